Background: an optimization exercise with open tools, aiming at a short achievable clock period and few clock cycles. Do not read the settings as production practice. At most, simulation tests tie the RTL to the original design; equivalence was not proved. The runs stand in the order in which they began. Some may have run side by side, so a run need not build on the results above it, and the first need not be the original design. Some runs may be left out. An edit can pass the tests and still lose a function that they never use. Only the layout flow was run in runs 5 to 9, 11 to 18, 20, 22, 26, 28 to 34, 36, 39, 47, 48, 50 and 51; the RTL was not checked for function there. Power and IR drop assume default switching activity.

--- design/flow/config.mk ---
export PLATFORM = sky130hd
export DESIGN_NAME = core
export DESIGN_NICKNAME = core
export VERILOG_FILES = /design/flow/design.v
export SDC_FILE = /design/flow/constraint.sdc
export NUM_CORES = 4
export LEC_CHECK = 0
export CAP_MARGIN = 20
export CORE_MARGIN = 2
export CORE_UTILIZATION = 40
export SLEW_MARGIN = 20
--- design/flow/constraint.sdc ---
create_clock -name core_clock -period 6.0 [get_ports {clk}]
set_input_delay 1.2000 -clock core_clock [delete_from_list [all_inputs] [get_ports {clk}]]
set_output_delay 1.2000 -clock core_clock [all_outputs]
set_load 0.01 [all_outputs]
--- design/flow/design.v ---
module alu (
    input [15:0] in_a,
    input [15:0] in_b,
    input [2:0] select,
    output reg [15:0] alu_out
);
  always @(*) begin
        case(select)
                3'b000: alu_out = in_a + in_b;
                3'b001: alu_out = in_a - in_b;
                3'b010: alu_out = in_a & in_b;
                3'b011: alu_out = in_a | in_b;
                3'b100: alu_out = in_a ^ in_b;
                3'b101: alu_out = (in_b < 16) ? in_a << in_b : 0;
                3'b110: alu_out = (in_b < 16) ? in_a >> in_b : 0;
                3'b111: alu_out = (in_a == in_b) ? 0 : ((in_a > in_b) ? 1 : 2);
        endcase
  end
endmodule
module mux (
    input wire [15:0] reg0,
    input wire [15:0] reg1,
    input wire [15:0] reg2,
    input wire [15:0] reg3,  
    input wire [15:0] reg4,
    input wire [15:0] reg5,
    input wire [15:0] reg6,
    input wire [15:0] reg7,
    input wire [15:0] imd,
    input wire [3:0] mux_sel,         
    output reg [15:0] out_data       
);
    always @(*) begin
        case (mux_sel)
            4'b0000: out_data = reg0;
            4'b0001: out_data = reg1;
            4'b0010: out_data = reg2;
            4'b0011: out_data = reg3;
            4'b0100: out_data = reg4;
            4'b0101: out_data = reg5;
            4'b0110: out_data = reg6;
            4'b0111: out_data = reg7;
            4'b1000: out_data = imd;
            default: out_data = 16'b0;   
        endcase
    end
endmodule
module register (
	input reset,
	input clk,
	input [15:0] d_in,
	input en,
	output reg [15:0] d_out 
);
	always @(posedge clk or posedge reset) begin
        if (reset) begin
            d_out <= 16'h0001;        
        end 
        else if (en) begin
            d_out <= d_in;         
        end
    end
endmodule
module pc (
    input wire reset,
	input wire clk,
	input wire [11:0] d_in,
	input wire en,
	output reg [11:0] d_out 
);
    always @(posedge clk or posedge reset) begin
        if (reset) begin
            d_out <= 12'd0;        
        end 
        else if (en) begin
            d_out <= d_in;         
        end
    end
endmodule
module branch(
    input [15:0] last_alu,
    input done,
    input [15:0] mem_out,
    input [11:0] pc_out,
    output reg [11:0] new_pc
);
    always @(*) begin
        new_pc = pc_out;
        if (done == 1) begin 
            new_pc = pc_out + 1;
            if (mem_out[1:0] == 2'b10) begin
                case(mem_out[3:2])
                    2'b00: begin 
                        if (last_alu == 16'd0) begin 
                            new_pc = mem_out[15:4];
                        end 
                    end
                    2'b01: begin 
                        if (last_alu == 16'd1) begin 
                            new_pc = mem_out[15:4];
                        end 
                    end
                    2'b10: begin 
                        if (last_alu == 16'd2) begin 
                            new_pc = mem_out[15:4];
                        end 
                    end
                    default: begin
                    end
                endcase
            end
        end 
    end 
endmodule
module control_unit (
    input clk,
    input rst,
    input run,
    input [15:0] reg_inst,
	output reg [2:0] alu_select,
    output reg [3:0] mux_select,
	output reg en_s,
	output reg en_c,
	output reg en_0,
	output reg en_1,
	output reg en_2,
	output reg en_3,
	output reg en_4,
    output reg en_5,
    output reg en_6,
    output reg en_7,
	output reg en_i,
	output reg done,   
    output reg [15:0] immediate
);
parameter s1 = 3'b000, s2 = 3'b001, s3 = 3'b010, s4 = 3'b011, s5 = 3'b100, s6 = 3'b101, s7 = 3'b110; 
reg [2:0] current_state, next_state;
always @(posedge clk or posedge rst) begin
    if (rst) begin
        current_state <= s2;
    end else begin
        current_state <= next_state;
    end
end
    always @(*) begin
        next_state = current_state;
        case (current_state)
            s2: begin
                next_state = s3;
            end
            s3: begin
                next_state = s4;
            end
            s4: begin
                next_state = s5;
            end
            s5: begin 
                next_state = s6;
            end
            s6: begin
                next_state = s7;
            end
            s7: begin
                next_state = s2;
            end
            default: begin
                next_state = s2;
            end
        endcase
    end
    always @(*) begin
        en_c = 0; 
        en_s = 0; 
        en_i = 0; 
        en_0 = 0; en_1 = 0; en_2 = 0; en_3 = 0; en_4 = 0; en_5 = 0; en_6 = 0; en_7 = 0;
        mux_select = 0; alu_select = 0;
        done = 0;
        immediate = 0;
        case (current_state)
            s2: begin
            end
            s3: begin
            end
            s4: begin
                en_i = 1;
            end
            s5: begin
                en_s = 1;
                if (reg_inst[1:0] < 2) begin
                    mux_select = {1'b0, reg_inst[15:13]};
                end 
            end
            s6: begin
                en_c = (reg_inst[1:0] < 2);  
                if (run == 1) begin 
                    case(reg_inst[1:0])
                        2'b00: begin 
                            mux_select = {1'b0, reg_inst[12:10]};  
                            alu_select = reg_inst[4:2];
                        end
                        2'b01: begin 
                            immediate = {8'd0, reg_inst[12:5]}; 
                            mux_select = 4'b1000;   
                            alu_select = reg_inst[4:2];
                        end   
                    endcase
                end
            end
            s7: begin
                if (reg_inst[1:0] < 2) begin
                    case (reg_inst[15:13])
                        3'b000: en_0 = 1;
                        3'b001: en_1 = 1;
                        3'b010: en_2 = 1;
                        3'b011: en_3 = 1;
                        3'b100: en_4 = 1;
                        3'b101: en_5 = 1;
                        3'b110: en_6 = 1;
                        3'b111: en_7 = 1;
                    endcase
                end
                done = 1;
            end
        endcase
    end
endmodule
module bitty_core (
    input clk,
    input rst,
    input [15:0] instr,
    input run,
    output done,
    output [15:0] out_C,
    output [2:0] out_rx
);
    wire en_s, en_c, en_0, en_1, en_2, en_3, en_4, en_5, en_6, en_7, en_i; 
    wire [15:0] to_control, mux_out, to_ina, out_to_regC, immediate;
    wire [2:0] sel_to_alu; 
    wire [3:0] sel_to_mux;
    wire [15:0] reg0, reg1, reg2, reg3, reg4, reg5, reg6, reg7; 
    register reg_i(
        .d_in(instr),
        .reset(rst),
        .clk(clk),
        .en(en_i),
        .d_out(to_control)
    );
    control_unit Control(
        .clk(clk), 
        .rst(rst), 
        .run(run), 
        .reg_inst(to_control),
        .alu_select(sel_to_alu), 
        .mux_select(sel_to_mux), 
        .en_i(en_i), 
        .en_s(en_s), 
        .en_c(en_c), 
        .en_0(en_0), 
        .en_1(en_1), 
        .en_2(en_2), 
        .en_3(en_3), 
        .en_4(en_4), 
        .en_5(en_5), 
        .en_6(en_6), 
        .en_7(en_7), 
        .done(done),
        .immediate(immediate)
    );
    register reg_s(
        .d_in(mux_out), 
        .reset(rst), 
        .clk(clk), 
        .en(en_s),
        .d_out(to_ina)
    );
    alu alu_inst(
        .in_a(to_ina), 
        .in_b(mux_out), 
        .select(sel_to_alu), 
        .alu_out(out_to_regC)
    );
    register reg_c(
        .d_in(out_to_regC), 
        .reset(rst), 
        .clk(clk), 
        .en(en_c), 
        .d_out(out_C)
    );
    register reg_0(
        .d_in(out_C), 
        .reset(rst), 
        .clk(clk), 
        .en(en_0), 
        .d_out(reg0));
    register reg_1(
        .d_in(out_C), 
        .reset(rst), 
        .clk(clk), 
        .en(en_1), 
        .d_out(reg1)
    );
    register reg_2(
        .d_in(out_C), 
        .reset(rst), 
        .clk(clk), 
        .en(en_2), 
        .d_out(reg2));
    register reg_3(
          .d_in(out_C), .reset(rst), .clk(clk), .en(en_3), 
          .d_out(reg3));
    register reg_4(
          .d_in(out_C), .reset(rst), .clk(clk), .en(en_4), 
          .d_out(reg4));
    register reg_5(
          .d_in(out_C), .reset(rst), .clk(clk), .en(en_5), 
          .d_out(reg5));
    register reg_6(
          .d_in(out_C), .reset(rst), .clk(clk), .en(en_6), 
          .d_out(reg6));
    register reg_7(
          .d_in(out_C), .reset(rst), .clk(clk), .en(en_7), 
          .d_out(reg7));
    mux mux_inst(
          .reg0(reg0), .reg1(reg1), .reg2(reg2), .reg3(reg3), .reg4(reg4), .reg5(reg5), .reg6(reg6), .reg7(reg7),
          .mux_sel(sel_to_mux), .imd(immediate),
          .out_data(mux_out));
    assign out_rx = to_control[15:13];
endmodule
module ifu(
    input clk,
    input reset,
    input en_pc,
    input done,
    input [15:0] last_alu,
    input [15:0] imem_data,
    output [11:0] imem_addr,
    output [15:0] instruction
);
    wire [11:0] current_address;  
    wire [11:0] next_address;
    assign instruction = imem_data;
    assign imem_addr = current_address;
    branch BranchLogic(
        .last_alu(last_alu),
        .done(done),
        .mem_out(instruction),
        .pc_out(next_address),
        .new_pc(current_address)
    );
    pc ProgramCounter(
        .clk(clk), 
        .reset(reset), 
        .en(en_pc), 
        .d_in(current_address), 
        .d_out(next_address)
    );
endmodule
module core (
    input clk,
    input reset,
    output [11:0] imem_addr,
    input [15:0] imem_data,
    output wb_valid,
    output [2:0] wb_reg,
    output [15:0] wb_data
);             
    wire bitty_core_done;
    wire [15:0] last_alu_result;
    wire [15:0] instruction;
    wire runny;
    assign runny = instruction[1:0] != 2'b10;
    ifu ifu_inst (
        .clk(clk),
        .reset(reset),
        .en_pc(bitty_core_done),
        .done(bitty_core_done),
        .last_alu(last_alu_result),
        .imem_data(imem_data),
        .imem_addr(imem_addr),
        .instruction(instruction)     
    );
    bitty_core bitty_core_inst (
        .clk(clk),
        .rst(reset),
        .instr(instruction),
        .run(runny),
        .done(bitty_core_done),
        .out_C(last_alu_result),
        .out_rx(wb_reg)
    );
    assign wb_valid = bitty_core_done && (instruction[1] == 1'b0);
    assign wb_data = last_alu_result;
endmodule
--- design/flow/run.sh ---
#!/bin/bash
# synth_recipe.tcl (not shown) runs the flow's synth.tcl, then flattens the netlist and writes it again
# the make line also repeats each setting of config.mk as NAME=value (left out here)
make -C /OpenROAD-flow-scripts/flow DESIGN_CONFIG=/design/flow/config.mk WORK_HOME=/design/flow/orfs CLKGATE_MAP_FILE= SYNTH_SCRIPT=/design/flow/synth_recipe.tcl finish
==> results of run 1 <==
## area by class of cell
type	count	share of cell area [%]
multi-input cells	1058	49.3
flip-flops and latches	191	31.4
repair buffers	202	10.9
well taps	402	3.29
clock buffers	19	2.96
inverters	54	1.35
clock inverters	13	0.802
## state kept, by name (all words and copies together) (netlist names)
name / flops
bitty_core_inst.Control.current_state: 3
bitty_core_inst.reg_0.d_out: 16
bitty_core_inst.reg_1.d_out: 16
bitty_core_inst.reg_2.d_out: 16
bitty_core_inst.reg_3.d_out: 16
bitty_core_inst.reg_4.d_out: 16
bitty_core_inst.reg_5.d_out: 16
bitty_core_inst.reg_6.d_out: 16
bitty_core_inst.reg_7.d_out: 16
bitty_core_inst.reg_c.d_out: 16
bitty_core_inst.reg_i.d_out: 16
bitty_core_inst.reg_s.d_out: 16
ifu_inst.ProgramCounter.d_out: 12
## power groups by stage
stage | clock (mW) | combinational, mW | sequential, mW
2_1_floorplan | 0 | 0.831 | 1.58
3_3_place_gp | 0 | 1.26 | 1.71
3_5_place_dp | 0 | 1.26 | 1.72
4_1_cts | 1.18 | 1.27 | 1.69
5_1_grt | 1.22 | 1.41 | 1.72
6_report | 1.14 | 1.30 | 1.70
## stage by stage
step	power, mW	setup slack (ns)	hold slack [ns]	instances	util (%)
after detailed placement	2.98	-0.506	0.474	1906	46.3
final	4.15	0.174	0.486	1939	48.3
after CTS	4.14	0.0121	0.490	1938	48.1
after floorplan	2.41	0.00905	0.444	1400	-
after global routing	4.36	0.00694	0.516	1939	48.3
after global placement	2.97	-0.571	0.461	1905	46.2
## cell families (layout without fill, tap and decap cells)
group | after synthesis | count (layout) | share of synthesized area, %
xor gates and xnor gates | 19 | 19 | 1.29
and+or+nand+nor | 414 | 414 | 16.3
buffers and inverters | 151 | 288 | 4.97
muxes | 167 | 167 | 14.4
DFF | 191 | 191 | 37.2
AOI/OAI and AO/OA | 399 | 399 | 19.9
adders and majority gates | 59 | 59 | 5.85
## worst register-to-register path: stages (launching register included)
cell	delay, ns
sky130_fd_sc_hd__dfrtp_1	0.56
sky130_fd_sc_hd__or3b_1	0.69
sky130_fd_sc_hd__nor2_2	0.26
sky130_fd_sc_hd__nor2_2	0.07
sky130_fd_sc_hd__mux2_2	0.27
sky130_fd_sc_hd__a222oi_1	0.33
sky130_fd_sc_hd__and3_4	0.29
sky130_fd_sc_hd__buf_6	0.17
sky130_fd_sc_hd__ha_1	0.20
sky130_fd_sc_hd__inv_1	0.08
sky130_fd_sc_hd__a221oi_2	0.28
sky130_fd_sc_hd__buf_4	0.15
sky130_fd_sc_hd__o41ai_1	0.10
sky130_fd_sc_hd__o41ai_1	0.39
sky130_fd_sc_hd__buf_4	0.17
sky130_fd_sc_hd__nor4_1	0.04
sky130_fd_sc_hd__buf_4	0.14
sky130_fd_sc_hd__o41a_1	0.42
sky130_fd_sc_hd__o21ai_1	0.15
sky130_fd_sc_hd__o31ai_1	0.10
sky130_fd_sc_hd__nor4bb_1	0.36
sky130_fd_sc_hd__buf_4	0.18
sky130_fd_sc_hd__a41o_1	0.16
sky130_fd_sc_hd__a21oi_1	0.04
## synthesized netlist by cell type, drive strengths merged, types with 17 or more instances
| master | count | area, sq um |
|---|---|---|
| and3 | 18 | 113 |
| inv | 53 | 199 |
| nand3 | 60 | 300 |
| dfrtp | 179 | 4480 |
| nor2b | 17 | 106 |
| mux2i | 20 | 200 |
| nand2 | 104 | 393 |
| buf | 39 | 218 |
| mux2 | 147 | 1660 |
| clkbuf | 58 | 219 |
| nor2 | 100 | 407 |
| a21oi | 112 | 561 |
| ha | 57 | 713 |
| nor3 | 42 | 210 |
| o21ai | 120 | 601 |
## repair_timing
item | 4_1_cts | 5_1_grt
resized for setup | 3 | 15
pin swaps | 1 | 3
endpoints found under the setup margin | 1 | 5
buffers inserted | 0 | 1
## layer usage
layer  GRT usage, %  part of all wire, %  vias up
met1           42.0                   45     5931
met2           43.0                   43      557
li1               -                    -     5384
met3           6.77                  9.3       88
met4           9.34                  3.0        0
met5              0                    0        -
## path summary, 6_finish.rpt
kind	depth (start not counted)	slack [ns]	endpoint	start
worst max register to register	23	0.26	bitty_core_inst.reg_c.d_out[15]	bitty_core_inst.Control.current_state[2]
max in group asynchronous	4	3.43	bitty_core_inst.reg_0.d_out[2]	reset
worst min-delay path	2	0.49	bitty_core_inst.reg_5.d_out[5]	bitty_core_inst.reg_5.d_out[5]
min in group asynchronous	3	1.31	bitty_core_inst.reg_3.d_out[15]	reset
worst min register to register	2	0.49	bitty_core_inst.reg_5.d_out[5]	bitty_core_inst.reg_5.d_out[5]
worst max-delay path	26	0.17	bitty_core_inst.reg_c.d_out[15]	imem_data[1]
==> notes.md, run 1 <==
status finished clean; #FFs+latches synth about 190; Seq/Total Area, Yosys around 37%; number of levels the H-tree was split into 4; Iter 0 DRT Violations 1231; most frequent cells in the layout sky130_fd_sc_hd__dfrtp_1, sky130_fd_sc_hd__buf_4, sky130_fd_sc_hd__mux2_2; yosys warns 6; antenna violations before repair 1; DR vias around 12000; per-cell via count in the routed design ~6; RSZ-0062 raised after global routing false; critical path data required time ~6.3 ns; overflow left after global routing 0; CTS tree yes; Die Wd 183 microns; commonest register cell after synthesis sky130_fd_sc_hd__dfrtp_1; kind of critical path in -> reg; net count of the mapped netlist ~1500; GRT Overall Usage approximately 29%; Final Hold Violating Endpoints 0; Post-Route Skew roughly 0.016 ns; highest fanout seen on the critical path 5; upper clock frequency limit roughly 170 MHz; antenna cells 0; last weighted congestion value of the routability-driven placer just over 1; estimated wirelength of the detail-placed design roughly 35 mm; share of power burned in combinational logic a little under a third; Layout Nets roughly 1600; largest stage delay on the critical path 0.42 ns; Final Instance Area between 0.015 and 0.02 sq mm; Startpoint Class input pin; peak supply drop ~220 uV; Num CTS Buffers 17; total power density per cell area about 270 mW/mm^2; clock tree root driver cell sky130_fd_sc_hd__clkbuf_16; clock network latency to the later pin of the worst-skew pair roughly 0.46 ns; number of port buffers 49; count of clock tree sinks between 150 and 200; Reg power frac 41.0%; count of buffering cells on the critical path with inverters included 8; CTS Hold Bufs 0; highest-delay cell along the critical path sky130_fd_sc_hd__o41a_1; final routed wirelength across all metal layers 48.4 mm; Power Internal approximately 2.6 mW; FF/Latch Area between 0.004 and 0.005 sq mm; Post-Syn Area per Cell 9.20 sq um; Setup crit end kind register; final-report max-slew violation count 0; transition time of the tightest slew-check pin around 1.1 ns; post-route clock period utilization between 90% and 100%; number of standard cells after synthesis 1400; number of global-route vias before repair 11600; clock network power share 27.6%; clock tree buffer depth 2; EDFF count, synth 0; total iterations of the first detailed-routing run 6; Die Y 183 microns; Largest delay share family, worst path compound AO/OA/AOI/OAI gates; count of filler cells inserted in the layout slightly above 3000; cell seen most often among critical-path stages sky130_fd_sc_hd__buf_4; wire length of the first global-routing pass approximately 73 mm; worst slew slack as a fraction of its limit 26.5%; remaining number of nets flagged by the antenna check after routing 0; setup_tns 0 ns; number of maximum-capacitance violations 0; Remaining DRCs 0; share of flip-flops with an asynchronous set or reset 100%; Initial Utilization approximately two fifths; classification of the worst-slack hold path reg -> reg; detailed-route wire length per cell approximately 25 microns; Leakage Power approximately 6.7 nW; worst endpoint data arrival time roughly 6.2 ns; Rows 65; area used by multi-input combinational logic 0.00754 sq mm; largest net degree at the start of global routing around 150; min Tclk post-route 5.83 ns; clock-pin slew of the registers on the worst-case setup and hold paths 0.08 ns; total standard cell area after synthesis approximately 0.013 sq mm; most common cell after layout, fill and taps aside sky130_fd_sc_hd__dfrtp_1; Final Setup Violations 0; count of cell types in the netlist between 90 and 100; Sw Pwr between 1.5 and 2 mW; Sw Share between 30% and 40%; layout cell share with drive strength beyond 1 roughly 25%; area growth from synthesis to layout 18.8%; I/O pins 50; floorplan core area 0.0316 sq mm; floorplan die area roughly 0.034 sq mm; placed inst area ~0.015 sq mm
Testbench counts, summed over its fixed seeds: cycles 544,020.
==> run 2: changes to the inputs <==
==> design/flow/design.v (replaced) <==
module core (
    input clk,
    input reset,
    output [11:0] imem_addr,
    input [15:0] imem_data,
    output wb_valid,
    output [2:0] wb_reg,
    output [15:0] wb_data
);
    reg [11:0] fa;              
    reg        dv;              
    reg [11:0] dpc;             
    reg        dpred;           
    reg        ev, e_alu, e_br;
    reg [2:0]  e_rx;
    reg [15:0] e_a, e_b;
    reg        e_fa, e_fb;      
    reg [7:0]  e_op;            
    reg [1:0]  e_cond;
    reg [11:0] e_tgt, e_fall, e_pc;
    reg        e_pred;
    reg [15:0] R [0:7];
    reg [15:0] C;
    reg        wbv;
    reg [2:0]  wbr;
    reg        bv   [0:7];
    reg [8:0]  btag [0:7];
    reg [11:0] btgt [0:7];
    reg [1:0]  bctr [0:7];
    assign imem_addr = fa;
    assign wb_valid  = wbv;
    assign wb_reg    = wbr;
    assign wb_data   = C;
    wire [15:0] a = e_fa ? C : e_a;
    wire [15:0] b = e_fb ? C : e_b;
    wire [15:0] r_add = a + b;
    wire [16:0] r_sub = {1'b0, a} - {1'b0, b};
    wire        eq    = (a == b);
    wire        b_big = |b[15:4];
    wire [15:0] r_shl = b_big ? 16'd0 : (a << b[3:0]);
    wire [15:0] r_shr = b_big ? 16'd0 : (a >> b[3:0]);
    wire [15:0] r_cmp = {14'd0, r_sub[16], ~r_sub[16] & ~eq};
    wire [15:0] res = ({16{e_op[0]}} & r_add)
                    | ({16{e_op[1]}} & r_sub[15:0])
                    | ({16{e_op[2]}} & (a & b))
                    | ({16{e_op[3]}} & (a | b))
                    | ({16{e_op[4]}} & (a ^ b))
                    | ({16{e_op[5]}} & r_shl)
                    | ({16{e_op[6]}} & r_shr)
                    | ({16{e_op[7]}} & r_cmp);
    wire do_alu = ev & e_alu;
    wire c_hi0 = ~|C[15:2];
    wire c_eq0 = c_hi0 & ~C[1] & ~C[0];
    wire c_eq1 = c_hi0 & ~C[1] &  C[0];
    wire c_eq2 = c_hi0 &  C[1] & ~C[0];
    wire taken = (e_cond == 2'd0) ? c_eq0 :
                 (e_cond == 2'd1) ? c_eq1 :
                 (e_cond == 2'd2) ? c_eq2 : 1'b0;
    wire do_br = ev & e_br;
    wire mis   = do_br & (taken != e_pred);
    wire [2:0]  fi   = fa[2:0];
    wire        bhit = bv[fi] & (btag[fi] == fa[11:3]) & bctr[fi][1];
    wire [11:0] fa_next = mis  ? (taken ? e_tgt : e_fall) :
                          bhit ? btgt[fi] : fa + 12'd1;
    wire [1:0] fmt = imem_data[1:0];
    wire [2:0] rx  = imem_data[15:13];
    wire [2:0] ry  = imem_data[12:10];
    wire       d_alu = ~fmt[1];
    wire [2:0] d_opc = imem_data[4:2];
    wire       ex_wr = do_alu;    
    integer i;
    always @(posedge clk or posedge reset) begin
        if (reset) begin
            fa <= 12'd0; dv <= 1'b0; dpc <= 12'd0; dpred <= 1'b0;
            ev <= 1'b0; e_alu <= 1'b0; e_br <= 1'b0; e_rx <= 3'd0;
            e_a <= 16'd0; e_b <= 16'd0; e_fa <= 1'b0; e_fb <= 1'b0;
            e_op <= 8'd0; e_cond <= 2'd0; e_tgt <= 12'd0; e_fall <= 12'd0;
            e_pc <= 12'd0; e_pred <= 1'b0;
            for (i = 0; i < 8; i = i + 1) R[i] <= 16'h0001;
            C <= 16'h0001;
            wbv <= 1'b0; wbr <= 3'd0;
            for (i = 0; i < 8; i = i + 1) begin
                bv[i] <= 1'b0; btag[i] <= 9'd0; btgt[i] <= 12'd0; bctr[i] <= 2'd0;
            end
        end else begin
            fa    <= fa_next;
            dv    <= ~mis;
            dpc   <= fa;
            dpred <= bhit;
            ev     <= dv & ~mis;
            e_alu  <= d_alu;
            e_br   <= (fmt == 2'b10) & (imem_data[3:2] != 2'b11);
            e_rx   <= rx;
            e_a    <= R[rx];
            e_b    <= fmt[0] ? {8'd0, imem_data[12:5]} : R[ry];
            e_fa   <= ex_wr & (e_rx == rx);
            e_fb   <= ex_wr & (e_rx == ry) & ~fmt[0];
            e_op   <= 8'd1 << d_opc;
            e_cond <= imem_data[3:2];
            e_tgt  <= imem_data[15:4];
            e_fall <= dpc + 12'd1;
            e_pc   <= dpc;
            e_pred <= dpred;
            wbv <= do_alu;
            wbr <= e_rx;
            if (do_alu) begin
                C       <= res;
                R[e_rx] <= res;
            end
            if (do_br) begin
                if (bv[e_pc[2:0]] && btag[e_pc[2:0]] == e_pc[11:3]) begin
                    if (taken && bctr[e_pc[2:0]] != 2'd3)
                        bctr[e_pc[2:0]] <= bctr[e_pc[2:0]] + 2'd1;
                    else if (!taken && bctr[e_pc[2:0]] != 2'd0)
                        bctr[e_pc[2:0]] <= bctr[e_pc[2:0]] - 2'd1;
                end else if (taken) begin
                    bv[e_pc[2:0]]   <= 1'b1;
                    btag[e_pc[2:0]] <= e_pc[11:3];
                    btgt[e_pc[2:0]] <= e_tgt;
                    bctr[e_pc[2:0]] <= 2'd2;
                end
            end
        end
    end
endmodule
==> notes.md, run 2 <==
status finished clean (unchanged); cell with the most instances after synthesis sky130_fd_sc_hd__dfrtp_1 (unchanged); last weighted congestion value of the routability-driven placer 0.996 (was 1.04); clock network latency to the later pin of the worst-skew pair 0.62 ns (was 0.46 ns); number of maximum-capacitance violations 0 (unchanged); total standard cell area after synthesis 0.0250 sq mm (was 0.0129 sq mm); largest stage delay on the critical path 0.67 ns (was 0.42 ns); detailed-route wire length per cell 24.3 microns (was 24.9 microns); worst endpoint data arrival time 5.41 ns (was 6.16 ns); Die Y 254 microns (was 183 microns); remaining number of nets flagged by the antenna check after routing 0 (unchanged); total iterations of the first detailed-routing run 7 (was 6); CTS tree yes (unchanged); Layout Nets 2400 (was 1601); Rows 91 (was 65); layout cell share with drive strength beyond 1 20.8% (was 25.4%); post-synthesis share of cell area spent on and, or, nand and nor gates 10.1% (was 16.3%); number of levels the H-tree was split into 2 (was 4); R2R setup slack 1.12 ns (was 0.26 ns); share of the synthesized area in compound gates (AO/OA/AOI/OAI) 14.0% (was 19.9%); Die Wd 254 microns (was 183 microns); Synth top cells by count sky130_fd_sc_hd__dfrtp_1, sky130_fd_sc_hd__mux2_2, sky130_fd_sc_hd__mux2i_1, sky130_fd_sc_hd__nor2_1, sky130_fd_sc_hd__nand2_1 (was sky130_fd_sc_hd__dfrtp_1, sky130_fd_sc_hd__mux2_2, sky130_fd_sc_hd__o21ai_0); peak supply drop 221 uV (was 222 uV); Initial Utilization 40.5% (was 40.7%); final-report max-slew violation count 0 (unchanged); share of flip-flops with an asynchronous set or reset 100% (unchanged); flip-flop count of the largest register, all copies and words added approximately 130; worst min-delay path startpoint dpred (was bitty_core_inst.reg_5.d_out[5]); transition time of the tightest slew-check pin 1.16 ns (was 1.10 ns); RSZ-0062 raised after global routing false (unchanged); min Tclk post-route 4.88 ns (was 5.83 ns); setup_tns 0 ns (unchanged); count of buffering cells on the critical path with inverters included 2 (was 8); Iter 0 DRT Violations 1762 (was 1231); floorplan die area 0.0644 sq mm (was 0.0336 sq mm); end of the worst register-to-register path R[3][14] (was bitty_core_inst.reg_c.d_out[15]); Post-Syn Area per Cell 10.7 sq um (was 9.20 sq um); worst slack, placed 1.23 ns (was -0.506 ns); DR vias 19300 (was 12000); total instance count after detailed placement 3109 (was 1906); most frequent cells in the layout sky130_fd_sc_hd__dfrtp_1, sky130_fd_sc_hd__mux2_2, sky130_fd_sc_hd__mux2i_1 (was sky130_fd_sc_hd__dfrtp_1, sky130_fd_sc_hd__buf_4, sky130_fd_sc_hd__mux2_2); net count of the mapped netlist 2403 (was 1477); CTS Hold Bufs 0 (unchanged); most common cell after layout, fill and taps aside sky130_fd_sc_hd__dfrtp_1 (unchanged); highest-delay cell along the critical path sky130_fd_sc_hd__o211ai_1 (was sky130_fd_sc_hd__o41a_1); clock tree buffer depth 3 (was 2); worst hold path depth 0 (was 2); highest fanout seen on the critical path 24 (was 5); Synth Area in Adders 2.97% (was 5.85%); antenna violations before repair 0 (was 1); number of port buffers 49 (unchanged); Num CTS Buffers 50 (was 17); overflow left after global routing 0 (unchanged); Reg-to-Reg Start e_fb (was bitty_core_inst.Control.current_state[2]); count of cell types in the netlist 88 (was 96); worst slew slack as a fraction of its limit 22.1% (was 26.5%); final routed wirelength across all metal layers 77.7 mm (was 48.4 mm); commonest register cell after synthesis sky130_fd_sc_hd__dfrtp_1 (unchanged); clock-pin slew of the registers on the worst-case setup and hold paths 0.06 ns (was 0.08 ns); Startpoint Class register (was input pin); Leakage Power 12.6 nW (was 6.65 nW); floorplan core area 0.0617 sq mm (was 0.0316 sq mm); Seq/Total Area, Yosys 45.1% (was 37.2%); Final Hold Violating Endpoints 0 (unchanged); I/O pins 50 (unchanged); post-CTS setup buffer count 0 (unchanged); total power density per cell area 398 mW/mm^2 (was 271 mW/mm^2); Synth Area in XOR/XNOR 1.61% (was 1.29%); post-route clock period utilization 81.3% (was 97.1%); Setup crit end kind register (unchanged); post-synth top area share 44.2% (was 34.8%)
-- run 2: cell types whose count changed in the layout (fill, tap and decap cells not counted), moves of 20 or more --
| cell | previous run | this run |
|---|---|---|
| sky130_fd_sc_hd__a21oi_1 | 112 | 140 |
| sky130_fd_sc_hd__a222oi_1 | 3 | 23 |
| sky130_fd_sc_hd__buf_4 | 150 | 55 |
| sky130_fd_sc_hd__clkbuf_16 | 17 | 50 |
| sky130_fd_sc_hd__dfrtp_1 | 179 | 439 |
| sky130_fd_sc_hd__inv_1 | 49 | 93 |
| sky130_fd_sc_hd__mux2_1 | 1 | 25 |
| sky130_fd_sc_hd__mux2_2 | 146 | 277 |
| sky130_fd_sc_hd__mux2i_1 | 20 | 154 |
| sky130_fd_sc_hd__mux4_2 | 0 | 23 |
| sky130_fd_sc_hd__nand2_1 | 102 | 145 |
| sky130_fd_sc_hd__nand3_1 | 59 | 28 |
| sky130_fd_sc_hd__nor2_1 | 92 | 152 |
-- run 2: routing by layer --
layer | GRT usage, % | share of wire (%) | vias up
li1 | - | - | 8552
met1 | 35.3 | 45 | 9750
met2 | 36.3 | 44 | 814
met3 | 4.09 | 7.3 | 149
met4 | 8.37 | 3.4 | 0
met5 | 0 | 0 | -
-- run 2: per-stage QoR --
step                cell area (sq um)  hold slack (ns)
floorplan                       25000            0.331
global placement                26400            0.334
detailed placement              26400            0.338
CTS                             28000            0.352
global route                    28000            0.356
finish                          28000            0.349
-- run 2: area by class of cell --
type,count,area (sq um)
diodes,2,5.00
clock buffers,79,1510
clock inverters,10,136
fillers,5796,33700
inverters,96,364
multi-input cells,1620,12800
flip-flops and latches,450,11300
well taps,837,1050
repair buffers,106,918
-- run 2: worst max-delay path by stage --
stage | from | to | slack, ns | cells past startpoint
after floorplan | reset | C[10] | -1.28 | 1
after global placement | e_fb | R[7][14] | 1.35 | 13
after detailed placement | e_fb | R[7][14] | 1.23 | 13
after CTS | e_fb | R[3][14] | 1.19 | 13
after global routing | e_fb | R[0][14] | 0.96 | 13
final | e_fb | R[3][14] | 1.12 | 13
-- run 2: where the power goes --
group | total, mW | switching [mW] | leakage (nW) | internal, mW
registers | 4.27 | 0.655 | 5.86 | 3.61
logic | 3.80 | 2.31 | 5.95 | 1.49
clock network | 3.08 | 1.27 | 0.806 | 1.81
total | 11.2 | 4.24 | 12.6 | 6.91
Testbench counts for the RTL of run 2, summed over its fixed seeds: cycles 91,006.
==> run 3: changes to the inputs <==
--- a/design/flow/config.mk
+++ b/design/flow/config.mk
@@ -5,7 +5,10 @@
 export SDC_FILE = /design/flow/constraint.sdc
 export NUM_CORES = 4
 export LEC_CHECK = 0
+export ABC_CLOCK_PERIOD_IN_PS = 2000
 export CAP_MARGIN = 20
 export CORE_MARGIN = 2
 export CORE_UTILIZATION = 40
+export SETUP_SLACK_MARGIN = 3.5
 export SLEW_MARGIN = 20
+export TNS_END_PERCENT = 100
==> notes.md, run 3 <==
Post-Syn Area per Cell 10.7 sq um (unchanged); number of levels the H-tree was split into 2 (unchanged); Num CTS Buffers 50 (unchanged); Final Setup Violations 0 (unchanged); post-route clock period utilization 60.4% (was 81.3%); share of flip-flops with an asynchronous set or reset 100% (unchanged); highest fanout seen on the critical path 10 (was 24); #FFs+latches synth 450 (unchanged); min Tclk post-route 3.62 ns (was 4.88 ns); EDFF count, synth 0 (unchanged); clock-pin slew of the registers on the worst-case setup and hold paths 0.07 ns (was 0.06 ns); yosys warns 6 (unchanged); CTS tree yes (unchanged); Final Hold Violating Endpoints 0 (unchanged); clock network latency to the later pin of the worst-skew pair 0.62 ns (about the same); kind of critical path reg -> reg (unchanged); cell type with the highest aggregate area in the netlist sky130_fd_sc_hd__dfrtp_1 (unchanged); Leakage Power 15.2 nW (was 12.6 nW); met3 usage in global routing 4.44% (was 4.09%); Iter 0 DRT Violations 2337 (was 1762); DR vias 22000 (was 19300); post-synth top area share 44.2% (unchanged); worst endpoint data arrival time 4.12 ns (was 5.41 ns); upper clock frequency limit 276 MHz (was 205 MHz); Rows 91 (unchanged); FF/Latch Area 0.0113 sq mm (about the same); Die Y 254 microns (unchanged); Initial Utilization 40.5% (unchanged); fraction of met1 tracks used by global routing 37.3% (was 35.3%); remaining number of nets flagged by the antenna check after routing 0 (unchanged); most common cell after layout, fill and taps aside sky130_fd_sc_hd__dfrtp_1 (unchanged); count of buffering cells on the critical path with inverters included 2 (unchanged); number of cells in the finished layout apart from fillers 3507 (was 3200); last weighted congestion value of the routability-driven placer 0.940 (was 0.996); count of filler cells inserted in the layout 5084 (was 5796); CTS Hold Bufs 0 (unchanged); Setup crit end kind register (unchanged); cell types with the largest area share after synthesis sky130_fd_sc_hd__dfrtp_1, sky130_fd_sc_hd__mux2_2, sky130_fd_sc_hd__mux2i_1, sky130_fd_sc_hd__a21oi_1, sky130_fd_sc_hd__ha_1 (unchanged); wire length of the first global-routing pass 139 mm (was 120 mm); Remaining DRCs 0 (unchanged); Largest delay share family, worst path compound AO/OA/AOI/OAI gates (unchanged); RSZ-0062 raised after global routing true (was false); detailed-route wire length per cell 27.6 microns (was 24.3 microns); Seq/Total Area, Yosys 45.1% (unchanged); Startpoint Class register (unchanged); total instance count after detailed placement 3104 (was 3109); net count of the mapped netlist 2403 (unchanged); GRT busiest layer met2 (unchanged); commonest register cell after synthesis sky130_fd_sc_hd__dfrtp_1 (unchanged); area used by multi-input combinational logic 0.0154 sq mm (was 0.0128 sq mm); per-cell via count in the routed design 6.26 (was 6.02); Synth top cells by count sky130_fd_sc_hd__dfrtp_1, sky130_fd_sc_hd__mux2_2, sky130_fd_sc_hd__mux2i_1, sky130_fd_sc_hd__nor2_1, sky130_fd_sc_hd__nand2_1 (unchanged); setup_tns 0 ns (unchanged); met2 capacity usage during global routing 46.7% (was 36.3%); number of standard cells after synthesis 2327 (unchanged); estimated wirelength of the detail-placed design 55.5 mm (was 52.1 mm); antenna violations before repair 0 (unchanged); layout cell share with drive strength beyond 1 42.8% (was 20.8%); classification of the worst-slack hold path reg -> reg (unchanged); largest stage delay on the critical path 0.51 ns (was 0.67 ns); Die Wd 254 microns (unchanged); most frequent cells in the layout sky130_fd_sc_hd__dfrtp_1, sky130_fd_sc_hd__mux2_2, sky130_fd_sc_hd__buf_4 (was sky130_fd_sc_hd__dfrtp_1, sky130_fd_sc_hd__mux2_2, sky130_fd_sc_hd__mux2i_1); peak supply drop 281 uV (was 221 uV); clock tree root driver cell sky130_fd_sc_hd__clkbuf_16 (unchanged); total power density per cell area 406 mW/mm^2 (was 398 mW/mm^2); critical path data required time 6.49 ns (was 6.53 ns); flip-flop count of the largest register, all copies and words added 128 (unchanged); clock tree buffer depth 3 (unchanged); final routed wirelength across all metal layers 96.8 mm (was 77.7 mm); tightest hold margin 0.342 ns (was 0.349 ns); status finished clean (unchanged)
==> run 3: through the flow <==
| step | area [sq um] | util [%] | power [mW] | worst slack (ns) |
|---|---|---|---|---|
| floorplan | 26000 | - | 7.05 | -1.28 |
| global placement | 27100 | 44.0 | 8.34 | 1.39 |
| detailed placement | 27100 | 44.0 | 8.40 | 1.26 |
| CTS | 33100 | 53.7 | 13.1 | 2.62 |
| global route | 34500 | 55.9 | 14.5 | 2.28 |
| finish | 34500 | 55.9 | 14.0 | 2.38 |
==> run 3: layer usage <==
layer  up-vias  part of all wire (%)
met5         -                     0
met4         0                   6.8
met3       377                   7.8
met2      1312                    47
met1     11100                    39
li1       9196                     -
==> run 3: what timing repair did <==
action	CTS	global route
gates cloned	26	8
hold endpoints to repair	0	0
buffers inserted	205	70
setup endpoints to repair	540	581
pin swaps	74	56
resized for setup	520	154
==> run 3: logic make-up (layout without fill, tap and decap cells) <==
group | after synthesis | after routing | share of synthesized area (%)
AO/OA/AOI/OAI | 518 | 522 | 14.0
AND/OR/NAND/NOR | 515 | 519 | 10.1
multiplexers | 483 | 483 | 22.1
flip-flops | 450 | 450 | 45.1
buffers and inverters | 257 | 590 | 4.10
adder cells (fa/ha/maj) | 58 | 58 | 2.97
XOR/XNOR | 46 | 46 | 1.61
other | 0 | 2 | 0
==> run 3: area by class of cell <==
cell class,instances,share of cell area (%)
clock inverter,21,0.573
tap,837,3.04
sequential,450,32.8
timing repair buffer,400,13.3
antenna,2,0.0145
inverter,96,1.21
clock buffer,71,4.29
multi-input combinational,1628,44.7
timing repair inverter,2,0.0399
==> run 3: final timing paths <==
kind / start / to / slack, ns / cells after the start
min in group asynchronous: reset / e_br / 1.11 / 2
max in group asynchronous: reset / fa[2] / 3.77 / 3
worst min register to register: dpred / e_pred / 0.34 / 0
worst min-delay path: dpred / e_pred / 0.34 / 0
worst max-delay path: e_pc[0] / bctr[6][1] / 2.38 / 10
worst max register to register: e_pc[0] / bctr[6][1] / 2.38 / 10
==> run 3: where the power goes <==
| group | total [mW] | switching [mW] | leakage (nW) | internal [mW] |
|---|---|---|---|---|
| clock | 3.14 | 1.33 | 0.821 | 1.81 |
| sequential | 4.26 | 0.631 | 5.82 | 3.63 |
| combinational | 6.60 | 3.51 | 8.57 | 3.09 |
--- run 4: outline of the changes from run 3 ---
design/flow/design.v: 125 -> 203 lines; modules unchanged: 0
  bitty_add16: new, 53 lines, not shown
  core: edited, 125 -> 150 lines, shown in part
==> module core, changes in run 4, first 54 of 180 lines <==
@@ -10,7 +10,8 @@
     reg [11:0] fa;              
     reg        dv;              
     reg [11:0] dpc;             
-    reg        dpred;           
+    reg        dhit;            
+    reg [3:0]  dmask;           
     reg        ev, e_alu, e_br;
     reg [2:0]  e_rx;
     reg [15:0] e_a, e_b;
@@ -18,77 +19,91 @@
     reg [7:0]  e_op;            
     reg [1:0]  e_cond;
     reg [11:0] e_tgt, e_fall, e_pc;
-    reg        e_pred;
+    reg        e_hit;
+    reg [3:0]  e_mask;
+    reg        vv;              
+    reg [3:0]  v_mask;
+    reg [11:0] v_fall;
+    reg        r_act, r_len;    
+    reg [11:0] r_key;
+    reg [3:0]  r_mask;
     reg [15:0] R [0:7];
     reg [15:0] C;
     reg        wbv;
     reg [2:0]  wbr;
-    reg        bv   [0:7];
-    reg [8:0]  btag [0:7];
-    reg [11:0] btgt [0:7];
-    reg [1:0]  bctr [0:7];
+    reg        tv    [0:15];
+    reg [7:0]  ttag  [0:15];
+    reg [11:0] tnext [0:15];
+    reg [3:0]  tmask [0:15];
     assign imem_addr = fa;
     assign wb_valid  = wbv;
     assign wb_reg    = wbr;
     assign wb_data   = C;
+    wire c_hi0 = ~|C[15:2];
+    wire [3:0] ccls = {~c_hi0, c_hi0 & C[1] & ~C[0], c_hi0 & ~C[1] & C[0], c_hi0 & ~C[1] & ~C[0]};
+    wire mis_v = vv & ~|(v_mask & ccls);
     wire [15:0] a = e_fa ? C : e_a;
     wire [15:0] b = e_fb ? C : e_b;
-    wire [15:0] r_add = a + b;
-    wire [16:0] r_sub = {1'b0, a} - {1'b0, b};
+    wire [15:0] r_add, r_sub;
+    wire        c_add, c_sub;
+    bitty_add16 u_add (.a(a), .b(b),  .cin(1'b0), .s(r_add), .cout(c_add));
+    bitty_add16 u_sub (.a(a), .b(~b), .cin(1'b1), .s(r_sub), .cout(c_sub));
+    wire        lt    = ~c_sub;
     wire        eq    = (a == b);
     wire        b_big = |b[15:4];
     wire [15:0] r_shl = b_big ? 16'd0 : (a << b[3:0]);
==> notes.md, run 4 <==
estimated wirelength of the detail-placed design 74.4 mm (was 55.5 mm); overflow left after global routing 0 (unchanged); clock tree buffer depth 3 (unchanged); final routed wirelength across all metal layers 144 mm (was 96.8 mm); count of buffering cells on the critical path with inverters included 2 (unchanged); Startpoint Class register (unchanged); Layout Nets 3438 (was 2704); worst slack, placed 1.22 ns (was 1.26 ns); Setup crit end kind register (unchanged); floorplan core area 0.0866 sq mm (was 0.0617 sq mm); count of clock tree sinks 701 (was 450); post-synth top area share 49.7% (was 44.2%); cell with the most instances after synthesis sky130_fd_sc_hd__dfrtp_1 (unchanged); Iter 0 DRT Violations 3423 (was 2337); Final Hold Violating Endpoints 0 (unchanged); post-synthesis share of cell area spent on and, or, nand and nor gates 8.70% (was 10.1%); #FFs+latches synth 701 (was 450); Final Instance Area 0.0479 sq mm (was 0.0345 sq mm); GRT Overall Usage 29.9% (was 28.9%); number of levels the H-tree was split into 3 (was 2); Die Y 299 microns (was 254 microns); Synth Area in XOR/XNOR 0.955% (was 1.61%); net count of the mapped netlist 3093 (was 2403); Num CTS Buffers 75 (was 50); most frequent cells in the layout sky130_fd_sc_hd__dfrtp_1, sky130_fd_sc_hd__mux2_4, sky130_fd_sc_hd__buf_4 (was sky130_fd_sc_hd__dfrtp_1, sky130_fd_sc_hd__mux2_2, sky130_fd_sc_hd__buf_4); antenna violations before repair 0 (unchanged); classification of the worst-slack hold path reg -> reg (unchanged); critical path data required time 6.57 ns (was 6.49 ns); count of cell types in the netlist 90 (was 88); upper clock frequency limit 271 MHz (was 276 MHz); total power of the final layout 24.3 mW (was 14.0 mW); placed inst area 0.0373 sq mm (was 0.0271 sq mm); last weighted congestion value of the routability-driven placer 0.904 (was 0.940); peak supply drop 325 uV (was 281 uV); per-cell via count in the routed design 6.36 (was 6.26); number of standard cells after synthesis 3019 (was 2327); number of global-route vias before repair 28800 (was 21600); yosys warns 6 (unchanged); total instance count after detailed placement 4083 (was 3104); Seq/Total Area, Yosys 50.3% (was 45.1%); layout cell share with drive strength beyond 1 43.2% (was 42.8%); total standard cell area after synthesis 0.0349 sq mm (was 0.0250 sq mm); clock tree root driver cell sky130_fd_sc_hd__clkbuf_16 (unchanged); cell type with the highest aggregate area in the netlist sky130_fd_sc_hd__dfrtp_1 (unchanged); Remaining DRCs 0 (unchanged); total power density per cell area 507 mW/mm^2 (was 406 mW/mm^2); Rows 108 (was 91); post-route clock period utilization 61.5% (was 60.4%); clock-pin slew of the registers on the worst-case setup and hold paths 0.06 ns (was 0.07 ns); highest-delay cell along the critical path sky130_fd_sc_hd__o21a_1 (was sky130_fd_sc_hd__dfrtp_4); cell types with the largest area share after synthesis sky130_fd_sc_hd__dfrtp_1, sky130_fd_sc_hd__mux2_2, sky130_fd_sc_hd__mux2i_1, sky130_fd_sc_hd__a22oi_1, sky130_fd_sc_hd__ha_1 (was sky130_fd_sc_hd__dfrtp_1, sky130_fd_sc_hd__mux2_2, sky130_fd_sc_hd__mux2i_1, sky130_fd_sc_hd__a21oi_1, sky130_fd_sc_hd__ha_1); dominant combinational cell family by area after synthesis multiplexers (unchanged); Post-Route Utilization 55.3% (was 55.9%); kind of critical path reg -> reg (unchanged); floorplan die area 0.0895 sq mm (was 0.0644 sq mm); Die Wd 299 microns (was 254 microns); remaining number of nets flagged by the antenna check after routing 0 (unchanged); number of cells in the finished layout apart from fillers 4581 (was 3507); tightest hold margin 0.347 ns (was 0.342 ns); number of port buffers 49 (unchanged); Leakage Power 20.7 nW (was 15.2 nW); area growth from synthesis to layout 37.3% (was 38.2%); min Tclk post-route 3.69 ns (was 3.62 ns); CTS Hold Bufs 0 (unchanged); total iterations of the first detailed-routing run 7 (was 8); Final Setup Violations 0 (unchanged); flip-flop count of the largest register, all copies and words added 192 (was 128); status finished clean (unchanged); RSZ-0062 raised after global routing true (unchanged); share of the synthesized area in compound gates (AO/OA/AOI/OAI) 12.4% (was 14.0%); CTS tree yes (unchanged)
-- run 4: changes by cell type in the layout (fill, tap and decap cells not counted), sizes merged, moves of 13 or more --
cell    previous run  this run
a22o              21        34
nand3             29        59
a21oi            140       122
buf              367       456
mux2             302       495
dfrtp            441       692
a22oi             12        97
inv               93        80
nor2             157       182
o21ai             98       124
mux2i            157       141
clkbuf            76       118
nand2            146       164
a211oi            24        38
-- run 4: worst paths after layout --
check	start	to	slack [ns]	cells after the start
worst min-delay path	dmask[1]	e_mask[1]	0.35	0
min in group asynchronous	reset	e_a[0]	1.25	3
worst max-delay path	e_fb	R[2][14]	2.31	10
max in group asynchronous	reset	tnext[1][9]	3.95	4
worst min register to register	dmask[1]	e_mask[1]	0.35	0
worst max register to register	e_fb	R[2][14]	2.31	10
-- run 4: what timing repair did --
action,CTS,global route
setup endpoints to repair,681,608
cloned,43,11
setup buffers,240,65
gates resized for setup,630,547
pin swaps,89,84
-- run 4: worst register-to-register path, cell delays in order, from the launching register on --
cell and delay, ns:
sky130_fd_sc_hd__dfrtp_4 0.50, sky130_fd_sc_hd__buf_8 0.15, sky130_fd_sc_hd__buf_4 0.17, sky130_fd_sc_hd__nor4_1 0.35
sky130_fd_sc_hd__nand4_1 0.19, sky130_fd_sc_hd__o21a_1 0.57, sky130_fd_sc_hd__nor2_2 0.46, sky130_fd_sc_hd__nand3_1 0.27
sky130_fd_sc_hd__o221ai_2 0.48, sky130_fd_sc_hd__a311o_2 0.30, sky130_fd_sc_hd__mux2_2 0.18
-- run 4: metal layers --
layer / share of wire [%] / vias up / routed length (microns) / track usage (%)
met1: 37 / 15000 / 53900 / 37.2
met4: 8.5 / 0 / 12200 / 20.3
met3: 8.4 / 581 / 12100 / 5.40
met5: 0 / - / 0 / 0
li1: - / 11800 / - / -
met2: 46 / 1777 / 65800 / 47.8
-- run 4: area by class of cell --
class                      count  area [sq um]  share of cell area [%]
multi-input combinational   2010         19800                    41.4
timing repair buffer         488          6140                    12.8
timing repair inverter         1          5.00                  0.0105
sequential                   701         17600                    36.8
clock inverter                30           340                   0.711
inverter                      87           387                   0.808
tap                         1155          1450                    3.02
clock buffer                 106          2140                    4.48
antenna                        3          7.51                  0.0157
-- run 4: power by group --
group	internal (mW)	total, mW	switching [mW]
logic	5.57	10.9	5.33
registers	6.71	8.62	1.90
clock network	2.70	4.77	2.08
total	15.0	24.3	9.31
Testbench counts for the RTL of run 4, summed over its fixed seeds: cycles 66,700.
==> run 5: changes to the inputs <==
--- a/design/flow/design.v
+++ b/design/flow/design.v
@@ -68,7 +68,6 @@
     reg        ev, e_alu, e_br;
     reg [2:0]  e_rx;
     reg [15:0] e_a, e_b;
-    reg        e_fa, e_fb;      
     reg [7:0]  e_op;            
     reg [1:0]  e_cond;
     reg [11:0] e_tgt, e_fall, e_pc;
@@ -95,8 +94,8 @@
     wire c_hi0 = ~|C[15:2];
     wire [3:0] ccls = {~c_hi0, c_hi0 & C[1] & ~C[0], c_hi0 & ~C[1] & C[0], c_hi0 & ~C[1] & ~C[0]};
     wire mis_v = vv & ~|(v_mask & ccls);
-    wire [15:0] a = e_fa ? C : e_a;
-    wire [15:0] b = e_fb ? C : e_b;
+    wire [15:0] a = e_a;
+    wire [15:0] b = e_b;
     wire [15:0] r_add, r_sub;
     wire        c_add, c_sub;
     bitty_add16 u_add (.a(a), .b(b),  .cin(1'b0), .s(r_add), .cout(c_add));
@@ -133,70 +132,69 @@
     wire [2:0] ry  = imem_data[12:10];
     wire [2:0] d_opc = imem_data[4:2];
     wire       ex_wr = ev & e_alu;    
+    wire       fwd_a = ex_wr & (e_rx == rx);
+    wire       fwd_b = ex_wr & (e_rx == ry);
     integer i;
     always @(posedge clk or posedge reset) begin
         if (reset) begin
-            fa <= 12'd0; dv <= 1'b0; dpc <= 12'd0; dhit <= 1'b0; dmask <= 4'd0;
-            ev <= 1'b0; e_alu <= 1'b0; e_br <= 1'b0; e_rx <= 3'd0;
-            e_a <= 16'd0; e_b <= 16'd0; e_fa <= 1'b0; e_fb <= 1'b0;
-            e_op <= 8'd0; e_cond <= 2'd0; e_tgt <= 12'd0; e_fall <= 12'd0;
-            e_pc <= 12'd0; e_hit <= 1'b0; e_mask <= 4'd0;
-            vv <= 1'b0; v_mask <= 4'd0; v_fall <= 12'd0;
-            r_act <= 1'b0; r_len <= 1'b0; r_key <= 12'd0; r_mask <= 4'd0;
+            fa <= 12'd0; dv <= 1'b0;
+            ev <= 1'b0;
+            vv <= 1'b0;
+            r_act <= 1'b0;
             for (i = 0; i < 8; i = i + 1) R[i] <= 16'h0001;
             C <= 16'h0001;
-            wbv <= 1'b0; wbr <= 3'd0;
-            for (i = 0; i < 16; i = i + 1) begin
-                tv[i] <= 1'b0; ttag[i] <= 8'd0; tnext[i] <= 12'd0; tmask[i] <= 4'd0;
-            end
+            wbv <= 1'b0;
+            for (i = 0; i < 16; i = i + 1) tv[i] <= 1'b0;
         end else begin
             fa    <= fa_next;
             dv    <= ~mis;
-            dpc   <= fa;
-            dhit  <= hit;
-            dmask <= tmask[fi];
             ev     <= dv & ~mis;
-            e_alu  <= ~fmt[1];
-            e_br   <= (fmt == 2'b10) & (imem_data[3:2] != 2'b11);
-            e_rx   <= rx;
-            e_a    <= R[rx];
-            e_b    <= fmt[0] ? {8'd0, imem_data[12:5]} : R[ry];
-            e_fa   <= ex_wr & (e_rx == rx);
-            e_fb   <= ex_wr & (e_rx == ry) & ~fmt[0];
-            e_op   <= 8'd1 << d_opc;
-            e_cond <= imem_data[3:2];
-            e_tgt  <= imem_data[15:4];
-            e_fall <= dpc + 12'd1;
-            e_pc   <= dpc;
-            e_hit  <= dhit;
-            e_mask <= dmask;
             wbv <= do_alu;
-            wbr <= e_rx;
             if (do_alu) begin
                 C       <= res;
                 R[e_rx] <= res;
             end
             vv     <= do_alu & e_hit;
-            v_mask <= e_mask;
-            v_fall <= e_fall;
             if (e_commit) begin
-                if (e_alu) begin
-                    if (r_act && r_len) begin
-                        tv[r_key[3:0]]    <= 1'b1;
-                        ttag[r_key[3:0]]  <= r_key[11:4];
-                        tnext[r_key[3:0]] <= e_pc;
-                        tmask[r_key[3:0]] <= r_mask;
-                    end
-                    r_act  <= 1'b1;
-                    r_len  <= 1'b0;
-                    r_key  <= e_pc;
-                    r_mask <= 4'b1111;
-                end else begin
-                    r_act  <= 1'b1;
-                    r_len  <= 1'b1;
-                    if (!r_act) r_key <= e_pc;
-                    r_mask <= (r_act ? r_mask : 4'b1111) & k_grp;
+                r_act <= 1'b1;
+                if (e_alu && r_act && r_len)
+                    tv[r_key[3:0]] <= 1'b1;
+            end
+        end
+    end
+    always @(posedge clk) begin
+        dpc    <= fa;
+        dhit   <= hit;
+        dmask  <= tmask[fi];
+        e_alu  <= ~fmt[1];
+        e_br   <= (fmt == 2'b10) & (imem_data[3:2] != 2'b11);
+        e_rx   <= rx;
+        e_a    <= fwd_a ? res : R[rx];
+        e_b    <= fmt[0] ? {8'd0, imem_data[12:5]} : fwd_b ? res : R[ry];
+        e_op   <= 8'd1 << d_opc;
+        e_cond <= imem_data[3:2];
+        e_tgt  <= imem_data[15:4];
+        e_fall <= dpc + 12'd1;
+        e_pc   <= dpc;
+        e_hit  <= dhit;
+        e_mask <= dmask;
+        wbr    <= e_rx;
+        v_mask <= e_mask;
+        v_fall <= e_fall;
+        if (e_commit) begin
+            if (e_alu) begin
+                if (r_act && r_len) begin
+                    ttag[r_key[3:0]]  <= r_key[11:4];
+                    tnext[r_key[3:0]] <= e_pc;
+                    tmask[r_key[3:0]] <= r_mask;
                 end
+                r_len  <= 1'b0;
+                r_key  <= e_pc;
+                r_mask <= 4'b1111;
+            end else begin
+                r_len  <= 1'b1;
+                if (!r_act) r_key <= e_pc;
+                r_mask <= (r_act ? r_mask : 4'b1111) & k_grp;
             end
         end
     end
==> notes.md, run 5 <==
status finished clean (unchanged); flip-flop count of the largest register, all copies and words added 192 (unchanged); peak supply drop 259 uV (was 325 uV); layout cell share with drive strength beyond 1 40.1% (was 43.2%); Final Setup Violations 0 (unchanged); floorplan die area 0.0815 sq mm (was 0.0895 sq mm); per-cell via count in the routed design 6.21 (was 6.36); final-report max-slew violation count 0 (unchanged); RSZ-0062 raised after global routing true (unchanged); largest net degree at the start of global routing 94 (was 123); clock tree buffer depth 3 (unchanged); Die Y 286 microns (was 299 microns); cell types with the largest area share after synthesis sky130_fd_sc_hd__edfxtp_1, sky130_fd_sc_hd__dfrtp_1, sky130_fd_sc_hd__mux4_2, sky130_fd_sc_hd__dfxtp_1, sky130_fd_sc_hd__mux2_2 (was sky130_fd_sc_hd__dfrtp_1, sky130_fd_sc_hd__mux2_2, sky130_fd_sc_hd__mux2i_1, sky130_fd_sc_hd__a22oi_1, sky130_fd_sc_hd__ha_1); Crit path depth 12 (was 10); placed inst area 0.0337 sq mm (was 0.0373 sq mm); CTS Hold Bufs 0 (unchanged); end of the worst register-to-register path fa[11] (was R[2][14]); clock-pin slew of the registers on the worst-case setup and hold paths 0.06 ns (about the same); clock network latency to the later pin of the worst-skew pair 0.66 ns (was 0.67 ns); final worst setup slack 2.86 ns (was 2.31 ns); transition time of the tightest slew-check pin 1.27 ns (was 1.21 ns); min Tclk post-route 3.14 ns (was 3.69 ns); Remaining DRCs 0 (unchanged); number of port buffers 49 (unchanged); total power density per cell area 467 mW/mm^2 (was 507 mW/mm^2); worst hold path depth 0 (unchanged); Initial Utilization 40.3% (about the same); Leakage Power 16.1 nW (was 20.7 nW); upper clock frequency limit 319 MHz (was 271 MHz); highest fanout seen on the critical path 13 (was 14); hold path endpoint e_mask[3] (was e_mask[1]); setup_tns 0 ns (unchanged); Largest delay share family, worst path compound AO/OA/AOI/OAI gates (unchanged); largest stage delay on the critical path 0.53 ns (was 0.57 ns); area growth from synthesis to layout 33.9% (was 37.3%); number of maximum-capacitance violations 0 (unchanged); Synth top cells by count sky130_fd_sc_hd__edfxtp_1, sky130_fd_sc_hd__nand2_1, sky130_fd_sc_hd__dfrtp_1 (was sky130_fd_sc_hd__dfrtp_1, sky130_fd_sc_hd__mux2_2, sky130_fd_sc_hd__nor2_1); post-synth top area share 38.0% (was 49.7%); number of standard cells after synthesis 2303 (was 3019); classification of the worst-slack hold path reg -> reg (unchanged); count of cell types in the netlist 83 (was 90); Layout Nets 2752 (was 3438); Post-Syn Area per Cell 13.8 sq um (was 11.5 sq um); net count of the mapped netlist 2382 (was 3093); Startpoint Class register (unchanged); floorplan core area 0.0787 sq mm (was 0.0866 sq mm); CTS tree yes (unchanged); Final Instance Area 0.0425 sq mm (was 0.0479 sq mm); total power of the final layout 19.8 mW (was 24.3 mW); cell seen most often among critical-path stages sky130_fd_sc_hd__a22oi_1; worst slack, placed 1.66 ns (was 1.22 ns); cell with the most instances after synthesis sky130_fd_sc_hd__edfxtp_1 (was sky130_fd_sc_hd__dfrtp_1); Final Hold Violating Endpoints 0 (unchanged); Iter 0 DRT Violations 2826 (was 3423); I/O pins 50 (unchanged); Rows 103 (was 108); worst endpoint data arrival time 3.63 ns (was 4.26 ns); estimated wirelength of the detail-placed design 56.8 mm (was 74.4 mm); R2R setup slack 2.86 ns (was 2.31 ns); most common cell after layout, fill and taps aside sky130_fd_sc_hd__edfxtp_1 (was sky130_fd_sc_hd__dfrtp_1); yosys warns 3 (was 6); GRT Overall Usage 26.8% (was 29.9%); count of clock tree sinks 699 (was 701); worst slew slack as a fraction of its limit 14.8% (was 19.6%); post-route clock period utilization 52.3% (was 61.5%); Num CTS Buffers 73 (was 75); cell type with the highest aggregate area in the netlist sky130_fd_sc_hd__edfxtp_1 (was sky130_fd_sc_hd__dfrtp_1); detailed-route wire length per cell 30.2 microns (was 31.4 microns); highest-delay cell along the critical path sky130_fd_sc_hd__dfrtp_4 (was sky130_fd_sc_hd__o21a_1); Setup crit end kind register (unchanged); Post-Route Utilization 53.9% (was 55.3%)
run 5: changes by cell type after synthesis, sizes merged, moves of 14 or more:
cell and change:
dfrtp -524, edfxtp +401, mux2 -369, dfxtp +121, mux4 +115, clkbuf -79
a22oi -74, nor2 -70, mux2i -44, a211oi -30, a21oi -30, nand3 -30
a22o -28, a221oi -14
run 5: worst max-delay path by stage:
stage	start	endpoint	slack, ns
after floorplan	reset	C[10]	2.54
after global placement	C[13]	ttag[4][6]	1.72
after detailed placement	C[13]	ttag[4][6]	1.66
after CTS	e_b[1]	R[2][13]	2.97
after global routing	fa[0]	fa[11]	2.80
final	fa[0]	fa[11]	2.86
run 5: per-stage QoR:
stage / hold WS [ns] / cells
4_1_cts: 0.343 / 3703
6_report: 0.340 / 3782
3_5_place_dp: 0.312 / 3297
2_1_floorplan: 0.310 / 2303
5_1_grt: 0.344 / 3782
3_3_place_gp: 0.313 / 3297
run 5: final cells by class:
class | count | area (sq um) | share of cell area [%]
Multi-Input combinational cell | 1394 | 14100 | 33.1
Clock inverter | 26 | 277 | 0.651
Clock buffer | 108 | 2070 | 4.87
Timing Repair inverter | 2 | 11.3 | 0.0265
Inverter | 88 | 370 | 0.872
Sequential cell | 699 | 19000 | 44.8
Tap cell | 1050 | 1310 | 3.09
Timing Repair Buffer | 415 | 5340 | 12.6
run 5: metal layers:
| layer | GRT usage, % | part of all wire (%) |
|---|---|---|
| met3 | 4.87 | 9.3 |
| met1 | 34.8 | 37 |
| met5 | 0 | 0.011 |
| met4 | 12.8 | 7.2 |
| met2 | 43.6 | 47 |
run 5: repair_timing:
action	4_1_cts	5_1_grt
buffers inserted	217	69
pin swaps	79	61
hold endpoints to repair	0	0
setup endpoints to repair	645	604
gates resized for setup	568	201
gates cloned	55	10
run 5: kinds of logic (layout without fill, tap and decap cells):
| logic type | count (synthesis) | count (layout) | share of synthesized area, % |
|---|---|---|---|
| adders and majority gates | 61 | 61 | 2.45 |
| muxes | 366 | 366 | 17.8 |
| xor gates and xnor gates | 40 | 40 | 1.13 |
| AOI/OAI and AO/OA | 440 | 443 | 9.07 |
| and+or+nand+nor | 463 | 484 | 6.82 |
| DFF | 699 | 699 | 59.6 |
| buffers and inverters | 234 | 639 | 3.10 |
run 5: report_power, final:
group	switching (mW)	total [mW]	internal, mW
sequential	1.10	7.35	6.25
clock	1.99	4.46	2.47
combinational	4.11	8.02	3.92
==> run 6: changes to the inputs <==
--- a/design/flow/design.v
+++ b/design/flow/design.v
@@ -67,7 +67,8 @@
     reg [3:0]  dmask;           
     reg        ev, e_alu, e_br;
     reg [2:0]  e_rx;
-    reg [15:0] e_a, e_b;
+    reg [15:0] e_a, e_b, e_bx;
+    reg        e_sub;
     reg [7:0]  e_op;            
     reg [1:0]  e_cond;
     reg [11:0] e_tgt, e_fall, e_pc;
@@ -96,18 +97,16 @@
     wire mis_v = vv & ~|(v_mask & ccls);
     wire [15:0] a = e_a;
     wire [15:0] b = e_b;
-    wire [15:0] r_add, r_sub;
-    wire        c_add, c_sub;
-    bitty_add16 u_add (.a(a), .b(b),  .cin(1'b0), .s(r_add), .cout(c_add));
-    bitty_add16 u_sub (.a(a), .b(~b), .cin(1'b1), .s(r_sub), .cout(c_sub));
-    wire        lt    = ~c_sub;
+    wire [15:0] r_sum;
+    wire        c_out;
+    bitty_add16 u_add (.a(a), .b(e_bx), .cin(e_sub), .s(r_sum), .cout(c_out));
+    wire        lt    = ~c_out;
     wire        eq    = (a == b);
     wire        b_big = |b[15:4];
     wire [15:0] r_shl = b_big ? 16'd0 : (a << b[3:0]);
     wire [15:0] r_shr = b_big ? 16'd0 : (a >> b[3:0]);
     wire [15:0] r_cmp = {14'd0, lt, ~lt & ~eq};
-    wire [15:0] res = ({16{e_op[0]}} & r_add)
-                    | ({16{e_op[1]}} & r_sub)
+    wire [15:0] res = ({16{e_op[0] | e_op[1]}} & r_sum)
                     | ({16{e_op[2]}} & (a & b))
                     | ({16{e_op[3]}} & (a | b))
                     | ({16{e_op[4]}} & (a ^ b))
@@ -134,6 +133,8 @@
     wire       ex_wr = ev & e_alu;    
     wire       fwd_a = ex_wr & (e_rx == rx);
     wire       fwd_b = ex_wr & (e_rx == ry);
+    wire [15:0] d_b  = fmt[0] ? {8'd0, imem_data[12:5]} : fwd_b ? res : R[ry];
+    wire       d_sub = (d_opc == 3'd1) | (d_opc == 3'd7);
     integer i;
     always @(posedge clk or posedge reset) begin
         if (reset) begin
@@ -170,7 +171,9 @@
         e_br   <= (fmt == 2'b10) & (imem_data[3:2] != 2'b11);
         e_rx   <= rx;
         e_a    <= fwd_a ? res : R[rx];
-        e_b    <= fmt[0] ? {8'd0, imem_data[12:5]} : fwd_b ? res : R[ry];
+        e_b    <= d_b;
+        e_bx   <= d_sub ? ~d_b : d_b;
+        e_sub  <= d_sub;
         e_op   <= 8'd1 << d_opc;
         e_cond <= imem_data[3:2];
         e_tgt  <= imem_data[15:4];
==> notes.md, run 6 <==
status finished clean (unchanged); GRT Overall Usage 24.5% (was 26.8%); per-cell via count in the routed design 5.96 (was 6.21); Initial Utilization 40.3% (about the same); most common cell after layout, fill and taps aside sky130_fd_sc_hd__edfxtp_1 (unchanged); number of standard cells after synthesis 2346 (was 2303); kind of critical path reg -> reg (unchanged); critical path data required time 6.49 ns (about the same); clock-pin slew of the registers on the worst-case setup and hold paths 0.07 ns (was 0.06 ns); Startpoint Class register (unchanged); antenna violations before repair 4 (was 1); Num CTS Buffers 74 (was 73); floorplan die area 0.0816 sq mm (was 0.0815 sq mm); worst endpoint data arrival time 3.74 ns (was 3.63 ns); clock tree buffer depth 3 (unchanged); I/O pins 50 (unchanged); total power of the final layout 18.2 mW (was 19.8 mW); wire length of the first global-routing pass 148 mm (was 161 mm); estimated wirelength of the detail-placed design 59.3 mm (was 56.8 mm); floorplan core area 0.0787 sq mm (unchanged); detailed-route wire length per cell 27.9 microns (was 30.2 microns); overflow left after global routing 0 (unchanged); cell type with the highest aggregate area in the netlist sky130_fd_sc_hd__edfxtp_1 (unchanged); final worst setup slack 2.75 ns (was 2.86 ns); Iter 0 DRT Violations 2585 (was 2826); final routed wirelength across all metal layers 106 mm (was 114 mm); cell types with the largest area share after synthesis sky130_fd_sc_hd__edfxtp_1, sky130_fd_sc_hd__dfrtp_1, sky130_fd_sc_hd__mux4_2, sky130_fd_sc_hd__dfxtp_1, sky130_fd_sc_hd__mux2i_1 (was sky130_fd_sc_hd__edfxtp_1, sky130_fd_sc_hd__dfrtp_1, sky130_fd_sc_hd__mux4_2, sky130_fd_sc_hd__dfxtp_1, sky130_fd_sc_hd__mux2_2); count of filler cells inserted in the layout 6208 (was 6205); Setup crit end kind register (unchanged); most frequent cells in the layout sky130_fd_sc_hd__edfxtp_1, sky130_fd_sc_hd__nand2_1, sky130_fd_sc_hd__mux4_2 (was sky130_fd_sc_hd__edfxtp_1, sky130_fd_sc_hd__nand2_1, sky130_fd_sc_hd__dfrtp_1); Die Wd 286 microns (about the same); worst slew slack as a fraction of its limit 30.2% (was 14.8%); CTS tree yes (unchanged); upper clock frequency limit 308 MHz (was 319 MHz); Die Y 286 microns (about the same); Final Setup Violations 0 (unchanged); Leakage Power 15.8 nW (was 16.1 nW); share of flip-flops with an asynchronous set or reset 24.7% (was 25.3%); #FFs+latches synth 716 (was 699); FF/Latch Area 0.0193 sq mm (was 0.0190 sq mm); highest fanout seen on the critical path 6 (was 13); min Tclk post-route 3.25 ns (was 3.14 ns); post-route clock period utilization 54.2% (was 52.3%); Remaining DRCs 0 (unchanged); count of cell types in the netlist 86 (was 83); last weighted congestion value of the routability-driven placer 0.897 (was 0.928); worst slack, placed 1.40 ns (was 1.66 ns); peak supply drop 322 uV (was 259 uV); largest net degree at the start of global routing 147 (was 94); area growth from synthesis to layout 33.7% (was 33.9%); total iterations of the first detailed-routing run 8 (was 6); largest stage delay on the critical path 0.51 ns (was 0.53 ns); layout cell share with drive strength beyond 1 39.1% (was 40.1%); number of maximum-capacitance violations 0 (unchanged); net count of the mapped netlist 2419 (was 2382); highest-delay cell along the critical path sky130_fd_sc_hd__dfrtp_4 (unchanged); number of levels the H-tree was split into 3 (unchanged); Synth top cells by count sky130_fd_sc_hd__edfxtp_1, sky130_fd_sc_hd__nand2_1, sky130_fd_sc_hd__dfrtp_1 (unchanged); met3 usage in global routing 3.98% (was 4.87%); fraction of met1 tracks used by global routing 32.1% (was 34.8%); remaining number of nets flagged by the antenna check after routing 0 (unchanged); EDFF count, synth 401 (unchanged); commonest register cell after synthesis sky130_fd_sc_hd__edfxtp_1 (unchanged); Rows 103 (unchanged); total power density per cell area 430 mW/mm^2 (was 467 mW/mm^2); classification of the worst-slack hold path reg -> reg (unchanged); area used by multi-input combinational logic 0.0137 sq mm (was 0.0141 sq mm); Post-Route Skew 0.0762 ns (was 0.0514 ns); Layout Nets 2753 (was 2752); Seq/Total Area, Yosys 60.7% (was 59.6%); met2 capacity usage during global routing 40.0% (was 43.6%)
## run 6: changes by cell type after synthesis, sizes merged, moves of 22 or more
cell,change
clkbuf,+32
o21ai,+51
nor2,+40
nand2,+32
mux2,-88
a21oi,+22
## run 6: what timing repair did
action                     in CTS  in global routing
gates cloned                   39                 25
setup buffers                 182                 80
setup endpoints to repair     667                704
resized for setup             468                320
hold buffers                    0                  0
pin swaps                      70                114
## run 6: cell type report
cell class	instances	area share, %
Antenna cell	2	0.0118
Tap cell	1050	3.10
Multi-Input combinational cell	1424	32.2
Inverter	66	0.673
Sequential cell	716	45.6
Timing Repair Buffer	398	12.6
Clock buffer	107	5.09
Clock inverter	30	0.761
## run 6: metal layers
layer,share of wire (%),wire (microns),vias up
li1,-,-,9538
met2,48,50500,1178
met3,7.8,8230,318
met5,0,0,-
met4,6.0,6320,0
met1,39,40800,11600
## run 6: cells by family after synthesis
group	share of synthesized area [%]
compound gates	8.61
xor+xnor	1.68
fa+ha+maj	2.22
buf+inv	2.93
flops	60.7
mux	16.2
simple gates	7.71
## run 6: worst max-delay path: cells and delay by family, from the launching register on
| family | cells | cell delay [ns] |
|---|---|---|
| compound gates | 4 | 0.93 |
| xor+xnor | 1 | 0.18 |
| buf+inv | 4 | 0.60 |
| flops | 1 | 0.51 |
| mux | 3 | 0.71 |
| simple gates | 1 | 0.16 |
## run 6: worst paths after layout
check / startpoint / end / slack, ns / cells past startpoint
setup / recovery: fa[0] / fa[3] / 2.75 / 13
hold / removal: dmask[0] / e_mask[0] / 0.33 / 0
setup reg to reg: fa[0] / fa[3] / 2.75 / 13
hold reg to reg: dmask[0] / e_mask[0] / 0.33 / 0
max in group asynchronous: reset / R[3][0] / 3.96 / 3
min in group asynchronous: reset / R[1][15] / 1.08 / 2
## run 6: report_power, final
group | internal (mW) | switching (mW) | total (mW)
logic | 3.21 | 3.25 | 6.46
registers | 6.17 | 0.970 | 7.14
clock network | 2.63 | 1.99 | 4.62
## run 6: per-stage QoR
stage	std cells	util, %	hold WS (ns)	instance area, sq um
2_1_floorplan	2346	-	0.310	32300
3_3_place_gp	3328	42.6	0.314	33500
3_5_place_dp	3328	42.6	0.314	33500
4_1_cts	3686	50.5	0.330	39800
5_1_grt	3791	53.9	0.335	42400
6_report	3793	53.9	0.332	42400
==> run 7: changes to the inputs <==
--- a/design/flow/design.v
+++ b/design/flow/design.v
@@ -60,14 +60,17 @@
     output [2:0] wb_reg,
     output [15:0] wb_data
 );
-    reg [11:0] fa;              
+    localparam NT = 8;          
+    reg [11:0] fa_out;          
+    reg [11:0] fa_n;            
+    wire [11:0] fa = ~fa_n;
     reg        dv;              
     reg [11:0] dpc;             
     reg        dhit;            
     reg [3:0]  dmask;           
     reg        ev, e_alu, e_br;
     reg [2:0]  e_rx;
-    reg [15:0] e_a, e_b, e_bx;
+    reg [15:0] e_a, e_b, e_bx;  
     reg        e_sub;
     reg [7:0]  e_op;            
     reg [1:0]  e_cond;
@@ -81,17 +84,20 @@
     reg [11:0] r_key;
     reg [3:0]  r_mask;
     reg [15:0] R [0:7];
-    reg [15:0] C;
+    reg [15:0] C_n;             
+    reg [15:0] wbd;             
     reg        wbv;
     reg [2:0]  wbr;
-    reg        tv    [0:15];
-    reg [7:0]  ttag  [0:15];
-    reg [11:0] tnext [0:15];
-    reg [3:0]  tmask [0:15];
-    assign imem_addr = fa;
+    reg          tv    [0:NT-1];
+    reg [11:0]   tkey  [0:NT-1];
+    reg [11:0]   tnext [0:NT-1];
+    reg [3:0]    tmask [0:NT-1];
+    reg [$clog2(NT)-1:0] tptr;        
+    assign imem_addr = fa_out;
     assign wb_valid  = wbv;
     assign wb_reg    = wbr;
-    assign wb_data   = C;
+    assign wb_data   = wbd;
+    wire [15:0] C = ~C_n;
     wire c_hi0 = ~|C[15:2];
     wire [3:0] ccls = {~c_hi0, c_hi0 & C[1] & ~C[0], c_hi0 & ~C[1] & C[0], c_hi0 & ~C[1] & ~C[0]};
     wire mis_v = vv & ~|(v_mask & ccls);
@@ -123,9 +129,26 @@
     wire [11:0] raddr = mis_v ? v_fall : (taken ? e_tgt : e_fall);
     wire [3:0] k_br  = ~e_br ? 4'b1111 : (taken ? cond_oh : ~cond_oh);
     wire [3:0] k_grp = k_br & ((e_hit & e_ok) ? e_mask : 4'b1111);
-    wire [3:0]  fi   = fa[3:0];
-    wire        hit  = tv[fi] & (ttag[fi] == fa[11:4]);
-    wire [11:0] fa_next = mis ? raddr : hit ? tnext[fi] : fa + 12'd1;
+    reg  [NT-1:0] m;            
+    reg  [NT-1:0] u;            
+    reg  [11:0]   t_next;
+    reg  [3:0]    t_mask;
+    integer k;
+    always @(*) begin
+        t_next = 12'd0;
+        t_mask = 4'd0;
+        for (k = 0; k < NT; k = k + 1) begin
+            m[k] = tv[k] & (tkey[k] == fa);
+            u[k] = tv[k] & (tkey[k] == r_key);
+            t_next = t_next | ({12{m[k]}} & tnext[k]);
+            t_mask = t_mask | ({4{m[k]}} & tmask[k]);
+        end
+    end
+    wire        hit  = |m;
+    wire [11:0] fa_next = mis ? raddr : hit ? t_next : fa + 12'd1;
+    wire          install = e_commit & e_alu & r_act & r_len;
+    wire          upd     = |u;
+    wire [NT-1:0] wsel    = upd ? u : ({{(NT-1){1'b0}}, 1'b1} << tptr);
     wire [1:0] fmt = imem_data[1:0];
     wire [2:0] rx  = imem_data[15:13];
     wire [2:0] ry  = imem_data[12:10];
@@ -138,35 +161,40 @@
     integer i;
     always @(posedge clk or posedge reset) begin
         if (reset) begin
-            fa <= 12'd0; dv <= 1'b0;
+            fa_out <= 12'd0; fa_n <= 12'hfff; dv <= 1'b0;
             ev <= 1'b0;
             vv <= 1'b0;
             r_act <= 1'b0;
             for (i = 0; i < 8; i = i + 1) R[i] <= 16'h0001;
-            C <= 16'h0001;
+            C_n <= 16'hfffe;
+            wbd <= 16'h0001;
             wbv <= 1'b0;
-            for (i = 0; i < 16; i = i + 1) tv[i] <= 1'b0;
+            for (i = 0; i < NT; i = i + 1) tv[i] <= 1'b0;
+            tptr <= 0;
         end else begin
-            fa    <= fa_next;
-            dv    <= ~mis;
+            fa_out <= fa_next;
+            fa_n   <= ~fa_next;
+            dv     <= ~mis;
             ev     <= dv & ~mis;
             wbv <= do_alu;
             if (do_alu) begin
-                C       <= res;
+                C_n     <= ~res;
+                wbd     <= res;
                 R[e_rx] <= res;
             end
             vv     <= do_alu & e_hit;
-            if (e_commit) begin
-                r_act <= 1'b1;
-                if (e_alu && r_act && r_len)
-                    tv[r_key[3:0]] <= 1'b1;
+            if (e_commit) r_act <= 1'b1;
+            if (install) begin
+                for (i = 0; i < NT; i = i + 1)
+                    if (wsel[i]) tv[i] <= 1'b1;
+                if (!upd) tptr <= tptr + 1'b1;
             end
         end
     end
     always @(posedge clk) begin
         dpc    <= fa;
         dhit   <= hit;
-        dmask  <= tmask[fi];
+        dmask  <= t_mask;
         e_alu  <= ~fmt[1];
         e_br   <= (fmt == 2'b10) & (imem_data[3:2] != 2'b11);
         e_rx   <= rx;
@@ -184,13 +212,16 @@
         wbr    <= e_rx;
         v_mask <= e_mask;
         v_fall <= e_fall;
+        if (install) begin
+            for (i = 0; i < NT; i = i + 1)
+                if (wsel[i]) begin
+                    tkey[i]  <= r_key;
+                    tnext[i] <= e_pc;
+                    tmask[i] <= r_mask;
+                end
+        end
         if (e_commit) begin
             if (e_alu) begin
-                if (r_act && r_len) begin
-                    ttag[r_key[3:0]]  <= r_key[11:4];
-                    tnext[r_key[3:0]] <= e_pc;
-                    tmask[r_key[3:0]] <= r_mask;
-                end
                 r_len  <= 1'b0;
                 r_key  <= e_pc;
                 r_mask <= 4'b1111;
==> notes.md, run 7 <==
#FFs+latches synth 579 (was 716); post-synth top area share 25.9% (was 38.0%); layout cell share with drive strength beyond 1 40.0% (was 39.1%); worst slack, placed 1.38 ns (was 1.40 ns); GRT Overall Usage 27.7% (was 24.5%); classification of the worst-slack hold path reg -> reg (unchanged); highest-delay cell along the critical path sky130_fd_sc_hd__nor4_4 (was sky130_fd_sc_hd__dfrtp_4); floorplan die area 0.0720 sq mm (was 0.0816 sq mm); per-cell via count in the routed design 6.04 (was 5.96); Seq/Total Area, Yosys 53.8% (was 60.7%); Die Wd 268 microns (was 286 microns); count of buffering cells on the critical path with inverters included 4 (unchanged); Iter 0 DRT Violations 2722 (was 2585); total power density per cell area 397 mW/mm^2 (was 430 mW/mm^2); flip-flop count of the largest register, all copies and words added 128 (was 192); total iterations of the first detailed-routing run 9 (was 8); min Tclk post-route 2.99 ns (was 3.25 ns); area growth from synthesis to layout 41.5% (was 33.7%); share of flip-flops with an asynchronous set or reset 34.5% (was 24.7%); total standard cell area after synthesis 0.0280 sq mm (was 0.0317 sq mm); count of cell types in the netlist 83 (was 86); number of standard cells after synthesis 2444 (was 2346); Layout Nets 2945 (was 2753); Die Y 268 microns (was 286 microns); largest stage delay on the critical path 0.57 ns (was 0.51 ns); cell type with the highest aggregate area in the netlist sky130_fd_sc_hd__edfxtp_1 (unchanged); last weighted congestion value of the routability-driven placer 0.885 (was 0.897); Final Setup Violations 0 (unchanged); CTS Hold Bufs 0 (unchanged); most frequent cells in the layout sky130_fd_sc_hd__edfxtp_1, sky130_fd_sc_hd__nand2_1, sky130_fd_sc_hd__buf_4 (was sky130_fd_sc_hd__edfxtp_1, sky130_fd_sc_hd__nand2_1, sky130_fd_sc_hd__mux4_2); Remaining DRCs 0 (unchanged); number of port buffers 49 (unchanged); worst endpoint data arrival time 3.30 ns (was 3.74 ns); DR vias 23300 (was 22600); Leakage Power 15.5 nW (was 15.8 nW); highest fanout seen on the critical path 14 (was 6); transition time of the tightest slew-check pin 0.761 ns (was 1.05 ns); Startpoint Class register (unchanged); number of global-route vias before repair 22700 (was 21800); total instance count after detailed placement 3317 (was 3328); EDFF count, synth 241 (was 401); FF/Latch Area 0.0151 sq mm (was 0.0193 sq mm); clock tree buffer depth 3 (unchanged); floorplan core area 0.0689 sq mm (was 0.0787 sq mm); final worst setup slack 3.01 ns (was 2.75 ns); Post-Syn Area per Cell 11.4 sq um (was 13.5 sq um); setup_tns 0 ns (unchanged); yosys warns 6 (was 3); clock tree root driver cell sky130_fd_sc_hd__clkbuf_16 (unchanged); RSZ-0062 raised after global routing true (unchanged); status finished clean (unchanged); net count of the mapped netlist 2520 (was 2419); worst slew slack as a fraction of its limit 49.2% (was 30.2%); Final Hold Violating Endpoints 0 (unchanged); clock network latency to the later pin of the worst-skew pair 0.65 ns (was 0.66 ns); kind of critical path reg -> reg (unchanged); cell seen most often among critical-path stages sky130_fd_sc_hd__buf_4 (was sky130_fd_sc_hd__mux2i_1); number of levels the H-tree was split into 2 (was 3); Num CTS Buffers 61 (was 74); largest net degree at the start of global routing 135 (was 147); I/O pins 50 (unchanged); Rows 96 (was 103); final routed wirelength across all metal layers 105 mm (was 106 mm); Post-Route Skew 0.0510 ns (was 0.0762 ns); CTS tree yes (unchanged); peak supply drop 313 uV (was 322 uV); estimated wirelength of the detail-placed design 56.3 mm (was 59.3 mm); cell with the most instances after synthesis sky130_fd_sc_hd__edfxtp_1 (unchanged); count of filler cells inserted in the layout 5285 (was 6208); cell types with the largest area share after synthesis sky130_fd_sc_hd__edfxtp_1, sky130_fd_sc_hd__dfrtp_1, sky130_fd_sc_hd__dfxtp_1, sky130_fd_sc_hd__xnor2_1, sky130_fd_sc_hd__mux4_2 (was sky130_fd_sc_hd__edfxtp_1, sky130_fd_sc_hd__dfrtp_1, sky130_fd_sc_hd__mux4_2, sky130_fd_sc_hd__dfxtp_1, sky130_fd_sc_hd__mux2i_1); Initial Utilization 40.6% (was 40.3%)
==> run 7: layout make-up <==
class                   count  share of cell area [%]
clock inverters            24                   0.756
well taps                 931                    2.94
repair buffers            486                    14.5
multi-input cells        1659                    37.8
diodes                      1                 0.00632
repair inverters            3                  0.0980
clock buffers              92                    4.72
flip-flops and latches    579                    38.3
inverters                  79                   0.882
==> run 7: through the flow <==
step | cell area [sq um] | hold WS, ns | power (mW) | util [%]
floorplan | 28700 | 0.310 | 8.19 | -
global placement | 29800 | 0.317 | 9.42 | 43.2
detailed placement | 29800 | 0.314 | 9.53 | 43.3
CTS | 37900 | 0.327 | 15.0 | 55.0
global route | 39600 | 0.333 | 16.2 | 57.4
finish | 39600 | 0.325 | 15.7 | 57.4
==> run 7: worst paths after layout <==
| check | end | cells past startpoint | startpoint | slack [ns] |
|---|---|---|---|---|
| hold reg to reg | e_mask[1] | 0 | dmask[1] | 0.32 |
| setup reg to reg | tmask[6][1] | 11 | r_key[4] | 3.01 |
| min in group asynchronous | wbd[9] | 2 | reset | 0.95 |
| hold / removal | e_mask[1] | 0 | dmask[1] | 0.32 |
| max in group asynchronous | wbd[11] | 3 | reset | 3.86 |
| setup / recovery | tmask[6][1] | 11 | r_key[4] | 3.01 |
==> run 7: logic make-up (layout without fill, tap and decap cells) <==
logic type / Yosys count / in the layout / share of synthesized area, %
AOI/OAI and AO/OA: 508 / 515 / 12.0
xor gates and xnor gates: 236 / 236 / 7.39
adders and majority gates: 58 / 58 / 2.65
buffers and inverters: 227 / 684 / 3.38
DFF: 579 / 579 / 53.8
muxes: 204 / 204 / 9.65
other: 0 / 1 / 0
and+or+nand+nor: 632 / 646 / 11.1
==> run 7: routing by layer <==
metal  global-route usage, %  vias to the layer above  wire [microns]  part of all wire [%]
li1                        -                     9818               -                     -
met1                    39.1                    11800           43500                    42
met2                    42.4                     1381           46200                    44
met3                    5.37                      309            9910                   9.5
met4                    10.1                        2            4950                   4.7
met5                       0                        -              13                 0.012
==> run 7: repair_timing <==
item | 4_1_cts | 5_1_grt
resized for setup | 681 | 279
setup buffers | 316 | 54
cloned | 42 | 8
hold endpoints to repair | 0 | 0
pin swaps | 127 | 100
setup endpoints to repair | 521 | 494
==> run 7: power by group <==
part | switching, mW | internal, mW
Combinational | 2.85 | 2.69
Sequential | 0.990 | 5.14
Clock | 1.65 | 2.37
Total | 5.49 | 10.2
==> run 8: changes to the inputs <==
--- a/design/flow/design.v
+++ b/design/flow/design.v
@@ -83,6 +83,12 @@
     reg        r_act, r_len;    
     reg [11:0] r_key;
     reg [3:0]  r_mask;
+    reg        i_v;             
+    reg [11:0] i_key, i_next;
+    reg [3:0]  i_mask;
+    reg        k_v;
+    reg [2:0]  k_rx;
+    reg [15:0] k_a, k_cn;
     reg [15:0] R [0:7];
     reg [15:0] C_n;             
     reg [15:0] wbd;             
@@ -121,6 +127,7 @@
                     | ({16{e_op[7]}} & r_cmp);
     wire e_commit = ev & ~mis_v;
     wire do_alu   = e_commit & e_alu;
+    wire ex_alu   = ev & e_alu;       
     wire [3:0] cond_oh = 4'd1 << e_cond;
     wire taken   = e_br & |(cond_oh[2:0] & ccls[2:0]);
     wire e_ok    = |(e_mask & ccls);
@@ -139,7 +146,7 @@
         t_mask = 4'd0;
         for (k = 0; k < NT; k = k + 1) begin
             m[k] = tv[k] & (tkey[k] == fa);
-            u[k] = tv[k] & (tkey[k] == r_key);
+            u[k] = tv[k] & (tkey[k] == i_key);
             t_next = t_next | ({12{m[k]}} & tnext[k]);
             t_mask = t_mask | ({4{m[k]}} & tmask[k]);
         end
@@ -147,7 +154,7 @@
     wire        hit  = |m;
     wire [11:0] fa_next = mis ? raddr : hit ? t_next : fa + 12'd1;
     wire          install = e_commit & e_alu & r_act & r_len;
-    wire          upd     = |u;
+    wire          upd     = |u;       
     wire [NT-1:0] wsel    = upd ? u : ({{(NT-1){1'b0}}, 1'b1} << tptr);
     wire [1:0] fmt = imem_data[1:0];
     wire [2:0] rx  = imem_data[15:13];
@@ -165,6 +172,8 @@
             ev <= 1'b0;
             vv <= 1'b0;
             r_act <= 1'b0;
+            i_v <= 1'b0;
+            k_v <= 1'b0;
             for (i = 0; i < 8; i = i + 1) R[i] <= 16'h0001;
             C_n <= 16'hfffe;
             wbd <= 16'h0001;
@@ -177,14 +186,19 @@
             dv     <= ~mis;
             ev     <= dv & ~mis;
             wbv <= do_alu;
-            if (do_alu) begin
+            if (ex_alu) begin
                 C_n     <= ~res;
                 wbd     <= res;
                 R[e_rx] <= res;
-            end
+            end else if (k_v) begin
+                C_n     <= k_cn;
+                R[k_rx] <= k_a;
+            end
+            k_v <= mis_v & ex_alu;
             vv     <= do_alu & e_hit;
             if (e_commit) r_act <= 1'b1;
-            if (install) begin
+            i_v <= install;
+            if (i_v) begin
                 for (i = 0; i < NT; i = i + 1)
                     if (wsel[i]) tv[i] <= 1'b1;
                 if (!upd) tptr <= tptr + 1'b1;
@@ -212,12 +226,18 @@
         wbr    <= e_rx;
         v_mask <= e_mask;
         v_fall <= e_fall;
-        if (install) begin
+        k_rx   <= e_rx;
+        k_a    <= e_a;
+        k_cn   <= C_n;
+        i_key  <= r_key;
+        i_next <= e_pc;
+        i_mask <= r_mask;
+        if (i_v) begin
             for (i = 0; i < NT; i = i + 1)
                 if (wsel[i]) begin
-                    tkey[i]  <= r_key;
-                    tnext[i] <= e_pc;
-                    tmask[i] <= r_mask;
+                    tkey[i]  <= i_key;
+                    tnext[i] <= i_next;
+                    tmask[i] <= i_mask;
                 end
         end
         if (e_commit) begin
==> notes.md, run 8 <==
status finished clean (unchanged); estimated wirelength of the detail-placed design 56.5 mm (was 56.3 mm); Seq group 6.45 mW (was 6.13 mW); number of global-route vias before repair 22500 (was 22700); overflow left after global routing 0 (unchanged); Sw Pwr 5.32 mW (was 5.49 mW); power of the combinational group 5.05 mW (was 5.54 mW); detailed-route wire length per cell 25.7 microns (was 27.1 microns); Synth top cells by count sky130_fd_sc_hd__nand2_1, sky130_fd_sc_hd__edfxtp_1, sky130_fd_sc_hd__dfxtp_1 (was sky130_fd_sc_hd__edfxtp_1, sky130_fd_sc_hd__nand2_1, sky130_fd_sc_hd__dfrtp_1); CTS Hold Bufs 0 (unchanged); Power Clock 4.38 mW (was 4.03 mW); startpoint of the worst setup timing path e_a[0] (was r_key[4]); Iter 0 DRT Violations 2283 (was 2722); EDFF count, synth 241 (unchanged); Layout Nets 2977 (was 2945); total iterations of the first detailed-routing run 5 (was 9); highest-delay cell along the critical path sky130_fd_sc_hd__fa_2 (was sky130_fd_sc_hd__nor4_4); RSZ-0062 raised after global routing true (unchanged); I/O pins 50 (unchanged); wire length of the first global-routing pass 143 mm (was 148 mm); most common cell after layout, fill and taps aside sky130_fd_sc_hd__edfxtp_1 (unchanged); cell type with the highest aggregate area in the netlist sky130_fd_sc_hd__edfxtp_1 (unchanged); hold path endpoint e_mask[0] (was e_mask[1]); clock-pin slew of the registers on the worst-case setup and hold paths 0.06 ns (about the same); antenna cells 0 (was 1); end point of the critical path e_bx[0] (was tmask[6][1]); clock network power share 27.6% (was 25.6%); final routed wirelength across all metal layers 101 mm (was 105 mm); Sw Share 33.5% (was 35.0%); area growth from synthesis to layout 34.8% (was 41.5%); flip-flop count of the largest register, all copies and words added 128 (unchanged); number of port buffers 49 (unchanged); number of levels the H-tree was split into 3 (was 2); cell types with the largest area share after synthesis sky130_fd_sc_hd__edfxtp_1, sky130_fd_sc_hd__dfrtp_1, sky130_fd_sc_hd__dfxtp_1, sky130_fd_sc_hd__xnor2_1, sky130_fd_sc_hd__mux4_2 (unchanged); count of clock tree sinks 641 (was 579); cell with the most instances after synthesis sky130_fd_sc_hd__nand2_1 (was sky130_fd_sc_hd__edfxtp_1); Largest delay share family, worst path compound AO/OA/AOI/OAI gates (was simple AND/OR/NAND/NOR gates); Final Hold Violating Endpoints 0 (unchanged); last weighted congestion value of the routability-driven placer 0.933 (was 0.885); count of cell types in the netlist 86 (was 83); Num CTS Buffers 69 (was 61); DR vias 22900 (was 23300); share of power burned in combinational logic 31.8% (was 35.3%); per-cell via count in the routed design 5.87 (was 6.04); worst slew slack as a fraction of its limit 40.4% (was 49.2%); Power Internal 10.6 mW (was 10.2 mW); share of flip-flops with an asynchronous set or reset 31.5% (was 34.5%); largest net degree at the start of global routing 149 (was 135); setup_tns 0 ns (unchanged); worst endpoint data arrival time 3.33 ns (was 3.30 ns); layout cell share with drive strength beyond 1 34.3% (was 40.0%); clock tree root driver cell sky130_fd_sc_hd__clkbuf_16 (unchanged); Post-Syn Area per Cell 11.5 sq um (was 11.4 sq um); Reg-to-Reg Start e_a[0] (was r_key[4]); Post-Route Utilization 54.7% (was 57.4%); peak supply drop 267 uV (was 313 uV); total standard cell area after synthesis 0.0291 sq mm (was 0.0280 sq mm); total power density per cell area 405 mW/mm^2 (was 397 mW/mm^2); critical path data required time 6.49 ns (was 6.31 ns); upper clock frequency limit 352 MHz (was 335 MHz); Post-Route Skew 0.0309 ns (was 0.0510 ns); remaining number of nets flagged by the antenna check after routing 0 (unchanged); number of standard cells after synthesis 2522 (was 2444); antenna violations before repair 2 (was 4); count of buffering cells on the critical path with inverters included 3 (was 4); Final Setup Violations 0 (unchanged); post-synth top area share 24.9% (was 25.9%); Initial Utilization 40.6% (about the same); clock network latency to the later pin of the worst-skew pair 0.62 ns (was 0.65 ns); #FFs+latches synth 641 (was 579); worst reg2reg path depth 13 (was 11)
-- run 8: changes by cell type in the layout (fill, tap and decap cells not counted), moves of 21 or more --
cell                      change
sky130_fd_sc_hd__o21ai_1     +48
sky130_fd_sc_hd__o21a_1      +25
sky130_fd_sc_hd__buf_4       +48
sky130_fd_sc_hd__buf_6       -58
sky130_fd_sc_hd__dfxtp_1     +42
sky130_fd_sc_hd__nand2_1     +33
sky130_fd_sc_hd__mux2_4      -48
sky130_fd_sc_hd__a21oi_1     +21
sky130_fd_sc_hd__o21ai_2     +28
sky130_fd_sc_hd__nor2_4      -26
sky130_fd_sc_hd__a21oi_2     -28
sky130_fd_sc_hd__dfxtp_4     +23
-- run 8: cell families (layout without fill, tap and decap cells) --
group | count (synthesis) | after routing | synth area share (%)
AO/OA/AOI/OAI | 597 | 598 | 13.4
AND/OR/NAND/NOR | 593 | 606 | 9.86
multiplexers | 158 | 158 | 7.64
buffers and inverters | 236 | 657 | 3.39
flip-flops | 641 | 641 | 56.0
XOR/XNOR | 239 | 239 | 7.19
adder cells (fa/ha/maj) | 58 | 58 | 2.54
-- run 8: per-stage QoR --
stage / instance area (sq um) / hold WS (ns) / worst slack, ns / power (mW) / cells
2_1_floorplan: 29500 / 0.310 / 2.21 / 8.38 / 2522
3_3_place_gp: 30700 / 0.318 / 2.08 / 9.53 / 3411
3_5_place_dp: 30700 / 0.319 / 2.06 / 9.62 / 3411
4_1_cts: 37000 / 0.325 / 3.17 / 15.0 / 3784
5_1_grt: 39200 / 0.336 / 3.13 / 16.5 / 3907
6_report: 39200 / 0.324 / 3.16 / 15.9 / 3907
-- run 8: final cells by class --
type	instances	area [sq um]
Clock buffer	99	2020
Multi-Input combinational cell	1659	14100
Timing Repair Buffer	444	4800
Tap cell	950	1190
Clock inverter	28	322
Inverter	86	338
Fill cell	5785	32500
Sequential cell	641	16500
-- run 8: per-layer routing --
metal | global-route usage [%] | wire length (microns) | up-vias
met1 | 33.4 | 40300 | 11600
li1 | - | - | 9979
met3 | 3.41 | 7310 | 282
met5 | 0 | 13 | -
met2 | 41.7 | 47800 | 1106
met4 | 11.5 | 5170 | 2
-- run 8: timing repair --
| item | in CTS | in global routing |
|---|---|---|
| pin swaps | 116 | 156 |
| endpoints found under the setup margin | 521 | 485 |
| gates cloned | 14 | 7 |
| gates resized for setup | 457 | 314 |
| setup buffers | 232 | 116 |
==> run 9: changes to the inputs <==
--- a/design/flow/config.mk
+++ b/design/flow/config.mk
@@ -8,7 +8,7 @@
 export ABC_CLOCK_PERIOD_IN_PS = 2000
 export CAP_MARGIN = 20
 export CORE_MARGIN = 2
-export CORE_UTILIZATION = 40
-export SETUP_SLACK_MARGIN = 3.5
+export CORE_UTILIZATION = 60
+export SETUP_SLACK_MARGIN = 4.0
 export SLEW_MARGIN = 20
 export TNS_END_PERCENT = 100
==> notes.md, run 9 <==
post-synthesis share of cell area spent on and, or, nand and nor gates 9.86% (unchanged); yosys warns 6 (unchanged); layout cell share with drive strength beyond 1 38.5% (was 34.3%); count of clock tree sinks 641 (unchanged); CTS tree yes (unchanged); flip-flop count of the largest register, all copies and words added 128 (unchanged); status finished clean (unchanged); net count of the mapped netlist 2598 (unchanged); EDFF count, synth 241 (unchanged); Post-Route Skew 0.0456 ns (was 0.0309 ns); detailed-route wire length per cell 33.6 microns (was 25.7 microns); Setup crit end kind register (unchanged); per-cell via count in the routed design 7.00 (was 5.87); dominant combinational cell family by area after synthesis compound AO/OA/AOI/OAI gates (unchanged); most common cell after layout, fill and taps aside sky130_fd_sc_hd__edfxtp_1 (unchanged); count of cell types in the netlist 86 (unchanged); Post-Syn Area per Cell 11.5 sq um (unchanged); Leakage Power 16.1 nW (was 15.3 nW); Largest delay share family, worst path simple AND/OR/NAND/NOR gates (was compound AO/OA/AOI/OAI gates); number of global-route vias before repair 24300 (was 22500); Final Hold Violating Endpoints 0 (unchanged); Num CTS Buffers 67 (was 69); final-report max-slew violation count 0 (unchanged); worst min-delay path startpoint dmask[3] (was dmask[0]); area growth from synthesis to layout 39.0% (was 34.8%); overflow left after global routing 0 (unchanged); area used by multi-input combinational logic 0.0145 sq mm (was 0.0141 sq mm); Synth Area in Adders 2.54% (unchanged); clock-pin slew of the registers on the worst-case setup and hold paths 0.07 ns (was 0.06 ns); antenna violations before repair 12 (was 2); count of filler cells inserted in the layout 2268 (was 5785); number of maximum-capacitance violations 0 (unchanged); upper clock frequency limit 318 MHz (was 352 MHz); commonest register cell after synthesis sky130_fd_sc_hd__edfxtp_1 (unchanged); remaining number of nets flagged by the antenna check after routing 0 (unchanged); clock tree root driver cell sky130_fd_sc_hd__clkbuf_16 (unchanged); largest stage delay on the critical path 0.39 ns (was 0.37 ns); Rows 80 (was 98); Seq/Total Area, Yosys 56.0% (unchanged); RSZ-0062 raised after global routing true (unchanged); DR vias 25600 (was 22900); wire length of the first global-routing pass 158 mm (was 143 mm); GRT busiest layer met2 (unchanged); share of the synthesized area in compound gates (AO/OA/AOI/OAI) 13.4% (unchanged); floorplan die area 0.0503 sq mm (was 0.0750 sq mm); GRT Overall Usage 42.9% (was 25.4%); Layout Nets 3060 (was 2977); count of buffering cells on the critical path with inverters included 6 (was 3); #FFs+latches synth 641 (unchanged); total power of the final layout 16.6 mW (was 15.9 mW); final routed wirelength across all metal layers 123 mm (was 101 mm); Final Setup Violations 0 (unchanged); Synth top cells by count sky130_fd_sc_hd__nand2_1, sky130_fd_sc_hd__edfxtp_1, sky130_fd_sc_hd__dfxtp_1 (unchanged); most frequent cells in the layout sky130_fd_sc_hd__edfxtp_1, sky130_fd_sc_hd__buf_4, sky130_fd_sc_hd__nand2_1 (unchanged); number of standard cells after synthesis 2522 (unchanged); tightest hold margin 0.340 ns (was 0.324 ns); fraction of met1 tracks used by global routing 51.0% (was 33.4%); number of port buffers 49 (unchanged); clock network latency to the later pin of the worst-skew pair 0.66 ns (was 0.62 ns); worst slew slack as a fraction of its limit 22.0% (was 40.4%); post-synth top area share 24.9% (unchanged); clock tree buffer depth 3 (unchanged); peak supply drop 349 uV (was 267 uV); R2R setup slack 2.86 ns (was 3.16 ns); floorplan core area 0.0478 sq mm (was 0.0717 sq mm); kind of critical path reg -> reg (unchanged); total power density per cell area 411 mW/mm^2 (was 405 mW/mm^2); multiplexer area fraction after synthesis 7.64% (unchanged); number of levels the H-tree was split into 3 (unchanged); cell type with the highest aggregate area in the netlist sky130_fd_sc_hd__edfxtp_1 (unchanged); worst endpoint data arrival time 3.49 ns (was 3.33 ns)
-- run 9: per-layer routing --
layer,up-vias,routed length (microns)
met5,-,99
met4,14,12500
met3,793,16000
met2,2165,54100
met1,12500,40300
li1,10200,-
-- run 9: power breakdown --
| part | switching (mW) | internal (mW) | total [mW] |
|---|---|---|---|
| clock | 1.92 | 2.41 | 4.32 |
| sequential | 0.985 | 5.58 | 6.57 |
| combinational | 3.10 | 2.64 | 5.74 |
-- run 9: timing repair --
action | CTS | global route
endpoints found under the setup margin | 708 | 531
setup buffers | 332 | 91
gates cloned | 28 | 6
pin swaps | 172 | 138
resized for setup | 804 | 218
-- run 9: metrics by stage --
stage	instances	setup WS, ns	util [%]	cell area (sq um)
final	3659	2.86	84.6	40500
after global routing	3654	2.89	84.6	40500
after CTS	3557	3.25	80.6	38600
after detailed placement	3073	1.83	63.2	30200
after global placement	3073	1.94	63.2	30200
after floorplan	2522	2.21	-	29300
-- run 9: cell families (layout without fill, tap and decap cells) --
kind of cell / Yosys count / count (layout)
xor gates and xnor gates: 239 / 239
and+or+nand+nor: 593 / 609
adders and majority gates: 58 / 58
muxes: 158 / 158
other: 0 / 5
buffers and inverters: 236 / 737
DFF: 641 / 641
AOI/OAI and AO/OA: 597 / 597
-- run 9: how the worst max path moves through the flow --
stage                        end      from  slack (ns)  cells after the start
floorplan                 C_n[0]     reset        2.21                      1
global placement       fa_out[8]    C_n[4]        1.94                      7
detailed placement     fa_out[6]    C_n[4]        1.83                      7
CTS                     e_bx[14]    e_a[0]        3.25                     12
global route        tnext[4][10]  i_key[5]        2.89                     13
finish               tnext[4][7]  i_key[5]        2.86                     13
-- run 9: worst reg2reg max path, delay by kind of cell, from the launching register on --
kind | cells | cell delay, ns
AOI/OAI and AO/OA | 1 | 0.06
xor gates and xnor gates | 1 | 0.13
buffers and inverters | 6 | 1.02
DFF | 1 | 0.39
and+or+nand+nor | 5 | 1.26
-- run 9: layout make-up --
type	count	share of cell area, %
repair buffers	526	15.0
well taps	615	1.90
clock inverters	25	0.609
flip-flops and latches	641	40.7
diodes	5	0.0309
inverters	86	0.853
repair inverters	1	0.0124
multi-input cells	1661	35.9
clock buffers	99	4.96
==> run 10: changes to the inputs <==
--- a/design/flow/design.v
+++ b/design/flow/design.v
@@ -98,7 +98,7 @@
     reg [11:0]   tkey  [0:NT-1];
     reg [11:0]   tnext [0:NT-1];
     reg [3:0]    tmask [0:NT-1];
-    reg [$clog2(NT)-1:0] tptr;        
+    reg [2:0]    tptr;        
     assign imem_addr = fa_out;
     assign wb_valid  = wbv;
     assign wb_reg    = wbr;
@@ -155,7 +155,7 @@
     wire [11:0] fa_next = mis ? raddr : hit ? t_next : fa + 12'd1;
     wire          install = e_commit & e_alu & r_act & r_len;
     wire          upd     = |u;       
-    wire [NT-1:0] wsel    = upd ? u : ({{(NT-1){1'b0}}, 1'b1} << tptr);
+    wire [NT-1:0] wsel    = upd ? u : (8'd1 << tptr);
     wire [1:0] fmt = imem_data[1:0];
     wire [2:0] rx  = imem_data[15:13];
     wire [2:0] ry  = imem_data[12:10];
--- a/design/flow/config.mk
+++ b/design/flow/config.mk
@@ -8,7 +8,7 @@
 export ABC_CLOCK_PERIOD_IN_PS = 2000
 export CAP_MARGIN = 20
 export CORE_MARGIN = 2
-export CORE_UTILIZATION = 60
-export SETUP_SLACK_MARGIN = 4.0
+export CORE_UTILIZATION = 40
+export SETUP_SLACK_MARGIN = 3.5
 export SLEW_MARGIN = 20
 export TNS_END_PERCENT = 100
==> notes.md, run 10 <==
status finished clean (unchanged); count of filler cells inserted in the layout 5785 (was 2268); RSZ-0062 raised after global routing true (unchanged); clock tree root driver cell sky130_fd_sc_hd__clkbuf_16 (unchanged); total iterations of the first detailed-routing run 5 (was 6); number of maximum-capacitance violations 0 (unchanged); number of levels the H-tree was split into 3 (unchanged); Sw Pwr 5.32 mW (was 6.00 mW); floorplan die area 0.0750 sq mm (was 0.0503 sq mm); routed wire length on met2 47.8 mm (was 54.1 mm); bufs w/o clock 444 (was 526); commonest register cell after synthesis sky130_fd_sc_hd__edfxtp_1 (unchanged); cell with the most instances after synthesis sky130_fd_sc_hd__nand2_1 (unchanged); FF/Latch Area 0.0165 sq mm (unchanged); multiplexer area fraction after synthesis 7.64% (unchanged); relative area of clock buffers and inverters in the final design 5.98% (was 5.57%); CTS tree yes (unchanged); layout cell share with drive strength beyond 1 34.3% (was 38.5%); net count of the mapped netlist 2598 (unchanged); Power Clock 4.38 mW (was 4.32 mW); floorplan core area 0.0717 sq mm (was 0.0478 sq mm); Synth Area in XOR/XNOR 7.19% (unchanged); worst slew slack as a fraction of its limit 40.4% (was 22.0%); classification of the worst-slack hold path reg -> reg (unchanged); Initial Utilization 40.6% (was 60.8%); Post-Syn Area per Cell 11.5 sq um (unchanged); multi-input gate share of the layout cell area 35.9% (about the same); yosys warns 6 (unchanged); dominant combinational cell family by area after synthesis compound AO/OA/AOI/OAI gates (unchanged); highest metal layer with signal wires met5 (unchanged); cell kind with the greatest summed area registers (unchanged); routed length on met3 7.31 mm (was 16.0 mm); number of cells in the finished layout apart from fillers 3907 (was 3659); Seq area share 42.0% (was 40.7%); I/O pins 50 (unchanged); antenna cells 0 (was 5); DR vias 22900 (was 25600); upper clock frequency limit 352 MHz (was 318 MHz); share of power burned in combinational logic 31.8% (was 34.5%); Layout Nets 2977 (was 3060); total power density per cell area 405 mW/mm^2 (was 411 mW/mm^2); met3 usage in global routing 3.41% (was 9.09%); critical path data required time 6.49 ns (was 6.35 ns); top power consumer group registers (unchanged); power of the combinational group 5.05 mW (was 5.74 mW); Final Setup Violations 0 (unchanged); count of cell types in the netlist 86 (unchanged); Non-CTS inverters 86 (was 87); final-report max-slew violation count 0 (unchanged); Reg power frac 40.6% (was 39.5%); post-synthesis share of cell area spent on and, or, nand and nor gates 9.86% (unchanged); Post-Route Skew 0.0309 ns (was 0.0456 ns); number of multi-input combinational cells 1659 (was 1661); clock tree buffer depth 3 (unchanged); share of flip-flops with an asynchronous set or reset 31.5% (unchanged); number of global-route vias before repair 22500 (was 24300); post-route clock period utilization 47.3% (was 52.4%); peak supply drop 267 uV (was 349 uV); clock-pin slew of the registers on the worst-case setup and hold paths 0.06 ns (was 0.07 ns); detailed-route wire length per cell 25.7 microns (was 33.6 microns); share of the synthesized area in compound gates (AO/OA/AOI/OAI) 13.4% (unchanged); Synth Area in Adders 2.54% (unchanged); Startpoint Class register (unchanged); overflow left after global routing 0 (unchanged); EDFF count, synth 241 (unchanged); Die Y 274 microns (was 224 microns); Remaining DRCs 0 (unchanged); fraction of met1 tracks used by global routing 33.4% (was 51.0%); estimated wirelength of the detail-placed design 56.5 mm (was 54.3 mm); most frequent cells in the layout sky130_fd_sc_hd__edfxtp_1, sky130_fd_sc_hd__buf_4, sky130_fd_sc_hd__nand2_1 (unchanged); setup_tns 0 ns (unchanged)
[run 10: cell types whose count changed in the layout (fill, tap and decap cells not counted), sizes merged]
cell           before  now
bufbuf              6    1
dlygate4sd2         3   12
bufinv              1    4
a21oi             107  108
nand2             250  246
clkdlybuf4s50       7    8
clkinvlp           10    5
clkinv             16   21
buf               503  396
inv                85   84
clkdlybuf4s15       1   21
diode               5    0
and2               10   11
[run 10: worst max-delay path, stage by stage (launching register included)]
cell and delay, ns:
sky130_fd_sc_hd__dfxtp_4 0.36, sky130_fd_sc_hd__fa_2 0.37, sky130_fd_sc_hd__inv_2 0.07, sky130_fd_sc_hd__fa_2 0.23, sky130_fd_sc_hd__nor2b_4 0.06, sky130_fd_sc_hd__o21ai_2 0.19, sky130_fd_sc_hd__a211oi_2 0.09, sky130_fd_sc_hd__buf_4 0.17
sky130_fd_sc_hd__o32ai_4 0.28, sky130_fd_sc_hd__buf_4 0.18, sky130_fd_sc_hd__o221a_4 0.22, sky130_fd_sc_hd__nor2_1 0.07, sky130_fd_sc_hd__o31a_1 0.28, sky130_fd_sc_hd__xnor2_1 0.15
[run 10: kinds of logic (layout without fill, tap and decap cells)]
logic type	count (synthesis)	count (layout)
AOI/OAI and AO/OA	597	598
xor gates and xnor gates	239	239
adders and majority gates	58	58
buffers and inverters	236	657
DFF	641	641
muxes	158	158
and+or+nand+nor	593	606
[run 10: metrics by stage]
| stage | worst slack [ns] | area [sq um] | utilization [%] | power, mW |
|---|---|---|---|---|
| CTS | 3.17 | 37000 | 51.6 | 15.0 |
| floorplan | 2.21 | 29500 | - | 8.38 |
| global placement | 2.08 | 30700 | 42.8 | 9.53 |
| detailed placement | 2.06 | 30700 | 42.8 | 9.62 |
| global route | 3.13 | 39200 | 54.7 | 16.5 |
| finish | 3.16 | 39200 | 54.7 | 15.9 |
[run 10: path summary, 6_finish.rpt]
kind | slack [ns] | start | end | cells after the start
min in group asynchronous | 1.22 | reset | R[2][7] | 3
worst max-delay path | 3.16 | e_a[0] | e_bx[0] | 13
worst min-delay path | 0.32 | dmask[0] | e_mask[0] | 0
max in group asynchronous | 4.11 | reset | wbd[4] | 3
worst max register to register | 3.16 | e_a[0] | e_bx[0] | 13
worst min register to register | 0.32 | dmask[0] | e_mask[0] | 0
Testbench counts for the RTL of run 10, summed over its fixed seeds: cycles 66,292.
==> run 11: changes to the inputs <==
--- a/design/flow/design.v
+++ b/design/flow/design.v
@@ -70,8 +70,7 @@
     reg [3:0]  dmask;           
     reg        ev, e_alu, e_br;
     reg [2:0]  e_rx;
-    reg [15:0] e_a, e_b, e_bx;  
-    reg        e_sub;
+    reg [15:0] e_a, e_b, e_nb;  
     reg [7:0]  e_op;            
     reg [1:0]  e_cond;
     reg [11:0] e_tgt, e_fall, e_pc;
@@ -86,9 +85,10 @@
     reg        i_v;             
     reg [11:0] i_key, i_next;
     reg [3:0]  i_mask;
+    reg        w_v;
+    reg [2:0]  w_rx;
     reg        k_v;
-    reg [2:0]  k_rx;
-    reg [15:0] k_a, k_cn;
+    reg [15:0] k_cn;
     reg [15:0] R [0:7];
     reg [15:0] C_n;             
     reg [15:0] wbd;             
@@ -109,16 +109,18 @@
     wire mis_v = vv & ~|(v_mask & ccls);
     wire [15:0] a = e_a;
     wire [15:0] b = e_b;
-    wire [15:0] r_sum;
-    wire        c_out;
-    bitty_add16 u_add (.a(a), .b(e_bx), .cin(e_sub), .s(r_sum), .cout(c_out));
-    wire        lt    = ~c_out;
+    wire [15:0] r_add, r_sub;
+    wire        c_add, c_sub;
+    bitty_add16 u_add (.a(a), .b(b),    .cin(1'b0), .s(r_add), .cout(c_add));
+    bitty_add16 u_sub (.a(a), .b(e_nb), .cin(1'b1), .s(r_sub), .cout(c_sub));
+    wire        lt    = ~c_sub;
     wire        eq    = (a == b);
     wire        b_big = |b[15:4];
     wire [15:0] r_shl = b_big ? 16'd0 : (a << b[3:0]);
     wire [15:0] r_shr = b_big ? 16'd0 : (a >> b[3:0]);
     wire [15:0] r_cmp = {14'd0, lt, ~lt & ~eq};
-    wire [15:0] res = ({16{e_op[0] | e_op[1]}} & r_sum)
+    wire [15:0] res = ({16{e_op[0]}} & r_add)
+                    | ({16{e_op[1]}} & r_sub)
                     | ({16{e_op[2]}} & (a & b))
                     | ({16{e_op[3]}} & (a | b))
                     | ({16{e_op[4]}} & (a ^ b))
@@ -162,9 +164,11 @@
     wire [2:0] d_opc = imem_data[4:2];
     wire       ex_wr = ev & e_alu;    
     wire       fwd_a = ex_wr & (e_rx == rx);
-    wire       fwd_b = ex_wr & (e_rx == ry);
-    wire [15:0] d_b  = fmt[0] ? {8'd0, imem_data[12:5]} : fwd_b ? res : R[ry];
-    wire       d_sub = (d_opc == 3'd1) | (d_opc == 3'd7);
+    wire       fwd_b = ex_wr & (e_rx == ry) & ~fmt[0];
+    wire [15:0] ra   = (w_v & (w_rx == rx)) ? C : R[rx];
+    wire [15:0] rb   = fmt[0] ? {8'd0, imem_data[12:5]} : (w_v & (w_rx == ry)) ? C : R[ry];
+    wire [15:0] d_a  = fwd_a ? res : ra;
+    wire [15:0] d_b  = fwd_b ? res : rb;
     integer i;
     always @(posedge clk or posedge reset) begin
         if (reset) begin
@@ -174,6 +178,7 @@
             r_act <= 1'b0;
             i_v <= 1'b0;
             k_v <= 1'b0;
+            w_v <= 1'b0;
             for (i = 0; i < 8; i = i + 1) R[i] <= 16'h0001;
             C_n <= 16'hfffe;
             wbd <= 16'h0001;
@@ -189,12 +194,12 @@
             if (ex_alu) begin
                 C_n     <= ~res;
                 wbd     <= res;
-                R[e_rx] <= res;
             end else if (k_v) begin
                 C_n     <= k_cn;
-                R[k_rx] <= k_a;
             end
             k_v <= mis_v & ex_alu;
+            w_v <= do_alu;
+            if (w_v) R[w_rx] <= C;
             vv     <= do_alu & e_hit;
             if (e_commit) r_act <= 1'b1;
             i_v <= install;
@@ -212,10 +217,9 @@
         e_alu  <= ~fmt[1];
         e_br   <= (fmt == 2'b10) & (imem_data[3:2] != 2'b11);
         e_rx   <= rx;
-        e_a    <= fwd_a ? res : R[rx];
+        e_a    <= d_a;
         e_b    <= d_b;
-        e_bx   <= d_sub ? ~d_b : d_b;
-        e_sub  <= d_sub;
+        e_nb   <= ~d_b;
         e_op   <= 8'd1 << d_opc;
         e_cond <= imem_data[3:2];
         e_tgt  <= imem_data[15:4];
@@ -226,9 +230,8 @@
         wbr    <= e_rx;
         v_mask <= e_mask;
         v_fall <= e_fall;
-        k_rx   <= e_rx;
-        k_a    <= e_a;
         k_cn   <= C_n;
+        w_rx   <= e_rx;
         i_key  <= r_key;
         i_next <= e_pc;
         i_mask <= r_mask;
==> notes.md, run 11 <==
status finished clean (unchanged); count of filler cells inserted in the layout 6017 (was 5785); worst slew slack as a fraction of its limit 23.4% (was 40.4%); Non-CTS inverters 76 (was 86); worst reg2reg path depth 11 (was 13); yosys warns 6 (unchanged); CP Cell Sequence buf_4 > xor2_1 > nand4_1 > nor4_4 > buf_12 > or4_4 > nor4b_4 > buf_6 > inv_8 > o2111a_1 > mux2_4 (was fa_2 > inv_2 > fa_2 > nor2b_4 > o21ai_2 > a211oi_2 > buf_4 > o32ai_4 > buf_4 > o221a_4 > nor2_1 > o31a_1 > xnor2_1); clock tree root driver cell sky130_fd_sc_hd__clkbuf_16 (unchanged); Sw Share 35.3% (was 33.5%); Initial Utilization 40.5% (was 40.6%); Post-Route Skew 0.0470 ns (was 0.0309 ns); Num CTS Buffers 67 (was 69); clock buffer instance count of the final layout 97 (was 99); Largest delay share family, worst path simple AND/OR/NAND/NOR gates (was compound AO/OA/AOI/OAI gates); critical path data required time 6.55 ns (was 6.49 ns); number of levels the H-tree was split into 3 (unchanged); Rows 99 (was 98); Leakage Power 14.9 nW (was 15.3 nW); per-cell via count in the routed design 5.96 (was 5.87); layout cell share with drive strength beyond 1 31.9% (was 34.3%); tap cell count 959 (was 950); last weighted congestion value of the routability-driven placer 0.928 (was 0.933); estimated wirelength of the detail-placed design 57.4 mm (was 56.5 mm); Die Y 276 microns (was 274 microns); flip-flop count of the largest register, all copies and words added 128 (unchanged); Final Hold Violating Endpoints 0 (unchanged); detailed-route wire length per cell 25.6 microns (was 25.7 microns); total power density per cell area 424 mW/mm^2 (was 405 mW/mm^2); cell kind with the greatest summed area registers (unchanged); Die Wd 276 microns (was 274 microns); Iter 0 DRT Violations 2790 (was 2283); placed inst area 0.0312 sq mm (was 0.0307 sq mm); hold path endpoint i_key[11] (was e_mask[0]); net count of the mapped netlist 2689 (was 2598); peak supply drop 208 uV (was 267 uV); Post-Syn Area per Cell 11.3 sq um (was 11.5 sq um); I/O pins 50 (unchanged); RSZ-0062 raised after global routing true (unchanged); Remaining DRCs 0 (unchanged); commonest register cell after synthesis sky130_fd_sc_hd__edfxtp_1 (unchanged); highest-delay cell along the critical path sky130_fd_sc_hd__dfstp_4 (was sky130_fd_sc_hd__fa_2); Power Internal 10.6 mW (about the same); remaining number of nets flagged by the antenna check after routing 0 (unchanged); num sequential 624 (was 641); Non-Clock Buffer Area Fraction 10.7% (was 12.2%); Post-Route Utilization 52.8% (was 54.7%); Layout Nets 2990 (was 2977); worst endpoint data arrival time 3.44 ns (was 3.33 ns); number of cells in the finished layout apart from fillers 3926 (was 3907); number of multi-input combinational cells 1744 (was 1659); final routed wirelength across all metal layers 101 mm (about the same); Sw Pwr 5.78 mW (was 5.32 mW); CTS Hold Bufs 0 (unchanged); setup_tns 0 ns (unchanged); most common cell after layout, fill and taps aside sky130_fd_sc_hd__nand2_1 (was sky130_fd_sc_hd__edfxtp_1); transition time of the tightest slew-check pin 1.15 ns (was 0.893 ns); min Tclk post-route 2.89 ns (was 2.84 ns); Seq area share 41.9% (was 42.0%); Setup crit end kind register (unchanged); floorplan core area 0.0731 sq mm (was 0.0717 sq mm); #FFs+latches synth 624 (was 641); worst min-delay path startpoint r_key[11] (was dmask[0]); most frequent cells in the layout sky130_fd_sc_hd__nand2_1, sky130_fd_sc_hd__edfxtp_1, sky130_fd_sc_hd__buf_4 (was sky130_fd_sc_hd__edfxtp_1, sky130_fd_sc_hd__buf_4, sky130_fd_sc_hd__nand2_1); antenna violations before repair 3 (was 2); clock tree buffer depth 3 (unchanged); upper clock frequency limit 346 MHz (was 352 MHz); Final Setup Violations 0 (unchanged); clock network latency to the later pin of the worst-skew pair 0.64 ns (was 0.62 ns); post-synth top area share 24.4% (was 24.9%); area growth from synthesis to layout 30.3% (was 34.8%); Reg power frac 39.6% (was 40.6%)
[run 11: cell count changes after synthesis, moves of 17 or more]
| cell | previous run | this run |
|---|---|---|
| sky130_fd_sc_hd__o21ai_0 | 176 | 229 |
| sky130_fd_sc_hd__clkbuf_1 | 87 | 132 |
| sky130_fd_sc_hd__nand2_1 | 244 | 276 |
| sky130_fd_sc_hd__buf_2 | 47 | 17 |
| sky130_fd_sc_hd__mux2_2 | 30 | 58 |
| sky130_fd_sc_hd__o21ai_1 | 23 | 0 |
| sky130_fd_sc_hd__a21oi_1 | 102 | 85 |
| sky130_fd_sc_hd__dfxtp_1 | 198 | 181 |
| sky130_fd_sc_hd__o22ai_1 | 22 | 5 |
[run 11: per-layer routing]
metal  routed length, microns  up-vias  part of all wire, %  GRT usage [%]
li1                         -    10200                    -              -
met1                    41900    11800                   42           34.8
met2                    45500     1179                   45           39.1
met3                     9360      247                  9.3           5.26
met4                     3760        4                  3.7           8.86
met5                       26        -                0.026              0
[run 11: kinds of logic (layout without fill, tap and decap cells)]
group	count (synthesis)	count (layout)	synth area share (%)
and+or+nand+nor	635	643	10.3
DFF	624	624	53.9
xor gates and xnor gates	240	240	7.10
AOI/OAI and AO/OA	602	604	13.2
adders and majority gates	60	60	2.59
muxes	197	197	9.28
buffers and inverters	253	599	3.58
[run 11: worst max path at each step]
stage	slack (ns)	endpoint	start	cells past startpoint
after global placement	1.85	fa_n[10]	C_n[3]	8
after floorplan	2.21	C_n[0]	reset	1
after CTS	3.18	fa_n[5]	fa_n[11]	11
final	3.11	fa_n[7]	fa_n[11]	11
after detailed placement	1.99	e_a[0]	imem_data[13]	9
after global routing	3.07	fa_n[7]	fa_n[11]	11
[run 11: power by group through the flow]
stage	clock network (mW)	registers [mW]	logic (mW)
global placement	0	6.73	3.58
finish	4.10	6.48	5.77
floorplan	0	6.02	3.04
global route	4.33	6.57	6.11
CTS	4.15	6.50	5.02
detailed placement	0	6.78	3.66
[run 11: what timing repair did]
| action | CTS | global route |
|---|---|---|
| gates resized for setup | 444 | 154 |
| endpoints found under the setup margin | 400 | 349 |
| pin swaps | 114 | 96 |
| cloned | 13 | 4 |
| buffers inserted | 218 | 87 |
==> run 12: changes to the inputs <==
==> design/flow/config.mk (replaced) <==
export PLATFORM = sky130hd
export DESIGN_NAME = core
export DESIGN_NICKNAME = core
export VERILOG_FILES = /design/flow/design.v
export SDC_FILE = /design/flow/constraint.sdc
export NUM_CORES = 4
export LEC_CHECK = 0
export CAP_MARGIN = 20
export CORE_MARGIN = 2
export CORE_UTILIZATION = 30
export SETUP_SLACK_MARGIN = 3.5
export SLEW_MARGIN = 20
export TNS_END_PERCENT = 100
==> notes.md, run 12 <==
status finished clean (unchanged); Post-Route Utilization 39.0% (was 52.8%); yosys warns 6 (unchanged); cell type with the highest aggregate area in the netlist sky130_fd_sc_hd__edfxtp_1 (unchanged); last weighted congestion value of the routability-driven placer 0.919 (was 0.928); Sw Pwr 5.61 mW (was 5.78 mW); dominant combinational cell family by area after synthesis compound AO/OA/AOI/OAI gates (unchanged); commonest register cell after synthesis sky130_fd_sc_hd__edfxtp_1 (unchanged); clock-pin slew of the registers on the worst-case setup and hold paths 0.07 ns (about the same); Final Instance Area 0.0383 sq mm (was 0.0386 sq mm); layout cell share with drive strength beyond 1 29.4% (was 31.9%); multiplexer area fraction after synthesis 9.28% (unchanged); worst slack, placed 2.32 ns (was 1.99 ns); Iter 0 DRT Violations 2602 (was 2790); post-synthesis share of cell area spent on and, or, nand and nor gates 10.3% (unchanged); CTS tree yes (unchanged); power of the combinational group 5.58 mW (was 5.77 mW); number of standard cells after synthesis 2611 (unchanged); DR vias 22700 (was 23400); Largest delay share family, worst path compound AO/OA/AOI/OAI gates (was simple AND/OR/NAND/NOR gates); total iterations of the first detailed-routing run 6 (was 20); Synth Area in Adders 2.59% (unchanged); Initial Utilization 30.2% (was 40.5%); number of maximum-capacitance violations 0 (unchanged); clock tree root driver cell sky130_fd_sc_hd__clkbuf_16 (unchanged); upper clock frequency limit 346 MHz (about the same); CP Cell Sequence clkinvlp_4 > ha_4 > a21oi_4 > o211ai_1 > a211o_1 > buf_6 > o41a_1 > nor2b_4 > nor4_4 > buf_6 > buf_6 > a31o_4 (was buf_4 > xor2_1 > nand4_1 > nor4_4 > buf_12 > or4_4 > nor4b_4 > buf_6 > inv_8 > o2111a_1 > mux2_4); net count of the mapped netlist 2689 (unchanged); clock network latency to the later pin of the worst-skew pair 0.66 ns (was 0.64 ns); detailed-route wire length per cell 23.3 microns (was 25.6 microns); number of levels the H-tree was split into 2 (was 3); remaining number of nets flagged by the antenna check after routing 0 (unchanged); Seq/Total Area, Yosys 53.9% (unchanged); share of the synthesized area in compound gates (AO/OA/AOI/OAI) 13.2% (unchanged); clock network power share 26.0% (was 25.1%); overflow left after global routing 0 (unchanged); top power consumer group registers (unchanged); Startpoint Class register (unchanged); transition time of the tightest slew-check pin 1.13 ns (was 1.15 ns); highest-delay cell along the critical path sky130_fd_sc_hd__dfxtp_4 (was sky130_fd_sc_hd__dfstp_4); Power Internal 10.6 mW (about the same); Remaining DRCs 0 (unchanged); Power Clock 4.23 mW (was 4.10 mW); estimated wirelength of the detail-placed design 56.1 mm (was 57.4 mm); cell seen most often among critical-path stages sky130_fd_sc_hd__buf_6; worst endpoint data arrival time 3.45 ns (was 3.44 ns); EDFF count, synth 241 (unchanged); Num CTS Buffers 60 (was 67); post-synth top area share 24.4% (unchanged); largest stage delay on the critical path 0.43 ns (was 0.69 ns); Sw Share 34.5% (was 35.3%); share of power burned in combinational logic 34.3% (was 35.3%); flip-flop count of the largest register, all copies and words added 128 (unchanged); total standard cell area after synthesis 0.0296 sq mm (unchanged); count of clock tree sinks 624 (unchanged); kind of critical path reg -> reg (unchanged); Synth Area in XOR/XNOR 7.10% (unchanged); clock tree buffer depth 3 (unchanged); total instance count after detailed placement 3805 (was 3480); classification of the worst-slack hold path reg -> reg (unchanged); count of cell types in the netlist 82 (unchanged); Leakage Power 14.5 nW (was 14.9 nW); wire length of the first global-routing pass 141 mm (was 146 mm); post-route clock period utilization 48.1% (about the same); Post-Route Skew 0.0481 ns (was 0.0470 ns); cell with the most instances after synthesis sky130_fd_sc_hd__nand2_1 (unchanged); total power density per cell area 424 mW/mm^2 (about the same); largest net degree at the start of global routing 131 (was 87); Post-Syn Area per Cell 11.3 sq um (unchanged); Final Setup Violations 0 (unchanged); share of flip-flops with an asynchronous set or reset 32.4% (unchanged)
==> run 12: cell types whose count changed in the layout (fill, tap and decap cells not counted), moves of 6 or more <==
cell                              previous run  this run
sky130_fd_sc_hd__ha_1                       30        40
sky130_fd_sc_hd__buf_4                     223       169
sky130_fd_sc_hd__bufinv_16                   0        12
sky130_fd_sc_hd__clkbuf_1                   16        10
sky130_fd_sc_hd__ha_4                       21        12
sky130_fd_sc_hd__buf_12                     49        59
sky130_fd_sc_hd__xnor2_1                   114       122
sky130_fd_sc_hd__clkdlybuf4s15_1            20        10
sky130_fd_sc_hd__xnor2_2                    21        13
sky130_fd_sc_hd__buf_8                      11         4
sky130_fd_sc_hd__buf_6                      63        53
==> run 12: logic make-up (layout without fill, tap and decap cells) <==
kind of cell	after synthesis	count (layout)
AO/OA/AOI/OAI	602	604
XOR/XNOR	240	240
adder cells (fa/ha/maj)	60	60
buffers and inverters	253	527
flip-flops	624	624
multiplexers	197	197
other	0	1
AND/OR/NAND/NOR	635	645
==> run 12: final timing paths <==
kind	slack (ns)	end	start	depth (start not counted)
min in group asynchronous	0.94	fa_out[10]	reset	2
worst min-delay path	0.31	i_key[4]	r_key[4]	0
worst max-delay path	3.11	C_n[13]	e_a[1]	12
max in group asynchronous	3.80	wbd[4]	reset	3
worst min register to register	0.31	i_key[4]	r_key[4]	0
worst max register to register	3.11	C_n[13]	e_a[1]	12
==> run 12: cell type report <==
class	count	area [sq um]	area share, %
Sequential cell	624	16200	42.2
Multi-Input combinational cell	1746	14300	37.4
Timing Repair Buffer	337	3680	9.62
Clock buffer	79	1670	4.37
Tap cell	1287	1610	4.20
Clock inverter	35	547	1.43
Inverter	76	310	0.810
Antenna cell	1	2.50	0.00653
==> run 12: layer usage <==
| layer | vias up | wire [microns] | GRT usage (%) |
|---|---|---|---|
| met3 | 235 | 8420 | 3.08 |
| met2 | 1118 | 43600 | 28.1 |
| li1 | 10000 | - | - |
| met4 | 4 | 3630 | 6.07 |
| met1 | 11300 | 41900 | 25.6 |
| met5 | - | 23 | 0 |
==> run 12: timing repair <==
action / CTS / global route
gates cloned: 12 / 8
pin swaps: 65 / 93
buffers inserted: 156 / 89
setup endpoints to repair: 397 / 349
resized for setup: 354 / 173
hold buffers: 0 / 0
==> run 13: changes to the inputs <==
--- a/design/flow/config.mk
+++ b/design/flow/config.mk
@@ -7,7 +7,7 @@
 export LEC_CHECK = 0
 export CAP_MARGIN = 20
 export CORE_MARGIN = 2
-export CORE_UTILIZATION = 30
-export SETUP_SLACK_MARGIN = 3.5
+export CORE_UTILIZATION = 40
+export SETUP_SLACK_MARGIN = 3.3
 export SLEW_MARGIN = 20
 export TNS_END_PERCENT = 100
==> notes.md, run 13 <==
final worst setup slack 3.15 ns (was 3.11 ns); Iter 0 DRT Violations 2396 (was 2602); clock network latency to the later pin of the worst-skew pair 0.62 ns (was 0.66 ns); estimated wirelength of the detail-placed design 57.3 mm (was 56.1 mm); startpoint of the worst setup timing path fa_n[11] (was e_a[1]); yosys warns 6 (unchanged); classification of the worst-slack hold path reg -> reg (unchanged); count of buffering cells on the critical path with inverters included 4 (unchanged); clock tree root driver cell sky130_fd_sc_hd__clkbuf_16 (unchanged); Final Setup Violations 0 (unchanged); total power of the final layout 16.0 mW (was 16.3 mW); Final Hold Violating Endpoints 0 (unchanged); largest stage delay on the critical path 0.68 ns (was 0.43 ns); Num CTS Buffers 67 (was 60); number of maximum-capacitance violations 0 (unchanged); number of standard cells after synthesis 2611 (unchanged); number of port buffers 49 (unchanged); detailed-route wire length per cell 25.3 microns (was 23.3 microns); per-cell via count in the routed design 5.88 (was 5.42); total standard cell area after synthesis 0.0296 sq mm (unchanged); final routed wirelength across all metal layers 96.6 mm (was 97.6 mm); most common cell after layout, fill and taps aside sky130_fd_sc_hd__nand2_1 (unchanged); cell with the most instances after synthesis sky130_fd_sc_hd__nand2_1 (unchanged); worst slew slack as a fraction of its limit 24.0% (was 24.7%); highest-delay cell along the critical path sky130_fd_sc_hd__dfstp_4 (was sky130_fd_sc_hd__dfxtp_4); transition time of the tightest slew-check pin 1.14 ns (was 1.13 ns); number of cells in the finished layout apart from fillers 3814 (was 4185); clock-pin slew of the registers on the worst-case setup and hold paths 0.06 ns (was 0.07 ns); most frequent cells in the layout sky130_fd_sc_hd__nand2_1, sky130_fd_sc_hd__edfxtp_1, sky130_fd_sc_hd__o21ai_0 (unchanged); floorplan die area 0.0762 sq mm (was 0.101 sq mm); Reg-to-Reg Start fa_n[11] (was e_a[1]); remaining number of nets flagged by the antenna check after routing 0 (unchanged); total power density per cell area 432 mW/mm^2 (was 424 mW/mm^2); clock tree buffer depth 3 (unchanged); GRT busiest layer met2 (unchanged); upper clock frequency limit 351 MHz (was 346 MHz); setup_tns 0 ns (unchanged); GRT Overall Usage 24.5% (was 18.1%); worst endpoint data arrival time 3.39 ns (was 3.45 ns); antenna violations before repair 0 (was 2); area growth from synthesis to layout 24.7% (was 29.4%); net count of the mapped netlist 2689 (unchanged); total iterations of the first detailed-routing run 17 (was 6); Synth top cells by count sky130_fd_sc_hd__nand2_1, sky130_fd_sc_hd__edfxtp_1, sky130_fd_sc_hd__o21ai_0 (unchanged); Die Y 276 microns (was 318 microns); overflow left after global routing 0 (unchanged); Initial Utilization 40.5% (was 30.2%); I/O pins 50 (unchanged); critical path data required time 6.54 ns (was 6.56 ns); Die Wd 276 microns (was 318 microns); status finished clean (unchanged); number of levels the H-tree was split into 3 (was 2); count of clock tree sinks 624 (unchanged); Setup crit end kind register (unchanged); Crit path depth 11 (was 12); floorplan core area 0.0731 sq mm (was 0.0981 sq mm); wire length of the first global-routing pass 143 mm (was 141 mm); cell seen most often among critical-path stages sky130_fd_sc_hd__buf_6 (unchanged); Post-Syn Area per Cell 11.3 sq um (unchanged); largest net degree at the start of global routing 107 (was 131); Layout Nets 2876 (was 2923); min Tclk post-route 2.85 ns (was 2.89 ns); Largest delay share family, worst path simple AND/OR/NAND/NOR gates (was compound AO/OA/AOI/OAI gates); last weighted congestion value of the routability-driven placer 0.932 (was 0.919); peak supply drop 227 uV (was 241 uV); post-route clock period utilization 47.5% (was 48.1%); flip-flop count of the largest register, all copies and words added 128 (unchanged); R2R setup slack 3.15 ns (was 3.11 ns); post-synth top area share 24.4% (unchanged); fraction of met1 tracks used by global routing 34.7% (was 25.6%); DR vias 22400 (was 22700)
==> run 13: worst min-delay path by stage <==
stage | from | endpoint | slack, ns | depth (start not counted)
floorplan | dhit | e_hit | 0.31 | 0
global placement | dmask[2] | e_mask[2] | 0.31 | 0
detailed placement | dmask[3] | e_mask[3] | 0.31 | 0
CTS | dmask[0] | e_mask[0] | 0.32 | 0
global route | dmask[1] | e_mask[1] | 0.33 | 0
finish | dmask[0] | e_mask[0] | 0.32 | 0
==> run 13: cell type report <==
type	instances	area [sq um]	share of cell area [%]
multi-input combinational	1744	14000	38.0
clock inverter	28	313	0.847
timing repair buffer	285	2890	7.83
antenna	2	5.00	0.0135
sequential	624	16200	43.8
inverter	76	340	0.921
tap	959	1200	3.25
clock buffer	96	1990	5.39
==> run 13: where the power goes <==
group | switching (mW) | internal [mW] | leakage, nW
combinational | 2.75 | 2.42 | 6.80
sequential | 1.02 | 5.52 | 6.18
clock | 1.79 | 2.48 | 1.13
total | 5.56 | 10.4 | 14.1
==> run 13: worst reg2reg max path: cells and delay by family, from the launching register on <==
| kind | cells | cell delay [ns] |
|---|---|---|
| buffers and inverters | 4 | 0.49 |
| xor gates and xnor gates | 1 | 0.06 |
| AOI/OAI and AO/OA | 1 | 0.27 |
| DFF | 1 | 0.68 |
| and+or+nand+nor | 4 | 1.00 |
| muxes | 1 | 0.28 |
==> run 13: metal layers <==
layer  vias up  part of all wire (%)
met2       955                    45
li1       9938                     -
met5         -                     0
met3       212                   8.1
met4         0                   3.7
met1     11300                    44
==> run 13: stage by stage <==
stage / hold WS, ns / utilization (%) / area [sq um]
final: 0.318 / 50.5 / 36900
after global routing: 0.327 / 50.5 / 36900
after CTS: 0.316 / 49.0 / 35800
after detailed placement: 0.312 / 42.4 / 31000
after global placement: 0.314 / 42.4 / 31000
after floorplan: 0.310 / - / 29900
==> run 13: cell families after synthesis <==
kind of cell               count (synthesis)  synth area share (%)
AOI/OAI and AO/OA                        602                  13.2
xor gates and xnor gates                 240                  7.10
adders and majority gates                 60                  2.59
buffers and inverters                    253                  3.58
DFF                                      624                  53.9
muxes                                    197                  9.28
and+or+nand+nor                          635                  10.3
==> run 13: timing repair <==
action / 4_1_cts / 5_1_grt
resized for setup: 313 / 131
setup buffers: 130 / 68
setup endpoints to repair: 391 / 237
cloned: 11 / 1
pin swaps: 67 / 58
--- run 14: outline of the changes from run 13 ---
design/flow/design.v: 258 -> 285 lines; modules unchanged: 1
  bitty_geq16: new, 32 lines
  core: edited, 205 -> 200 lines, shown in part
==> module bitty_geq16 as of run 14 <==
module bitty_geq16 (
    input  [15:0] x,
    input  [15:0] y,
    output        cout
);
    wire [15:0] g0 = x & y;
    wire [15:0] p0 = x | y;
    wire [7:0] g1, p1;
    wire [3:0] g2, p2;
    wire [1:0] g3, p3;
    genvar i;
    generate
        for (i = 0; i < 8; i = i + 1) begin : l1
            if (i == 0) begin : c0
                assign g1[i] = g0[1] | (p0[1] & (g0[0] | p0[0]));
                assign p1[i] = 1'b0;
            end else begin : cn
                assign g1[i] = g0[2*i+1] | (p0[2*i+1] & g0[2*i]);
                assign p1[i] = p0[2*i+1] & p0[2*i];
            end
        end
        for (i = 0; i < 4; i = i + 1) begin : l2
            assign g2[i] = g1[2*i+1] | (p1[2*i+1] & g1[2*i]);
            assign p2[i] = p1[2*i+1] & p1[2*i];
        end
        for (i = 0; i < 2; i = i + 1) begin : l3
            assign g3[i] = g2[2*i+1] | (p2[2*i+1] & g2[2*i]);
            assign p3[i] = p2[2*i+1] & p2[2*i];
        end
    endgenerate
    assign cout = g3[1] | (p3[1] & g3[0]);
endmodule
==> module core, changes in run 14, first 41 of 164 lines <==
@@ -8,16 +8,15 @@
     output [15:0] wb_data
 );
     localparam NT = 8;          
-    reg [11:0] fa_out;          
-    reg [11:0] fa_n;            
-    wire [11:0] fa = ~fa_n;
+    reg [11:0] fa;              
     reg        dv;              
     reg [11:0] dpc;             
     reg        dhit;            
     reg [3:0]  dmask;           
     reg        ev, e_alu, e_br;
     reg [2:0]  e_rx;
-    reg [15:0] e_a, e_b, e_nb;  
+    reg [15:0] e_a, e_b;        
+    reg [15:0] e_na, e_nb;      
     reg [7:0]  e_op;            
     reg [1:0]  e_cond;
     reg [11:0] e_tgt, e_fall, e_pc;
@@ -30,27 +29,25 @@
     reg [11:0] r_key;
     reg [3:0]  r_mask;
     reg        i_v;             
-    reg [11:0] i_key, i_next;
+    reg [11:0] i_key, i_del;
     reg [3:0]  i_mask;
     reg        w_v;
     reg [2:0]  w_rx;
     reg        k_v;
-    reg [15:0] k_cn;
+    reg [15:0] k_c;
     reg [15:0] R [0:7];
-    reg [15:0] C_n;             
-    reg [15:0] wbd;             
+    reg [15:0] C;               
     reg        wbv;
     reg [2:0]  wbr;
     reg          tv    [0:NT-1];
     reg [11:0]   tkey  [0:NT-1];
-    reg [11:0]   tnext [0:NT-1];
==> notes.md, run 14 <==
highest-delay cell along the critical path sky130_fd_sc_hd__fa_2 (was sky130_fd_sc_hd__dfstp_4); commonest register cell after synthesis sky130_fd_sc_hd__edfxtp_1 (unchanged); count of clock tree sinks 612 (was 624); total instance count after detailed placement 3571 (was 3478); Post-Syn Area per Cell 11.3 sq um (about the same); cell types with the largest area share after synthesis sky130_fd_sc_hd__edfxtp_1, sky130_fd_sc_hd__dfrtp_1, sky130_fd_sc_hd__dfxtp_1, sky130_fd_sc_hd__xnor2_1, sky130_fd_sc_hd__mux2_2 (was sky130_fd_sc_hd__edfxtp_1, sky130_fd_sc_hd__dfrtp_1, sky130_fd_sc_hd__dfxtp_1, sky130_fd_sc_hd__mux4_2, sky130_fd_sc_hd__xnor2_1); classification of the worst-slack hold path reg -> reg (unchanged); total power density per cell area 442 mW/mm^2 (was 432 mW/mm^2); I/O pins 50 (unchanged); upper clock frequency limit 356 MHz (was 351 MHz); transition time of the tightest slew-check pin 1.08 ns (was 1.14 ns); Iter 0 DRT Violations 2347 (was 2396); DR vias 22800 (was 22400); CP Cell Sequence inv_2 > ha_2 > fa_2 > nor2b_4 > o2111ai_2 > nand3_2 > a41oi_2 > or3_1 > nand4_1 > buf_6 > nor2_4 > a21o_1 (was buf_6 > xor2_2 > nand4_1 > nor4_4 > buf_12 > or4_4 > nor4b_4 > buf_6 > inv_8 > o2111a_1 > mux2_4); number of standard cells after synthesis 2648 (was 2611); total standard cell area after synthesis 0.0300 sq mm (was 0.0296 sq mm); floorplan core area 0.0743 sq mm (was 0.0731 sq mm); antenna violations before repair 0 (unchanged); highest fanout seen on the critical path 3 (was 6); Post-Route Skew 0.0326 ns (was 0.0323 ns); flip-flop count of the largest register, all copies and words added 128 (unchanged); critical path data required time 6.47 ns (was 6.54 ns); final-report max-slew violation count 0 (unchanged); Die Y 278 microns (was 276 microns); number of cells in the finished layout apart from fillers 3854 (was 3814); CTS tree yes (unchanged); overflow left after global routing 0 (unchanged); Rows 100 (was 99); count of filler cells inserted in the layout 6583 (was 6293); status finished clean (unchanged); FF/Latch Area 0.0157 sq mm (was 0.0162 sq mm); #FFs+latches synth 612 (was 624); last weighted congestion value of the routability-driven placer 0.903 (was 0.932); setup_tns 0 ns (unchanged); Seq/Total Area, Yosys 51.9% (was 53.9%); yosys warns 6 (unchanged); most frequent cells in the layout sky130_fd_sc_hd__xnor2_1, sky130_fd_sc_hd__edfxtp_1, sky130_fd_sc_hd__nand2_1 (was sky130_fd_sc_hd__nand2_1, sky130_fd_sc_hd__edfxtp_1, sky130_fd_sc_hd__o21ai_0); remaining number of nets flagged by the antenna check after routing 0 (unchanged); net count of the mapped netlist 2742 (was 2689); estimated wirelength of the detail-placed design 61.7 mm (was 57.3 mm); Remaining DRCs 0 (unchanged); Num CTS Buffers 68 (was 67); clock-pin slew of the registers on the worst-case setup and hold paths 0.06 ns (about the same); Final Hold Violating Endpoints 0 (unchanged); Leakage Power 14.2 nW (was 14.1 nW); min Tclk post-route 2.81 ns (was 2.85 ns); total power of the final layout 16.4 mW (was 16.0 mW); Startpoint Class register (unchanged); cell with the most instances after synthesis sky130_fd_sc_hd__xnor2_1 (was sky130_fd_sc_hd__nand2_1); Synth top cells by count sky130_fd_sc_hd__xnor2_1, sky130_fd_sc_hd__edfxtp_1, sky130_fd_sc_hd__nand2_1 (was sky130_fd_sc_hd__nand2_1, sky130_fd_sc_hd__edfxtp_1, sky130_fd_sc_hd__o21ai_0); peak supply drop 217 uV (was 227 uV); number of global-route vias before repair 22500 (was 22100); placed inst area 0.0316 sq mm (was 0.0310 sq mm); EDFF count, synth 241 (unchanged); cell type with the highest aggregate area in the netlist sky130_fd_sc_hd__edfxtp_1 (unchanged); number of levels the H-tree was split into 3 (unchanged); layout cell share with drive strength beyond 1 26.4% (was 26.1%); post-route clock period utilization 46.8% (was 47.5%); worst slew slack as a fraction of its limit 28.1% (was 24.0%); Layout Nets 2925 (was 2876); number of port buffers 49 (unchanged); RSZ-0062 raised after global routing true (unchanged); share of flip-flops with an asynchronous set or reset 28.4% (was 32.4%); largest stage delay on the critical path 0.43 ns (was 0.68 ns); tightest hold margin 0.324 ns (was 0.318 ns); area used by multi-input combinational logic 0.0145 sq mm (was 0.0140 sq mm); count of cell types in the netlist 94 (was 82); clock network latency to the later pin of the worst-skew pair 0.61 ns (was 0.62 ns); R2R setup slack 3.19 ns (was 3.15 ns); kind of critical path reg -> reg (unchanged); per-cell via count in the routed design 5.91 (was 5.88)
[run 14: area by class of cell]
type | count | area share (%)
clock buffer | 96 | 5.06
clock inverter | 27 | 1.05
sequential | 612 | 42.4
timing repair buffer | 267 | 7.78
tap | 969 | 3.27
inverter | 101 | 1.24
multi-input combinational | 1781 | 39.2
antenna | 1 | 0.00675
[run 14: worst max-delay path, delay by kind of cell, from the launching register on]
kind                     cells  cell delay (ns)
adder cells (fa/ha/maj)      2             0.63
AO/OA/AOI/OAI                3             0.48
buffers and inverters        2             0.23
AND/OR/NAND/NOR              5             0.96
flip-flops                   1             0.39
[run 14: through the flow]
step,setup WS (ns),utilization (%)
after detailed placement,1.68,42.5
final,3.19,49.9
after global placement,1.82,42.5
after floorplan,2.58,-
after CTS,3.21,48.2
after global routing,3.09,49.9
[run 14: worst max-delay path by stage]
| stage | start | to | slack, ns | depth (start not counted) |
|---|---|---|---|---|
| finish | e_a[0] | e_na[12] | 3.19 | 12 |
| detailed placement | imem_data[14] | e_a[8] | 1.68 | 6 |
| global route | fa[6] | fa[10] | 3.09 | 11 |
| global placement | imem_data[14] | e_na[11] | 1.82 | 6 |
| CTS | e_a[1] | e_b[15] | 3.21 | 10 |
| floorplan | reset | C[10] | 2.58 | 1 |
[run 14: timing repair]
action,in CTS,in global routing
hold endpoints to repair,0,0
resized for setup,332,155
pin swaps,42,56
hold buffers,0,0
buffers inserted,91,59
setup endpoints to repair,383,320
gates cloned,6,3
[run 14: cells by family after synthesis]
| group | share of synthesized area, % |
|---|---|
| DFF | 51.9 |
| adders and majority gates | 3.22 |
| buffers and inverters | 3.65 |
| xor gates and xnor gates | 7.83 |
| and+or+nand+nor | 10.1 |
| AOI/OAI and AO/OA | 12.8 |
| muxes | 10.6 |
[run 14: report_power, final]
part / switching [mW] / internal (mW)
Clock: 1.70 / 2.55
Combinational: 3.05 / 2.66
Sequential: 0.946 / 5.49
[run 14: layer usage]
| layer | vias to the layer above | share of wire (%) | global-route usage, % |
|---|---|---|---|
| met5 | - | 0 | 0 |
| li1 | 10100 | - | - |
| met4 | 0 | 3.3 | 8.04 |
| met1 | 11500 | 43 | 35.3 |
| met3 | 198 | 8.5 | 4.35 |
| met2 | 1087 | 45 | 38.1 |
==> run 15: changes to the inputs <==
--- a/design/flow/config.mk
+++ b/design/flow/config.mk
@@ -8,6 +8,6 @@
 export CAP_MARGIN = 20
 export CORE_MARGIN = 2
 export CORE_UTILIZATION = 40
-export SETUP_SLACK_MARGIN = 3.3
+export SETUP_SLACK_MARGIN = 3.5
 export SLEW_MARGIN = 20
 export TNS_END_PERCENT = 100
==> notes.md, run 15 <==
status finished clean (unchanged); share of flip-flops with an asynchronous set or reset 28.4% (unchanged); number of levels the H-tree was split into 3 (unchanged); Die Wd 278 microns (unchanged); highest fanout seen on the critical path 5 (was 3); detailed-route wire length per cell 26.9 microns (was 25.4 microns); kind of critical path reg -> reg (unchanged); cell types with the largest area share after synthesis sky130_fd_sc_hd__edfxtp_1, sky130_fd_sc_hd__dfrtp_1, sky130_fd_sc_hd__dfxtp_1, sky130_fd_sc_hd__xnor2_1, sky130_fd_sc_hd__mux2_2 (unchanged); Rows 100 (unchanged); most frequent cells in the layout sky130_fd_sc_hd__buf_4, sky130_fd_sc_hd__edfxtp_1, sky130_fd_sc_hd__xnor2_1 (was sky130_fd_sc_hd__xnor2_1, sky130_fd_sc_hd__edfxtp_1, sky130_fd_sc_hd__nand2_1); Remaining DRCs 0 (unchanged); Iter 0 DRT Violations 2840 (was 2347); RSZ-0062 raised after global routing true (unchanged); dominant combinational cell family by area after synthesis compound AO/OA/AOI/OAI gates (unchanged); classification of the worst-slack hold path reg -> reg (unchanged); EDFF count, synth 241 (unchanged); Synth top cells by count sky130_fd_sc_hd__xnor2_1, sky130_fd_sc_hd__edfxtp_1, sky130_fd_sc_hd__nand2_1 (unchanged); number of maximum-capacitance violations 0 (unchanged); number of global-route vias before repair 23900 (was 22500); DR vias 24500 (was 22800); Final Hold Violating Endpoints 0 (unchanged); #FFs+latches synth 612 (unchanged); clock tree buffer depth 3 (unchanged); post-synth top area share 24.1% (unchanged); Die Y 278 microns (unchanged); most common cell after layout, fill and taps aside sky130_fd_sc_hd__buf_4; worst slew slack as a fraction of its limit 16.4% (was 28.1%); critical path data required time 6.46 ns (was 6.47 ns); cell type with the highest aggregate area in the netlist sky130_fd_sc_hd__edfxtp_1 (unchanged); startpoint of the worst setup timing path e_a[3] (was e_a[0]); per-cell via count in the routed design 6.04 (was 5.91); FF/Latch Area 0.0157 sq mm (about the same); met2 capacity usage during global routing 43.7% (was 38.1%); GRT busiest layer met2 (unchanged); Synth Area in Adders 3.22% (unchanged); net count of the mapped netlist 2742 (unchanged); post-synthesis share of cell area spent on and, or, nand and nor gates 10.1% (unchanged); final routed wirelength across all metal layers 109 mm (was 97.7 mm); antenna violations before repair 4 (was 0); area used by multi-input combinational logic 0.0156 sq mm (was 0.0145 sq mm); final worst setup slack 3.22 ns (was 3.19 ns); upper clock frequency limit 359 MHz (was 356 MHz); remaining number of nets flagged by the antenna check after routing 0 (unchanged); Reg-to-Reg Start e_a[3] (was e_a[0]); CTS tree yes (unchanged); share of the synthesized area in compound gates (AO/OA/AOI/OAI) 12.8% (unchanged); clock tree root driver cell sky130_fd_sc_hd__clkbuf_16 (unchanged); setup_tns 0 ns (unchanged); yosys warns 6 (unchanged); I/O pins 50 (unchanged); count of filler cells inserted in the layout 6078 (was 6583); estimated wirelength of the detail-placed design 59.7 mm (was 61.7 mm); Layout Nets 3120 (was 2925); post-route clock period utilization 46.4% (was 46.8%); Post-Route Skew 0.0981 ns (was 0.0326 ns); Setup crit end kind register (unchanged); GRT Overall Usage 26.7% (was 24.7%); met3 usage in global routing 5.26% (was 4.35%); total iterations of the first detailed-routing run 6 (unchanged); count of cell types in the netlist 94 (unchanged); clock network latency to the later pin of the worst-skew pair 0.66 ns (was 0.61 ns); count of clock tree sinks 612 (unchanged); commonest register cell after synthesis sky130_fd_sc_hd__edfxtp_1 (unchanged); area growth from synthesis to layout 34.0% (was 23.6%); number of port buffers 49 (unchanged); wire length of the first global-routing pass 155 mm (was 146 mm); multiplexer area fraction after synthesis 10.6% (unchanged); floorplan die area 0.0772 sq mm (unchanged); worst min-delay path startpoint dmask[0] (was dmask[1]); clock-pin slew of the registers on the worst-case setup and hold paths 0.06 ns (about the same); Post-Route Utilization 54.1% (was 49.9%)
run 15: cell counts after synthesis:
No cell type changed its count.
run 15: worst max-delay path: stages, from the launching register on:
cell                         delay (ns)
sky130_fd_sc_hd__dfxtp_4           0.39
sky130_fd_sc_hd__clkinvlp_4        0.16
sky130_fd_sc_hd__ha_4              0.35
sky130_fd_sc_hd__o21ai_4           0.08
sky130_fd_sc_hd__o21ai_4           0.19
sky130_fd_sc_hd__a2111oi_4         0.10
sky130_fd_sc_hd__buf_4             0.18
sky130_fd_sc_hd__o31ai_4           0.21
sky130_fd_sc_hd__mux2i_2           0.30
sky130_fd_sc_hd__nor4b_4           0.07
sky130_fd_sc_hd__buf_4             0.18
sky130_fd_sc_hd__buf_6             0.12
sky130_fd_sc_hd__mux2_4            0.25
run 15: cells by family (layout without fill, tap and decap cells):
kind of cell | after synthesis | in the layout
fa+ha+maj | 76 | 76
mux | 252 | 252
buf+inv | 257 | 681
compound gates | 576 | 576
other cells | 0 | 1
xor+xnor | 268 | 268
flops | 612 | 612
simple gates | 607 | 618
run 15: layout make-up:
| cell class | count | area share (%) |
|---|---|---|
| antenna | 1 | 0.00623 |
| multi-input combinational | 1790 | 38.9 |
| tap | 969 | 3.02 |
| timing repair buffer | 452 | 12.0 |
| clock buffer | 96 | 4.75 |
| inverter | 101 | 1.13 |
| clock inverter | 32 | 0.953 |
| sequential | 612 | 39.2 |
run 15: final timing paths:
check	end	slack (ns)	cells after the start
min in group asynchronous	R[3][6]	1.10	3
worst min-delay path	e_mask[0]	0.33	0
worst max register to register	e_na[15]	3.22	12
max in group asynchronous	fa[11]	3.71	3
worst max-delay path	e_na[15]	3.22	12
worst min register to register	e_mask[0]	0.33	0
run 15: timing repair:
action | in CTS | in global routing
pin swaps | 128 | 128
gates cloned | 24 | 5
endpoints found under the setup margin | 389 | 321
gates resized for setup | 561 | 231
buffers inserted | 256 | 90
hold buffers | 0 | 0
run 15: where the power goes:
| group | internal [mW] | switching (mW) |
|---|---|---|
| Sequential | 5.51 | 1.01 |
| Clock | 2.40 | 1.83 |
| Combinational | 3.31 | 3.56 |
run 15: routing by layer:
layer	routed length (microns)	share of wire [%]
met1	42100	39
met2	51300	47
met3	9790	9.0
met4	5820	5.3
met5	22	0.020
==> run 16: changes to the inputs <==
==> design/flow/flow/run.sh (new file) <==
#!/bin/bash
# Layout flow: the standard layout (standard.sh), plus one more setup repair
# pass after global routing that only removes buffers, resizes and swaps pins.
set -euo pipefail
export POST_GLOBAL_ROUTE_TCL="$PWD/flow/post_grt.tcl"
bash standard.sh > standard.log 2>&1
==> design/flow/flow/post_grt.tcl (new file) <==
# extra setup repair on global-route parasitics, then reroute what changed
global_route -start_incremental
repair_timing -setup -setup_margin 3.5 -sequence "unbuffer,sizeup,swap" -verbose
detailed_placement
global_route -end_incremental
estimate_parasitics -global_routing
write_guides $::env(RESULTS_DIR)/route.guide
==> design/flow/standard.sh (new file) <==
#!/bin/bash
# synth_recipe.tcl (not shown) runs the flow's synth.tcl, then flattens the netlist and writes it again
# the make line also repeats each setting of config.mk as NAME=value (left out here)
make -C /OpenROAD-flow-scripts/flow DESIGN_CONFIG=/design/flow/config.mk WORK_HOME=/design/flow/orfs CLKGATE_MAP_FILE= SYNTH_SCRIPT=/design/flow/synth_recipe.tcl "${@:-finish}"
removed: design/flow/run.sh
==> notes.md, run 16 <==
Crit path depth 11 (was 12); number of levels the H-tree was split into 3 (unchanged); Final Instance Area 0.0405 sq mm (was 0.0402 sq mm); final-report max-slew violation count 0 (unchanged); upper clock frequency limit 359 MHz (about the same); Reg-to-Reg Start e_a[2] (was e_a[3]); min Tclk post-route 2.78 ns (about the same); count of buffering cells on the critical path with inverters included 4 (unchanged); CP Cell Sequence clkinvlp_4 > ha_4 > buf_6 > a211oi_4 > o21ai_2 > a31oi_4 > buf_6 > buf_6 > or4b_4 > and3_4 > mux2_2 (was clkinvlp_4 > ha_4 > o21ai_4 > o21ai_4 > a2111oi_4 > buf_4 > o31ai_4 > mux2i_2 > nor4b_4 > buf_4 > buf_6 > mux2_4); Post-Route Utilization 54.5% (was 54.1%); Power Internal 11.3 mW (was 11.2 mW); number of standard cells after synthesis 2648 (unchanged); end of the worst register-to-register path e_na[14] (was e_na[15]); CTS tree yes (unchanged); commonest register cell after synthesis sky130_fd_sc_hd__edfxtp_1 (unchanged); Leakage Power 15.8 nW (was 15.7 nW); post-CTS setup buffer count 256 (unchanged); number of port buffers 49 (unchanged); floorplan die area 0.0772 sq mm (unchanged); DR vias 24600 (was 24500); Initial Utilization 40.3% (unchanged); Seq/Total Area, Yosys 51.9% (unchanged); most frequent cells in the layout sky130_fd_sc_hd__edfxtp_1, sky130_fd_sc_hd__buf_4, sky130_fd_sc_hd__xnor2_1 (was sky130_fd_sc_hd__buf_4, sky130_fd_sc_hd__edfxtp_1, sky130_fd_sc_hd__xnor2_1); yosys warns 6 (unchanged); routed wire length on met2 51.7 mm (was 51.3 mm); Reg power frac 36.7% (was 37.0%); last weighted congestion value of the routability-driven placer 0.935 (unchanged); detailed-route wire length per cell 27.1 microns (was 26.9 microns); CTS Hold Bufs 0 (unchanged); GRT Overall Usage 26.7% (unchanged); total power density per cell area 439 mW/mm^2 (about the same); Sw Share 36.5% (was 36.4%); Layout Nets 3120 (unchanged); highest fanout seen on the critical path 4 (was 5); largest net degree at the start of global routing 175 (unchanged); Rows 100 (unchanged); net count of the mapped netlist 2742 (unchanged); worst slew slack as a fraction of its limit 18.3% (was 16.4%); status finished clean (unchanged); cell with the most instances after synthesis sky130_fd_sc_hd__xnor2_1 (unchanged); total standard cell area after synthesis 0.0300 sq mm (unchanged); number of maximum-capacitance violations 0 (unchanged); met2 capacity usage during global routing 43.7% (unchanged); count of filler cells inserted in the layout 6013 (was 6078); setup_tns 0 ns (unchanged); share of flip-flops with an asynchronous set or reset 28.4% (unchanged); highest metal layer with signal wires met5 (unchanged); highest-delay cell along the critical path sky130_fd_sc_hd__or4b_4 (was sky130_fd_sc_hd__dfxtp_4); flip-flop count of the largest register, all copies and words added 128 (unchanged); floorplan core area 0.0743 sq mm (unchanged); clock tree buffer depth 3 (unchanged); transition time of the tightest slew-check pin 1.23 ns (was 1.25 ns); kind of critical path reg -> reg (unchanged); final routed wirelength across all metal layers 110 mm (was 109 mm); worst endpoint data arrival time 3.31 ns (was 3.24 ns); overflow left after global routing 0 (unchanged); worst min-delay path startpoint dmask[0] (unchanged); Final Setup Violations 0 (unchanged); number of global-route vias before repair 23900 (unchanged); Die Y 278 microns (unchanged); routed length on met1 42.0 mm (was 42.1 mm); post-synth top area share 24.1% (unchanged); EDFF count, synth 241 (unchanged); clock network latency to the later pin of the worst-skew pair 0.66 ns (about the same); hold path endpoint e_mask[0] (unchanged); cell types with the largest area share after synthesis sky130_fd_sc_hd__edfxtp_1, sky130_fd_sc_hd__dfrtp_1, sky130_fd_sc_hd__dfxtp_1, sky130_fd_sc_hd__xnor2_1, sky130_fd_sc_hd__mux2_2 (unchanged); GRT busiest layer met2 (unchanged); Synth top cells by count sky130_fd_sc_hd__xnor2_1, sky130_fd_sc_hd__edfxtp_1, sky130_fd_sc_hd__nand2_1 (unchanged); tightest hold margin 0.325 ns (about the same); Sw Pwr 6.49 mW (was 6.41 mW); Remaining DRCs 0 (unchanged)
==> run 16: cell counts after synthesis <==
No cell type changed its count.
==> run 16: how the worst max path moves through the flow <==
| stage | startpoint | to | slack, ns |
|---|---|---|---|
| 2_1_floorplan | reset | C[10] | 2.58 |
| 3_3_place_gp | imem_data[12] | e_nb[5] | 2.20 |
| 3_5_place_dp | imem_data[12] | e_nb[5] | 2.17 |
| 4_1_cts | e_b[1] | e_b[15] | 3.20 |
| 6_report | e_a[2] | e_na[14] | 3.22 |
==> run 16: cell families (layout without fill, tap and decap cells) <==
group	Yosys count	count (layout)	share of synthesized area [%]
AO/OA/AOI/OAI	576	576	12.8
AND/OR/NAND/NOR	607	618	10.1
XOR/XNOR	268	268	7.83
adder cells (fa/ha/maj)	76	76	3.22
flip-flops	612	612	51.9
multiplexers	252	252	10.6
other	0	1	0
buffers and inverters	257	681	3.65
==> run 16: layout make-up <==
type                    count  area, sq um  area share (%)
diodes                      1         2.50         0.00617
clock buffers              96         1910            4.71
clock inverters            32          383           0.945
inverters                 101          453            1.12
multi-input cells        1790        15900            39.2
flip-flops and latches    612        15700            38.8
well taps                 969         1210            2.99
repair buffers            452         4940            12.2
==> run 16: power by group through the flow <==
| stage | combinational [mW] | sequential [mW] | clock (mW) |
|---|---|---|---|
| final | 7.04 | 6.53 | 4.24 |
| after detailed placement | 4.01 | 6.93 | 0 |
| after CTS | 5.90 | 6.50 | 4.25 |
| after floorplan | 3.28 | 6.10 | 0 |
| after global placement | 3.94 | 6.89 | 0 |
==> run 16: worst reg2reg max path, stage by stage, from the launching register on <==
cell and delay (ns):
sky130_fd_sc_hd__dfxtp_4 0.38, sky130_fd_sc_hd__clkinvlp_4 0.15, sky130_fd_sc_hd__ha_4 0.32, sky130_fd_sc_hd__buf_6 0.12, sky130_fd_sc_hd__a211oi_4 0.07, sky130_fd_sc_hd__o21ai_2 0.22, sky130_fd_sc_hd__a31oi_4 0.18, sky130_fd_sc_hd__buf_6 0.16
sky130_fd_sc_hd__buf_6 0.11, sky130_fd_sc_hd__or4b_4 0.49, sky130_fd_sc_hd__and3_4 0.20, sky130_fd_sc_hd__mux2_2 0.27
==> run 16: metrics by stage <==
step           std cells  worst slack [ns]
2_1_floorplan       2648              2.58
3_3_place_gp        3547              2.20
3_5_place_dp        3549              2.17
4_1_cts             3957              3.20
6_report            4053              3.22
==> run 17: changes to the inputs <==
==> design/flow/flow/run.sh (replaced) <==
#!/bin/bash
# Layout flow: the standard layout (standard.sh), with setup repair told not
# to insert buffers (the sequence below has no "buffer" move).
set -euo pipefail
export SETUP_MOVE_SEQUENCE="unbuffer,sizeup,swap,clone,split"
bash standard.sh > standard.log 2>&1
removed: design/flow/flow/post_grt.tcl
==> notes.md, run 17 <==
Post-Route Skew 0.0950 ns (was 0.0938 ns); #FFs+latches synth 612 (unchanged); highest fanout seen on the critical path 10 (was 4); Iter 0 DRT Violations 2596 (was 2923); total instance count after detailed placement 3549 (unchanged); remaining number of nets flagged by the antenna check after routing 0 (unchanged); post-route clock period utilization 49.5% (was 46.4%); CTS tree yes (unchanged); wire length of the first global-routing pass 155 mm (about the same); R2R setup slack 3.03 ns (was 3.22 ns); Final Hold Violating Endpoints 0 (unchanged); peak supply drop 357 uV (was 398 uV); multiplexer area fraction after synthesis 10.6% (unchanged); total power of the final layout 16.5 mW (was 17.8 mW); placed inst area 0.0316 sq mm (unchanged); clock tree root driver cell sky130_fd_sc_hd__clkbuf_16 (unchanged); estimated wirelength of the detail-placed design 59.7 mm (unchanged); Post-Syn Area per Cell 11.3 sq um (unchanged); post-CTS setup buffer count 53 (was 256); per-cell via count in the routed design 6.12 (was 6.07); clock tree buffer depth 3 (unchanged); share of flip-flops with an asynchronous set or reset 28.4% (unchanged); cell types with the largest area share after synthesis sky130_fd_sc_hd__edfxtp_1, sky130_fd_sc_hd__dfrtp_1, sky130_fd_sc_hd__dfxtp_1, sky130_fd_sc_hd__xnor2_1, sky130_fd_sc_hd__mux2_2 (unchanged); RSZ-0062 raised after global routing true; Die Wd 278 microns (unchanged); cell type with the highest aggregate area in the netlist sky130_fd_sc_hd__edfxtp_1 (unchanged); number of levels the H-tree was split into 3 (unchanged); total power density per cell area 451 mW/mm^2 (was 439 mW/mm^2); most frequent cells in the layout sky130_fd_sc_hd__edfxtp_1, sky130_fd_sc_hd__xnor2_1, sky130_fd_sc_hd__nand2_1 (was sky130_fd_sc_hd__edfxtp_1, sky130_fd_sc_hd__buf_4, sky130_fd_sc_hd__xnor2_1); total standard cell area after synthesis 0.0300 sq mm (unchanged); Setup crit end kind register (unchanged); EDFF count, synth 241 (unchanged); worst endpoint data arrival time 3.47 ns (was 3.31 ns); share of the synthesized area in compound gates (AO/OA/AOI/OAI) 12.8% (unchanged); final-report max-slew violation count 0 (unchanged); Initial Utilization 40.3% (unchanged); worst slack, placed 2.17 ns (unchanged); count of clock tree sinks 612 (unchanged); met3 usage in global routing 4.77% (was 5.26%); I/O pins 50 (unchanged); kind of critical path reg -> reg (unchanged); clock network latency to the later pin of the worst-skew pair 0.65 ns (was 0.66 ns); final routed wirelength across all metal layers 106 mm (was 110 mm); GRT Overall Usage 26.9% (was 26.7%); tightest hold margin 0.325 ns (about the same); flip-flop count of the largest register, all copies and words added 128 (unchanged); area growth from synthesis to layout 22.0% (was 35.2%); commonest register cell after synthesis sky130_fd_sc_hd__edfxtp_1 (unchanged); Num CTS Buffers 69 (unchanged); CTS Hold Bufs 0 (unchanged); number of port buffers 49 (unchanged); layout cell share with drive strength beyond 1 26.5% (was 37.8%); Leakage Power 13.7 nW (was 15.8 nW); Post-Route Utilization 49.2% (was 54.5%); Rows 100 (unchanged); status finished clean (unchanged); cell with the most instances after synthesis sky130_fd_sc_hd__xnor2_1 (unchanged); dominant combinational cell family by area after synthesis compound AO/OA/AOI/OAI gates (unchanged); transition time of the tightest slew-check pin 1.04 ns (was 1.23 ns); count of cell types in the netlist 94 (unchanged); Seq/Total Area, Yosys 51.9% (unchanged); DR vias 23100 (was 24600); Synth top cells by count sky130_fd_sc_hd__xnor2_1, sky130_fd_sc_hd__edfxtp_1, sky130_fd_sc_hd__nand2_1 (unchanged); Layout Nets 2843 (was 3120); antenna violations before repair 3 (was 4); worst slew slack as a fraction of its limit 30.7% (was 18.3%); detailed-route wire length per cell 28.0 microns (was 27.1 microns); net count of the mapped netlist 2742 (unchanged); Final Instance Area 0.0366 sq mm (was 0.0405 sq mm); GRT busiest layer met2 (unchanged); count of cells resized by post-cts repair 503 (was 561)
==> run 17: cell types whose count changed in the layout (fill, tap and decap cells not counted), sizes merged <==
cell,delta
buf,-288
nor2b,+14
clkbuf,-8
clkdlybuf4s18,+3
dlygate4sd2,-3
a21oi,+2
clkdlybuf4s15,-2
inv,+1
nand2,+1
nand4,+1
nor4,+1
or3b,+1
==> run 17: routing by layer <==
| layer | vias to the layer above | part of all wire [%] |
|---|---|---|
| met5 | - | 0.010 |
| met4 | 2 | 5.4 |
| met3 | 314 | 8.1 |
| met2 | 1215 | 47 |
| met1 | 11600 | 40 |
| li1 | 9951 | - |
==> run 17: layout make-up <==
type | instances | area [sq um]
repair buffers | 154 | 1620
clock buffers | 96 | 1910
multi-input cells | 1810 | 15300
fillers | 6504 | 37700
well taps | 969 | 1210
diodes | 1 | 2.50
flip-flops and latches | 612 | 15700
inverters | 101 | 435
clock inverters | 32 | 383
repair inverters | 1 | 5.00
==> run 17: power by group <==
| part | internal, mW | leakage [nW] | switching (mW) |
|---|---|---|---|
| Combinational | 2.47 | 6.59 | 2.97 |
| Clock | 2.40 | 1.10 | 1.81 |
| Sequential | 5.51 | 5.97 | 1.34 |
| Total | 10.4 | 13.7 | 6.11 |
==> run 17: final timing paths <==
check                      startpoint         to  depth (start not counted)
setup / recovery                C[11]      fa[5]                          7
hold / removal               dmask[0]  e_mask[0]                          0
setup reg to reg                C[11]      fa[5]                          7
hold reg to reg              dmask[0]  e_mask[0]                          0
max in group asynchronous       reset      C[15]                          3
min in group asynchronous       reset    R[3][6]                          3
==> run 17: cell families (layout without fill, tap and decap cells) <==
group	count (synthesis)	in the layout
xor gates and xnor gates	268	268
muxes	252	252
adders and majority gates	76	76
and+or+nand+nor	607	636
AOI/OAI and AO/OA	576	578
DFF	612	612
other	0	1
buffers and inverters	257	384
==> run 17: critical path, stage by stage, from the launching register on <==
cell                      delay (ns)
sky130_fd_sc_hd__dfrtp_2        0.53
sky130_fd_sc_hd__nor4_4         0.36
sky130_fd_sc_hd__nand4_4        0.29
sky130_fd_sc_hd__or3b_4         0.56
sky130_fd_sc_hd__or2_4          0.30
sky130_fd_sc_hd__a21oi_4        0.34
sky130_fd_sc_hd__nor2_2         0.12
sky130_fd_sc_hd__a221o_1        0.32
==> run 18: changes to the inputs <==
--- a/design/flow/design.v
+++ b/design/flow/design.v
@@ -51,6 +51,59 @@
     assign s    = p ^ {g4[14:0], cin};
     assign cout = g4[15];
 endmodule
+module bitty_carry16 (
+    input  [15:0] a,
+    input  [15:0] b,
+    input         cin,
+    output [15:0] c,
+    output        cout
+);
+    wire [15:0] p = a ^ b;
+    wire [15:0] g0 = a & b;
+    wire [15:0] g1, p1, g2, p2, g3, p3, g4, p4;
+    wire [15:0] gi = {g0[15:1], g0[0] | (p[0] & cin)};
+    genvar i;
+    generate
+        for (i = 0; i < 16; i = i + 1) begin : l1
+            if (i >= 1) begin : a1
+                assign g1[i] = gi[i] | (p[i] & gi[i-1]);
+                assign p1[i] = p[i] & p[i-1];
+            end else begin : b1
+                assign g1[i] = gi[i];
+                assign p1[i] = p[i];
+            end
+        end
+        for (i = 0; i < 16; i = i + 1) begin : l2
+            if (i >= 2) begin : a2
+                assign g2[i] = g1[i] | (p1[i] & g1[i-2]);
+                assign p2[i] = p1[i] & p1[i-2];
+            end else begin : b2
+                assign g2[i] = g1[i];
+                assign p2[i] = p1[i];
+            end
+        end
+        for (i = 0; i < 16; i = i + 1) begin : l3
+            if (i >= 4) begin : a3
+                assign g3[i] = g2[i] | (p2[i] & g2[i-4]);
+                assign p3[i] = p2[i] & p2[i-4];
+            end else begin : b3
+                assign g3[i] = g2[i];
+                assign p3[i] = p2[i];
+            end
+        end
+        for (i = 0; i < 16; i = i + 1) begin : l4
+            if (i >= 8) begin : a4
+                assign g4[i] = g3[i] | (p3[i] & g3[i-8]);
+                assign p4[i] = p3[i] & p3[i-8];
+            end else begin : b4
+                assign g4[i] = g3[i];
+                assign p4[i] = p3[i];
+            end
+        end
+    endgenerate
+    assign c    = {g4[14:0], cin};
+    assign cout = g4[15];
+endmodule
 module bitty_geq16 (
     input  [15:0] x,
     input  [15:0] y,
@@ -102,6 +155,8 @@
     reg [2:0]  e_rx;
     reg [15:0] e_a, e_b;        
     reg [15:0] e_na, e_nb;      
+    reg [15:0] e_bx;            
+    reg        e_sub, e_ar;     
     reg [7:0]  e_op;            
     reg [1:0]  e_cond;
     reg [11:0] e_tgt, e_fall, e_pc;
@@ -138,10 +193,10 @@
     wire mis_v = vv & ~|(v_mask & ccls);
     wire [15:0] a = e_a;
     wire [15:0] b = e_b;
-    wire [15:0] r_add, r_sub;
-    wire        c_add, c_sub;
-    bitty_add16 u_add (.a(a), .b(b),    .cin(1'b0), .s(r_add), .cout(c_add));
-    bitty_add16 u_sub (.a(a), .b(e_nb), .cin(1'b1), .s(r_sub), .cout(c_sub));
+    wire [15:0] cy;
+    wire        cy_out;
+    bitty_carry16 u_cy (.a(a), .b(e_bx), .cin(e_sub), .c(cy), .cout(cy_out));
+    wire [15:0] p_ab = a ^ e_bx;
     wire        ge, le;
     bitty_geq16 u_ge (.x(a), .y(e_nb), .cout(ge));    
     bitty_geq16 u_le (.x(b), .y(e_na), .cout(le));    
@@ -149,14 +204,15 @@
     wire [15:0] r_shl = b_big ? 16'd0 : (a << b[3:0]);
     wire [15:0] r_shr = b_big ? 16'd0 : (a >> b[3:0]);
     wire [15:0] r_cmp = {14'd0, ~ge, ~le};
-    wire [15:0] res = ({16{e_op[0]}} & r_add)
-                    | ({16{e_op[1]}} & r_sub)
-                    | ({16{e_op[2]}} & (a & b))
+    wire [15:0] oth = ({16{e_op[2]}} & (a & b))
                     | ({16{e_op[3]}} & (a | b))
                     | ({16{e_op[4]}} & (a ^ b))
                     | ({16{e_op[5]}} & r_shl)
                     | ({16{e_op[6]}} & r_shr)
                     | ({16{e_op[7]}} & r_cmp);
+    wire [15:0] res0 = ({16{e_ar}} &  p_ab) | oth;    
+    wire [15:0] res1 = ({16{e_ar}} & ~p_ab) | oth;    
+    wire [15:0] res  = (cy & res1) | (~cy & res0);
     wire e_commit = ev & ~mis_v;
     wire do_alu   = e_commit & e_alu;
     wire ex_alu   = ev & e_alu;       
@@ -199,6 +255,13 @@
     wire [15:0] rb   = fmt[0] ? {8'd0, imem_data[12:5]} : (w_v & (w_rx == ry)) ? C : R[ry];
     wire [15:0] d_a  = fwd_a ? res : ra;
     wire [15:0] d_b  = fwd_b ? res : rb;
+    wire       d_sub = (d_opc == 3'd1) | (d_opc == 3'd7);
+    wire [15:0] a1   = fwd_a ? res1 : ra;
+    wire [15:0] a0   = fwd_a ? res0 : ra;
+    wire [15:0] b1   = fwd_b ? res1 : rb;
+    wire [15:0] b0   = fwd_b ? res0 : rb;
+    wire [15:0] bx1  = b1 ^ {16{d_sub}};
+    wire [15:0] bx0  = b0 ^ {16{d_sub}};
     integer i;
     always @(posedge clk or posedge reset) begin
         if (reset) begin
@@ -243,10 +306,13 @@
         e_alu  <= ~fmt[1];
         e_br   <= (fmt == 2'b10) & (imem_data[3:2] != 2'b11);
         e_rx   <= rx;
-        e_a    <= d_a;
-        e_b    <= d_b;
-        e_nb   <= ~d_b;
-        e_na   <= ~d_a;
+        e_a    <= (cy & a1) | (~cy & a0);
+        e_b    <= (cy & b1) | (~cy & b0);
+        e_nb   <= ~((cy & b1) | (~cy & b0));
+        e_na   <= ~((cy & a1) | (~cy & a0));
+        e_bx   <= (cy & bx1) | (~cy & bx0);
+        e_sub  <= d_sub;
+        e_ar   <= ~d_opc[2] & ~d_opc[1];
         e_op   <= 8'd1 << d_opc;
         e_cond <= imem_data[3:2];
         e_tgt  <= imem_data[15:4];
==> design/flow/run.sh (new file) <==
#!/bin/bash
# synth_recipe.tcl (not shown) runs the flow's synth.tcl, then flattens the netlist and writes it again
# the make line also repeats each setting of config.mk as NAME=value (left out here)
make -C /OpenROAD-flow-scripts/flow DESIGN_CONFIG=/design/flow/config.mk WORK_HOME=/design/flow/orfs CLKGATE_MAP_FILE= SYNTH_SCRIPT=/design/flow/synth_recipe.tcl finish
removed: design/flow/flow/run.sh
removed: design/flow/standard.sh
==> notes.md, run 18 <==
Iter 0 DRT Violations 2391 (was 2596); largest net degree at the start of global routing 175 (unchanged); Final Setup Violations 0 (unchanged); cell types with the largest area share after synthesis sky130_fd_sc_hd__edfxtp_1, sky130_fd_sc_hd__dfxtp_1, sky130_fd_sc_hd__dfrtp_1, sky130_fd_sc_hd__xnor2_1, sky130_fd_sc_hd__mux2_2 (was sky130_fd_sc_hd__edfxtp_1, sky130_fd_sc_hd__dfrtp_1, sky130_fd_sc_hd__dfxtp_1, sky130_fd_sc_hd__xnor2_1, sky130_fd_sc_hd__mux2_2); EDFF count, synth 241 (unchanged); Final Hold Violating Endpoints 0 (unchanged); final worst setup slack 3.14 ns (was 3.03 ns); Post-Route Skew 0.0509 ns (was 0.0950 ns); cell with the most instances after synthesis sky130_fd_sc_hd__edfxtp_1 (was sky130_fd_sc_hd__xnor2_1); classification of the worst-slack hold path reg -> reg (unchanged); DR vias 22800 (was 23100); CTS tree yes (unchanged); number of levels the H-tree was split into 3 (unchanged); number of port buffers 49 (unchanged); number of cells in the finished layout apart from fillers 3843 (was 3776); worst slew slack as a fraction of its limit 30.1% (was 30.7%); total power of the final layout 16.7 mW (was 16.5 mW); peak supply drop 258 uV (was 357 uV); clock network power share 25.2% (was 25.5%); clock-pin slew of the registers on the worst-case setup and hold paths 0.06 ns (about the same); Layout Nets 2903 (was 2843); total instance count after detailed placement 3385 (was 3549); RSZ-0062 raised after global routing true (unchanged); status finished clean (unchanged); CTS Hold Bufs 0 (unchanged); share of power burned in combinational logic 35.1% (was 33.0%); flip-flop count of the largest register, all copies and words added 128 (unchanged); Num CTS Buffers 68 (was 69); Leakage Power 15.1 nW (was 13.7 nW); estimated wirelength of the detail-placed design 56.4 mm (was 59.7 mm); Sw Share 34.7% (was 37.1%); number of maximum-capacitance violations 0 (unchanged); Reg power frac 39.7% (was 41.5%); overflow left after global routing 0 (unchanged); total iterations of the first detailed-routing run 6 (was 8); clock tree root driver cell sky130_fd_sc_hd__clkbuf_16 (unchanged); worst slack, placed 1.98 ns (was 2.17 ns); Die Wd 276 microns (was 278 microns); Final Instance Area 0.0390 sq mm (was 0.0366 sq mm); post-synth top area share 24.5% (was 24.1%); layout cell share with drive strength beyond 1 34.9% (was 26.5%); Post-Route Utilization 53.5% (was 49.2%); most common cell after layout, fill and taps aside sky130_fd_sc_hd__edfxtp_1 (unchanged); tightest hold margin 0.330 ns (was 0.325 ns); per-cell via count in the routed design 5.93 (was 6.12); antenna cells 0 (was 1); placed inst area 0.0311 sq mm (was 0.0316 sq mm); cell type with the highest aggregate area in the netlist sky130_fd_sc_hd__edfxtp_1 (unchanged); post-route clock period utilization 47.6% (was 49.5%); clock network latency to the later pin of the worst-skew pair 0.63 ns (was 0.65 ns); yosys warns 6 (unchanged); count of cell types in the netlist 96 (was 94); GRT Overall Usage 25.6% (was 26.9%); CP Cell Sequence buf_12 > xnor2_1 > nand4_1 > nor4_4 > or4_4 > nor4b_4 > buf_4 > and2_4 > a21oi_4 > nor2b_4 > clkbuf_16 (was nor4_4 > nand4_4 > or3b_4 > or2_4 > a21oi_4 > nor2_2 > a221o_1); final-report max-slew violation count 0 (unchanged); highest fanout seen on the critical path 7 (was 10); upper clock frequency limit 350 MHz (was 336 MHz); net count of the mapped netlist 2563 (was 2742); number of global-route vias before repair 22300 (was 22800); worst endpoint data arrival time 3.18 ns (was 3.47 ns); setup_tns 0 ns (unchanged); commonest register cell after synthesis sky130_fd_sc_hd__edfxtp_1 (unchanged); Initial Utilization 40.4% (was 40.3%); transition time of the tightest slew-check pin 1.05 ns (was 1.04 ns); largest stage delay on the critical path 0.54 ns (was 0.56 ns); antenna violations before repair 1 (was 3); count of clock tree sinks 628 (was 612); detailed-route wire length per cell 26.3 microns (was 28.0 microns); total standard cell area after synthesis 0.0295 sq mm (was 0.0300 sq mm); final routed wirelength across all metal layers 101 mm (was 106 mm); Post-Syn Area per Cell 11.9 sq um (was 11.3 sq um)
run 18: cell types whose count changed after synthesis, sizes merged, moves of 16 or more:
cell / change
nor2: -47
a21oi: -36
o21ai: -25
dfxtp: +16
xor2: +29
a22o: -18
ha: -17
a22oi: +28
a221oi: -19
nand2: -32
run 18: worst max-delay path, delay by kind of cell, from the launching register on:
kind,cells,cell delay (ns)
simple gates,6,1.41
buf+inv,3,0.51
flops,1,0.37
xor+xnor,1,0.13
compound gates,1,0.11
run 18: area by class of cell:
type / instances / area [sq um]
Fill cell: 5911 / 33900
Sequential cell: 628 / 16000
Multi-Input combinational cell: 1616 / 14300
Timing Repair Buffer: 421 / 4880
Clock buffer: 108 / 2020
Tap cell: 959 / 1200
Inverter: 93 / 377
Clock inverter: 18 / 226
run 18: routing by layer:
layer  vias to the layer above  wire length [microns]  global-route usage, %
li1                       9839                      -                      -
met1                     11500                  42500                   35.7
met2                      1173                  45000                   39.5
met3                       264                   9280                   4.94
met4                         2                   4470                   10.0
met5                         -                     13                      0
run 18: power groups by stage:
stage / sequential [mW] / clock (mW) / combinational (mW)
5_1_grt: 6.73 / 4.44 / 6.20
4_1_cts: 6.61 / 4.26 / 5.19
6_report: 6.63 / 4.22 / 5.87
2_1_floorplan: 6.24 / 0 / 3.00
3_5_place_dp: 6.97 / 0 / 3.69
3_3_place_gp: 6.91 / 0 / 3.61
run 18: logic make-up after synthesis:
| family | after synthesis | share of synthesized area, % |
|---|---|---|
| flops | 628 | 53.8 |
| compound gates | 489 | 11.3 |
| mux | 261 | 11.3 |
| buf+inv | 250 | 3.78 |
| simple gates | 516 | 8.80 |
| xor+xnor | 284 | 8.43 |
| fa+ha+maj | 60 | 2.52 |
run 18: final timing paths:
check / start / endpoint / slack (ns) / depth (start not counted)
worst max register to register: i_key[3] / tmask[0][3] / 3.14 / 11
max in group asynchronous: reset / C[14] / 3.89 / 3
worst min-delay path: dmask[0] / e_mask[0] / 0.33 / 0
worst max-delay path: i_key[3] / tmask[0][3] / 3.14 / 11
min in group asynchronous: reset / R[5][2] / 1.23 / 3
worst min register to register: dmask[0] / e_mask[0] / 0.33 / 0
run 18: repair_timing:
item	CTS	global route
gates resized for setup	437	217
hold endpoints to repair	0	0
buffers inserted	210	95
gates cloned	16	11
pin swaps	65	132
setup endpoints to repair	406	358
==> run 19: changes to the inputs <==
--- a/design/flow/design.v
+++ b/design/flow/design.v
@@ -169,6 +169,8 @@
     reg [11:0] r_key;
     reg [3:0]  r_mask;
     reg        i_v;             
+    reg [7:0]  i_sel;           
+    reg        i_upd;           
     reg [11:0] i_key, i_del;
     reg [3:0]  i_mask;
     reg        w_v;
@@ -234,7 +236,7 @@
         t_mask = 4'd0;
         for (k = 0; k < NT; k = k + 1) begin
             m[k] = tv[k] & (tkey[k] == fa);
-            u[k] = tv[k] & (tkey[k] == i_key);
+            u[k] = tv[k] & (tkey[k] == r_key);
             t_del = t_del | ({12{m[k]}} & tdel[k]);
             t_mask = t_mask | ({4{m[k]}} & tmask[k]);
         end
@@ -242,7 +244,7 @@
     wire        hit  = |m;
     wire [11:0] fa_next = mis ? raddr : (fa + 12'd1) ^ t_del;
     wire          install = e_commit & e_alu & r_act & r_len;
-    wire          upd     = |u;       
+    wire          upd     = |u;
     wire [NT-1:0] wsel    = upd ? u : (8'd1 << tptr);
     wire [1:0] fmt = imem_data[1:0];
     wire [2:0] rx  = imem_data[15:13];
@@ -294,8 +296,8 @@
             i_v <= install;
             if (i_v) begin
                 for (i = 0; i < NT; i = i + 1)
-                    if (wsel[i]) tv[i] <= 1'b1;
-                if (!upd) tptr <= tptr + 1'b1;
+                    if (i_sel[i]) tv[i] <= 1'b1;
+                if (!i_upd) tptr <= tptr + 1'b1;
             end
         end
     end
@@ -328,9 +330,11 @@
         i_key  <= r_key;
         i_del  <= e_pc ^ (r_key + 12'd1);
         i_mask <= r_mask;
+        i_sel  <= wsel;
+        i_upd  <= upd;
         if (i_v) begin
             for (i = 0; i < NT; i = i + 1)
-                if (wsel[i]) begin
+                if (i_sel[i]) begin
                     tkey[i]  <= i_key;
                     tdel[i]  <= i_del;
                     tmask[i] <= i_mask;
--- a/design/flow/config.mk
+++ b/design/flow/config.mk
@@ -8,6 +8,8 @@
 export CAP_MARGIN = 20
 export CORE_MARGIN = 2
 export CORE_UTILIZATION = 40
+export CTS_CLUSTER_DIAMETER = 100
+export CTS_CLUSTER_SIZE = 30
 export SETUP_SLACK_MARGIN = 3.5
 export SLEW_MARGIN = 20
 export TNS_END_PERCENT = 100
==> notes.md, run 19 <==
status finished clean (unchanged); number of global-route vias before repair 21400 (was 22300); clock network latency to the later pin of the worst-skew pair 0.64 ns (was 0.63 ns); total standard cell area after synthesis 0.0302 sq mm (was 0.0295 sq mm); Largest delay share family, worst path flip-flops (was simple AND/OR/NAND/NOR gates); per-cell via count in the routed design 5.95 (was 5.93); net count of the mapped netlist 2604 (was 2563); Final Hold Violating Endpoints 0 (unchanged); number of port buffers 49 (unchanged); area growth from synthesis to layout 18.5% (was 32.3%); commonest register cell after synthesis sky130_fd_sc_hd__edfxtp_1 (unchanged); cell types with the largest area share after synthesis sky130_fd_sc_hd__edfxtp_1, sky130_fd_sc_hd__dfxtp_1, sky130_fd_sc_hd__dfrtp_1, sky130_fd_sc_hd__xnor2_1, sky130_fd_sc_hd__mux2_2 (unchanged); overflow left after global routing 0 (unchanged); worst slew slack as a fraction of its limit 41.5% (was 30.1%); number of cells in the finished layout apart from fillers 3674 (was 3843); CP Cell Sequence buf_6 (was buf_12 > xnor2_1 > nand4_1 > nor4_4 > or4_4 > nor4b_4 > buf_4 > and2_4 > a21oi_4 > nor2b_4 > clkbuf_16); number of standard cells after synthesis 2529 (was 2488); count of filler cells inserted in the layout 6602 (was 5911); CTS tree yes (unchanged); wire length of the first global-routing pass 142 mm (was 145 mm); layout cell share with drive strength beyond 1 29.1% (was 34.9%); Die Y 279 microns (was 276 microns); final worst setup slack 3.39 ns (was 3.14 ns); GRT Overall Usage 24.1% (was 25.6%); peak supply drop 306 uV (was 258 uV); total power density per cell area 402 mW/mm^2 (was 429 mW/mm^2); floorplan core area 0.0746 sq mm (was 0.0730 sq mm); most frequent cells in the layout sky130_fd_sc_hd__edfxtp_1, sky130_fd_sc_hd__xnor2_1, sky130_fd_sc_hd__dfxtp_1 (was sky130_fd_sc_hd__edfxtp_1, sky130_fd_sc_hd__buf_4, sky130_fd_sc_hd__xnor2_1); Synth top cells by count sky130_fd_sc_hd__edfxtp_1, sky130_fd_sc_hd__xnor2_1, sky130_fd_sc_hd__dfxtp_1 (unchanged); number of maximum-capacitance violations 0 (unchanged); largest stage delay on the critical path 0.66 ns (was 0.54 ns); share of flip-flops with an asynchronous set or reset 27.3% (was 27.7%); detailed-route wire length per cell 26.3 microns (about the same); I/O pins 50 (unchanged); total instance count after detailed placement 3426 (was 3385); critical path data required time 4.80 ns (was 6.32 ns); clock tree buffer depth 3 (unchanged); upper clock frequency limit 384 MHz (was 350 MHz); count of cell types in the netlist 95 (was 96); most common cell after layout, fill and taps aside sky130_fd_sc_hd__edfxtp_1 (unchanged); antenna violations before repair 3 (was 1); highest fanout seen on the critical path 2 (was 7); tightest hold margin 0.339 ns (was 0.330 ns); Remaining DRCs 0 (unchanged); DR vias 21900 (was 22800); highest-delay cell along the critical path sky130_fd_sc_hd__dfstp_4 (was sky130_fd_sc_hd__or4_4); number of levels the H-tree was split into 1 (was 3); kind of critical path reg -> out (was reg -> reg); clock-pin slew of the registers on the worst-case setup and hold paths 0.11 ns (was 0.06 ns); worst slack, placed 1.81 ns (was 1.98 ns); worst hold path depth 0 (unchanged); min Tclk post-route 2.61 ns (was 2.86 ns); total iterations of the first detailed-routing run 7 (was 6); worst endpoint data arrival time 1.41 ns (was 3.18 ns); CTS Hold Bufs 0 (unchanged); yosys warns 6 (unchanged); final-report max-slew violation count 0 (unchanged); Post-Route Utilization 47.9% (was 53.5%); Layout Nets 2757 (was 2903); #FFs+latches synth 637 (was 628); total power of the final layout 14.4 mW (was 16.7 mW); Rows 100 (was 99); worst reg2reg path depth 11 (unchanged); RSZ-0062 raised after global routing true (unchanged); final routed wirelength across all metal layers 96.5 mm (was 101 mm); R2R setup slack 3.44 ns (was 3.14 ns); flip-flop count of the largest register, all copies and words added 128 (unchanged); Startpoint Class register (unchanged); Final Setup Violations 0 (unchanged); Setup crit end kind primary output (was register); transition time of the tightest slew-check pin 0.872 ns (was 1.05 ns)
-- run 19: cell types whose count changed in the layout (fill, tap and decap cells not counted), moves of 17 or more --
cell                        before  now
sky130_fd_sc_hd__buf_4         219  167
sky130_fd_sc_hd__clkbuf_16      78   31
sky130_fd_sc_hd__buf_12         75   34
sky130_fd_sc_hd__o21ai_0       104   66
sky130_fd_sc_hd__nand2_1       156  134
sky130_fd_sc_hd__xnor2_1       215  236
sky130_fd_sc_hd__a22oi_1        56   74
sky130_fd_sc_hd__dfxtp_1       181  198
sky130_fd_sc_hd__mux2_2        138  155
-- run 19: layout make-up --
| class | instances | area, sq um | share of cell area, % |
|---|---|---|---|
| Antenna cell | 2 | 5.00 | 0.0140 |
| Sequential cell | 637 | 16200 | 45.3 |
| Tap cell | 969 | 1210 | 3.39 |
| Timing Repair Buffer | 289 | 2990 | 8.36 |
| Inverter | 95 | 383 | 1.07 |
| Multi-Input combinational cell | 1632 | 14100 | 39.4 |
| Clock buffer | 42 | 732 | 2.05 |
| Clock inverter | 8 | 125 | 0.350 |
-- run 19: cells by family (layout without fill, tap and decap cells) --
group / Yosys count / in the layout / share of synthesized area [%]
adders and majority gates: 59 / 59 / 2.43
DFF: 637 / 637 / 53.2
buffers and inverters: 261 / 434 / 3.66
AOI/OAI and AO/OA: 492 / 492 / 11.7
muxes: 285 / 285 / 12.2
and+or+nand+nor: 518 / 519 / 8.84
other: 0 / 2 / 0
xor gates and xnor gates: 277 / 277 / 8.04
-- run 19: final timing paths --
kind,endpoint,from
setup / recovery,wb_data[0],C[0]
hold / removal,e_hit,dhit
setup reg to reg,r_key[6],C[10]
hold reg to reg,e_hit,dhit
max in group asynchronous,R[5][13],reset
min in group asynchronous,tv[4],reset
-- run 19: where the power goes --
group	leakage, nW	internal (mW)	total [mW]	switching, mW
combinational	7.05	2.57	5.33	2.75
clock	0.405	0.895	2.32	1.42
sequential	6.17	5.70	6.73	1.03
total	13.6	9.17	14.4	5.21
-- run 19: routing by layer --
metal	track usage, %	up-vias	share of wire (%)
met1	32.5	11200	42
met4	6.51	0	3.3
met5	0	-	0
met3	3.10	158	7.0
met2	41.0	919	48
li1	-	9622	-
-- run 19: what timing repair did --
action                     4_1_cts  5_1_grt
cloned                           6        4
pin swaps                       29       54
hold endpoints to repair         0        0
buffers inserted               152       33
setup endpoints to repair      180      128
resized for setup              352      132
Testbench counts for the RTL of run 19, summed over its fixed seeds: cycles 66,292.
==> run 20: changes to the inputs <==
--- a/design/flow/design.v
+++ b/design/flow/design.v
@@ -171,7 +171,7 @@
     reg        i_v;             
     reg [7:0]  i_sel;           
     reg        i_upd;           
-    reg [11:0] i_key, i_del;
+    reg [11:0] i_key, i_next;
     reg [3:0]  i_mask;
     reg        w_v;
     reg [2:0]  w_rx;
@@ -183,7 +183,10 @@
     reg [2:0]  wbr;
     reg          tv    [0:NT-1];
     reg [11:0]   tkey  [0:NT-1];
-    reg [11:0]   tdel  [0:NT-1];    
+    reg [11:0]   tnext [0:NT-1];
+    reg [11:0]   tkm1  [0:NT-1];    
+    reg [NT-1:0] chain [0:NT-1];    
+    reg [NT-1:0] m;                 
     reg [3:0]    tmask [0:NT-1];
     reg [2:0]    tptr;        
     assign imem_addr = fa;
@@ -226,23 +229,32 @@
     wire [11:0] raddr = mis_v ? v_fall : (taken ? e_tgt : e_fall);
     wire [3:0] k_br  = ~e_br ? 4'b1111 : (taken ? cond_oh : ~cond_oh);
     wire [3:0] k_grp = k_br & ((e_hit & e_ok) ? e_mask : 4'b1111);
-    reg  [NT-1:0] m;            
     reg  [NT-1:0] u;            
-    reg  [11:0]   t_del;
+    reg  [NT-1:0] m_seq;        
+    reg  [NT-1:0] m_hit;        
+    reg  [NT-1:0] m_vf, m_tg, m_fl;    
+    reg  [11:0]   t_next;
     reg  [3:0]    t_mask;
     integer k;
     always @(*) begin
-        t_del = 12'd0;
+        t_next = 12'd0;
         t_mask = 4'd0;
+        m_hit  = {NT{1'b0}};
         for (k = 0; k < NT; k = k + 1) begin
-            m[k] = tv[k] & (tkey[k] == fa);
-            u[k] = tv[k] & (tkey[k] == r_key);
-            t_del = t_del | ({12{m[k]}} & tdel[k]);
+            u[k]     = tv[k] & (tkey[k] == r_key);
+            m_seq[k] = tv[k] & (tkm1[k] == fa);
+            m_vf[k]  = tv[k] & (tkey[k] == v_fall);
+            m_tg[k]  = tv[k] & (tkey[k] == e_tgt);
+            m_fl[k]  = tv[k] & (tkey[k] == e_fall);
+            t_next = t_next | ({12{m[k]}} & tnext[k]);
             t_mask = t_mask | ({4{m[k]}} & tmask[k]);
+            m_hit  = m_hit  | ({NT{m[k]}} & chain[k]);
         end
     end
     wire        hit  = |m;
-    wire [11:0] fa_next = mis ? raddr : (fa + 12'd1) ^ t_del;
+    wire [11:0] fa_next = mis ? raddr : hit ? t_next : fa + 12'd1;
+    wire [NT-1:0] m_mis  = mis_v ? m_vf : (taken ? m_tg : m_fl);    
+    wire [NT-1:0] m_next = (mis ? m_mis : hit ? m_hit : m_seq) & ~({NT{i_v & ~i_upd}} & i_sel);
     wire          install = e_commit & e_alu & r_act & r_len;
     wire          upd     = |u;
     wire [NT-1:0] wsel    = upd ? u : (8'd1 << tptr);
@@ -267,7 +279,7 @@
     integer i;
     always @(posedge clk or posedge reset) begin
         if (reset) begin
-            fa <= 12'd0; dv <= 1'b0;
+            fa <= 12'd0; dv <= 1'b0; m <= {NT{1'b0}};
             ev <= 1'b0;
             vv <= 1'b0;
             r_act <= 1'b0;
@@ -281,6 +293,7 @@
             tptr <= 0;
         end else begin
             fa     <= fa_next;
+            m      <= m_next;
             dv     <= ~mis;
             ev     <= dv & ~mis;
             wbv <= do_alu;
@@ -328,15 +341,24 @@
         k_c    <= C;
         w_rx   <= e_rx;
         i_key  <= r_key;
-        i_del  <= e_pc ^ (r_key + 12'd1);
+        i_next <= e_pc;
         i_mask <= r_mask;
         i_sel  <= wsel;
         i_upd  <= upd;
         if (i_v) begin
             for (i = 0; i < NT; i = i + 1)
+                for (k = 0; k < NT; k = k + 1)
+                    if (i_sel[i])
+                        chain[i][k] <= i_sel[k] ? (i_key == i_next) : (tv[k] & (tkey[k] == i_next));
+                    else if (i_sel[k])
+                        chain[i][k] <= (tnext[i] == i_key);
+        end
+        if (i_v) begin
+            for (i = 0; i < NT; i = i + 1)
                 if (i_sel[i]) begin
                     tkey[i]  <= i_key;
-                    tdel[i]  <= i_del;
+                    tnext[i] <= i_next;
+                    tkm1[i]  <= i_key - 12'd1;
                     tmask[i] <= i_mask;
                 end
         end
--- a/design/flow/config.mk
+++ b/design/flow/config.mk
@@ -8,8 +8,6 @@
 export CAP_MARGIN = 20
 export CORE_MARGIN = 2
 export CORE_UTILIZATION = 40
-export CTS_CLUSTER_DIAMETER = 100
-export CTS_CLUSTER_SIZE = 30
 export SETUP_SLACK_MARGIN = 3.5
 export SLEW_MARGIN = 20
 export TNS_END_PERCENT = 100
==> notes.md, run 20 <==
status finished clean (unchanged); overflow left after global routing 0 (unchanged); net count of the mapped netlist 3482 (was 2604); count of filler cells inserted in the layout 8442 (was 6602); antenna violations before repair 5 (was 3); Num CTS Buffers 88 (was 27); Seq/Total Area, Yosys 52.8% (was 53.2%); worst hold path depth 0 (unchanged); setup_tns 0 ns (unchanged); final routed wirelength across all metal layers 152 mm (was 96.5 mm); final worst setup slack 2.81 ns (was 3.39 ns); highest fanout seen on the critical path 25 (was 2); number of global-route vias before repair 30200 (was 21400); remaining number of nets flagged by the antenna check after routing 0 (unchanged); wire length of the first global-routing pass 217 mm (was 142 mm); most frequent cells in the layout sky130_fd_sc_hd__edfxtp_1, sky130_fd_sc_hd__xnor2_1, sky130_fd_sc_hd__buf_4 (was sky130_fd_sc_hd__edfxtp_1, sky130_fd_sc_hd__xnor2_1, sky130_fd_sc_hd__dfxtp_1); floorplan die area 0.102 sq mm (was 0.0776 sq mm); end point of the critical path m[4] (was wb_data[0]); hold path endpoint e_mask[3] (was e_hit); per-cell via count in the routed design 6.25 (was 5.95); largest stage delay on the critical path 0.45 ns (was 0.66 ns); total power density per cell area 412 mW/mm^2 (was 402 mW/mm^2); Initial Utilization 40.4% (was 40.5%); most common cell after layout, fill and taps aside sky130_fd_sc_hd__edfxtp_1 (unchanged); #FFs+latches synth 805 (was 637); RSZ-0062 raised after global routing true (unchanged); Startpoint Class register (unchanged); floorplan core area 0.0986 sq mm (was 0.0746 sq mm); layout cell share with drive strength beyond 1 30.6% (was 29.1%); Reg-to-Reg Start m[7] (was C[10]); clock-pin slew of the registers on the worst-case setup and hold paths 0.06 ns (was 0.11 ns); Rows 115 (was 100); worst slack, placed 1.90 ns (was 1.81 ns); CTS Hold Bufs 0 (unchanged); Leakage Power 18.7 nW (was 13.6 nW); highest-delay cell along the critical path sky130_fd_sc_hd__nor4_2 (was sky130_fd_sc_hd__dfstp_4); min Tclk post-route 3.19 ns (was 2.61 ns); commonest register cell after synthesis sky130_fd_sc_hd__edfxtp_1 (unchanged); CP Cell Sequence buf_4 > nor4_4 > and2_1 > clkinvlp_4 > buf_4 > nor4_2 > nand3_2 > nand3_1 > nand3_1 > o41ai_2 (was buf_6); worst min-delay path startpoint dmask[3] (was dhit); number of levels the H-tree was split into 3 (was 1); GRT Overall Usage 28.9% (was 24.1%); count of buffering cells on the critical path with inverters included 3 (was 1); worst reg2reg path depth 10 (was 11); Die Y 320 microns (was 279 microns); cell types with the largest area share after synthesis sky130_fd_sc_hd__edfxtp_1, sky130_fd_sc_hd__dfxtp_1, sky130_fd_sc_hd__dfrtp_1, sky130_fd_sc_hd__xnor2_1, sky130_fd_sc_hd__mux2_2 (unchanged); clock tree buffer depth 3 (unchanged); Post-Route Skew 0.0439 ns (was 0.0457 ns); Iter 0 DRT Violations 4374 (was 2148); startpoint of the worst setup timing path m[7] (was C[0]); count of cell types in the netlist 96 (was 95); Final Setup Violations 0 (unchanged); post-synth top area share 30.2% (was 24.0%); detailed-route wire length per cell 29.8 microns (was 26.3 microns); Final Hold Violating Endpoints 0 (unchanged); Largest delay share family, worst path simple AND/OR/NAND/NOR gates (was flip-flops); clock tree root driver cell sky130_fd_sc_hd__clkbuf_16 (unchanged); area growth from synthesis to layout 25.4% (was 18.5%); largest net degree at the start of global routing 153 (was 72); yosys warns 8 (was 6); classification of the worst-slack hold path reg -> reg (unchanged); number of standard cells after synthesis 3407 (was 2529); worst endpoint data arrival time 3.75 ns (was 1.41 ns); number of maximum-capacitance violations 0 (unchanged); DR vias 31800 (was 21900); worst slew slack as a fraction of its limit 28.6% (was 41.5%); Layout Nets 3795 (was 2757); clock network latency to the later pin of the worst-skew pair 0.68 ns (was 0.64 ns); R2R setup slack 2.81 ns (was 3.44 ns); end of the worst register-to-register path m[4] (was r_key[6]); total iterations of the first detailed-routing run 6 (was 7)
==> run 20: cell types whose count changed after synthesis, sizes merged, moves of 30 or more <==
cell | previous run | this run
a22o | 13 | 47
xnor2 | 240 | 324
nor4 | 29 | 66
o21ai | 94 | 126
nand2 | 138 | 262
a21o | 15 | 45
nand4 | 47 | 93
xor2 | 37 | 167
clkbuf | 106 | 166
edfxtp | 241 | 401
==> run 20: timing repair <==
action / CTS / global route
endpoints found under the setup margin: 360 / 300
pin swaps: 81 / 95
gates cloned: 10 / 2
endpoints found under the hold margin: 0 / 0
setup buffers: 229 / 64
resized for setup: 499 / 192
==> run 20: stage by stage <==
step | cell area, sq um | total power [mW] | hold slack [ns] | instances | utilization [%]
2_1_floorplan | 40500 | 11.1 | 0.310 | 3407 | -
3_3_place_gp | 42100 | 13.0 | 0.311 | 4612 | 42.7
3_5_place_dp | 42100 | 13.1 | 0.312 | 4612 | 42.7
4_1_cts | 48600 | 19.9 | 0.308 | 5017 | 49.3
5_1_grt | 50000 | 21.3 | 0.304 | 5084 | 50.7
6_report | 50000 | 20.6 | 0.297 | 5084 | 50.7
==> run 20: kinds of logic (layout without fill, tap and decap cells) <==
group	count (synthesis)	in the layout	synth area share (%)
buffers and inverters	346	731	3.45
multiplexers	264	266	8.82
AO/OA/AOI/OAI	668	669	12.4
other	0	1	0
XOR/XNOR	491	491	10.8
flip-flops	805	805	52.8
AND/OR/NAND/NOR	776	777	9.95
adder cells (fa/ha/maj)	57	57	1.79
==> run 20: layout make-up <==
type                            instances  area, sq um  area share [%]
Sequential cell                       805        21200            42.5
Multi-Input combinational cell       2260        19300            38.6
Timing Repair Buffer                  446         4350            8.69
Clock buffer                          129         2660            5.32
Tap cell                             1287         1610            3.22
Inverter                              119          494           0.989
Clock inverter                         37          348           0.696
Antenna cell                            1         2.50         0.00501
==> run 20: routing by layer <==
metal	share of wire (%)	track usage, %
met1	43	42.1
met2	43	41.9
met3	11	6.41
met4	3.9	10.6
met5	0	0
==> run 20: report_power, final <==
part / leakage (nW) / switching (mW) / internal [mW] / total [mW]
sequential: 7.34 / 1.11 / 6.91 / 8.02
clock: 1.48 / 2.34 / 3.27 / 5.62
combinational: 9.93 / 3.74 / 3.23 / 6.97
total: 18.7 / 7.20 / 13.4 / 20.6
==> run 21: changes to the inputs <==
==> design/flow/design.v: back to that of run 19 <==
==> notes.md, run 21 <==
yosys warns 6 (was 8); largest stage delay on the critical path 0.65 ns (was 0.45 ns); floorplan die area 0.0776 sq mm (was 0.102 sq mm); remaining number of nets flagged by the antenna check after routing 0 (unchanged); cell type with the highest aggregate area in the netlist sky130_fd_sc_hd__edfxtp_1 (unchanged); post-synth top area share 24.0% (was 30.2%); Final Hold Violating Endpoints 0 (unchanged); clock-pin slew of the registers on the worst-case setup and hold paths 0.06 ns (about the same); clock network latency to the later pin of the worst-skew pair 0.62 ns (was 0.68 ns); status finished clean (unchanged); total instance count after detailed placement 3426 (was 4612); count of clock tree sinks 637 (was 805); GRT Overall Usage 24.6% (was 28.9%); Initial Utilization 40.5% (was 40.4%); Rows 100 (was 115); Iter 0 DRT Violations 2241 (was 4374); Post-Route Skew 0.0311 ns (was 0.0439 ns); Num CTS Buffers 68 (was 88); Layout Nets 2790 (was 3795); per-cell via count in the routed design 5.94 (was 6.25); share of flip-flops with an asynchronous set or reset 27.3% (was 22.6%); classification of the worst-slack hold path reg -> reg (unchanged); number of levels the H-tree was split into 3 (unchanged); worst min-delay path startpoint dmask[3] (unchanged); cell with the most instances after synthesis sky130_fd_sc_hd__edfxtp_1 (unchanged); number of cells in the finished layout apart from fillers 3738 (was 5084); commonest register cell after synthesis sky130_fd_sc_hd__edfxtp_1 (unchanged); flip-flop count of the largest register, all copies and words added 128 (unchanged); worst reg2reg path depth 9 (was 10); Crit path depth 1 (was 10); Final Setup Violations 0 (unchanged); RSZ-0062 raised after global routing true (unchanged); upper clock frequency limit 390 MHz (was 314 MHz); Die Y 279 microns (was 320 microns); most frequent cells in the layout sky130_fd_sc_hd__edfxtp_1, sky130_fd_sc_hd__xnor2_1, sky130_fd_sc_hd__dfxtp_1 (was sky130_fd_sc_hd__edfxtp_1, sky130_fd_sc_hd__xnor2_1, sky130_fd_sc_hd__buf_4); total power density per cell area 442 mW/mm^2 (was 412 mW/mm^2); Reg-to-Reg Start e_b[1] (was m[7]); CP Cell Sequence buf_6 (was buf_4 > nor4_4 > and2_1 > clkinvlp_4 > buf_4 > nor4_2 > nand3_2 > nand3_1 > nand3_1 > o41ai_2); worst endpoint data arrival time 1.36 ns (was 3.75 ns); Remaining DRCs 0 (unchanged); detailed-route wire length per cell 26.1 microns (was 29.8 microns); R2R setup slack 3.46 ns (was 2.81 ns); transition time of the tightest slew-check pin 0.869 ns (was 1.06 ns); layout cell share with drive strength beyond 1 29.9% (was 30.6%); number of global-route vias before repair 21800 (was 30200); Post-Syn Area per Cell 11.9 sq um (was 11.7 sq um); largest net degree at the start of global routing 72 (was 153); clock tree root driver cell sky130_fd_sc_hd__clkbuf_16 (unchanged); EDFF count, synth 241 (was 401); end of the worst register-to-register path C[10] (was m[4]); Largest delay share family, worst path flip-flops (was simple AND/OR/NAND/NOR gates); last weighted congestion value of the routability-driven placer 0.919 (was 1.00); Seq/Total Area, Yosys 53.2% (was 52.8%); setup_tns 0 ns (unchanged); final-report max-slew violation count 0 (unchanged); #FFs+latches synth 637 (was 805); kind of critical path reg -> out (was reg -> reg); total iterations of the first detailed-routing run 7 (was 6); cell types with the largest area share after synthesis sky130_fd_sc_hd__edfxtp_1, sky130_fd_sc_hd__dfxtp_1, sky130_fd_sc_hd__dfrtp_1, sky130_fd_sc_hd__xnor2_1, sky130_fd_sc_hd__mux2_2 (unchanged); count of buffering cells on the critical path with inverters included 1 (was 3); Die Wd 279 microns (was 320 microns); estimated wirelength of the detail-placed design 60.2 mm (was 96.0 mm); DR vias 22200 (was 31800); number of maximum-capacitance violations 0 (unchanged); count of cell types in the netlist 95 (was 96); final routed wirelength across all metal layers 97.4 mm (was 152 mm); hold path endpoint e_mask[3] (unchanged); worst hold path depth 0 (unchanged); peak supply drop 458 uV (was 231 uV); worst slew slack as a fraction of its limit 41.7% (was 28.6%); highest fanout seen on the critical path 2 (was 25)
[run 21: cell type report]
class | count | area (sq um)
repair buffers | 281 | 2790
clock buffers | 92 | 1960
multi-input cells | 1632 | 14000
flip-flops and latches | 637 | 16200
inverters | 95 | 385
clock inverters | 32 | 370
fillers | 6504 | 37700
well taps | 969 | 1210
[run 21: worst max-delay path by stage]
stage / start / end / slack (ns)
CTS: C[0] / wb_data[0] / 3.41
detailed placement: imem_data[12] / e_bx[3] / 1.81
finish: C[0] / wb_data[0] / 3.44
global placement: imem_data[12] / e_bx[3] / 1.88
global route: e_b[1] / C[10] / 3.37
floorplan: reset / C[10] / 2.58
[run 21: layer usage]
| layer | routed length (microns) | GRT usage, % |
|---|---|---|
| met1 | 40500 | 32.7 |
| met2 | 47100 | 41.2 |
| met3 | 6710 | 3.88 |
| met4 | 3030 | 7.73 |
| met5 | 13 | 0 |
[run 21: logic make-up after synthesis]
logic type | count (synthesis) | share of synthesized area (%)
AO/OA/AOI/OAI | 492 | 11.7
XOR/XNOR | 277 | 8.04
adder cells (fa/ha/maj) | 59 | 2.43
buffers and inverters | 261 | 3.66
flip-flops | 637 | 53.2
multiplexers | 285 | 12.2
AND/OR/NAND/NOR | 518 | 8.84
[run 21: through the flow]
stage	setup slack (ns)	hold WS [ns]	total power, mW	area (sq um)
final	3.44	0.327	16.3	36900
after global routing	3.37	0.330	17.0	36900
after CTS	3.41	0.328	16.0	36200
after detailed placement	1.81	0.313	11.0	31800
after global placement	1.88	0.311	10.9	31800
after floorplan	2.58	0.310	9.49	30700
[run 21: repair_timing]
| action | CTS | global route |
|---|---|---|
| gates resized for setup | 334 | 105 |
| buffers inserted | 148 | 31 |
| gates cloned | 5 | 3 |
| hold buffers | 0 | 0 |
| setup endpoints to repair | 180 | 108 |
| hold endpoints to repair | 0 | 0 |
| pin swaps | 23 | 35 |
[run 21: where the power goes]
group / internal, mW / leakage (nW) / switching (mW)
clock network: 2.54 / 1.15 / 1.80
registers: 5.72 / 6.17 / 1.05
logic: 2.51 / 6.97 / 2.70
Testbench counts for the RTL of run 21, summed over its fixed seeds: cycles 66,292.
==> run 22: changes to the inputs <==
--- a/design/flow/design.v
+++ b/design/flow/design.v
@@ -179,6 +179,7 @@
     reg [15:0] k_c;
     reg [15:0] R [0:7];
     reg [15:0] C;               
+    reg [15:0] wbd;             
     reg        wbv;
     reg [2:0]  wbr;
     reg          tv    [0:NT-1];
@@ -189,7 +190,7 @@
     assign imem_addr = fa;
     assign wb_valid  = wbv;
     assign wb_reg    = wbr;
-    assign wb_data   = C;
+    assign wb_data   = wbd;
     wire c_hi0 = ~|C[15:2];
     wire [3:0] ccls = {~c_hi0, c_hi0 & C[1] & ~C[0], c_hi0 & ~C[1] & C[0], c_hi0 & ~C[1] & ~C[0]};
     wire mis_v = vv & ~|(v_mask & ccls);
@@ -323,6 +324,7 @@
         e_hit  <= dhit;
         e_mask <= dmask;
         wbr    <= e_rx;
+        if (ex_alu) wbd <= res;
         v_mask <= e_mask;
         v_fall <= e_fall;
         k_c    <= C;
==> notes.md, run 22 <==
kind of critical path reg -> reg (was reg -> out); Die Y 282 microns (was 279 microns); Iter 0 DRT Violations 2750 (was 2241); total power density per cell area 441 mW/mm^2 (was 442 mW/mm^2); cell with the most instances after synthesis sky130_fd_sc_hd__edfxtp_1 (unchanged); cell types with the largest area share after synthesis sky130_fd_sc_hd__edfxtp_1, sky130_fd_sc_hd__dfxtp_1, sky130_fd_sc_hd__dfrtp_1, sky130_fd_sc_hd__xnor2_1, sky130_fd_sc_hd__mux2_2 (unchanged); FF/Latch Area 0.0167 sq mm (was 0.0162 sq mm); number of levels the H-tree was split into 3 (unchanged); total standard cell area after synthesis 0.0310 sq mm (was 0.0302 sq mm); number of maximum-capacitance violations 0 (unchanged); Sw Pwr 6.02 mW (was 5.56 mW); most common cell after layout, fill and taps aside sky130_fd_sc_hd__edfxtp_1 (unchanged); last weighted congestion value of the routability-driven placer 0.935 (was 0.919); Post-Syn Area per Cell 11.8 sq um (was 11.9 sq um); post-synth top area share 24.9% (was 24.0%); Die Wd 282 microns (was 279 microns); detailed-route wire length per cell 26.4 microns (was 26.1 microns); status finished clean (unchanged); tightest hold margin 0.326 ns (was 0.327 ns); Initial Utilization 40.2% (was 40.5%); critical path data required time 6.50 ns (was 4.80 ns); Power Clock 4.15 mW (was 4.34 mW); overflow left after global routing 0 (unchanged); count of cell types in the netlist 91 (was 95); power of the combinational group 5.92 mW (was 5.21 mW); count of filler cells inserted in the layout 6647 (was 6504); Seq group 7.00 mW (was 6.77 mW); area growth from synthesis to layout 25.2% (was 22.3%); wire length of the first global-routing pass 151 mm (was 143 mm); Leakage Power 15.1 nW (was 14.3 nW); flip-flop count of the largest register, all copies and words added 128 (unchanged); total iterations of the first detailed-routing run 7 (unchanged); worst min-delay path startpoint dmask[0] (was dmask[3]); floorplan die area 0.0796 sq mm (was 0.0776 sq mm); Startpoint Class register (unchanged); transition time of the tightest slew-check pin 0.905 ns (was 0.869 ns); worst slew slack as a fraction of its limit 39.0% (was 41.7%); worst endpoint data arrival time 3.14 ns (was 1.36 ns); CTS Hold Bufs 0 (unchanged); CTS tree yes (unchanged); Final Hold Violating Endpoints 0 (unchanged); Seq/Total Area, Yosys 53.4% (was 53.2%); net count of the mapped netlist 2696 (was 2604); I/O pins 50 (unchanged); floorplan core area 0.0771 sq mm (was 0.0746 sq mm); Reg power frac 41.0% (was 41.5%); peak supply drop 217 uV (was 458 uV); final worst setup slack 3.36 ns (was 3.44 ns); EDFF count, synth 257 (was 241); Layout Nets 2953 (was 2790); Post-Route Skew 0.0234 ns (was 0.0311 ns); clock network power share 24.3% (was 26.6%); clock network latency to the later pin of the worst-skew pair 0.62 ns (about the same); area used by multi-input combinational logic 0.0146 sq mm (was 0.0140 sq mm); min Tclk post-route 2.64 ns (was 2.56 ns); clock tree root driver cell sky130_fd_sc_hd__clkbuf_16 (unchanged); final-report max-slew violation count 0 (unchanged); RSZ-0062 raised after global routing true (unchanged); yosys warns 6 (unchanged); clock tree buffer depth 3 (unchanged); antenna violations before repair 3 (was 5); GRT Overall Usage 25.5% (was 24.6%); Setup crit end kind register (was primary output); largest net degree at the start of global routing 157 (was 72); worst slack, placed 2.07 ns (was 1.81 ns); number of port buffers 49 (unchanged); upper clock frequency limit 379 MHz (was 390 MHz); number of standard cells after synthesis 2621 (was 2529); Reg-to-Reg Start e_bx[2] (was e_b[1]); final routed wirelength across all metal layers 105 mm (was 97.4 mm); setup_tns 0 ns (unchanged)
run 22: area by class of cell:
class	count	share of cell area (%)
tap	1040	3.36
multi-input combinational	1706	37.7
timing repair buffer	342	9.18
clock buffer	96	4.97
inverter	109	1.16
clock inverter	24	0.649
sequential	653	43.0
run 22: worst paths after layout:
path	slack [ns]	depth (start not counted)	endpoint
max reg2reg	3.36	9	e_b[13]
min reg2reg	0.33	0	e_mask[0]
min	0.33	0	e_mask[0]
max	3.36	9	e_b[13]
max in group asynchronous	3.91	3	R[0][0]
min in group asynchronous	1.13	2	tptr[0]
run 22: logic make-up (layout without fill, tap and decap cells):
family,Yosys count,after routing,synth area share [%]
AO/OA/AOI/OAI,497,497,11.2
XOR/XNOR,269,269,7.61
adder cells (fa/ha/maj),57,57,2.30
buffers and inverters,264,571,3.62
flip-flops,653,653,53.4
multiplexers,273,273,11.6
AND/OR/NAND/NOR,608,610,10.3
run 22: per-stage QoR:
stage / utilization [%] / cell area [sq um] / power, mW / cells
2_1_floorplan: - / 31400 / 9.79 / 2621
3_3_place_gp: 42.5 / 32800 / 11.3 / 3618
3_5_place_dp: 42.5 / 32800 / 11.4 / 3618
4_1_cts: 48.6 / 37500 / 16.5 / 3907
5_1_grt: 50.3 / 38800 / 17.7 / 3970
6_report: 50.3 / 38800 / 17.1 / 3970
run 22: per-layer routing:
layer / part of all wire (%) / track usage [%] / wire [microns]
met4: 3.0 / 7.69 / 3130
met2: 44 / 38.8 / 46400
met3: 9.3 / 4.28 / 9740
met5: 0.024 / 0 / 25
met1: 43 / 37.1 / 45400
run 22: repair_timing:
action,4_1_cts,5_1_grt
buffers inserted,161,58
setup endpoints to repair,187,254
gates resized for setup,354,172
cloned,8,5
pin swaps,55,68
run 22: critical path: stages (launching register included):
cell,delay [ns]
sky130_fd_sc_hd__dfxtp_2,0.34
sky130_fd_sc_hd__ha_4,0.25
sky130_fd_sc_hd__a21o_1,0.17
sky130_fd_sc_hd__a221o_2,0.45
sky130_fd_sc_hd__a2111oi_4,0.40
sky130_fd_sc_hd__nor4_2,0.08
sky130_fd_sc_hd__nor3_2,0.29
sky130_fd_sc_hd__nor2b_4,0.29
sky130_fd_sc_hd__inv_2,0.10
sky130_fd_sc_hd__a21o_1,0.17
==> run 23: changes to the inputs <==
--- a/design/flow/design.v
+++ b/design/flow/design.v
@@ -179,7 +179,6 @@
     reg [15:0] k_c;
     reg [15:0] R [0:7];
     reg [15:0] C;               
-    reg [15:0] wbd;             
     reg        wbv;
     reg [2:0]  wbr;
     reg          tv    [0:NT-1];
@@ -190,7 +189,7 @@
     assign imem_addr = fa;
     assign wb_valid  = wbv;
     assign wb_reg    = wbr;
-    assign wb_data   = wbd;
+    assign wb_data   = C;
     wire c_hi0 = ~|C[15:2];
     wire [3:0] ccls = {~c_hi0, c_hi0 & C[1] & ~C[0], c_hi0 & ~C[1] & C[0], c_hi0 & ~C[1] & ~C[0]};
     wire mis_v = vv & ~|(v_mask & ccls);
@@ -324,7 +323,6 @@
         e_hit  <= dhit;
         e_mask <= dmask;
         wbr    <= e_rx;
-        if (ex_alu) wbd <= res;
         v_mask <= e_mask;
         v_fall <= e_fall;
         k_c    <= C;
--- a/design/flow/config.mk
+++ b/design/flow/config.mk
@@ -8,6 +8,7 @@
 export CAP_MARGIN = 20
 export CORE_MARGIN = 2
 export CORE_UTILIZATION = 40
+export PLACE_DENSITY = 0.75
 export SETUP_SLACK_MARGIN = 3.5
 export SLEW_MARGIN = 20
 export TNS_END_PERCENT = 100
==> notes.md, run 23 <==
largest stage delay on the critical path 0.53 ns (was 0.45 ns); most frequent cells in the layout sky130_fd_sc_hd__edfxtp_1, sky130_fd_sc_hd__xnor2_1, sky130_fd_sc_hd__buf_4 (was sky130_fd_sc_hd__edfxtp_1, sky130_fd_sc_hd__buf_4, sky130_fd_sc_hd__xnor2_1); worst slew slack as a fraction of its limit 27.5% (was 39.0%); status finished clean (unchanged); peak supply drop 271 uV (was 217 uV); Remaining DRCs 0 (unchanged); worst min-delay path startpoint e_fall[5] (was dmask[0]); wire length of the first global-routing pass 143 mm (was 151 mm); Die Y 279 microns (was 282 microns); worst endpoint data arrival time 3.17 ns (was 3.14 ns); clock tree buffer depth 3 (unchanged); layout cell share with drive strength beyond 1 31.8% (was 31.4%); Layout Nets 2832 (was 2953); antenna cells 0 (unchanged); largest net degree at the start of global routing 49 (was 157); commonest register cell after synthesis sky130_fd_sc_hd__edfxtp_1 (unchanged); CTS tree yes (unchanged); min Tclk post-route 2.63 ns (was 2.64 ns); per-cell via count in the routed design 6.21 (was 6.00); Initial Utilization 40.5% (was 40.2%); Startpoint Class register (unchanged); floorplan die area 0.0776 sq mm (was 0.0796 sq mm); Die Wd 279 microns (was 282 microns); RSZ-0062 raised after global routing true (unchanged); remaining number of nets flagged by the antenna check after routing 0 (unchanged); Synth top cells by count sky130_fd_sc_hd__edfxtp_1, sky130_fd_sc_hd__xnor2_1, sky130_fd_sc_hd__dfxtp_1 (was sky130_fd_sc_hd__edfxtp_1, sky130_fd_sc_hd__dfxtp_1, sky130_fd_sc_hd__xnor2_1); startpoint of the worst setup timing path e_b[0] (was e_bx[2]); share of flip-flops with an asynchronous set or reset 27.3% (was 26.6%); number of levels the H-tree was split into 2 (was 3); number of standard cells after synthesis 2529 (was 2621); transition time of the tightest slew-check pin 1.08 ns (was 0.905 ns); Post-Route Skew 0.0533 ns (was 0.0234 ns); CP Cell Sequence buf_12 > mux4_2 > mux2_4 > a221o_1 > a211o_4 > mux2i_4 > xnor2_1 (was ha_4 > a21o_1 > a221o_2 > a2111oi_4 > nor4_2 > nor3_2 > nor2b_4 > inv_2 > a21o_1); Final Hold Violating Endpoints 0 (unchanged); DR vias 23500 (was 23800); cell types with the largest area share after synthesis sky130_fd_sc_hd__edfxtp_1, sky130_fd_sc_hd__dfxtp_1, sky130_fd_sc_hd__dfrtp_1, sky130_fd_sc_hd__xnor2_1, sky130_fd_sc_hd__mux2_2 (unchanged); yosys warns 6 (unchanged); clock-pin slew of the registers on the worst-case setup and hold paths 0.07 ns (was 0.06 ns); Rows 100 (was 102); floorplan core area 0.0746 sq mm (was 0.0771 sq mm); I/O pins 50 (unchanged); Post-Route Utilization 50.0% (was 50.3%); antenna violations before repair 1 (was 3); setup_tns 0 ns (unchanged); flip-flop count of the largest register, all copies and words added 128 (unchanged); GRT Overall Usage 24.0% (was 25.5%); FF/Latch Area 0.0162 sq mm (was 0.0167 sq mm); count of cell types in the netlist 95 (was 91); clock network latency to the later pin of the worst-skew pair 0.68 ns (was 0.62 ns); total standard cell area after synthesis 0.0302 sq mm (was 0.0310 sq mm); number of global-route vias before repair 22400 (was 22600); overflow left after global routing 0 (unchanged); Seq/Total Area, Yosys 53.2% (was 53.4%); Num CTS Buffers 61 (was 66); most common cell after layout, fill and taps aside sky130_fd_sc_hd__edfxtp_1 (unchanged); number of port buffers 49 (unchanged); highest-delay cell along the critical path sky130_fd_sc_hd__mux4_2 (was sky130_fd_sc_hd__a221o_2); post-route clock period utilization 43.8% (was 44.0%); number of maximum-capacitance violations 0 (unchanged); cell with the most instances after synthesis sky130_fd_sc_hd__edfxtp_1 (unchanged); net count of the mapped netlist 2604 (was 2696); Final Setup Violations 0 (unchanged); count of clock tree sinks 637 (was 653); area growth from synthesis to layout 23.7% (was 25.2%); Largest delay share family, worst path multiplexers (was compound AO/OA/AOI/OAI gates); count of buffering cells on the critical path with inverters included 1 (unchanged); Post-Syn Area per Cell 11.9 sq um (was 11.8 sq um); estimated wirelength of the detail-placed design 56.7 mm (was 63.1 mm); critical path data required time 6.55 ns (was 6.50 ns); total power density per cell area 442 mW/mm^2 (was 441 mW/mm^2); clock tree root driver cell sky130_fd_sc_hd__clkbuf_16 (unchanged)
## run 23: per-layer routing
layer | share of wire (%) | routed length [microns] | vias up | GRT usage (%)
li1 | - | - | 9799 | -
met1 | 38 | 37600 | 11500 | 31.9
met4 | 6.5 | 6420 | 2 | 12.9
met5 | 0.013 | 13 | - | 0
met3 | 11 | 10500 | 422 | 4.49
met2 | 45 | 44100 | 1711 | 37.3
## run 23: final cells by class
type	instances	area share [%]
tap	969	3.25
inverter	95	1.04
multi-input combinational	1632	37.7
timing repair buffer	327	8.70
clock buffer	76	4.54
sequential	637	43.4
timing repair inverter	3	0.0469
clock inverter	39	1.39
## run 23: stage by stage
step                cells  hold slack, ns  setup WS (ns)  total power [mW]  instance area (sq um)
finish               3778           0.317           3.37              16.5                  37300
global route         3778           0.326           3.34              17.1                  37300
CTS                  3728           0.311           3.42              15.9                  36300
floorplan            2529           0.310           2.58              9.49                  30700
detailed placement   3427           0.314           1.80              10.9                  31700
global placement     3427           0.312           1.87              10.8                  31700
## run 23: logic make-up (layout without fill, tap and decap cells)
group,Yosys count,after routing,share of synthesized area (%)
flops,637,637,53.2
simple gates,518,519,8.84
compound gates,492,492,11.7
mux,285,285,12.2
xor+xnor,277,277,8.04
buf+inv,261,540,3.66
fa+ha+maj,59,59,2.43
## run 23: what timing repair did
| item | in CTS | in global routing |
|---|---|---|
| gates cloned | 9 | 7 |
| resized for setup | 342 | 119 |
| endpoints found under the setup margin | 178 | 211 |
| pin swaps | 33 | 47 |
| hold buffers | 0 | 0 |
| buffers inserted | 177 | 43 |
## run 23: where the power goes
group | internal [mW] | total (mW) | switching, mW
Sequential | 5.70 | 6.79 | 1.09
Clock | 2.41 | 4.21 | 1.80
Combinational | 2.67 | 5.51 | 2.84
Total | 10.8 | 16.5 | 5.72
## run 23: final timing paths
check                       endpoint  slack, ns  cells after the start
min                        v_fall[5]       0.32                      0
min reg2reg                v_fall[5]       0.32                      0
max                          e_bx[6]       3.37                      7
max reg2reg                  e_bx[6]       3.37                      7
min in group asynchronous    R[4][2]       1.11                      2
max in group asynchronous      fa[0]       3.69                      3
Testbench counts for the RTL of run 23, summed over its fixed seeds: cycles 66,292.
==> run 24: changes to the inputs <==
--- a/design/flow/config.mk
+++ b/design/flow/config.mk
@@ -7,8 +7,8 @@
 export LEC_CHECK = 0
 export CAP_MARGIN = 20
 export CORE_MARGIN = 2
-export CORE_UTILIZATION = 40
-export PLACE_DENSITY = 0.75
-export SETUP_SLACK_MARGIN = 3.5
+export CORE_UTILIZATION = 50
+export PLACE_DENSITY = 0.7
+export SETUP_SLACK_MARGIN = 3.6
 export SLEW_MARGIN = 20
 export TNS_END_PERCENT = 100
==> notes.md, run 24 <==
status finished clean (unchanged); Die Wd 250 microns (was 279 microns); number of standard cells after synthesis 2529 (unchanged); critical path data required time 4.80 ns (was 6.55 ns); Remaining DRCs 0 (unchanged); dominant combinational cell family by area after synthesis multiplexers (unchanged); yosys warns 6 (unchanged); number of levels the H-tree was split into 3 (was 2); final-report max-slew violation count 0 (unchanged); floorplan core area 0.0600 sq mm (was 0.0746 sq mm); EDFF count, synth 241 (unchanged); flip-flop count of the largest register, all copies and words added 128 (unchanged); clock tree buffer depth 3 (unchanged); peak supply drop 317 uV (was 271 uV); Synth Area in Adders 2.43% (unchanged); worst slew slack as a fraction of its limit 29.9% (was 27.5%); largest stage delay on the critical path 0.64 ns (was 0.53 ns); count of clock tree sinks 637 (unchanged); post-route clock period utilization 42.7% (was 43.8%); min Tclk post-route 2.56 ns (was 2.63 ns); number of cells in the finished layout apart from fillers 3651 (was 3778); GRT Overall Usage 32.4% (was 24.0%); Iter 0 DRT Violations 2937 (was 3256); Final Hold Violating Endpoints 0 (unchanged); post-synth top area share 24.0% (unchanged); #FFs+latches synth 637 (unchanged); Num CTS Buffers 67 (was 61); clock-pin slew of the registers on the worst-case setup and hold paths 0.06 ns (was 0.07 ns); total iterations of the first detailed-routing run 16 (was 8); Post-Syn Area per Cell 11.9 sq um (unchanged); Synth Area in XOR/XNOR 8.04% (unchanged); clock tree root driver cell sky130_fd_sc_hd__clkbuf_16 (unchanged); Post-Route Skew 0.0317 ns (was 0.0533 ns); highest-delay cell along the critical path sky130_fd_sc_hd__dfstp_4 (was sky130_fd_sc_hd__mux4_2); overflow left after global routing 0 (unchanged); DR vias 23700 (was 23500); highest fanout seen on the critical path 2 (was 7); Final Setup Violations 0 (unchanged); I/O pins 50 (unchanged); largest net degree at the start of global routing 175 (was 49); CTS Hold Bufs 0 (unchanged); total power density per cell area 438 mW/mm^2 (was 442 mW/mm^2); setup_tns 0 ns (unchanged); most common cell after layout, fill and taps aside sky130_fd_sc_hd__edfxtp_1 (unchanged); RSZ-0062 raised after global routing true (unchanged); CTS tree yes (unchanged); per-cell via count in the routed design 6.49 (was 6.21); total instance count after detailed placement 3234 (was 3427); Layout Nets 2890 (was 2832); clock network latency to the later pin of the worst-skew pair 0.63 ns (was 0.68 ns); Seq/Total Area, Yosys 53.2% (unchanged); area growth from synthesis to layout 28.3% (was 23.7%); count of cell types in the netlist 95 (unchanged); detailed-route wire length per cell 28.6 microns (was 26.1 microns); share of the synthesized area in compound gates (AO/OA/AOI/OAI) 11.7% (unchanged); cell with the most instances after synthesis sky130_fd_sc_hd__edfxtp_1 (unchanged); count of buffering cells on the critical path with inverters included 1 (unchanged); transition time of the tightest slew-check pin 1.05 ns (was 1.08 ns); wire length of the first global-routing pass 151 mm (was 143 mm); Largest delay share family, worst path flip-flops (was multiplexers); Die Y 250 microns (was 279 microns); number of global-route vias before repair 23400 (was 22400); commonest register cell after synthesis sky130_fd_sc_hd__edfxtp_1 (unchanged); worst endpoint data arrival time 1.36 ns (was 3.17 ns); cell type with the highest aggregate area in the netlist sky130_fd_sc_hd__edfxtp_1 (unchanged); number of maximum-capacitance violations 0 (unchanged); upper clock frequency limit 390 MHz (was 381 MHz); post-synthesis share of cell area spent on and, or, nand and nor gates 8.84% (unchanged); classification of the worst-slack hold path reg -> reg (unchanged); cell types with the largest area share after synthesis sky130_fd_sc_hd__edfxtp_1, sky130_fd_sc_hd__dfxtp_1, sky130_fd_sc_hd__dfrtp_1, sky130_fd_sc_hd__xnor2_1, sky130_fd_sc_hd__mux2_2 (unchanged); last weighted congestion value of the routability-driven placer 0.955 (was 0.963); Rows 90 (was 100); number of port buffers 49 (unchanged); antenna violations before repair 5 (was 1); Leakage Power 15.1 nW (was 14.5 nW); layout cell share with drive strength beyond 1 35.7% (was 31.8%); CP Cell Sequence buf_6 (was buf_12 > mux4_2 > mux2_4 > a221o_1 > a211o_4 > mux2i_4 > xnor2_1); Startpoint Class register (unchanged); multiplexer area fraction after synthesis 12.2% (unchanged); total standard cell area after synthesis 0.0302 sq mm (unchanged); most frequent cells in the layout sky130_fd_sc_hd__edfxtp_1, sky130_fd_sc_hd__xnor2_1, sky130_fd_sc_hd__buf_4 (unchanged); Setup crit end kind primary output (was register); floorplan die area 0.0623 sq mm (was 0.0776 sq mm); share of flip-flops with an asynchronous set or reset 27.3% (unchanged); final routed wirelength across all metal layers 105 mm (was 98.7 mm); remaining number of nets flagged by the antenna check after routing 0 (unchanged); kind of critical path reg -> out (was reg -> reg); net count of the mapped netlist 2604 (unchanged); Synth top cells by count sky130_fd_sc_hd__edfxtp_1, sky130_fd_sc_hd__xnor2_1, sky130_fd_sc_hd__dfxtp_1 (unchanged); FF/Latch Area 0.0162 sq mm (about the same); count of filler cells inserted in the layout 4260 (was 6078); Initial Utilization 50.3% (was 40.5%); area used by multi-input combinational logic 0.0147 sq mm (was 0.0141 sq mm); estimated wirelength of the detail-placed design 59.5 mm (was 56.7 mm)
run 24: worst paths after layout:
check | from | end | slack (ns) | cells past startpoint
setup / recovery | C[0] | wb_data[0] | 3.44 | 1
hold / removal | dhit | e_hit | 0.32 | 0
setup reg to reg | e_b[1] | e_bx[15] | 3.44 | 7
hold reg to reg | dhit | e_hit | 0.32 | 0
max in group asynchronous | reset | C[3] | 3.87 | 3
min in group asynchronous | reset | R[7][15] | 1.21 | 3
run 24: logic make-up after synthesis:
logic type | after synthesis
compound gates | 492
xor+xnor | 277
fa+ha+maj | 59
buf+inv | 261
flops | 637
mux | 285
simple gates | 518
run 24: routing by layer:
| layer | GRT usage, % | routed length, microns |
|---|---|---|
| met5 | 0 | 29 |
| met4 | 16.1 | 5940 |
| met3 | 8.23 | 11100 |
| met2 | 51.7 | 49000 |
| met1 | 41.1 | 38500 |
run 24: power breakdown:
part           internal (mW)  total (mW)  switching (mW)
registers               5.72        6.87            1.15
logic                   2.88        5.87            3.00
clock network           2.38        4.19            1.81
run 24: area by class of cell:
| cell class | count | share of cell area [%] |
|---|---|---|
| flip-flops and latches | 637 | 41.9 |
| repair buffers | 380 | 10.8 |
| well taps | 782 | 2.53 |
| repair inverters | 1 | 0.0194 |
| inverters | 95 | 1.04 |
| diodes | 1 | 0.00647 |
| multi-input cells | 1633 | 38.0 |
| clock buffers | 98 | 5.14 |
| clock inverters | 24 | 0.592 |
run 24: metrics by stage:
step	setup slack [ns]	utilization (%)	hold slack [ns]	cell area [sq um]	power [mW]
floorplan	2.58	-	0.310	30900	9.52
global placement	1.53	52.7	0.310	31600	10.9
detailed placement	1.49	52.7	0.312	31600	11.1
CTS	3.41	62.2	0.326	37300	16.3
global route	3.40	64.5	0.330	38700	17.5
finish	3.44	64.5	0.324	38700	16.9
run 24: timing repair:
action                                  CTS  global route
pin swaps                                62            78
endpoints found under the setup margin  180           146
gates resized for setup                 486           180
cloned                                   17             4
setup buffers                           221            52
==> run 25: changes to the inputs <==
--- a/design/flow/design.v
+++ b/design/flow/design.v
@@ -147,6 +147,8 @@
 );
     localparam NT = 8;          
     reg [11:0] fa;              
+    reg [11:0] fa_out;          
+    reg        first;           
     reg        dv;              
     reg [11:0] dpc;             
     reg        dhit;            
@@ -179,6 +181,7 @@
     reg [15:0] k_c;
     reg [15:0] R [0:7];
     reg [15:0] C;               
+    reg [15:0] wbd;             
     reg        wbv;
     reg [2:0]  wbr;
     reg          tv    [0:NT-1];
@@ -186,10 +189,10 @@
     reg [11:0]   tdel  [0:NT-1];    
     reg [3:0]    tmask [0:NT-1];
     reg [2:0]    tptr;        
-    assign imem_addr = fa;
+    assign imem_addr = fa_out;
     assign wb_valid  = wbv;
     assign wb_reg    = wbr;
-    assign wb_data   = C;
+    assign wb_data   = wbd;
     wire c_hi0 = ~|C[15:2];
     wire [3:0] ccls = {~c_hi0, c_hi0 & C[1] & ~C[0], c_hi0 & ~C[1] & C[0], c_hi0 & ~C[1] & ~C[0]};
     wire mis_v = vv & ~|(v_mask & ccls);
@@ -267,7 +270,7 @@
     integer i;
     always @(posedge clk or posedge reset) begin
         if (reset) begin
-            fa <= 12'd0; dv <= 1'b0;
+            fa <= 12'd0; dv <= 1'b0; first <= 1'b1;
             ev <= 1'b0;
             vv <= 1'b0;
             r_act <= 1'b0;
@@ -280,8 +283,9 @@
             for (i = 0; i < NT; i = i + 1) tv[i] <= 1'b0;
             tptr <= 0;
         end else begin
-            fa     <= fa_next;
-            dv     <= ~mis;
+            first  <= 1'b0;
+            fa     <= first ? 12'd0 : fa_next;
+            dv     <= ~mis & ~first;
             ev     <= dv & ~mis;
             wbv <= do_alu;
             if (ex_alu)
@@ -323,6 +327,8 @@
         e_hit  <= dhit;
         e_mask <= dmask;
         wbr    <= e_rx;
+        fa_out <= first ? 12'd0 : fa_next;
+        if (ex_alu) wbd <= res;
         v_mask <= e_mask;
         v_fall <= e_fall;
         k_c    <= C;
--- a/design/flow/config.mk
+++ b/design/flow/config.mk
@@ -7,8 +7,7 @@
 export LEC_CHECK = 0
 export CAP_MARGIN = 20
 export CORE_MARGIN = 2
-export CORE_UTILIZATION = 50
-export PLACE_DENSITY = 0.7
-export SETUP_SLACK_MARGIN = 3.6
+export CORE_UTILIZATION = 40
+export SETUP_SLACK_MARGIN = 3.5
 export SLEW_MARGIN = 20
 export TNS_END_PERCENT = 100
==> notes.md, run 25 <==
status finished clean (unchanged); startpoint of the worst setup timing path C[2] (was C[0]); fraction of met1 tracks used by global routing 33.3% (was 41.1%); Sw Share 30.6% (was 35.2%); number of levels the H-tree was split into 3 (unchanged); antenna violations before repair 2 (was 5); Synth top cells by count sky130_fd_sc_hd__edfxtp_1, sky130_fd_sc_hd__dfxtp_1, sky130_fd_sc_hd__xnor2_1 (was sky130_fd_sc_hd__edfxtp_1, sky130_fd_sc_hd__xnor2_1, sky130_fd_sc_hd__dfxtp_1); Final Setup Violations 0 (unchanged); Reg power frac 43.8% (was 40.6%); clock network power share 33.8% (was 24.7%); Post-Route Utilization 49.8% (was 64.5%); Setup crit end kind register (was primary output); highest fanout seen on the critical path 6 (was 2); met3 usage in global routing 3.98% (was 8.23%); net count of the mapped netlist 2681 (was 2604); final routed wirelength across all metal layers 99.3 mm (was 105 mm); met2 capacity usage during global routing 40.4% (was 51.7%); worst slack, placed 1.94 ns (was 1.49 ns); yosys warns 6 (unchanged); GRT Overall Usage 24.5% (was 32.4%); count of cells resized by post-cts repair 291 (was 486); routed wire length on met2 47.0 mm (was 49.0 mm); clock-pin slew of the registers on the worst-case setup and hold paths 0.06 ns (about the same); kind of critical path reg -> reg (was reg -> out); number of port buffers 49 (unchanged); Initial Utilization 40.2% (was 50.3%); worst endpoint data arrival time 3.12 ns (was 1.36 ns); clock tree buffer depth 3 (unchanged); #FFs+latches synth 666 (was 637); Die Wd 283 microns (was 250 microns); most frequent cells in the layout sky130_fd_sc_hd__edfxtp_1, sky130_fd_sc_hd__xnor2_1, sky130_fd_sc_hd__dfxtp_1 (was sky130_fd_sc_hd__edfxtp_1, sky130_fd_sc_hd__xnor2_1, sky130_fd_sc_hd__buf_4); post-route clock period utilization 43.4% (was 42.7%); critical path data required time 6.51 ns (was 4.80 ns); Leakage Power 14.6 nW (was 15.1 nW); Startpoint Class register (unchanged); clock tree root driver cell sky130_fd_sc_hd__clkbuf_16 (unchanged); floorplan core area 0.0772 sq mm (was 0.0600 sq mm); cell with the most instances after synthesis sky130_fd_sc_hd__edfxtp_1 (unchanged); clock network latency to the later pin of the worst-skew pair 0.63 ns (about the same); worst slew slack as a fraction of its limit 37.3% (was 29.9%); routed length on met3 7.32 mm (was 11.1 mm); total standard cell area after synthesis 0.0311 sq mm (was 0.0302 sq mm); final worst setup slack 3.40 ns (was 3.44 ns); area growth from synthesis to layout 23.8% (was 28.3%); post-CTS setup buffer count 117 (was 221); RSZ-0062 raised after global routing true (unchanged); classification of the worst-slack hold path reg -> reg (unchanged); largest net degree at the start of global routing 168 (was 175); remaining number of nets flagged by the antenna check after routing 0 (unchanged); GRT busiest layer met2 (unchanged); EDFF count, synth 257 (was 241); cell type with the highest aggregate area in the netlist sky130_fd_sc_hd__edfxtp_1 (unchanged); per-cell via count in the routed design 5.84 (was 6.49); share of power burned in combinational logic 22.4% (was 34.7%); Num CTS Buffers 70 (was 67); Layout Nets 2862 (was 2890); total instance count after detailed placement 3577 (was 3234); min Tclk post-route 2.60 ns (was 2.56 ns); commonest register cell after synthesis sky130_fd_sc_hd__edfxtp_1 (unchanged); floorplan die area 0.0799 sq mm (was 0.0623 sq mm); count of cell types in the netlist 97 (was 95); post-synth top area share 24.8% (was 24.0%); final-report max-slew violation count 0 (unchanged); Iter 0 DRT Violations 2413 (was 2937); Seq/Total Area, Yosys 54.1% (was 53.2%); worst min-delay path startpoint dmask[1] (was dhit); DR vias 22700 (was 23700); transition time of the tightest slew-check pin 0.941 ns (was 1.05 ns); detailed-route wire length per cell 25.5 microns (was 28.6 microns); Power Internal 9.61 mW (was 11.0 mW); number of cells in the finished layout apart from fillers 3886 (was 3651)
==> run 25: cell count changes in the layout (fill, tap and decap cells not counted), sizes merged, moves of 15 or more <==
| cell | before | now |
|---|---|---|
| a22oi | 77 | 60 |
| buf | 358 | 224 |
| edfxtp | 241 | 257 |
| inv | 91 | 111 |
| mux2 | 164 | 149 |
| nand2 | 139 | 171 |
| o21ai | 94 | 110 |
| xnor2 | 240 | 218 |
| xor2 | 37 | 56 |
==> run 25: final cells by class <==
class                   instances  area, sq um
diodes                          1         2.50
repair buffers                270         2690
well taps                    1040         1300
clock inverters                34          490
multi-input cells            1666        14500
repair inverters                1         5.00
inverters                     112          458
flip-flops and latches        666        16900
fillers                      6643        38800
clock buffers                  96         2030
==> run 25: worst paths after layout <==
kind                              to  slack [ns]
min reg2reg                e_mask[1]        0.33
max reg2reg                    fa[4]        3.40
max                            fa[4]        3.40
min in group asynchronous      tv[6]        0.85
max in group asynchronous      C[10]        3.83
min                        e_mask[1]        0.33
==> run 25: through the flow <==
step	total power [mW]	area [sq um]
after floorplan	7.67	31600
after global placement	8.50	32800
after detailed placement	8.55	32800
after CTS	13.6	37600
after global routing	14.4	38400
final	13.8	38400
==> run 25: power by group through the flow <==
stage	logic (mW)	registers [mW]	clock network, mW
finish	3.10	6.06	4.68
global route	3.30	6.12	4.94
CTS	2.82	6.07	4.74
detailed placement	2.38	6.17	0
global placement	2.34	6.15	0
floorplan	1.95	5.73	0
==> run 25: critical path, cell delays in order (launching register included) <==
cell                       delay [ns]
sky130_fd_sc_hd__dfrtp_4         0.52
sky130_fd_sc_hd__nor4_4          0.39
sky130_fd_sc_hd__buf_4           0.18
sky130_fd_sc_hd__and4_4          0.29
sky130_fd_sc_hd__o211ai_1        0.11
sky130_fd_sc_hd__o211ai_1        0.26
sky130_fd_sc_hd__and3_4          0.33
sky130_fd_sc_hd__a311o_1         0.34
sky130_fd_sc_hd__a31oi_4         0.06
==> run 25: logic make-up (layout without fill, tap and decap cells) <==
group,after synthesis,in the layout,synth area share (%)
muxes,278,278,11.6
other,1,2,0.0121
AOI/OAI and AO/OA,497,497,11.4
and+or+nand+nor,558,559,9.21
adders and majority gates,57,57,2.30
DFF,666,666,54.1
xor gates and xnor gates,274,274,7.73
buffers and inverters,275,513,3.74
Testbench counts for the RTL of run 25, summed over its fixed seeds: cycles 66,324.
==> run 26: changes to the inputs <==
--- a/design/flow/design.v
+++ b/design/flow/design.v
@@ -202,16 +202,19 @@
     wire        cy_out;
     bitty_carry16 u_cy (.a(a), .b(e_bx), .cin(e_sub), .c(cy), .cout(cy_out));
     wire [15:0] p_ab = a ^ e_bx;
+    wire [15:0] b_n  = ~e_nb;
+    wire [15:0] a_n  = ~e_na;
     wire        ge, le;
-    bitty_geq16 u_ge (.x(a), .y(e_nb), .cout(ge));    
-    bitty_geq16 u_le (.x(b), .y(e_na), .cout(le));    
-    wire        b_big = |b[15:4];
-    wire [15:0] r_shl = b_big ? 16'd0 : (a << b[3:0]);
-    wire [15:0] r_shr = b_big ? 16'd0 : (a >> b[3:0]);
+    bitty_geq16 u_ge (.x(a),   .y(e_nb), .cout(ge));    
+    bitty_geq16 u_le (.x(b_n), .y(e_na), .cout(le));    
+    wire        big_l = |b[15:4];
+    wire        big_r = |b_n[15:4];
+    wire [15:0] r_shl = big_l ? 16'd0 : (a << b[3:0]);
+    wire [15:0] r_shr = big_r ? 16'd0 : (a_n >> b_n[3:0]);
     wire [15:0] r_cmp = {14'd0, ~ge, ~le};
-    wire [15:0] oth = ({16{e_op[2]}} & (a & b))
-                    | ({16{e_op[3]}} & (a | b))
-                    | ({16{e_op[4]}} & (a ^ b))
+    wire [15:0] oth = ({16{e_op[2]}} & (a & e_bx))
+                    | ({16{e_op[3]}} & (a | e_bx))
+                    | ({16{e_op[4]}} & p_ab)
                     | ({16{e_op[5]}} & r_shl)
                     | ({16{e_op[6]}} & r_shr)
                     | ({16{e_op[7]}} & r_cmp);
==> notes.md, run 26 <==
post-route clock period utilization 45.4% (was 43.4%); area used by multi-input combinational logic 0.0148 sq mm (was 0.0145 sq mm); worst slack, placed 1.92 ns (was 1.94 ns); DR vias 23000 (was 22700); share of flip-flops with an asynchronous set or reset 26.3% (unchanged); area growth from synthesis to layout 30.2% (was 23.8%); cell with the most instances after synthesis sky130_fd_sc_hd__edfxtp_1 (unchanged); net count of the mapped netlist 2640 (was 2681); number of cells in the finished layout apart from fillers 3894 (was 3886); kind of critical path reg -> reg (unchanged); Synth top cells by count sky130_fd_sc_hd__edfxtp_1, sky130_fd_sc_hd__dfxtp_1, sky130_fd_sc_hd__xnor2_1 (unchanged); Die Y 281 microns (was 283 microns); CTS tree yes (unchanged); cell type with the highest aggregate area in the netlist sky130_fd_sc_hd__edfxtp_1 (unchanged); Crit path depth 12 (was 8); Initial Utilization 40.3% (was 40.2%); Setup crit end kind register (unchanged); final routed wirelength across all metal layers 104 mm (was 99.3 mm); peak supply drop 202 uV (was 291 uV); count of clock tree sinks 666 (unchanged); clock-pin slew of the registers on the worst-case setup and hold paths 0.07 ns (was 0.06 ns); count of cell types in the netlist 98 (was 97); per-cell via count in the routed design 5.92 (was 5.84); Die Wd 281 microns (was 283 microns); EDFF count, synth 257 (unchanged); Rows 101 (was 102); placed inst area 0.0323 sq mm (was 0.0328 sq mm); detailed-route wire length per cell 26.6 microns (was 25.5 microns); Final Hold Violating Endpoints 0 (unchanged); upper clock frequency limit 367 MHz (was 384 MHz); largest stage delay on the critical path 0.37 ns (was 0.52 ns); Iter 0 DRT Violations 2410 (was 2413); Num CTS Buffers 73 (was 70); total power density per cell area 365 mW/mm^2 (was 360 mW/mm^2); commonest register cell after synthesis sky130_fd_sc_hd__edfxtp_1 (unchanged); FF/Latch Area 0.0170 sq mm (was 0.0169 sq mm); flip-flop count of the largest register, all copies and words added 128 (unchanged); end point of the critical path e_bx[6] (was fa[4]); status finished clean (unchanged); Reg-to-Reg Start e_a[0] (was C[2]); classification of the worst-slack hold path reg -> reg (unchanged); Post-Syn Area per Cell 11.8 sq um (was 11.9 sq um); startpoint of the worst setup timing path e_a[0] (was C[2]); Seq/Total Area, Yosys 54.9% (was 54.1%); last weighted congestion value of the routability-driven placer 0.925 (was 0.938); post-synth top area share 25.2% (was 24.8%); cell types with the largest area share after synthesis sky130_fd_sc_hd__edfxtp_1, sky130_fd_sc_hd__dfxtp_1, sky130_fd_sc_hd__dfrtp_1, sky130_fd_sc_hd__xnor2_1, sky130_fd_sc_hd__mux2_2 (unchanged); total instance count after detailed placement 3499 (was 3577); count of filler cells inserted in the layout 6308 (was 6643); clock network latency to the later pin of the worst-skew pair 0.63 ns (about the same); number of maximum-capacitance violations 0 (unchanged); Remaining DRCs 0 (unchanged); worst slew slack as a fraction of its limit 23.4% (was 37.3%); wire length of the first global-routing pass 146 mm (about the same); highest fanout seen on the critical path 3 (was 6); R2R setup slack 3.27 ns (was 3.40 ns); Layout Nets 2917 (was 2862); GRT Overall Usage 25.0% (was 24.5%); floorplan core area 0.0758 sq mm (was 0.0772 sq mm); final worst setup slack 3.27 ns (was 3.40 ns); yosys warns 6 (unchanged); CP Cell Sequence inv_4 > ha_4 > a211oi_4 > o21bai_4 > buf_6 > buf_6 > o311a_4 > a21oi_4 > a221o_2 > a2bb2oi_1 > mux2i_2 > xnor2_1 (was nor4_4 > buf_4 > and4_4 > o211ai_1 > o211ai_1 > and3_4 > a311o_1 > a31oi_4); number of port buffers 49 (unchanged); count of buffering cells on the critical path with inverters included 3 (was 1); critical path data required time 6.50 ns (was 6.51 ns); RSZ-0062 raised after global routing true (unchanged); Final Instance Area 0.0398 sq mm (was 0.0384 sq mm); Post-Route Skew 0.0325 ns (was 0.0452 ns); overflow left after global routing 0 (unchanged); total standard cell area after synthesis 0.0306 sq mm (was 0.0311 sq mm); CTS Hold Bufs 0 (unchanged)
[run 26: how the worst min path moves through the flow]
stage | startpoint | endpoint | slack, ns | depth (start not counted)
floorplan | dhit | e_hit | 0.31 | 0
global placement | dmask[1] | e_mask[1] | 0.32 | 0
detailed placement | dmask[1] | e_mask[1] | 0.32 | 0
CTS | dmask[2] | e_mask[2] | 0.33 | 0
global route | dmask[3] | e_mask[3] | 0.34 | 0
finish | dmask[2] | e_mask[2] | 0.33 | 0
[run 26: routing by layer]
layer / track usage [%] / share of wire, % / wire length, microns / up-vias
li1: - / - / - / 9987
met2: 39.0 / 45 / 46600 / 1056
met1: 35.4 / 44 / 45300 / 11700
met3: 3.94 / 7.6 / 7870 / 238
met4: 8.75 / 3.6 / 3720 / 4
met5: 0 / 0.027 / 28 / -
[run 26: cell type report]
cell class / count / area share (%)
clock buffer: 98 / 5.34
clock inverter: 35 / 1.17
inverter: 112 / 1.14
multi-input combinational: 1643 / 37.1
sequential: 666 / 42.6
tap: 978 / 3.07
timing repair buffer: 361 / 9.51
timing repair inverter: 1 / 0.0189
[run 26: what timing repair did]
item                                    in CTS  in global routing
pin swaps                                   60                122
endpoints found under the setup margin     206                149
setup buffers                              143                104
gates resized for setup                    390                264
cloned                                       7                  7
[run 26: kinds of logic (layout without fill, tap and decap cells)]
logic type               Yosys count  count (layout)  share of synthesized area (%)
flip-flops                       666             666                           54.9
AND/OR/NAND/NOR                  559             559                           9.36
AO/OA/AOI/OAI                    492             494                           11.3
XOR/XNOR                         278             278                           7.96
buffers and inverters            274             607                           3.65
multiplexers                     265             265                           10.9
adder cells (fa/ha/maj)           46              46                           1.85
other                              1               1                         0.0123
[run 26: power breakdown]
part / internal (mW) / leakage, nW / total (mW) / switching, mW
combinational: 1.75 / 7.60 / 3.65 / 1.90
clock: 2.90 / 1.27 / 4.81 / 1.91
sequential: 5.40 / 6.48 / 6.05 / 0.655
total: 10.1 / 15.4 / 14.5 / 4.47
==> run 27: changes to the inputs <==
--- a/design/flow/design.v
+++ b/design/flow/design.v
@@ -202,19 +202,16 @@
     wire        cy_out;
     bitty_carry16 u_cy (.a(a), .b(e_bx), .cin(e_sub), .c(cy), .cout(cy_out));
     wire [15:0] p_ab = a ^ e_bx;
-    wire [15:0] b_n  = ~e_nb;
-    wire [15:0] a_n  = ~e_na;
     wire        ge, le;
-    bitty_geq16 u_ge (.x(a),   .y(e_nb), .cout(ge));    
-    bitty_geq16 u_le (.x(b_n), .y(e_na), .cout(le));    
-    wire        big_l = |b[15:4];
-    wire        big_r = |b_n[15:4];
-    wire [15:0] r_shl = big_l ? 16'd0 : (a << b[3:0]);
-    wire [15:0] r_shr = big_r ? 16'd0 : (a_n >> b_n[3:0]);
+    bitty_geq16 u_ge (.x(a), .y(e_nb), .cout(ge));    
+    bitty_geq16 u_le (.x(b), .y(e_na), .cout(le));    
+    wire        b_big = |b[15:4];
+    wire [15:0] r_shl = b_big ? 16'd0 : (a << b[3:0]);
+    wire [15:0] r_shr = b_big ? 16'd0 : (a >> b[3:0]);
     wire [15:0] r_cmp = {14'd0, ~ge, ~le};
-    wire [15:0] oth = ({16{e_op[2]}} & (a & e_bx))
-                    | ({16{e_op[3]}} & (a | e_bx))
-                    | ({16{e_op[4]}} & p_ab)
+    wire [15:0] oth = ({16{e_op[2]}} & (a & b))
+                    | ({16{e_op[3]}} & (a | b))
+                    | ({16{e_op[4]}} & (a ^ b))
                     | ({16{e_op[5]}} & r_shl)
                     | ({16{e_op[6]}} & r_shr)
                     | ({16{e_op[7]}} & r_cmp);
--- a/design/flow/config.mk
+++ b/design/flow/config.mk
@@ -10,4 +10,6 @@
 export CORE_UTILIZATION = 40
 export SETUP_SLACK_MARGIN = 3.5
 export SLEW_MARGIN = 20
+export SYNTH_HIERARCHICAL = 1
+export SYNTH_MINIMUM_KEEP_SIZE = 0
 export TNS_END_PERCENT = 100
==> notes.md, run 27 <==
FF/Latch Area 0.0170 sq mm (about the same); overflow left after global routing 0 (unchanged); number of maximum-capacitance violations 0 (unchanged); highest fanout seen on the critical path 4 (was 3); number of port buffers 49 (unchanged); worst slew slack as a fraction of its limit 32.6% (was 23.4%); most frequent cells in the layout sky130_fd_sc_hd__edfxtp_1, sky130_fd_sc_hd__buf_4, sky130_fd_sc_hd__dfxtp_1 (unchanged); antenna violations before repair 2 (unchanged); most common cell after layout, fill and taps aside sky130_fd_sc_hd__edfxtp_1 (unchanged); I/O pins 50 (unchanged); kind of critical path reg -> reg (unchanged); clock tree buffer depth 3 (unchanged); per-cell via count in the routed design 6.04 (was 5.92); total power of the final layout 13.9 mW (was 14.5 mW); yosys warns 12 (was 6); Reg-to-Reg Start e_a[0] (unchanged); number of standard cells after synthesis 2677 (was 2581); Layout Nets 2984 (was 2917); placed inst area 0.0332 sq mm (was 0.0323 sq mm); post-route clock period utilization 50.2% (was 45.4%); clock network latency to the later pin of the worst-skew pair 0.64 ns (was 0.63 ns); Final Instance Area 0.0402 sq mm (was 0.0398 sq mm); CTS tree yes (unchanged); total power density per cell area 346 mW/mm^2 (was 365 mW/mm^2); Die Wd 284 microns (was 281 microns); Crit path depth 13 (was 12); final-report max-slew violation count 0 (unchanged); floorplan core area 0.0776 sq mm (was 0.0758 sq mm); Remaining DRCs 0 (unchanged); largest net degree at the start of global routing 143 (was 176); total instance count after detailed placement 3633 (was 3499); estimated wirelength of the detail-placed design 67.9 mm (was 63.6 mm); CP Cell Sequence ha_4 > a21o_4 > nand4_1 > buf_4 > a21oi_4 > o211ai_1 > a31oi_1 > xnor3_1 > o2111ai_2 > a31oi_1 > o211ai_2 > buf_6 > mux2_4 (was inv_4 > ha_4 > a211oi_4 > o21bai_4 > buf_6 > buf_6 > o311a_4 > a21oi_4 > a221o_2 > a2bb2oi_1 > mux2i_2 > xnor2_1); Leakage Power 15.1 nW (was 15.4 nW); largest stage delay on the critical path 0.36 ns (was 0.37 ns); net count of the mapped netlist 2752 (was 2640); worst endpoint data arrival time 3.52 ns (was 3.22 ns); Setup crit end kind register (unchanged); R2R setup slack 2.99 ns (was 3.27 ns); wire length of the first global-routing pass 157 mm (was 146 mm); remaining number of nets flagged by the antenna check after routing 0 (unchanged); count of clock tree sinks 666 (unchanged); detailed-route wire length per cell 26.9 microns (was 26.6 microns); area growth from synthesis to layout 27.7% (was 30.2%); DR vias 24200 (was 23000); area used by multi-input combinational logic 0.0157 sq mm (was 0.0148 sq mm); Post-Syn Area per Cell 11.8 sq um (about the same); Post-Route Skew 0.0239 ns (was 0.0325 ns); critical path data required time 6.51 ns (was 6.50 ns); transition time of the tightest slew-check pin 1.01 ns (was 1.15 ns); tightest hold margin 0.326 ns (was 0.328 ns); count of filler cells inserted in the layout 6599 (was 6308); Die Y 284 microns (was 281 microns); peak supply drop 251 uV (was 202 uV); total standard cell area after synthesis 0.0315 sq mm (was 0.0306 sq mm); min Tclk post-route 3.01 ns (was 2.73 ns); worst reg2reg path depth 13 (was 12); final routed wirelength across all metal layers 108 mm (was 104 mm); Iter 0 DRT Violations 2695 (was 2410); Initial Utilization 40.5% (was 40.3%); RSZ-0062 raised after global routing true (unchanged); Largest delay share family, worst path compound AO/OA/AOI/OAI gates (unchanged); total iterations of the first detailed-routing run 8 (was 6); clock tree root driver cell sky130_fd_sc_hd__clkbuf_16 (unchanged); Startpoint Class register (unchanged); CTS Hold Bufs 0 (unchanged); GRT Overall Usage 25.7% (was 25.0%); clock-pin slew of the registers on the worst-case setup and hold paths 0.06 ns (was 0.07 ns); highest-delay cell along the critical path sky130_fd_sc_hd__dfxtp_4 (unchanged); classification of the worst-slack hold path reg -> reg (unchanged); Final Setup Violations 0 (unchanged); last weighted congestion value of the routability-driven placer 0.957 (was 0.925); layout cell share with drive strength beyond 1 34.5% (was 35.2%); end of the worst register-to-register path e_a[11] (was e_bx[6]); number of global-route vias before repair 23800 (was 22200); Num CTS Buffers 72 (was 73); number of levels the H-tree was split into 3 (unchanged); setup_tns 0 ns (unchanged); Final Hold Violating Endpoints 0 (unchanged); count of buffering cells on the critical path with inverters included 2 (was 3); upper clock frequency limit 332 MHz (was 367 MHz); number of cells in the finished layout apart from fillers 4010 (was 3894); cell seen most often among critical-path stages sky130_fd_sc_hd__a31oi_1 (was sky130_fd_sc_hd__buf_6); startpoint of the worst setup timing path e_a[0] (unchanged); status finished clean (unchanged); flip-flop count of the largest register, all copies and words added 128 (unchanged); end point of the critical path e_a[11] (was e_bx[6]); Rows 102 (was 101); floorplan die area 0.0809 sq mm (was 0.0787 sq mm)
==> run 27: worst reg2reg max path, cell delays in order, from the launching register on <==
cell and delay [ns]:
sky130_fd_sc_hd__dfxtp_4 0.36, sky130_fd_sc_hd__ha_4 0.26, sky130_fd_sc_hd__a21o_4 0.11, sky130_fd_sc_hd__nand4_1 0.16, sky130_fd_sc_hd__buf_4 0.19, sky130_fd_sc_hd__a21oi_4 0.20
sky130_fd_sc_hd__o211ai_1 0.19, sky130_fd_sc_hd__a31oi_1 0.24, sky130_fd_sc_hd__xnor3_1 0.20, sky130_fd_sc_hd__o2111ai_2 0.14, sky130_fd_sc_hd__a31oi_1 0.19, sky130_fd_sc_hd__o211ai_2 0.20
sky130_fd_sc_hd__buf_6 0.19, sky130_fd_sc_hd__mux2_4 0.26
==> run 27: layer usage <==
layer | share of wire (%) | GRT usage [%]
met1 | 39 | 32.8
met2 | 48 | 43.0
met3 | 7.3 | 4.02
met4 | 5.4 | 11.8
met5 | 0 | 0
==> run 27: through the flow <==
stage               setup slack [ns]  utilization [%]
floorplan                       2.57                -
global placement                1.96             42.7
detailed placement              2.01             42.8
CTS                             3.09             49.9
global route                    2.92             51.8
finish                          2.99             51.8
==> run 27: area by class of cell <==
class,instances,area share (%)
flip-flops and latches,666,42.2
multi-input cells,1727,39.0
repair buffers,342,8.39
clock buffers,102,5.23
well taps,1040,3.24
inverters,100,0.990
clock inverters,32,0.925
diodes,1,0.00623
==> run 27: what timing repair did <==
action | 4_1_cts | 5_1_grt
endpoints found under the setup margin | 210 | 163
pin swaps | 104 | 89
setup buffers | 191 | 47
gates cloned | 3 | 1
gates resized for setup | 381 | 189
==> run 27: power by group <==
group	internal [mW]	switching, mW
clock	2.72	1.89
combinational	1.57	1.66
sequential	5.35	0.719
==> run 27: worst min path at each step <==
stage | cells after the start | from | endpoint | slack, ns
2_1_floorplan | 0 | dhit | e_hit | 0.31
3_3_place_gp | 0 | dhit | e_hit | 0.31
3_5_place_dp | 0 | dhit | e_hit | 0.31
4_1_cts | 0 | dhit | e_hit | 0.33
5_1_grt | 0 | dmask[1] | e_mask[1] | 0.34
6_report | 0 | dhit | e_hit | 0.33
Testbench counts for the RTL of run 27, summed over its fixed seeds: cycles 66,324.
==> run 28: changes to the inputs <==
--- a/design/flow/design.v
+++ b/design/flow/design.v
@@ -104,6 +104,14 @@
     assign c    = {g4[14:0], cin};
     assign cout = g4[15];
 endmodule
+module bitty_csel16 (
+    input  [15:0] c,
+    input  [15:0] x1,
+    input  [15:0] x0,
+    output [15:0] y
+);
+    assign y = (c & x1) | (~c & x0);
+endmodule
 module bitty_geq16 (
     input  [15:0] x,
     input  [15:0] y,
@@ -217,7 +225,8 @@
                     | ({16{e_op[7]}} & r_cmp);
     wire [15:0] res0 = ({16{e_ar}} &  p_ab) | oth;    
     wire [15:0] res1 = ({16{e_ar}} & ~p_ab) | oth;    
-    wire [15:0] res  = (cy & res1) | (~cy & res0);
+    wire [15:0] res;
+    bitty_csel16 u_res (.c(cy), .x1(res1), .x0(res0), .y(res));
     wire e_commit = ev & ~mis_v;
     wire do_alu   = e_commit & e_alu;
     wire ex_alu   = ev & e_alu;       
@@ -267,6 +276,12 @@
     wire [15:0] b0   = fwd_b ? res0 : rb;
     wire [15:0] bx1  = b1 ^ {16{d_sub}};
     wire [15:0] bx0  = b0 ^ {16{d_sub}};
+    wire [15:0] d_a_c, d_b_c, d_na_c, d_nb_c, d_bx_c;
+    bitty_csel16 u_da  (.c(cy), .x1(a1),   .x0(a0),   .y(d_a_c));
+    bitty_csel16 u_db  (.c(cy), .x1(b1),   .x0(b0),   .y(d_b_c));
+    bitty_csel16 u_dna (.c(cy), .x1(~a1),  .x0(~a0),  .y(d_na_c));
+    bitty_csel16 u_dnb (.c(cy), .x1(~b1),  .x0(~b0),  .y(d_nb_c));
+    bitty_csel16 u_dbx (.c(cy), .x1(bx1),  .x0(bx0),  .y(d_bx_c));
     integer i;
     always @(posedge clk or posedge reset) begin
         if (reset) begin
@@ -312,11 +327,11 @@
         e_alu  <= ~fmt[1];
         e_br   <= (fmt == 2'b10) & (imem_data[3:2] != 2'b11);
         e_rx   <= rx;
-        e_a    <= (cy & a1) | (~cy & a0);
-        e_b    <= (cy & b1) | (~cy & b0);
-        e_nb   <= ~((cy & b1) | (~cy & b0));
-        e_na   <= ~((cy & a1) | (~cy & a0));
-        e_bx   <= (cy & bx1) | (~cy & bx0);
+        e_a    <= d_a_c;
+        e_b    <= d_b_c;
+        e_nb   <= d_nb_c;
+        e_na   <= d_na_c;
+        e_bx   <= d_bx_c;
         e_sub  <= d_sub;
         e_ar   <= ~d_opc[2] & ~d_opc[1];
         e_op   <= 8'd1 << d_opc;
==> notes.md, run 28 <==
CTS tree yes (unchanged); Post-Route Skew 0.0333 ns (was 0.0239 ns); worst slew slack as a fraction of its limit 27.2% (was 32.6%); status finished clean (unchanged); fraction of met1 tracks used by global routing 33.1% (was 32.8%); upper clock frequency limit 354 MHz (was 332 MHz); total iterations of the first detailed-routing run 6 (was 8); final worst setup slack 3.17 ns (was 2.99 ns); area growth from synthesis to layout 31.0% (was 27.7%); number of levels the H-tree was split into 3 (unchanged); clock-pin slew of the registers on the worst-case setup and hold paths 0.07 ns (was 0.06 ns); most common cell after layout, fill and taps aside sky130_fd_sc_hd__buf_4 (was sky130_fd_sc_hd__edfxtp_1); Leakage Power 17.0 nW (was 15.1 nW); number of cells in the finished layout apart from fillers 4430 (was 4010); wire length of the first global-routing pass 171 mm (was 157 mm); clock tree root driver cell sky130_fd_sc_hd__clkbuf_16 (unchanged); setup_tns 0 ns (unchanged); clock tree buffer depth 3 (unchanged); estimated wirelength of the detail-placed design 72.9 mm (was 67.9 mm); CTS Hold Bufs 0 (unchanged); remaining number of nets flagged by the antenna check after routing 0 (unchanged); GRT busiest layer met2 (unchanged); worst endpoint data arrival time 3.34 ns (was 3.52 ns); Rows 106 (was 102); number of standard cells after synthesis 2942 (was 2677); number of maximum-capacitance violations 0 (unchanged); post-route clock period utilization 47.1% (was 50.2%); Final Setup Violations 0 (unchanged); overflow left after global routing 0 (unchanged); DR vias 26800 (was 24200); I/O pins 50 (unchanged); worst slack, placed 1.62 ns (was 2.01 ns); per-cell via count in the routed design 6.06 (was 6.04); worst hold path depth 0 (unchanged); count of clock tree sinks 666 (unchanged); final-report max-slew violation count 0 (unchanged); layout cell share with drive strength beyond 1 38.4% (was 34.5%); clock network latency to the later pin of the worst-skew pair 0.64 ns (about the same); total standard cell area after synthesis 0.0337 sq mm (was 0.0315 sq mm); Die Wd 294 microns (was 284 microns); GRT Overall Usage 26.2% (was 25.7%); last weighted congestion value of the routability-driven placer 0.918 (was 0.957); Die Y 294 microns (was 284 microns); total power of the final layout 16.8 mW (was 13.9 mW); largest net degree at the start of global routing 90 (was 143); Startpoint Class register (unchanged); total instance count after detailed placement 3932 (was 3633); Post-Syn Area per Cell 11.5 sq um (was 11.8 sq um); transition time of the tightest slew-check pin 1.09 ns (was 1.01 ns); Final Instance Area 0.0442 sq mm (was 0.0402 sq mm); Iter 0 DRT Violations 2545 (was 2695); Num CTS Buffers 72 (unchanged); final routed wirelength across all metal layers 119 mm (was 108 mm); peak supply drop 253 uV (was 251 uV); Final Hold Violating Endpoints 0 (unchanged); Remaining DRCs 0 (unchanged); antenna violations before repair 0 (was 2); critical path data required time 6.51 ns (about the same); detailed-route wire length per cell 26.8 microns (was 26.9 microns); RSZ-0062 raised after global routing true (unchanged); classification of the worst-slack hold path reg -> reg (unchanged); Setup crit end kind register (unchanged); Initial Utilization 40.4% (was 40.5%); highest fanout seen on the critical path 5 (was 4); floorplan core area 0.0836 sq mm (was 0.0776 sq mm); net count of the mapped netlist 3017 (was 2752); worst reg2reg path depth 8 (was 13); total power density per cell area 379 mW/mm^2 (was 346 mW/mm^2); kind of critical path reg -> reg (unchanged); most frequent cells in the layout sky130_fd_sc_hd__buf_4, sky130_fd_sc_hd__edfxtp_1, sky130_fd_sc_hd__xnor2_1 (was sky130_fd_sc_hd__edfxtp_1, sky130_fd_sc_hd__buf_4, sky130_fd_sc_hd__dfxtp_1); number of global-route vias before repair 26400 (was 23800); placed inst area 0.0357 sq mm (was 0.0332 sq mm); Layout Nets 3364 (was 2984); flip-flop count of the largest register, all copies and words added 128 (unchanged); met2 capacity usage during global routing 44.7% (was 43.0%); yosys warns 12 (unchanged); floorplan die area 0.0867 sq mm (was 0.0809 sq mm); min Tclk post-route 2.83 ns (was 3.01 ns); met3 usage in global routing 4.41% (was 4.02%); number of port buffers 49 (unchanged)
==> run 28: area by class of cell <==
type / count / area [sq um]
Antenna cell: 1 / 2.50
Clock buffer: 100 / 2050
Clock inverter: 34 / 350
Fill cell: 6910 / 39300
Inverter: 107 / 430
Multi-Input combinational cell: 1973 / 18100
Sequential cell: 666 / 17000
Tap cell: 1080 / 1350
Timing Repair Buffer: 467 / 4920
Timing Repair inverter: 2 / 15.0
==> run 28: final timing paths <==
check                         start   endpoint  slack [ns]
hold reg to reg            dmask[3]  e_mask[3]        0.33
max in group asynchronous     reset    R[5][5]        3.87
setup / recovery             e_b[0]    e_a[14]        3.17
hold / removal             dmask[3]  e_mask[3]        0.33
setup reg to reg             e_b[0]    e_a[14]        3.17
min in group asynchronous     reset      tv[2]        1.07
==> run 28: stage by stage <==
step	hold slack, ns	util [%]
after floorplan	0.310	-
after global placement	0.313	42.7
after detailed placement	0.315	42.7
after CTS	0.328	50.2
after global routing	0.336	52.9
final	0.328	52.9
==> run 28: repair_timing <==
action,in CTS,in global routing
resized for setup,441,248
endpoints found under the hold margin,0,0
gates cloned,16,7
setup endpoints to repair,208,209
buffers inserted,221,119
pin swaps,117,100
==> run 28: routing by layer <==
metal / part of all wire [%] / routed length [microns]
met1: 40 / 47200
met2: 49 / 57900
met3: 7.2 / 8510
met4: 4.3 / 5120
met5: 0 / 0
==> run 28: critical path: stages (launching register included) <==
cell                       delay [ns]
sky130_fd_sc_hd__dfxtp_4         0.43
sky130_fd_sc_hd__buf_8           0.16
sky130_fd_sc_hd__mux2_4          0.31
sky130_fd_sc_hd__mux4_2          0.54
sky130_fd_sc_hd__a221oi_4        0.36
sky130_fd_sc_hd__o211ai_1        0.26
sky130_fd_sc_hd__buf_4           0.24
sky130_fd_sc_hd__a21o_1          0.16
sky130_fd_sc_hd__mux2_4          0.25
==> run 28: report_power, final <==
group	leakage, nW	internal [mW]	switching, mW
Sequential	6.54	5.57	1.11
Combinational	9.30	2.81	2.74
Clock	1.17	2.63	1.93
Total	17.0	11.0	5.77
==> run 29: changes to the inputs <==
==> design/flow/design.v: back to that of run 22 <==
--- a/design/flow/config.mk
+++ b/design/flow/config.mk
@@ -8,8 +8,6 @@
 export CAP_MARGIN = 20
 export CORE_MARGIN = 2
 export CORE_UTILIZATION = 40
-export SETUP_SLACK_MARGIN = 3.5
+export SETUP_SLACK_MARGIN = 3.7
 export SLEW_MARGIN = 20
-export SYNTH_HIERARCHICAL = 1
-export SYNTH_MINIMUM_KEEP_SIZE = 0
 export TNS_END_PERCENT = 100
==> notes.md, run 29 <==
count of clock tree sinks 653 (was 666); hold path endpoint e_mask[0] (was e_mask[3]); CTS tree yes (unchanged); Crit path depth 9 (was 8); transition time of the tightest slew-check pin 1.01 ns (was 1.09 ns); count of cell types in the netlist 91; min Tclk post-route 2.77 ns (was 2.83 ns); floorplan core area 0.0771 sq mm (was 0.0836 sq mm); most common cell after layout, fill and taps aside sky130_fd_sc_hd__edfxtp_1 (was sky130_fd_sc_hd__buf_4); cell types with the largest area share after synthesis sky130_fd_sc_hd__edfxtp_1, sky130_fd_sc_hd__dfxtp_1, sky130_fd_sc_hd__dfrtp_1, sky130_fd_sc_hd__xnor2_1, sky130_fd_sc_hd__mux2_2; end of the worst register-to-register path wbd[13] (was e_a[14]); worst slew slack as a fraction of its limit 32.7% (was 27.2%); Die Y 282 microns (was 294 microns); setup_tns 0 ns (unchanged); Synth top cells by count sky130_fd_sc_hd__edfxtp_1, sky130_fd_sc_hd__dfxtp_1, sky130_fd_sc_hd__xnor2_1; cell with the most instances after synthesis sky130_fd_sc_hd__edfxtp_1; #FFs+latches synth between 600 and 700; antenna cells 0 (was 1); count of buffering cells on the critical path with inverters included 2 (unchanged); Startpoint Class register (unchanged); kind of critical path reg -> reg (unchanged); clock-pin slew of the registers on the worst-case setup and hold paths 0.06 ns (was 0.07 ns); wire length of the first global-routing pass 157 mm (was 171 mm); Leakage Power 15.6 nW (was 17.0 nW); post-route clock period utilization 46.1% (was 47.1%); total power density per cell area 445 mW/mm^2 (was 379 mW/mm^2); estimated wirelength of the detail-placed design 65.0 mm (was 72.9 mm); worst min-delay path startpoint dmask[0] (was dmask[3]); worst reg2reg path depth 9 (was 8); total iterations of the first detailed-routing run 6 (unchanged); per-cell via count in the routed design 5.94 (was 6.06); highest-delay cell along the critical path sky130_fd_sc_hd__a221o_2 (was sky130_fd_sc_hd__mux4_2); number of global-route vias before repair 23300 (was 26400); last weighted congestion value of the routability-driven placer 0.928 (was 0.918); commonest register cell after synthesis sky130_fd_sc_hd__edfxtp_1; number of standard cells after synthesis 2621 (was 2942); classification of the worst-slack hold path reg -> reg (unchanged); critical path data required time 6.35 ns (was 6.51 ns); GRT busiest layer met2 (unchanged); Layout Nets 2998 (was 3364); share of flip-flops with an asynchronous set or reset 26.6%; fraction of met1 tracks used by global routing 38.5% (was 33.1%); Final Setup Violations 0 (unchanged); clock tree buffer depth 3 (unchanged); Num CTS Buffers 70 (was 72); Seq/Total Area, Yosys around 53%; tightest hold margin 0.327 ns (was 0.328 ns); Setup crit end kind register (unchanged); yosys warns 6 (was 12); CP Cell Sequence ha_4 > a21o_1 > a221o_2 > a2111oi_4 > buf_4 > nor4_2 > nor3_2 > nor2b_4 > inv_2 (was buf_8 > mux2_4 > mux4_2 > a221oi_4 > o211ai_1 > buf_4 > a21o_1 > mux2_4); post-synth top area share between 20% and 30%; GRT Overall Usage 26.6% (was 26.2%); Post-Syn Area per Cell 11.8 sq um (was 11.5 sq um); clock tree root driver cell sky130_fd_sc_hd__clkbuf_16 (unchanged); worst hold path depth 0 (unchanged); largest stage delay on the critical path 0.44 ns (was 0.54 ns); status finished clean (unchanged); I/O pins 50 (unchanged); Reg-to-Reg Start e_a[0] (was e_b[0]); largest net degree at the start of global routing 79 (was 90); peak supply drop 186 uV (was 253 uV); total standard cell area after synthesis 0.0310 sq mm (was 0.0337 sq mm); highest fanout seen on the critical path 4 (was 5); upper clock frequency limit 361 MHz (was 354 MHz); overflow left after global routing 0 (unchanged); Post-Route Skew 0.0272 ns (was 0.0333 ns); number of port buffers 49 (unchanged); met3 usage in global routing 4.15% (was 4.41%); cell type with the highest aggregate area in the netlist sky130_fd_sc_hd__edfxtp_1; floorplan die area 0.0796 sq mm (was 0.0867 sq mm); Final Hold Violating Endpoints 0 (unchanged)
-- run 29: cell count changes in the layout (fill, tap and decap cells not counted), sizes merged, moves of 18 or more --
cell   previous run  this run
a21oi            84        66
a22oi            36        78
buf             412       359
mux2            248       136
mux2i            64        83
nand4           142        55
nor2            101        67
o22ai            60        24
xnor2           253       212
-- run 29: power breakdown --
part | total, mW | internal (mW) | switching, mW | leakage, nW
logic | 6.22 | 2.97 | 3.25 | 8.04
clock network | 4.63 | 2.83 | 1.81 | 1.23
registers | 7.04 | 5.88 | 1.16 | 6.38
total | 17.9 | 11.7 | 6.21 | 15.6
-- run 29: per-layer routing --
layer  part of all wire [%]  routed length, microns
met5                      0                       0
met2                     44                   47700
met3                    8.6                    9250
met4                    4.0                    4300
met1                     43                   46700
-- run 29: kinds of logic (layout without fill, tap and decap cells) --
family                     after synthesis  in the layout  share of synthesized area (%)
AOI/OAI and AO/OA                      497            497                           11.2
buffers and inverters                  264            621                           3.62
xor gates and xnor gates               269            269                           7.61
and+or+nand+nor                        608            610                           10.3
muxes                                  273            273                           11.6
DFF                                    653            653                           53.4
adders and majority gates               57             57                           2.30
-- run 29: cell type report --
class,instances,area (sq um)
Timing Repair inverter,1,5.00
Clock inverter,29,397
Sequential cell,653,16700
Fill cell,6537,36900
Tap cell,1040,1300
Multi-Input combinational cell,1706,15200
Timing Repair Buffer,382,4040
Inverter,109,473
Clock buffer,100,2090
-- run 29: how the worst max path moves through the flow --
stage / from / to / slack, ns
3_3_place_gp: imem_data[12] / e_bx[5] / 1.75
6_report: e_a[0] / wbd[13] / 3.23
5_1_grt: e_a[2] / e_b[13] / 3.24
4_1_cts: e_a[2] / e_b[13] / 3.30
2_1_floorplan: reset / C[10] / 2.58
3_5_place_dp: imem_data[12] / e_bx[5] / 1.68
-- run 29: timing repair --
action	CTS	global route
endpoints found under the setup margin	359	197
hold buffers	0	0
gates resized for setup	586	118
gates cloned	13	3
pin swaps	86	94
setup buffers	203	57
-- run 29: stage by stage --
step / setup WS (ns) / std cells / power (mW) / utilization [%]
floorplan: 2.58 / 2621 / 9.86 / -
global placement: 1.75 / 3615 / 11.4 / 42.7
detailed placement: 1.68 / 3615 / 11.5 / 42.7
CTS: 3.30 / 3960 / 17.4 / 50.8
global route: 3.24 / 4020 / 18.6 / 52.1
finish: 3.23 / 4020 / 17.9 / 52.1
==> run 30: changes to the inputs <==
--- a/design/flow/config.mk
+++ b/design/flow/config.mk
@@ -8,6 +8,6 @@
 export CAP_MARGIN = 20
 export CORE_MARGIN = 2
 export CORE_UTILIZATION = 40
-export SETUP_SLACK_MARGIN = 3.7
+export SETUP_SLACK_MARGIN = 3.3
 export SLEW_MARGIN = 20
 export TNS_END_PERCENT = 100
==> notes.md, run 30 <==
CP Cell Sequence buf_4 > inv_1 > mux4_2 > o21ai_0 > a2111o_1 > nor2_1 > o31a_1 > xnor2_1 (was ha_4 > a21o_1 > a221o_2 > a2111oi_4 > buf_4 > nor4_2 > nor3_2 > nor2b_4 > inv_2); total iterations of the first detailed-routing run 9 (was 6); final-report max-slew violation count 0 (unchanged); flip-flop count of the largest register, all copies and words added 128 (unchanged); Setup crit end kind register (unchanged); total power density per cell area 442 mW/mm^2 (was 445 mW/mm^2); CTS Hold Bufs 0 (unchanged); clock-pin slew of the registers on the worst-case setup and hold paths 0.06 ns (about the same); Iter 0 DRT Violations 2731 (was 2858); wire length of the first global-routing pass 144 mm (was 157 mm); worst endpoint data arrival time 3.20 ns (was 3.12 ns); Layout Nets 2859 (was 2998); number of levels the H-tree was split into 3 (unchanged); Final Hold Violating Endpoints 0 (unchanged); R2R setup slack 3.30 ns (was 3.23 ns); worst min-delay path startpoint dmask[0] (unchanged); Num CTS Buffers 69 (was 70); RSZ-0062 raised after global routing true (unchanged); count of clock tree sinks 653 (unchanged); remaining number of nets flagged by the antenna check after routing 0 (unchanged); cell type with the highest aggregate area in the netlist sky130_fd_sc_hd__edfxtp_1 (unchanged); number of standard cells after synthesis 2621 (unchanged); Post-Syn Area per Cell 11.8 sq um (unchanged); most frequent cells in the layout sky130_fd_sc_hd__edfxtp_1, sky130_fd_sc_hd__xnor2_1, sky130_fd_sc_hd__dfxtp_1 (was sky130_fd_sc_hd__edfxtp_1, sky130_fd_sc_hd__buf_4, sky130_fd_sc_hd__xnor2_1); overflow left after global routing 0 (unchanged); CTS tree yes (unchanged); clock tree buffer depth 3 (unchanged); detailed-route wire length per cell 25.0 microns (was 26.9 microns); routed length on met3 7.64 mm (was 9.25 mm); post-route clock period utilization 45.0% (was 46.1%); Post-Route Skew 0.0269 ns (was 0.0272 ns); total power of the final layout 16.3 mW (was 17.9 mW); post-synth top area share 24.9% (unchanged); worst slack, placed 1.85 ns (was 1.68 ns); Final Setup Violations 0 (unchanged); Remaining DRCs 0 (unchanged); worst reg2reg path depth 8 (was 9); number of port buffers 49 (unchanged); kind of critical path reg -> reg (unchanged); area growth from synthesis to layout 19.2% (was 29.8%); Reg-to-Reg Start e_a[3] (was e_a[0]); clock tree root driver cell sky130_fd_sc_hd__clkbuf_16 (unchanged); Seq/Total Area, Yosys 53.4% (unchanged); number of global-route vias before repair 22100 (was 23300); floorplan die area 0.0796 sq mm (unchanged); status finished clean (unchanged); highest-delay cell along the critical path sky130_fd_sc_hd__o21ai_0 (was sky130_fd_sc_hd__a221o_2); Rows 102 (unchanged); worst hold path depth 0 (unchanged); final routed wirelength across all metal layers 97.1 mm (was 108 mm); cell types with the largest area share after synthesis sky130_fd_sc_hd__edfxtp_1, sky130_fd_sc_hd__dfxtp_1, sky130_fd_sc_hd__dfrtp_1, sky130_fd_sc_hd__xnor2_1, sky130_fd_sc_hd__mux2_2 (unchanged); hold path endpoint e_mask[0] (unchanged); Largest delay share family, worst path compound AO/OA/AOI/OAI gates (unchanged); Initial Utilization 40.2% (unchanged); #FFs+latches synth 653 (unchanged); cell with the most instances after synthesis sky130_fd_sc_hd__edfxtp_1 (unchanged); end of the worst register-to-register path e_bx[4] (was wbd[13]); estimated wirelength of the detail-placed design 62.5 mm (was 65.0 mm); floorplan core area 0.0771 sq mm (unchanged); critical path data required time 6.50 ns (was 6.35 ns); Post-Route Utilization 47.9% (was 52.1%); per-cell via count in the routed design 5.87 (was 5.94); routed length on met1 43.3 mm (was 46.7 mm); last weighted congestion value of the routability-driven placer 0.969 (was 0.928); Leakage Power 14.3 nW (was 15.6 nW); I/O pins 50 (unchanged); commonest register cell after synthesis sky130_fd_sc_hd__edfxtp_1 (unchanged); DR vias 22800 (was 23900); number of cells in the finished layout apart from fillers 3880 (was 4020); Startpoint Class register (unchanged); Die Wd 282 microns (unchanged)
-- run 30: metrics by stage --
step	hold WS, ns	area, sq um
after floorplan	0.310	31100
after global placement	0.317	32600
after detailed placement	0.314	32600
after CTS	0.332	36200
after global routing	0.344	36900
final	0.330	36900
-- run 30: how the worst max path moves through the flow --
| stage | startpoint | to | cells after the start |
|---|---|---|---|
| detailed placement | imem_data[12] | e_bx[5] | 8 |
| finish | e_a[3] | e_bx[4] | 8 |
| floorplan | reset | C[10] | 1 |
| CTS | imem_data[11] | e_bx[9] | 8 |
| global placement | imem_data[12] | e_bx[5] | 8 |
| global route | e_b[0] | e_bx[3] | 11 |
-- run 30: area by class of cell --
type / instances / area, sq um
sequential: 653 / 16600
clock inverter: 23 / 243
clock buffer: 104 / 2010
timing repair buffer: 243 / 2330
tap: 1040 / 1300
multi-input combinational: 1708 / 13900
fill: 6836 / 40200
inverter: 109 / 437
-- run 30: cells by family (layout without fill, tap and decap cells) --
family | count (synthesis) | after routing | synth area share (%)
DFF | 653 | 653 | 53.4
and+or+nand+nor | 608 | 611 | 10.3
AOI/OAI and AO/OA | 497 | 498 | 11.2
muxes | 273 | 273 | 11.6
xor gates and xnor gates | 269 | 269 | 7.61
buffers and inverters | 264 | 479 | 3.62
adders and majority gates | 57 | 57 | 2.30
-- run 30: timing repair --
| item | 4_1_cts | 5_1_grt |
|---|---|---|
| endpoints found under the setup margin | 176 | 85 |
| setup buffers | 85 | 50 |
| pin swaps | 19 | 19 |
| resized for setup | 190 | 68 |
| hold endpoints to repair | 0 | 0 |
| gates cloned | 6 | 0 |
-- run 30: layer usage --
metal	global-route usage (%)	up-vias
met3	4.23	182
met1	35.3	11500
li1	-	10100
met2	36.4	999
met4	8.59	2
met5	0	-
-- run 30: report_power, final --
group          internal, mW  leakage [nW]  switching [mW]
clock network          2.43          1.10            1.80
registers              5.87          6.39            1.09
logic                  2.36          6.76            2.76
total                  10.7          14.3            5.65
==> run 31: changes to the inputs <==
--- a/design/flow/design.v
+++ b/design/flow/design.v
@@ -177,8 +177,10 @@
     reg [2:0]  w_rx;
     reg        k_v;
     reg [15:0] k_c;
+    reg        k_chz;
     reg [15:0] R [0:7];
     reg [15:0] C;               
+    reg        chz;             
     reg [15:0] wbd;             
     reg        wbv;
     reg [2:0]  wbr;
@@ -191,7 +193,7 @@
     assign wb_valid  = wbv;
     assign wb_reg    = wbr;
     assign wb_data   = wbd;
-    wire c_hi0 = ~|C[15:2];
+    wire c_hi0 = chz;
     wire [3:0] ccls = {~c_hi0, c_hi0 & C[1] & ~C[0], c_hi0 & ~C[1] & C[0], c_hi0 & ~C[1] & ~C[0]};
     wire mis_v = vv & ~|(v_mask & ccls);
     wire [15:0] a = e_a;
@@ -213,6 +215,10 @@
                     | ({16{e_op[5]}} & r_shl)
                     | ({16{e_op[6]}} & r_shr)
                     | ({16{e_op[7]}} & r_cmp);
+    wire [15:0] t_ab   = a | e_bx;
+    wire        hz_sum = ~(cy[2] ^ p_ab[2]) & ~|(p_ab[15:3] ^ t_ab[14:2]);
+    wire        hz_oth = ~|oth[15:2];
+    wire        hz     = e_ar ? hz_sum : hz_oth;
     wire [15:0] res0 = ({16{e_ar}} &  p_ab) | oth;    
     wire [15:0] res1 = ({16{e_ar}} & ~p_ab) | oth;    
     wire [15:0] res  = (cy & res1) | (~cy & res0);
@@ -277,6 +283,7 @@
             w_v <= 1'b0;
             for (i = 0; i < 8; i = i + 1) R[i] <= 16'h0001;
             C <= 16'h0001;
+            chz <= 1'b1;
             wbv <= 1'b0;
             for (i = 0; i < NT; i = i + 1) tv[i] <= 1'b0;
             tptr <= 0;
@@ -285,10 +292,13 @@
             dv     <= ~mis;
             ev     <= dv & ~mis;
             wbv <= do_alu;
-            if (ex_alu)
-                C <= res;
-            else if (k_v)
-                C <= k_c;
+            if (ex_alu) begin
+                C   <= res;
+                chz <= hz;
+            end else if (k_v) begin
+                C   <= k_c;
+                chz <= k_chz;
+            end
             k_v <= mis_v & ex_alu;
             w_v <= do_alu;
             if (w_v) R[w_rx] <= C;
@@ -328,6 +338,7 @@
         v_mask <= e_mask;
         v_fall <= e_fall;
         k_c    <= C;
+        k_chz  <= chz;
         w_rx   <= e_rx;
         i_key  <= r_key;
         i_del  <= e_pc ^ (r_key + 12'd1);
--- a/design/flow/config.mk
+++ b/design/flow/config.mk
@@ -8,6 +8,6 @@
 export CAP_MARGIN = 20
 export CORE_MARGIN = 2
 export CORE_UTILIZATION = 40
-export SETUP_SLACK_MARGIN = 3.3
+export SETUP_SLACK_MARGIN = 3.5
 export SLEW_MARGIN = 20
 export TNS_END_PERCENT = 100
==> notes.md, run 31 <==
cell with the most instances after synthesis sky130_fd_sc_hd__xnor2_1 (was sky130_fd_sc_hd__edfxtp_1); commonest register cell after synthesis sky130_fd_sc_hd__edfxtp_1 (unchanged); Setup crit end kind register (unchanged); post-route clock period utilization 44.4% (was 45.0%); floorplan die area 0.0791 sq mm (was 0.0796 sq mm); floorplan core area 0.0761 sq mm (was 0.0771 sq mm); flip-flop count of the largest register, all copies and words added 128 (unchanged); total iterations of the first detailed-routing run 6 (was 9); CTS Hold Bufs 0 (unchanged); Synth Area in XOR/XNOR 8.46% (was 7.61%); last weighted congestion value of the routability-driven placer 0.977 (was 0.969); final routed wirelength across all metal layers 104 mm (was 97.1 mm); share of flip-flops with an asynchronous set or reset 26.7% (was 26.6%); post-synthesis share of cell area spent on and, or, nand and nor gates 8.92% (was 10.3%); share of the synthesized area in compound gates (AO/OA/AOI/OAI) 11.6% (was 11.2%); number of port buffers 49 (unchanged); Layout Nets 3006 (was 2859); worst hold path depth 0 (unchanged); Die Y 281 microns (was 282 microns); largest net degree at the start of global routing 90 (was 152); Post-Syn Area per Cell 11.7 sq um (was 11.8 sq um); end of the worst register-to-register path e_bx[10] (was e_bx[4]); Reg-to-Reg Start e_a[4] (was e_a[3]); CTS tree yes (unchanged); transition time of the tightest slew-check pin 0.960 ns (was 0.946 ns); post-synth top area share 25.1% (was 24.9%); worst endpoint data arrival time 3.21 ns (was 3.20 ns); hold path endpoint e_mask[2] (was e_mask[0]); highest-delay cell along the critical path sky130_fd_sc_hd__a2111o_1 (was sky130_fd_sc_hd__o21ai_0); count of clock tree sinks 655 (was 653); Final Hold Violating Endpoints 0 (unchanged); DR vias 23400 (was 22800); number of global-route vias before repair 22800 (was 22100); yosys warns 6 (unchanged); antenna violations before repair 4 (was 2); multiplexer area fraction after synthesis 10.5% (was 11.6%); total power density per cell area 434 mW/mm^2 (was 442 mW/mm^2); peak supply drop 258 uV (was 195 uV); kind of critical path reg -> reg (unchanged); estimated wirelength of the detail-placed design 65.2 mm (was 62.5 mm); cell type with the highest aggregate area in the netlist sky130_fd_sc_hd__edfxtp_1 (unchanged); dominant combinational cell family by area after synthesis compound AO/OA/AOI/OAI gates (was multiplexers); I/O pins 50 (unchanged); RSZ-0062 raised after global routing true (unchanged); cell seen most often among critical-path stages sky130_fd_sc_hd__buf_6; highest fanout seen on the critical path 4 (was 15); startpoint of the worst setup timing path e_a[4] (was e_a[3]); clock tree root driver cell sky130_fd_sc_hd__clkbuf_16 (unchanged); Iter 0 DRT Violations 2478 (was 2731); upper clock frequency limit 376 MHz (was 370 MHz); Startpoint Class register (unchanged); Synth top cells by count sky130_fd_sc_hd__xnor2_1, sky130_fd_sc_hd__edfxtp_1, sky130_fd_sc_hd__dfxtp_1 (was sky130_fd_sc_hd__edfxtp_1, sky130_fd_sc_hd__dfxtp_1, sky130_fd_sc_hd__xnor2_1); FF/Latch Area 0.0167 sq mm (was 0.0166 sq mm); #FFs+latches synth 655 (was 653); remaining number of nets flagged by the antenna check after routing 0 (unchanged); area used by multi-input combinational logic 0.0147 sq mm (was 0.0139 sq mm); total standard cell area after synthesis 0.0307 sq mm (was 0.0310 sq mm); number of maximum-capacitance violations 0 (unchanged); total power of the final layout 17.1 mW (was 16.3 mW); worst slew slack as a fraction of its limit 35.7% (was 36.7%); count of filler cells inserted in the layout 6460 (was 6836); count of cell types in the netlist 87 (was 91); CP Cell Sequence clkinvlp_4 > ha_4 > and3_4 > a211o_4 > buf_6 > buf_6 > a2111o_1 > o211ai_4 > nand2_1 > a21oi_2 > xnor2_1 (was buf_4 > inv_1 > mux4_2 > o21ai_0 > a2111o_1 > nor2_1 > o31a_1 > xnor2_1); number of standard cells after synthesis 2638 (was 2621); clock tree buffer depth 3 (unchanged); status finished clean (unchanged); Die Wd 281 microns (was 282 microns); R2R setup slack 3.34 ns (was 3.30 ns); clock network latency to the later pin of the worst-skew pair 0.65 ns (was 0.62 ns); GRT Overall Usage 25.7% (was 24.3%); Synth Area in Adders 2.91% (was 2.30%)
## run 31: critical path: cells and delay by family, from the launching register on
family | cells | cell delay (ns)
adder cells (fa/ha/maj) | 1 | 0.28
AO/OA/AOI/OAI | 4 | 1.10
buffers and inverters | 3 | 0.39
XOR/XNOR | 1 | 0.14
AND/OR/NAND/NOR | 2 | 0.27
flip-flops | 1 | 0.37
## run 31: stage by stage
stage	hold WS [ns]	std cells	setup slack (ns)	cell area (sq um)	util, %
2_1_floorplan	0.310	2638	2.57	31400	-
3_3_place_gp	0.316	3609	2.01	32600	42.9
3_5_place_dp	0.319	3609	1.95	32600	42.9
4_1_cts	0.325	3942	3.36	38200	50.2
5_1_grt	0.339	4005	3.25	39500	51.9
6_report	0.320	4006	3.34	39500	51.9
## run 31: timing repair
item	CTS	global route
setup buffers	198	57
pin swaps	83	90
cloned	6	5
setup endpoints to repair	214	146
gates resized for setup	422	173
## run 31: worst max path at each step
stage	endpoint	slack [ns]
final	e_bx[10]	3.34
after global placement	e_bx[1]	2.01
after global routing	e_bx[4]	3.25
after CTS	e_bx[10]	3.36
after detailed placement	e_bx[0]	1.95
after floorplan	C[10]	2.57
## run 31: kinds of logic (layout without fill, tap and decap cells)
group           count (synthesis)  count (layout)
compound gates                520             520
other cells                     0               1
mux                           264             264
buf+inv                       289             625
xor+xnor                      297             297
simple gates                  541             542
flops                         655             655
fa+ha+maj                      72              72
## run 31: where the power goes
group	internal [mW]	leakage (nW)	switching, mW
clock network	2.62	1.19	1.89
registers	5.80	6.38	1.07
logic	2.76	7.62	3.01
## run 31: layout make-up
class	count	share of cell area, %
Tap cell	1030	3.27
Multi-Input combinational cell	1695	37.1
Clock inverter	21	0.900
Clock buffer	108	5.29
Timing Repair Buffer	374	9.82
Inverter	122	1.29
Antenna cell	1	0.00634
Sequential cell	655	42.3
## run 31: per-layer routing
layer / routed length (microns) / GRT usage [%] / vias up
met5: 22 / 0 / -
met4: 4620 / 10.1 / 4
met3: 8880 / 5.17 / 280
met2: 47300 / 40.5 / 1197
met1: 43300 / 34.8 / 11700
li1: - / - / 10200
==> run 32: changes to the inputs <==
--- a/design/flow/design.v
+++ b/design/flow/design.v
@@ -177,10 +177,8 @@
     reg [2:0]  w_rx;
     reg        k_v;
     reg [15:0] k_c;
-    reg        k_chz;
     reg [15:0] R [0:7];
     reg [15:0] C;               
-    reg        chz;             
     reg [15:0] wbd;             
     reg        wbv;
     reg [2:0]  wbr;
@@ -193,7 +191,7 @@
     assign wb_valid  = wbv;
     assign wb_reg    = wbr;
     assign wb_data   = wbd;
-    wire c_hi0 = chz;
+    wire c_hi0 = ~|C[15:2];
     wire [3:0] ccls = {~c_hi0, c_hi0 & C[1] & ~C[0], c_hi0 & ~C[1] & C[0], c_hi0 & ~C[1] & ~C[0]};
     wire mis_v = vv & ~|(v_mask & ccls);
     wire [15:0] a = e_a;
@@ -215,10 +213,6 @@
                     | ({16{e_op[5]}} & r_shl)
                     | ({16{e_op[6]}} & r_shr)
                     | ({16{e_op[7]}} & r_cmp);
-    wire [15:0] t_ab   = a | e_bx;
-    wire        hz_sum = ~(cy[2] ^ p_ab[2]) & ~|(p_ab[15:3] ^ t_ab[14:2]);
-    wire        hz_oth = ~|oth[15:2];
-    wire        hz     = e_ar ? hz_sum : hz_oth;
     wire [15:0] res0 = ({16{e_ar}} &  p_ab) | oth;    
     wire [15:0] res1 = ({16{e_ar}} & ~p_ab) | oth;    
     wire [15:0] res  = (cy & res1) | (~cy & res0);
@@ -283,7 +277,6 @@
             w_v <= 1'b0;
             for (i = 0; i < 8; i = i + 1) R[i] <= 16'h0001;
             C <= 16'h0001;
-            chz <= 1'b1;
             wbv <= 1'b0;
             for (i = 0; i < NT; i = i + 1) tv[i] <= 1'b0;
             tptr <= 0;
@@ -292,13 +285,10 @@
             dv     <= ~mis;
             ev     <= dv & ~mis;
             wbv <= do_alu;
-            if (ex_alu) begin
-                C   <= res;
-                chz <= hz;
-            end else if (k_v) begin
-                C   <= k_c;
-                chz <= k_chz;
-            end
+            if (ex_alu)
+                C <= res;
+            else if (k_v)
+                C <= k_c;
             k_v <= mis_v & ex_alu;
             w_v <= do_alu;
             if (w_v) R[w_rx] <= C;
@@ -338,7 +328,6 @@
         v_mask <= e_mask;
         v_fall <= e_fall;
         k_c    <= C;
-        k_chz  <= chz;
         w_rx   <= e_rx;
         i_key  <= r_key;
         i_del  <= e_pc ^ (r_key + 12'd1);
--- a/design/flow/config.mk
+++ b/design/flow/config.mk
@@ -7,7 +7,7 @@
 export LEC_CHECK = 0
 export CAP_MARGIN = 20
 export CORE_MARGIN = 2
-export CORE_UTILIZATION = 40
+export CORE_UTILIZATION = 45
 export SETUP_SLACK_MARGIN = 3.5
 export SLEW_MARGIN = 20
 export TNS_END_PERCENT = 100
==> notes.md, run 32 <==
clock tree buffer depth 3 (unchanged); per-cell via count in the routed design 6.24 (was 5.83); overflow left after global routing 0 (unchanged); Iter 0 DRT Violations 3097 (was 2478); end of the worst register-to-register path e_b[13] (was e_bx[10]); highest fanout seen on the critical path 5 (was 4); count of buffering cells on the critical path with inverters included 1 (was 3); number of standard cells after synthesis 2621 (was 2638); Post-Route Utilization 56.5% (was 51.9%); Initial Utilization 45.3% (was 40.4%); I/O pins 50 (unchanged); tightest hold margin 0.318 ns (was 0.320 ns); wire length of the first global-routing pass 149 mm (was 151 mm); final-report max-slew violation count 0 (unchanged); floorplan die area 0.0709 sq mm (was 0.0791 sq mm); floorplan core area 0.0683 sq mm (was 0.0761 sq mm); Setup crit end kind register (unchanged); number of levels the H-tree was split into 3 (unchanged); last weighted congestion value of the routability-driven placer 0.943 (was 0.977); yosys warns 6 (unchanged); peak supply drop 284 uV (was 258 uV); worst hold path depth 0 (unchanged); Leakage Power 15.1 nW (was 15.2 nW); clock tree root driver cell sky130_fd_sc_hd__clkbuf_16 (unchanged); total power of the final layout 17.1 mW (about the same); net count of the mapped netlist 2696 (was 2726); number of global-route vias before repair 22600 (was 22800); total iterations of the first detailed-routing run 6 (unchanged); clock-pin slew of the registers on the worst-case setup and hold paths 0.06 ns (was 0.07 ns); status finished clean (unchanged); critical path data required time 6.51 ns (was 6.55 ns); worst endpoint data arrival time 3.12 ns (was 3.21 ns); commonest register cell after synthesis sky130_fd_sc_hd__edfxtp_1 (unchanged); flip-flop count of the largest register, all copies and words added 128 (unchanged); kind of critical path reg -> reg (unchanged); Die Wd 266 microns (was 281 microns); total power density per cell area 444 mW/mm^2 (was 434 mW/mm^2); Largest delay share family, worst path compound AO/OA/AOI/OAI gates (unchanged); cell types with the largest area share after synthesis sky130_fd_sc_hd__edfxtp_1, sky130_fd_sc_hd__dfxtp_1, sky130_fd_sc_hd__dfrtp_1, sky130_fd_sc_hd__xnor2_1, sky130_fd_sc_hd__mux2_2 (unchanged); Seq/Total Area, Yosys 53.4% (was 53.9%); Post-Route Skew 0.0267 ns (was 0.0570 ns); startpoint of the worst setup timing path e_a[2] (was e_a[4]); detailed-route wire length per cell 27.3 microns (was 26.0 microns); post-synth top area share 24.9% (was 25.1%); antenna violations before repair 1 (was 4); RSZ-0062 raised after global routing true (unchanged); DR vias 23800 (was 23400); Startpoint Class register (unchanged); Post-Syn Area per Cell 11.8 sq um (was 11.7 sq um); Sw Pwr 6.01 mW (was 5.96 mW); classification of the worst-slack hold path reg -> reg (unchanged); remaining number of nets flagged by the antenna check after routing 0 (unchanged); #FFs+latches synth 653 (was 655); Crit path depth 9 (was 11); upper clock frequency limit 384 MHz (was 376 MHz); Power Internal 11.1 mW (was 11.2 mW); count of cell types in the netlist 91 (was 87); cell seen most often among critical-path stages sky130_fd_sc_hd__a21o_1 (was sky130_fd_sc_hd__buf_6); Rows 96 (was 101); end point of the critical path e_b[13] (was e_bx[10]); antenna cells 0 (was 1); Remaining DRCs 0 (unchanged); cell with the most instances after synthesis sky130_fd_sc_hd__edfxtp_1 (was sky130_fd_sc_hd__xnor2_1); min Tclk post-route 2.61 ns (was 2.66 ns); Final Setup Violations 0 (unchanged); transition time of the tightest slew-check pin 0.969 ns (was 0.960 ns); highest-delay cell along the critical path sky130_fd_sc_hd__a221o_2 (was sky130_fd_sc_hd__a2111o_1); total standard cell area after synthesis 0.0310 sq mm (was 0.0307 sq mm); cell type with the highest aggregate area in the netlist sky130_fd_sc_hd__edfxtp_1 (unchanged); largest net degree at the start of global routing 175 (was 90); worst reg2reg path depth 9 (was 11)
## run 32: cell count changes after synthesis, moves of 15 or more
cell / previous run / this run
sky130_fd_sc_hd__o21ai_0: 125 / 110
sky130_fd_sc_hd__nor2_1: 85 / 67
sky130_fd_sc_hd__xnor2_1: 260 / 212
sky130_fd_sc_hd__mux4_2: 29 / 54
sky130_fd_sc_hd__a221oi_1: 30 / 15
sky130_fd_sc_hd__nor3_1: 17 / 32
sky130_fd_sc_hd__inv_1: 119 / 101
sky130_fd_sc_hd__nand3_1: 67 / 85
sky130_fd_sc_hd__nand2_1: 163 / 184
sky130_fd_sc_hd__xor2_1: 37 / 57
## run 32: kinds of logic after synthesis
group | Yosys count | share of synthesized area [%]
flip-flops | 653 | 53.4
multiplexers | 273 | 11.6
adder cells (fa/ha/maj) | 57 | 2.30
buffers and inverters | 264 | 3.62
AO/OA/AOI/OAI | 497 | 11.2
AND/OR/NAND/NOR | 608 | 10.3
XOR/XNOR | 269 | 7.61
## run 32: how the worst min path moves through the flow
stage              from        end  slack (ns)
4_1_cts        dmask[1]  e_mask[1]        0.32
5_1_grt        dmask[1]  e_mask[1]        0.32
6_report       dmask[1]  e_mask[1]        0.32
2_1_floorplan      dhit      e_hit        0.31
3_5_place_dp   dmask[3]  e_mask[3]        0.31
3_3_place_gp   dmask[2]  e_mask[2]        0.31
## run 32: per-layer routing
metal	wire length, microns	vias up	global-route usage (%)
met5	0	-	0
met4	2890	0	8.35
met3	9820	205	5.08
met2	45600	1237	42.2
met1	45800	12100	42.1
li1	-	10200	-
## run 32: power by group through the flow
| stage | combinational, mW | clock (mW) | sequential [mW] |
|---|---|---|---|
| floorplan | 3.27 | 0 | 6.52 |
| global placement | 4.08 | 0 | 7.19 |
| detailed placement | 4.15 | 0 | 7.25 |
| CTS | 5.21 | 4.47 | 6.97 |
| global route | 6.08 | 4.66 | 7.09 |
| finish | 5.74 | 4.42 | 6.98 |
## run 32: cell type report
type,instances,area (sq um)
multi-input cells,1709,14600
well taps,882,1100
clock buffers,109,2130
repair buffers,327,3410
inverters,109,442
flip-flops and latches,653,16600
clock inverters,23,244
fillers,5508,29700
## run 32: timing repair
item / 4_1_cts / 5_1_grt
endpoints found under the setup margin: 188 / 138
pin swaps: 40 / 47
cloned: 4 / 13
buffers inserted: 153 / 52
gates resized for setup: 343 / 142
==> run 33: changes to the inputs <==
--- a/design/flow/design.v
+++ b/design/flow/design.v
@@ -52,14 +52,12 @@
     assign cout = g4[15];
 endmodule
 module bitty_carry16 (
-    input  [15:0] a,
-    input  [15:0] b,
+    input  [15:0] g0,           
+    input  [15:0] p,            
     input         cin,
     output [15:0] c,
     output        cout
 );
-    wire [15:0] p = a ^ b;
-    wire [15:0] g0 = a & b;
     wire [15:0] g1, p1, g2, p2, g3, p3, g4, p4;
     wire [15:0] gi = {g0[15:1], g0[0] | (p[0] & cin)};
     genvar i;
@@ -156,6 +154,7 @@
     reg [15:0] e_a, e_b;        
     reg [15:0] e_na, e_nb;      
     reg [15:0] e_bx;            
+    reg [15:0] e_nbx;           
     reg        e_sub, e_ar;     
     reg [7:0]  e_op;            
     reg [1:0]  e_cond;
@@ -177,8 +176,10 @@
     reg [2:0]  w_rx;
     reg        k_v;
     reg [15:0] k_c;
+    reg        k_chz;
     reg [15:0] R [0:7];
     reg [15:0] C;               
+    reg        chz;             
     reg [15:0] wbd;             
     reg        wbv;
     reg [2:0]  wbr;
@@ -191,14 +192,16 @@
     assign wb_valid  = wbv;
     assign wb_reg    = wbr;
     assign wb_data   = wbd;
-    wire c_hi0 = ~|C[15:2];
+    wire c_hi0 = chz;
     wire [3:0] ccls = {~c_hi0, c_hi0 & C[1] & ~C[0], c_hi0 & ~C[1] & C[0], c_hi0 & ~C[1] & ~C[0]};
     wire mis_v = vv & ~|(v_mask & ccls);
     wire [15:0] a = e_a;
     wire [15:0] b = e_b;
     wire [15:0] cy;
     wire        cy_out;
-    bitty_carry16 u_cy (.a(a), .b(e_bx), .cin(e_sub), .c(cy), .cout(cy_out));
+    wire [15:0] g_ab = ~(e_na | e_nbx);
+    wire [15:0] t_ab = ~(e_na & e_nbx);
+    bitty_carry16 u_cy (.g0(g_ab), .p(t_ab), .cin(e_sub), .c(cy), .cout(cy_out));
     wire [15:0] p_ab = a ^ e_bx;
     wire        ge, le;
     bitty_geq16 u_ge (.x(a), .y(e_nb), .cout(ge));    
@@ -209,10 +212,13 @@
     wire [15:0] r_cmp = {14'd0, ~ge, ~le};
     wire [15:0] oth = ({16{e_op[2]}} & (a & b))
                     | ({16{e_op[3]}} & (a | b))
-                    | ({16{e_op[4]}} & (a ^ b))
+                    | ({16{e_op[4]}} & p_ab)
                     | ({16{e_op[5]}} & r_shl)
                     | ({16{e_op[6]}} & r_shr)
                     | ({16{e_op[7]}} & r_cmp);
+    wire        hz_sum = ~(cy[2] ^ p_ab[2]) & ~|(p_ab[15:3] ^ t_ab[14:2]);
+    wire        hz_oth = ~|oth[15:2];
+    wire        hz     = e_ar ? hz_sum : hz_oth;
     wire [15:0] res0 = ({16{e_ar}} &  p_ab) | oth;    
     wire [15:0] res1 = ({16{e_ar}} & ~p_ab) | oth;    
     wire [15:0] res  = (cy & res1) | (~cy & res0);
@@ -277,6 +283,7 @@
             w_v <= 1'b0;
             for (i = 0; i < 8; i = i + 1) R[i] <= 16'h0001;
             C <= 16'h0001;
+            chz <= 1'b1;
             wbv <= 1'b0;
             for (i = 0; i < NT; i = i + 1) tv[i] <= 1'b0;
             tptr <= 0;
@@ -285,10 +292,13 @@
             dv     <= ~mis;
             ev     <= dv & ~mis;
             wbv <= do_alu;
-            if (ex_alu)
-                C <= res;
-            else if (k_v)
-                C <= k_c;
+            if (ex_alu) begin
+                C   <= res;
+                chz <= hz;
+            end else if (k_v) begin
+                C   <= k_c;
+                chz <= k_chz;
+            end
             k_v <= mis_v & ex_alu;
             w_v <= do_alu;
             if (w_v) R[w_rx] <= C;
@@ -314,6 +324,7 @@
         e_nb   <= ~((cy & b1) | (~cy & b0));
         e_na   <= ~((cy & a1) | (~cy & a0));
         e_bx   <= (cy & bx1) | (~cy & bx0);
+        e_nbx  <= ~((cy & bx1) | (~cy & bx0));
         e_sub  <= d_sub;
         e_ar   <= ~d_opc[2] & ~d_opc[1];
         e_op   <= 8'd1 << d_opc;
@@ -328,6 +339,7 @@
         v_mask <= e_mask;
         v_fall <= e_fall;
         k_c    <= C;
+        k_chz  <= chz;
         w_rx   <= e_rx;
         i_key  <= r_key;
         i_del  <= e_pc ^ (r_key + 12'd1);
--- a/design/flow/config.mk
+++ b/design/flow/config.mk
@@ -7,7 +7,7 @@
 export LEC_CHECK = 0
 export CAP_MARGIN = 20
 export CORE_MARGIN = 2
-export CORE_UTILIZATION = 45
+export CORE_UTILIZATION = 40
 export SETUP_SLACK_MARGIN = 3.5
 export SLEW_MARGIN = 20
 export TNS_END_PERCENT = 100
==> notes.md, run 33 <==
Synth top cells by count sky130_fd_sc_hd__edfxtp_1, sky130_fd_sc_hd__xnor2_1, sky130_fd_sc_hd__dfxtp_1 (was sky130_fd_sc_hd__edfxtp_1, sky130_fd_sc_hd__dfxtp_1, sky130_fd_sc_hd__xnor2_1); most frequent cells in the layout sky130_fd_sc_hd__edfxtp_1, sky130_fd_sc_hd__xnor2_1, sky130_fd_sc_hd__dfxtp_1 (was sky130_fd_sc_hd__edfxtp_1, sky130_fd_sc_hd__buf_4, sky130_fd_sc_hd__xnor2_1); estimated wirelength of the detail-placed design 61.8 mm (was 63.0 mm); floorplan core area 0.0771 sq mm (was 0.0683 sq mm); clock-pin slew of the registers on the worst-case setup and hold paths 0.06 ns (about the same); final routed wirelength across all metal layers 101 mm (was 104 mm); tightest hold margin 0.321 ns (was 0.318 ns); setup_tns 0 ns (unchanged); R2R setup slack 3.22 ns (was 3.39 ns); largest stage delay on the critical path 0.55 ns (was 0.43 ns); CP Cell Sequence buf_12 > mux4_2 > mux4_2 > a221o_2 > nor2_4 > inv_4 > a311o_1 (was ha_4 > a21o_1 > a221o_2 > a2111oi_4 > nor4_2 > nor3_2 > nor2b_4 > inv_2 > a21o_1); worst min-delay path startpoint dhit (was dmask[1]); worst hold path depth 0 (unchanged); min Tclk post-route 2.78 ns (was 2.61 ns); wire length of the first global-routing pass 148 mm (was 149 mm); count of clock tree sinks 670 (was 653); I/O pins 50 (unchanged); number of standard cells after synthesis 2648 (was 2621); Initial Utilization 40.3% (was 45.3%); Rows 102 (was 96); hold path endpoint e_hit (was e_mask[1]); yosys warns 6 (unchanged); clock tree buffer depth 3 (unchanged); total power density per cell area 440 mW/mm^2 (was 444 mW/mm^2); total iterations of the first detailed-routing run 5 (was 6); FF/Latch Area 0.0170 sq mm (was 0.0166 sq mm); total standard cell area after synthesis 0.0310 sq mm (about the same); Largest delay share family, worst path multiplexers (was compound AO/OA/AOI/OAI gates); antenna violations before repair 2 (was 1); Layout Nets 2890 (was 2946); flip-flop count of the largest register, all copies and words added 128 (unchanged); worst endpoint data arrival time 3.29 ns (was 3.12 ns); peak supply drop 267 uV (was 284 uV); Die Y 283 microns (was 266 microns); layout cell share with drive strength beyond 1 30.6% (was 31.0%); per-cell via count in the routed design 5.85 (was 6.24); Leakage Power 14.9 nW (was 15.1 nW); Post-Route Skew 0.0335 ns (was 0.0267 ns); clock network latency to the later pin of the worst-skew pair 0.63 ns (about the same); largest net degree at the start of global routing 86 (was 175); post-synth top area share 24.9% (about the same); count of filler cells inserted in the layout 6635 (was 5508); cell seen most often among critical-path stages sky130_fd_sc_hd__mux4_2 (was sky130_fd_sc_hd__a21o_1); #FFs+latches synth 670 (was 653); highest fanout seen on the critical path 6 (was 5); highest-delay cell along the critical path sky130_fd_sc_hd__mux4_2 (was sky130_fd_sc_hd__a221o_2); Seq/Total Area, Yosys 54.4% (was 53.4%); area used by multi-input combinational logic 0.0147 sq mm (was 0.0146 sq mm); clock tree root driver cell sky130_fd_sc_hd__clkbuf_16 (unchanged); number of port buffers 49 (unchanged); status finished clean (unchanged); Setup crit end kind register (unchanged); worst slew slack as a fraction of its limit 37.0% (was 35.4%); Startpoint Class register (unchanged); EDFF count, synth 257 (unchanged); Post-Route Utilization 50.8% (was 56.5%); transition time of the tightest slew-check pin 0.943 ns (was 0.969 ns); area growth from synthesis to layout 26.1% (was 24.8%); RSZ-0062 raised after global routing true (unchanged); remaining number of nets flagged by the antenna check after routing 0 (unchanged); cell types with the largest area share after synthesis sky130_fd_sc_hd__edfxtp_1, sky130_fd_sc_hd__dfxtp_1, sky130_fd_sc_hd__dfrtp_1, sky130_fd_sc_hd__xnor2_1, sky130_fd_sc_hd__mux2_2 (unchanged); detailed-route wire length per cell 25.5 microns (was 27.3 microns); CTS Hold Bufs 0 (unchanged); post-route clock period utilization 46.4% (was 43.4%); classification of the worst-slack hold path reg -> reg (unchanged); floorplan die area 0.0798 sq mm (was 0.0709 sq mm); kind of critical path reg -> reg (unchanged); Reg-to-Reg Start e_b[0] (was e_a[2]); worst reg2reg path depth 7 (was 9); critical path data required time 6.51 ns (about the same); share of flip-flops with an asynchronous set or reset 26.1% (was 26.6%)
==> run 33: how the worst max path moves through the flow <==
stage / to / slack [ns] / cells past startpoint
detailed placement: e_nbx[1] / 1.74 / 7
global placement: e_nbx[1] / 1.77 / 7
finish: e_nbx[1] / 3.22 / 7
global route: chz / 3.20 / 9
floorplan: C[10] / 2.57 / 1
CTS: e_nbx[2] / 3.27 / 9
==> run 33: report_power, final <==
part           switching [mW]  internal [mW]  leakage [nW]
Clock                    1.91           2.62          1.19
Combinational            2.82           2.64          7.20
Sequential               1.26           5.99          6.47
==> run 33: stage by stage <==
step | instances | cell area (sq um) | worst slack, ns | power (mW)
after global routing | 3963 | 39100 | 3.20 | 18.0
after CTS | 3898 | 37600 | 3.27 | 16.7
after floorplan | 2648 | 31700 | 2.57 | 9.88
after detailed placement | 3621 | 32900 | 1.74 | 11.5
after global placement | 3621 | 32900 | 1.77 | 11.4
final | 3965 | 39100 | 3.22 | 17.2
==> run 33: repair_timing <==
action | in CTS | in global routing
pin swaps | 35 | 88
setup endpoints to repair | 203 | 167
setup buffers | 137 | 58
endpoints found under the hold margin | 0 | 0
resized for setup | 319 | 214
cloned | 5 | 7
==> run 33: area by class of cell <==
class / instances / area share (%)
Sequential cell: 670 / 43.4
Multi-Input combinational cell: 1730 / 37.4
Clock inverter: 32 / 0.860
Antenna cell: 2 / 0.0128
Timing Repair Buffer: 311 / 8.74
Clock buffer: 103 / 5.38
Inverter: 77 / 0.844
Tap cell: 1040 / 3.33
==> run 33: kinds of logic (layout without fill, tap and decap cells) <==
logic type	count (synthesis)	after routing	synth area share, %
flops	670	670	54.4
simple gates	569	569	9.34
compound gates	541	541	12.0
xor+xnor	323	323	9.12
mux	278	278	11.3
buf+inv	248	523	3.16
fa+ha+maj	19	19	0.689
other cells	0	2	0
==> run 33: routing by layer <==
metal,track usage [%],vias to the layer above,routed length [microns]
met3,3.68,215,7150
met2,41.2,1063,48400
met4,9.28,0,4190
li1,-,10200,-
met1,33.0,11700,41500
met5,0,-,0
==> run 34: changes to the inputs <==
--- a/design/flow/design.v
+++ b/design/flow/design.v
@@ -155,6 +155,7 @@
     reg [15:0] e_na, e_nb;      
     reg [15:0] e_bx;            
     reg [15:0] e_nbx;           
+    reg [3:0]  e_sl_lo, e_sl_hi, e_sr_lo_n, e_sr_hi_n;    
     reg        e_sub, e_ar;     
     reg [7:0]  e_op;            
     reg [1:0]  e_cond;
@@ -206,9 +207,27 @@
     wire        ge, le;
     bitty_geq16 u_ge (.x(a), .y(e_nb), .cout(ge));    
     bitty_geq16 u_le (.x(b), .y(e_na), .cout(le));    
-    wire        b_big = |b[15:4];
-    wire [15:0] r_shl = b_big ? 16'd0 : (a << b[3:0]);
-    wire [15:0] r_shr = b_big ? 16'd0 : (a >> b[3:0]);
+    reg  [15:0] s1l, s1r, r_shl, r_shr;
+    wire [3:0]  e_sr_lo = ~e_sr_lo_n;
+    wire [3:0]  e_sr_hi = ~e_sr_hi_n;
+    wire [15:0] a_r     = ~e_na;          
+    integer q, j;
+    always @(*) begin
+        for (q = 0; q < 16; q = q + 1) begin
+            s1l[q] = 1'b0; s1r[q] = 1'b0;
+            for (j = 0; j < 4; j = j + 1) begin
+                if (q - j >= 0)  s1l[q] = s1l[q] | (e_sl_lo[j] & a[q-j]);
+                if (q + j <= 15) s1r[q] = s1r[q] | (e_sr_lo[j] & a_r[q+j]);
+            end
+        end
+        for (q = 0; q < 16; q = q + 1) begin
+            r_shl[q] = 1'b0; r_shr[q] = 1'b0;
+            for (j = 0; j < 4; j = j + 1) begin
+                if (q - 4*j >= 0)  r_shl[q] = r_shl[q] | (e_sl_hi[j] & s1l[q-4*j]);
+                if (q + 4*j <= 15) r_shr[q] = r_shr[q] | (e_sr_hi[j] & s1r[q+4*j]);
+            end
+        end
+    end
     wire [15:0] r_cmp = {14'd0, ~ge, ~le};
     wire [15:0] oth = ({16{e_op[2]}} & (a & b))
                     | ({16{e_op[3]}} & (a | b))
@@ -219,6 +238,8 @@
     wire        hz_sum = ~(cy[2] ^ p_ab[2]) & ~|(p_ab[15:3] ^ t_ab[14:2]);
     wire        hz_oth = ~|oth[15:2];
     wire        hz     = e_ar ? hz_sum : hz_oth;
+    wire        hz4_sum = ~(cy[4] ^ p_ab[4]) & ~|(p_ab[15:5] ^ t_ab[14:4]);
+    wire        hz4     = e_ar ? hz4_sum : ~|oth[15:4];
     wire [15:0] res0 = ({16{e_ar}} &  p_ab) | oth;    
     wire [15:0] res1 = ({16{e_ar}} & ~p_ab) | oth;    
     wire [15:0] res  = (cy & res1) | (~cy & res0);
@@ -264,6 +285,10 @@
     wire [15:0] rb   = fmt[0] ? {8'd0, imem_data[12:5]} : (w_v & (w_rx == ry)) ? C : R[ry];
     wire [15:0] d_a  = fwd_a ? res : ra;
     wire [15:0] d_b  = fwd_b ? res : rb;
+    wire [3:0]  d_sa  = fwd_b ? res[3:0] : rb[3:0];
+    wire        d_big = fwd_b ? ~hz4 : |rb[15:4];
+    wire [3:0]  d_lo  = 4'd1 << d_sa[1:0];
+    wire [3:0]  d_hi  = d_big ? 4'd0 : (4'd1 << d_sa[3:2]);
     wire       d_sub = (d_opc == 3'd1) | (d_opc == 3'd7);
     wire [15:0] a1   = fwd_a ? res1 : ra;
     wire [15:0] a0   = fwd_a ? res0 : ra;
@@ -325,6 +350,10 @@
         e_na   <= ~((cy & a1) | (~cy & a0));
         e_bx   <= (cy & bx1) | (~cy & bx0);
         e_nbx  <= ~((cy & bx1) | (~cy & bx0));
+        e_sl_lo <= d_lo;
+        e_sl_hi <= d_hi;
+        e_sr_lo_n <= ~d_lo;
+        e_sr_hi_n <= ~d_hi;
         e_sub  <= d_sub;
         e_ar   <= ~d_opc[2] & ~d_opc[1];
         e_op   <= 8'd1 << d_opc;
==> notes.md, run 34 <==
status finished clean (unchanged); Non-CTS inverters 81 (was 77); setup_tns 0 ns (unchanged); final worst setup slack 2.75 ns (was 3.22 ns); worst slack, placed 1.45 ns (was 1.74 ns); clock-pin slew of the registers on the worst-case setup and hold paths 0.06 ns (about the same); net count of the mapped netlist 2670 (was 2675); Final Setup Violations 0 (unchanged); RSZ-0062 raised after global routing true (unchanged); last weighted congestion value of the routability-driven placer 0.960 (was 0.945); Post-Syn Area per Cell 11.6 sq um (was 11.7 sq um); area growth from synthesis to layout 30.1% (was 26.1%); worst min-delay path startpoint dmask[1] (was dhit); detailed-route wire length per cell 25.8 microns (was 25.5 microns); floorplan die area 0.0789 sq mm (was 0.0798 sq mm); post-route clock period utilization 54.2% (was 46.4%); Rows 101 (was 102); floorplan core area 0.0759 sq mm (was 0.0771 sq mm); Layout Nets 2931 (was 2890); remaining number of nets flagged by the antenna check after routing 0 (unchanged); largest net degree at the start of global routing 171 (was 86); count of clock tree sinks 686 (was 670); fraction of met1 tracks used by global routing 33.1% (was 33.0%); wire length of the first global-routing pass 151 mm (was 148 mm); worst endpoint data arrival time 3.80 ns (was 3.29 ns); Setup crit end kind register (unchanged); Non-Clock Buffer Area Fraction 9.03% (was 8.74%); num sequential 686 (was 670); estimated wirelength of the detail-placed design 65.6 mm (was 61.8 mm); highest-delay cell along the critical path sky130_fd_sc_hd__or3_4 (was sky130_fd_sc_hd__mux4_2); number of global-route vias before repair 22900 (was 23000); per-cell via count in the routed design 5.82 (was 5.85); commonest register cell after synthesis sky130_fd_sc_hd__edfxtp_1 (unchanged); R2R setup slack 2.75 ns (was 3.22 ns); multi-input gate share of the layout cell area 36.7% (was 37.4%); Final Instance Area 0.0399 sq mm (was 0.0391 sq mm); highest metal layer with signal wires met4 (unchanged); layout cell share with drive strength beyond 1 33.5% (was 30.6%); Num CTS Buffers 75 (was 73); placed inst area 0.0327 sq mm (was 0.0329 sq mm); routed length on met3 6.84 mm (was 7.15 mm); I/O pins 50 (unchanged); end of the worst register-to-register path e_sr_lo_n[0] (was e_nbx[1]); relative area of clock buffers and inverters in the final design 6.73% (was 6.24%); Remaining DRCs 0 (unchanged); largest stage delay on the critical path 0.42 ns (was 0.55 ns); Die Wd 281 microns (was 283 microns); tap cell count 1030 (was 1040); number of multi-input combinational cells 1713 (was 1730); total iterations of the first detailed-routing run 8 (was 5); Initial Utilization 40.4% (was 40.3%); routed wire length on met2 49.3 mm (was 48.4 mm); min Tclk post-route 3.25 ns (was 2.78 ns); #FFs+latches synth 686 (was 670); Post-Route Utilization 52.6% (was 50.8%); critical path data required time 6.55 ns (was 6.51 ns); Leakage Power 15.5 nW (was 14.9 nW); CTS tree yes (unchanged); worst hold path depth 0 (unchanged); most common cell after layout, fill and taps aside sky130_fd_sc_hd__edfxtp_1 (unchanged); clock tree root driver cell sky130_fd_sc_hd__clkbuf_16 (unchanged); GRT Overall Usage 25.7% (was 24.9%); GRT busiest layer met2 (unchanged); most frequent cells in the layout sky130_fd_sc_hd__edfxtp_1, sky130_fd_sc_hd__dfxtp_1, sky130_fd_sc_hd__buf_4 (was sky130_fd_sc_hd__edfxtp_1, sky130_fd_sc_hd__xnor2_1, sky130_fd_sc_hd__dfxtp_1); number of port buffers 49 (unchanged); worst reg2reg path depth 12 (was 7); kind of critical path reg -> reg (unchanged); total power density per cell area 478 mW/mm^2 (was 440 mW/mm^2); number of maximum-capacitance violations 0 (unchanged); highest fanout seen on the critical path 6 (unchanged); flip-flop count of the largest register, all copies and words added 128 (unchanged)
==> run 34: cell count changes after synthesis, moves of 18 or more <==
cell	delta
sky130_fd_sc_hd__buf_2	-20
sky130_fd_sc_hd__a31oi_1	-18
sky130_fd_sc_hd__o21ai_0	+31
sky130_fd_sc_hd__clkbuf_1	+19
sky130_fd_sc_hd__a22oi_1	-26
sky130_fd_sc_hd__mux2i_1	-50
sky130_fd_sc_hd__a21oi_1	-21
sky130_fd_sc_hd__nor2_1	+38
sky130_fd_sc_hd__a22o_1	+42
==> run 34: timing repair <==
action,in CTS,in global routing
setup endpoints to repair,222,171
pin swaps,79,90
setup buffers,182,55
resized for setup,428,192
gates cloned,11,2
endpoints found under the hold margin,0,0
==> run 34: worst max path at each step <==
| stage | to | start | cells past startpoint | slack [ns] |
|---|---|---|---|---|
| after global routing | e_sl_hi[1] | e_a[2] | 11 | 2.68 |
| after floorplan | C[10] | reset | 1 | 2.57 |
| final | e_sr_lo_n[0] | e_a[0] | 12 | 2.75 |
| after detailed placement | e_sr_hi_n[2] | imem_data[11] | 9 | 1.45 |
| after CTS | e_sl_hi[1] | e_sl_lo[1] | 11 | 2.80 |
| after global placement | e_sr_hi_n[3] | imem_data[11] | 9 | 1.64 |
==> run 34: power breakdown <==
group	switching [mW]	internal (mW)	leakage [nW]
clock network	2.02	2.90	1.32
registers	1.59	6.32	6.68
logic	3.19	3.08	7.54
total	6.80	12.3	15.5
==> run 34: logic make-up after synthesis <==
logic type / count (synthesis) / synth area share, %
AND/OR/NAND/NOR: 578 / 9.17
AO/OA/AOI/OAI: 558 / 12.5
flip-flops: 686 / 56.1
adder cells (fa/ha/maj): 22 / 0.800
XOR/XNOR: 327 / 9.34
buffers and inverters: 246 / 3.12
multiplexers: 226 / 9.05
==> run 34: critical path: cells and delay by family (launching register included) <==
family / cells / cell delay (ns)
DFF: 1 / 0.37
and+or+nand+nor: 3 / 0.61
AOI/OAI and AO/OA: 5 / 1.29
buffers and inverters: 2 / 0.31
adders and majority gates: 2 / 0.62
==> run 34: through the flow <==
stage	power [mW]	hold WS (ns)	std cells
floorplan	10.6	0.310	2643
global placement	12.3	0.312	3606
detailed placement	12.4	0.313	3606
CTS	18.5	0.327	3939
global route	19.9	0.330	3997
finish	19.1	0.326	3997
==> run 35: changes to the inputs <==
==> design/flow/design.v: back to that of run 19 <==
--- a/design/flow/config.mk
+++ b/design/flow/config.mk
@@ -10,4 +10,4 @@
 export CORE_UTILIZATION = 40
 export SETUP_SLACK_MARGIN = 3.5
 export SLEW_MARGIN = 20
-export TNS_END_PERCENT = 100
+export TNS_END_PERCENT = 5
==> notes.md, run 35 <==
overflow left after global routing 0 (unchanged); post-synth top area share 24.0% (was 25.2%); Rows 100 (was 101); EDFF count, synth 241 (was 257); area growth from synthesis to layout 19.3% (was 30.1%); share of flip-flops with an asynchronous set or reset 27.3% (was 25.5%); number of port buffers 49 (unchanged); largest net degree at the start of global routing 111 (was 171); most frequent cells in the layout sky130_fd_sc_hd__edfxtp_1, sky130_fd_sc_hd__xnor2_1, sky130_fd_sc_hd__dfxtp_1 (was sky130_fd_sc_hd__edfxtp_1, sky130_fd_sc_hd__dfxtp_1, sky130_fd_sc_hd__buf_4); end of the worst register-to-register path e_a[1] (was e_sr_lo_n[0]); #FFs+latches synth 637 (was 686); worst slack, placed 1.57 ns (was 1.45 ns); number of standard cells after synthesis 2529 (was 2643); multiplexer area fraction after synthesis 12.2% (was 9.05%); Final Setup Violations 0 (unchanged); total iterations of the first detailed-routing run 6 (was 8); R2R setup slack 3.29 ns (was 2.75 ns); CTS Hold Bufs 0 (unchanged); Leakage Power 13.9 nW (was 15.5 nW); detailed-route wire length per cell 26.1 microns (was 25.8 microns); total standard cell area after synthesis 0.0302 sq mm (was 0.0307 sq mm); total instance count after detailed placement 3427 (was 3606); hold path endpoint e_mask[3] (was e_mask[1]); cell type with the highest aggregate area in the netlist sky130_fd_sc_hd__edfxtp_1 (unchanged); min Tclk post-route 2.73 ns (was 3.25 ns); wire length of the first global-routing pass 140 mm (was 151 mm); Reg-to-Reg Start e_b[1] (was e_a[0]); classification of the worst-slack hold path reg -> reg (unchanged); worst reg2reg path depth 9 (was 12); share of the synthesized area in compound gates (AO/OA/AOI/OAI) 11.7% (was 12.5%); Die Wd 279 microns (was 281 microns); post-route clock period utilization 45.6% (was 54.2%); final worst setup slack 3.27 ns (was 2.75 ns); count of clock tree sinks 637 (was 686); Final Hold Violating Endpoints 0 (unchanged); Post-Route Skew 0.0262 ns (was 0.0520 ns); Synth Area in XOR/XNOR 8.04% (was 9.34%); most common cell after layout, fill and taps aside sky130_fd_sc_hd__edfxtp_1 (unchanged); clock tree buffer depth 3 (unchanged); commonest register cell after synthesis sky130_fd_sc_hd__edfxtp_1 (unchanged); post-synthesis share of cell area spent on and, or, nand and nor gates 8.84% (was 9.17%); placed inst area 0.0316 sq mm (was 0.0327 sq mm); peak supply drop 215 uV (was 249 uV); floorplan die area 0.0776 sq mm (was 0.0789 sq mm); tightest hold margin 0.327 ns (was 0.326 ns); floorplan core area 0.0746 sq mm (was 0.0759 sq mm); final-report max-slew violation count 0 (unchanged); last weighted congestion value of the routability-driven placer 0.956 (was 0.960); Layout Nets 2739 (was 2931); cell types with the largest area share after synthesis sky130_fd_sc_hd__edfxtp_1, sky130_fd_sc_hd__dfxtp_1, sky130_fd_sc_hd__dfrtp_1, sky130_fd_sc_hd__xnor2_1, sky130_fd_sc_hd__mux2_2 (unchanged); Iter 0 DRT Violations 2732 (was 2169); upper clock frequency limit 366 MHz (was 307 MHz); I/O pins 50 (unchanged); kind of critical path in -> reg (was reg -> reg); final routed wirelength across all metal layers 96.1 mm (was 103 mm); Die Y 279 microns (was 281 microns); RSZ-0062 raised after global routing true (unchanged); worst min-delay path startpoint dmask[3] (was dmask[1]); clock network latency to the later pin of the worst-skew pair 0.63 ns (was 0.64 ns); layout cell share with drive strength beyond 1 25.8% (was 33.5%); Remaining DRCs 0 (unchanged); clock-pin slew of the registers on the worst-case setup and hold paths 0.06 ns (about the same); flip-flop count of the largest register, all copies and words added 128 (unchanged); status finished clean (unchanged); Final Instance Area 0.0360 sq mm (was 0.0399 sq mm); Startpoint Class input pin (was register); worst endpoint data arrival time 3.23 ns (was 3.80 ns); Synth top cells by count sky130_fd_sc_hd__edfxtp_1, sky130_fd_sc_hd__xnor2_1, sky130_fd_sc_hd__dfxtp_1 (was sky130_fd_sc_hd__edfxtp_1, sky130_fd_sc_hd__dfxtp_1, sky130_fd_sc_hd__xnor2_1); number of global-route vias before repair 21100 (was 22900); count of cell types in the netlist 95 (was 83); dominant combinational cell family by area after synthesis multiplexers (was compound AO/OA/AOI/OAI gates)
==> run 35: logic make-up after synthesis <==
| kind of cell | Yosys count |
|---|---|
| mux | 285 |
| simple gates | 518 |
| fa+ha+maj | 59 |
| flops | 637 |
| xor+xnor | 277 |
| compound gates | 492 |
| buf+inv | 261 |
==> run 35: metrics by stage <==
step,power [mW],utilization [%]
finish,16.2,48.3
global placement,10.9,42.3
floorplan,9.42,-
detailed placement,11.0,42.3
CTS,15.9,47.1
global route,16.9,48.3
==> run 35: per-layer routing <==
| metal | up-vias | global-route usage, % | share of wire [%] |
|---|---|---|---|
| met5 | - | 0 | 0.0094 |
| met4 | 2 | 6.96 | 2.6 |
| met3 | 176 | 3.56 | 7.9 |
| met2 | 1024 | 36.8 | 45 |
| met1 | 11100 | 35.2 | 45 |
| li1 | 9616 | - | - |
==> run 35: power by group <==
part	switching (mW)	internal, mW
Clock	1.80	2.70
Sequential	1.15	5.71
Combinational	2.54	2.30
Total	5.49	10.7
==> run 35: worst max-delay path, cell delays in order <==
cell,delay [ns]
sky130_fd_sc_hd__buf_6,0.25
sky130_fd_sc_hd__buf_8,0.26
sky130_fd_sc_hd__clkinvlp_4,0.28
sky130_fd_sc_hd__o2bb2ai_1,0.23
sky130_fd_sc_hd__a221oi_2,0.12
sky130_fd_sc_hd__o21ai_0,0.28
sky130_fd_sc_hd__o21ai_0,0.12
sky130_fd_sc_hd__mux2_2,0.32
sky130_fd_sc_hd__xnor2_1,0.13
==> run 35: cell type report <==
cell class | instances | area (sq um)
fillers | 6541 | 38600
flip-flops and latches | 637 | 16200
multi-input cells | 1632 | 13600
repair buffers | 231 | 2250
clock buffers | 89 | 1900
well taps | 969 | 1210
clock inverters | 35 | 517
inverters | 95 | 380
==> run 35: repair_timing <==
item / 4_1_cts / 5_1_grt
setup endpoints to repair: 179 / 159
setup buffers: 77 / 53
cloned: 3 / 4
pin swaps: 8 / 16
resized for setup: 174 / 84
==> run 35: how the worst max path moves through the flow <==
stage | startpoint | end | cells after the start
after detailed placement | imem_data[12] | e_bx[0] | 8
after floorplan | reset | C[10] | 1
after global routing | e_b[0] | e_bx[10] | 10
after global placement | imem_data[12] | e_bx[0] | 8
after CTS | C[15] | wb_data[15] | 1
final | imem_data[11] | e_bx[1] | 9
Testbench counts for the RTL of run 35, summed over its fixed seeds: cycles 66,292.
==> run 36: changes to the inputs <==
--- a/design/flow/design.v
+++ b/design/flow/design.v
@@ -179,6 +179,7 @@
     reg [15:0] k_c;
     reg [15:0] R [0:7];
     reg [15:0] C;               
+    reg [15:0] wbd;             
     reg        wbv;
     reg [2:0]  wbr;
     reg          tv    [0:NT-1];
@@ -189,7 +190,7 @@
     assign imem_addr = fa;
     assign wb_valid  = wbv;
     assign wb_reg    = wbr;
-    assign wb_data   = C;
+    assign wb_data   = wbd;
     wire c_hi0 = ~|C[15:2];
     wire [3:0] ccls = {~c_hi0, c_hi0 & C[1] & ~C[0], c_hi0 & ~C[1] & C[0], c_hi0 & ~C[1] & ~C[0]};
     wire mis_v = vv & ~|(v_mask & ccls);
@@ -323,6 +324,7 @@
         e_hit  <= dhit;
         e_mask <= dmask;
         wbr    <= e_rx;
+        if (ex_alu) wbd <= res;
         v_mask <= e_mask;
         v_fall <= e_fall;
         k_c    <= C;
--- a/design/flow/config.mk
+++ b/design/flow/config.mk
@@ -10,4 +10,4 @@
 export CORE_UTILIZATION = 40
 export SETUP_SLACK_MARGIN = 3.5
 export SLEW_MARGIN = 20
-export TNS_END_PERCENT = 5
+export TNS_END_PERCENT = 50
==> notes.md, run 36 <==
status finished clean (unchanged); number of standard cells after synthesis 2621 (was 2529); RSZ-0062 raised after global routing true (unchanged); FF/Latch Area 0.0167 sq mm (was 0.0162 sq mm); number of global-route vias before repair 22400 (was 21100); flip-flop count of the largest register, all copies and words added 128 (unchanged); most frequent cells in the layout sky130_fd_sc_hd__edfxtp_1, sky130_fd_sc_hd__buf_4, sky130_fd_sc_hd__xnor2_1 (was sky130_fd_sc_hd__edfxtp_1, sky130_fd_sc_hd__xnor2_1, sky130_fd_sc_hd__dfxtp_1); Synth top cells by count sky130_fd_sc_hd__edfxtp_1, sky130_fd_sc_hd__dfxtp_1, sky130_fd_sc_hd__xnor2_1 (was sky130_fd_sc_hd__edfxtp_1, sky130_fd_sc_hd__xnor2_1, sky130_fd_sc_hd__dfxtp_1); antenna violations before repair 3 (was 2); number of port buffers 49 (unchanged); count of cell types in the netlist 91 (was 95); area growth from synthesis to layout 25.9% (was 19.3%); floorplan core area 0.0771 sq mm (was 0.0746 sq mm); total iterations of the first detailed-routing run 8 (was 6); Post-Syn Area per Cell 11.8 sq um (was 11.9 sq um); #FFs+latches synth 653 (was 637); floorplan die area 0.0796 sq mm (was 0.0776 sq mm); post-route clock period utilization 43.7% (was 45.6%); Synth Area in XOR/XNOR 7.61% (was 8.04%); post-synthesis share of cell area spent on and, or, nand and nor gates 10.3% (was 8.84%); upper clock frequency limit 382 MHz (was 366 MHz); CTS Hold Bufs 0 (unchanged); Final Instance Area 0.0390 sq mm (was 0.0360 sq mm); per-cell via count in the routed design 5.89 (was 5.93); last weighted congestion value of the routability-driven placer 0.966 (was 0.956); count of filler cells inserted in the layout 6582 (was 6541); peak supply drop 228 uV (was 215 uV); min Tclk post-route 2.62 ns (was 2.73 ns); DR vias 23600 (was 21900); share of flip-flops with an asynchronous set or reset 26.6% (was 27.3%); placed inst area 0.0326 sq mm (was 0.0316 sq mm); Die Wd 282 microns (was 279 microns); final routed wirelength across all metal layers 102 mm (was 96.1 mm); remaining number of nets flagged by the antenna check after routing 0 (unchanged); layout cell share with drive strength beyond 1 31.1% (was 25.8%); area used by multi-input combinational logic 0.0145 sq mm (was 0.0136 sq mm); CTS tree yes (unchanged); antenna cells 0 (unchanged); total standard cell area after synthesis 0.0310 sq mm (was 0.0302 sq mm); Post-Route Skew 0.0339 ns (was 0.0262 ns); cell with the most instances after synthesis sky130_fd_sc_hd__edfxtp_1 (unchanged); number of levels the H-tree was split into 3 (unchanged); Final Setup Violations 0 (unchanged); clock tree root driver cell sky130_fd_sc_hd__clkbuf_16 (unchanged); Setup crit end kind register (unchanged); estimated wirelength of the detail-placed design 62.5 mm (was 60.5 mm); Leakage Power 15.4 nW (was 13.9 nW); kind of critical path reg -> reg (was in -> reg); number of maximum-capacitance violations 0 (unchanged); total power density per cell area 439 mW/mm^2 (was 450 mW/mm^2); final-report max-slew violation count 0 (unchanged); wire length of the first global-routing pass 148 mm (was 140 mm); clock-pin slew of the registers on the worst-case setup and hold paths 0.06 ns (about the same); I/O pins 50 (unchanged); worst endpoint data arrival time 3.10 ns (was 3.23 ns); Iter 0 DRT Violations 2545 (was 2732); detailed-route wire length per cell 25.4 microns (was 26.1 microns); highest fanout seen on the critical path 6 (was 25); net count of the mapped netlist 2696 (was 2604); EDFF count, synth 257 (was 241); clock tree buffer depth 3 (unchanged); Final Hold Violating Endpoints 0 (unchanged); Remaining DRCs 0 (unchanged); multiplexer area fraction after synthesis 11.6% (was 12.2%); total power of the final layout 17.1 mW (was 16.2 mW); most common cell after layout, fill and taps aside sky130_fd_sc_hd__edfxtp_1 (unchanged); Seq/Total Area, Yosys 53.4% (was 53.2%); post-synth top area share 24.9% (was 24.0%); critical path data required time 6.48 ns (was 6.50 ns); Die Y 282 microns (was 279 microns); classification of the worst-slack hold path reg -> reg (unchanged)
[run 36: what timing repair did]
action,CTS,global route
setup endpoints to repair,186,140
resized for setup,309,212
pin swaps,54,52
buffers inserted,137,108
cloned,12,4
[run 36: worst max-delay path, stage by stage (launching register included)]
cell and delay [ns]:
sky130_fd_sc_hd__dfxtp_4 0.36, sky130_fd_sc_hd__ha_4 0.23, sky130_fd_sc_hd__a21o_1 0.19, sky130_fd_sc_hd__a221o_2 0.45, sky130_fd_sc_hd__a2111oi_4 0.45, sky130_fd_sc_hd__nor4_2 0.08
sky130_fd_sc_hd__nor3_2 0.29, sky130_fd_sc_hd__nor2b_4 0.25, sky130_fd_sc_hd__buf_4 0.14, sky130_fd_sc_hd__o21ai_0 0.06
[run 36: kinds of logic after synthesis]
| kind of cell | after synthesis |
|---|---|
| adder cells (fa/ha/maj) | 57 |
| XOR/XNOR | 269 |
| flip-flops | 653 |
| AND/OR/NAND/NOR | 608 |
| buffers and inverters | 264 |
| AO/OA/AOI/OAI | 497 |
| multiplexers | 273 |
[run 36: final cells by class]
class	count	area share (%)
clock buffers	96	5.03
flip-flops and latches	653	42.7
repair buffers	374	9.70
inverters	109	1.18
multi-input cells	1707	37.2
clock inverters	30	0.819
well taps	1040	3.34
[run 36: stage by stage]
stage	hold WS, ns	utilization (%)	worst slack [ns]	instances
final	0.328	50.6	3.38	4009
after global placement	0.314	42.3	1.71	3621
after CTS	0.329	48.3	3.28	3896
after detailed placement	0.315	42.3	1.62	3621
after global routing	0.332	50.6	3.32	4009
after floorplan	0.310	-	2.58	2621
[run 36: worst paths after layout]
kind	slack, ns	from	depth (start not counted)	end
max	3.38	e_a[2]	9	C[13]
min	0.33	dmask[2]	0	e_mask[2]
max reg2reg	3.38	e_a[2]	9	C[13]
min reg2reg	0.33	dmask[2]	0	e_mask[2]
max in group asynchronous	4.15	reset	3	fa[11]
min in group asynchronous	0.92	reset	2	R[2][2]
[run 36: routing by layer]
layer / global-route usage, % / vias to the layer above / routed length [microns]
met5: 0 / - / 12
met1: 36.1 / 11800 / 44800
li1: - / 10300 / -
met3: 4.42 / 218 / 8930
met2: 37.7 / 1227 / 45500
met4: 7.71 / 2 / 2820
[run 36: power breakdown]
group          total (mW)  switching [mW]  internal (mW)
Combinational        5.86            3.01           2.86
Clock                4.29            1.83           2.45
Sequential           6.97            1.09           5.87
==> run 37: changes to the inputs <==
--- a/design/flow/design.v
+++ b/design/flow/design.v
@@ -179,7 +179,6 @@
     reg [15:0] k_c;
     reg [15:0] R [0:7];
     reg [15:0] C;               
-    reg [15:0] wbd;             
     reg        wbv;
     reg [2:0]  wbr;
     reg          tv    [0:NT-1];
@@ -190,7 +189,7 @@
     assign imem_addr = fa;
     assign wb_valid  = wbv;
     assign wb_reg    = wbr;
-    assign wb_data   = wbd;
+    assign wb_data   = C;
     wire c_hi0 = ~|C[15:2];
     wire [3:0] ccls = {~c_hi0, c_hi0 & C[1] & ~C[0], c_hi0 & ~C[1] & C[0], c_hi0 & ~C[1] & ~C[0]};
     wire mis_v = vv & ~|(v_mask & ccls);
@@ -324,7 +323,6 @@
         e_hit  <= dhit;
         e_mask <= dmask;
         wbr    <= e_rx;
-        if (ex_alu) wbd <= res;
         v_mask <= e_mask;
         v_fall <= e_fall;
         k_c    <= C;
--- a/design/flow/config.mk
+++ b/design/flow/config.mk
@@ -8,6 +8,7 @@
 export CAP_MARGIN = 20
 export CORE_MARGIN = 2
 export CORE_UTILIZATION = 40
+export GPL_ROUTABILITY_DRIVEN = 0
 export SETUP_SLACK_MARGIN = 3.5
 export SLEW_MARGIN = 20
-export TNS_END_PERCENT = 50
+export TNS_END_PERCENT = 100
==> notes.md, run 37 <==
remaining number of nets flagged by the antenna check after routing 0 (unchanged); Post-Route Skew 0.0311 ns (was 0.0339 ns); yosys warns 6 (unchanged); worst min-delay path startpoint dmask[1] (was dmask[2]); net count of the mapped netlist 2604 (was 2696); Setup crit end kind register (unchanged); post-synthesis share of cell area spent on and, or, nand and nor gates 8.84% (was 10.3%); DR vias 22400 (was 23600); EDFF count, synth 241 (was 257); Final Setup Violations 0 (unchanged); commonest register cell after synthesis sky130_fd_sc_hd__edfxtp_1 (unchanged); highest-delay cell along the critical path sky130_fd_sc_hd__mux4_2 (was sky130_fd_sc_hd__a221o_2); total iterations of the first detailed-routing run 8 (unchanged); Final Hold Violating Endpoints 0 (unchanged); detailed-route wire length per cell 26.0 microns (was 25.4 microns); number of levels the H-tree was split into 3 (unchanged); transition time of the tightest slew-check pin 0.999 ns (was 0.922 ns); #FFs+latches synth 637 (was 653); antenna violations before repair 3 (unchanged); classification of the worst-slack hold path reg -> reg (unchanged); CTS Hold Bufs 0 (unchanged); number of port buffers 49 (unchanged); cell seen most often among critical-path stages sky130_fd_sc_hd__mux4_2; post-route clock period utilization 43.8% (was 43.7%); worst reg2reg path depth 9 (unchanged); clock tree root driver cell sky130_fd_sc_hd__clkbuf_16 (unchanged); Power Clock 4.27 mW (was 4.29 mW); share of flip-flops with an asynchronous set or reset 27.3% (was 26.6%); clock tree buffer depth 3 (unchanged); count of filler cells inserted in the layout 6396 (was 6582); Power Internal 10.8 mW (was 11.2 mW); per-cell via count in the routed design 5.97 (was 5.89); floorplan die area 0.0776 sq mm (was 0.0796 sq mm); RSZ-0062 raised after global routing true (unchanged); largest stage delay on the critical path 0.55 ns (was 0.45 ns); status finished clean (unchanged); layout cell share with drive strength beyond 1 30.2% (was 31.1%); most common cell after layout, fill and taps aside sky130_fd_sc_hd__edfxtp_1 (unchanged); clock network power share 26.1% (was 25.0%); cell with the most instances after synthesis sky130_fd_sc_hd__edfxtp_1 (unchanged); final-report max-slew violation count 0 (unchanged); cell types with the largest area share after synthesis sky130_fd_sc_hd__edfxtp_1, sky130_fd_sc_hd__dfxtp_1, sky130_fd_sc_hd__dfrtp_1, sky130_fd_sc_hd__xnor2_1, sky130_fd_sc_hd__mux2_2 (unchanged); Startpoint Class register (unchanged); dominant combinational cell family by area after synthesis multiplexers (unchanged); Seq group 6.77 mW (was 6.97 mW); estimated wirelength of the detail-placed design 58.6 mm (was 62.5 mm); final worst setup slack 3.37 ns (was 3.38 ns); peak supply drop 283 uV (was 228 uV); post-synth top area share 24.0% (was 24.9%); Die Y 279 microns (was 282 microns); Layout Nets 2801 (was 2988); area growth from synthesis to layout 23.1% (was 25.9%); share of power burned in combinational logic 32.6% (was 34.3%); kind of critical path reg -> reg (unchanged); end of the worst register-to-register path e_bx[15] (was C[13]); count of cell types in the netlist 95 (was 91); met3 usage in global routing 4.54% (was 4.42%); Post-Syn Area per Cell 11.9 sq um (was 11.8 sq um); Seq/Total Area, Yosys 53.2% (was 53.4%); CTS tree yes (unchanged); count of buffering cells on the critical path with inverters included 3 (was 1); number of global-route vias before repair 21900 (was 22400); worst endpoint data arrival time 3.14 ns (was 3.10 ns); fraction of met1 tracks used by global routing 32.6% (was 36.1%); Sw Share 34.2% (was 34.7%); upper clock frequency limit 380 MHz (was 382 MHz); antenna cells 0 (unchanged); Leakage Power 14.3 nW (was 15.4 nW); floorplan core area 0.0746 sq mm (was 0.0771 sq mm); number of maximum-capacitance violations 0 (unchanged); most frequent cells in the layout sky130_fd_sc_hd__edfxtp_1, sky130_fd_sc_hd__xnor2_1, sky130_fd_sc_hd__dfxtp_1 (was sky130_fd_sc_hd__edfxtp_1, sky130_fd_sc_hd__buf_4, sky130_fd_sc_hd__xnor2_1)
[run 37: cells by family (layout without fill, tap and decap cells)]
logic type               count (synthesis)  after routing
AO/OA/AOI/OAI                          492            492
flip-flops                             637            637
buffers and inverters                  261            511
multiplexers                           285            285
XOR/XNOR                               277            277
adder cells (fa/ha/maj)                 59             59
AND/OR/NAND/NOR                        518            520
[run 37: layer usage]
layer	vias up	share of wire (%)	wire length, microns
met1	11300	41	40300
met5	-	0.012	12
met4	2	3.6	3510
met2	1071	47	46100
met3	230	7.9	7740
li1	9751	-	-
[run 37: worst max path at each step]
stage,startpoint,endpoint,slack [ns]
floorplan,reset,C[10],2.58
global placement,imem_data[12],e_bx[14],1.71
detailed placement,imem_data[12],e_bx[14],1.66
CTS,e_b[1],e_bx[15],3.39
global route,e_b[1],e_bx[1],3.35
finish,e_b[1],e_bx[15],3.37
[run 37: per-stage QoR]
step           instances  instance area (sq um)  hold slack [ns]  power (mW)
6_report            3750                  37200            0.325        16.4
5_1_grt             3750                  37200            0.331        17.1
4_1_cts             3711                  36300            0.326        16.0
3_5_place_dp        3423                  31700            0.312        11.0
3_3_place_gp        3423                  31700            0.311        10.8
2_1_floorplan       2529                  30700            0.310        9.49
[run 37: worst register-to-register path, stage by stage, from the launching register on]
cell	delay (ns)
sky130_fd_sc_hd__dfxtp_4	0.42
sky130_fd_sc_hd__buf_12	0.15
sky130_fd_sc_hd__buf_6	0.10
sky130_fd_sc_hd__mux4_2	0.55
sky130_fd_sc_hd__mux4_2	0.49
sky130_fd_sc_hd__nor2b_4	0.15
sky130_fd_sc_hd__a2111oi_4	0.25
sky130_fd_sc_hd__buf_4	0.18
sky130_fd_sc_hd__a21oi_2	0.04
sky130_fd_sc_hd__o221a_1	0.20
[run 37: area by class of cell]
type                            instances  area share (%)
Sequential cell                       637            43.6
Timing Repair Buffer                  291            8.09
Tap cell                              969            3.26
Clock inverter                         28           0.936
Clock buffer                           97            5.26
Inverter                               95            1.05
Multi-Input combinational cell       1633            37.8
[run 37: timing repair]
| item | 4_1_cts | 5_1_grt |
|---|---|---|
| gates resized for setup | 340 | 113 |
| setup buffers | 154 | 36 |
| pin swaps | 37 | 51 |
| gates cloned | 9 | 2 |
| endpoints found under the setup margin | 176 | 143 |
Testbench counts for the RTL of run 37, summed over its fixed seeds: cycles 66,292.
==> run 38: changes to the inputs <==
--- a/design/flow/config.mk
+++ b/design/flow/config.mk
@@ -5,10 +5,10 @@
 export SDC_FILE = /design/flow/constraint.sdc
 export NUM_CORES = 4
 export LEC_CHECK = 0
+export ABC_AREA = 1
 export CAP_MARGIN = 20
 export CORE_MARGIN = 2
 export CORE_UTILIZATION = 40
-export GPL_ROUTABILITY_DRIVEN = 0
 export SETUP_SLACK_MARGIN = 3.5
 export SLEW_MARGIN = 20
 export TNS_END_PERCENT = 100
==> notes.md, run 38 <==
cell types with the largest area share after synthesis sky130_fd_sc_hd__edfxtp_1, sky130_fd_sc_hd__nand2_1, sky130_fd_sc_hd__dfxtp_1, sky130_fd_sc_hd__dfrtp_1, sky130_fd_sc_hd__nand3_1 (was sky130_fd_sc_hd__edfxtp_1, sky130_fd_sc_hd__dfxtp_1, sky130_fd_sc_hd__dfrtp_1, sky130_fd_sc_hd__xnor2_1, sky130_fd_sc_hd__mux2_2); post-synth top area share 22.3% (was 24.0%); I/O pins 50 (unchanged); CP Cell Sequence buf_6 (was buf_12 > buf_6 > mux4_2 > mux4_2 > nor2b_4 > a2111oi_4 > buf_4 > a21oi_2 > o221a_1); flip-flop count of the largest register, all copies and words added 128 (unchanged); clock tree root driver cell sky130_fd_sc_hd__clkbuf_16 (unchanged); Post-Route Utilization 48.1% (was 49.8%); Layout Nets 4356 (was 2801); DR vias 29800 (was 22400); Synth top cells by count sky130_fd_sc_hd__nand2_1, sky130_fd_sc_hd__inv_1, sky130_fd_sc_hd__nor2_1 (was sky130_fd_sc_hd__edfxtp_1, sky130_fd_sc_hd__xnor2_1, sky130_fd_sc_hd__dfxtp_1); antenna violations before repair 5 (was 3); area growth from synthesis to layout 19.3% (was 23.1%); remaining number of nets flagged by the antenna check after routing 0 (unchanged); worst slack, placed 2.06 ns (was 1.66 ns); Final Setup Violations 0 (unchanged); upper clock frequency limit 382 MHz (was 380 MHz); Rows 104 (was 100); highest-delay cell along the critical path sky130_fd_sc_hd__dfstp_4 (was sky130_fd_sc_hd__mux4_2); final worst setup slack 3.38 ns (was 3.37 ns); Remaining DRCs 0 (unchanged); EDFF count, synth 241 (unchanged); critical path data required time 4.80 ns (was 6.51 ns); area used by multi-input combinational logic 0.0143 sq mm (was 0.0140 sq mm); most common cell after layout, fill and taps aside sky130_fd_sc_hd__nand2_1 (was sky130_fd_sc_hd__edfxtp_1); Largest delay share family, worst path flip-flops (was multiplexers); Seq/Total Area, Yosys 49.5% (was 53.2%); Sw Pwr 6.39 mW (was 5.60 mW); count of buffering cells on the critical path with inverters included 1 (was 3); number of global-route vias before repair 27400 (was 21900); largest net degree at the start of global routing 168 (was 175); status finished clean (unchanged); estimated wirelength of the detail-placed design 81.1 mm (was 58.6 mm); count of filler cells inserted in the layout 7798 (was 6396); wire length of the first global-routing pass 177 mm (was 143 mm); Die Y 289 microns (was 279 microns); number of maximum-capacitance violations 0 (unchanged); min Tclk post-route 2.62 ns (was 2.63 ns); kind of critical path reg -> out (was reg -> reg); Sw Share 38.7% (was 34.2%); Leakage Power 17.4 nW (was 14.3 nW); total iterations of the first detailed-routing run 6 (was 8); RSZ-0062 raised after global routing true (unchanged); #FFs+latches synth 637 (unchanged); setup_tns 0 ns (unchanged); commonest register cell after synthesis sky130_fd_sc_hd__edfxtp_1 (unchanged); yosys warns 6 (unchanged); CTS Hold Bufs 0 (unchanged); Reg power frac 39.4% (was 41.3%); clock-pin slew of the registers on the worst-case setup and hold paths 0.06 ns (about the same); Final Hold Violating Endpoints 0 (unchanged); worst slew slack as a fraction of its limit 29.7% (was 33.1%); floorplan die area 0.0834 sq mm (was 0.0776 sq mm); detailed-route wire length per cell 22.6 microns (was 26.0 microns); number of port buffers 49 (unchanged); Initial Utilization 40.3% (was 40.5%); net count of the mapped netlist 4165 (was 2604); count of clock tree sinks 637 (unchanged); count of cell types in the netlist 62 (was 95); last weighted congestion value of the routability-driven placer 0.976; clock tree buffer depth 3 (unchanged); number of standard cells after synthesis 4090 (was 2529); clock network latency to the later pin of the worst-skew pair 0.66 ns (was 0.63 ns); overflow left after global routing 0 (unchanged); peak supply drop 240 uV (was 283 uV); highest fanout seen on the critical path 2 (was 5); classification of the worst-slack hold path reg -> reg (unchanged); Iter 0 DRT Violations 3947 (was 2388); total standard cell area after synthesis 0.0324 sq mm (was 0.0302 sq mm); number of levels the H-tree was split into 3 (unchanged); floorplan core area 0.0804 sq mm (was 0.0746 sq mm); cell type with the highest aggregate area in the netlist sky130_fd_sc_hd__edfxtp_1 (unchanged)
==> run 38: cell count changes after synthesis, sizes merged, moves of 164 or more <==
| cell | delta |
|---|---|
| mux2 | -164 |
| nand3 | +285 |
| o21ai | +174 |
| nand2 | +1113 |
| nor2 | +266 |
| inv | +354 |
| xnor2 | -197 |
==> run 38: final cells by class <==
type                       instances  share of cell area (%)
antenna                            1                 0.00646
timing repair buffer             257                    6.79
clock inverter                    38                    1.32
multi-input combinational       2854                    36.8
tap                             1060                    3.43
timing repair inverter             4                  0.0776
clock buffer                      96                    5.17
inverter                         455                    4.79
sequential                       637                    41.6
==> run 38: final timing paths <==
kind                       cells after the start  slack, ns         end     start
min reg2reg                                    0       0.32   e_mask[0]  dmask[0]
min in group asynchronous                      2       0.87       tv[1]     reset
max reg2reg                                   14       3.52    dmask[1]     fa[9]
max                                            1       3.38  wb_data[0]      C[0]
max in group asynchronous                      3       3.71       fa[5]     reset
min                                            0       0.32   e_mask[0]  dmask[0]
==> run 38: metrics by stage <==
step,cells,cell area (sq um)
after floorplan,4090,32500
after global placement,5096,33800
after detailed placement,5098,33800
after CTS,5347,37800
after global routing,5401,38700
final,5402,38700
==> run 38: cell families after synthesis <==
logic type                 share of synthesized area (%)
AOI/OAI and AO/OA                                   9.58
DFF                                                 49.5
and+or+nand+nor                                     28.6
buffers and inverters                               7.75
xor gates and xnor gates                            2.43
adders and majority gates                           2.20
==> run 38: what timing repair did <==
action | in CTS | in global routing
setup endpoints to repair | 168 | 139
gates resized for setup | 268 | 125
cloned | 4 | 5
pin swaps | 16 | 22
setup buffers | 111 | 49
==> run 38: metal layers <==
| layer | up-vias | wire length [microns] | GRT usage, % |
|---|---|---|---|
| li1 | 13800 | - | - |
| met1 | 14200 | 54300 | 42.3 |
| met2 | 1507 | 52000 | 42.1 |
| met3 | 258 | 11600 | 4.99 |
| met4 | 8 | 3990 | 9.82 |
| met5 | - | 50 | 0 |
==> run 38: power groups by stage <==
stage | Combinational [mW] | Clock (mW) | Sequential (mW)
global route | 5.78 | 4.86 | 6.57
detailed placement | 4.43 | 0 | 6.62
finish | 5.38 | 4.62 | 6.49
global placement | 4.41 | 0 | 6.61
floorplan | 2.88 | 0 | 6.17
CTS | 5.03 | 4.68 | 6.45
==> run 39: changes to the inputs <==
--- a/design/flow/design.v
+++ b/design/flow/design.v
@@ -147,6 +147,8 @@
 );
     localparam NT = 8;          
     reg [11:0] fa;              
+    reg [11:0] fa_out;          
+    reg        first;           
     reg        dv;              
     reg [11:0] dpc;             
     reg        dhit;            
@@ -177,8 +179,11 @@
     reg [2:0]  w_rx;
     reg        k_v;
     reg [15:0] k_c;
+    reg        k_chz;
     reg [15:0] R [0:7];
     reg [15:0] C;               
+    reg        chz;             
+    reg [15:0] wbd;             
     reg        wbv;
     reg [2:0]  wbr;
     reg          tv    [0:NT-1];
@@ -186,11 +191,11 @@
     reg [11:0]   tdel  [0:NT-1];    
     reg [3:0]    tmask [0:NT-1];
     reg [2:0]    tptr;        
-    assign imem_addr = fa;
+    assign imem_addr = fa_out;
     assign wb_valid  = wbv;
     assign wb_reg    = wbr;
-    assign wb_data   = C;
-    wire c_hi0 = ~|C[15:2];
+    assign wb_data   = wbd;
+    wire c_hi0 = chz;
     wire [3:0] ccls = {~c_hi0, c_hi0 & C[1] & ~C[0], c_hi0 & ~C[1] & C[0], c_hi0 & ~C[1] & ~C[0]};
     wire mis_v = vv & ~|(v_mask & ccls);
     wire [15:0] a = e_a;
@@ -212,6 +217,10 @@
                     | ({16{e_op[5]}} & r_shl)
                     | ({16{e_op[6]}} & r_shr)
                     | ({16{e_op[7]}} & r_cmp);
+    wire [15:0] t_ab   = a | e_bx;
+    wire        hz_sum = ~(cy[2] ^ p_ab[2]) & ~|(p_ab[15:3] ^ t_ab[14:2]);
+    wire        hz_oth = ~|oth[15:2];
+    wire        hz     = e_ar ? hz_sum : hz_oth;
     wire [15:0] res0 = ({16{e_ar}} &  p_ab) | oth;    
     wire [15:0] res1 = ({16{e_ar}} & ~p_ab) | oth;    
     wire [15:0] res  = (cy & res1) | (~cy & res0);
@@ -267,7 +276,7 @@
     integer i;
     always @(posedge clk or posedge reset) begin
         if (reset) begin
-            fa <= 12'd0; dv <= 1'b0;
+            fa <= 12'd0; dv <= 1'b0; first <= 1'b1;
             ev <= 1'b0;
             vv <= 1'b0;
             r_act <= 1'b0;
@@ -276,18 +285,23 @@
             w_v <= 1'b0;
             for (i = 0; i < 8; i = i + 1) R[i] <= 16'h0001;
             C <= 16'h0001;
+            chz <= 1'b1;
             wbv <= 1'b0;
             for (i = 0; i < NT; i = i + 1) tv[i] <= 1'b0;
             tptr <= 0;
         end else begin
-            fa     <= fa_next;
-            dv     <= ~mis;
+            first  <= 1'b0;
+            fa     <= first ? 12'd0 : fa_next;
+            dv     <= ~mis & ~first;
             ev     <= dv & ~mis;
             wbv <= do_alu;
-            if (ex_alu)
-                C <= res;
-            else if (k_v)
-                C <= k_c;
+            if (ex_alu) begin
+                C   <= res;
+                chz <= hz;
+            end else if (k_v) begin
+                C   <= k_c;
+                chz <= k_chz;
+            end
             k_v <= mis_v & ex_alu;
             w_v <= do_alu;
             if (w_v) R[w_rx] <= C;
@@ -323,9 +337,12 @@
         e_hit  <= dhit;
         e_mask <= dmask;
         wbr    <= e_rx;
+        fa_out <= first ? 12'd0 : fa_next;
+        if (ex_alu) wbd <= res;
         v_mask <= e_mask;
         v_fall <= e_fall;
         k_c    <= C;
+        k_chz  <= chz;
         w_rx   <= e_rx;
         i_key  <= r_key;
         i_del  <= e_pc ^ (r_key + 12'd1);
==> notes.md, run 39 <==
Die Y 284 microns (was 289 microns); Leakage Power 15.6 nW (was 17.4 nW); CP Cell Sequence buf_6 (unchanged); peak supply drop 190 uV (was 240 uV); most frequent cells in the layout sky130_fd_sc_hd__nand2_1, sky130_fd_sc_hd__inv_1, sky130_fd_sc_hd__nand3_1 (was sky130_fd_sc_hd__nand2_1, sky130_fd_sc_hd__inv_1, sky130_fd_sc_hd__nor2_1); per-cell via count in the routed design 5.49 (was 5.52); FF/Latch Area 0.0169 sq mm (was 0.0161 sq mm); number of levels the H-tree was split into 3 (unchanged); Initial Utilization 40.4% (was 40.3%); RSZ-0062 raised after global routing true (unchanged); net count of the mapped netlist 3614 (was 4165); status finished clean (unchanged); number of global-route vias before repair 24300 (was 27400); highest-delay cell along the critical path sky130_fd_sc_hd__dfrtp_2 (was sky130_fd_sc_hd__dfstp_4); transition time of the tightest slew-check pin 1.10 ns (was 1.05 ns); setup_tns 0 ns (unchanged); worst endpoint data arrival time 1.29 ns (was 1.42 ns); yosys warns 6 (unchanged); total iterations of the first detailed-routing run 8 (was 6); total instance count after detailed placement 4505 (was 5098); Startpoint Class register (unchanged); number of cells in the finished layout apart from fillers 4774 (was 5402); count of filler cells inserted in the layout 7374 (was 7798); detailed-route wire length per cell 21.9 microns (was 22.6 microns); highest fanout seen on the critical path 4 (was 2); critical path data required time 4.80 ns (about the same); count of clock tree sinks 668 (was 637); total power of the final layout 12.3 mW (was 16.5 mW); floorplan core area 0.0776 sq mm (was 0.0804 sq mm); Iter 0 DRT Violations 3439 (was 3947); Final Setup Violations 0 (unchanged); Final Instance Area 0.0371 sq mm (was 0.0387 sq mm); area used by multi-input combinational logic 0.0129 sq mm (was 0.0143 sq mm); kind of critical path reg -> out (unchanged); Remaining DRCs 0 (unchanged); count of buffering cells on the critical path with inverters included 1 (unchanged); CTS Hold Bufs 0 (unchanged); CTS tree yes (unchanged); min Tclk post-route 2.49 ns (was 2.62 ns); cell with the most instances after synthesis sky130_fd_sc_hd__nand2_1 (unchanged); clock tree root driver cell sky130_fd_sc_hd__clkbuf_16 (unchanged); #FFs+latches synth 668 (was 637); final-report max-slew violation count 0 (unchanged); GRT Overall Usage 25.3% (was 28.6%); Num CTS Buffers 71 (was 72); cell types with the largest area share after synthesis sky130_fd_sc_hd__edfxtp_1, sky130_fd_sc_hd__dfxtp_1, sky130_fd_sc_hd__dfrtp_1, sky130_fd_sc_hd__nand2_1, sky130_fd_sc_hd__nand3_1 (was sky130_fd_sc_hd__edfxtp_1, sky130_fd_sc_hd__nand2_1, sky130_fd_sc_hd__dfxtp_1, sky130_fd_sc_hd__dfrtp_1, sky130_fd_sc_hd__nand3_1); Post-Route Skew 0.0273 ns (was 0.0595 ns); worst slew slack as a fraction of its limit 26.4% (was 29.7%); flip-flop count of the largest register, all copies and words added 128 (unchanged); Post-Route Utilization 47.8% (was 48.1%); wire length of the first global-routing pass 155 mm (was 177 mm); Die Wd 284 microns (was 289 microns); overflow left after global routing 0 (unchanged); Rows 102 (was 104); area growth from synthesis to layout 18.3% (was 19.3%); Seq/Total Area, Yosys 53.7% (was 49.5%); layout cell share with drive strength beyond 1 14.4% (was 13.1%); largest stage delay on the critical path 0.50 ns (was 0.66 ns); count of cell types in the netlist 68 (was 62); cell type with the highest aggregate area in the netlist sky130_fd_sc_hd__edfxtp_1 (unchanged); DR vias 26200 (was 29800); remaining number of nets flagged by the antenna check after routing 0 (unchanged); final routed wirelength across all metal layers 104 mm (was 122 mm); post-synth top area share 24.6% (was 22.3%); Setup crit end kind primary output (unchanged); number of standard cells after synthesis 3526 (was 4090); number of port buffers 49 (unchanged); clock network latency to the later pin of the worst-skew pair 0.63 ns (was 0.66 ns); I/O pins 50 (unchanged); most common cell after layout, fill and taps aside sky130_fd_sc_hd__nand2_1 (unchanged); Synth top cells by count sky130_fd_sc_hd__nand2_1, sky130_fd_sc_hd__inv_1, sky130_fd_sc_hd__nand3_1 (was sky130_fd_sc_hd__nand2_1, sky130_fd_sc_hd__inv_1, sky130_fd_sc_hd__nor2_1)
run 39: path summary, 6_finish.rpt:
path	slack, ns	to	depth (start not counted)	start
setup reg to reg	3.53	fa[7]	13	fa[9]
setup / recovery	3.51	wb_valid	1	wbv
hold reg to reg	0.32	e_mask[0]	0	dmask[0]
max in group asynchronous	3.75	fa[4]	3	reset
min in group asynchronous	1.15	R[5][2]	2	reset
hold / removal	0.32	e_mask[0]	0	dmask[0]
run 39: metal layers:
| metal | track usage [%] | routed length [microns] | part of all wire, % | up-vias |
|---|---|---|---|---|
| met1 | 37.9 | 47500 | 46 | 12500 |
| met4 | 7.25 | 2820 | 2.7 | 4 |
| met2 | 37.3 | 44500 | 43 | 1283 |
| li1 | - | - | - | 12200 |
| met5 | 0 | 30 | 0.029 | - |
| met3 | 4.33 | 9590 | 9.2 | 179 |
run 39: final cells by class:
class / count / area share (%)
sequential: 668 / 45.6
multi-input combinational: 2355 / 34.9
clock buffer: 103 / 5.58
timing repair buffer: 214 / 5.57
inverter: 364 / 4.01
tap: 1040 / 3.51
clock inverter: 27 / 0.836
timing repair inverter: 2 / 0.0337
antenna: 1 / 0.00674
run 39: kinds of logic (layout without fill, tap and decap cells):
kind of cell | Yosys count | count (layout) | share of synthesized area [%]
AND/OR/NAND/NOR | 1538 | 1540 | 21.3
flip-flops | 668 | 668 | 53.7
AO/OA/AOI/OAI | 615 | 615 | 11.7
buffers and inverters | 505 | 710 | 6.89
XOR/XNOR | 129 | 129 | 3.60
adder cells (fa/ha/maj) | 70 | 70 | 2.79
other | 1 | 2 | 0.0120
run 39: timing repair:
item	4_1_cts	5_1_grt
resized for setup	181	130
endpoints found under the setup margin	188	157
pin swaps	15	15
cloned	2	3
buffers inserted	80	53
run 39: stage by stage:
step,hold slack [ns],setup WS (ns)
CTS,0.324,3.48
detailed placement,0.317,1.92
floorplan,0.310,2.56
global placement,0.312,1.96
finish,0.318,3.51
global route,0.326,3.41
run 39: power breakdown:
group / total [mW] / leakage, nW / switching, mW / internal, mW
sequential: 5.74 / 6.56 / 0.473 / 5.27
clock: 4.47 / 1.17 / 1.90 / 2.57
combinational: 2.14 / 7.87 / 1.40 / 0.734
==> run 40: changes to the inputs <==
--- a/design/flow/design.v
+++ b/design/flow/design.v
@@ -179,10 +179,8 @@
     reg [2:0]  w_rx;
     reg        k_v;
     reg [15:0] k_c;
-    reg        k_chz;
     reg [15:0] R [0:7];
     reg [15:0] C;               
-    reg        chz;             
     reg [15:0] wbd;             
     reg        wbv;
     reg [2:0]  wbr;
@@ -195,7 +193,7 @@
     assign wb_valid  = wbv;
     assign wb_reg    = wbr;
     assign wb_data   = wbd;
-    wire c_hi0 = chz;
+    wire c_hi0 = ~|C[15:2];
     wire [3:0] ccls = {~c_hi0, c_hi0 & C[1] & ~C[0], c_hi0 & ~C[1] & C[0], c_hi0 & ~C[1] & ~C[0]};
     wire mis_v = vv & ~|(v_mask & ccls);
     wire [15:0] a = e_a;
@@ -217,10 +215,6 @@
                     | ({16{e_op[5]}} & r_shl)
                     | ({16{e_op[6]}} & r_shr)
                     | ({16{e_op[7]}} & r_cmp);
-    wire [15:0] t_ab   = a | e_bx;
-    wire        hz_sum = ~(cy[2] ^ p_ab[2]) & ~|(p_ab[15:3] ^ t_ab[14:2]);
-    wire        hz_oth = ~|oth[15:2];
-    wire        hz     = e_ar ? hz_sum : hz_oth;
     wire [15:0] res0 = ({16{e_ar}} &  p_ab) | oth;    
     wire [15:0] res1 = ({16{e_ar}} & ~p_ab) | oth;    
     wire [15:0] res  = (cy & res1) | (~cy & res0);
@@ -285,7 +279,6 @@
             w_v <= 1'b0;
             for (i = 0; i < 8; i = i + 1) R[i] <= 16'h0001;
             C <= 16'h0001;
-            chz <= 1'b1;
             wbv <= 1'b0;
             for (i = 0; i < NT; i = i + 1) tv[i] <= 1'b0;
             tptr <= 0;
@@ -295,13 +288,10 @@
             dv     <= ~mis & ~first;
             ev     <= dv & ~mis;
             wbv <= do_alu;
-            if (ex_alu) begin
-                C   <= res;
-                chz <= hz;
-            end else if (k_v) begin
-                C   <= k_c;
-                chz <= k_chz;
-            end
+            if (ex_alu)
+                C <= res;
+            else if (k_v)
+                C <= k_c;
             k_v <= mis_v & ex_alu;
             w_v <= do_alu;
             if (w_v) R[w_rx] <= C;
@@ -342,7 +332,6 @@
         v_mask <= e_mask;
         v_fall <= e_fall;
         k_c    <= C;
-        k_chz  <= chz;
         w_rx   <= e_rx;
         i_key  <= r_key;
         i_del  <= e_pc ^ (r_key + 12'd1);
==> notes.md, run 40 <==
R2R setup slack 3.52 ns (was 3.53 ns); estimated wirelength of the detail-placed design 79.3 mm (was 70.4 mm); largest net degree at the start of global routing 101 (was 105); Leakage Power 17.0 nW (was 15.6 nW); Power Clock 4.74 mW (was 4.47 mW); peak supply drop 309 uV (was 190 uV); top power consumer group registers (unchanged); GRT Overall Usage 28.2% (was 25.3%); layout cell share with drive strength beyond 1 13.3% (was 14.4%); count of cell types in the netlist 61 (was 68); most common cell after layout, fill and taps aside sky130_fd_sc_hd__nand2_1 (unchanged); floorplan core area 0.0802 sq mm (was 0.0776 sq mm); status finished clean (unchanged); Largest delay share family, worst path flip-flops (unchanged); Remaining DRCs 0 (unchanged); Sw Pwr 3.84 mW (was 3.78 mW); Synth top cells by count sky130_fd_sc_hd__nand2_1, sky130_fd_sc_hd__inv_1, sky130_fd_sc_hd__nor2_1 (was sky130_fd_sc_hd__nand2_1, sky130_fd_sc_hd__inv_1, sky130_fd_sc_hd__nand3_1); Layout Nets 4147 (was 3764); EDFF count, synth 257 (unchanged); Num CTS Buffers 73 (was 71); cell type with the highest aggregate area in the netlist sky130_fd_sc_hd__edfxtp_1 (unchanged); Post-Syn Area per Cell 8.24 sq um (was 8.90 sq um); floorplan die area 0.0828 sq mm (was 0.0807 sq mm); cell with the most instances after synthesis sky130_fd_sc_hd__nand2_1 (unchanged); count of buffering cells on the critical path with inverters included 1 (unchanged); remaining number of nets flagged by the antenna check after routing 0 (unchanged); total iterations of the first detailed-routing run 5 (was 8); post-synth top area share 24.0% (was 24.6%); worst slew slack as a fraction of its limit 29.1% (was 26.4%); area growth from synthesis to layout 19.5% (was 18.3%); critical path data required time 4.80 ns (about the same); highest fanout seen on the critical path 4 (unchanged); overflow left after global routing 0 (unchanged); I/O pins 50 (unchanged); share of power burned in combinational logic 16.8% (was 17.3%); clock tree buffer depth 3 (unchanged); RSZ-0062 raised after global routing true (unchanged); last weighted congestion value of the routability-driven placer 0.963 (was 0.950); DR vias 28300 (was 26200); power of the combinational group 2.12 mW (was 2.14 mW); post-CTS setup buffer count 104 (was 80); number of port buffers 49 (unchanged); number of levels the H-tree was split into 3 (unchanged); Setup crit end kind primary output (unchanged); cell types with the largest area share after synthesis sky130_fd_sc_hd__edfxtp_1, sky130_fd_sc_hd__dfxtp_1, sky130_fd_sc_hd__nand2_1, sky130_fd_sc_hd__dfrtp_1, sky130_fd_sc_hd__inv_1 (was sky130_fd_sc_hd__edfxtp_1, sky130_fd_sc_hd__dfxtp_1, sky130_fd_sc_hd__dfrtp_1, sky130_fd_sc_hd__nand2_1, sky130_fd_sc_hd__nand3_1); Final Setup Violations 0 (unchanged); Die Wd 288 microns (was 284 microns); clock network power share 37.7% (was 36.2%); Initial Utilization 40.2% (was 40.4%); classification of the worst-slack hold path reg -> reg (unchanged); detailed-route wire length per cell 22.8 microns (was 21.9 microns); antenna cells 0 (was 1); clock tree root driver cell sky130_fd_sc_hd__clkbuf_16 (unchanged); net count of the mapped netlist 3986 (was 3614); Seq/Total Area, Yosys 52.1% (was 53.7%); most frequent cells in the layout sky130_fd_sc_hd__nand2_1, sky130_fd_sc_hd__inv_1, sky130_fd_sc_hd__nor2_1, sky130_fd_sc_hd__nand3_1, sky130_fd_sc_hd__edfxtp_1 (was sky130_fd_sc_hd__nand2_1, sky130_fd_sc_hd__inv_1, sky130_fd_sc_hd__nand3_1); clock network latency to the later pin of the worst-skew pair 0.66 ns (was 0.63 ns); Final Hold Violating Endpoints 0 (unchanged); min Tclk post-route 2.48 ns (was 2.49 ns); transition time of the tightest slew-check pin 1.06 ns (was 1.10 ns); Die Y 288 microns (was 284 microns); antenna violations before repair 1 (was 2); count of clock tree sinks 666 (was 668); total instance count after detailed placement 4915 (was 4505); flip-flop count of the largest register, all copies and words added 128 (unchanged); per-cell via count in the routed design 5.44 (was 5.49); post-route clock period utilization 41.4% (was 41.5%); CTS Hold Bufs 0 (unchanged); count of cells resized by post-cts repair 205 (was 181); setup_tns 0 ns (unchanged); upper clock frequency limit 402 MHz (about the same)
==> run 40: cell count changes after synthesis, moves of 15 or more <==
cell | before | now
sky130_fd_sc_hd__nand2_1 | 809 | 1185
sky130_fd_sc_hd__inv_1 | 329 | 417
sky130_fd_sc_hd__nor2_1 | 258 | 311
sky130_fd_sc_hd__o21ai_1 | 35 | 9
sky130_fd_sc_hd__xnor2_1 | 65 | 42
sky130_fd_sc_hd__nand3_1 | 310 | 291
sky130_fd_sc_hd__nand3b_1 | 8 | 26
sky130_fd_sc_hd__buf_2 | 45 | 60
==> run 40: metrics by stage <==
step | cell area, sq um | worst slack (ns) | hold WS (ns)
2_1_floorplan | 32400 | 2.57 | 0.310
6_report | 38500 | 3.52 | 0.325
5_1_grt | 38500 | 3.36 | 0.332
3_5_place_dp | 33800 | 1.98 | 0.312
3_3_place_gp | 33800 | 2.02 | 0.311
4_1_cts | 37700 | 3.45 | 0.326
==> run 40: worst paths after layout <==
check	from	endpoint	depth (start not counted)
max	wbv	wb_valid	1
min in group asynchronous	reset	R[5][2]	3
max in group asynchronous	reset	C[11]	3
min reg2reg	dmask[3]	e_mask[3]	0
min	dmask[3]	e_mask[3]	0
max reg2reg	fa[2]	fa[0]	19
==> run 40: kinds of logic (layout without fill, tap and decap cells) <==
logic type / count (synthesis) / count (layout) / synth area share (%)
compound gates: 559 / 559 / 10.4
xor+xnor: 95 / 95 / 2.58
fa+ha+maj: 57 / 57 / 2.21
buf+inv: 584 / 803 / 7.34
flops: 666 / 666 / 52.1
other cells: 1 / 1 / 0.0116
simple gates: 1949 / 1951 / 25.3
==> run 40: final cells by class <==
type                            count  area (sq um)
Fill cell                        7784         41600
Tap cell                         1060          1330
Timing Repair Buffer              228          2290
Multi-Input combinational cell   2663         13800
Clock inverter                     34           454
Sequential cell                   666         16800
Timing Repair inverter              1          7.51
Inverter                          439          1770
Clock buffer                      101          2080
==> run 40: layer usage <==
metal	share of wire, %	vias up	track usage [%]	routed length, microns
li1	-	13200	-	-
met1	41	13400	37.1	49000
met2	46	1307	45.3	54200
met3	7.4	349	4.54	8760
met4	5.6	2	13.9	6620
met5	0.011	-	0	13
Testbench counts for the RTL of run 40, summed over its fixed seeds: cycles 66,324.
==> run 41: changes to the inputs <==
--- a/design/flow/design.v
+++ b/design/flow/design.v
@@ -148,6 +148,7 @@
     localparam NT = 8;          
     reg [11:0] fa;              
     reg [11:0] fa_out;          
+    reg [11:0] fa_cn;           
     reg        first;           
     reg        dv;              
     reg [11:0] dpc;             
@@ -175,7 +176,8 @@
     reg        i_upd;           
     reg [11:0] i_key, i_del;
     reg [3:0]  i_mask;
-    reg        w_v;
+    reg        w_vn;            
+    wire       w_v = ~w_vn;
     reg [2:0]  w_rx;
     reg        k_v;
     reg [15:0] k_c;
@@ -238,7 +240,7 @@
         t_del = 12'd0;
         t_mask = 4'd0;
         for (k = 0; k < NT; k = k + 1) begin
-            m[k] = tv[k] & (tkey[k] == fa);
+            m[k] = tv[k] & (tkey[k] == ~fa_cn);
             u[k] = tv[k] & (tkey[k] == r_key);
             t_del = t_del | ({12{m[k]}} & tdel[k]);
             t_mask = t_mask | ({4{m[k]}} & tmask[k]);
@@ -276,7 +278,7 @@
             r_act <= 1'b0;
             i_v <= 1'b0;
             k_v <= 1'b0;
-            w_v <= 1'b0;
+            w_vn <= 1'b1;
             for (i = 0; i < 8; i = i + 1) R[i] <= 16'h0001;
             C <= 16'h0001;
             wbv <= 1'b0;
@@ -293,7 +295,7 @@
             else if (k_v)
                 C <= k_c;
             k_v <= mis_v & ex_alu;
-            w_v <= do_alu;
+            w_vn <= ~do_alu;
             if (w_v) R[w_rx] <= C;
             vv     <= do_alu & e_hit;
             if (e_commit) r_act <= 1'b1;
@@ -328,6 +330,7 @@
         e_mask <= dmask;
         wbr    <= e_rx;
         fa_out <= first ? 12'd0 : fa_next;
+        fa_cn  <= ~(first ? 12'd0 : fa_next);
         if (ex_alu) wbd <= res;
         v_mask <= e_mask;
         v_fall <= e_fall;
==> notes.md, run 41 <==
detailed-route wire length per cell 22.0 microns (was 22.8 microns); Seq/Total Area, Yosys 53.3% (was 52.1%); Layout Nets 3916 (was 4147); kind of critical path reg -> out (unchanged); Final Hold Violating Endpoints 0 (unchanged); number of cells in the finished layout apart from fillers 4955 (was 5192); highest metal layer with signal wires met4 (was met5); CTS tree yes (unchanged); wire length of the first global-routing pass 159 mm (was 174 mm); Leakage Power 16.1 nW (was 17.0 nW); number of maximum-capacitance violations 0 (unchanged); cell with the most instances after synthesis sky130_fd_sc_hd__nand2_1 (unchanged); worst slew slack as a fraction of its limit 28.1% (was 29.1%); highest fanout seen on the critical path 1 (was 4); number of global-route vias before repair 25200 (was 27000); count of filler cells inserted in the layout 7631 (was 7784); DR vias 27200 (was 28300); number of port buffers 49 (unchanged); highest-delay cell along the critical path sky130_fd_sc_hd__edfxtp_1 (was sky130_fd_sc_hd__dfrtp_2); classification of the worst-slack hold path reg -> reg (unchanged); Post-Route Utilization 47.6% (was 48.0%); floorplan core area 0.0791 sq mm (was 0.0802 sq mm); routed wire length on met2 46.8 mm (was 54.2 mm); Largest delay share family, worst path flip-flops (unchanged); largest stage delay on the critical path 0.36 ns (was 0.49 ns); last weighted congestion value of the routability-driven placer 0.980 (was 0.963); clock network latency to the later pin of the worst-skew pair 0.64 ns (was 0.66 ns); cell types with the largest area share after synthesis sky130_fd_sc_hd__edfxtp_1, sky130_fd_sc_hd__dfxtp_1, sky130_fd_sc_hd__dfrtp_1, sky130_fd_sc_hd__nand2_1, sky130_fd_sc_hd__inv_1 (was sky130_fd_sc_hd__edfxtp_1, sky130_fd_sc_hd__dfxtp_1, sky130_fd_sc_hd__nand2_1, sky130_fd_sc_hd__dfrtp_1, sky130_fd_sc_hd__inv_1); setup_tns 0 ns (unchanged); #FFs+latches synth 679 (was 666); most frequent cells in the layout sky130_fd_sc_hd__nand2_1, sky130_fd_sc_hd__inv_1, sky130_fd_sc_hd__nor2_1 (was sky130_fd_sc_hd__nand2_1, sky130_fd_sc_hd__inv_1, sky130_fd_sc_hd__nor2_1, sky130_fd_sc_hd__nand3_1, sky130_fd_sc_hd__edfxtp_1); met2 capacity usage during global routing 38.7% (was 45.3%); Die Y 287 microns (was 288 microns); GRT busiest layer met2 (unchanged); status finished clean (unchanged); fraction of met1 tracks used by global routing 37.8% (was 37.1%); CP Cell Sequence dlygate4sd2_1 (was buf_6); total instance count after detailed placement 4710 (was 4915); floorplan die area 0.0824 sq mm (was 0.0828 sq mm); Rows 103 (was 104); transition time of the tightest slew-check pin 1.08 ns (was 1.06 ns); clock tree buffer depth 3 (unchanged); final-report max-slew violation count 0 (unchanged); peak supply drop 281 uV (was 309 uV); share of flip-flops with an asynchronous set or reset 25.9% (was 26.3%); estimated wirelength of the detail-placed design 73.5 mm (was 79.3 mm); number of levels the H-tree was split into 3 (unchanged); largest net degree at the start of global routing 149 (was 101); final worst setup slack 3.54 ns (was 3.52 ns); routed length on met3 9.56 mm (was 8.76 mm); remaining number of nets flagged by the antenna check after routing 0 (unchanged); Post-Syn Area per Cell 8.60 sq um (was 8.24 sq um); clock tree root driver cell sky130_fd_sc_hd__clkbuf_16 (unchanged); total power density per cell area 334 mW/mm^2 (was 326 mW/mm^2); clock-pin slew of the registers on the worst-case setup and hold paths 0.06 ns (about the same); routed length on met1 49.7 mm (was 49.0 mm); most common cell after layout, fill and taps aside sky130_fd_sc_hd__nand2_1 (unchanged); Setup crit end kind primary output (unchanged); RSZ-0062 raised after global routing true (unchanged); Num CTS Buffers 76 (was 73); min Tclk post-route 2.46 ns (was 2.48 ns); net count of the mapped netlist 3798 (was 3986); cell type with the highest aggregate area in the netlist sky130_fd_sc_hd__edfxtp_1 (unchanged); final routed wirelength across all metal layers 109 mm (was 119 mm); flip-flop count of the largest register, all copies and words added 128 (unchanged); EDFF count, synth 257 (unchanged); commonest register cell after synthesis sky130_fd_sc_hd__edfxtp_1 (unchanged); critical path data required time 4.80 ns (about the same); total iterations of the first detailed-routing run 6 (was 5); post-synth top area share 24.1% (was 24.0%); area growth from synthesis to layout 17.6% (was 19.5%)
[run 41: changes by cell type in the layout (fill, tap and decap cells not counted), sizes merged, moves of 23 or more]
cell	delta
buf	-48
o211ai	+30
nand3	-86
inv	-65
o21ai	+42
nand2	-198
o22ai	-23
[run 41: area by class of cell]
| type | count | area [sq um] | share of cell area [%] |
|---|---|---|---|
| multi-input combinational | 2522 | 13400 | 35.6 |
| timing repair inverter | 5 | 37.5 | 0.0997 |
| timing repair buffer | 181 | 1720 | 4.57 |
| clock buffer | 105 | 2180 | 5.78 |
| antenna | 1 | 2.50 | 0.00664 |
| tap | 1050 | 1310 | 3.49 |
| sequential | 679 | 17100 | 45.4 |
| inverter | 376 | 1520 | 4.04 |
| clock inverter | 36 | 378 | 1.00 |
[run 41: path summary, 6_finish.rpt]
path / startpoint / endpoint / slack, ns / cells past startpoint
max: wbd[13] / wb_data[13] / 3.54 / 1
max in group asynchronous: reset / wbv / 3.72 / 3
max reg2reg: e_b[1] / wbd[13] / 3.58 / 11
min reg2reg: dmask[2] / e_mask[2] / 0.33 / 0
min: dmask[2] / e_mask[2] / 0.33 / 0
min in group asynchronous: reset / R[7][6] / 1.03 / 2
[run 41: logic make-up (layout without fill, tap and decap cells)]
logic type / count (synthesis) / count (layout) / synth area share [%]
buf+inv: 525 / 703 / 7.05
other cells: 1 / 2 / 0.0117
mux: 10 / 10 / 0.312
flops: 679 / 679 / 53.3
compound gates: 626 / 626 / 11.7
simple gates: 1734 / 1737 / 23.0
xor+xnor: 91 / 91 / 2.49
fa+ha+maj: 57 / 57 / 2.23
[run 41: power breakdown]
group / internal [mW] / switching [mW]
Combinational: 0.705 / 1.35
Sequential: 5.32 / 0.476
Clock: 2.78 / 1.96
[run 41: per-stage QoR]
step / instance area (sq um) / hold WS, ns / power [mW]
floorplan: 32200 / 0.310 / 6.96
global placement: 33400 / 0.311 / 7.69
detailed placement: 33400 / 0.314 / 7.70
CTS: 36600 / 0.328 / 12.5
global route: 37700 / 0.335 / 13.1
finish: 37700 / 0.329 / 12.6
[run 41: what timing repair did]
action / 4_1_cts / 5_1_grt
hold buffers: 0 / 0
resized for setup: 169 / 171
buffers inserted: 46 / 44
cloned: 3 / 10
pin swaps: 7 / 23
endpoints found under the setup margin: 223 / 263
Testbench counts for the RTL of run 41, summed over its fixed seeds: cycles 66,324.
==> run 42: changes to the inputs <==
--- a/design/flow/config.mk
+++ b/design/flow/config.mk
@@ -8,7 +8,8 @@
 export ABC_AREA = 1
 export CAP_MARGIN = 20
 export CORE_MARGIN = 2
-export CORE_UTILIZATION = 40
-export SETUP_SLACK_MARGIN = 3.5
+export CORE_UTILIZATION = 50
+export PLACE_DENSITY = 0.7
+export SETUP_SLACK_MARGIN = 3.6
 export SLEW_MARGIN = 20
 export TNS_END_PERCENT = 100
==> notes.md, run 42 <==
Setup crit end kind register (was primary output); cell types with the largest area share after synthesis sky130_fd_sc_hd__edfxtp_1, sky130_fd_sc_hd__dfxtp_1, sky130_fd_sc_hd__dfrtp_1, sky130_fd_sc_hd__nand2_1, sky130_fd_sc_hd__inv_1 (unchanged); Initial Utilization 50.7% (was 40.5%); fraction of met1 tracks used by global routing 44.7% (was 37.8%); final-report max-slew violation count 0 (unchanged); total power density per cell area 329 mW/mm^2 (was 334 mW/mm^2); critical path data required time 6.49 ns (was 4.80 ns); highest metal layer with signal wires met5 (was met4); Post-Syn Area per Cell 8.60 sq um (unchanged); net count of the mapped netlist 3798 (unchanged); worst reg2reg path depth 14 (was 11); antenna violations before repair 2 (was 1); placed inst area 0.0333 sq mm (was 0.0334 sq mm); yosys warns 6 (unchanged); status finished clean (unchanged); upper clock frequency limit 402 MHz (was 407 MHz); Seq/Total Area, Yosys 53.3% (unchanged); GRT Overall Usage 30.7% (was 25.7%); total instance count after detailed placement 4502 (was 4710); count of cell types in the netlist 63 (unchanged); met2 capacity usage during global routing 45.8% (was 38.7%); RSZ-0062 raised after global routing true (unchanged); clock network latency to the later pin of the worst-skew pair 0.64 ns (about the same); Post-Route Utilization 59.9% (was 47.6%); GRT busiest layer met2 (unchanged); Post-Route Skew 0.0412 ns (was 0.0337 ns); worst min-delay path startpoint dhit (was dmask[2]); R2R setup slack 3.51 ns (was 3.58 ns); number of maximum-capacitance violations 0 (unchanged); Final Hold Violating Endpoints 0 (unchanged); Die Y 257 microns (was 287 microns); worst endpoint data arrival time 2.98 ns (was 1.26 ns); clock tree root driver cell sky130_fd_sc_hd__clkbuf_16 (unchanged); min Tclk post-route 2.49 ns (was 2.46 ns); commonest register cell after synthesis sky130_fd_sc_hd__edfxtp_1 (unchanged); peak supply drop 216 uV (was 281 uV); post-route clock period utilization 41.5% (was 41.0%); CTS tree yes (unchanged); estimated wirelength of the detail-placed design 69.3 mm (was 73.5 mm); routed length on met1 44.8 mm (was 49.7 mm); largest net degree at the start of global routing 177 (was 149); classification of the worst-slack hold path reg -> reg (unchanged); setup_tns 0 ns (unchanged); Layout Nets 3925 (was 3916); floorplan die area 0.0661 sq mm (was 0.0824 sq mm); transition time of the tightest slew-check pin 1.07 ns (was 1.08 ns); Synth top cells by count sky130_fd_sc_hd__nand2_1, sky130_fd_sc_hd__inv_1, sky130_fd_sc_hd__nor2_1 (unchanged); final routed wirelength across all metal layers 105 mm (was 109 mm); Die Wd 257 microns (was 287 microns); kind of critical path reg -> reg (was reg -> out); number of levels the H-tree was split into 3 (unchanged); clock tree buffer depth 3 (unchanged); EDFF count, synth 257 (unchanged); total iterations of the first detailed-routing run 6 (unchanged); wire length of the first global-routing pass 155 mm (was 159 mm); Num CTS Buffers 71 (was 76); total power of the final layout 12.5 mW (was 12.6 mW); Iter 0 DRT Violations 3704 (was 3212); worst slew slack as a fraction of its limit 28.5% (was 28.1%); hold path endpoint e_hit (was e_mask[2]); last weighted congestion value of the routability-driven placer 0.995 (was 0.980); DR vias 28100 (was 27200); total standard cell area after synthesis 0.0320 sq mm (unchanged); Leakage Power 16.2 nW (was 16.1 nW); most frequent cells in the layout sky130_fd_sc_hd__nand2_1, sky130_fd_sc_hd__inv_1, sky130_fd_sc_hd__nor2_1 (unchanged); cell with the most instances after synthesis sky130_fd_sc_hd__nand2_1 (unchanged); #FFs+latches synth 679 (unchanged); met3 usage in global routing 6.07% (was 4.29%); clock-pin slew of the registers on the worst-case setup and hold paths 0.06 ns (about the same); routed wire length on met2 45.6 mm (was 46.8 mm); Reg-to-Reg Start C[8] (was e_b[1])
==> run 42: what timing repair did <==
action / CTS / global route
gates cloned: 4 / 4
endpoints found under the setup margin: 221 / 158
setup buffers: 58 / 54
hold buffers: 0 / 0
gates resized for setup: 263 / 218
pin swaps: 15 / 43
==> run 42: metrics by stage <==
step	hold slack (ns)	setup WS [ns]
finish	0.329	3.51
global route	0.346	3.40
CTS	0.328	3.60
detailed placement	0.313	1.99
global placement	0.310	2.04
floorplan	0.310	2.56
==> run 42: worst max-delay path by stage <==
stage | start | to | slack, ns
after floorplan | reset | C[10] | 2.56
after global placement | imem_data[11] | e_bx[1] | 2.04
after detailed placement | imem_data[11] | e_bx[6] | 1.99
after CTS | e_a[0] | e_bx[12] | 3.60
after global routing | C[8] | fa_out[1] | 3.40
final | C[8] | fa_out[10] | 3.51
==> run 42: logic make-up after synthesis <==
kind of cell	synth area share [%]
other	0.0117
muxes	0.312
adders and majority gates	2.23
AOI/OAI and AO/OA	11.7
DFF	53.3
buffers and inverters	7.05
xor gates and xnor gates	2.49
and+or+nand+nor	23.0
==> run 42: worst max-delay path: stages (launching register included) <==
cell and delay, ns:
sky130_fd_sc_hd__dfrtp_2 0.44, sky130_fd_sc_hd__nor2_1 0.11, sky130_fd_sc_hd__nand2_1 0.12, sky130_fd_sc_hd__nor2_2 0.20, sky130_fd_sc_hd__buf_4 0.15, sky130_fd_sc_hd__a21boi_0 0.08
sky130_fd_sc_hd__nor2_1 0.24, sky130_fd_sc_hd__nand3_4 0.13, sky130_fd_sc_hd__a21oi_4 0.19, sky130_fd_sc_hd__buf_4 0.14, sky130_fd_sc_hd__nand2_2 0.09, sky130_fd_sc_hd__nand2_4 0.15
sky130_fd_sc_hd__nand2_1 0.15, sky130_fd_sc_hd__nand2_1 0.10, sky130_fd_sc_hd__nor2_2 0.05
==> run 42: area by class of cell <==
class	count	area [sq um]	share of cell area (%)
clock inverters	33	362	0.955
well taps	846	1060	2.80
repair buffers	198	1890	4.98
multi-input cells	2521	13800	36.4
inverters	376	1550	4.09
repair inverters	3	22.5	0.0595
clock buffers	99	2090	5.51
flip-flops and latches	679	17100	45.2
==> run 42: power breakdown <==
part	internal [mW]	switching [mW]
Sequential	5.32	0.480
Clock	2.61	1.97
Combinational	0.715	1.36
==> run 43: changes to the inputs <==
--- a/design/flow/config.mk
+++ b/design/flow/config.mk
@@ -8,8 +8,7 @@
 export ABC_AREA = 1
 export CAP_MARGIN = 20
 export CORE_MARGIN = 2
-export CORE_UTILIZATION = 50
-export PLACE_DENSITY = 0.7
-export SETUP_SLACK_MARGIN = 3.6
+export CORE_UTILIZATION = 40
+export SETUP_SLACK_MARGIN = 3.8
 export SLEW_MARGIN = 20
 export TNS_END_PERCENT = 100
==> notes.md, run 43 <==
CTS Hold Bufs 0 (unchanged); Final Hold Violating Endpoints 0 (unchanged); I/O pins 50 (unchanged); number of global-route vias before repair 25700 (was 25500); Post-Route Skew 0.0669 ns (was 0.0412 ns); #FFs+latches synth 679 (unchanged); GRT Overall Usage 26.5% (was 30.7%); Rows 103 (was 92); Layout Nets 4088 (was 3925); clock network latency to the later pin of the worst-skew pair 0.67 ns (was 0.64 ns); Reg-to-Reg Start C[12] (was C[8]); Post-Syn Area per Cell 8.60 sq um (unchanged); Leakage Power 17.4 nW (was 16.2 nW); antenna violations before repair 3 (was 2); per-cell via count in the routed design 5.53 (was 5.90); layout cell share with drive strength beyond 1 24.7% (was 15.8%); remaining number of nets flagged by the antenna check after routing 0 (unchanged); Sw Pwr 4.01 mW (was 3.81 mW); final-report max-slew violation count 0 (unchanged); Startpoint Class register (unchanged); Setup crit end kind register (unchanged); count of clock tree sinks 679 (unchanged); critical path data required time 6.55 ns (was 6.49 ns); cell with the most instances after synthesis sky130_fd_sc_hd__nand2_1 (unchanged); Power Internal 8.96 mW (was 8.65 mW); clock-pin slew of the registers on the worst-case setup and hold paths 0.06 ns (about the same); Final Setup Violations 0 (unchanged); last weighted congestion value of the routability-driven placer 0.963 (was 0.995); cell seen most often among critical-path stages sky130_fd_sc_hd__nor2_4 (was sky130_fd_sc_hd__nand2_1); commonest register cell after synthesis sky130_fd_sc_hd__edfxtp_1 (unchanged); share of the synthesized area in compound gates (AO/OA/AOI/OAI) 11.7% (unchanged); overflow left after global routing 0 (unchanged); Iter 0 DRT Violations 3223 (was 3704); number of maximum-capacitance violations 0 (unchanged); net count of the mapped netlist 3798 (unchanged); Synth Area in XOR/XNOR 2.49% (unchanged); detailed-route wire length per cell 22.5 microns (was 22.2 microns); transition time of the tightest slew-check pin 1.01 ns (was 1.07 ns); R2R setup slack 3.57 ns (was 3.51 ns); met2 capacity usage during global routing 40.1% (was 45.8%); total iterations of the first detailed-routing run 6 (unchanged); post-CTS setup buffer count 112 (was 58); multiplexer area fraction after synthesis 0.312% (unchanged); Seq/Total Area, Yosys 53.3% (unchanged); status finished clean (unchanged); CP Cell Sequence nor2_1 > nand2_1 > nor2_4 > nand2_4 > nor2_4 > nand3_4 > nand3_4 > nand2_8 > nand2_4 > buf_6 > a21oi_4 > buf_12 > nand3_2 > nand2_2 > nor2_4 (was nor2_1 > nand2_1 > nor2_2 > buf_4 > a21boi_0 > nor2_1 > nand3_4 > a21oi_4 > buf_4 > nand2_2 > nand2_4 > nand2_1 > nand2_1 > nor2_2); post-synth top area share 24.1% (unchanged); largest net degree at the start of global routing 118 (was 177); min Tclk post-route 2.43 ns (was 2.49 ns); Reg power frac 45.0% (was 46.6%); DR vias 28400 (was 28100); most common cell after layout, fill and taps aside sky130_fd_sc_hd__nand2_1 (unchanged); number of standard cells after synthesis 3723 (unchanged); fraction of met1 tracks used by global routing 38.3% (was 44.7%); count of filler cells inserted in the layout 7154 (was 5329); Remaining DRCs 0 (unchanged); Die Y 287 microns (was 257 microns); highest-delay cell along the critical path sky130_fd_sc_hd__dfrtp_1 (was sky130_fd_sc_hd__dfrtp_2); Num CTS Buffers 75 (was 71); EDFF count, synth 257 (unchanged); GRT busiest layer met2 (unchanged); estimated wirelength of the detail-placed design 74.2 mm (was 69.3 mm); peak supply drop 274 uV (was 216 uV); clock network power share 35.8% (was 36.7%); Power Clock 4.64 mW (was 4.58 mW); number of levels the H-tree was split into 3 (unchanged); most frequent cells in the layout sky130_fd_sc_hd__nand2_1, sky130_fd_sc_hd__inv_1, sky130_fd_sc_hd__nor2_1 (unchanged); Initial Utilization 40.5% (was 50.7%); highest fanout seen on the critical path 6 (was 7); area growth from synthesis to layout 28.6% (was 18.2%); Seq group 5.83 mW (was 5.80 mW)
run 43: cell counts after synthesis:
Identical to the previous run, type by type.
run 43: critical path: cells and delay by family, from the launching register on:
| family | cells | cell delay [ns] |
|---|---|---|
| AND/OR/NAND/NOR | 12 | 1.56 |
| buffers and inverters | 2 | 0.28 |
| flip-flops | 1 | 0.42 |
| AO/OA/AOI/OAI | 1 | 0.05 |
run 43: stage by stage:
| step | std cells | power [mW] | hold slack [ns] | worst slack, ns | utilization (%) |
|---|---|---|---|---|---|
| floorplan | 3723 | 7.00 | 0.310 | 2.56 | - |
| global placement | 4712 | 7.73 | 0.311 | 2.03 | 42.5 |
| detailed placement | 4712 | 7.73 | 0.314 | 1.96 | 42.5 |
| CTS | 4971 | 12.6 | 0.329 | 3.58 | 48.5 |
| global route | 5126 | 13.5 | 0.332 | 3.49 | 52.0 |
| finish | 5127 | 13.0 | 0.326 | 3.57 | 52.0 |
run 43: layer usage:
metal,up-vias,routed length [microns],share of wire (%)
li1,13100,-,-
met1,13600,49900,43
met2,1462,50600,44
met3,264,10700,9.3
met4,4,4350,3.8
met5,-,20,0.017
run 43: cell families (layout without fill, tap and decap cells):
| family | count (synthesis) | count (layout) |
|---|---|---|
| buf+inv | 525 | 874 |
| mux | 10 | 10 |
| xor+xnor | 91 | 91 |
| compound gates | 626 | 627 |
| flops | 679 | 679 |
| other cells | 1 | 2 |
| fa+ha+maj | 57 | 57 |
| simple gates | 1734 | 1737 |
run 43: worst max path at each step:
stage / cells past startpoint / startpoint / slack [ns] / end
after CTS: 1 / wbd[0] / 3.58 / wb_data[0]
final: 15 / C[12] / 3.57 / fa[6]
after global placement: 10 / imem_data[11] / 2.03 / e_bx[7]
after floorplan: 1 / reset / 2.56 / C[10]
after global routing: 15 / C[12] / 3.49 / fa[6]
after detailed placement: 10 / imem_data[13] / 1.96 / e_a[11]
run 43: layout make-up:
cell class / count / area, sq um / area share [%]
repair buffers: 354 / 3650 / 8.85
clock buffers: 113 / 2170 / 5.28
flip-flops and latches: 679 / 17200 / 41.7
clock inverters: 27 / 332 / 0.805
diodes: 1 / 2.50 / 0.00608
repair inverters: 4 / 31.3 / 0.0760
multi-input cells: 2523 / 14900 / 36.2
well taps: 1050 / 1310 / 3.19
inverters: 376 / 1620 / 3.93
==> run 44: changes to the inputs <==
--- a/design/flow/config.mk
+++ b/design/flow/config.mk
@@ -9,6 +9,6 @@
 export CAP_MARGIN = 20
 export CORE_MARGIN = 2
 export CORE_UTILIZATION = 40
-export SETUP_SLACK_MARGIN = 3.8
+export SETUP_SLACK_MARGIN = 4.1
 export SLEW_MARGIN = 20
 export TNS_END_PERCENT = 100
==> notes.md, run 44 <==
Layout Nets 4170 (was 4088); Leakage Power 18.3 nW (was 17.4 nW); total instance count after detailed placement 4705 (was 4712); total standard cell area after synthesis 0.0320 sq mm (unchanged); number of standard cells after synthesis 3723 (unchanged); FF/Latch Area 0.0172 sq mm (about the same); number of levels the H-tree was split into 3 (unchanged); overflow left after global routing 0 (unchanged); worst min-delay path startpoint dmask[0] (unchanged); RSZ-0062 raised after global routing true (unchanged); number of port buffers 49 (unchanged); DR vias 29400 (was 28400); floorplan core area 0.0791 sq mm (unchanged); Initial Utilization 40.5% (unchanged); transition time of the tightest slew-check pin 0.831 ns (was 1.01 ns); worst endpoint data arrival time 2.90 ns (was 2.98 ns); Seq/Total Area, Yosys 53.3% (unchanged); Post-Route Skew 0.0501 ns (was 0.0669 ns); post-route clock period utilization 40.1% (was 40.4%); final routed wirelength across all metal layers 121 mm (was 116 mm); per-cell via count in the routed design 5.64 (was 5.53); status finished clean (unchanged); #FFs+latches synth 679 (unchanged); GRT Overall Usage 28.5% (was 26.5%); Remaining DRCs 0 (unchanged); I/O pins 50 (unchanged); total iterations of the first detailed-routing run 6 (unchanged); count of cell types in the netlist 63 (unchanged); yosys warns 6 (unchanged); floorplan die area 0.0824 sq mm (unchanged); detailed-route wire length per cell 23.3 microns (was 22.5 microns); CP Cell Sequence nor2_1 > nand2_1 > nor2_4 > nand2_4 > nand2_1 > nand2_1 > a21oi_2 > nand3_4 > buf_12 > buf_6 > clkinv_8 > a21oi_2 > nor2_1 > nand2_1 > nand2_2 > nor2_4 (was nor2_1 > nand2_1 > nor2_4 > nand2_4 > nor2_4 > nand3_4 > nand3_4 > nand2_8 > nand2_4 > buf_6 > a21oi_4 > buf_12 > nand3_2 > nand2_2 > nor2_4); setup_tns 0 ns (unchanged); Die Y 287 microns (unchanged); clock-pin slew of the registers on the worst-case setup and hold paths 0.06 ns (about the same); CTS tree yes (unchanged); critical path data required time 6.49 ns (was 6.55 ns); count of buffering cells on the critical path with inverters included 3 (was 2); clock network latency to the later pin of the worst-skew pair 0.65 ns (was 0.67 ns); peak supply drop 260 uV (was 274 uV); kind of critical path reg -> reg (unchanged); Rows 103 (unchanged); total power of the final layout 13.4 mW (was 13.0 mW); last weighted congestion value of the routability-driven placer 0.954 (was 0.963); upper clock frequency limit 416 MHz (was 412 MHz); area growth from synthesis to layout 36.4% (was 28.6%); largest net degree at the start of global routing 78 (was 118); Setup crit end kind register (unchanged); Num CTS Buffers 74 (was 75); cell seen most often among critical-path stages sky130_fd_sc_hd__nand2_1 (was sky130_fd_sc_hd__nor2_4); count of filler cells inserted in the layout 6740 (was 7154); most common cell after layout, fill and taps aside sky130_fd_sc_hd__nand2_1 (unchanged); cell with the most instances after synthesis sky130_fd_sc_hd__nand2_1 (unchanged); cell types with the largest area share after synthesis sky130_fd_sc_hd__edfxtp_1, sky130_fd_sc_hd__dfxtp_1, sky130_fd_sc_hd__dfrtp_1, sky130_fd_sc_hd__nand2_1, sky130_fd_sc_hd__inv_1 (unchanged); highest fanout seen on the critical path 7 (was 6); most frequent cells in the layout sky130_fd_sc_hd__nand2_1, sky130_fd_sc_hd__inv_1, sky130_fd_sc_hd__nor2_1 (unchanged); area used by multi-input combinational logic 0.0164 sq mm (was 0.0149 sq mm); CTS Hold Bufs 0 (unchanged); cell type with the highest aggregate area in the netlist sky130_fd_sc_hd__edfxtp_1 (unchanged); Synth top cells by count sky130_fd_sc_hd__nand2_1, sky130_fd_sc_hd__inv_1, sky130_fd_sc_hd__nor2_1 (unchanged); Die Wd 287 microns (unchanged); number of cells in the finished layout apart from fillers 5210 (was 5127); share of flip-flops with an asynchronous set or reset 25.9% (unchanged); total power density per cell area 307 mW/mm^2 (was 315 mW/mm^2); post-synth top area share 24.1% (unchanged); Final Hold Violating Endpoints 0 (unchanged); number of global-route vias before repair 27700 (was 25700); estimated wirelength of the detail-placed design 73.7 mm (was 74.2 mm); startpoint of the worst setup timing path C[2] (was C[12]); clock tree root driver cell sky130_fd_sc_hd__clkbuf_16 (unchanged); Post-Syn Area per Cell 8.60 sq um (unchanged)
[run 44: through the flow]
| stage | hold slack [ns] | worst slack (ns) | cell area (sq um) |
|---|---|---|---|
| global placement | 0.311 | 1.99 | 33600 |
| detailed placement | 0.312 | 1.94 | 33600 |
| floorplan | 0.310 | 2.56 | 32600 |
| finish | 0.326 | 3.59 | 43700 |
| CTS | 0.325 | 3.58 | 41900 |
| global route | 0.332 | 3.53 | 43700 |
[run 44: path summary, 6_finish.rpt]
path | end | cells past startpoint | slack, ns
max in group asynchronous | R[3][7] | 3 | 4.10
worst max register to register | fa[0] | 16 | 3.59
worst max-delay path | fa[0] | 16 | 3.59
worst min register to register | e_mask[0] | 0 | 0.33
min in group asynchronous | tv[6] | 2 | 1.25
worst min-delay path | e_mask[0] | 0 | 0.33
[run 44: logic make-up (layout without fill, tap and decap cells)]
logic type | count (synthesis) | in the layout | share of synthesized area, %
muxes | 10 | 10 | 0.312
other | 1 | 6 | 0.0117
buffers and inverters | 525 | 950 | 7.05
and+or+nand+nor | 1734 | 1740 | 23.0
DFF | 679 | 679 | 53.3
AOI/OAI and AO/OA | 626 | 627 | 11.7
adders and majority gates | 57 | 57 | 2.23
xor gates and xnor gates | 91 | 91 | 2.49
[run 44: final cells by class]
class                      instances  area share [%]
sequential                       679            39.4
inverter                         376            3.88
clock buffer                     108            4.74
timing repair buffer             426            10.2
tap                             1050            3.01
multi-input combinational       2526            37.6
clock inverter                    28           0.925
antenna                            5          0.0286
timing repair inverter            12           0.235
[run 44: timing repair]
item                       4_1_cts  5_1_grt
gates resized for setup       1043      309
pin swaps                      254      208
setup endpoints to repair      503      352
cloned                          29        1
buffers inserted               266       68
[run 44: power breakdown]
group          internal (mW)  leakage, nW  total [mW]  switching [mW]
Combinational           1.18         10.5        2.97            1.78
Clock                   2.66         1.19        4.63            1.97
Sequential              5.33         6.66        5.83           0.505
Total                   9.17         18.3        13.4            4.26
[run 44: per-layer routing]
metal / part of all wire [%] / wire [microns] / track usage, %
met2: 44 / 53200 / 43.5
met3: 10 / 12500 / 5.93
met4: 4.3 / 5260 / 10.5
met5: 0.011 / 13 / 0
met1: 41 / 50100 / 39.8
==> run 45: changes to the inputs <==
--- a/design/flow/config.mk
+++ b/design/flow/config.mk
@@ -9,6 +9,6 @@
 export CAP_MARGIN = 20
 export CORE_MARGIN = 2
 export CORE_UTILIZATION = 40
-export SETUP_SLACK_MARGIN = 4.1
+export SETUP_SLACK_MARGIN = 4.5
 export SLEW_MARGIN = 20
 export TNS_END_PERCENT = 100
==> notes.md, run 45 <==
Layout Nets 4253 (was 4170); critical path data required time 6.55 ns (was 6.49 ns); last weighted congestion value of the routability-driven placer 0.946 (was 0.954); Final Setup Violations 0 (unchanged); upper clock frequency limit 401 MHz (was 416 MHz); cell with the most instances after synthesis sky130_fd_sc_hd__nand2_1 (unchanged); peak supply drop 265 uV (was 260 uV); Iter 0 DRT Violations 3769 (was 3344); total power of the final layout 13.9 mW (was 13.4 mW); clock-pin slew of the registers on the worst-case setup and hold paths 0.06 ns (about the same); clock tree buffer depth 3 (unchanged); highest-delay cell along the critical path sky130_fd_sc_hd__dfxtp_4 (was sky130_fd_sc_hd__dfrtp_1); worst slack, placed 1.52 ns (was 1.94 ns); worst endpoint data arrival time 3.05 ns (was 2.90 ns); placed inst area 0.0342 sq mm (was 0.0336 sq mm); met2 capacity usage during global routing 45.2% (was 43.5%); Reg-to-Reg Start wbr[2] (was C[2]); Initial Utilization 40.5% (unchanged); count of cell types in the netlist 63 (unchanged); count of clock tree sinks 679 (unchanged); #FFs+latches synth 679 (unchanged); floorplan core area 0.0791 sq mm (unchanged); largest net degree at the start of global routing 60 (was 78); status finished clean (unchanged); final-report max-slew violation count 0 (unchanged); I/O pins 50 (unchanged); number of maximum-capacitance violations 0 (unchanged); fraction of met1 tracks used by global routing 42.3% (was 39.8%); min Tclk post-route 2.50 ns (was 2.41 ns); post-synth top area share 24.1% (unchanged); total iterations of the first detailed-routing run 6 (unchanged); Final Instance Area 0.0458 sq mm (was 0.0437 sq mm); classification of the worst-slack hold path reg -> reg (unchanged); post-route clock period utilization 41.6% (was 40.1%); worst slew slack as a fraction of its limit 29.3% (was 44.5%); end of the worst register-to-register path e_nb[15] (was fa[0]); cell seen most often among critical-path stages sky130_fd_sc_hd__buf_6 (was sky130_fd_sc_hd__nand2_1); commonest register cell after synthesis sky130_fd_sc_hd__edfxtp_1 (unchanged); yosys warns 6 (unchanged); floorplan die area 0.0824 sq mm (unchanged); setup_tns 0 ns (unchanged); final worst setup slack 3.50 ns (was 3.59 ns); final routed wirelength across all metal layers 134 mm (was 121 mm); number of standard cells after synthesis 3723 (unchanged); Rows 103 (unchanged); worst hold path depth 0 (unchanged); Die Y 287 microns (unchanged); most common cell after layout, fill and taps aside sky130_fd_sc_hd__nand2_1 (unchanged); total standard cell area after synthesis 0.0320 sq mm (unchanged); remaining number of nets flagged by the antenna check after routing 0 (unchanged); most frequent cells in the layout sky130_fd_sc_hd__nand2_1, sky130_fd_sc_hd__inv_1, sky130_fd_sc_hd__edfxtp_1 (was sky130_fd_sc_hd__nand2_1, sky130_fd_sc_hd__inv_1, sky130_fd_sc_hd__nor2_1); EDFF count, synth 257 (unchanged); cell types with the largest area share after synthesis sky130_fd_sc_hd__edfxtp_1, sky130_fd_sc_hd__dfxtp_1, sky130_fd_sc_hd__dfrtp_1, sky130_fd_sc_hd__nand2_1, sky130_fd_sc_hd__inv_1 (unchanged); Num CTS Buffers 76 (was 74); total power density per cell area 303 mW/mm^2 (was 307 mW/mm^2); net count of the mapped netlist 3798 (unchanged); number of levels the H-tree was split into 3 (unchanged); worst min-delay path startpoint dmask[0] (unchanged); overflow left after global routing 0 (unchanged); Remaining DRCs 0 (unchanged); GRT Overall Usage 30.1% (was 28.5%); Post-Route Utilization 57.9% (was 55.2%); met3 usage in global routing 6.22% (was 5.93%); Post-Syn Area per Cell 8.60 sq um (unchanged); Post-Route Skew 0.0566 ns (was 0.0501 ns); share of flip-flops with an asynchronous set or reset 25.9% (unchanged); antenna violations before repair 3 (was 7); number of port buffers 49 (unchanged); per-cell via count in the routed design 5.79 (was 5.64); estimated wirelength of the detail-placed design 74.7 mm (was 73.7 mm); flip-flop count of the largest register, all copies and words added 128 (unchanged)
[run 45: critical path, delay by kind of cell, from the launching register on]
family	cells	cell delay [ns]
AO/OA/AOI/OAI	3	0.68
buffers and inverters	6	0.74
flip-flops	1	0.41
AND/OR/NAND/NOR	4	0.56
[run 45: worst max-delay path by stage]
stage / from / endpoint / depth (start not counted)
after floorplan: reset / C[10] / 1
after CTS: wbd[1] / wb_data[1] / 1
after global routing: C[14] / fa_out[8] / 15
after global placement: imem_data[13] / e_na[1] / 8
after detailed placement: imem_data[13] / e_na[4] / 8
final: wbr[2] / e_nb[15] / 13
[run 45: cell families (layout without fill, tap and decap cells)]
logic type	count (synthesis)	after routing	share of synthesized area [%]
xor+xnor	91	91	2.49
mux	10	10	0.312
simple gates	1734	1750	23.0
compound gates	626	626	11.7
fa+ha+maj	57	57	2.23
other cells	1	3	0.0117
buf+inv	525	1028	7.05
flops	679	679	53.3
[run 45: metal layers]
metal	routed length, microns	vias up
met4	7780	4
met1	53700	14700
met5	23	-
met2	57000	2018
li1	-	13400
met3	15600	530
[run 45: report_power, final]
part,internal (mW),switching [mW],leakage (nW)
clock,2.84,2.06,1.27
sequential,5.33,0.543,6.67
combinational,1.24,1.87,11.1
[run 45: area by class of cell]
class,count,area [sq um]
fill,6515,33300
sequential,679,17200
multi-input combinational,2535,17100
timing repair buffer,497,5640
clock buffer,102,2130
inverter,376,1800
tap,1050,1310
clock inverter,40,490
timing repair inverter,13,93.8
antenna,2,5.00
[run 45: through the flow]
step	instances	hold WS, ns
floorplan	3723	0.310
global placement	4692	0.311
detailed placement	4692	0.316
CTS	5203	0.326
global route	5293	0.341
finish	5294	0.320
[run 45: timing repair]
action / 4_1_cts / 5_1_grt
setup buffers: 332 / 79
pin swaps: 329 / 242
cloned: 37 / 10
setup endpoints to repair: 777 / 506
gates resized for setup: 1083 / 360
hold buffers: 0 / 0
==> run 46: changes to the inputs <==
--- a/design/flow/design.v
+++ b/design/flow/design.v
@@ -181,8 +181,10 @@
     reg [2:0]  w_rx;
     reg        k_v;
     reg [15:0] k_c;
+    reg        k_chz;
     reg [15:0] R [0:7];
     reg [15:0] C;               
+    reg        chz;             
     reg [15:0] wbd;             
     reg        wbv;
     reg [2:0]  wbr;
@@ -195,7 +197,7 @@
     assign wb_valid  = wbv;
     assign wb_reg    = wbr;
     assign wb_data   = wbd;
-    wire c_hi0 = ~|C[15:2];
+    wire c_hi0 = chz;
     wire [3:0] ccls = {~c_hi0, c_hi0 & C[1] & ~C[0], c_hi0 & ~C[1] & C[0], c_hi0 & ~C[1] & ~C[0]};
     wire mis_v = vv & ~|(v_mask & ccls);
     wire [15:0] a = e_a;
@@ -217,6 +219,10 @@
                     | ({16{e_op[5]}} & r_shl)
                     | ({16{e_op[6]}} & r_shr)
                     | ({16{e_op[7]}} & r_cmp);
+    wire [15:0] t_ab   = a | e_bx;
+    wire        hz_sum = ~(cy[2] ^ p_ab[2]) & ~|(p_ab[15:3] ^ t_ab[14:2]);
+    wire        hz_oth = ~|oth[15:2];
+    wire        hz     = e_ar ? hz_sum : hz_oth;
     wire [15:0] res0 = ({16{e_ar}} &  p_ab) | oth;    
     wire [15:0] res1 = ({16{e_ar}} & ~p_ab) | oth;    
     wire [15:0] res  = (cy & res1) | (~cy & res0);
@@ -281,6 +287,7 @@
             w_vn <= 1'b1;
             for (i = 0; i < 8; i = i + 1) R[i] <= 16'h0001;
             C <= 16'h0001;
+            chz <= 1'b1;
             wbv <= 1'b0;
             for (i = 0; i < NT; i = i + 1) tv[i] <= 1'b0;
             tptr <= 0;
@@ -290,10 +297,13 @@
             dv     <= ~mis & ~first;
             ev     <= dv & ~mis;
             wbv <= do_alu;
-            if (ex_alu)
-                C <= res;
-            else if (k_v)
-                C <= k_c;
+            if (ex_alu) begin
+                C   <= res;
+                chz <= hz;
+            end else if (k_v) begin
+                C   <= k_c;
+                chz <= k_chz;
+            end
             k_v <= mis_v & ex_alu;
             w_vn <= ~do_alu;
             if (w_v) R[w_rx] <= C;
@@ -335,6 +345,7 @@
         v_mask <= e_mask;
         v_fall <= e_fall;
         k_c    <= C;
+        k_chz  <= chz;
         w_rx   <= e_rx;
         i_key  <= r_key;
         i_del  <= e_pc ^ (r_key + 12'd1);
--- a/design/flow/config.mk
+++ b/design/flow/config.mk
@@ -9,6 +9,6 @@
 export CAP_MARGIN = 20
 export CORE_MARGIN = 2
 export CORE_UTILIZATION = 40
-export SETUP_SLACK_MARGIN = 4.5
+export SETUP_SLACK_MARGIN = 3.9
 export SLEW_MARGIN = 20
 export TNS_END_PERCENT = 100
==> notes.md, run 46 <==
Setup crit end kind primary output (was register); cell type with the highest aggregate area in the netlist sky130_fd_sc_hd__edfxtp_1 (unchanged); Post-Route Skew 0.0143 ns (was 0.0566 ns); post-route clock period utilization 40.1% (was 41.6%); overflow left after global routing 0 (unchanged); antenna cells 0 (was 2); met2 capacity usage during global routing 40.1% (was 45.2%); worst endpoint data arrival time 1.21 ns (was 3.05 ns); clock-pin slew of the registers on the worst-case setup and hold paths 0.06 ns (about the same); Rows 103 (unchanged); highest-delay cell along the critical path sky130_fd_sc_hd__edfxtp_1 (was sky130_fd_sc_hd__dfxtp_4); yosys warns 6 (unchanged); Post-Syn Area per Cell 8.89 sq um (was 8.60 sq um); highest fanout seen on the critical path 1 (was 7); commonest register cell after synthesis sky130_fd_sc_hd__edfxtp_1 (unchanged); classification of the worst-slack hold path reg -> reg (unchanged); worst slew slack as a fraction of its limit 40.7% (was 29.3%); number of global-route vias before repair 25900 (was 28500); count of cell types in the netlist 63 (unchanged); Synth top cells by count sky130_fd_sc_hd__nand2_1, sky130_fd_sc_hd__nand3_1, sky130_fd_sc_hd__inv_1 (was sky130_fd_sc_hd__nand2_1, sky130_fd_sc_hd__inv_1, sky130_fd_sc_hd__nor2_1); cell types with the largest area share after synthesis sky130_fd_sc_hd__edfxtp_1, sky130_fd_sc_hd__dfxtp_1, sky130_fd_sc_hd__dfrtp_1, sky130_fd_sc_hd__nand2_1, sky130_fd_sc_hd__nand3_1 (was sky130_fd_sc_hd__edfxtp_1, sky130_fd_sc_hd__dfxtp_1, sky130_fd_sc_hd__dfrtp_1, sky130_fd_sc_hd__nand2_1, sky130_fd_sc_hd__inv_1); Final Setup Violations 0 (unchanged); critical path data required time 4.80 ns (was 6.55 ns); Power Internal 9.40 mW (was 9.41 mW); count of filler cells inserted in the layout 6763 (was 6515); number of cells in the finished layout apart from fillers 5063 (was 5294); kind of critical path reg -> out (was reg -> reg); RSZ-0062 raised after global routing true (unchanged); antenna violations before repair 1 (was 3); Num CTS Buffers 73 (was 76); cell with the most instances after synthesis sky130_fd_sc_hd__nand2_1 (unchanged); share of flip-flops with an asynchronous set or reset 26.0% (was 25.9%); floorplan core area 0.0786 sq mm (was 0.0791 sq mm); transition time of the tightest slew-check pin 0.890 ns (was 1.06 ns); share of power burned in combinational logic 23.2% (was 22.4%); total standard cell area after synthesis 0.0316 sq mm (was 0.0320 sq mm); CTS Hold Bufs 0 (unchanged); count of clock tree sinks 681 (was 679); number of maximum-capacitance violations 0 (unchanged); EDFF count, synth 257 (unchanged); min Tclk post-route 2.41 ns (was 2.50 ns); total power density per cell area 316 mW/mm^2 (was 303 mW/mm^2); net count of the mapped netlist 3646 (was 3798); Sw Pwr 4.35 mW (was 4.47 mW); number of port buffers 49 (unchanged); setup_tns 0 ns (unchanged); Reg power frac 42.6% (was 42.3%); fraction of met1 tracks used by global routing 38.7% (was 42.3%); Remaining DRCs 0 (unchanged); largest net degree at the start of global routing 82 (was 60); floorplan die area 0.0814 sq mm (was 0.0824 sq mm); R2R setup slack 3.72 ns (was 3.50 ns); total iterations of the first detailed-routing run 6 (unchanged); estimated wirelength of the detail-placed design 70.6 mm (was 74.7 mm); #FFs+latches synth 681 (was 679); post-synth top area share 24.4% (was 24.1%); DR vias 28300 (was 30700); detailed-route wire length per cell 23.0 microns (was 25.3 microns); Startpoint Class register (unchanged); Largest delay share family, worst path flip-flops (was buffers and inverters); Die Y 285 microns (was 287 microns); Iter 0 DRT Violations 3247 (was 3769); Seq/Total Area, Yosys 54.1% (was 53.3%); met3 usage in global routing 4.11% (was 6.22%); GRT Overall Usage 26.5% (was 30.1%); Final Hold Violating Endpoints 0 (unchanged); Layout Nets 4041 (was 4253); Leakage Power 18.3 nW (was 19.0 nW); area growth from synthesis to layout 37.5% (was 43.1%); final-report max-slew violation count 0 (unchanged); status finished clean (unchanged)
==> run 46: kinds of logic after synthesis <==
group,share of synthesized area [%]
adders and majority gates,2.77
AOI/OAI and AO/OA,11.3
and+or+nand+nor,21.9
DFF,54.1
buffers and inverters,6.54
xor gates and xnor gates,3.43
other,0.0119
==> run 46: path summary, 6_finish.rpt <==
kind / cells past startpoint / end / start
hold reg to reg: 0 / e_hit / dhit
min in group asynchronous: 3 / tptr[2] / reset
setup reg to reg: 14 / fa[1] / C[0]
hold / removal: 0 / e_hit / dhit
setup / recovery: 1 / wb_data[2] / wbd[2]
max in group asynchronous: 4 / R[7][6] / reset
==> run 46: final cells by class <==
cell class                 count  area [sq um]  area share, %
multi-input combinational   2390         16000           36.8
sequential                   681         17300           39.7
inverter                     351          1660           3.81
timing repair inverter         5          41.3         0.0949
timing repair buffer         451          4710           10.8
tap                         1050          1310           3.02
clock inverter                33           382          0.877
clock buffer                 102          2120           4.88
==> run 46: stage by stage <==
stage | utilization [%] | total power, mW | hold slack [ns] | worst slack [ns] | instance area (sq um)
after floorplan | - | 7.14 | 0.310 | 2.54 | 32200
after global placement | 42.3 | 7.85 | 0.312 | 1.95 | 33300
after detailed placement | 42.4 | 7.87 | 0.314 | 1.83 | 33300
after CTS | 49.9 | 13.0 | 0.329 | 3.58 | 39300
after global routing | 55.4 | 14.3 | 0.342 | 3.58 | 43500
final | 55.4 | 13.7 | 0.329 | 3.59 | 43500
==> run 46: power by group through the flow <==
stage	registers [mW]	logic (mW)	clock network, mW
after CTS	5.82	2.45	4.75
after global placement	5.92	1.93	0
final	5.85	3.19	4.71
after detailed placement	5.92	1.95	0
after global routing	5.90	3.42	4.95
after floorplan	5.71	1.43	0
==> run 46: layer usage <==
metal,routed length [microns],up-vias
met4,4190,2
li1,-,12800
met2,51400,1520
met3,10900,286
met1,49800,13700
met5,13,-
==> run 46: timing repair <==
item	in CTS	in global routing
cloned	9	12
gates resized for setup	653	646
setup buffers	192	166
endpoints found under the setup margin	397	290
endpoints found under the hold margin	0	0
pin swaps	119	309
Testbench counts for the RTL of run 46, summed over its fixed seeds: cycles 66,324.
==> run 47: changes to the inputs <==
--- a/design/flow/design.v
+++ b/design/flow/design.v
@@ -52,14 +52,12 @@
     assign cout = g4[15];
 endmodule
 module bitty_carry16 (
-    input  [15:0] a,
-    input  [15:0] b,
+    input  [15:0] g0,           
+    input  [15:0] p,            
     input         cin,
     output [15:0] c,
     output        cout
 );
-    wire [15:0] p = a ^ b;
-    wire [15:0] g0 = a & b;
     wire [15:0] g1, p1, g2, p2, g3, p3, g4, p4;
     wire [15:0] gi = {g0[15:1], g0[0] | (p[0] & cin)};
     genvar i;
@@ -159,6 +157,7 @@
     reg [15:0] e_a, e_b;        
     reg [15:0] e_na, e_nb;      
     reg [15:0] e_bx;            
+    reg [15:0] e_nbx;           
     reg        e_sub, e_ar;     
     reg [7:0]  e_op;            
     reg [1:0]  e_cond;
@@ -181,10 +180,8 @@
     reg [2:0]  w_rx;
     reg        k_v;
     reg [15:0] k_c;
-    reg        k_chz;
     reg [15:0] R [0:7];
     reg [15:0] C;               
-    reg        chz;             
     reg [15:0] wbd;             
     reg        wbv;
     reg [2:0]  wbr;
@@ -197,14 +194,16 @@
     assign wb_valid  = wbv;
     assign wb_reg    = wbr;
     assign wb_data   = wbd;
-    wire c_hi0 = chz;
+    wire c_hi0 = ~|C[15:2];
     wire [3:0] ccls = {~c_hi0, c_hi0 & C[1] & ~C[0], c_hi0 & ~C[1] & C[0], c_hi0 & ~C[1] & ~C[0]};
     wire mis_v = vv & ~|(v_mask & ccls);
     wire [15:0] a = e_a;
     wire [15:0] b = e_b;
     wire [15:0] cy;
     wire        cy_out;
-    bitty_carry16 u_cy (.a(a), .b(e_bx), .cin(e_sub), .c(cy), .cout(cy_out));
+    wire [15:0] g_ab = ~(e_na | e_nbx);
+    wire [15:0] t_ab = ~(e_na & e_nbx);
+    bitty_carry16 u_cy (.g0(g_ab), .p(t_ab), .cin(e_sub), .c(cy), .cout(cy_out));
     wire [15:0] p_ab = a ^ e_bx;
     wire        ge, le;
     bitty_geq16 u_ge (.x(a), .y(e_nb), .cout(ge));    
@@ -215,14 +214,10 @@
     wire [15:0] r_cmp = {14'd0, ~ge, ~le};
     wire [15:0] oth = ({16{e_op[2]}} & (a & b))
                     | ({16{e_op[3]}} & (a | b))
-                    | ({16{e_op[4]}} & (a ^ b))
+                    | ({16{e_op[4]}} & p_ab)
                     | ({16{e_op[5]}} & r_shl)
                     | ({16{e_op[6]}} & r_shr)
                     | ({16{e_op[7]}} & r_cmp);
-    wire [15:0] t_ab   = a | e_bx;
-    wire        hz_sum = ~(cy[2] ^ p_ab[2]) & ~|(p_ab[15:3] ^ t_ab[14:2]);
-    wire        hz_oth = ~|oth[15:2];
-    wire        hz     = e_ar ? hz_sum : hz_oth;
     wire [15:0] res0 = ({16{e_ar}} &  p_ab) | oth;    
     wire [15:0] res1 = ({16{e_ar}} & ~p_ab) | oth;    
     wire [15:0] res  = (cy & res1) | (~cy & res0);
@@ -287,7 +282,6 @@
             w_vn <= 1'b1;
             for (i = 0; i < 8; i = i + 1) R[i] <= 16'h0001;
             C <= 16'h0001;
-            chz <= 1'b1;
             wbv <= 1'b0;
             for (i = 0; i < NT; i = i + 1) tv[i] <= 1'b0;
             tptr <= 0;
@@ -297,13 +291,10 @@
             dv     <= ~mis & ~first;
             ev     <= dv & ~mis;
             wbv <= do_alu;
-            if (ex_alu) begin
-                C   <= res;
-                chz <= hz;
-            end else if (k_v) begin
-                C   <= k_c;
-                chz <= k_chz;
-            end
+            if (ex_alu)
+                C <= res;
+            else if (k_v)
+                C <= k_c;
             k_v <= mis_v & ex_alu;
             w_vn <= ~do_alu;
             if (w_v) R[w_rx] <= C;
@@ -329,6 +320,7 @@
         e_nb   <= ~((cy & b1) | (~cy & b0));
         e_na   <= ~((cy & a1) | (~cy & a0));
         e_bx   <= (cy & bx1) | (~cy & bx0);
+        e_nbx  <= ~((cy & bx1) | (~cy & bx0));
         e_sub  <= d_sub;
         e_ar   <= ~d_opc[2] & ~d_opc[1];
         e_op   <= 8'd1 << d_opc;
@@ -345,7 +337,6 @@
         v_mask <= e_mask;
         v_fall <= e_fall;
         k_c    <= C;
-        k_chz  <= chz;
         w_rx   <= e_rx;
         i_key  <= r_key;
         i_del  <= e_pc ^ (r_key + 12'd1);
==> notes.md, run 47 <==
largest net degree at the start of global routing 83 (was 82); highest-delay cell along the critical path sky130_fd_sc_hd__dfrtp_2 (was sky130_fd_sc_hd__edfxtp_1); transition time of the tightest slew-check pin 1.05 ns (was 0.890 ns); tightest hold margin 0.309 ns (was 0.329 ns); cell seen most often among critical-path stages sky130_fd_sc_hd__nand2_8; peak supply drop 246 uV (was 185 uV); antenna cells 0 (unchanged); post-synthesis share of cell area spent on and, or, nand and nor gates 25.1% (was 21.9%); Final Setup Violations 0 (unchanged); clock tree root driver cell sky130_fd_sc_hd__clkbuf_16 (unchanged); CTS tree yes (unchanged); Iter 0 DRT Violations 2959 (was 3247); upper clock frequency limit 421 MHz (was 416 MHz); Num CTS Buffers 76 (was 73); post-synth top area share 23.9% (was 24.4%); clock-pin slew of the registers on the worst-case setup and hold paths 0.06 ns (about the same); setup_tns 0 ns (unchanged); detailed-route wire length per cell 22.1 microns (was 23.0 microns); number of global-route vias before repair 27000 (was 25900); post-route clock period utilization 39.5% (was 40.1%); flip-flop count of the largest register, all copies and words added 128 (unchanged); Synth Area in Adders 0.349% (was 2.77%); EDFF count, synth 257 (unchanged); critical path data required time 6.54 ns (was 4.80 ns); floorplan die area 0.0829 sq mm (was 0.0814 sq mm); number of maximum-capacitance violations 0 (unchanged); antenna violations before repair 3 (was 1); worst endpoint data arrival time 2.91 ns (was 1.21 ns); Sw Share 30.3% (was 31.6%); total power density per cell area 312 mW/mm^2 (was 316 mW/mm^2); net count of the mapped netlist 3855 (was 3646); Seq/Total Area, Yosys 53.8% (was 54.1%); Layout Nets 4149 (was 4041); count of buffering cells on the critical path with inverters included 1 (unchanged); number of cells in the finished layout apart from fillers 5245 (was 5063); Synth Area in XOR/XNOR 2.93% (was 3.43%); Power Internal 9.18 mW (was 9.40 mW); clock network latency to the later pin of the worst-skew pair 0.64 ns (was 0.62 ns); estimated wirelength of the detail-placed design 73.4 mm (was 70.6 mm); number of levels the H-tree was split into 3 (unchanged); total instance count after detailed placement 4803 (was 4549); Sw Pwr 4.00 mW (was 4.35 mW); wire length of the first global-routing pass 170 mm (was 163 mm); area growth from synthesis to layout 30.7% (was 37.5%); Post-Syn Area per Cell 8.43 sq um (was 8.89 sq um); cell types with the largest area share after synthesis sky130_fd_sc_hd__edfxtp_1, sky130_fd_sc_hd__dfxtp_1, sky130_fd_sc_hd__nand2_1, sky130_fd_sc_hd__dfrtp_1, sky130_fd_sc_hd__nand3_1 (was sky130_fd_sc_hd__edfxtp_1, sky130_fd_sc_hd__dfxtp_1, sky130_fd_sc_hd__dfrtp_1, sky130_fd_sc_hd__nand2_1, sky130_fd_sc_hd__nand3_1); area used by multi-input combinational logic 0.0149 sq mm (was 0.0160 sq mm); count of filler cells inserted in the layout 7243 (was 6763); cell with the most instances after synthesis sky130_fd_sc_hd__nand2_1 (unchanged); total power of the final layout 13.2 mW (was 13.7 mW); Die Wd 288 microns (was 285 microns); final routed wirelength across all metal layers 116 mm (about the same); share of power burned in combinational logic 17.9% (was 23.2%); count of clock tree sinks 694 (was 681); floorplan core area 0.0802 sq mm (was 0.0786 sq mm); Synth top cells by count sky130_fd_sc_hd__nand2_1, sky130_fd_sc_hd__nand3_1, sky130_fd_sc_hd__inv_1 (unchanged); Post-Route Skew 0.0376 ns (was 0.0143 ns); number of standard cells after synthesis 3828 (was 3558); status finished clean (unchanged); worst slew slack as a fraction of its limit 30.1% (was 40.7%); RSZ-0062 raised after global routing true (unchanged); Die Y 288 microns (was 285 microns); CP Cell Sequence nor2_2 > nand2_2 > nor2_4 > nand2_4 > nor2_8 > nand3_4 > nand3_4 > nand2_8 > nand2_8 > nand2_8 > buf_4 > nand3_2 > nand2_2 > nor2_4 (was buf_2); per-cell via count in the routed design 5.50 (was 5.59); cell type with the highest aggregate area in the netlist sky130_fd_sc_hd__edfxtp_1 (unchanged); classification of the worst-slack hold path reg -> reg (unchanged); total iterations of the first detailed-routing run 6 (unchanged); yosys warns 6 (unchanged); GRT Overall Usage 27.3% (was 26.5%); clock tree buffer depth 3 (unchanged); Setup crit end kind register (was primary output)
## run 47: cell types whose count changed after synthesis, sizes merged, moves of 15 or more
cell,change
a21oi,+17
a22oi,-15
ha,-61
inv,+27
nand2,+217
nand3,+42
nand3b,+21
nand4,-15
nor2,+21
xor2,-27
## run 47: final cells by class
type	instances	area share (%)
Sequential cell	694	41.4
Timing Repair inverter	8	0.178
Clock buffer	103	5.18
Clock inverter	38	1.01
Tap cell	1060	3.15
Timing Repair Buffer	362	9.46
Multi-Input combinational cell	2598	35.4
Inverter	382	4.19
## run 47: final timing paths
path,startpoint,endpoint,depth (start not counted),slack [ns]
min reg2reg,dmask[0],e_mask[0],0,0.31
min in group asynchronous,reset,tptr[2],2,0.96
max reg2reg,C[2],fa_out[5],14,3.63
min,dmask[0],e_mask[0],0,0.31
max in group asynchronous,reset,R[6][0],3,4.05
max,C[2],fa_out[5],14,3.63
## run 47: per-layer routing
metal	vias to the layer above	part of all wire (%)	track usage, %
met5	-	0.018	0
met4	4	4.1	11.0
met3	286	8.9	4.92
met2	1446	46	43.9
met1	13800	41	36.3
li1	13300	-	-
## run 47: power groups by stage
stage	logic [mW]	clock network (mW)	registers, mW
6_report	2.35	4.91	5.91
5_1_grt	2.58	5.15	5.96
4_1_cts	2.09	4.96	5.88
3_5_place_dp	1.83	0	5.98
3_3_place_gp	1.80	0	5.98
2_1_floorplan	1.36	0	5.77
## run 47: kinds of logic (layout without fill, tap and decap cells)
kind of cell | Yosys count | after routing
AOI/OAI and AO/OA | 589 | 589
xor gates and xnor gates | 108 | 108
adders and majority gates | 9 | 9
buffers and inverters | 542 | 893
DFF | 694 | 694
other | 1 | 1
and+or+nand+nor | 1885 | 1891
## run 47: metrics by stage
stage	setup slack (ns)	util (%)	cell area (sq um)
2_1_floorplan	2.56	-	32800
3_3_place_gp	1.83	42.3	33900
3_5_place_dp	1.78	42.3	33900
4_1_cts	3.62	50.0	40000
5_1_grt	3.56	52.6	42200
6_report	3.63	52.6	42200
## run 47: repair_timing
action,in CTS,in global routing
gates cloned,21,10
buffers inserted,185,85
pin swaps,133,164
endpoints found under the hold margin,0,0
resized for setup,587,314
setup endpoints to repair,470,225
==> run 48: changes to the inputs <==
--- a/design/flow/design.v
+++ b/design/flow/design.v
@@ -180,8 +180,10 @@
     reg [2:0]  w_rx;
     reg        k_v;
     reg [15:0] k_c;
+    reg        k_chz;
     reg [15:0] R [0:7];
     reg [15:0] C;               
+    reg        chz;             
     reg [15:0] wbd;             
     reg        wbv;
     reg [2:0]  wbr;
@@ -194,7 +196,7 @@
     assign wb_valid  = wbv;
     assign wb_reg    = wbr;
     assign wb_data   = wbd;
-    wire c_hi0 = ~|C[15:2];
+    wire c_hi0 = chz;
     wire [3:0] ccls = {~c_hi0, c_hi0 & C[1] & ~C[0], c_hi0 & ~C[1] & C[0], c_hi0 & ~C[1] & ~C[0]};
     wire mis_v = vv & ~|(v_mask & ccls);
     wire [15:0] a = e_a;
@@ -218,6 +220,9 @@
                     | ({16{e_op[5]}} & r_shl)
                     | ({16{e_op[6]}} & r_shr)
                     | ({16{e_op[7]}} & r_cmp);
+    wire        hz_sum = ~(cy[2] ^ p_ab[2]) & ~|(p_ab[15:3] ^ t_ab[14:2]);
+    wire        hz_oth = ~|oth[15:2];
+    wire        hz     = e_ar ? hz_sum : hz_oth;
     wire [15:0] res0 = ({16{e_ar}} &  p_ab) | oth;    
     wire [15:0] res1 = ({16{e_ar}} & ~p_ab) | oth;    
     wire [15:0] res  = (cy & res1) | (~cy & res0);
@@ -282,6 +287,7 @@
             w_vn <= 1'b1;
             for (i = 0; i < 8; i = i + 1) R[i] <= 16'h0001;
             C <= 16'h0001;
+            chz <= 1'b1;
             wbv <= 1'b0;
             for (i = 0; i < NT; i = i + 1) tv[i] <= 1'b0;
             tptr <= 0;
@@ -291,10 +297,13 @@
             dv     <= ~mis & ~first;
             ev     <= dv & ~mis;
             wbv <= do_alu;
-            if (ex_alu)
-                C <= res;
-            else if (k_v)
-                C <= k_c;
+            if (ex_alu) begin
+                C   <= res;
+                chz <= hz;
+            end else if (k_v) begin
+                C   <= k_c;
+                chz <= k_chz;
+            end
             k_v <= mis_v & ex_alu;
             w_vn <= ~do_alu;
             if (w_v) R[w_rx] <= C;
@@ -337,6 +346,7 @@
         v_mask <= e_mask;
         v_fall <= e_fall;
         k_c    <= C;
+        k_chz  <= chz;
         w_rx   <= e_rx;
         i_key  <= r_key;
         i_del  <= e_pc ^ (r_key + 12'd1);
==> notes.md, run 48 <==
clock tree buffer depth 3 (unchanged); most frequent cells in the layout sky130_fd_sc_hd__nand2_1, sky130_fd_sc_hd__nand3_1, sky130_fd_sc_hd__inv_1 (was sky130_fd_sc_hd__nand2_1, sky130_fd_sc_hd__inv_1, sky130_fd_sc_hd__nand3_1); number of levels the H-tree was split into 3 (unchanged); DR vias 28100 (was 28900); cell type with the highest aggregate area in the netlist sky130_fd_sc_hd__edfxtp_1 (unchanged); count of clock tree sinks 696 (was 694); cell types with the largest area share after synthesis sky130_fd_sc_hd__edfxtp_1, sky130_fd_sc_hd__dfxtp_1, sky130_fd_sc_hd__dfrtp_1, sky130_fd_sc_hd__nand2_1, sky130_fd_sc_hd__nand3_1 (was sky130_fd_sc_hd__edfxtp_1, sky130_fd_sc_hd__dfxtp_1, sky130_fd_sc_hd__nand2_1, sky130_fd_sc_hd__dfrtp_1, sky130_fd_sc_hd__nand3_1); CTS tree yes (unchanged); layout cell share with drive strength beyond 1 24.0% (was 25.3%); per-cell via count in the routed design 5.51 (was 5.50); Final Hold Violating Endpoints 0 (unchanged); remaining number of nets flagged by the antenna check after routing 0 (unchanged); final-report max-slew violation count 0 (unchanged); estimated wirelength of the detail-placed design 75.5 mm (was 73.4 mm); Post-Route Skew 0.0354 ns (was 0.0376 ns); placed inst area 0.0339 sq mm (about the same); Final Setup Violations 0 (unchanged); status finished clean (unchanged); last weighted congestion value of the routability-driven placer 0.967 (was 0.945); classification of the worst-slack hold path reg -> reg (unchanged); total standard cell area after synthesis 0.0322 sq mm (was 0.0323 sq mm); final worst setup slack 3.48 ns (was 3.63 ns); highest-delay cell along the critical path sky130_fd_sc_hd__edfxtp_1 (was sky130_fd_sc_hd__dfrtp_2); flip-flop count of the largest register, all copies and words added 128 (unchanged); total iterations of the first detailed-routing run 8 (was 6); post-route clock period utilization 41.9% (was 39.5%); worst hold path depth 0 (unchanged); largest stage delay on the critical path 0.50 ns (was 0.45 ns); Synth top cells by count sky130_fd_sc_hd__nand2_1, sky130_fd_sc_hd__nand3_1, sky130_fd_sc_hd__inv_1 (unchanged); upper clock frequency limit 397 MHz (was 421 MHz); critical path data required time 4.80 ns (was 6.54 ns); wire length of the first global-routing pass 165 mm (was 170 mm); Post-Syn Area per Cell 8.62 sq um (was 8.43 sq um); total instance count after detailed placement 4726 (was 4803); I/O pins 50 (unchanged); worst reg2reg path depth 16 (was 14); Num CTS Buffers 75 (was 76); #FFs+latches synth 696 (was 694); count of cell types in the netlist 66 (was 64); detailed-route wire length per cell 22.6 microns (was 22.1 microns); min Tclk post-route 2.52 ns (was 2.37 ns); hold path endpoint e_mask[1] (was e_mask[0]); Seq/Total Area, Yosys 54.0% (was 53.8%); count of filler cells inserted in the layout 7325 (was 7243); Die Wd 288 microns (about the same); total power density per cell area 322 mW/mm^2 (was 312 mW/mm^2); worst slack, placed 2.00 ns (was 1.78 ns); Post-Route Utilization 50.9% (was 52.6%); tightest hold margin 0.321 ns (was 0.309 ns); Leakage Power 17.6 nW (was 18.1 nW); net count of the mapped netlist 3762 (was 3855); Rows 104 (unchanged); area growth from synthesis to layout 26.7% (was 30.7%); floorplan core area 0.0802 sq mm (unchanged); share of flip-flops with an asynchronous set or reset 25.4% (about the same); EDFF count, synth 257 (unchanged); setup_tns 0 ns (unchanged); number of cells in the finished layout apart from fillers 5102 (was 5245); kind of critical path reg -> out (was reg -> reg); Initial Utilization 40.2% (was 40.3%); RSZ-0062 raised after global routing true (unchanged); number of port buffers 49 (unchanged); Largest delay share family, worst path flip-flops (was simple AND/OR/NAND/NOR gates); transition time of the tightest slew-check pin 0.728 ns (was 1.05 ns); peak supply drop 218 uV (was 246 uV); highest fanout seen on the critical path 1 (was 6); GRT Overall Usage 26.6% (was 27.3%); R2R setup slack 3.67 ns (was 3.63 ns); overflow left after global routing 0 (unchanged); count of buffering cells on the critical path with inverters included 1 (unchanged); worst endpoint data arrival time 1.32 ns (was 2.91 ns)
run 48: changes by cell type after synthesis, sizes merged, moves of 13 or more:
cell	before	now
clkbuf	68	52
xnor2	62	45
nand3	382	366
nor3	16	29
nor2	275	300
nand4	26	41
nand2	1130	1005
a21oi	121	105
xor2	46	82
run 48: cell type report:
cell class	instances	area, sq um	area share, %
antenna	3	7.51	0.0184
clock buffer	96	2100	5.14
clock inverter	44	477	1.17
inverter	383	1770	4.34
multi-input combinational	2517	14500	35.6
sequential	696	17500	42.9
tap	1060	1330	3.25
timing repair buffer	288	2940	7.21
timing repair inverter	15	149	0.365
run 48: worst max-delay path by stage:
stage | from | end | slack, ns | depth (start not counted)
after global routing | wbd[0] | wb_data[0] | 3.49 | 1
after CTS | wbd[0] | wb_data[0] | 3.49 | 1
after global placement | imem_data[15] | e_na[7] | 1.98 | 8
final | wbd[0] | wb_data[0] | 3.48 | 1
after detailed placement | imem_data[15] | e_a[9] | 2.00 | 8
after floorplan | reset | C[10] | 2.54 | 1
run 48: timing repair:
action	CTS	global route
setup buffers	125	83
pin swaps	87	106
gates resized for setup	472	330
cloned	12	13
setup endpoints to repair	277	293
run 48: routing by layer:
metal	vias to the layer above	share of wire [%]	global-route usage [%]
met5	-	0	0
met4	0	3.5	8.52
met3	269	9.0	3.93
met2	1388	44	40.3
met1	13500	44	39.1
li1	12900	-	-
run 48: kinds of logic (layout without fill, tap and decap cells):
| kind of cell | after synthesis | after routing | synth area share [%] |
|---|---|---|---|
| and+or+nand+nor | 1813 | 1818 | 24.7 |
| DFF | 696 | 696 | 54.0 |
| AOI/OAI and AO/OA | 562 | 562 | 10.5 |
| buffers and inverters | 527 | 826 | 6.89 |
| xor gates and xnor gates | 127 | 127 | 3.45 |
| adders and majority gates | 9 | 9 | 0.350 |
| other | 1 | 4 | 0.0116 |
run 48: where the power goes:
| group | total [mW] | switching [mW] | internal (mW) |
|---|---|---|---|
| Combinational | 2.43 | 1.56 | 0.872 |
| Sequential | 5.98 | 0.521 | 5.46 |
| Clock | 4.75 | 2.05 | 2.70 |
| Total | 13.2 | 4.13 | 9.03 |
==> run 49: changes to the inputs <==
--- a/design/flow/design.v
+++ b/design/flow/design.v
@@ -52,12 +52,14 @@
     assign cout = g4[15];
 endmodule
 module bitty_carry16 (
-    input  [15:0] g0,           
-    input  [15:0] p,            
+    input  [15:0] a,
+    input  [15:0] b,
     input         cin,
     output [15:0] c,
     output        cout
 );
+    wire [15:0] p = a ^ b;
+    wire [15:0] g0 = a & b;
     wire [15:0] g1, p1, g2, p2, g3, p3, g4, p4;
     wire [15:0] gi = {g0[15:1], g0[0] | (p[0] & cin)};
     genvar i;
@@ -157,7 +159,6 @@
     reg [15:0] e_a, e_b;        
     reg [15:0] e_na, e_nb;      
     reg [15:0] e_bx;            
-    reg [15:0] e_nbx;           
     reg        e_sub, e_ar;     
     reg [7:0]  e_op;            
     reg [1:0]  e_cond;
@@ -203,9 +204,7 @@
     wire [15:0] b = e_b;
     wire [15:0] cy;
     wire        cy_out;
-    wire [15:0] g_ab = ~(e_na | e_nbx);
-    wire [15:0] t_ab = ~(e_na & e_nbx);
-    bitty_carry16 u_cy (.g0(g_ab), .p(t_ab), .cin(e_sub), .c(cy), .cout(cy_out));
+    bitty_carry16 u_cy (.a(a), .b(e_bx), .cin(e_sub), .c(cy), .cout(cy_out));
     wire [15:0] p_ab = a ^ e_bx;
     wire        ge, le;
     bitty_geq16 u_ge (.x(a), .y(e_nb), .cout(ge));    
@@ -216,10 +215,11 @@
     wire [15:0] r_cmp = {14'd0, ~ge, ~le};
     wire [15:0] oth = ({16{e_op[2]}} & (a & b))
                     | ({16{e_op[3]}} & (a | b))
-                    | ({16{e_op[4]}} & p_ab)
+                    | ({16{e_op[4]}} & (a ^ b))
                     | ({16{e_op[5]}} & r_shl)
                     | ({16{e_op[6]}} & r_shr)
                     | ({16{e_op[7]}} & r_cmp);
+    wire [15:0] t_ab   = a | e_bx;
     wire        hz_sum = ~(cy[2] ^ p_ab[2]) & ~|(p_ab[15:3] ^ t_ab[14:2]);
     wire        hz_oth = ~|oth[15:2];
     wire        hz     = e_ar ? hz_sum : hz_oth;
@@ -329,7 +329,6 @@
         e_nb   <= ~((cy & b1) | (~cy & b0));
         e_na   <= ~((cy & a1) | (~cy & a0));
         e_bx   <= (cy & bx1) | (~cy & bx0);
-        e_nbx  <= ~((cy & bx1) | (~cy & bx0));
         e_sub  <= d_sub;
         e_ar   <= ~d_opc[2] & ~d_opc[1];
         e_op   <= 8'd1 << d_opc;
--- a/design/flow/config.mk
+++ b/design/flow/config.mk
@@ -9,6 +9,6 @@
 export CAP_MARGIN = 20
 export CORE_MARGIN = 2
 export CORE_UTILIZATION = 40
-export SETUP_SLACK_MARGIN = 3.9
+export SETUP_SLACK_MARGIN = 4.2
 export SLEW_MARGIN = 20
 export TNS_END_PERCENT = 100
==> notes.md, run 49 <==
Largest delay share family, worst path flip-flops (unchanged); Synth top cells by count sky130_fd_sc_hd__nand2_1, sky130_fd_sc_hd__nand3_1, sky130_fd_sc_hd__inv_1 (unchanged); R2R setup slack 3.72 ns (was 3.67 ns); CTS tree yes (unchanged); layout cell share with drive strength beyond 1 38.2% (was 24.0%); highest metal layer with signal wires met4 (unchanged); min Tclk post-route 2.40 ns (was 2.52 ns); highest fanout seen on the critical path 1 (unchanged); per-cell via count in the routed design 5.69 (was 5.51); cell type with the highest aggregate area in the netlist sky130_fd_sc_hd__edfxtp_1 (unchanged); Layout Nets 4131 (was 4003); Iter 0 DRT Violations 3712 (was 3274); clock tree root driver cell sky130_fd_sc_hd__clkbuf_16 (unchanged); largest net degree at the start of global routing 65 (was 103); yosys warns 6 (unchanged); wire length of the first global-routing pass 172 mm (was 165 mm); floorplan die area 0.0814 sq mm (was 0.0828 sq mm); end of the worst register-to-register path e_bx[15] (was fa[10]); clock network latency to the later pin of the worst-skew pair 0.65 ns (about the same); number of levels the H-tree was split into 3 (unchanged); worst endpoint data arrival time 1.20 ns (was 1.32 ns); final routed wirelength across all metal layers 121 mm (was 115 mm); kind of critical path reg -> out (unchanged); CP Cell Sequence buf_6 (was buf_2); cell with the most instances after synthesis sky130_fd_sc_hd__nand2_1 (unchanged); status finished clean (unchanged); total iterations of the first detailed-routing run 6 (was 8); final-report max-slew violation count 0 (unchanged); total instance count after detailed placement 4551 (was 4726); hold path endpoint e_mask[3] (was e_mask[1]); upper clock frequency limit 417 MHz (was 397 MHz); net count of the mapped netlist 3646 (was 3762); Final Setup Violations 0 (unchanged); Rows 103 (was 104); antenna cells 0 (was 3); EDFF count, synth 257 (unchanged); total standard cell area after synthesis 0.0316 sq mm (was 0.0322 sq mm); Seq/Total Area, Yosys 54.1% (was 54.0%); Post-Syn Area per Cell 8.89 sq um (was 8.62 sq um); RSZ-0062 raised after global routing true (unchanged); Post-Route Skew 0.0360 ns (was 0.0354 ns); Num CTS Buffers 74 (was 75); routed wire length on met2 53.5 mm (was 50.5 mm); final worst setup slack 3.60 ns (was 3.48 ns); transition time of the tightest slew-check pin 0.965 ns (was 0.728 ns); antenna violations before repair 0 (unchanged); critical path data required time 4.80 ns (about the same); commonest register cell after synthesis sky130_fd_sc_hd__edfxtp_1 (was sky130_fd_sc_hd__dfxtp_1); Initial Utilization 40.3% (was 40.2%); tightest hold margin 0.327 ns (was 0.321 ns); largest stage delay on the critical path 0.41 ns (was 0.50 ns); count of clock tree sinks 681 (was 696); worst reg2reg path depth 17 (was 16); total power density per cell area 310 mW/mm^2 (was 322 mW/mm^2); worst slew slack as a fraction of its limit 35.6% (was 51.5%); area growth from synthesis to layout 43.0% (was 26.7%); Die Y 285 microns (was 288 microns); count of buffering cells on the critical path with inverters included 1 (unchanged); overflow left after global routing 0 (unchanged); setup_tns 0 ns (unchanged); count of cell types in the netlist 63 (was 66); Die Wd 285 microns (was 288 microns); worst slack, placed 1.86 ns (was 2.00 ns); #FFs+latches synth 681 (was 696); FF/Latch Area 0.0173 sq mm (was 0.0175 sq mm); Leakage Power 19.0 nW (was 17.6 nW); remaining number of nets flagged by the antenna check after routing 0 (unchanged); count of filler cells inserted in the layout 6432 (was 7325); share of flip-flops with an asynchronous set or reset 26.0% (was 25.4%); number of global-route vias before repair 27300 (was 26100); clock-pin slew of the registers on the worst-case setup and hold paths 0.06 ns (about the same)
==> run 49: final cells by class <==
cell class	count	area share, %
sequential	681	38.2
timing repair inverter	9	0.180
tap	1050	2.90
multi-input combinational	2391	36.8
clock inverter	29	0.799
clock buffer	105	4.86
timing repair buffer	535	12.5
inverter	351	3.74
==> run 49: timing repair <==
item,in CTS,in global routing
buffers inserted,329,108
pin swaps,249,270
setup endpoints to repair,482,298
hold buffers,0,0
gates cloned,22,7
resized for setup,1043,470
==> run 49: power by group <==
part | switching (mW) | internal, mW
clock network | 1.97 | 2.77
registers | 0.517 | 5.36
logic | 2.01 | 1.40
==> run 49: cells by family after synthesis <==
kind of cell / Yosys count / synth area share, %
buf+inv: 488 / 6.54
flops: 681 / 54.1
simple gates: 1613 / 21.9
fa+ha+maj: 70 / 2.77
other cells: 1 / 0.0119
compound gates: 581 / 11.3
xor+xnor: 124 / 3.43
==> run 49: routing by layer <==
layer | up-vias | global-route usage [%]
li1 | 13000 | -
met1 | 14100 | 39.0
met2 | 1750 | 42.7
met3 | 404 | 5.10
met4 | 0 | 10.8
met5 | - | 0
==> run 49: stage by stage <==
stage / util [%] / power [mW] / cell area [sq um]
after global routing: 57.6 / 14.5 / 45300
after global placement: 42.7 / 7.93 / 33600
after CTS: 53.9 / 13.6 / 42300
after floorplan: - / 7.20 / 32500
after detailed placement: 42.7 / 7.96 / 33600
final: 57.6 / 14.0 / 45300
==> run 49: how the worst max path moves through the flow <==
stage                     cells past startpoint          start  slack (ns)  endpoint
after floorplan                               1          reset        2.54     C[10]
after global placement                        9  imem_data[15]        1.95    e_a[3]
after detailed placement                      9  imem_data[15]        1.86    e_a[3]
after CTS                                     1            wbv        3.58  wb_valid
after global routing                          1            wbv        3.59  wb_valid
final                                         1            wbv        3.60  wb_valid
Testbench counts for the RTL of run 49, summed over its fixed seeds: cycles 66,324.
==> run 50: changes to the inputs <==
--- a/design/flow/design.v
+++ b/design/flow/design.v
@@ -341,7 +341,7 @@
         wbr    <= e_rx;
         fa_out <= first ? 12'd0 : fa_next;
         fa_cn  <= ~(first ? 12'd0 : fa_next);
-        if (ex_alu) wbd <= res;
+        wbd    <= res;      
         v_mask <= e_mask;
         v_fall <= e_fall;
         k_c    <= C;
==> notes.md, run 50 <==
clock network latency to the later pin of the worst-skew pair 0.65 ns (about the same); yosys warns 6 (unchanged); EDFF count, synth 241 (was 257); hold path endpoint e_mask[2] (was e_mask[3]); min Tclk post-route 2.38 ns (was 2.40 ns); startpoint of the worst setup timing path imem_data[11] (was wbv); estimated wirelength of the detail-placed design 72.7 mm (was 71.6 mm); Largest delay share family, worst path buffers and inverters (was flip-flops); clock tree root driver cell sky130_fd_sc_hd__clkbuf_16 (unchanged); number of maximum-capacitance violations 0 (unchanged); Reg-to-Reg Start C[0] (was e_b[0]); end point of the critical path e_bx[7] (was wb_valid); Leakage Power 18.6 nW (was 19.0 nW); worst reg2reg path depth 16 (was 17); number of standard cells after synthesis 3540 (was 3558); clock tree buffer depth 3 (unchanged); Seq/Total Area, Yosys 54.2% (was 54.1%); antenna violations before repair 6 (was 0); highest fanout seen on the critical path 6 (was 1); Crit path depth 15 (was 1); Setup crit end kind register (was primary output); worst hold path depth 0 (unchanged); total iterations of the first detailed-routing run 6 (unchanged); count of cell types in the netlist 60 (was 63); number of global-route vias before repair 26800 (was 27300); area growth from synthesis to layout 39.9% (was 43.0%); post-synth top area share 23.2% (was 24.4%); Layout Nets 4043 (was 4131); highest-delay cell along the critical path sky130_fd_sc_hd__a21boi_2 (was sky130_fd_sc_hd__dfrtp_1); share of flip-flops with an asynchronous set or reset 26.0% (unchanged); remaining number of nets flagged by the antenna check after routing 0 (unchanged); most frequent cells in the layout sky130_fd_sc_hd__nand2_1, sky130_fd_sc_hd__edfxtp_1, sky130_fd_sc_hd__inv_1 (was sky130_fd_sc_hd__nand2_1, sky130_fd_sc_hd__buf_4, sky130_fd_sc_hd__edfxtp_1); count of buffering cells on the critical path with inverters included 5 (was 1); most common cell after layout, fill and taps aside sky130_fd_sc_hd__nand2_1 (unchanged); Post-Route Utilization 56.5% (was 57.6%); DR vias 28500 (was 29300); per-cell via count in the routed design 5.63 (was 5.69); Die Wd 283 microns (was 285 microns); largest stage delay on the critical path 0.26 ns (was 0.41 ns); Final Setup Violations 0 (unchanged); I/O pins 50 (unchanged); Rows 102 (was 103); worst min-delay path startpoint dmask[2] (was dmask[3]); detailed-route wire length per cell 23.2 microns (was 23.5 microns); number of port buffers 49 (unchanged); Startpoint Class input pin (was register); kind of critical path in -> reg (was reg -> out); transition time of the tightest slew-check pin 0.806 ns (was 0.965 ns); Initial Utilization 40.4% (was 40.3%); Die Y 283 microns (was 285 microns); layout cell share with drive strength beyond 1 34.4% (was 38.2%); wire length of the first global-routing pass 168 mm (was 172 mm); #FFs+latches synth 681 (unchanged); Post-Route Skew 0.0577 ns (was 0.0360 ns); Remaining DRCs 0 (unchanged); Iter 0 DRT Violations 3325 (was 3712); GRT Overall Usage 27.6% (was 27.8%); end of the worst register-to-register path fa_cn[7] (was e_bx[15]); floorplan die area 0.0803 sq mm (was 0.0814 sq mm); CTS tree yes (unchanged); upper clock frequency limit 421 MHz (was 417 MHz); clock-pin slew of the registers on the worst-case setup and hold paths 0.06 ns (about the same); total power density per cell area 312 mW/mm^2 (was 310 mW/mm^2); status finished clean (unchanged); Final Hold Violating Endpoints 0 (unchanged); Post-Syn Area per Cell 8.82 sq um (was 8.89 sq um); net count of the mapped netlist 3628 (was 3646); worst endpoint data arrival time 2.93 ns (was 1.20 ns); cell with the most instances after synthesis sky130_fd_sc_hd__nand2_1 (unchanged); critical path data required time 6.55 ns (was 4.80 ns); final-report max-slew violation count 0 (unchanged)
==> run 50: cell count changes in the layout (fill, tap and decap cells not counted), sizes merged, moves of 8 or more <==
cell and delta:
o21ai +13, nand3 -37, xnor2 -11, xor2 +14
clkinv +13, nand2 -23, o22ai -8, a22o +15
dfxtp +16, buf -73, edfxtp -16
==> run 50: per-stage QoR <==
step | total power [mW] | worst slack (ns) | cells | hold slack (ns)
2_1_floorplan | 7.13 | 2.54 | 3540 | 0.310
3_3_place_gp | 7.88 | 1.86 | 4525 | 0.311
3_5_place_dp | 7.90 | 1.82 | 4526 | 0.313
4_1_cts | 13.2 | 3.64 | 4951 | 0.326
5_1_grt | 14.2 | 3.61 | 5056 | 0.330
6_report | 13.7 | 3.62 | 5059 | 0.325
==> run 50: cell type report <==
| type | instances | area, sq um |
|---|---|---|
| Fill cell | 6570 | 33600 |
| Sequential cell | 681 | 17100 |
| Multi-Input combinational cell | 2372 | 16000 |
| Timing Repair Buffer | 458 | 5030 |
| Clock buffer | 101 | 2080 |
| Inverter | 358 | 1680 |
| Tap cell | 1040 | 1300 |
| Clock inverter | 36 | 394 |
| Timing Repair inverter | 10 | 115 |
| Antenna cell | 3 | 7.51 |
==> run 50: report_power, final <==
group / switching (mW) / leakage, nW / internal [mW] / total [mW]
Combinational: 1.84 / 10.6 / 1.29 / 3.13
Clock: 1.99 / 1.21 / 2.67 / 4.66
Sequential: 0.513 / 6.70 / 5.35 / 5.86
==> run 50: cells by family (layout without fill, tap and decap cells) <==
kind of cell | after synthesis | count (layout) | synth area share (%)
AOI/OAI and AO/OA | 603 | 603 | 11.7
other | 1 | 4 | 0.0120
buffers and inverters | 491 | 963 | 6.39
adders and majority gates | 70 | 70 | 2.80
and+or+nand+nor | 1567 | 1571 | 21.2
xor gates and xnor gates | 127 | 127 | 3.56
DFF | 681 | 681 | 54.2
==> run 50: metal layers <==
| metal | track usage [%] | wire length (microns) |
|---|---|---|
| met4 | 9.23 | 4690 |
| met3 | 4.77 | 11600 |
| met5 | 0 | 13 |
| met2 | 42.2 | 51700 |
| met1 | 39.6 | 49400 |
==> run 50: repair_timing <==
item / CTS / global route
pin swaps: 252 / 229
setup endpoints to repair: 500 / 375
hold buffers: 0 / 0
buffers inserted: 267 / 101
resized for setup: 971 / 413
gates cloned: 21 / 4
==> run 51: changes to the inputs <==
--- a/design/flow/config.mk
+++ b/design/flow/config.mk
@@ -9,6 +9,6 @@
 export CAP_MARGIN = 20
 export CORE_MARGIN = 2
 export CORE_UTILIZATION = 40
-export SETUP_SLACK_MARGIN = 4.2
+export SETUP_SLACK_MARGIN = 3.9
 export SLEW_MARGIN = 20
 export TNS_END_PERCENT = 100
==> notes.md, run 51 <==
number of global-route vias before repair 25900 (was 26800); RSZ-0062 raised after global routing true (unchanged); commonest register cell after synthesis sky130_fd_sc_hd__dfxtp_1 (unchanged); Num CTS Buffers 72 (was 74); Post-Syn Area per Cell 8.82 sq um (unchanged); largest stage delay on the critical path 0.32 ns (was 0.26 ns); worst reg2reg path depth 18 (was 16); total iterations of the first detailed-routing run 6 (unchanged); kind of critical path reg -> reg (was in -> reg); clock-pin slew of the registers on the worst-case setup and hold paths 0.06 ns (about the same); last weighted congestion value of the routability-driven placer 0.983 (was 0.972); largest net degree at the start of global routing 115 (was 111); cell type with the highest aggregate area in the netlist sky130_fd_sc_hd__edfxtp_1 (unchanged); CTS tree yes (unchanged); Sw Pwr 4.13 mW (was 4.34 mW); end of the worst register-to-register path fa_out[10] (was fa_cn[7]); clock network latency to the later pin of the worst-skew pair 0.64 ns (was 0.65 ns); total standard cell area after synthesis 0.0312 sq mm (unchanged); wire length of the first global-routing pass 163 mm (was 168 mm); overflow left after global routing 0 (unchanged); CP Cell Sequence buf_6 > buf_12 > clkinvlp_4 > buf_6 > buf_6 > a22oi_2 > nand4_1 > nor2_2 > nand2_4 > buf_12 > clkinv_8 > nand2_1 > nand2_2 > nor2_4 > nand3b_1 > nand3_4 > nand2_4 > inv_2 (was buf_12 > buf_12 > inv_8 > nand3_4 > clkinv_4 > nand2_2 > o21ai_1 > nor2_1 > o2111ai_2 > o21ai_1 > nand2_1 > a21boi_2 > buf_4 > nand3_1 > nand2_1); Reg-to-Reg Start fa_cn[7] (was C[0]); worst endpoint data arrival time 2.86 ns (was 2.93 ns); #FFs+latches synth 681 (unchanged); highest-delay cell along the critical path sky130_fd_sc_hd__dfxtp_2 (was sky130_fd_sc_hd__a21boi_2); Post-Route Skew 0.0281 ns (was 0.0577 ns); total power of the final layout 13.2 mW (was 13.7 mW); worst hold path depth 0 (unchanged); setup_tns 0 ns (unchanged); post-synth top area share 23.2% (unchanged); Seq/Total Area, Yosys 54.2% (unchanged); count of clock tree sinks 681 (unchanged); share of power burned in combinational logic 21.9% (was 22.9%); most common cell after layout, fill and taps aside sky130_fd_sc_hd__nand2_1 (unchanged); final worst setup slack 3.66 ns (was 3.62 ns); antenna cells 0 (was 3); Leakage Power 17.7 nW (was 18.6 nW); CTS Hold Bufs 0 (unchanged); worst slack, placed 1.80 ns (was 1.82 ns); worst slew slack as a fraction of its limit 46.8% (was 46.3%); cell with the most instances after synthesis sky130_fd_sc_hd__nand2_1 (unchanged); status finished clean (unchanged); tightest hold margin 0.319 ns (was 0.325 ns); Synth top cells by count sky130_fd_sc_hd__nand2_1, sky130_fd_sc_hd__inv_1, sky130_fd_sc_hd__nand3_1 (unchanged); peak supply drop 263 uV (was 249 uV); Remaining DRCs 0 (unchanged); upper clock frequency limit 428 MHz (was 421 MHz); number of port buffers 49 (unchanged); highest fanout seen on the critical path 6 (unchanged); I/O pins 50 (unchanged); critical path data required time 6.52 ns (was 6.55 ns); R2R setup slack 3.66 ns (was 3.67 ns); Rows 102 (unchanged); floorplan core area 0.0773 sq mm (unchanged); Sw Share 31.2% (was 31.8%); most frequent cells in the layout sky130_fd_sc_hd__nand2_1, sky130_fd_sc_hd__inv_1, sky130_fd_sc_hd__edfxtp_1 (was sky130_fd_sc_hd__nand2_1, sky130_fd_sc_hd__edfxtp_1, sky130_fd_sc_hd__inv_1); Reg power frac 44.1% (was 42.9%); Die Wd 283 microns (unchanged); number of standard cells after synthesis 3540 (unchanged); yosys warns 6 (unchanged); area growth from synthesis to layout 33.7% (was 39.9%); worst min-delay path startpoint dmask[0] (was dmask[2]); layout cell share with drive strength beyond 1 30.4% (was 34.4%); number of levels the H-tree was split into 3 (unchanged); Layout Nets 3951 (was 4043); min Tclk post-route 2.34 ns (was 2.38 ns); clock tree buffer depth 3 (unchanged); Power Internal 9.09 mW (was 9.31 mW); flip-flop count of the largest register, all copies and words added 128 (unchanged); cell seen most often among critical-path stages sky130_fd_sc_hd__buf_6; per-cell via count in the routed design 5.58 (was 5.63)
## run 51: final cells by class
type	instances	area (sq um)
inverters	358	1640
multi-input cells	2369	15300
clock buffers	109	2150
flip-flops and latches	681	17100
repair buffers	376	3930
fillers	6814	35600
well taps	1040	1300
clock inverters	22	241
repair inverters	5	68.8
## run 51: timing repair
| item | 4_1_cts | 5_1_grt |
|---|---|---|
| buffers inserted | 185 | 98 |
| resized for setup | 755 | 415 |
| pin swaps | 135 | 209 |
| setup endpoints to repair | 224 | 267 |
| gates cloned | 13 | 5 |
## run 51: layer usage
metal	up-vias	GRT usage [%]	wire length (microns)
met5	-	0	13
met4	2	8.78	4000
met3	288	4.50	10000
met2	1427	40.3	49500
li1	12600	-	-
met1	13400	38.8	48800
## run 51: cell families (layout without fill, tap and decap cells)
kind of cell	count (synthesis)	after routing	share of synthesized area [%]
flops	681	681	54.2
fa+ha+maj	70	70	2.80
simple gates	1567	1568	21.2
other cells	1	1	0.0120
buf+inv	491	870	6.39
xor+xnor	127	127	3.56
compound gates	603	603	11.7
## run 51: power groups by stage
stage               combinational (mW)  sequential (mW)  clock, mW
floorplan                         1.37             5.69          0
global placement                  1.93             5.89          0
detailed placement                1.94             5.89          0
CTS                               2.47             5.80       4.56
global route                      3.14             5.88       4.75
finish                            2.90             5.83       4.50
## run 51: critical path, delay by kind of cell (launching register included)
kind,cells,cell delay (ns)
DFF,1,0.32
AOI/OAI and AO/OA,1,0.10
and+or+nand+nor,9,0.93
buffers and inverters,8,0.85
## run 51: how the worst max path moves through the flow
stage | cells after the start | slack [ns] | start | to
final | 18 | 3.66 | fa_cn[7] | fa_out[10]
after global routing | 16 | 3.58 | fa_cn[7] | dmask[0]
after CTS | 1 | 3.64 | wbv | wb_valid
after detailed placement | 13 | 1.80 | imem_data[11] | e_bx[1]
after global placement | 13 | 1.89 | imem_data[11] | e_bx[1]
after floorplan | 1 | 2.54 | reset | C[10]
## run 51: per-stage QoR
step | std cells | util, % | area [sq um]
finish | 4960 | 54.0 | 41800
global route | 4960 | 54.0 | 41800
CTS | 4857 | 50.9 | 39400
detailed placement | 4528 | 42.7 | 33000
global placement | 4527 | 42.7 | 33000
floorplan | 3540 | - | 31700
==> run 52: changes to the inputs <==
--- a/design/flow/design.v
+++ b/design/flow/design.v
@@ -181,10 +181,11 @@
     reg [2:0]  w_rx;
     reg        k_v;
     reg [15:0] k_c;
-    reg        k_chz;
+    reg        k_chz_n, k_c0_n;
     reg [15:0] R [0:7];
     reg [15:0] C;               
-    reg        chz;             
+    reg        chz_n;           
+    reg        c0_n;            
     reg [15:0] wbd;             
     reg        wbv;
     reg [2:0]  wbr;
@@ -197,8 +198,9 @@
     assign wb_valid  = wbv;
     assign wb_reg    = wbr;
     assign wb_data   = wbd;
-    wire c_hi0 = chz;
-    wire [3:0] ccls = {~c_hi0, c_hi0 & C[1] & ~C[0], c_hi0 & ~C[1] & C[0], c_hi0 & ~C[1] & ~C[0]};
+    wire c_hi0 = ~chz_n;
+    wire c_0   = ~c0_n;
+    wire [3:0] ccls = {~c_hi0, c_hi0 & C[1] & ~c_0, c_hi0 & ~C[1] & c_0, c_hi0 & ~C[1] & ~c_0};
     wire mis_v = vv & ~|(v_mask & ccls);
     wire [15:0] a = e_a;
     wire [15:0] b = e_b;
@@ -287,7 +289,8 @@
             w_vn <= 1'b1;
             for (i = 0; i < 8; i = i + 1) R[i] <= 16'h0001;
             C <= 16'h0001;
-            chz <= 1'b1;
+            chz_n <= 1'b0;
+            c0_n  <= 1'b0;
             wbv <= 1'b0;
             for (i = 0; i < NT; i = i + 1) tv[i] <= 1'b0;
             tptr <= 0;
@@ -298,11 +301,13 @@
             ev     <= dv & ~mis;
             wbv <= do_alu;
             if (ex_alu) begin
-                C   <= res;
-                chz <= hz;
+                C     <= res;
+                chz_n <= ~hz;
+                c0_n  <= ~res[0];
             end else if (k_v) begin
-                C   <= k_c;
-                chz <= k_chz;
+                C     <= k_c;
+                chz_n <= k_chz_n;
+                c0_n  <= k_c0_n;
             end
             k_v <= mis_v & ex_alu;
             w_vn <= ~do_alu;
@@ -345,7 +350,8 @@
         v_mask <= e_mask;
         v_fall <= e_fall;
         k_c    <= C;
-        k_chz  <= chz;
+        k_chz_n <= chz_n;
+        k_c0_n  <= c0_n;
         w_rx   <= e_rx;
         i_key  <= r_key;
         i_del  <= e_pc ^ (r_key + 12'd1);
==> notes.md, run 52 <==
floorplan core area 0.0790 sq mm (was 0.0773 sq mm); EDFF count, synth 241 (unchanged); CTS tree yes (unchanged); count of cell types in the netlist 68 (was 60); Post-Syn Area per Cell 8.75 sq um (was 8.82 sq um); number of standard cells after synthesis 3645 (was 3540); last weighted congestion value of the routability-driven placer 0.954 (was 0.983); placed inst area 0.0336 sq mm (was 0.0330 sq mm); share of flip-flops with an asynchronous set or reset 26.1% (was 26.0%); peak supply drop 291 uV (was 263 uV); CTS Hold Bufs 0 (unchanged); kind of critical path in -> reg (was reg -> reg); Remaining DRCs 0 (unchanged); status finished clean (unchanged); Layout Nets 4086 (was 3951); layout cell share with drive strength beyond 1 32.1% (was 30.4%); Post-Route Skew 0.0437 ns (was 0.0281 ns); clock network latency to the later pin of the worst-skew pair 0.64 ns (about the same); Startpoint Class input pin (was register); remaining number of nets flagged by the antenna check after routing 0 (unchanged); overflow left after global routing 0 (unchanged); Largest delay share family, worst path compound AO/OA/AOI/OAI gates (was simple AND/OR/NAND/NOR gates); number of levels the H-tree was split into 3 (unchanged); transition time of the tightest slew-check pin 1.14 ns (was 0.799 ns); yosys warns 6 (unchanged); area growth from synthesis to layout 34.6% (was 33.7%); DR vias 28600 (was 27700); #FFs+latches synth 683 (was 681); cell with the most instances after synthesis sky130_fd_sc_hd__nand2_1 (unchanged); number of global-route vias before repair 26500 (was 25900); most common cell after layout, fill and taps aside sky130_fd_sc_hd__nand2_1 (unchanged); Initial Utilization 40.4% (about the same); post-route clock period utilization 39.5% (was 38.9%); total standard cell area after synthesis 0.0319 sq mm (was 0.0312 sq mm); per-cell via count in the routed design 5.59 (was 5.58); number of maximum-capacitance violations 0 (unchanged); cell types with the largest area share after synthesis sky130_fd_sc_hd__edfxtp_1, sky130_fd_sc_hd__dfxtp_1, sky130_fd_sc_hd__dfrtp_1, sky130_fd_sc_hd__nand2_1, sky130_fd_sc_hd__nand3_1 (unchanged); Die Y 286 microns (was 283 microns); worst slack, placed 1.77 ns (was 1.80 ns); final worst setup slack 3.63 ns (was 3.66 ns); Rows 103 (was 102); net count of the mapped netlist 3733 (was 3628); total power density per cell area 316 mW/mm^2 (was 317 mW/mm^2); Leakage Power 18.5 nW (was 17.7 nW); upper clock frequency limit 422 MHz (was 428 MHz); Final Instance Area 0.0429 sq mm (was 0.0418 sq mm); Final Hold Violating Endpoints 0 (unchanged); Final Setup Violations 0 (unchanged); wire length of the first global-routing pass 166 mm (was 163 mm); highest-delay cell along the critical path sky130_fd_sc_hd__a22oi_2 (was sky130_fd_sc_hd__dfxtp_2); min Tclk post-route 2.37 ns (was 2.34 ns); CP Cell Sequence buf_12 > buf_8 > nor3_4 > buf_6 > buf_4 > a22oi_2 > nand4_1 > o21ai_1 > nand2_1 > a22oi_2 > nand2_2 > xor2_1 (was buf_6 > buf_12 > clkinvlp_4 > buf_6 > buf_6 > a22oi_2 > nand4_1 > nor2_2 > nand2_4 > buf_12 > clkinv_8 > nand2_1 > nand2_2 > nor2_4 > nand3b_1 > nand3_4 > nand2_4 > inv_2); estimated wirelength of the detail-placed design 73.3 mm (was 71.9 mm); classification of the worst-slack hold path reg -> reg (unchanged); floorplan die area 0.0820 sq mm (was 0.0803 sq mm); RSZ-0062 raised after global routing true (unchanged); tightest hold margin 0.299 ns (was 0.319 ns); Die Wd 286 microns (was 283 microns); clock tree root driver cell sky130_fd_sc_hd__clkbuf_16 (unchanged); final-report max-slew violation count 0 (unchanged); setup_tns 0 ns (unchanged); I/O pins 50 (unchanged); number of port buffers 49 (unchanged); clock tree buffer depth 3 (unchanged); largest net degree at the start of global routing 84 (was 115); Num CTS Buffers 75 (was 72); total iterations of the first detailed-routing run 6 (unchanged); commonest register cell after synthesis sky130_fd_sc_hd__dfxtp_1 (unchanged); clock-pin slew of the registers on the worst-case setup and hold paths 0.06 ns (about the same); highest fanout seen on the critical path 6 (unchanged); final routed wirelength across all metal layers 116 mm (was 112 mm)
-- run 52: changes by cell type after synthesis, moves of 14 or more --
cell,delta
sky130_fd_sc_hd__inv_1,+30
sky130_fd_sc_hd__nor2_1,+34
sky130_fd_sc_hd__xor2_1,+14
sky130_fd_sc_hd__a21oi_1,+15
sky130_fd_sc_hd__nand4_1,+28
sky130_fd_sc_hd__o21ai_0,-20
sky130_fd_sc_hd__nor3_1,+19
sky130_fd_sc_hd__nand3_1,-15
sky130_fd_sc_hd__o22ai_1,-26
-- run 52: layout make-up --
type	count	area, sq um
timing repair buffer	393	4100
clock inverter	32	320
clock buffer	108	2210
timing repair inverter	10	110
tap	1050	1310
sequential	683	17200
multi-input combinational	2447	15900
inverter	388	1790
fill	6802	36100
-- run 52: routing by layer --
metal | wire length (microns) | track usage, % | vias to the layer above
li1 | - | - | 13000
met1 | 50300 | 38.9 | 13800
met2 | 51400 | 41.4 | 1531
met3 | 10100 | 3.70 | 319
met4 | 4480 | 8.48 | 2
met5 | 13 | 0 | -
-- run 52: metrics by stage --
step,util (%),cells
global placement,42.5,4645
floorplan,-,3645
global route,54.3,5111
finish,54.3,5111
detailed placement,42.5,4645
CTS,50.3,5003
-- run 52: what timing repair did --
item                                    in CTS  in global routing
gates resized for setup                    675                584
gates cloned                                13                  9
endpoints found under the hold margin        0                  0
setup buffers                              205                 99
endpoints found under the setup margin     381                202
pin swaps                                  145                283
-- run 52: cell families after synthesis --
group	share of synthesized area, %
compound gates	10.7
xor+xnor	3.93
fa+ha+maj	2.75
buf+inv	6.69
flops	53.3
other cells	0.0118
simple gates	22.7
-- run 52: path summary, 6_finish.rpt --
path | cells after the start | startpoint | slack, ns | to
worst max register to register | 17 | e_b[0] | 3.74 | e_bx[14]
worst min register to register | 0 | dmask[2] | 0.30 | e_mask[2]
worst max-delay path | 12 | imem_data[10] | 3.63 | e_bx[4]
worst min-delay path | 0 | dmask[2] | 0.30 | e_mask[2]
min in group asynchronous | 2 | reset | 0.99 | fa[8]
max in group asynchronous | 3 | reset | 4.02 | R[4][8]
-- run 52: power breakdown --
| group | leakage, nW | internal (mW) | switching, mW | total, mW |
|---|---|---|---|---|
| Sequential | 6.70 | 5.38 | 0.539 | 5.92 |
| Combinational | 10.5 | 1.16 | 1.76 | 2.92 |
| Clock | 1.25 | 2.76 | 1.95 | 4.71 |
Testbench counts for the RTL of run 52, summed over its fixed seeds: cycles 66,324.
==> run 53: changes to the inputs <==
--- a/design/flow/config.mk
+++ b/design/flow/config.mk
@@ -9,6 +9,6 @@
 export CAP_MARGIN = 20
 export CORE_MARGIN = 2
 export CORE_UTILIZATION = 40
-export SETUP_SLACK_MARGIN = 3.9
+export SETUP_SLACK_MARGIN = 4.2
 export SLEW_MARGIN = 20
 export TNS_END_PERCENT = 100
==> notes.md, run 53 <==
total iterations of the first detailed-routing run 6 (unchanged); highest fanout seen on the critical path 1 (was 6); peak supply drop 252 uV (was 291 uV); Die Wd 286 microns (unchanged); critical path data required time 4.80 ns (was 6.51 ns); Die Y 286 microns (unchanged); most common cell after layout, fill and taps aside sky130_fd_sc_hd__nand2_1 (unchanged); Layout Nets 4154 (was 4086); Rows 103 (unchanged); last weighted congestion value of the routability-driven placer 0.972 (was 0.954); yosys warns 6 (unchanged); number of standard cells after synthesis 3645 (unchanged); setup_tns 0 ns (unchanged); floorplan die area 0.0820 sq mm (unchanged); status finished clean (unchanged); transition time of the tightest slew-check pin 0.739 ns (was 1.14 ns); CTS tree yes (unchanged); Num CTS Buffers 74 (was 75); CP Cell Sequence buf_2 (was buf_12 > buf_8 > nor3_4 > buf_6 > buf_4 > a22oi_2 > nand4_1 > o21ai_1 > nand2_1 > a22oi_2 > nand2_2 > xor2_1); post-route clock period utilization 38.7% (was 39.5%); placed inst area 0.0338 sq mm (was 0.0336 sq mm); I/O pins 50 (unchanged); wire length of the first global-routing pass 172 mm (was 166 mm); Startpoint Class register (was input pin); most frequent cells in the layout sky130_fd_sc_hd__nand2_1, sky130_fd_sc_hd__inv_1, sky130_fd_sc_hd__edfxtp_1 (unchanged); detailed-route wire length per cell 23.2 microns (was 22.8 microns); largest stage delay on the critical path 0.36 ns (was 0.25 ns); count of clock tree sinks 683 (unchanged); kind of critical path reg -> out (was in -> reg); Post-Syn Area per Cell 8.75 sq um (unchanged); total standard cell area after synthesis 0.0319 sq mm (unchanged); Remaining DRCs 0 (unchanged); total power density per cell area 307 mW/mm^2 (was 316 mW/mm^2); cell type with the highest aggregate area in the netlist sky130_fd_sc_hd__edfxtp_1 (unchanged); clock network latency to the later pin of the worst-skew pair 0.64 ns (about the same); antenna violations before repair 4 (was 2); Iter 0 DRT Violations 3540 (was 3200); overflow left after global routing 0 (unchanged); Initial Utilization 40.4% (unchanged); Seq/Total Area, Yosys 53.3% (unchanged); Leakage Power 19.0 nW (was 18.5 nW); cell with the most instances after synthesis sky130_fd_sc_hd__nand2_1 (unchanged); count of buffering cells on the critical path with inverters included 1 (was 4); remaining number of nets flagged by the antenna check after routing 0 (unchanged); post-synth top area share 22.7% (unchanged); Largest delay share family, worst path flip-flops (was compound AO/OA/AOI/OAI gates); upper clock frequency limit 431 MHz (was 422 MHz); floorplan core area 0.0790 sq mm (unchanged); clock tree buffer depth 3 (unchanged); Final Setup Violations 0 (unchanged); final routed wirelength across all metal layers 120 mm (was 116 mm); number of levels the H-tree was split into 3 (unchanged); estimated wirelength of the detail-placed design 72.4 mm (was 73.3 mm); final-report max-slew violation count 0 (unchanged); Post-Route Skew 0.0410 ns (was 0.0437 ns); largest net degree at the start of global routing 83 (was 84); count of cell types in the netlist 68 (unchanged); number of port buffers 49 (unchanged); share of flip-flops with an asynchronous set or reset 26.1% (unchanged); clock tree root driver cell sky130_fd_sc_hd__clkbuf_16 (unchanged); commonest register cell after synthesis sky130_fd_sc_hd__dfxtp_1 (unchanged); #FFs+latches synth 683 (unchanged); area growth from synthesis to layout 39.9% (was 34.6%); clock-pin slew of the registers on the worst-case setup and hold paths 0.06 ns (about the same); flip-flop count of the largest register, all copies and words added 128 (unchanged); Synth top cells by count sky130_fd_sc_hd__nand2_1, sky130_fd_sc_hd__inv_1, sky130_fd_sc_hd__nor2_1 (unchanged); GRT Overall Usage 27.8% (was 26.8%); EDFF count, synth 241 (unchanged); net count of the mapped netlist 3733 (unchanged); number of maximum-capacitance violations 0 (unchanged); Final Hold Violating Endpoints 0 (unchanged); classification of the worst-slack hold path reg -> reg (unchanged); min Tclk post-route 2.32 ns (was 2.37 ns); per-cell via count in the routed design 5.66 (was 5.59); DR vias 29300 (was 28600); worst endpoint data arrival time 1.12 ns (was 2.88 ns); number of global-route vias before repair 27500 (was 26500); Final Instance Area 0.0446 sq mm (was 0.0429 sq mm); cell types with the largest area share after synthesis sky130_fd_sc_hd__edfxtp_1, sky130_fd_sc_hd__dfxtp_1, sky130_fd_sc_hd__dfrtp_1, sky130_fd_sc_hd__nand2_1, sky130_fd_sc_hd__nand3_1 (unchanged); worst slew slack as a fraction of its limit 50.6% (was 24.1%); Setup crit end kind primary output (was register); highest-delay cell along the critical path sky130_fd_sc_hd__dfrtp_1 (was sky130_fd_sc_hd__a22oi_2); RSZ-0062 raised after global routing true (unchanged); layout cell share with drive strength beyond 1 35.8% (was 32.1%)
[run 53: kinds of logic (layout without fill, tap and decap cells)]
| logic type | Yosys count | in the layout | synth area share, % |
|---|---|---|---|
| flops | 683 | 683 | 53.3 |
| buf+inv | 517 | 997 | 6.69 |
| other cells | 1 | 2 | 0.0118 |
| simple gates | 1667 | 1670 | 22.7 |
| xor+xnor | 143 | 143 | 3.93 |
| compound gates | 564 | 564 | 10.7 |
| fa+ha+maj | 70 | 70 | 2.75 |
[run 53: what timing repair did]
action,CTS,global route
gates cloned,19,4
resized for setup,1005,443
pin swaps,271,296
setup buffers,273,99
hold buffers,0,0
endpoints found under the setup margin,484,278
[run 53: worst paths after layout]
kind,startpoint,slack (ns),endpoint,cells past startpoint
min,dmask[0],0.33,e_mask[0],0
min reg2reg,dmask[0],0.33,e_mask[0],0
max,wbv,3.68,wb_valid,1
max in group asynchronous,reset,4.29,C[11],4
max reg2reg,e_a[4],3.78,e_bx[11],15
min in group asynchronous,reset,1.15,fa[4],3
[run 53: power breakdown]
group | switching (mW) | internal, mW | leakage (nW) | total, mW
registers | 0.537 | 5.38 | 6.70 | 5.92
logic | 1.87 | 1.27 | 11.1 | 3.14
clock network | 1.96 | 2.68 | 1.22 | 4.65
total | 4.37 | 9.33 | 19.0 | 13.7
[run 53: per-stage QoR]
stage	cells	setup WS (ns)	hold slack (ns)	utilization, %	power (mW)
after floorplan	3645	2.53	0.310	-	7.25
after global placement	4645	1.84	0.311	42.8	8.00
after detailed placement	4645	1.76	0.312	42.8	8.02
after CTS	5075	3.66	0.326	53.0	13.3
after global routing	5178	3.66	0.332	56.4	14.2
final	5179	3.68	0.327	56.4	13.7
[run 53: metal layers]
metal | routed length, microns | global-route usage (%) | up-vias
li1 | - | - | 13100
met1 | 50600 | 39.3 | 14200
met2 | 53400 | 43.0 | 1600
met3 | 10700 | 4.34 | 390
met4 | 5250 | 10.3 | 2
met5 | 13 | 0 | -
[run 53: layout make-up]
| class | count | area, sq um |
|---|---|---|
| Antenna cell | 1 | 2.50 |
| Clock buffer | 106 | 2180 |
| Clock inverter | 32 | 297 |
| Fill cell | 6549 | 34400 |
| Inverter | 388 | 1840 |
| Multi-Input combinational cell | 2448 | 16700 |
| Sequential cell | 683 | 17200 |
| Tap cell | 1050 | 1310 |
| Timing Repair Buffer | 463 | 5010 |
| Timing Repair inverter | 8 | 105 |
==> run 54: changes to the inputs <==
--- a/design/flow/config.mk
+++ b/design/flow/config.mk
@@ -8,7 +8,7 @@
 export ABC_AREA = 1
 export CAP_MARGIN = 20
 export CORE_MARGIN = 2
-export CORE_UTILIZATION = 40
+export CORE_UTILIZATION = 35
 export SETUP_SLACK_MARGIN = 4.2
 export SLEW_MARGIN = 20
 export TNS_END_PERCENT = 100
==> notes.md, run 54 <==
status finished clean (unchanged); post-route clock period utilization 38.9% (was 38.7%); per-cell via count in the routed design 5.42 (was 5.66); upper clock frequency limit 428 MHz (was 431 MHz); Reg-to-Reg Start fa_cn[5] (was e_a[4]); transition time of the tightest slew-check pin 0.713 ns (was 0.739 ns); setup_tns 0 ns (unchanged); Synth top cells by count sky130_fd_sc_hd__nand2_1, sky130_fd_sc_hd__inv_1, sky130_fd_sc_hd__nor2_1 (unchanged); final worst setup slack 3.66 ns (was 3.68 ns); worst reg2reg path depth 15 (unchanged); Sw Pwr 4.42 mW (was 4.37 mW); critical path data required time 4.80 ns (about the same); placed inst area 0.0339 sq mm (was 0.0338 sq mm); #FFs+latches synth 683 (unchanged); Power Internal 9.41 mW (was 9.33 mW); floorplan die area 0.0935 sq mm (was 0.0820 sq mm); startpoint of the worst setup timing path wbv (unchanged); Remaining DRCs 0 (unchanged); share of power burned in combinational logic 24.1% (was 22.9%); post-synth top area share 22.7% (unchanged); DR vias 29100 (was 29300); most common cell after layout, fill and taps aside sky130_fd_sc_hd__nand2_1 (unchanged); hold path endpoint e_mask[1] (was e_mask[0]); number of cells in the finished layout apart from fillers 5373 (was 5179); highest fanout seen on the critical path 1 (unchanged); Leakage Power 19.3 nW (was 19.0 nW); cell with the most instances after synthesis sky130_fd_sc_hd__nand2_1 (unchanged); wire length of the first global-routing pass 174 mm (was 172 mm); EDFF count, synth 241 (unchanged); end of the worst register-to-register path fa[6] (was e_bx[11]); Startpoint Class register (unchanged); largest stage delay on the critical path 0.36 ns (about the same); CTS tree yes (unchanged); Die Wd 306 microns (was 286 microns); floorplan core area 0.0901 sq mm (was 0.0790 sq mm); layout cell share with drive strength beyond 1 36.6% (was 35.8%); I/O pins 50 (unchanged); clock network latency to the later pin of the worst-skew pair 0.64 ns (about the same); clock tree buffer depth 3 (unchanged); dominant combinational cell family by area after synthesis simple AND/OR/NAND/NOR gates (unchanged); number of standard cells after synthesis 3645 (unchanged); CP Cell Sequence buf_2 (unchanged); Seq/Total Area, Yosys 53.3% (unchanged); worst slew slack as a fraction of its limit 52.4% (was 50.6%); number of maximum-capacitance violations 0 (unchanged); post-synthesis share of cell area spent on and, or, nand and nor gates 22.7% (unchanged); Crit path depth 1 (unchanged); Final Instance Area 0.0452 sq mm (was 0.0446 sq mm); Synth Area in Adders 2.75% (unchanged); Die Y 306 microns (was 286 microns); worst slack, placed 1.84 ns (was 1.76 ns); Num CTS Buffers 74 (unchanged); Setup crit end kind primary output (unchanged); Rows 110 (was 103); net count of the mapped netlist 3733 (unchanged); kind of critical path reg -> out (unchanged); overflow left after global routing 0 (unchanged); clock-pin slew of the registers on the worst-case setup and hold paths 0.06 ns (about the same); Post-Route Skew 0.0362 ns (was 0.0410 ns); CTS Hold Bufs 0 (unchanged); Final Setup Violations 0 (unchanged); commonest register cell after synthesis sky130_fd_sc_hd__dfxtp_1 (unchanged); final routed wirelength across all metal layers 121 mm (was 120 mm); cell type with the highest aggregate area in the netlist sky130_fd_sc_hd__edfxtp_1 (unchanged); share of the synthesized area in compound gates (AO/OA/AOI/OAI) 10.7% (unchanged); multiplexer area fraction after synthesis 0% (unchanged); detailed-route wire length per cell 22.5 microns (was 23.2 microns); yosys warns 6 (unchanged); count of clock tree sinks 683 (unchanged); last weighted congestion value of the routability-driven placer 0.922 (was 0.972); antenna violations before repair 4 (unchanged); flip-flop count of the largest register, all copies and words added 128 (unchanged); cell types with the largest area share after synthesis sky130_fd_sc_hd__edfxtp_1, sky130_fd_sc_hd__dfxtp_1, sky130_fd_sc_hd__dfrtp_1, sky130_fd_sc_hd__nand2_1, sky130_fd_sc_hd__nand3_1 (unchanged); total iterations of the first detailed-routing run 6 (unchanged); remaining number of nets flagged by the antenna check after routing 0 (unchanged); Initial Utilization 35.4% (was 40.4%); Iter 0 DRT Violations 3055 (was 3540); peak supply drop 211 uV (was 252 uV); worst hold path depth 0 (unchanged); total instance count after detailed placement 4771 (was 4645); Post-Syn Area per Cell 8.75 sq um (unchanged); estimated wirelength of the detail-placed design 74.7 mm (was 72.4 mm); clock tree root driver cell sky130_fd_sc_hd__clkbuf_16 (unchanged); Reg power frac 42.8% (was 43.2%); Layout Nets 4223 (was 4154); GRT Overall Usage 24.6% (was 27.8%); classification of the worst-slack hold path reg -> reg (unchanged); most frequent cells in the layout sky130_fd_sc_hd__nand2_1, sky130_fd_sc_hd__inv_1, sky130_fd_sc_hd__buf_4 (was sky130_fd_sc_hd__nand2_1, sky130_fd_sc_hd__inv_1, sky130_fd_sc_hd__edfxtp_1); Final Hold Violating Endpoints 0 (unchanged); worst endpoint data arrival time 1.14 ns (was 1.12 ns); total standard cell area after synthesis 0.0319 sq mm (unchanged); total power of the final layout 13.8 mW (was 13.7 mW); RSZ-0062 raised after global routing true (unchanged); count of buffering cells on the critical path with inverters included 1 (unchanged); Sw Share 31.9% (about the same); share of flip-flops with an asynchronous set or reset 26.1% (unchanged); clock network power share 33.1% (was 33.9%); final-report max-slew violation count 0 (unchanged); worst min-delay path startpoint dmask[1] (was dmask[0]); number of port buffers 49 (unchanged); count of cell types in the netlist 68 (unchanged); highest-delay cell along the critical path sky130_fd_sc_hd__dfrtp_1 (unchanged)
-- run 54: cell counts after synthesis --
No cell type changed its count.
-- run 54: through the flow --
stage               hold slack (ns)  util [%]
global placement              0.312      37.6
finish                        0.310      50.1
global route                  0.327      50.1
CTS                           0.307      47.3
floorplan                     0.310         -
detailed placement            0.312      37.6
-- run 54: metal layers --
layer / global-route usage (%) / up-vias / wire [microns]
li1: - / 13200 / -
met5: 0 / - / 0
met3: 4.11 / 336 / 10600
met4: 8.76 / 0 / 4690
met1: 34.7 / 14100 / 51900
met2: 37.9 / 1469 / 53900
-- run 54: logic make-up after synthesis --
kind of cell             after synthesis
AO/OA/AOI/OAI                        564
adder cells (fa/ha/maj)               70
XOR/XNOR                             143
buffers and inverters                517
flip-flops                           683
other                                  1
AND/OR/NAND/NOR                     1667
-- run 54: how the worst max path moves through the flow --
stage,end
after floorplan,C[10]
after global placement,e_bx[5]
after detailed placement,e_bx[5]
after CTS,wb_valid
after global routing,wb_valid
final,wb_valid
-- run 54: area by class of cell --
type	count	area (sq um)
Tap cell	1176	1470
Clock inverter	30	307
Antenna cell	2	5.00
Timing Repair inverter	17	160
Inverter	388	1830
Multi-Input combinational cell	2447	16600
Fill cell	7876	45000
Clock buffer	106	2110
Sequential cell	683	17200
Timing Repair Buffer	524	5570
-- run 54: what timing repair did --
action | in CTS | in global routing
gates cloned | 29 | 7
pin swaps | 316 | 293
resized for setup | 1071 | 374
setup buffers | 322 | 106
setup endpoints to repair | 559 | 475
-- run 54: power groups by stage --
stage	Clock [mW]	Combinational (mW)	Sequential [mW]
after global placement	0	2.06	5.95
after CTS	4.62	2.88	5.88
after floorplan	0	1.50	5.75
after global routing	4.82	3.57	5.97
after detailed placement	0	2.08	5.96
final	4.58	3.34	5.91

separate check: timing with driven ports:
The flow's constraints put no driver on any port. The routed layouts listed below were extracted and timed again, unchanged, in two steps. Step 1 assumes that a clkbuf_16 drives the clock port and a buf_2 every other input. Step 2 moves the port delays by t, midway between the first and last clock arrival at a register: inputs arrive t later, outputs are due t later. That takes back most of the time a late clock gives input paths. Slacks: ideal ports / drivers / drivers and shift; pairs: ideal ports / drivers.
| run | shift t [ns] | slack for setup (ns) | worst setup path after step 2 | worst slew at a driven data input, ns | cell pins on the clock port's net |
|---|---|---|---|---|---|
| run 1 | 0.498 | 0.174 / 0.208 / -0.291 | input to register | 0.05 | 1 |
| run 2 | 0.657 | 1.124 / 1.124 / 1.124 | register to register | 0.06 | 1 |
| run 3 | 0.661 | 2.378 / 2.378 / 2.378 | register to register | 0.05 | 1 |
| run 4 | 0.714 | 2.310 / 2.310 / 2.310 | register to register | 0.06 | 1 |
| run 5 | 0.692 | 2.862 / 2.862 / 2.709 | input to register | 0.05 | 1 |
| run 6 | 0.674 | 2.749 / 2.749 / 2.607 | input to register | 0.18 | 1 |
| run 7 | 0.691 | 3.013 / 3.013 / 2.655 | input to register | 0.07 | 1 |
| run 8 | 0.663 | 3.161 / 3.161 / 2.617 | input to register | 0.04 | 1 |
| run 9 | 0.696 | 2.855 / 2.855 / 2.694 | input to register | 0.05 | 1 |
| run 10 | 0.663 | 3.161 / 3.161 / 2.617 | input to register | 0.04 | 1 |
| run 11 | 0.689 | 3.113 / 3.113 / 2.707 | input to register | 0.13 | 1 |
| run 12 | 0.700 | 3.112 / 3.112 / 2.755 | input to register | 0.08 | 1 |
| run 13 | 0.663 | 3.148 / 3.148 / 2.719 | input to register | 0.13 | 1 |
| run 14 | 0.655 | 3.194 / 3.194 / 2.691 | input to register | 0.08 | 1 |
| run 15 | 0.675 | 3.218 / 3.218 / 2.568 | input to register | 0.12 | 1 |
| run 16 | 0.679 | 3.216 / 3.216 / 2.768 | input to register | 0.12 | 1 |
| run 17 | 0.668 | 3.028 / 3.028 / 2.671 | input to register | 0.11 | 1 |
| run 18 | 0.665 | 3.142 / 3.142 / 2.773 | input to register | 0.10 | 1 |
| run 19 | 0.679 | 3.394 / 3.336 / 2.794 | input to register | 0.12 | 1 |
| run 20 | 0.724 | 2.812 / 2.812 / 2.610 | input to register | 0.18 | 1 |
| run 21 | 0.667 | 3.438 / 3.380 / 2.794 | input to register | 0.12 | 1 |
| run 22 | 0.671 | 3.361 / 3.361 / 2.695 | input to register | 0.21 | 1 |
| run 23 | 0.706 | 3.373 / 3.318 / 2.662 | input to register | 0.19 | 1 |
| run 24 | 0.673 | 3.436 / 3.374 / 2.717 | input to register | 0.23 | 1 |
| run 25 | 0.675 | 3.396 / 3.319 / 2.643 | input to register | 0.22 | 1 |
| run 26 | 0.683 | 3.274 / 3.274 / 2.763 | input to register | 0.22 | 1 |
| run 27 | 0.681 | 2.990 / 2.990 / 2.484 | input to register | 0.06 | 1 |
| run 28 | 0.682 | 3.173 / 3.068 / 2.386 | input to register | 0.19 | 1 |
| run 29 | 0.666 | 3.232 / 3.232 / 2.659 | input to register | 0.15 | 1 |
| run 30 | 0.674 | 3.301 / 3.273 / 2.706 | input to register | 0.07 | 1 |
| run 31 | 0.688 | 3.339 / 3.339 / 2.674 | input to register | 0.16 | 1 |
| run 32 | 0.686 | 3.395 / 3.374 / 2.687 | input to register | 0.20 | 1 |
| run 33 | 0.679 | 3.218 / 3.218 / 2.601 | input to register | 0.13 | 1 |
| run 34 | 0.680 | 2.747 / 2.747 / 2.139 | input to register | 0.27 | 1 |
| run 35 | 0.676 | 3.265 / 3.205 / 2.601 | input to register | 0.10 | 1 |
| run 36 | 0.667 | 3.380 / 3.351 / 2.761 | input to register | 0.07 | 1 |
| run 37 | 0.676 | 3.370 / 3.343 / 2.667 | input to register | 0.30 | 1 |
| run 38 | 0.695 | 3.382 / 3.315 / 2.826 | input to register | 0.12 | 1 |
| run 39 | 0.687 | 3.512 / 3.445 / 2.841 | input to register | 0.08 | 1 |
| run 40 | 0.707 | 3.515 / 3.449 / 2.851 | input to register | 0.13 | 1 |
| run 41 | 0.681 | 3.543 / 3.482 / 2.831 | input to register | 0.13 | 1 |
| run 42 | 0.678 | 3.510 / 3.510 / 2.939 | input to register | 0.09 | 1 |
| run 43 | 0.695 | 3.574 / 3.553 / 2.898 | input to register | 0.17 | 1 |
| run 44 | 0.699 | 3.595 / 3.537 / 3.010 | input to register | 0.17 | 1 |
| run 45 | 0.696 | 3.503 / 3.503 / 2.828 | input to register | 0.22 | 1 |
| run 46 | 0.684 | 3.593 / 3.527 / 2.940 | input to register | 0.21 | 1 |
| run 47 | 0.690 | 3.627 / 3.583 / 2.942 | input to register | 0.24 | 1 |
| run 48 | 0.701 | 3.483 / 3.417 / 2.924 | input to register | 0.16 | 1 |
| run 49 | 0.694 | 3.603 / 3.539 / 2.965 | input to register | 0.25 | 1 |
| run 50 | 0.684 | 3.624 / 3.599 / 2.943 | input to register | 0.14 | 1 |
| run 51 | 0.685 | 3.664 / 3.603 / 3.091 | input to register | 0.16 | 1 |
| run 52 | 0.681 | 3.630 / 3.597 / 2.929 | input to register | 0.15 | 1 |
| run 53 | 0.683 | 3.680 / 3.578 / 2.895 | input to register | 0.21 | 1 |
| run 54 | 0.692 | 3.664 / 3.598 / 2.926 | input to register | 0.20 | 1 |
Met with ideal ports but missed after step 2: setup timing in run 1. For run 28, which loses most, drivers alone change the setup slack by -0.105 ns; drivers and shift together by -0.787 ns.
